This design comes from an exercise in tuning for small area and a short achievable clock period on the open sky130 flow, not from production work. RTL that was checked went through simulation tests only; none was proved equivalent to the original. The runs stand in the order in which they began. Some may have run side by side, so a run need not build on the results above it, and the first need not be the original design. Not every run is shown, and edits may drop behaviour that the tests do not exercise. For runs 2 to 9, 12 to 15, 21 and 26, only the layout was checked, not whether the RTL still works. Power and IR drop assume default switching activity.

File: flow/design.v
`timescale 1ns / 1ps
module Full_adder(
	output sum,
	output carryout,
	input x,
	input y,
	input carryin
	);
	assign sum = carryin^(x^y);						 
	assign carryout = ((x^y)&carryin) | (x&y);	 
endmodule
`timescale 1ns / 1ps
module add_sub_8bit(
	output [7:0] S_D,
	output C_B ,
	output Overflow,
	input [7:0] A,
	input [7:0] B,
	input Operator
	);
	wire [7:0] Bq;		 
	wire [6:0] Cout;
	assign Bq[0] = B[0] ^ Operator;
	assign Bq[1] = B[1] ^ Operator;
	assign Bq[2] = B[2] ^ Operator;
	assign Bq[3] = B[3] ^ Operator;
	assign Bq[4] = B[4] ^ Operator;
	assign Bq[5] = B[5] ^ Operator;
	assign Bq[6] = B[6] ^ Operator;
	assign Bq[7] = B[7] ^ Operator;
	Full_adder fb1(S_D[0], Cout[0], A[0], Bq[0], Operator);
	Full_adder fb2(S_D[1], Cout[1], A[1], Bq[1], Cout[0]);
	Full_adder fb3(S_D[2], Cout[2], A[2], Bq[2], Cout[1]);
	Full_adder fb4(S_D[3], Cout[3], A[3], Bq[3], Cout[2]);
	Full_adder fb5(S_D[4], Cout[4], A[4], Bq[4], Cout[3]);
	Full_adder fb6(S_D[5], Cout[5], A[5], Bq[5], Cout[4]);
	Full_adder fb7(S_D[6], Cout[6], A[6], Bq[6], Cout[5]);
	Full_adder fb8(S_D[7], C_B, A[7], Bq[7], Cout[6]);
	assign Overflow = C_B ^ Cout[6];
endmodule
`timescale 1ns / 1ps
module ALU(
	output [7:0] ans_tmp,
	output [7:0] data_out_buff,
	output [3:0] flag_ex,
	input [7:0] data_in,
	input [4:0] op_dec,
	input [7:0] A,
	input [7:0] B,
	input [7:0] ans_ex,
	input [7:0] data_out,
	input [3:0] flag_prev	 
	);
	wire [7:0] sum;
	wire tmp1, tmp2;
	add_sub_8bit adder1(sum, tmp1 , tmp2, A, B, op_dec[0]);
	assign ans_tmp = (op_dec == 5'b00000 || op_dec == 5'b01000) ? (sum) : 	 
						  (op_dec == 5'b00001 || op_dec == 5'b01001) ? (A - B) :  
						  (op_dec == 5'b00010 || op_dec == 5'b01010) ? (B) :		 
						  (op_dec == 5'b00100 || op_dec == 5'b01100) ? (A & B) :	 
						  (op_dec == 5'b00101 || op_dec == 5'b01101) ? (A | B) :	 
						  (op_dec == 5'b00110 || op_dec == 5'b01110) ? (A ^ B) :  
						  (op_dec == 5'b00111 || op_dec == 5'b01111) ? (~B) :		 
						  (op_dec == 5'b10100 || op_dec == 5'b10101) ? (A) :		 
						  (op_dec == 5'b10110) ? (data_in) :							 
						  (op_dec == 5'b11001) ? (A << B) :								 
						  (op_dec == 5'b11010) ? (A >> B) :								 
						  (op_dec == 5'b11011) ?((A[7]) ?								 
															((B == 0) ? A :
														   (B == 1) ? {1'b1, A[7:1]} :
														   (B == 2) ? {2'b11, A[7:2]} :
														   (B == 3) ? {3'b111, A[7:3]} :
														   (B == 4) ? {4'b1111, A[7:4]} :
														   (B == 5) ? {5'b11111, A[7:5]} :
														   (B == 6) ? {6'b111111, A[7:6]} :
														   (B == 7) ? {7'b1111111, A[7]} :
														    8'b11111111)
													  : (A >> B) ):
						(op_dec == 5'b10000 || op_dec == 5'b10001 || op_dec == 5'b10111 || op_dec == 5'b11000 || op_dec == 5'b11100 || op_dec == 5'b11101 || op_dec == 5'b11110 || op_dec == 5'b11111) ? ans_ex :  8'b0000_0000;
	assign data_out_buff  = (op_dec == 5'b10111 ) ? A : data_out;	 
	assign flag_ex[0] = (op_dec == 5'b00000 || op_dec == 5'b01000 || op_dec == 5'b00001 || op_dec == 5'b01001) ? tmp1 : (op_dec[4:2] == 3'b111) ? flag_prev[0] : 1'b0 ;
	assign flag_ex[1] = (op_dec == 5'b10000 || op_dec == 5'b10001 || op_dec == 5'b10100 || op_dec == 5'b10101 || op_dec == 5'b10111 || op_dec == 5'b11000) ? 1'b0 : (op_dec[4:2] == 3'b111) ? flag_prev[1] : &(~ans_tmp);												
	assign flag_ex[2] = (op_dec == 5'b00000 || op_dec == 5'b01000 || op_dec == 5'b00001 || op_dec == 5'b01001) ? tmp2 : (op_dec[4:2] == 3'b111) ? flag_prev[2] : 1'b0 ;	
	assign flag_ex[3] = (op_dec == 5'b10000 || op_dec == 5'b10001 || op_dec == 5'b10100 || op_dec == 5'b10101 || op_dec == 5'b10111 || op_dec == 5'b11000) ? 1'b0 : (op_dec[4:2] == 3'b111) ? flag_prev[3] : (^ans_tmp);												 
endmodule
`timescale 1ns / 1ps
module register(
    output reg [7:0] ans_ex,
    output reg [7:0] data_out,
    output reg [7:0] DM_data,
    input [7:0] ans_tmp,
    input [7:0] data_out_buff,
    input [7:0] B,
    input clk,
    input reset
    );
	 wire [7:0] temp1, temp2, temp3;
	 assign temp1 = (reset) ? ans_tmp : 8'b0000_0000;			 
	 assign temp2 = (reset) ? data_out_buff : 8'b0000_0000;	 
	 assign temp3 = (reset) ? B : 8'b0000_0000;					 
	 always @ (posedge clk)												 
	 begin
		ans_ex <= temp1;
		data_out <= temp2;
		DM_data <= temp3; 
	 end
endmodule
`timescale 1ns / 1ps
module execution_block(
    output [7:0] ans_ex,
    output [7:0] DM_data,
    output [7:0] data_out,
    output [3:0] flag_ex,
    input [7:0] A,
    input [7:0] B,
	 input [7:0] data_in,
    input [4:0] op_dec,
    input clk,
    input reset
    );
		wire [7:0] ans_tmp, data_out_buff;
		reg [3:0] flag_prev;
		always @(posedge clk)		 
			flag_prev <= reset ? flag_ex : 4'b0000;
		ALU ALU1(ans_tmp, data_out_buff, flag_ex, data_in, op_dec, A, B, ans_ex, data_out, flag_prev);		 
		register register1(ans_ex, data_out, DM_data, ans_tmp, data_out_buff, B, clk, reset);	 
endmodule
`timescale 1ns / 1ps
module Data_Memory_Block(
	 output [7:0] ans_dm,
    input [7:0] DM_out,
    input [7:0] ans_ex,
    input [7:0] DM_data,
    input mem_rw_ex,
    input mem_en_ex,
    input mem_mux_sel_dm,
    input reset,
    input clk
    );
	wire [7:0] Ex_out_tmp;
	reg [7:0] Ex_out;
	assign ans_dm = (mem_mux_sel_dm) ? DM_out : Ex_out;	 
	assign Ex_out_tmp = reset ?  ans_ex : 8'b0000_0000;
	always @(posedge clk)
	begin
		Ex_out <= Ex_out_tmp;
	end
endmodule
`timescale 1ns / 1ps
module Dependency_Check_Block(imm, RW_dm, op_dec, mux_sel_A, mux_sel_B, imm_sel, mem_en_ex, mem_rw_ex, mem_mux_sel_dm, ins, clk, reset);
	input [23:0] ins;
	input clk, reset;
	output reg [7:0] imm;
	output reg [4:0] RW_dm, op_dec;
	output [1:0] mux_sel_A, mux_sel_B;
	output imm_sel, mem_en_ex, mem_rw_ex, mem_mux_sel_dm;
	wire [5:0] op_dec_rst;
	wire JMP, Cond_J;
	wire [18:0] nJCL, flag, ins_tmp;
	wire mask;
	wire [4:0] RA, RB, RW;
	wire imm_flag, LD_flag, ST_flag, mem_rw;
	reg [4:0] RA_dec, RB_dec, RW_dec, RW_ex, RW_wb;
	reg LD1, LD_dec, mem_rw_dec, mem_mux_sel_ex, ST_dec, imm_sel, mem_rw_ex, mem_en_ex, mem_mux_sel_dm;
	wire LD1_rst, imm_flag_rst, LD_dec_rst, ST_dec_rst, mem_rw_dec_rst, mem_rw_ex_rst, mem_mux_sel_ex_rst, mem_en_ex_rst, mem_mux_sel_dm_rst;
	wire [4:0] RA_rst, RB_rst, RW_rst, RW_dec_rst, RW_ex_rst, RW_dm_rst;
	wire [7:0] imm_rst;
	assign JMP = ins[23] & ins[22] & ~ins[21] & ~ins[20] & ~ins[19];	 
	assign Cond_J = ins[23] & ins[22] & ins[21];  
	assign mask = ~(JMP | Cond_J | LD1);  
	assign nJCL = {mask, mask, mask, mask, mask, mask, mask, mask, mask, mask, mask, mask, mask, mask, mask, mask, mask, mask, mask};
	assign flag = ins[18:0] & nJCL;  
	assign ins_tmp = ins[18:0] & nJCL;
	assign RW = ins_tmp[18:14];	 
	assign RA = ins_tmp[13:9];  
	assign RB = ins_tmp[8:4];  
	assign mux_sel_A = (RA_dec == RW_ex) ? 2'b01 : (RA_dec == RW_dm) ? 2'b10 : (RA_dec == RW_wb) ? 2'b11 : 2'b00;
	assign mux_sel_B = (RB_dec == RW_ex) ? 2'b01 : (RB_dec == RW_dm) ? 2'b10 : (RB_dec == RW_wb) ? 2'b11 : 2'b00;
	assign imm_flag = ~ins[23] & ins[22];
	assign mem_rw = ins[19];
	assign LD_flag = ins[23] & ~ins[22] & ins[21] & ~ins[20] & ~ins[19];	 
	assign ST_flag = ins[23] & ~ins[22] & ins[21] & ~ins[20] & ins[19];  
	assign LD1_rst = (reset == 1'b0) ? 1'b0 : ins[23] & ~ins[22] & ins[21] & ~ins[20] & ~ins[19] & ~LD1;
	assign RA_rst = (reset == 1'b0) ? 5'b0_0000 : RA;
	assign RB_rst = (reset == 1'b0) ? 5'b0_0000 : RB;
	assign RW_rst = (reset == 1'b0) ? 5'b0_0000 : RW;
	assign RW_dec_rst = (reset == 1'b0) ? 5'b0_0000 : RW_dec;
	assign RW_ex_rst = (reset == 1'b0) ? 5'b0_0000 : RW_ex;
	assign RW_dm_rst = (reset == 1'b0) ? 5'b0_0000 : RW_dm;
	assign imm_flag_rst = (reset == 1'b0) ? 1'b0 : imm_flag;
	assign imm_rst = (reset == 1'b0) ? 8'b0000_0000 : ins[8:1];
	assign LD_dec_rst = (reset == 1'b0) ? 1'b0 : LD_flag & ~LD_dec;
	assign ST_dec_rst = (reset == 1'b0) ? 1'b0 : ST_flag;
	assign op_dec_rst = (reset == 1'b0) ? 5'b0_0000 : ins[23:19];
	assign mem_rw_dec_rst = (reset == 1'b0) ? 1'b0 : ins[19];
	assign mem_rw_ex_rst = (reset == 1'b0) ? 1'b0 : mem_rw_dec;
	assign mem_mux_sel_ex_rst = (reset == 1'b0) ? 1'b0 : ~mem_rw_dec & (LD_dec | ST_dec);
	assign mem_en_ex_rst = (reset == 1'b0) ? 1'b0 : LD_dec | ST_dec;
	assign mem_mux_sel_dm_rst = (reset == 1'b0) ? 1'b0 : mem_mux_sel_ex;
	always @ (posedge clk)  
	begin
		op_dec <= op_dec_rst;
		LD1 <= LD1_rst;
		RA_dec <= RA_rst;
		RB_dec <= RB_rst;
		RW_dec <= RW_rst;
		RW_ex <= RW_dec_rst;
		RW_dm <= RW_ex_rst;
		RW_wb <= RW_dm_rst;
		imm_sel <= imm_flag_rst;
		imm <= imm_rst;
		LD_dec <= LD_dec_rst;
		ST_dec <= ST_dec_rst;
		mem_rw_dec <= mem_rw_dec_rst;
		mem_rw_ex <= mem_rw_ex_rst;
		mem_mux_sel_ex <= mem_mux_sel_ex_rst;
		mem_en_ex <= mem_en_ex_rst;
		mem_mux_sel_dm <= mem_mux_sel_dm_rst;
	end
endmodule
`timescale 1ns / 1ps
module Jump_Control_Block(
    output [7:0] jmp_loc,
    output pc_mux_sel,
    input [23:0] ins,
    input [7:0] Current_Address,
    input [3:0] flag_ex,
    input interrupt,
    input clk,
    input reset
    );
	wire JC, JNC, JZ, JNZ, JMP, RET;
	wire [7:0] Current_Address_temp1, Current_Address_temp2;
	reg [7:0] Current_Address_temp3;
	reg interrupt_temp1, interrupt_temp2;
	wire interrupt_rst, interrupt_temp1_rst;
	wire [3:0] flag_ex_temp1, flag_ex_temp3;
	reg [3:0] flag_ex_temp2;
	wire [7:0] jmp_loc_temp;
	assign JC = ~ins[19] & ~ins[20] & ins[21] & ins[22] & ins[23];
	assign JZ = ~ins[19] & ins[20] & ins[21] & ins[22] & ins[23];
	assign JNC = ins[19] & ~ins[20] & ins[21] & ins[22] & ins[23];
	assign JNZ = ins[19] & ins[20] & ins[21] & ins[22] & ins[23];
	assign JMP = ~ins[19] &  ~ins[20] & ~ins[21] & ins[22] & ins[23];
	assign RET = ~ins[19] & ~ins[20] & ~ins[21] & ~ins[22] & ins[23];
	assign Current_Address_temp1 = Current_Address + 1'b1;	 
	assign Current_Address_temp2 = (reset == 1'b1) ? ((interrupt == 1'b0) ? Current_Address_temp3 : Current_Address_temp1) : 8'b0000_0000;	 
	assign jmp_loc_temp = (interrupt_temp1 == 1'b0) ? ins[7:0] : 8'hf0;	 
	assign jmp_loc = (RET == 1'b1) ? Current_Address_temp3 : jmp_loc_temp;	 
	assign flag_ex_temp1 = (reset == 1'b1) ? ((interrupt_temp2 == 1'b1) ? flag_ex : flag_ex_temp2) : 4'b0000;  
	assign interrupt_rst = (reset == 1'b1) ? interrupt : 1'b0;
	assign interrupt_temp1_rst = (reset == 1'b1) ? interrupt_temp1 : 1'b0;
	assign flag_ex_temp3 = (RET == 1'b1) ? flag_ex_temp2 : flag_ex;  
	assign pc_mux_sel = (JC & flag_ex_temp3[0]) | (~flag_ex_temp3[0] & JNC) | (JZ & flag_ex_temp3[1]) | (JNZ & ~flag_ex_temp3[1]) | JMP | RET | interrupt_temp1;
	always @ (posedge clk)
	begin
		Current_Address_temp3 <= Current_Address_temp2;	 
		interrupt_temp1 <= interrupt_rst;  
		interrupt_temp2 <= interrupt_temp1_rst;  
		flag_ex_temp2 <= flag_ex_temp1;  
	end
endmodule
`timescale 1ns / 1ps
module PCIM(
    output [23:0] ins,
    input [23:0] PM_out,
    output [7:0] Current_Address,
	 input [7:0] jmp_loc,
    input pc_mux_sel,
    input Stall,
    input Stall_pm,
    input reset,
    input clk
    );
	wire [7:0] CAJ, CAR, Hold_Address_temp, Next_Address_temp;
	wire [23:0] ins_pm;
	wire [23:0] ins_prv_temp;
	reg [7:0] Hold_Address, Next_Address;
	reg [23:0] ins_prv;
	assign CAJ = (Stall) ? Hold_Address : Next_Address;
	assign CAR = (pc_mux_sel) ? jmp_loc : CAJ;
	assign Current_Address = (reset) ? CAR : 8'b0000_0000;
	assign ins_pm = (Stall_pm) ? ins_prv : PM_out;
	assign ins = (reset) ? ins_pm : 24'b0000_0000_0000_0000_0000_0000;
	assign ins_prv_temp = (reset) ? ins : 24'b0000_0000_0000_0000_0000_0000;
	assign Hold_Address_temp = (reset) ? Current_Address : 8'b0000_0000;
	assign Next_Address_temp = (reset) ? Current_Address + 8'b0000_0001 : 8'b0000_0000;
	always @ (posedge clk)
	begin
		ins_prv <= ins_prv_temp;
		Hold_Address <= Hold_Address_temp;
		Next_Address <= Next_Address_temp;
	end
endmodule
`timescale 1ns / 1ps
module Register_Bank_Block(
	output [7:0] A,
    output [7:0] B,
    input [23:0] ins,
    input [7:0] ans_ex,
    input [7:0] ans_dm,
    input [7:0] ans_wb,
    input [7:0] imm,
    input [4:0] RW_dm,
    input [1:0] mux_sel_A,
    input [1:0] mux_sel_B,
    input imm_sel,
    input clk
    );
	wire [7:0] BI; 
	reg [7:0] reg_bank[0:31];		 
	reg [7:0] AR, BR;
	assign A = mux_sel_A[0] & mux_sel_A[1] ? ans_wb : mux_sel_A[0] & ~mux_sel_A[1] ? ans_ex : ~mux_sel_A[0] & mux_sel_A[1] ? ans_dm : AR;
	assign BI = mux_sel_B[0] & mux_sel_B[1] ? ans_wb : mux_sel_B[0] & ~mux_sel_B[1] ? ans_ex : ~mux_sel_B[0] & mux_sel_B[1] ? ans_dm : BR;
	assign B = imm_sel ? imm : BI;
	always@(posedge clk)
	begin
		AR <= reg_bank[ins[13:9]];
		BR <= reg_bank[ins[8:4]];
		reg_bank[RW_dm] <= ans_dm;
	end
endmodule
`timescale 1ns / 1ps
module Stall_Control_Block(
    output reg Stall_pm,
    output Stall,
    input [23:0] ins,
    input clk,
    input reset
    );
	wire jump_temp1, jump_temp3, ld_temp1;
	wire jump, ld, hlt, Stall_temp;
	wire [4:0] ins_temp;	 
	reg jump_temp2, jump_temp4, ld_temp2;
	assign ins_temp = ins[23:19];
	assign jump = ins_temp[4] & ins_temp[3] & ins_temp[2] & ~jump_temp4;
	assign ld = ins_temp[4] & ~ins_temp[3] & ins_temp[2] & ~ins_temp[1] & ~ins_temp[0] & ~ld_temp2;
	assign hlt = ins_temp[4] & ~ins_temp[3] & ~ins_temp[2] & ~ins_temp[1] & ins_temp[0];
	assign Stall = jump | ld | hlt;  
	assign jump_temp1 = reset ?  jump : 1'b0;	 
	assign ld_temp1 = reset ?  ld : 1'b0;	 
	assign jump_temp3 = reset ?  jump_temp2 : 1'b0;	 
	assign Stall_temp = reset ? Stall : 1'b0;	 
	always @(posedge clk)
	begin
		jump_temp2 <= jump_temp1;	 
		jump_temp4 <= jump_temp3;	 
		ld_temp2 <= ld_temp1;	 
		Stall_pm <= Stall_temp;	 
	end
endmodule
`timescale 1ns / 1ps
module Write_Back_Block(
    output reg [7:0] ans_wb,
    input [7:0] ans_dm,
    input clk,
    input reset
    );
	 wire[7:0] ans_wb_temp;
	 assign ans_wb_temp = (reset == 1'b0) ? 8'b0000_0000 : ans_dm;  
	always@(posedge clk)
	begin
		ans_wb <= ans_wb_temp;	 
	end
endmodule
`timescale 1ns / 1ps
module Microprocessor(
    input clk,
    input reset,                  
    input interrupt,
    input [7:0] data_in,          
    output [7:0] data_out,        
    output [7:0] pm_addr,         
    input [23:0] pm_data,         
    output dm_en,                 
    output dm_we,                 
    output [7:0] dm_addr,         
    output [7:0] dm_wdata,        
    input [7:0] dm_rdata          
    );
wire [7:0] DM_data, imm, jmp_loc;
wire mem_rw_ex, mem_en_ex, mem_mux_sel_dm, pc_mux_sel, Stall, Stall_pm;
wire [4:0] RW_dm, op_dec;
wire [3:0] flag_ex;
wire [23:0] ins;
wire [7:0] A, B, Current_Address, ans_ex, ans_dm, ans_wb;
wire [1:0] mux_sel_A, mux_sel_B;
wire imm_sel;
assign pm_addr = Current_Address;
assign dm_en = mem_en_ex;
assign dm_we = mem_rw_ex;
assign dm_addr = ans_ex;
assign dm_wdata = DM_data;
Data_Memory_Block Data_Memory_Block1(ans_dm, dm_rdata, ans_ex, DM_data, mem_rw_ex, mem_en_ex, mem_mux_sel_dm, reset, clk);
Dependency_Check_Block Dependency_Check_Block1(imm, RW_dm, op_dec, mux_sel_A, mux_sel_B, imm_sel, mem_en_ex, mem_rw_ex, mem_mux_sel_dm, ins, clk, reset);
execution_block Execution_block1(ans_ex, DM_data, data_out, flag_ex, A, B, data_in, op_dec, clk, reset);
Jump_Control_Block Jump_Control_Block1(jmp_loc, pc_mux_sel, ins, Current_Address, flag_ex, interrupt, clk, reset);
PCIM PCIM1(ins, pm_data, Current_Address, jmp_loc, pc_mux_sel, Stall, Stall_pm, reset, clk);
Register_Bank_Block Register_Bank_Block1(A, B, ins, ans_ex, ans_dm, ans_wb, imm, RW_dm, mux_sel_A, mux_sel_B, imm_sel, clk);
Stall_Control_Block Stall_Control_Block1(Stall_pm, Stall, ins, clk, reset);
Write_Back_Block Write_Back_Block1(ans_wb, ans_dm, clk, reset);
endmodule
File: flow/run.sh
#!/bin/bash
# synth_recipe.tcl (not shown) runs the flow's synth.tcl, then flattens the netlist and writes it again
# the make line also repeats each setting of config.mk as NAME=value (left out here)
make -C /OpenROAD-flow-scripts/flow DESIGN_CONFIG=/design/flow/config.mk WORK_HOME=/design/flow/orfs CLKGATE_MAP_FILE= SYNTH_SCRIPT=/design/flow/synth_recipe.tcl finish
File: flow/config.mk
export PLATFORM = sky130hd
export DESIGN_NAME = Microprocessor
export DESIGN_NICKNAME = Microprocessor
export VERILOG_FILES = /design/flow/design.v
export SDC_FILE = /design/flow/constraint.sdc
export NUM_CORES = 4
export LEC_CHECK = 0
export CAP_MARGIN = 20
export CORE_MARGIN = 2
export CORE_UTILIZATION = 40
export SLEW_MARGIN = 20
File: flow/constraint.sdc
create_clock -name core_clock -period 12.5 [get_ports {clk}]
set_input_delay 2.5000 -clock core_clock [delete_from_list [all_inputs] [get_ports {clk}]]
set_output_delay 2.5000 -clock core_clock [all_outputs]
set_load 0.01 [all_outputs]
==> key figures, run 1 <==
Die
  – Die X: 236.5 µm
  – Initial core utilization: 0.4035
  – FP Rows: 85
  – Core region area: 53,600 µm²
  – Die Y: 236.5 µm
  – Die Footprint: 55,950 µm²
  – Number of top-level pins: 77

Global route
  – Vias in the first global route: 16,440
  – Antenna violations before repair: 0
  – Largest net degree at the start of global routing: 66
  – First-pass GRT wire length: 107.0 mm
  – GRT Overall Usage: 0.2538
  – Gr ovfl total: 0

Finish
  – Layout cells sized above 1: 0.1575
  – Fin nets: 2,145
  – Final Util: 0.4660
  – Filler cells: 5,028
  – ANT cells: 0
  – Layout area overhead: 15.48%
  – Final std cells w/o fill: 2,804

Clocking
  – H-tree Lvls: 2
  – Clk slew on worst S/H paths: 0.06 ns
  – Clock Latency Late Sink: 0.61 ns
  – Total CTS buffers: 48
  – CTS max path bufs: 3
  – TritonCTS clock tree: built
  – Clock sinks: 407
  – CTS Root Cell: clkbuf_16

Synth
  – Cell accounting for the most synthesized area: edfxtp_1
  – Yosys warnings: 9
  – Post-synth top flop: edfxtp_1
  – Gate Count Post-Synth: 2,004
  – Post-Syn Area: 21,630 µm²
  – Yosys top cell area share: 0.3554
  – Syn avg cell area: 10.79 µm²
  – Synthesized flop and latch total: 407
  – EDFF count, synth: 256
  – Ys async rst share: 0
  – Unique masters post-synth: 98
  – Sequential share of the synthesized area: 0.4952
  – Top cells by area, synth: edfxtp_1 (36%), dfxtp_1 (14%), mux4_2 (8.3%)

Setup path
  – Setup Crit Path Kind: in -> out
  – Worst R2R Path Depth: 32
  – Max incr delay on CP: 0.46 ns
  – Worst Path Max Fanout: 4
  – Crit path depth: 27
  – Setup crit end kind: output pin
  – Top Family by Delay on Critical Path: adder cells
  – Most frequent CP cell: fa_2
  – CP max-delay cell: or4_4
  – Buf/Inv on CP: 5
  – CP startpoint kind: primary input
  – Critical Path AT: 9.84 ns
  – Worst endpoint required time: 10.00 ns

Routing
  – Post-route DRC violation count: 0
  – Drt first-iter violations: 1,643
  – Post-DRT Antenna Nets: 0
  – WL/cell: 25.53 µm
  – Vias per std cell: 6.035
  – Routed WL: 71.58 mm
  – Drt pass-1 iters: 5
  – Vias: 16,920

STA
  – Final min period: 12.34 ns
  – Slew HR: 0.2464
  – Worst-margin pin slew: 1.122 ns
  – Max Clock Skew: 0.03759 ns
  – # setup viols final: 0
  – Final Hold Viols: 0
  – RSZ-0062 raised after global routing: false
  – Fin. max-slew vios: 0
  – Final period utilization: 0.9872
  – Worst hold slack: 0.4080 ns
  – Final setup slack of the worst path: 0.1605 ns
  – TNS Setup: 0 ns
  – F_max: 81.04 MHz

Min path
  – Min-Delay Path Class: reg -> reg
  – Min-Delay Path Depth: 1

Pwr
  – Worst VDD drop: 0.1157 mV
  – PwrDens: 165.8 nW/µm²
  – Static Leak: 0.009124 µW

Placed design
  – I/O Buffers: 76
  – GP Congestion: 0.9423
  – Setup WS pre-CTS: -0.5794 ns
  – Dpl hpwl: 48.95 mm
  – Placed cells: 2,709

Flow run
  – Max Cap Viol: 0

Outcome
  – Status: timing/DRC/antenna clean
==> synth_stat cells, types with 46 or more instances <==
library cell / count
edfxtp_1: 256
nand2_1: 252
nor2_1: 180
dfxtp_1: 151
mux2i_1: 99
clkbuf_1: 98
a21oi_1: 88
mux4_2: 80
nand3_1: 78
o21ai_0: 57
and2_1: 47
and3_1: 46
==> cell families (layout without fill, tap and decap cells) <==
logic type               Yosys count  in the layout  synth area share
AO/OA/AOI/OAI                    393            394            0.1299
XOR/XNOR                          52             52           0.02175
adder cells (fa/ha/maj)           32             32           0.02129
buffers and inverters            202            305           0.03714
flip-flops                       407            407            0.4952
multiplexers                     201            201            0.1407
AND/OR/NAND/NOR                  717            717            0.1540
==> registers in the layout, indices dropped and copies added, names as in the netlist, 2 cells and up <==
name,count
Data_Memory_Block1.Ex_out,8
Dependency_Check_Block1.RA_dec,5
Dependency_Check_Block1.RB_dec,5
Dependency_Check_Block1.RW_dec,5
Dependency_Check_Block1.RW_dm,5
Dependency_Check_Block1.RW_ex,5
Dependency_Check_Block1.RW_wb,5
Dependency_Check_Block1.imm,7
Dependency_Check_Block1.op_dec,5
Execution_block1.flag_prev,2
Execution_block1.register1.DM_data,8
Execution_block1.register1.ans_ex,8
Execution_block1.register1.data_out,8
Jump_Control_Block1.Current_Address_temp3,8
PCIM1.Hold_Address,8
PCIM1.Next_Address,8
PCIM1.ins_prv,12
Register_Bank_Block1.AR,8
Register_Bank_Block1.BR,8
Register_Bank_Block1.reg_bank,256
Write_Back_Block1.ans_wb,8
==> stage by stage <==
step	instance area [µm²]	total power [µW]
after global placement	23280	2699
after floorplan	21630	2278
after global routing	24980	4303
after CTS	24950	4134
final	24980	4143
after detailed placement	23280	2700
==> path summary, 6_finish.rpt <==
check	from	end	slack (ns)
worst max-delay path	dm_rdata[1]	pm_addr[5]	0.16
worst min-delay path	Stall_Control_Block1.jump_temp4	Stall_Control_Block1.jump_temp2	0.41
worst max register to register	Dependency_Check_Block1.RW_dm[0]	Jump_Control_Block1.Current_Address_temp3[6]	3.40
worst min register to register	Stall_Control_Block1.jump_temp4	Stall_Control_Block1.jump_temp2	0.41
==> layout make-up <==
type                       instances  area, µm²  area share
sequential                       407      10710      0.4288
multi-input combinational       1396      10220      0.4093
timing repair buffer             159       1358     0.05435
clock buffer                      60       1266     0.05069
tap                              696      870.8     0.03486
clock inverter                    28      327.8     0.01312
inverter                          58      220.2    0.008816
==> cells in the final DEF (no fill, tap or decap), types with 7 or more instances in the layout <==
| cell | instances |
|---|---|
| clkbuf_1 | 10 |
| a21o_1 | 12 |
| nand2_1 | 248 |
| ha_1 | 24 |
| inv_1 | 42 |
| nand4_1 | 11 |
| mux4_2 | 80 |
| a221oi_1 | 7 |
| a221o_1 | 11 |
| xor2_1 | 9 |
| nand3_1 | 78 |
| clkbuf_16 | 48 |
| and2_1 | 47 |
| a211oi_1 | 38 |
| xnor2_1 | 41 |
| mux2_2 | 21 |
| a21oi_1 | 88 |
| buf_4 | 82 |
| o211ai_1 | 10 |
| o221ai_1 | 8 |
| nor4_1 | 9 |
| nor2_1 | 177 |
| inv_2 | 12 |
| clkinv_1 | 12 |
| and3_1 | 46 |
| dfxtp_1 | 150 |
| clkdlybuf4s50_1 | 67 |
| mux2i_1 | 97 |
| a311oi_1 | 25 |
| o22ai_1 | 12 |
| a32oi_1 | 7 |
| o21ai_0 | 56 |
| nand2b_1 | 8 |
| edfxtp_1 | 256 |
| o31ai_1 | 8 |
| clkinv_2 | 8 |
| a31oi_1 | 29 |
| nor3_1 | 35 |
| or3_1 | 9 |
==> what timing repair did <==
action                     in CTS  in global routing
setup buffers                   4                  1
resized for setup              21                 13
gates cloned                    1                  0
pin swaps                       4                  6
hold buffers                    0                  0
setup endpoints to repair       8                  7
==> routing by layer <==
| metal | up-vias | global-route usage | wire (µm) |
|---|---|---|---|
| li1 | 7647 | - | - |
| met1 | 8418 | 0.3417 | 30590 |
| met2 | 706 | 0.4162 | 33590 |
| met3 | 151 | 0.03544 | 4613 |
| met4 | 0 | 0.09858 | 2782 |
| met5 | - | 0 | 0 |
==> power by group <==
group	leakage, µW	switching, µW	internal, µW
Clock	0.000774	588	845
Combinational	0.00473	719	425
Sequential	0.00362	51.2	1510
==> inputs of run 2 (changes only) <==
==> flow/design.v (replaced) <==
`timescale 1ns / 1ps
module Microprocessor(
    input clk,
    input reset,                  
    input interrupt,
    input [7:0] data_in,          
    output [7:0] data_out,        
    output [7:0] pm_addr,         
    input [23:0] pm_data,         
    output dm_en,                 
    output dm_we,                 
    output [7:0] dm_addr,         
    output [7:0] dm_wdata,        
    input [7:0] dm_rdata          
    );
reg  [23:0] ins_prv;         
reg  [7:0]  pc_q;            
reg         rst_q;           
reg  [7:0]  ret_q;           
reg         int_q;           
reg         stall_q;         
reg         jt2, jt4;        
reg         ld1;             
reg  [4:0]  op_dec;
reg  [4:0]  RA_dec, RW_dec;
reg  [7:0]  imm;             
reg  [7:0]  AR;              
reg  [4:0]  RW_ex, RW_dm, RW_wb;
reg  [7:0]  ans_ex, ex_out, ans_wb;
reg  [7:0]  dout_q, dm_data_q;
reg  [1:0]  flag_q;          
reg         mem_rw_ex, mem_en_ex, msel_ex, msel_dm;
reg  [7:0]  rf [0:31];
wire [23:0] ins_raw = stall_q ? ins_prv : pm_data;
wire [23:0] ins = reset ? ins_raw : 24'd0;
wire [4:0]  op = ins[23:19];
wire is_cj  = op[4] & op[3] & op[2];
wire is_jmp = (op == 5'b11000);
wire is_ret = (op == 5'b10000);
wire is_ld  = (op == 5'b10100);
wire is_hlt = (op == 5'b10001);
wire stall = (is_cj & ~jt4) | (is_ld & ~ld1) | is_hlt;
wire [7:0] next_addr = rst_q ? pc_q + 8'd1 : 8'd0;
wire [7:0] ret_addr  = int_q ? next_addr : ret_q;
wire [7:0] seq_addr  = stall ? pc_q : next_addr;
wire [7:0] jmp_loc   = is_ret ? ret_addr : (int_q ? 8'hf0 : ins[7:0]);
wire       uncond    = is_jmp | is_ret | int_q;
wire [7:0] ans_dm = msel_dm ? dm_rdata : ex_out;
wire [4:0] RB_dec = imm[7:3];
wire imm_sel = ~op_dec[4] & op_dec[3];
wire [7:0] A = (RA_dec == RW_ex) ? ans_ex :
               (RA_dec == RW_dm) ? ans_dm :
               (RA_dec == RW_wb) ? ans_wb : AR;
wire [7:0] B = imm_sel ? imm :
               (RB_dec == RW_ex) ? ans_ex :
               (RB_dec == RW_dm) ? ans_dm : rf[RB_dec];
wire sub = op_dec[0];
wire [7:0] Bx = B ^ {8{sub}};
wire [8:0] sum = {1'b0, A} + {1'b0, Bx} + {8'd0, sub};
wire big = |B[7:3];
wire fill = op_dec[1] & op_dec[0] & A[7];
wire [15:0] rsh = {{8{fill}}, A} >> B[2:0];
wire [7:0] shr = big ? {8{fill}} : rsh[7:0];
wire [7:0] shl = big ? 8'd0 : (A << B[2:0]);
reg [7:0] res_nadd;      
always @* begin
    casez (op_dec)
        5'b0?010: res_nadd = B;
        5'b0?100: res_nadd = A & B;
        5'b0?101: res_nadd = A | B;
        5'b0?110: res_nadd = A ^ B;
        5'b0?111: res_nadd = ~B;
        5'b1010?: res_nadd = A;
        5'b10110: res_nadd = data_in;
        5'b11001: res_nadd = shl;
        5'b11010, 5'b11011: res_nadd = shr;
        5'b10000, 5'b10001, 5'b10111, 5'b11000, 5'b111??: res_nadd = ans_ex;
        default:  res_nadd = 8'd0;
    endcase
end
wire is_addsub = ~op_dec[4] & ~op_dec[2] & ~op_dec[1];
wire [7:0] ans_tmp = is_addsub ? sum[7:0] : res_nadd;
wire [7:0] kin = {A[6:0] | Bx[6:0], sub};
wire [7:0] zt  = A ^ Bx ^ kin;
wire zero_res = ~|(is_addsub ? zt : res_nadd);
wire op_j   = op_dec[4] & op_dec[3] & op_dec[2];
wire z_off  = (op_dec == 5'b10000) | (op_dec == 5'b10001) | (op_dec == 5'b10100) |
              (op_dec == 5'b10101) | (op_dec == 5'b10111) | (op_dec == 5'b11000);
wire flag_z = op_j ? flag_q[1] : (~z_off & zero_res);
wire flag_c = op_j ? flag_q[0] : (is_addsub & sum[8]);
wire fsel  = ins[20] ? flag_z : flag_c;     
wire tk1   = uncond | (is_cj & ~ins[19]);   
wire tk0   = uncond | (is_cj &  ins[19]);   
wire [7:0] addr1 = tk1 ? jmp_loc : seq_addr;
wire [7:0] addr0 = tk0 ? jmp_loc : seq_addr;
wire [7:0] cur_addr = reset ? (fsel ? addr1 : addr0) : 8'd0;
wire mask = is_jmp | is_cj | ld1;
always @(posedge clk) begin
    ins_prv <= ins_raw;
    pc_q    <= cur_addr;
    rst_q   <= reset;
    ret_q   <= reset ? ret_addr : 8'd0;
    int_q   <= reset & interrupt;
    stall_q <= reset & stall;
    jt2     <= reset & is_cj & ~jt4;
    jt4     <= reset & jt2;
    ld1     <= reset & is_ld & ~ld1;
    op_dec  <= op;
    RA_dec  <= mask ? 5'd0 : ins[13:9];
    RW_dec  <= mask ? 5'd0 : ins[18:14];
    imm     <= ins[8:1];
    AR      <= rf[ins_raw[13:9]];
    RW_ex   <= reset ? RW_dec : 5'd0;
    RW_dm   <= reset ? RW_ex : 5'd0;
    RW_wb   <= reset ? RW_dm : 5'd0;
    ans_ex  <= reset ? ans_tmp : 8'd0;
    ex_out  <= reset ? ans_ex : 8'd0;
    ans_wb  <= reset ? ans_dm : 8'd0;
    dout_q  <= reset ? ((op_dec == 5'b10111) ? A : dout_q) : 8'd0;
    dm_data_q <= B;
    flag_q  <= reset ? {flag_z, flag_c} : 2'd0;
    mem_rw_ex <= reset & op_dec[0];
    mem_en_ex <= reset & (ld1 | (op_dec == 5'b10101));
    msel_ex   <= reset & ld1;
    msel_dm   <= reset & msel_ex;
    rf[RW_dm] <= ans_dm;
end
assign pm_addr  = cur_addr;
assign data_out = dout_q;
assign dm_en    = mem_en_ex;
assign dm_we    = mem_rw_ex;
assign dm_addr  = ans_ex;
assign dm_wdata = dm_data_q;
endmodule
==> key figures, run 2 <==
Die
  – Die Footprint: 51,820 µm² (-7.4%)
  – Core region area: 49,150 µm² (-8.3%)
  – Initial core utilization: 0.4070 (+0.003450)
  – Die Y: 227.6 µm (-3.8%)
  – FP Rows: 81 (-4.7%)
  – Number of top-level pins: 77 (unchanged)
  – Die X: 227.6 µm (-3.8%)

Routing
  – Post-route DRC violation count: 0 (unchanged)
  – WL/cell: 25.60 µm (+0.30%)
  – Drt first-iter violations: 1,909 (+16%)
  – Vias per std cell: 6.009 (-0.43%)
  – Routed WL: 65.19 mm (-8.9%)
  – Post-DRT Antenna Nets: 0 (unchanged)
  – Vias: 15,300 (-9.6%)
  – Drt pass-1 iters: 5 (unchanged)

Synth
  – Post-synth top flop: edfxtp_1
  – Post-Synth Adder-Cell Area: 0.01238 (-0.008903)
  – Synthesized flop and latch total: 394 (-3.2%)
  – Synth Area in XOR/XNOR: 0.02452 (+0.002768)
  – EDFF count, synth: 256 (unchanged)
  – Commonest cells in the netlist: nand2_1 (315), edfxtp_1 (256), dfxtp_1 (138)
  – Gate Count Post-Synth: 1,819 (-9.2%)
  – Post-Synth Simple-Gate Area: 0.1631 (+0.009013)
  – Top-count cell post-synth: nand2_1
  – Mux cell area share after synthesis: 0.1215 (-0.01928)
  – Yosys warnings: 1 (-8)
  – Unique masters post-synth: 83 (-15%)
  – Synth Area in Compound Gates: 0.1197 (-0.01015)
  – Largest family of logic cells by synthesized area: simple AND/OR/NAND/NOR gates
  – Syn avg cell area: 11.00 µm² (+1.9%)
  – Ys async rst share: 0 (unchanged)
  – Cell accounting for the most synthesized area: edfxtp_1
  – Yosys top cell area share: 0.3843 (+0.02888)
  – Sequential share of the synthesized area: 0.5224 (+0.02722)
  – Top cells by area, synth: edfxtp_1 (38%), dfxtp_1 (14%), mux4_2 (6.1%)
  – Post-Syn Area: 20,000 µm² (-7.5%)

Finish
  – Fin nets: 1,908 (-11%)
  – Layout cells sized above 1: 0.1217 (-0.03582)
  – Max reg flops: 256 (unchanged)
  – Commonest cells after routing, fill and taps aside: nand2_1 (315), edfxtp_1 (256), dfxtp_1 (134), nor2_1 (85), nand3_1 (77)
  – ANT cells: 0 (unchanged)
  – Reg with most FFs: rf
  – Commonest non-fill, non-tap cell in the layout: nand2_1
  – Layout area overhead: 14.12%
  – Biggest regs: rf: 256 flops, ins_prv: 24 flops

STA
  – RSZ-0062 raised after global routing: false
  – Max Clock Skew: 0.02464 ns (-0.01296 ns)
  – Final Hold Viols: 0 (unchanged)
  – # setup viols final: 0 (unchanged)
  – Worst-margin pin slew: 1.253 ns (+0.1310 ns)
  – Final period utilization: 0.9205 (-0.06664)
  – TNS Setup: 0 ns (unchanged)
  – Worst hold slack: 0.3998 ns (-0.008213 ns)
  – Slew HR: 0.1542 (-0.09216)
  – Fin. max-slew vios: 0 (unchanged)
  – F_max: 86.91 MHz (+7.2%)
  – Final min period: 11.51 ns (-0.8330 ns)

Global route
  – First-pass GRT wire length: 95.97 mm (-10%)
  – Vias in the first global route: 14,660 (-11%)
  – Antenna violations before repair: 1 (+1)
  – Largest net degree at the start of global routing: 92 (+39%)
  – Gr ovfl total: 0 (unchanged)
  – GRT Overall Usage: 0.2516 (-0.002260)

Min path
  – Hold_sp: jt4
  – Min-Delay Path Depth: 1 (unchanged)
  – Min-Delay Path Class: reg -> reg
  – WHS Endpoint: jt2

Setup path
  – Setup Crit Path Kind: in -> out
  – Worst endpoint required time: 10.00 ns (about the same)
  – Worst R2R Path Depth: 19 (-41%)
  – CP startpoint kind: primary input
  – R2R Path End: pc_q[6]
  – R2R Path Start: imm[5]
  – Worst Path Max Fanout: 35 (+31)
  – Setup crit end kind: output pin
  – FF-to-FF setup slack: 5.24 ns (+1.84 ns)
  – Critical Path AT: 9.01 ns (-0.83 ns)

Pwr
  – PwrDens: 174.9 nW/µm² (+5.5%)
  – Worst VDD drop: 0.09676 mV (-16%)
  – Static Leak: 0.008219 µW (-9.9%)

Clocking
  – Post-CTS Hold Buffers: 0 (unchanged)
  – H-tree Lvls: 2 (unchanged)
  – TritonCTS clock tree: built
  – Clock Latency Late Sink: 0.59 ns (-0.02 ns)
  – CTS Root Cell: clkbuf_16
  – Setup bufs post-CTS: 0 (-4)
  – Cts repair resizes: 0 (-100%)
  – Clk slew on worst S/H paths: 0.06 ns (about the same)
  – Clock sinks: 394 (-3.2%)
  – Total CTS buffers: 45 (-6.3%)
  – CTS max path bufs: 3 (unchanged)

Placed design
  – GP Congestion: 0.9674 (+2.7%)
  – Dpl hpwl: 42.38 mm (-13%)
  – I/O Buffers: 76 (unchanged)

Outcome
  – Status: timing/DRC/antenna clean

Flow run
  – Max Cap Viol: 0 (unchanged)
-- run 2: cell count changes after synthesis, moves of 26 or more --
| cell | delta |
|---|---|
| nor2_1 | -95 |
| nand2_1 | +63 |
| a21oi_1 | -47 |
| a22oi_1 | +33 |
| a311oi_1 | +32 |
| a211oi_1 | -31 |
| mux4_2 | -26 |
-- run 2: report_power, final --
group / leakage, µW / switching [µW] / total [µW] / internal [µW]
combinational: 0.00397 / 646 / 1050 / 403
clock: 0.000739 / 560 / 1370 / 808
sequential: 0.00351 / 76.9 / 1580 / 1500
total: 0.00822 / 1280 / 3990 / 2710
-- run 2: stage by stage --
stage | setup WS, ns | area [µm²] | utilization | power [µW] | cells
after global routing | 0.6471 | 22830 | 0.4644 | 4147 | 2546
after detailed placement | 1.063 | 21280 | 0.4330 | 2629 | 2460
after global placement | 1.128 | 21270 | 0.4328 | 2622 | 2458
after floorplan | 3.021 | 20000 | - | 2250 | 1819
after CTS | 1.026 | 22800 | 0.4638 | 3987 | 2543
final | 0.9935 | 22830 | 0.4644 | 3993 | 2546
-- run 2: kinds of logic (layout without fill, tap and decap cells) --
kind of cell,Yosys count,after routing
xor gates and xnor gates,56,56
buffers and inverters,164,227
AOI/OAI and AO/OA,320,320
DFF,394,394
muxes,168,168
adders and majority gates,20,20
and+or+nand+nor,697,697
-- run 2: worst max-delay path: stages --
cell and delay (ns):
clkdlybuf4s50_1 0.39, mux2_2 0.52, o2111ai_1 0.22, a21oi_1 0.11
a21oi_2 0.77, inv_2 0.38, ha_1 0.31, a22oi_1 0.15
o21ai_0 0.13, o21bai_1 0.17, a221oi_1 0.23, o211ai_1 0.14
a311oi_1 0.21, o21ai_1 0.14, or4_1 0.57, or4_4 0.59
mux2i_4 0.21, a21oi_4 0.37, mux2i_1 0.29, clkdlybuf4s50_1 0.57
-- run 2: how the worst max path moves through the flow --
stage	start	endpoint	slack, ns	cells past startpoint
finish	dm_rdata[0]	pm_addr[0]	0.99	20
global route	dm_rdata[0]	pm_addr[7]	0.65	20
global placement	dm_rdata[0]	pm_addr[7]	1.13	20
CTS	dm_rdata[0]	pm_addr[3]	1.03	20
floorplan	dm_rdata[0]	pm_addr[0]	3.02	20
detailed placement	dm_rdata[0]	pm_addr[3]	1.06	20
-- run 2: cell type report --
| class | count | area [µm²] |
|---|---|---|
| multi-input combinational | 1261 | 8871 |
| sequential | 394 | 10460 |
| fill | 4480 | 26330 |
| inverter | 35 | 133.9 |
| tap | 664 | 830.8 |
| clock inverter | 29 | 324.1 |
| timing repair buffer | 109 | 1021 |
| clock buffer | 54 | 1190 |
-- run 2: metal layers --
metal | track usage | vias up | part of all wire
met1 | 0.3384 | 7603 | 0.41
li1 | - | 6827 | -
met3 | 0.03702 | 140 | 0.071
met5 | 0 | - | 0.00017
met2 | 0.4006 | 727 | 0.47
met4 | 0.1212 | 2 | 0.045
==> inputs of run 3 (changes only) <==
--- a/flow/config.mk
+++ b/flow/config.mk
@@ -7,5 +7,6 @@
 export LEC_CHECK = 0
 export CAP_MARGIN = 20
 export CORE_MARGIN = 2
-export CORE_UTILIZATION = 40
+export CORE_UTILIZATION = 60
+export SETUP_SLACK_MARGIN = 5.0
 export SLEW_MARGIN = 20
==> key figures, run 3 <==
Global route
  – GRT Overall Usage: 0.3575 (+0.1059)
  – First-pass GRT wire length: 93.78 mm (-2.3%)
  – Gr ovfl total: 0 (unchanged)
  – Antenna violations before repair: 2 (+1)
  – Largest net degree at the start of global routing: 92 (unchanged)
  – Vias in the first global route: 15,210 (+3.7%)

Finish
  – Reg with most FFs: rf
  – Layout cells sized above 1: 0.1786 (+0.05693)
  – Max reg flops: 256 (unchanged)
  – Multi-input logic area: 9368 µm² (+5.6%)
  – Seq. cell area: 10,460 µm² (about the same)
  – Commonest cells after routing, fill and taps aside: nand2_1 (315), edfxtp_1 (256), dfxtp_1 (133), nand3_1 (77), nor2_1 (75)
  – Biggest regs: rf: 256 flops, ins_prv: 24 flops
  – Commonest non-fill, non-tap cell in the layout: nand2_1
  – Final Util: 0.7094 (+0.2450)
  – Layout area overhead: 15.97%
  – Filler cells: 2,376 (-47%)
  – Fin nets: 1,956 (+2.5%)

Synth
  – Synth Area in Compound Gates: 0.1197 (unchanged)
  – Gate Count Post-Synth: 1,819 (unchanged)
  – Synth Area in XOR/XNOR: 0.02452 (unchanged)
  – EDFF count, synth: 256 (unchanged)
  – Yosys warnings: 1 (unchanged)
  – Post-Synth Adder-Cell Area: 0.01238 (unchanged)
  – Largest family of logic cells by synthesized area: simple AND/OR/NAND/NOR gates
  – Unique masters post-synth: 83 (unchanged)
  – Post-synth top flop: edfxtp_1
  – Synthesized flop and latch total: 394 (unchanged)
  – Syn avg cell area: 11.00 µm² (unchanged)
  – Ys async rst share: 0 (unchanged)
  – Top cells by area, synth: edfxtp_1 (38%), dfxtp_1 (14%), mux4_2 (6.1%)
  – Yosys top cell area share: 0.3843 (unchanged)
  – Post-Synth Simple-Gate Area: 0.1631 (unchanged)
  – Post-Syn Area: 20,000 µm² (unchanged)
  – Commonest cells in the netlist: nand2_1 (315), edfxtp_1 (256), dfxtp_1 (138)
  – Sequential share of the synthesized area: 0.5224 (unchanged)
  – Top-count cell post-synth: nand2_1
  – Cell accounting for the most synthesized area: edfxtp_1
  – Mux cell area share after synthesis: 0.1215 (unchanged)

Routing
  – Routed WL: 63.13 mm (-3.2%)
  – Drt pass-1 iters: 8 (+3)
  – Post-DRT Antenna Nets: 0 (unchanged)
  – Post-route DRC violation count: 0 (unchanged)
  – WL/cell: 26.65 µm (+4.1%)
  – Vias: 15,910 (+4.0%)
  – Drt first-iter violations: 2,378 (+25%)
  – Vias per std cell: 6.717 (+12%)

Clocking
  – Post-CTS Hold Buffers: 0 (unchanged)
  – Clk slew on worst S/H paths: 0.06 ns (about the same)
  – CTS max path bufs: 3 (unchanged)
  – Clock sinks: 394 (unchanged)
  – CTS Root Cell: clkbuf_16
  – TritonCTS clock tree: built
  – Total CTS buffers: 42 (-6.7%)
  – Clock Latency Late Sink: 0.58 ns (about the same)
  – H-tree Lvls: 2 (unchanged)

STA
  – Worst-margin pin slew: 1.169 ns (-0.08366 ns)
  – Slew HR: 0.2177 (+0.06350)
  – Max Clock Skew: 0.03172 ns (+0.007082 ns)
  – TNS Setup: 0 ns (unchanged)
  – Final Hold Viols: 0 (unchanged)
  – # setup viols final: 0 (unchanged)
  – Final period utilization: 0.7579 (-0.1626)
  – Final min period: 9.474 ns (-2.032 ns)
  – F_max: 105.6 MHz (+21%)
  – Worst hold slack: 0.4030 ns (+0.003187 ns)
  – RSZ-0062 raised after global routing: true
  – Fin. max-slew vios: 0 (unchanged)

Die
  – Initial core utilization: 0.6117 (+0.2047)
  – Die X: 186.6 µm (-18%)
  – FP Rows: 66 (-19%)
  – Die Y: 186.6 µm (-18%)
  – Core region area: 32,700 µm² (-33%)
  – Die Footprint: 34,820 µm² (-33%)
  – Number of top-level pins: 77 (unchanged)

Placed design
  – GP Congestion: 0.9873 (+2.1%)
  – Dpl hpwl: 39.31 mm (-7.2%)
  – I/O Buffers: 76 (unchanged)

Pwr
  – PwrDens: 171.3 nW/µm² (-2.1%)
  – Worst VDD drop: 0.1738 mV (+80%)
  – Static Leak: 0.008496 µW (+3.4%)

Setup path
  – Worst endpoint required time: 10.00 ns (about the same)
  – Setup crit end kind: output pin
  – CP max-delay cell: or4_4
  – Setup Crit Path Kind: in -> out
  – Max incr delay on CP: 0.59 ns (-0.18 ns)
  – Critical Path AT: 6.97 ns (-2.04 ns)
  – Worst Path Max Fanout: 8 (-77%)
  – Most frequent CP cell: buf_4
  – CP startpoint kind: primary input

Flow run
  – Max Cap Viol: 0 (unchanged)

Min path
  – Min-Delay Path Class: reg -> reg

Outcome
  – Status: timing/DRC/antenna clean
## run 3: cell counts after synthesis
Identical to the previous run, type by type.
## run 3: worst paths after layout
kind	slack (ns)	depth (start not counted)	endpoint	start
max reg2reg	6.13	22	pc_q[4]	imm[3]
min reg2reg	0.40	1	jt2	jt4
max	3.03	25	pm_addr[2]	dm_rdata[0]
min	0.40	1	jt2	jt4
## run 3: where the power goes
group          switching [µW]  internal [µW]
registers                83.9           1500
clock network             525            677
logic                     691            500
## run 3: cells by family after synthesis
group                      Yosys count
buffers and inverters              164
muxes                              168
AOI/OAI and AO/OA                  320
and+or+nand+nor                    697
xor gates and xnor gates            56
adders and majority gates           20
DFF                                394
## run 3: cell type report
type,count,share of cell area
inverter,35,0.006095
sequential,394,0.4511
tap,442,0.02384
timing repair buffer,156,0.05830
antenna,1,0.0001079
clock buffer,49,0.04735
multi-input combinational,1265,0.4038
clock inverter,27,0.009439
## run 3: routing by layer
layer  track usage  vias to the layer above  wire length (µm)  part of all wire
li1              -                     6932                 -                 -
met1        0.5053                     7717             24690              0.39
met2        0.5362                     1080             28220              0.45
met3       0.07974                      182              7626              0.12
met4        0.1523                        2              2591             0.041
met5             0                        -                 4          0.000063
## run 3: worst max-delay path, delay by kind of cell
kind / cells / cell delay, ns
buffers and inverters: 12 / 1.32
muxes: 6 / 1.46
and+or+nand+nor: 4 / 1.26
AOI/OAI and AO/OA: 3 / 0.42
## run 3: timing repair
item,in CTS,in global routing
buffers inserted,36,7
setup endpoints to repair,8,8
pin swaps,22,14
gates cloned,6,0
gates resized for setup,93,28
## run 3: per-stage QoR
step | power (µW) | cell area (µm²) | instances | worst slack [ns]
after floorplan | 2258 | 20070 | 1819 | 3.338
after global placement | 2596 | 21110 | 2243 | 1.781
after detailed placement | 2601 | 21110 | 2243 | 1.665
after CTS | 3910 | 23000 | 2361 | 3.036
after global routing | 4107 | 23200 | 2368 | 2.920
final | 3975 | 23200 | 2369 | 3.026
==> inputs of run 4 (changes only) <==
==> flow/design.v (replaced) <==
`timescale 1ns / 1ps
module Microprocessor(
    input clk,
    input reset,                  
    input interrupt,
    input [7:0] data_in,          
    output [7:0] data_out,        
    output [7:0] pm_addr,         
    input [23:0] pm_data,         
    output dm_en,                 
    output dm_we,                 
    output [7:0] dm_addr,         
    output [7:0] dm_wdata,        
    input [7:0] dm_rdata          
    );
reg  [23:0] ins_prv;         
reg  [7:0]  pc_q;            
reg         rst_q;           
reg  [7:0]  ret_q;           
reg         int_q;           
reg         stall_q;         
reg         jt2, jt4;        
reg         ld1;             
reg  [4:0]  op_dec;
reg  [4:0]  RA_dec, RW_dec;
reg  [7:0]  imm;             
reg  [7:0]  AR;              
reg  [4:0]  RW_ex, RW_dm, RW_wb;
reg  [7:0]  ans_ex, ex_out, ans_wb;
reg  [7:0]  dout_q, dm_data_q;
reg  [1:0]  flag_q;          
reg         mem_rw_ex, mem_en_ex, msel_ex, msel_dm;
reg  [7:0]  rf [0:31];
wire [23:0] ins_raw = stall_q ? ins_prv : pm_data;
wire [23:0] ins = reset ? ins_raw : 24'd0;
wire [4:0]  op = ins[23:19];
wire is_cj  = op[4] & op[3] & op[2];
wire is_jmp = (op == 5'b11000);
wire is_ret = (op == 5'b10000);
wire is_ld  = (op == 5'b10100);
wire is_hlt = (op == 5'b10001);
wire stall;
wire [7:0] ret_addr;
wire [7:0] ans_dm = msel_dm ? dm_rdata : ex_out;
wire [4:0] RB_dec = imm[7:3];
wire imm_sel = ~op_dec[4] & op_dec[3];
wire a_ex = (RA_dec == RW_ex);
wire a_dm = ~a_ex & (RA_dec == RW_dm);
wire [7:0] A_e = a_ex ? ans_ex : a_dm ? ex_out : (RA_dec == RW_wb) ? ans_wb : AR;
wire a_rd = a_dm & msel_dm;
wire b_ex = (RB_dec == RW_ex);
wire b_dm = ~b_ex & (RB_dec == RW_dm);
wire [7:0] B_e = imm_sel ? imm : b_ex ? ans_ex : b_dm ? ex_out : rf[RB_dec];
wire b_rd = ~imm_sel & b_dm & msel_dm;
wire [7:0] A, B, ans_tmp;
wire flag_z, flag_c;
wire [7:0] cur_addr;
Late_Block late(
    .rdata(dm_rdata), .A_e(A_e), .B_e(B_e), .a_rd(a_rd), .b_rd(b_rd),
    .op_dec(op_dec), .flag_q(flag_q), .data_in(data_in), .ans_ex(ans_ex),
    .ins(ins), .reset(reset), .stall_q(stall_q), .jt4(jt4), .ld1(ld1), .int_q(int_q),
    .pc_q(pc_q), .rst_q(rst_q), .ret_q(ret_q),
    .A(A), .B(B), .ans_tmp(ans_tmp), .flag_z(flag_z), .flag_c(flag_c),
    .stall(stall), .ret_addr(ret_addr), .cur_addr(cur_addr));
wire mask = is_jmp | is_cj | ld1;
always @(posedge clk) begin
    ins_prv <= ins_raw;
    pc_q    <= cur_addr;
    rst_q   <= reset;
    ret_q   <= reset ? ret_addr : 8'd0;
    int_q   <= reset & interrupt;
    stall_q <= reset & stall;
    jt2     <= reset & is_cj & ~jt4;
    jt4     <= reset & jt2;
    ld1     <= reset & is_ld & ~ld1;
    op_dec  <= op;
    RA_dec  <= mask ? 5'd0 : ins[13:9];
    RW_dec  <= mask ? 5'd0 : ins[18:14];
    imm     <= ins[8:1];
    AR      <= rf[ins_raw[13:9]];
    RW_ex   <= reset ? RW_dec : 5'd0;
    RW_dm   <= reset ? RW_ex : 5'd0;
    RW_wb   <= reset ? RW_dm : 5'd0;
    ans_ex  <= reset ? ans_tmp : 8'd0;
    ex_out  <= reset ? ans_ex : 8'd0;
    ans_wb  <= reset ? ans_dm : 8'd0;
    dout_q  <= reset ? ((op_dec == 5'b10111) ? A : dout_q) : 8'd0;
    dm_data_q <= B;
    flag_q  <= reset ? {flag_z, flag_c} : 2'd0;
    mem_rw_ex <= reset & op_dec[0];
    mem_en_ex <= reset & (ld1 | (op_dec == 5'b10101));
    msel_ex   <= reset & ld1;
    msel_dm   <= reset & msel_ex;
    rf[RW_dm] <= ans_dm;
end
assign pm_addr  = cur_addr;
assign data_out = dout_q;
assign dm_en    = mem_en_ex;
assign dm_we    = mem_rw_ex;
assign dm_addr  = ans_ex;
assign dm_wdata = dm_data_q;
endmodule
module Late_Block(
    input  [7:0] rdata,
    input  [7:0] A_e, B_e,
    input        a_rd, b_rd,
    input  [4:0] op_dec,
    input  [1:0] flag_q,
    input  [7:0] data_in,
    input  [7:0] ans_ex,
    input  [23:0] ins,
    input        reset, stall_q, jt4, ld1, int_q,
    input  [7:0] pc_q,
    input        rst_q,
    input  [7:0] ret_q,
    output [7:0] A, B,
    output [7:0] ans_tmp,
    output       flag_z, flag_c,
    output       stall,
    output [7:0] ret_addr,
    output [7:0] cur_addr
    );
assign A = a_rd ? rdata : A_e;
assign B = b_rd ? rdata : B_e;
wire sub = op_dec[0];
wire [7:0] Bx = B ^ {8{sub}};
wire [8:0] sum = {1'b0, A} + {1'b0, Bx} + {8'd0, sub};
wire big = |B[7:3];
wire fill = op_dec[1] & op_dec[0] & A[7];
wire [15:0] rsh = {{8{fill}}, A} >> B[2:0];
wire [7:0] shr = big ? {8{fill}} : rsh[7:0];
wire [7:0] shl = big ? 8'd0 : (A << B[2:0]);
reg [7:0] res_nadd;      
always @* begin
    casez (op_dec)
        5'b0?010: res_nadd = B;
        5'b0?100: res_nadd = A & B;
        5'b0?101: res_nadd = A | B;
        5'b0?110: res_nadd = A ^ B;
        5'b0?111: res_nadd = ~B;
        5'b1010?: res_nadd = A;
        5'b10110: res_nadd = data_in;
        5'b11001: res_nadd = shl;
        5'b11010, 5'b11011: res_nadd = shr;
        5'b10000, 5'b10001, 5'b10111, 5'b11000, 5'b111??: res_nadd = ans_ex;
        default:  res_nadd = 8'd0;
    endcase
end
wire is_addsub = ~op_dec[4] & ~op_dec[2] & ~op_dec[1];
assign ans_tmp = is_addsub ? sum[7:0] : res_nadd;
wire [7:0] kin = {A[6:0] | Bx[6:0], sub};
wire [7:0] zt  = A ^ Bx ^ kin;
wire zero_res = ~|(is_addsub ? zt : res_nadd);
wire op_j   = op_dec[4] & op_dec[3] & op_dec[2];
wire z_off  = (op_dec == 5'b10000) | (op_dec == 5'b10001) | (op_dec == 5'b10100) |
              (op_dec == 5'b10101) | (op_dec == 5'b10111) | (op_dec == 5'b11000);
assign flag_z = op_j ? flag_q[1] : (~z_off & zero_res);
assign flag_c = op_j ? flag_q[0] : (is_addsub & sum[8]);
wire [4:0] op = ins[23:19];
wire is_cj  = op[4] & op[3] & op[2];
wire is_jmp = (op == 5'b11000);
wire is_ret = (op == 5'b10000);
wire is_ld  = (op == 5'b10100);
wire is_hlt = (op == 5'b10001);
assign stall = (is_cj & ~jt4) | (is_ld & ~ld1) | is_hlt;
wire [7:0] next_addr = rst_q ? pc_q + 8'd1 : 8'd0;
assign ret_addr = int_q ? next_addr : ret_q;
wire [7:0] seq_addr  = stall ? pc_q : next_addr;
wire [7:0] jmp_loc   = is_ret ? ret_addr : (int_q ? 8'hf0 : ins[7:0]);
wire       uncond    = is_jmp | is_ret | int_q;
wire fsel  = ins[20] ? flag_z : flag_c;     
wire tk1   = uncond | (is_cj & ~ins[19]);   
wire tk0   = uncond | (is_cj &  ins[19]);   
wire [7:0] addr1 = tk1 ? jmp_loc : seq_addr;
wire [7:0] addr0 = tk0 ? jmp_loc : seq_addr;
assign cur_addr = reset ? (fsel ? addr1 : addr0) : 8'd0;
endmodule
--- a/flow/config.mk
+++ b/flow/config.mk
@@ -10,3 +10,4 @@
 export CORE_UTILIZATION = 60
 export SETUP_SLACK_MARGIN = 5.0
 export SLEW_MARGIN = 20
+export SYNTH_HIERARCHICAL = 1
==> key figures, run 4 <==
Clocking
  – CTS Root Cell: clkbuf_16
  – CTS max path bufs: 3 (unchanged)
  – Post-CTS Hold Buffers: 0 (unchanged)
  – Total CTS buffers: 42 (unchanged)
  – Clock sinks: 394 (unchanged)
  – Clk slew on worst S/H paths: 0.06 ns (about the same)
  – Clock Latency Late Sink: 0.56 ns (-0.02 ns)
  – TritonCTS clock tree: built
  – H-tree Lvls: 2 (unchanged)

Global route
  – GR Util met3: 0.07472 (-0.005024)
  – Met2 usage in global routing: 0.5321 (-0.004091)
  – First-pass GRT wire length: 95.08 mm (+1.4%)
  – Antenna violations before repair: 1 (-1)
  – GR peak layer: met2
  – Largest net degree at the start of global routing: 88 (-4.3%)
  – Grt met1 use: 0.5018 (-0.003487)
  – GRT Overall Usage: 0.3484 (-0.009119)
  – Vias in the first global route: 15,620 (+2.7%)
  – Gr ovfl total: 0 (unchanged)

Routing
  – Vias per std cell: 6.829 (+1.7%)
  – Post-DRT Antenna Nets: 0 (unchanged)
  – Vias: 16,420 (+3.2%)
  – Post-route DRC violation count: 0 (unchanged)
  – Drt pass-1 iters: 6 (-2)
  – WL/cell: 26.70 µm (+0.20%)
  – Drt first-iter violations: 2,248 (-5.5%)
  – Routed WL: 64.20 mm (+1.7%)

Setup path
  – R2R Path Start: imm[3]
  – CP startpoint kind: primary input
  – Setup Crit Path Kind: in -> out
  – Most frequent CP cell: buf_6
  – Worst Path Max Fanout: 8 (unchanged)
  – Crit-path cells: clkdlybuf4s15_2 > nor4b_1 > a22o_2 > nand2_1 > nor4_1 > a211oi_1 > and4b_2 > buf_6 > and4_4 > or4_4 > nand3_2 > buf_6
  – FF-to-FF setup slack: 7.52 ns (+1.39 ns)
  – Max incr delay on CP: 0.54 ns (-0.05 ns)
  – Worst R2R Path Depth: 21 (-4.5%)
  – Crit path depth: 12 (-52%)
  – Setup crit end kind: output pin
  – Crit. Startpoint: dm_rdata[5]
  – CP max-delay cell: nor4_1
  – Top Family by Delay on Critical Path: simple AND/OR/NAND/NOR gates
  – Worst endpoint required time: 10.00 ns (about the same)
  – Buf/Inv on CP: 3 (-9)
  – R2R Path End: pc_q[0]
  – Critical Path AT: 5.61 ns (-1.36 ns)
  – Critical Path End: pm_addr[0]

Die
  – Initial core utilization: 0.6098 (-0.001936)
  – Die X: 191.4 µm (+2.6%)
  – Number of top-level pins: 77 (unchanged)
  – Core region area: 34,540 µm² (+5.6%)
  – FP Rows: 68 (+3.0%)
  – Die Y: 191.4 µm (+2.6%)
  – Die Footprint: 36,620 µm² (+5.2%)

Finish
  – Biggest regs: rf: 256 flops, ins_prv: 24 flops
  – Commonest non-fill, non-tap cell in the layout: edfxtp_1
  – Final std cells w/o fill: 2,404 (+1.5%)
  – Max reg flops: 256 (unchanged)
  – ANT cells: 0 (-1)
  – Layout area overhead: 17.68%
  – Layout cells sized above 1: 0.2201 (+0.04150)
  – Final Util: 0.7176 (+0.008213)
  – Commonest cells after routing, fill and taps aside: edfxtp_1 (256), mux2i_1 (146), dfxtp_1 (130), nand2_1 (121), buf_4 (101)
  – Filler cells: 2,449 (+3.1%)
  – Multi-input logic area: 10,390 µm² (+11%)
  – Fin nets: 1,988 (+1.6%)
  – Seq. cell area: 10,470 µm² (about the same)
  – Reg with most FFs: rf

Pwr
  – Static Leak: 0.008945 µW (+5.3%)
  – PwrDens: 157.3 nW/µm² (-8.2%)
  – Tot Pwr: 3901 µW (-1.9%)
  – Worst VDD drop: 0.1638 mV (-5.7%)

STA
  – Final period utilization: 0.6484 (-0.1095)
  – Worst-margin pin slew: 1.113 ns (-0.05653 ns)
  – TNS Setup: 0 ns (unchanged)
  – Worst hold slack: 0.4271 ns (+0.02415 ns)
  – RSZ-0062 raised after global routing: true
  – Max Clock Skew: 0.02380 ns (-0.007917 ns)
  – Slew HR: 0.2556 (+0.03783)
  – Final Hold Viols: 0 (unchanged)
  – Final min period: 8.105 ns (-1.369 ns)
  – # setup viols final: 0 (unchanged)
  – F_max: 123.4 MHz (+17%)
  – Fin. max-slew vios: 0 (unchanged)

Synth
  – Yosys warnings: 8 (+7)
  – Syn avg cell area: 11.72 µm² (+6.6%)
  – Gate Count Post-Synth: 1,797 (-1.2%)
  – Post-Syn Area: 21,060 µm² (+5.3%)

Placed design
  – Dpl hpwl: 40.83 mm (+3.9%)
  – I/O Buffers: 76 (unchanged)
  – Placed cells: 2,228 (-0.67%)
  – GP Congestion: 0.9847 (-0.26%)

Min path
  – Min-Delay Path Class: reg -> reg

Flow run
  – Max Cap Viol: 0 (unchanged)

Outcome
  – Status: timing/DRC/antenna clean
[run 4: per-layer routing]
metal	routed length, µm	share of wire
met5	10	0.00016
met4	2006	0.031
met3	7576	0.12
met2	28780	0.45
met1	25830	0.40
[run 4: final cells by class]
class | count | area share
Sequential cell | 394 | 0.4223
Multi-Input combinational cell | 1230 | 0.4192
Timing Repair Buffer | 198 | 0.07379
Clock buffer | 52 | 0.04512
Tap cell | 455 | 0.02297
Inverter | 53 | 0.009237
Clock inverter | 22 | 0.007420
[run 4: worst min path at each step]
stage,to,slack [ns],cells past startpoint,from
after global routing,jt2,0.44,1,jt4
after CTS,jt2,0.43,1,jt4
final,jt2,0.43,1,jt4
after floorplan,jt2,0.40,1,jt4
after global placement,jt2,0.42,1,jt4
after detailed placement,jt2,0.42,1,jt4
[run 4: through the flow]
| stage | setup slack, ns | area [µm²] |
|---|---|---|
| 2_1_floorplan | 4.929 | 21120 |
| 3_3_place_gp | 3.018 | 22000 |
| 3_5_place_dp | 2.970 | 22000 |
| 4_1_cts | 4.373 | 24310 |
| 5_1_grt | 4.302 | 24790 |
| 6_report | 4.395 | 24790 |
[run 4: what timing repair did]
item,CTS,global route
hold endpoints to repair,0,0
resized for setup,147,62
setup buffers,73,28
gates cloned,0,1
endpoints found under the setup margin,8,8
pin swaps,32,22
[run 4: power breakdown]
part	switching, µW	total (µW)	internal, µW
logic	661	1160	502
clock network	516	1190	679
registers	59.9	1540	1480
total	1240	3900	2660
==> inputs of run 5 (changes only) <==
--- a/flow/config.mk
+++ b/flow/config.mk
@@ -7,7 +7,8 @@
 export LEC_CHECK = 0
 export CAP_MARGIN = 20
 export CORE_MARGIN = 2
-export CORE_UTILIZATION = 60
+export CORE_UTILIZATION = 70
+export CTS_BUF_LIST = sky130_fd_sc_hd__clkbuf_4
 export SETUP_SLACK_MARGIN = 5.0
 export SLEW_MARGIN = 20
 export SYNTH_HIERARCHICAL = 1
==> key figures, run 5 <==
STA
  – Max Clock Skew: 0.06575 ns (+0.04195 ns)
  – Worst-margin pin slew: 1.037 ns (-0.07552 ns)
  – Slew HR: 0.3061 (+0.05053)
  – Worst hold slack: 0.4288 ns (+0.001694 ns)
  – Fin. max-slew vios: 0 (unchanged)
  – TNS Setup: 0 ns (unchanged)
  – Final min period: 8.339 ns (+0.2340 ns)
  – # setup viols final: 0 (unchanged)
  – Final Hold Viols: 0 (unchanged)
  – Final period utilization: 0.6671 (+0.01872)
  – F_max: 119.9 MHz (-2.8%)
  – RSZ-0062 raised after global routing: true

Pwr
  – Sw Share: 0.3407 (+0.02368)
  – Net Sw Power: 1319 µW (+6.7%)
  – Static Leak: 0.009086 µW (+1.6%)
  – Worst VDD drop: 0.1287 mV (-21%)
  – Clock power share: 0.282 (-0.024)
  – PwrDens: 155.5 nW/µm² (-1.2%)
  – Reg power frac: 0.400 (+0.004)
  – Comb pwr share: 0.319 (+0.021)
  – Internal: 2552 µW (-4.2%)

Die
  – Number of top-level pins: 77 (unchanged)
  – Die X: 177.5 µm (-7.3%)
  – Core region area: 29,640 µm² (-14%)
  – Die Footprint: 31,500 µm² (-14%)
  – Initial core utilization: 0.7107 (+0.1009)
  – Die Y: 177.5 µm (-7.3%)
  – FP Rows: 63 (-7.4%)

Synth
  – Yosys warnings: 8 (unchanged)
  – Syn avg cell area: 11.72 µm² (unchanged)
  – Post-Syn Area: 21,060 µm² (unchanged)
  – Gate Count Post-Synth: 1,797 (unchanged)

Clocking
  – Total CTS buffers: 95 (+130%)
  – CTS Root Cell: clkbuf_4
  – Clk slew on worst S/H paths: 0.07 ns (about the same)
  – Post-CTS Hold Buffers: 0 (unchanged)
  – TritonCTS clock tree: built
  – Clock sinks: 394 (unchanged)
  – CTS max path bufs: 3 (unchanged)
  – H-tree Lvls: 3 (+1)
  – Clock Latency Late Sink: 0.79 ns (+0.23 ns)

Global route
  – Gr ovfl total: 0 (unchanged)
  – First-pass GRT wire length: 100.7 mm (+5.9%)
  – Largest net degree at the start of global routing: 88 (unchanged)
  – Vias in the first global route: 17,530 (+12%)
  – Antenna violations before repair: 1 (unchanged)
  – GRT Overall Usage: 0.4295 (+0.08117)

Finish
  – Layout cells sized above 1: 0.2666 (+0.04646)
  – Biggest regs: rf: 256 flops, ins_prv: 24 flops
  – Layout area overhead: 18.21%
  – Final std cells w/o fill: 2,428 (+1.0%)
  – Commonest non-fill, non-tap cell in the layout: edfxtp_1
  – Max reg flops: 256 (unchanged)
  – Filler cells: 1,526 (-38%)
  – Reg with most FFs: rf
  – Commonest cells after routing, fill and taps aside: edfxtp_1 (256), mux2i_1 (137), clkbuf_4 (136), dfxtp_1 (129), nand2_1 (121)
  – Fin nets: 2,041 (+2.7%)

Flow run
  – Max Cap Viol: 0 (unchanged)

Placed design
  – GP Congestion: 0.9455 (-4.0%)
  – Dpl hpwl: 40.43 mm (-0.97%)
  – Placed cells: 2,161 (-3.0%)
  – I/O Buffers: 76 (unchanged)

Setup path
  – CP startpoint kind: register
  – Worst endpoint required time: 10.00 ns (about the same)
  – Setup crit end kind: output pin
  – Worst R2R Path Depth: 20 (-4.8%)
  – Setup Crit Path Kind: reg -> out
  – Worst Path Max Fanout: 24 (+16)
  – Critical Path AT: 5.84 ns (+0.23 ns)

Routing
  – Drt pass-1 iters: 8 (+2)
  – Post-route DRC violation count: 0 (unchanged)
  – Vias per std cell: 7.359 (+7.8%)
  – Vias: 17,870 (+8.8%)
  – Routed WL: 69.40 mm (+8.1%)
  – WL/cell: 28.58 µm (+7.0%)
  – Drt first-iter violations: 3,704 (+65%)
  – Post-DRT Antenna Nets: 0 (unchanged)

Outcome
  – Status: timing/DRC/antenna clean

Min path
  – Min-Delay Path Depth: 1 (unchanged)
  – Min-Delay Path Class: reg -> reg
## run 5: final cells by class
class | instances | area (µm²) | area share
clock inverters | 26 | 178.9 | 0.007186
well taps | 390 | 488.0 | 0.01960
diodes | 1 | 2.502 | 0.0001005
clock buffers | 136 | 1021 | 0.04101
repair buffers | 198 | 1898 | 0.07623
multi-input cells | 1230 | 10610 | 0.4261
flip-flops and latches | 394 | 10470 | 0.4206
inverters | 53 | 230.2 | 0.009246
## run 5: through the flow
step	power, µW	setup WS (ns)	instance area, µm²	utilization
2_1_floorplan	2182	4.929	21120	-
3_3_place_gp	2461	3.124	21900	0.7390
3_5_place_dp	2472	3.010	21900	0.7390
4_1_cts	3712	4.396	24410	0.8238
5_1_grt	3973	4.055	24900	0.8401
6_report	3871	4.161	24900	0.8401
## run 5: path summary, 6_finish.rpt
check	startpoint	to	slack (ns)
worst min-delay path	RW_dec[3]	RW_ex[3]	0.43
worst max register to register	imm[3]	pc_q[2]	7.45
worst min register to register	RW_dec[3]	RW_ex[3]	0.43
worst max-delay path	imm[3]	pm_addr[0]	4.16
## run 5: critical path, stage by stage (launching register included)
cell      delay (ns)
dfxtp_4         0.41
buf_8           0.17
buf_12          0.24
mux2i_1         0.37
a221oi_2        0.15
o21a_1          0.23
a221oi_2        0.48
a221oi_2        0.21
mux2i_4         0.22
xor2_1          0.23
ha_1            0.38
xor2_1          0.21
a41oi_1         0.23
nor4_1          0.08
and4b_2         0.32
buf_6           0.14
and4_4          0.21
or4_1           0.54
nand3_2         0.11
buf_6           0.10
## run 5: power groups by stage
stage               clock, µW  combinational (µW)  sequential (µW)
finish                   1090                1230             1550
floorplan                   0                 638             1540
global placement            0                 886             1580
CTS                      1070                1100             1540
detailed placement          0                 895             1580
global route             1140                1280             1550
## run 5: what timing repair did
action	in CTS	in global routing
gates resized for setup	174	63
pin swaps	27	26
buffers inserted	83	19
gates cloned	1	1
endpoints found under the setup margin	8	8
## run 5: per-layer routing
layer  GRT usage  wire length [µm]  vias to the layer above
met5           0                 0                        -
met4      0.2247              4397                        0
met3      0.1452             10700                      466
met2      0.6581             31220                     1705
met1      0.5439             23080                     8442
li1            -                 -                     7254
==> inputs of run 6 (changes only) <==
--- a/flow/config.mk
+++ b/flow/config.mk
@@ -8,7 +8,7 @@
 export CAP_MARGIN = 20
 export CORE_MARGIN = 2
 export CORE_UTILIZATION = 70
-export CTS_BUF_LIST = sky130_fd_sc_hd__clkbuf_4
-export SETUP_SLACK_MARGIN = 5.0
+export CTS_BUF_LIST = sky130_fd_sc_hd__clkbuf_8
+export SETUP_SLACK_MARGIN = 3.5
 export SLEW_MARGIN = 20
 export SYNTH_HIERARCHICAL = 1
==> key figures, run 6 <==
Pwr
  – Sw Share: 0.3264 (-0.01432)
  – Net Sw Power: 1182 µW (-10%)
  – Static Leak: 0.008668 µW (-4.6%)
  – Clock power share: 0.293 (+0.011)
  – Internal: 2440 µW (-4.4%)
  – Comb pwr share: 0.279 (-0.040)
  – PwrDens: 152.8 nW/µm² (-1.8%)
  – Worst VDD drop: 0.1426 mV (+11%)
  – Reg power frac: 0.427 (+0.027)

Finish
  – Filler cells: 1,813 (+19%)
  – Commonest non-fill, non-tap cell in the layout: edfxtp_1
  – Reg with most FFs: rf
  – Fin nets: 1,948 (-4.6%)
  – Biggest regs: rf: 256 flops, ins_prv: 24 flops
  – Final Util: 0.8000 (-0.04010)
  – Layout area overhead: 12.56%
  – Layout cells sized above 1: 0.1643 (-0.1022)
  – ANT cells: 0 (-1)
  – Commonest cells after routing, fill and taps aside: edfxtp_1 (256), mux2i_1 (146), dfxtp_1 (133), nand2_1 (122), nor2_1 (97)
  – Max reg flops: 256 (unchanged)
  – Final std cells w/o fill: 2,319 (-4.5%)

STA
  – Final Hold Viols: 0 (unchanged)
  – F_max: 110.9 MHz (-7.5%)
  – Fin. max-slew vios: 0 (unchanged)
  – TNS Setup: 0 ns (unchanged)
  – Worst-margin pin slew: 1.150 ns (+0.1134 ns)
  – RSZ-0062 raised after global routing: true
  – Final min period: 9.013 ns (+0.6740 ns)
  – Max Clock Skew: 0.03310 ns (-0.03265 ns)
  – Final period utilization: 0.7211 (+0.05392)
  – # setup viols final: 0 (unchanged)
  – Slew HR: 0.2179 (-0.08823)

Die
  – Die X: 177.5 µm (unchanged)
  – Die Y: 177.5 µm (unchanged)
  – Die Footprint: 31,500 µm² (unchanged)
  – Number of top-level pins: 77 (unchanged)
  – FP Rows: 63 (unchanged)
  – Initial core utilization: 0.7107 (unchanged)
  – Core region area: 29,640 µm² (unchanged)

Setup path
  – Max incr delay on CP: 0.60 ns (+0.06 ns)
  – Most frequent CP cell: clkdlybuf4s50_1
  – Crit-path cells: clkdlybuf4s50_1 > mux2i_4 > inv_2 > o2111ai_1 > a41oi_1 > or4_4 > nor3_1 > and4_4 > o311ai_0 > o211ai_1 > clkdlybuf4s50_1
  – CP max-delay cell: clkdlybuf4s50_1
  – Worst Path Max Fanout: 8 (-67%)
  – Worst endpoint required time: 10.00 ns (about the same)
  – Critical Path AT: 6.51 ns (+0.67 ns)
  – Setup Crit Path Kind: in -> out
  – CP startpoint kind: primary input
  – Worst R2R Path Depth: 19 (-5.0%)
  – Setup crit end kind: output pin

Global route
  – Vias in the first global route: 16,000 (-8.7%)
  – Largest net degree at the start of global routing: 88 (unchanged)
  – GRT Overall Usage: 0.3929 (-0.03664)
  – Antenna violations before repair: 0 (-1)
  – Gr ovfl total: 0 (unchanged)
  – First-pass GRT wire length: 92.83 mm (-7.8%)
  – GR Util met3: 0.1131 (-0.03213)
  – Grt met1 use: 0.5344 (-0.009448)
  – GR peak layer: met2
  – Met2 usage in global routing: 0.5959 (-0.06218)

Min path
  – Min-Delay Path Class: reg -> reg
  – Min-Delay Path Depth: 1 (unchanged)

Clocking
  – H-tree Lvls: 2 (-1)
  – Total CTS buffers: 59 (-38%)
  – Clk slew on worst S/H paths: 0.06 ns (about the same)
  – CTS Root Cell: clkbuf_8
  – TritonCTS clock tree: built
  – Clock Latency Late Sink: 0.63 ns (-0.16 ns)
  – CTS max path bufs: 3 (unchanged)
  – Clock sinks: 394 (unchanged)

Routing
  – Drt pass-1 iters: 7 (-1)
  – WL/cell: 27.11 µm (-5.1%)
  – Post-route DRC violation count: 0 (unchanged)
  – Post-DRT Antenna Nets: 0 (unchanged)
  – Drt first-iter violations: 2,731 (-26%)
  – Vias: 16,790 (-6.0%)
  – Routed WL: 62.88 mm (-9.4%)
  – Vias per std cell: 7.239 (-1.6%)

Synth
  – Syn avg cell area: 11.72 µm² (unchanged)
  – Post-Syn Area: 21,060 µm² (unchanged)
  – Gate Count Post-Synth: 1,797 (unchanged)
  – Yosys warnings: 8 (unchanged)

Outcome
  – Status: timing/DRC/antenna clean

Flow run
  – Max Cap Viol: 0 (unchanged)

Placed design
  – GP Congestion: 0.9485 (+0.32%)
  – Placed cells: 2,159 (-0.093%)
  – I/O Buffers: 76 (unchanged)
  – Dpl hpwl: 39.71 mm (-1.8%)
## run 6: cell type report
cell class / instances / area, µm² / share of cell area
clock buffers: 63 / 867.1 / 0.03657
flip-flops and latches: 394 / 10460 / 0.4412
multi-input cells: 1230 / 10000 / 0.4217
well taps: 390 / 488.0 / 0.02058
clock inverters: 48 / 309.0 / 0.01303
inverters: 53 / 220.2 / 0.009288
repair buffers: 141 / 1365 / 0.05757
## run 6: per-layer routing
layer  part of all wire  up-vias
met1               0.37     8030
met3               0.14      280
met2               0.45     1451
li1                   -     7027
met4              0.045        0
met5                  0        -
## run 6: worst paths after layout
path                            slack, ns         from    endpoint
worst min register to register       0.43          jt4         jt2
worst max register to register       7.19       imm[3]     pc_q[0]
worst max-delay path                 3.49  dm_rdata[4]  pm_addr[3]
worst min-delay path                 0.43          jt4         jt2
## run 6: critical path, delay by kind of cell
family,cells,cell delay (ns)
muxes,1,0.44
AOI/OAI and AO/OA,4,0.81
buffers and inverters,3,1.35
and+or+nand+nor,3,1.41
## run 6: what timing repair did
item | 4_1_cts | 5_1_grt
setup endpoints to repair | 8 | 8
hold endpoints to repair | 0 | 0
resized for setup | 31 | 33
hold buffers | 0 | 0
buffers inserted | 14 | 35
pin swaps | 0 | 11
## run 6: per-stage QoR
stage	hold WS (ns)	cell area [µm²]	total power, µW	setup slack (ns)
floorplan	0.3980	21060	2172	4.595
global placement	0.4150	21850	2441	2.764
detailed placement	0.4196	21850	2458	2.700
CTS	0.4351	23280	3534	3.444
global route	0.4470	23710	3722	3.426
finish	0.4314	23710	3622	3.487
## run 6: power by group through the flow
| stage | Clock, µW | Sequential [µW] | Combinational, µW |
|---|---|---|---|
| 3_5_place_dp | 0 | 1580 | 883 |
| 3_3_place_gp | 0 | 1570 | 868 |
| 6_report | 1060 | 1550 | 1010 |
| 2_1_floorplan | 0 | 1540 | 627 |
| 5_1_grt | 1110 | 1550 | 1070 |
| 4_1_cts | 1060 | 1550 | 933 |
==> inputs of run 7 (changes only) <==
--- a/flow/design.v
+++ b/flow/design.v
@@ -41,6 +41,19 @@
 wire is_hlt = (op == 5'b10001);
 wire stall;
 wire [7:0] ret_addr;
+wire [31:0] sel_a, sel_b;
+wire [7:0] rd_a, rd_b;
+Read_Decode dec_a(.idx(ins_raw[13:9]), .sel(sel_a));
+Read_Decode dec_b(.idx(imm[7:3]), .sel(sel_b));
+genvar gi, gr;
+generate for (gi = 0; gi < 8; gi = gi + 1) begin : rdbit
+    wire [31:0] col;
+    for (gr = 0; gr < 32; gr = gr + 1) begin : row
+        assign col[gr] = rf[gr][gi];
+    end
+    Read_Select rsa(.d(col), .sel(sel_a), .y(rd_a[gi]));
+    Read_Select rsb(.d(col), .sel(sel_b), .y(rd_b[gi]));
+end endgenerate
 wire [7:0] ans_dm = msel_dm ? dm_rdata : ex_out;
 wire [4:0] RB_dec = imm[7:3];
 wire imm_sel = ~op_dec[4] & op_dec[3];
@@ -50,7 +63,7 @@
 wire a_rd = a_dm & msel_dm;
 wire b_ex = (RB_dec == RW_ex);
 wire b_dm = ~b_ex & (RB_dec == RW_dm);
-wire [7:0] B_e = imm_sel ? imm : b_ex ? ans_ex : b_dm ? ex_out : rf[RB_dec];
+wire [7:0] B_e = imm_sel ? imm : b_ex ? ans_ex : b_dm ? ex_out : rd_b;
 wire b_rd = ~imm_sel & b_dm & msel_dm;
 wire [7:0] A, B, ans_tmp;
 wire flag_z, flag_c;
@@ -77,7 +90,7 @@
     RA_dec  <= mask ? 5'd0 : ins[13:9];
     RW_dec  <= mask ? 5'd0 : ins[18:14];
     imm     <= ins[8:1];
-    AR      <= rf[ins_raw[13:9]];
+    AR      <= rd_a;
     RW_ex   <= reset ? RW_dec : 5'd0;
     RW_dm   <= reset ? RW_ex : 5'd0;
     RW_wb   <= reset ? RW_dm : 5'd0;
@@ -175,3 +188,9 @@
 wire [7:0] addr0 = tk0 ? jmp_loc : seq_addr;
 assign cur_addr = reset ? (fsel ? addr1 : addr0) : 8'd0;
 endmodule
+module Read_Decode(input [4:0] idx, output [31:0] sel);
+assign sel = 32'd1 << idx;
+endmodule
+module Read_Select(input [31:0] d, input [31:0] sel, output y);
+assign y = |(d & sel);
+endmodule
--- a/flow/config.mk
+++ b/flow/config.mk
@@ -8,7 +8,7 @@
 export CAP_MARGIN = 20
 export CORE_MARGIN = 2
 export CORE_UTILIZATION = 70
-export CTS_BUF_LIST = sky130_fd_sc_hd__clkbuf_8
-export SETUP_SLACK_MARGIN = 3.5
+export CTS_BUF_LIST = sky130_fd_sc_hd__clkbuf_4
+export SETUP_SLACK_MARGIN = 5.0
 export SLEW_MARGIN = 20
 export SYNTH_HIERARCHICAL = 1
==> key figures, run 7 <==
Clocking
  – CTS max path bufs: 3 (unchanged)
  – Clk slew on worst S/H paths: 0.10 ns (+0.04 ns)
  – H-tree Lvls: 3 (+1)
  – CTS Root Cell: clkbuf_4
  – Clock sinks: 394 (unchanged)
  – Clock Latency Late Sink: 0.83 ns (+0.20 ns)
  – Total CTS buffers: 96 (+63%)
  – TritonCTS clock tree: built

Setup path
  – Crit. Startpoint: imm[6]
  – Worst endpoint required time: 10.00 ns (about the same)
  – Worst Path Max Fanout: 8 (unchanged)
  – Top Family by Delay on Critical Path: simple AND/OR/NAND/NOR gates
  – R2R Path Start: imm[6]
  – FF-to-FF setup slack: 6.14 ns (-1.05 ns)
  – Buf/Inv on CP: 4 (+1)
  – Setup crit end kind: output pin
  – Crit-path cells: buf_6 > or3b_4 > buf_6 > nor2_4 > a22oi_2 > nand4_1 > or4_4 > mux2i_2 > a211oi_2 > nor4_2 > a22o_2 > a21oi_1 > o21a_1 > a2111oi_2 > or4b_4 > o31ai_4 > mux2i_2 > a211oi_4 > buf_12 > mux2i_4 > buf_2
  – Critical Path AT: 6.92 ns (+0.41 ns)
  – CP startpoint kind: register
  – Crit path depth: 21 (+10)
  – Setup Crit Path Kind: reg -> out
  – R2R Path End: pc_q[6]
  – Worst R2R Path Depth: 23 (+4)
  – Critical Path End: pm_addr[5]
  – Max incr delay on CP: 0.76 ns (+0.16 ns)
  – CP max-delay cell: or4_4

Pwr
  – Sw Share: 0.3332 (+0.006771)
  – Comb pwr share: 0.268 (-0.011)
  – PwrDens: 163.0 nW/µm² (+6.7%)
  – Worst VDD drop: 0.1406 mV (-1.4%)
  – Static Leak: 0.007901 µW (-8.8%)
  – Tot Pwr: 3645 µW (+0.63%)
  – Reg power frac: 0.424 (-0.003)
  – Clock power share: 0.307 (+0.014)
  – Net Sw Power: 1214 µW (+2.7%)
  – Internal: 2430 µW (-0.38%)

Routing
  – Post-DRT Antenna Nets: 0 (unchanged)
  – Vias: 16,930 (+0.82%)
  – Drt first-iter violations: 3,040 (+11%)
  – Vias per std cell: 7.532 (+4.0%)
  – WL/cell: 29.89 µm (+10%)
  – Drt pass-1 iters: 9 (+2)
  – Routed WL: 67.17 mm (+6.8%)
  – Post-route DRC violation count: 0 (unchanged)

Finish
  – Layout cells sized above 1: 0.2244 (+0.06005)
  – Biggest regs: rf: 256 flops, ins_prv: 24 flops
  – Max reg flops: 256 (unchanged)
  – Reg with most FFs: rf
  – Fin nets: 1,901 (-2.4%)
  – Commonest non-fill, non-tap cell in the layout: edfxtp_1
  – Final Cell Area: 22,370 µm² (-5.7%)
  – Commonest cells after routing, fill and taps aside: edfxtp_1 (256), a22oi_1 (230), clkbuf_4 (141), dfxtp_1 (129), nor2_1 (127)
  – Final std cells w/o fill: 2,247 (-3.1%)
  – Layout area overhead: 17.85%

Placed design
  – I/O Buffers: 76 (unchanged)
  – GP Congestion: 1.063 (+12%)
  – Cell Area, Placed: 20,010 µm² (-8.4%)
  – Dpl hpwl: 41.09 mm (+3.5%)
  – Placed cells: 2,013 (-6.8%)

Die
  – FP Rows: 60 (-4.8%)
  – Die X: 168.7 µm (-5.0%)
  – Number of top-level pins: 77 (unchanged)
  – Die Y: 168.7 µm (-5.0%)
  – Initial core utilization: 0.7081 (-0.002621)
  – Die Footprint: 28,440 µm² (-9.7%)
  – Core region area: 26,800 µm² (-9.6%)

STA
  – # setup viols final: 0 (unchanged)
  – F_max: 106.2 MHz (-4.3%)
  – Final Hold Viols: 0 (unchanged)
  – Slew HR: 0.3326 (+0.1147)
  – RSZ-0062 raised after global routing: true
  – TNS Setup: 0 ns (unchanged)
  – Final period utilization: 0.7532 (+0.03216)
  – Final min period: 9.415 ns (+0.4021 ns)
  – Worst-margin pin slew: 0.9998 ns (-0.1507 ns)
  – Max Clock Skew: 0.1180 ns (+0.08494 ns)
  – Fin. max-slew vios: 0 (unchanged)

Global route
  – Antenna violations before repair: 6 (+6)
  – Grt met1 use: 0.5288 (-0.005665)
  – Met2 usage in global routing: 0.7245 (+0.1285)
  – First-pass GRT wire length: 96.05 mm (+3.5%)
  – Largest net degree at the start of global routing: 98 (+11%)
  – Vias in the first global route: 16,400 (+2.6%)
  – Gr ovfl total: 0 (unchanged)
  – GRT Overall Usage: 0.4502 (+0.05732)
  – GR peak layer: met2
  – GR Util met3: 0.1202 (+0.007067)

Synth
  – Post-Syn Area: 18,980 µm² (-9.9%)
  – Gate Count Post-Synth: 1,651 (-8.1%)
  – Yosys warnings: 8 (unchanged)
  – Syn avg cell area: 11.49 µm² (-1.9%)

Outcome
  – Status: timing/DRC/antenna clean

Min path
  – Min-Delay Path Class: reg -> reg

Flow run
  – Max Cap Viol: 0 (unchanged)
[run 7: cell count changes in the layout (fill, tap and decap cells not counted), sizes merged, moves of 28 or more]
| cell | change |
|---|---|
| a211oi | -28 |
| mux4 | -71 |
| a21oi | -40 |
| clkbuf | +78 |
| nand2 | -66 |
| nand4 | +55 |
| nor2 | +57 |
| mux2i | -92 |
| a22oi | +233 |
[run 7: metrics by stage]
stage	hold slack (ns)	setup WS (ns)	utilization
3_5_place_dp	0.4210	2.346	0.7467
6_report	0.3856	3.085	0.8345
3_3_place_gp	0.4175	2.486	0.7467
4_1_cts	0.3741	3.725	0.8220
2_1_floorplan	0.4024	4.374	-
5_1_grt	0.4084	3.159	0.8344
[run 7: power by group through the flow]
stage / registers [µW] / clock network [µW] / logic [µW]
2_1_floorplan: 1540 / 0 / 514
3_3_place_gp: 1560 / 0 / 747
3_5_place_dp: 1560 / 0 / 760
4_1_cts: 1540 / 1100 / 869
5_1_grt: 1550 / 1180 / 1010
6_report: 1550 / 1120 / 977
[run 7: layout make-up]
cell class                      count  area (µm²)
Sequential cell                   394       10470
Multi-Input combinational cell   1147        8688
Fill cell                        1376        4436
Timing Repair Buffer              146        1328
Clock buffer                      141        1059
Tap cell                          341       426.7
Clock inverter                     28       193.9
Inverter                           47       188.9
Antenna cell                        3       7.507
[run 7: layer usage]
metal | vias to the layer above | routed length, µm
li1 | 6832 | -
met1 | 7843 | 21640
met2 | 1705 | 30660
met3 | 541 | 8695
met4 | 4 | 6157
met5 | - | 24
[run 7: how the worst min path moves through the flow]
| stage | start | slack, ns | endpoint | cells after the start |
|---|---|---|---|---|
| 2_1_floorplan | jt4 | 0.40 | jt2 | 1 |
| 3_3_place_gp | jt4 | 0.42 | jt2 | 1 |
| 3_5_place_dp | jt4 | 0.42 | jt2 | 1 |
| 4_1_cts | RW_dec[0] | 0.37 | RW_ex[0] | 1 |
| 5_1_grt | RW_dec[0] | 0.41 | RW_ex[0] | 1 |
| 6_report | RW_dec[0] | 0.39 | RW_ex[0] | 1 |
[run 7: what timing repair did]
action | in CTS | in global routing
endpoints found under the hold margin | 0 | 0
setup endpoints to repair | 8 | 8
resized for setup | 149 | 43
pin swaps | 16 | 18
setup buffers | 43 | 17
hold buffers | 0 | 0
cloned | 1 | 0
==> inputs of run 8 (changes only) <==
--- a/flow/design.v
+++ b/flow/design.v
@@ -65,15 +65,33 @@
 wire b_dm = ~b_ex & (RB_dec == RW_dm);
 wire [7:0] B_e = imm_sel ? imm : b_ex ? ans_ex : b_dm ? ex_out : rd_b;
 wire b_rd = ~imm_sel & b_dm & msel_dm;
-wire [7:0] A, B, ans_tmp;
+wire [7:0] A = a_rd ? dm_rdata : A_e;
+wire [7:0] B = b_rd ? dm_rdata : B_e;
+wire [7:0] ans_tmp;
 wire flag_z, flag_c;
 wire [7:0] cur_addr;
-Late_Block late(
-    .rdata(dm_rdata), .A_e(A_e), .B_e(B_e), .a_rd(a_rd), .b_rd(b_rd),
-    .op_dec(op_dec), .flag_q(flag_q), .data_in(data_in), .ans_ex(ans_ex),
-    .ins(ins), .reset(reset), .stall_q(stall_q), .jt4(jt4), .ld1(ld1), .int_q(int_q),
+wire is_addsub = ~op_dec[4] & ~op_dec[2] & ~op_dec[1];
+wire f_mov = ~op_dec[4] & (op_dec[2:0] == 3'b010);
+wire f_and = ~op_dec[4] & (op_dec[2:0] == 3'b100);
+wire f_or  = ~op_dec[4] & (op_dec[2:0] == 3'b101);
+wire f_xor = ~op_dec[4] & (op_dec[2:0] == 3'b110);
+wire f_not = ~op_dec[4] & (op_dec[2:0] == 3'b111);
+wire f_in  = (op_dec == 5'b10110);
+wire f_ls  = (op_dec == 5'b11001);
+wire f_rs  = (op_dec == 5'b11010) | (op_dec == 5'b11011);
+wire f_rsa = (op_dec == 5'b11011);
+wire op_j  = op_dec[4] & op_dec[3] & op_dec[2];
+wire z_off = (op_dec == 5'b10000) | (op_dec == 5'b10001) | (op_dec == 5'b10100) |
+             (op_dec == 5'b10101) | (op_dec == 5'b10111) | (op_dec == 5'b11000);
+ALU_Result alu(.A(A), .B(B), .op_dec(op_dec), .data_in(data_in), .ans_ex(ans_ex), .ans_tmp(ans_tmp));
+Flag_Unit flags(
+    .rdata(dm_rdata), .A_e(A_e), .B_e(B_e), .a_rd(a_rd), .b_rd(b_rd), .data_in(data_in),
+    .sub(op_dec[0]), .f_add(is_addsub), .f_mov(f_mov), .f_and(f_and), .f_or(f_or), .f_xor(f_xor),
+    .f_not(f_not), .f_in(f_in), .f_ls(f_ls), .f_rs(f_rs), .f_rsa(f_rsa),
+    .op_j(op_j), .z_off(z_off), .flag_q(flag_q), .flag_z(flag_z), .flag_c(flag_c));
+Next_Address nxt(
+    .ins(ins), .flag_z(flag_z), .flag_c(flag_c), .reset(reset), .jt4(jt4), .ld1(ld1), .int_q(int_q),
     .pc_q(pc_q), .rst_q(rst_q), .ret_q(ret_q),
-    .A(A), .B(B), .ans_tmp(ans_tmp), .flag_z(flag_z), .flag_c(flag_c),
     .stall(stall), .ret_addr(ret_addr), .cur_addr(cur_addr));
 wire mask = is_jmp | is_cj | ld1;
 always @(posedge clk) begin
@@ -113,62 +131,100 @@
 assign dm_addr  = ans_ex;
 assign dm_wdata = dm_data_q;
 endmodule
-module Late_Block(
-    input  [7:0] rdata,
-    input  [7:0] A_e, B_e,
-    input        a_rd, b_rd,
+module ALU_Result(
+    input  [7:0] A, B,
     input  [4:0] op_dec,
-    input  [1:0] flag_q,
     input  [7:0] data_in,
     input  [7:0] ans_ex,
-    input  [23:0] ins,
-    input        reset, stall_q, jt4, ld1, int_q,
-    input  [7:0] pc_q,
-    input        rst_q,
-    input  [7:0] ret_q,
-    output [7:0] A, B,
-    output [7:0] ans_tmp,
-    output       flag_z, flag_c,
-    output       stall,
-    output [7:0] ret_addr,
-    output [7:0] cur_addr
-    );
-assign A = a_rd ? rdata : A_e;
-assign B = b_rd ? rdata : B_e;
+    output [7:0] ans_tmp
+    );
 wire sub = op_dec[0];
-wire [7:0] Bx = B ^ {8{sub}};
-wire [8:0] sum = {1'b0, A} + {1'b0, Bx} + {8'd0, sub};
+wire [7:0] sum = A + (B ^ {8{sub}}) + {7'd0, sub};
 wire big = |B[7:3];
 wire fill = op_dec[1] & op_dec[0] & A[7];
 wire [15:0] rsh = {{8{fill}}, A} >> B[2:0];
 wire [7:0] shr = big ? {8{fill}} : rsh[7:0];
 wire [7:0] shl = big ? 8'd0 : (A << B[2:0]);
-reg [7:0] res_nadd;      
+reg [7:0] res;
 always @* begin
     casez (op_dec)
-        5'b0?010: res_nadd = B;
-        5'b0?100: res_nadd = A & B;
-        5'b0?101: res_nadd = A | B;
-        5'b0?110: res_nadd = A ^ B;
-        5'b0?111: res_nadd = ~B;
-        5'b1010?: res_nadd = A;
-        5'b10110: res_nadd = data_in;
-        5'b11001: res_nadd = shl;
-        5'b11010, 5'b11011: res_nadd = shr;
-        5'b10000, 5'b10001, 5'b10111, 5'b11000, 5'b111??: res_nadd = ans_ex;
-        default:  res_nadd = 8'd0;
+        5'b0?000, 5'b0?001: res = sum;
+        5'b0?010: res = B;
+        5'b0?100: res = A & B;
+        5'b0?101: res = A | B;
+        5'b0?110: res = A ^ B;
+        5'b0?111: res = ~B;
+        5'b1010?: res = A;
+        5'b10110: res = data_in;
+        5'b11001: res = shl;
+        5'b11010, 5'b11011: res = shr;
+        5'b10000, 5'b10001, 5'b10111, 5'b11000, 5'b111??: res = ans_ex;
+        default:  res = 8'd0;
     endcase
 end
-wire is_addsub = ~op_dec[4] & ~op_dec[2] & ~op_dec[1];
-assign ans_tmp = is_addsub ? sum[7:0] : res_nadd;
-wire [7:0] kin = {A[6:0] | Bx[6:0], sub};
-wire [7:0] zt  = A ^ Bx ^ kin;
-wire zero_res = ~|(is_addsub ? zt : res_nadd);
-wire op_j   = op_dec[4] & op_dec[3] & op_dec[2];
-wire z_off  = (op_dec == 5'b10000) | (op_dec == 5'b10001) | (op_dec == 5'b10100) |
-              (op_dec == 5'b10101) | (op_dec == 5'b10111) | (op_dec == 5'b11000);
-assign flag_z = op_j ? flag_q[1] : (~z_off & zero_res);
-assign flag_c = op_j ? flag_q[0] : (is_addsub & sum[8]);
+assign ans_tmp = res;
+endmodule
+module Flag_Unit(
+    input  [7:0] rdata,
+    input  [7:0] A_e, B_e,
+    input        a_rd, b_rd,
+    input  [7:0] data_in,
+    input        sub, f_add, f_mov, f_and, f_or, f_xor, f_not, f_in, f_ls, f_rs, f_rsa,
+    input        op_j, z_off,
+    input  [1:0] flag_q,
+    output       flag_z, flag_c
+    );
+wire [7:0] a = a_rd ? rdata : A_e;
+wire [7:0] b = b_rd ? rdata : B_e;
+wire [7:0] bx = b ^ {8{sub}};
+wire [7:0] kin = {a[6:0] | bx[6:0], sub};
+wire [7:0] zt  = a ^ bx ^ kin;
+wire [2:0] s = b[2:0];
+wire nb = ~|b[7:3];
+wire [7:0] ls_keep, rs_keep;    
+genvar i;
+generate for (i = 0; i < 8; i = i + 1) begin : sh
+    assign ls_keep[i] = nb & (s <= 7 - i);
+    assign rs_keep[i] = (nb & (s <= i)) | ((i == 7) ? f_rsa : 1'b0);
+end endgenerate
+wire [7:0] t = ({8{f_add}} & zt) |
+               ({8{f_mov}} & b) |
+               ({8{f_and}} & a & b) |
+               ({8{f_or}}  & (a | b)) |
+               ({8{f_xor}} & (a ^ b)) |
+               ({8{f_not}} & ~b) |
+               ({8{f_in}}  & data_in) |
+               ({8{f_ls}}  & a & ls_keep) |
+               ({8{f_rs}}  & a & rs_keep);
+wire zero = ~|t;
+wire [7:0] g = a & bx;
+wire [7:0] p = a | bx;
+wire g0 = g[0] | (p[0] & sub);
+wire g10 = g[1] | (p[1] & g0);
+wire g32 = g[3] | (p[3] & g[2]);
+wire p32 = p[3] & p[2];
+wire g54 = g[5] | (p[5] & g[4]);
+wire p54 = p[5] & p[4];
+wire g76 = g[7] | (p[7] & g[6]);
+wire p76 = p[7] & p[6];
+wire g30 = g32 | (p32 & g10);
+wire g74 = g76 | (p76 & g54);
+wire p74 = p76 & p54;
+wire cout = g74 | (p74 & g30);
+assign flag_z = op_j ? flag_q[1] : (~z_off & zero);
+assign flag_c = op_j ? flag_q[0] : (f_add & cout);
+endmodule
+module Next_Address(
+    input  [23:0] ins,
+    input        flag_z, flag_c,
+    input        reset, jt4, ld1, int_q,
+    input  [7:0] pc_q,
+    input        rst_q,
+    input  [7:0] ret_q,
+    output       stall,
+    output [7:0] ret_addr,
+    output [7:0] cur_addr
+    );
 wire [4:0] op = ins[23:19];
 wire is_cj  = op[4] & op[3] & op[2];
 wire is_jmp = (op == 5'b11000);
@@ -184,9 +240,9 @@
 wire fsel  = ins[20] ? flag_z : flag_c;     
 wire tk1   = uncond | (is_cj & ~ins[19]);   
 wire tk0   = uncond | (is_cj &  ins[19]);   
-wire [7:0] addr1 = tk1 ? jmp_loc : seq_addr;
-wire [7:0] addr0 = tk0 ? jmp_loc : seq_addr;
-assign cur_addr = reset ? (fsel ? addr1 : addr0) : 8'd0;
+wire [7:0] addr1 = reset ? (tk1 ? jmp_loc : seq_addr) : 8'd0;
+wire [7:0] addr0 = reset ? (tk0 ? jmp_loc : seq_addr) : 8'd0;
+assign cur_addr = fsel ? addr1 : addr0;
 endmodule
 module Read_Decode(input [4:0] idx, output [31:0] sel);
 assign sel = 32'd1 << idx;
==> key figures, run 8 <==
Outcome
  – Status: timing/DRC/antenna clean

Finish
  – Biggest regs: rf: 256 flops, ins_prv: 24 flops
  – Fin nets: 2,051 (+7.9%)
  – Layout area overhead: 17.22%
  – Final Cell Area: 23,440 µm² (+4.8%)
  – Layout cells sized above 1: 0.2229 (-0.001503)
  – Commonest non-fill, non-tap cell in the layout: edfxtp_1
  – Commonest cells after routing, fill and taps aside: edfxtp_1 (256), a22oi_1 (222), clkbuf_4 (144), nor2_1 (141), dfxtp_1 (129)
  – Max reg flops: 256 (unchanged)
  – Reg with most FFs: rf

Clocking
  – CTS max path bufs: 3 (unchanged)
  – TritonCTS clock tree: built
  – H-tree Lvls: 3 (unchanged)
  – Clock Latency Late Sink: 0.80 ns (-0.03 ns)
  – Total CTS buffers: 96 (unchanged)
  – Clk slew on worst S/H paths: 0.08 ns (-0.02 ns)
  – CTS Root Cell: clkbuf_4
  – Clock sinks: 394 (unchanged)
  – Post-CTS Hold Buffers: 0 (unchanged)

STA
  – TNS Setup: 0 ns (unchanged)
  – Fin. max-slew vios: 0 (unchanged)
  – Worst-margin pin slew: 1.120 ns (+0.1207 ns)
  – Final min period: 9.225 ns (-0.1905 ns)
  – Final Hold Viols: 0 (unchanged)
  – # setup viols final: 0 (unchanged)
  – F_max: 108.4 MHz (+2.1%)
  – RSZ-0062 raised after global routing: true
  – Final setup slack of the worst path: 3.275 ns (+0.1905 ns)
  – Slew HR: 0.2522 (-0.08038)
  – Worst hold slack: 0.4465 ns (+0.06092 ns)
  – Max Clock Skew: 0.06747 ns (-0.05058 ns)
  – Final period utilization: 0.7380 (-0.01524)

Pwr
  – Worst VDD drop: 0.1798 mV (+28%)
  – Net Sw Power: 1261 µW (+3.8%)
  – Static Leak: 0.008243 µW (+4.3%)
  – Sw Share: 0.3407 (+0.007541)
  – Clock power share: 0.295 (-0.012)
  – Reg power frac: 0.413 (-0.011)
  – PwrDens: 157.9 nW/µm² (-3.1%)
  – Internal: 2439 µW (+0.37%)
  – Comb pwr share: 0.293 (+0.025)

Routing
  – Vias: 18,040 (+6.6%)
  – Post-DRT Antenna Nets: 0 (unchanged)
  – Post-route DRC violation count: 0 (unchanged)
  – Routed WL: 69.58 mm (+3.6%)
  – Vias per std cell: 7.492 (-0.53%)
  – WL/cell: 28.90 µm (-3.3%)
  – Drt first-iter violations: 3,053 (+0.43%)
  – Drt pass-1 iters: 7 (-2)

Die
  – FP Rows: 61 (+1.7%)
  – Core region area: 27,930 µm² (+4.2%)
  – Die Footprint: 29,930 µm² (+5.2%)
  – Number of top-level pins: 77 (unchanged)
  – Die X: 173 µm (+2.6%)
  – Initial core utilization: 0.7157 (+0.007636)
  – Die Y: 173 µm (+2.6%)

Global route
  – First-pass GRT wire length: 104.6 mm (+8.9%)
  – Gr ovfl total: 0 (unchanged)
  – Largest net degree at the start of global routing: 63 (-36%)
  – Antenna violations before repair: 2 (-4)
  – GRT Overall Usage: 0.4565 (+0.006260)
  – Vias in the first global route: 17,490 (+6.6%)

Setup path
  – CP startpoint kind: register
  – Critical Path AT: 6.72 ns (-0.20 ns)
  – R2R Path Start: imm[3]
  – Crit. Startpoint: imm[3]
  – Setup Crit Path Kind: reg -> out
  – Top Family by Delay on Critical Path: simple AND/OR/NAND/NOR gates
  – Worst Path Max Fanout: 8 (unchanged)
  – Buf/Inv on CP: 3 (-1)
  – Worst endpoint required time: 10.00 ns (about the same)
  – Max incr delay on CP: 0.70 ns (-0.06 ns)
  – Setup crit end kind: output pin
  – CP max-delay cell: or4_4

Synth
  – Gate Count Post-Synth: 1,796 (+8.8%)
  – Syn avg cell area: 11.13 µm² (-3.2%)
  – Yosys warnings: 8 (unchanged)
  – Post-Syn Area: 19,990 µm² (+5.4%)

Placed design
  – Dpl hpwl: 44.25 mm (+7.7%)
  – Setup WS pre-CTS: 3.017 ns (+0.6708 ns)
  – GP Congestion: 0.9812 (-7.7%)
  – Cell Area, Placed: 21,150 µm² (+5.7%)
  – I/O Buffers: 76 (unchanged)

Flow run
  – Max Cap Viol: 0 (unchanged)

Min path
  – Hold_sp: msel_ex
  – Min-Delay Path Class: reg -> reg
==> run 8: worst paths after layout <==
kind / end / slack, ns / depth (start not counted)
max: pm_addr[0] / 3.28 / 25
min reg2reg: msel_dm / 0.45 / 1
max reg2reg: pc_q[0] / 6.60 / 25
min: msel_dm / 0.45 / 1
==> run 8: worst register-to-register path, cell delays in order, from the launching register on <==
cell and delay (ns):
dfxtp_4 0.38, or3b_4 0.31, nor2_4 0.09, a22oi_1 0.23, nand4_1 0.45, or4_4 0.70, mux2_4 0.31, a21oi_4 0.15
o21ai_2 0.08, nand2b_1 0.15, nand2_2 0.09, inv_4 0.09, xnor2_2 0.07, ha_1 0.33, xor2_1 0.17, nand4_1 0.12
o21ai_2 0.17, nand3_2 0.11, o41ai_4 0.47, nand2_1 0.16, nor3b_2 0.25, o311ai_4 0.13, buf_6 0.19, a221oi_1 0.36
a211oi_2 0.10, buf_4 0.15
==> run 8: timing repair <==
item                                    in CTS  in global routing
pin swaps                                   29                 27
endpoints found under the hold margin        0                  0
resized for setup                          180                 27
endpoints found under the setup margin       8                  8
buffers inserted                            34                 10
==> run 8: stage by stage <==
step                total power [µW]  cells    util
floorplan                       2160   1796       -
global placement                2446   2195  0.7570
detailed placement              2477   2195  0.7570
CTS                             3594   2396  0.8315
global route                    3819   2407  0.8389
finish                          3700   2408  0.8390
==> run 8: layout make-up <==
class | instances | area (µm²)
Antenna cell | 2 | 5.005
Clock buffer | 144 | 1081
Clock inverter | 23 | 131.4
Fill cell | 1449 | 4498
Inverter | 80 | 304.0
Multi-Input combinational cell | 1255 | 9753
Sequential cell | 394 | 10470
Tap cell | 378 | 473.0
Timing Repair Buffer | 132 | 1215
==> run 8: routing by layer <==
metal  track usage  share of wire
met1        0.5401           0.33
met2        0.7320           0.46
met3        0.1229           0.13
met4        0.3111          0.090
met5             0        0.00019
==> run 8: power by group through the flow <==
stage               sequential [µW]  combinational (µW)  clock (µW)
floorplan                      1540                 623           0
global placement               1550                 898           0
detailed placement             1550                 927           0
CTS                            1520                 998        1070
global route                   1530                1140        1150
finish                         1530                1080        1090
==> inputs of run 9 (changes only) <==
--- a/flow/design.v
+++ b/flow/design.v
@@ -24,7 +24,7 @@
 reg  [4:0]  op_dec;
 reg  [4:0]  RA_dec, RW_dec;
 reg  [7:0]  imm;             
-reg  [7:0]  AR;              
+reg  [7:0]  AR, BR;          
 reg  [4:0]  RW_ex, RW_dm, RW_wb;
 reg  [7:0]  ans_ex, ex_out, ans_wb;
 reg  [7:0]  dout_q, dm_data_q;
@@ -44,7 +44,7 @@
 wire [31:0] sel_a, sel_b;
 wire [7:0] rd_a, rd_b;
 Read_Decode dec_a(.idx(ins_raw[13:9]), .sel(sel_a));
-Read_Decode dec_b(.idx(imm[7:3]), .sel(sel_b));
+Read_Decode dec_b(.idx(ins_raw[8:4]), .sel(sel_b));
 genvar gi, gr;
 generate for (gi = 0; gi < 8; gi = gi + 1) begin : rdbit
     wire [31:0] col;
@@ -63,7 +63,7 @@
 wire a_rd = a_dm & msel_dm;
 wire b_ex = (RB_dec == RW_ex);
 wire b_dm = ~b_ex & (RB_dec == RW_dm);
-wire [7:0] B_e = imm_sel ? imm : b_ex ? ans_ex : b_dm ? ex_out : rd_b;
+wire [7:0] B_e = imm_sel ? imm : b_ex ? ans_ex : b_dm ? ex_out : (RB_dec == RW_wb) ? ans_wb : BR;
 wire b_rd = ~imm_sel & b_dm & msel_dm;
 wire [7:0] A = a_rd ? dm_rdata : A_e;
 wire [7:0] B = b_rd ? dm_rdata : B_e;
@@ -109,6 +109,7 @@
     RW_dec  <= mask ? 5'd0 : ins[18:14];
     imm     <= ins[8:1];
     AR      <= rd_a;
+    BR      <= rd_b;
     RW_ex   <= reset ? RW_dec : 5'd0;
     RW_dm   <= reset ? RW_ex : 5'd0;
     RW_wb   <= reset ? RW_dm : 5'd0;
==> key figures, run 9 <==
Die
  – Die Y: 176.1 µm (+1.8%)
  – Core region area: 28,940 µm² (+3.6%)
  – FP Rows: 62 (+1.6%)
  – Number of top-level pins: 77 (unchanged)
  – Die X: 176.1 µm (+1.8%)
  – Initial core utilization: 0.7163 (about the same)
  – Die Footprint: 31,000 µm² (+3.6%)

Setup path
  – Critical Path AT: 5.63 ns (-1.09 ns)
  – Setup crit end kind: output pin
  – CP startpoint kind: register
  – Setup Crit Path Kind: reg -> out
  – Worst Path Max Fanout: 7 (-1)
  – Worst endpoint required time: 10.00 ns (about the same)

Synth
  – Post-Syn Area: 20,730 µm² (+3.7%)
  – Syn avg cell area: 11.06 µm² (-0.64%)
  – Gate Count Post-Synth: 1,874 (+4.3%)
  – Yosys warnings: 8 (unchanged)

Finish
  – Commonest non-fill, non-tap cell in the layout: edfxtp_1
  – Reg with most FFs: rf
  – Biggest regs: rf: 256 flops, ins_prv: 24 flops
  – Layout cells sized above 1: 0.2132 (-0.009672)
  – Fin nets: 2,136 (+4.1%)
  – Commonest cells after routing, fill and taps aside: edfxtp_1 (256), a22oi_1 (246), clkbuf_4 (155), nor2_1 (152), dfxtp_1 (131)
  – Max reg flops: 256 (unchanged)
  – Filler cells: 1,536 (+6.0%)
  – Final Cell Area: 24,270 µm² (+3.6%)
  – Layout area overhead: 17.09%

Clocking
  – TritonCTS clock tree: built
  – Clock sinks: 402 (+2.0%)
  – Total CTS buffers: 99 (+3.1%)
  – Clk slew on worst S/H paths: 0.08 ns (about the same)
  – CTS max path bufs: 3 (unchanged)
  – Post-CTS Hold Buffers: 0 (unchanged)
  – H-tree Lvls: 3 (unchanged)
  – Clock Latency Late Sink: 0.82 ns (+0.02 ns)
  – CTS Root Cell: clkbuf_4

STA
  – TNS Setup: 0 ns (unchanged)
  – # setup viols final: 0 (unchanged)
  – Fin. max-slew vios: 0 (unchanged)
  – Final Hold Viols: 0 (unchanged)
  – Final period utilization: 0.6506 (-0.08740)
  – F_max: 123.0 MHz (+13%)
  – Final min period: 8.132 ns (-1.092 ns)
  – Max Clock Skew: 0.08479 ns (+0.01732 ns)
  – Slew HR: 0.2367 (-0.01553)
  – Worst hold slack: 0.4368 ns (-0.009679 ns)
  – RSZ-0062 raised after global routing: true
  – Worst-margin pin slew: 1.113 ns (-0.007312 ns)

Global route
  – Gr ovfl total: 0 (unchanged)
  – Largest net degree at the start of global routing: 79 (+25%)
  – GRT Overall Usage: 0.4644 (+0.007894)
  – First-pass GRT wire length: 107.8 mm (+3.1%)
  – Antenna violations before repair: 8 (+6)
  – Vias in the first global route: 18,050 (+3.2%)

Routing
  – Routed WL: 73.57 mm (+5.7%)
  – Drt pass-1 iters: 13 (+6)
  – Vias per std cell: 7.552 (+0.80%)
  – Vias: 18,950 (+5.0%)
  – Post-DRT Antenna Nets: 0 (unchanged)
  – Post-route DRC violation count: 0 (unchanged)
  – WL/cell: 29.32 µm (+1.5%)
  – Drt first-iter violations: 3,341 (+9.4%)

Placed design
  – Dpl hpwl: 47.24 mm (+6.8%)
  – GP Congestion: 1.070 (+9.1%)
  – I/O Buffers: 76 (unchanged)
  – Cell Area, Placed: 21,810 µm² (+3.1%)

Pwr
  – PwrDens: 163.6 nW/µm² (+3.6%)
  – Static Leak: 0.008540 µW (+3.6%)
  – Worst VDD drop: 0.1784 mV (-0.75%)

Outcome
  – Status: timing/DRC/antenna clean

Min path
  – Min-Delay Path Class: reg -> reg

Flow run
  – Max Cap Viol: 0 (unchanged)
run 9: cell count changes in the layout (fill, tap and decap cells not counted), sizes merged, moves of 9 or more:
cell	before	now
a21boi	3	27
a21oi	33	43
mux2i	50	41
buf	63	90
nor2	172	157
clkbuf	144	155
o21a	12	3
nor3	26	41
nand2	86	72
run 9: final timing paths:
check | start | end | slack, ns | cells after the start
worst max-delay path | RW_wb[1] | pm_addr[5] | 4.37 | 23
worst min-delay path | jt4 | jt2 | 0.44 | 1
worst max register to register | RW_wb[1] | pc_q[0] | 7.67 | 23
worst min register to register | jt4 | jt2 | 0.44 | 1
run 9: timing repair:
action,in CTS,in global routing
gates cloned,2,2
endpoints found under the setup margin,8,8
resized for setup,171,60
setup buffers,26,31
pin swaps,40,23
run 9: power breakdown:
| group | internal (µW) | switching [µW] |
|---|---|---|
| registers | 1510 | 63.1 |
| clock network | 626 | 568 |
| logic | 478 | 725 |
run 9: worst max-delay path, cell delays in order, from the launching register on:
cell and delay, ns:
dfxtp_1 0.43, xor2_2 0.35, nor3_4 0.12, buf_4 0.17, a21boi_1 0.23, o21ai_0 0.20
a21oi_2 0.26, nand2b_1 0.15, nand2_4 0.10, inv_4 0.04, buf_4 0.15, ha_1 0.32
nor4_4 0.18, nand2_1 0.10, a21oi_2 0.14, nand4_1 0.12, o41ai_2 0.41, nand2_1 0.13
nor3b_2 0.26, o311ai_4 0.12, buf_6 0.18, a21o_4 0.24, o32ai_4 0.26, buf_2 0.17
run 9: layout make-up:
cell class | instances | area (µm²) | area share
diodes | 5 | 12.51 | 0.0005155
clock buffers | 155 | 1164 | 0.04795
clock inverters | 22 | 188.9 | 0.007785
inverters | 73 | 300.3 | 0.01237
multi-input cells | 1318 | 10120 | 0.4169
flip-flops and latches | 402 | 10650 | 0.4387
well taps | 384 | 480.5 | 0.01980
repair buffers | 149 | 1354 | 0.05578
repair inverters | 1 | 5.005 | 0.0002062
run 9: per-stage QoR:
step                worst slack [ns]  instances  total power (µW)    util
finish                         4.368       2509              3971  0.8388
global route                   4.103       2507              4083  0.8386
CTS                            4.510       2470              3806  0.8197
detailed placement             3.264       2265              2580  0.7536
global placement               3.305       2263              2557  0.7526
floorplan                      5.000       1874              2250       -
run 9: routing by layer:
metal,GRT usage,vias to the layer above,share of wire
met2,0.7525,1841,0.46
met5,0,-,0.00058
met3,0.1270,554,0.13
met4,0.2941,6,0.085
li1,-,7746,-
met1,0.5502,8802,0.32
==> inputs of run 10 (changes only) <==
--- a/flow/design.v
+++ b/flow/design.v
@@ -22,10 +22,10 @@
 reg         jt2, jt4;        
 reg         ld1;             
 reg  [4:0]  op_dec;
-reg  [4:0]  RA_dec, RW_dec;
+reg  [4:0]  RW_dec;
 reg  [7:0]  imm;             
 reg  [7:0]  AR, BR;          
-reg  [4:0]  RW_ex, RW_dm, RW_wb;
+reg  [4:0]  RW_ex, RW_dm;
 reg  [7:0]  ans_ex, ex_out, ans_wb;
 reg  [7:0]  dout_q, dm_data_q;
 reg  [1:0]  flag_q;          
@@ -40,6 +40,7 @@
 wire is_ld  = (op == 5'b10100);
 wire is_hlt = (op == 5'b10001);
 wire stall;
+wire mask = is_jmp | is_cj | ld1;
 wire [7:0] ret_addr;
 wire [31:0] sel_a, sel_b;
 wire [7:0] rd_a, rd_b;
@@ -55,16 +56,35 @@
     Read_Select rsb(.d(col), .sel(sel_b), .y(rd_b[gi]));
 end endgenerate
 wire [7:0] ans_dm = msel_dm ? dm_rdata : ex_out;
-wire [4:0] RB_dec = imm[7:3];
-wire imm_sel = ~op_dec[4] & op_dec[3];
-wire a_ex = (RA_dec == RW_ex);
-wire a_dm = ~a_ex & (RA_dec == RW_dm);
-wire [7:0] A_e = a_ex ? ans_ex : a_dm ? ex_out : (RA_dec == RW_wb) ? ans_wb : AR;
-wire a_rd = a_dm & msel_dm;
-wire b_ex = (RB_dec == RW_ex);
-wire b_dm = ~b_ex & (RB_dec == RW_dm);
-wire [7:0] B_e = imm_sel ? imm : b_ex ? ans_ex : b_dm ? ex_out : (RB_dec == RW_wb) ? ans_wb : BR;
-wire b_rd = ~imm_sel & b_dm & msel_dm;
+wire [4:0] RA_n    = mask ? 5'd0 : ins[13:9];
+wire [4:0] RB_n    = ins[8:4];
+wire [4:0] RWex_n  = reset ? RW_dec : 5'd0;
+wire [4:0] RWdm_n  = reset ? RW_ex : 5'd0;
+wire [4:0] RWwb_n  = reset ? RW_dm : 5'd0;
+wire       mseldm_n = reset & msel_ex;
+wire       immsel_n = ~op[4] & op[3];
+wire ea_ex = (RA_n == RWex_n), ea_dm = (RA_n == RWdm_n), ea_wb = (RA_n == RWwb_n);
+wire eb_ex = (RB_n == RWex_n), eb_dm = (RB_n == RWdm_n), eb_wb = (RB_n == RWwb_n);
+reg sa_ex, sa_x, sa_rd, sa_wb, sa_r;
+reg sb_imm, sb_ex, sb_x, sb_rd, sb_wb, sb_r;
+always @(posedge clk) begin
+    sa_ex <= ea_ex;
+    sa_x  <= ~ea_ex & ea_dm & ~mseldm_n;
+    sa_rd <= ~ea_ex & ea_dm & mseldm_n;
+    sa_wb <= ~ea_ex & ~ea_dm & ea_wb;
+    sa_r  <= ~ea_ex & ~ea_dm & ~ea_wb;
+    sb_imm <= immsel_n;
+    sb_ex <= ~immsel_n & eb_ex;
+    sb_x  <= ~immsel_n & ~eb_ex & eb_dm & ~mseldm_n;
+    sb_rd <= ~immsel_n & ~eb_ex & eb_dm & mseldm_n;
+    sb_wb <= ~immsel_n & ~eb_ex & ~eb_dm & eb_wb;
+    sb_r  <= ~immsel_n & ~eb_ex & ~eb_dm & ~eb_wb;
+end
+wire [7:0] A_e = ({8{sa_ex}} & ans_ex) | ({8{sa_x}} & ex_out) | ({8{sa_wb}} & ans_wb) | ({8{sa_r}} & AR);
+wire a_rd = sa_rd;
+wire [7:0] B_e = ({8{sb_imm}} & imm) | ({8{sb_ex}} & ans_ex) | ({8{sb_x}} & ex_out) |
+                 ({8{sb_wb}} & ans_wb) | ({8{sb_r}} & BR);
+wire b_rd = sb_rd;
 wire [7:0] A = a_rd ? dm_rdata : A_e;
 wire [7:0] B = b_rd ? dm_rdata : B_e;
 wire [7:0] ans_tmp;
@@ -93,7 +113,6 @@
     .ins(ins), .flag_z(flag_z), .flag_c(flag_c), .reset(reset), .jt4(jt4), .ld1(ld1), .int_q(int_q),
     .pc_q(pc_q), .rst_q(rst_q), .ret_q(ret_q),
     .stall(stall), .ret_addr(ret_addr), .cur_addr(cur_addr));
-wire mask = is_jmp | is_cj | ld1;
 always @(posedge clk) begin
     ins_prv <= ins_raw;
     pc_q    <= cur_addr;
@@ -105,14 +124,12 @@
     jt4     <= reset & jt2;
     ld1     <= reset & is_ld & ~ld1;
     op_dec  <= op;
-    RA_dec  <= mask ? 5'd0 : ins[13:9];
     RW_dec  <= mask ? 5'd0 : ins[18:14];
     imm     <= ins[8:1];
     AR      <= rd_a;
     BR      <= rd_b;
     RW_ex   <= reset ? RW_dec : 5'd0;
     RW_dm   <= reset ? RW_ex : 5'd0;
-    RW_wb   <= reset ? RW_dm : 5'd0;
     ans_ex  <= reset ? ans_tmp : 8'd0;
     ex_out  <= reset ? ans_ex : 8'd0;
     ans_wb  <= reset ? ans_dm : 8'd0;
==> flow/flow/run.sh (new file) <==
#!/bin/bash
# The standard layout, with two changes to how it is made:
#  - ports are buffered with buf_4 cells instead of the default delay-buffer cell,
#  - the resizer may swap a cell for one of a different footprint.
set -euo pipefail
bash standard.sh MATCH_CELL_FOOTPRINT=0 "BUFFER_PORTS_ARGS=-buffer_cell sky130_fd_sc_hd__buf_4" finish > flow_make.log 2>&1
==> flow/standard.sh (new file) <==
#!/bin/bash
# synth_recipe.tcl (not shown) runs the flow's synth.tcl, then flattens the netlist and writes it again
# the make line also repeats each setting of config.mk as NAME=value (left out here)
make -C /OpenROAD-flow-scripts/flow DESIGN_CONFIG=/design/flow/config.mk WORK_HOME=/design/flow/orfs CLKGATE_MAP_FILE= SYNTH_SCRIPT=/design/flow/synth_recipe.tcl "${@:-finish}"
--- a/flow/config.mk
+++ b/flow/config.mk
@@ -8,7 +8,6 @@
 export CAP_MARGIN = 20
 export CORE_MARGIN = 2
 export CORE_UTILIZATION = 70
-export CTS_BUF_LIST = sky130_fd_sc_hd__clkbuf_4
 export SETUP_SLACK_MARGIN = 5.0
 export SLEW_MARGIN = 20
 export SYNTH_HIERARCHICAL = 1
removed: flow/run.sh
==> key figures, run 10 <==
Global route
  – Antenna violations before repair: 1 (-7)
  – GRT Overall Usage: 0.4223 (-0.04205)
  – First-pass GRT wire length: 98.01 mm (-9.1%)
  – Gr ovfl total: 0 (unchanged)
  – Vias in the first global route: 16,320 (-9.6%)
  – Largest net degree at the start of global routing: 93 (+18%)

STA
  – # setup viols final: 0 (unchanged)
  – F_max: 124.1 MHz (+0.93%)
  – Slew HR: 0.2666 (+0.02990)
  – Max Clock Skew: 0.03295 ns (-0.05184 ns)
  – Fin. max-slew vios: 0 (unchanged)
  – Final min period: 8.058 ns (-0.07482 ns)
  – Worst-margin pin slew: 1.096 ns (-0.01706 ns)
  – Final Hold Viols: 0 (unchanged)
  – TNS Setup: 0 ns (unchanged)
  – Final period utilization: 0.6446 (-0.005986)
  – RSZ-0062 raised after global routing: true

Setup path
  – Buf/Inv on CP: 3 (-2)
  – R2R Path Start: sb_rd
  – CP startpoint kind: primary input
  – Critical Path AT: 5.56 ns (-0.07 ns)
  – Most frequent CP cell: buf_6
  – Worst Path Max Fanout: 7 (unchanged)
  – Setup crit end kind: output pin
  – Max incr delay on CP: 0.37 ns (-0.06 ns)
  – Crit. Startpoint: dm_rdata[3]
  – CP max-delay cell: o41ai_2
  – Crit-path cells: buf_6 > mux2i_4 > xnor2_2 > ha_1 > xor2_1 > nand4_1 > o21ai_2 > nand3_1 > o41ai_2 > nand2_1 > nor3b_2 > o311ai_4 > buf_12 > a21o_4 > o32ai_4 > buf_6
  – Top Family by Delay on Critical Path: compound AO/OA/AOI/OAI gates
  – Worst endpoint required time: 10.00 ns (about the same)
  – Setup Crit Path Kind: in -> out

Clocking
  – H-tree Lvls: 2 (-1)
  – Total CTS buffers: 41 (-59%)
  – Clock Latency Late Sink: 0.56 ns (-0.26 ns)
  – Clock sinks: 403 (+0.25%)
  – Clk slew on worst S/H paths: 0.06 ns (-0.02 ns)
  – TritonCTS clock tree: built
  – CTS max path bufs: 3 (unchanged)
  – CTS Root Cell: clkbuf_16
  – Post-CTS Hold Buffers: 0 (unchanged)

Routing
  – WL/cell: 28.34 µm (-3.3%)
  – Vias: 17,110 (-9.7%)
  – Post-DRT Antenna Nets: 0 (unchanged)
  – Drt pass-1 iters: 10 (-3)
  – Post-route DRC violation count: 0 (unchanged)
  – Drt first-iter violations: 3,569 (+6.8%)
  – Routed WL: 64.45 mm (-12%)
  – Vias per std cell: 7.525 (-0.37%)

Die
  – Initial core utilization: 0.7078 (-0.008582)
  – Die Y: 174.1 µm (-1.1%)
  – Core region area: 28,630 µm² (-1.1%)
  – Die X: 174.1 µm (-1.1%)
  – Number of top-level pins: 77 (unchanged)
  – FP Rows: 62 (unchanged)
  – Die Footprint: 30,320 µm² (-2.2%)

Pwr
  – Static Leak: 0.008251 µW (-3.4%)
  – PwrDens: 155.0 nW/µm² (-5.3%)
  – Worst VDD drop: 0.1891 mV (+6.0%)

Outcome
  – Status: timing/DRC/antenna clean

Placed design
  – I/O Buffers: 76 (unchanged)
  – Placed cells: 2,180 (-3.8%)
  – GP Congestion: 1.092 (+2.0%)
  – Dpl hpwl: 42.76 mm (-9.5%)
  – Cell Area, Placed: 21,180 µm² (-2.9%)

Finish
  – Layout cells sized above 1: 0.1667 (-0.04654)
  – Final Util: 0.8074 (-0.03138)
  – Commonest cells after routing, fill and taps aside: a22oi_1 (270), edfxtp_1 (256), nor2_1 (157), dfxtp_1 (145), buf_4 (88)
  – Reg with most FFs: rf
  – Final std cells w/o fill: 2,274 (-9.4%)
  – Max reg flops: 256 (unchanged)
  – Commonest non-fill, non-tap cell in the layout: a22oi_1
  – Biggest regs: rf: 256 flops, ins_prv: 24 flops
  – Filler cells: 1,685 (+9.7%)
  – Layout area overhead: 14.07%
  – Fin nets: 1,949 (-8.8%)
  – ANT cells: 0 (-5)
  – Final Cell Area: 23,110 µm² (-4.8%)

Flow run
  – Max Cap Viol: 0 (unchanged)

Synth
  – Syn avg cell area: 11.38 µm² (+2.8%)
  – Yosys warnings: 8 (unchanged)
  – Gate Count Post-Synth: 1,781 (-5.0%)
  – Post-Syn Area: 20,260 µm² (-2.3%)

Min path
  – Min-Delay Path Class: reg -> reg
  – Hold_sp: jt4
==> run 10: worst register-to-register path, stage by stage, from the launching register on <==
cell and delay, ns:
dfxtp_2 1.01, mux2i_4 0.47, xnor2_2 0.10, ha_1 0.33, xor2_1 0.15, nand4_1 0.12
o21ai_2 0.18, nand3_1 0.11, o41ai_2 0.37, nand2_1 0.13, nor3b_2 0.26, o311ai_4 0.13
buf_12 0.18, a21o_4 0.23, o32ai_4 0.24, buf_4 0.15
==> run 10: worst paths after layout <==
path,endpoint,slack (ns),cells past startpoint
worst min register to register,jt2,0.45,1
worst min-delay path,jt2,0.45,1
worst max-delay path,pm_addr[5],4.44,16
worst max register to register,pc_q[6],8.30,15
==> run 10: layout make-up <==
| cell class | instances | area [µm²] | area share |
|---|---|---|---|
| tap | 384 | 480.5 | 0.02079 |
| sequential | 403 | 10630 | 0.4601 |
| multi-input combinational | 1239 | 9440 | 0.4085 |
| timing repair buffer | 102 | 839.6 | 0.03633 |
| inverter | 71 | 280.3 | 0.01213 |
| clock inverter | 27 | 354.1 | 0.01532 |
| clock buffer | 48 | 1084 | 0.04688 |
==> run 10: routing by layer <==
| layer | up-vias | global-route usage | routed length (µm) |
|---|---|---|---|
| met4 | 2 | 0.2335 | 4784 |
| met2 | 1504 | 0.6648 | 29360 |
| li1 | 7189 | - | - |
| met3 | 356 | 0.09252 | 7860 |
| met1 | 8060 | 0.5484 | 22430 |
| met5 | - | 0 | 14 |
==> run 10: through the flow <==
stage	setup slack (ns)	power, µW	hold WS (ns)
after global routing	4.288	3685	0.4544
after global placement	4.143	2190	0.4155
after detailed placement	4.158	2206	0.4268
after CTS	4.433	3520	0.4533
final	4.442	3581	0.4524
after floorplan	4.988	1990	0.3905
==> run 10: repair_timing <==
action,CTS,global route
gates resized for setup,34,29
setup buffers,17,2
cloned,0,0
setup endpoints to repair,8,8
pin swaps,24,23
==> run 10: power breakdown <==
part           switching (µW)  internal, µW  total, µW  leakage (µW)
clock                     536           774       1310      0.000699
combinational             442           289        731       0.00396
sequential               52.5          1490       1540       0.00359
==> inputs of run 11 (changes only) <==
==> flow/run.sh (new file) <==
#!/bin/bash
# synth_recipe.tcl (not shown) runs the flow's synth.tcl, then flattens the netlist and writes it again
# the make line also repeats each setting of config.mk as NAME=value (left out here)
make -C /OpenROAD-flow-scripts/flow DESIGN_CONFIG=/design/flow/config.mk WORK_HOME=/design/flow/orfs CLKGATE_MAP_FILE= SYNTH_SCRIPT=/design/flow/synth_recipe.tcl finish
removed: flow/flow/run.sh
removed: flow/standard.sh
==> key figures, run 11 <==
STA
  – Final Hold Viols: 0 (unchanged)
  – TNS Setup: 0 ns (unchanged)
  – Worst hold slack: 0.4319 ns (-0.02047 ns)
  – Fin. max-slew vios: 0 (unchanged)
  – Slew HR: 0.3034 (+0.03680)
  – Worst-margin pin slew: 1.045 ns (-0.05115 ns)
  – Max Clock Skew: 0.03127 ns (-0.001679 ns)
  – # setup viols final: 0 (unchanged)
  – Final period utilization: 0.6496 (+0.005030)
  – F_max: 123.1 MHz (-0.77%)
  – RSZ-0062 raised after global routing: true
  – Final min period: 8.120 ns (+0.06287 ns)
  – Final setup slack of the worst path: 4.380 ns (-0.06287 ns)

Setup path
  – Crit. Startpoint: dm_rdata[0]
  – Max incr delay on CP: 0.42 ns (+0.05 ns)
  – CP max-delay cell: o41ai_2
  – CP startpoint kind: primary input
  – Critical Path AT: 5.62 ns (+0.06 ns)
  – R2R Path Start: stall_q
  – Most frequent CP cell: nand2_1
  – Worst Path Max Fanout: 3 (-4)
  – Worst endpoint required time: 10.00 ns (about the same)
  – Setup crit end kind: output pin
  – Setup Crit Path Kind: in -> out
  – Crit-path cells: buf_12 > mux2_4 > inv_4 > ha_4 > nor4_4 > nand2_1 > a21oi_1 > nand4_1 > o41ai_2 > nand2_1 > nor3b_2 > o311ai_4 > buf_6 > a21o_4 > o32ai_4 > buf_2

Routing
  – WL/cell: 27.65 µm (-2.5%)
  – Drt first-iter violations: 3,226 (-9.6%)
  – Routed WL: 63.11 mm (-2.1%)
  – Post-DRT Antenna Nets: 0 (unchanged)
  – Post-route DRC violation count: 0 (unchanged)
  – Vias per std cell: 7.476 (-0.65%)
  – Vias: 17,070 (-0.26%)
  – Drt pass-1 iters: 10 (unchanged)

Clocking
  – H-tree Lvls: 2 (unchanged)
  – Total CTS buffers: 41 (unchanged)
  – CTS Root Cell: clkbuf_16
  – Clock Latency Late Sink: 0.56 ns (about the same)
  – TritonCTS clock tree: built
  – CTS max path bufs: 3 (unchanged)
  – Clk slew on worst S/H paths: 0.06 ns (about the same)
  – Clock sinks: 403 (unchanged)

Finish
  – Layout area overhead: 14.00% (about the same)
  – Max reg flops: 256 (unchanged)
  – Commonest cells after routing, fill and taps aside: a22oi_1 (270), edfxtp_1 (256), nor2_1 (157), dfxtp_1 (145), nand2_1 (74)
  – Filler cells: 1,660 (-1.5%)
  – Multi-input logic area: 9423 µm² (-0.19%)
  – Reg with most FFs: rf
  – Fin nets: 1,955 (+0.31%)
  – Seq. cell area: 10,630 µm² (unchanged)
  – Commonest non-fill, non-tap cell in the layout: a22oi_1
  – Layout cells sized above 1: 0.1339 (-0.03277)
  – Biggest regs: rf: 256 flops, ins_prv: 24 flops

Global route
  – Largest net degree at the start of global routing: 93 (unchanged)
  – Antenna violations before repair: 4 (+3)
  – First-pass GRT wire length: 96.46 mm (-1.6%)
  – Gr ovfl total: 0 (unchanged)
  – Vias in the first global route: 16,360 (+0.25%)
  – GRT Overall Usage: 0.4135 (-0.008836)

Placed design
  – GP Congestion: 1.024 (-6.2%)
  – Setup WS pre-CTS: 3.180 ns (-0.9773 ns)
  – I/O Buffers: 76 (unchanged)
  – Dpl hpwl: 42.64 mm (-0.27%)

Synth
  – Yosys warnings: 8 (unchanged)
  – Gate Count Post-Synth: 1,781 (unchanged)
  – Post-Syn Area: 20,260 µm² (unchanged)
  – Syn avg cell area: 11.38 µm² (unchanged)

Min path
  – Min-Delay Path Class: reg -> reg
  – Hold_sp: jt4

Die
  – Initial core utilization: 0.7078 (unchanged)
  – Die Y: 174.1 µm (unchanged)
  – Die Footprint: 30,320 µm² (unchanged)
  – Number of top-level pins: 77 (unchanged)
  – Core region area: 28,630 µm² (unchanged)
  – FP Rows: 62 (unchanged)
  – Die X: 174.1 µm (unchanged)

Pwr
  – Static Leak: 0.008135 µW (-1.4%)
  – Worst VDD drop: 0.2020 mV (+6.8%)
  – PwrDens: 149.2 nW/µm² (-3.7%)

Outcome
  – Status: timing/DRC/antenna clean

Flow run
  – Max Cap Viol: 0 (unchanged)
[run 11: per-layer routing]
| metal | routed length [µm] | vias up | GRT usage | share of wire |
|---|---|---|---|---|
| met4 | 4290 | 4 | 0.2244 | 0.068 |
| li1 | - | 7188 | - | - |
| met5 | 21 | - | 0 | 0.00033 |
| met3 | 7787 | 351 | 0.08946 | 0.12 |
| met1 | 22510 | 7966 | 0.5394 | 0.36 |
| met2 | 28500 | 1558 | 0.6509 | 0.45 |
[run 11: layout make-up]
cell class	count	share of cell area
Sequential cell	403	0.4604
Multi-Input combinational cell	1239	0.4080
Clock buffer	61	0.05076
Timing Repair Buffer	108	0.04323
Tap cell	384	0.02080
Inverter	71	0.01214
Clock inverter	15	0.004496
Antenna cell	2	0.0002167
[run 11: repair_timing]
item,4_1_cts,5_1_grt
setup buffers,22,3
endpoints found under the setup margin,8,8
pin swaps,26,11
gates resized for setup,123,14
hold buffers,0,0
[run 11: worst paths after layout]
kind / slack [ns] / endpoint / cells past startpoint
max: 4.38 / pm_addr[5] / 16
min: 0.43 / jt2 / 1
min reg2reg: 0.43 / jt2 / 1
max reg2reg: 8.23 / BR[0] / 8
[run 11: where the power goes]
part / total, µW / internal [µW] / switching (µW)
Sequential: 1540 / 1490 / 51.9
Clock: 1170 / 656 / 518
Combinational: 732 / 295 / 438
Total: 3450 / 2440 / 1010
[run 11: metrics by stage]
stage | power (µW) | std cells | utilization | cell area [µm²]
final | 3446 | 2283 | 0.8068 | 23100
after global routing | 3545 | 2281 | 0.8067 | 23090
after CTS | 3399 | 2278 | 0.8023 | 22970
after detailed placement | 2210 | 2180 | 0.7464 | 21370
after global placement | 2194 | 2180 | 0.7464 | 21370
after floorplan | 1990 | 1781 | - | 20410
[run 11: critical path, delay by kind of cell]
kind | cells | cell delay [ns]
multiplexers | 1 | 0.28
AND/OR/NAND/NOR | 5 | 0.93
AO/OA/AOI/OAI | 5 | 1.17
adder cells (fa/ha/maj) | 1 | 0.20
buffers and inverters | 4 | 0.53
==> inputs of run 12 (changes only) <==
--- a/flow/design.v
+++ b/flow/design.v
@@ -104,15 +104,32 @@
 wire z_off = (op_dec == 5'b10000) | (op_dec == 5'b10001) | (op_dec == 5'b10100) |
              (op_dec == 5'b10101) | (op_dec == 5'b10111) | (op_dec == 5'b11000);
 ALU_Result alu(.A(A), .B(B), .op_dec(op_dec), .data_in(data_in), .ans_ex(ans_ex), .ans_tmp(ans_tmp));
-Flag_Unit flags(
-    .rdata(dm_rdata), .A_e(A_e), .B_e(B_e), .a_rd(a_rd), .b_rd(b_rd), .data_in(data_in),
+wire [7:0] t00, t01, t10, t11, g0, g1, p0, p1;
+wire ls_d, rs_d, rsa_d;
+Flag_Tables ftab(
+    .A_e(A_e), .B_e(B_e), .a_rd(a_rd), .b_rd(b_rd), .data_in(data_in),
     .sub(op_dec[0]), .f_add(is_addsub), .f_mov(f_mov), .f_and(f_and), .f_or(f_or), .f_xor(f_xor),
     .f_not(f_not), .f_in(f_in), .f_ls(f_ls), .f_rs(f_rs), .f_rsa(f_rsa),
-    .op_j(op_j), .z_off(z_off), .flag_q(flag_q), .flag_z(flag_z), .flag_c(flag_c));
+    .t00(t00), .t01(t01), .t10(t10), .t11(t11), .g0(g0), .g1(g1), .p0(p0), .p1(p1),
+    .ls_d(ls_d), .rs_d(rs_d), .rsa_d(rsa_d));
+wire zero, cout;
+Flag_Late flate(
+    .d(dm_rdata), .A_e(A_e), .a_rd(a_rd),
+    .t00(t00), .t01(t01), .t10(t10), .t11(t11), .g0(g0), .g1(g1), .p0(p0), .p1(p1),
+    .ls_d(ls_d), .rs_d(rs_d), .rsa_d(rsa_d), .zero(zero), .cout(cout));
+assign flag_z = op_j ? flag_q[1] : (~z_off & zero);
+assign flag_c = op_j ? flag_q[0] : (is_addsub & cout);
+wire [7:0] addr1, addr0;
+wire k_f, en_z, en_c;
 Next_Address nxt(
-    .ins(ins), .flag_z(flag_z), .flag_c(flag_c), .reset(reset), .jt4(jt4), .ld1(ld1), .int_q(int_q),
+    .ins(ins), .reset(reset), .jt4(jt4), .ld1(ld1), .int_q(int_q),
     .pc_q(pc_q), .rst_q(rst_q), .ret_q(ret_q),
-    .stall(stall), .ret_addr(ret_addr), .cur_addr(cur_addr));
+    .op_j(op_j), .z_off(z_off), .f_add(is_addsub), .flag_q(flag_q),
+    .stall(stall), .ret_addr(ret_addr), .addr1(addr1), .addr0(addr0),
+    .k_f(k_f), .en_z(en_z), .en_c(en_c));
+Address_Select asel(
+    .zero(zero), .cout(cout), .k_f(k_f), .en_z(en_z), .en_c(en_c),
+    .addr1(addr1), .addr0(addr0), .cur_addr(cur_addr));
 always @(posedge clk) begin
     ins_prv <= ins_raw;
     pc_q    <= cur_addr;
@@ -182,43 +199,94 @@
 end
 assign ans_tmp = res;
 endmodule
-module Flag_Unit(
-    input  [7:0] rdata,
+module Flag_Tables(
     input  [7:0] A_e, B_e,
     input        a_rd, b_rd,
     input  [7:0] data_in,
     input        sub, f_add, f_mov, f_and, f_or, f_xor, f_not, f_in, f_ls, f_rs, f_rsa,
-    input        op_j, z_off,
-    input  [1:0] flag_q,
-    output       flag_z, flag_c
+    output [7:0] t00, t01, t10, t11,    
+    output [7:0] g0, g1, p0, p1,        
+    output       ls_d, rs_d, rsa_d      
+    );
+wire [2:0] s = B_e[2:0];
+wire nb = ~|B_e[7:3];
+function tbit;
+    input x, y;             
+    input ae, aem1, be, bem1, first, din, lsk, rsk;
+    reg a, am1, b, bm1, bx, bxm1, k, zt;
+    begin
+        a   = a_rd ? x : ae;
+        am1 = a_rd ? y : aem1;
+        b   = b_rd ? x : be;
+        bm1 = b_rd ? y : bem1;
+        bx   = b ^ sub;
+        bxm1 = bm1 ^ sub;
+        k  = first ? sub : (am1 | bxm1);
+        zt = a ^ bx ^ k;
+        tbit = (f_add & zt) | (f_mov & b) | (f_and & a & b) | (f_or & (a | b)) |
+               (f_xor & (a ^ b)) | (f_not & ~b) | (f_in & din) |
+               (~b_rd & f_ls & a & lsk) | (~b_rd & f_rs & a & rsk);
+    end
+endfunction
+function gbit;
+    input x, ae, be, first;
+    reg a, bx, g, pp;
+    begin
+        a  = a_rd ? x : ae;
+        bx = (b_rd ? x : be) ^ sub;
+        g  = a & bx;
+        pp = a | bx;
+        gbit = first ? (g | (pp & sub)) : g;
+    end
+endfunction
+function pbit;
+    input x, ae, be;
+    begin
+        pbit = (a_rd ? x : ae) | ((b_rd ? x : be) ^ sub);
+    end
+endfunction
+genvar i;
+generate for (i = 0; i < 8; i = i + 1) begin : tb
+    wire aem1 = (i == 0) ? 1'b0 : A_e[(i == 0) ? 0 : i - 1];
+    wire bem1 = (i == 0) ? 1'b0 : B_e[(i == 0) ? 0 : i - 1];
+    wire lsk = nb & (s <= 7 - i);
+    wire rsk = (nb & (s <= i)) | ((i == 7) ? f_rsa : 1'b0);
+    wire first = (i == 0);
+    assign t00[i] = tbit(1'b0, 1'b0, A_e[i], aem1, B_e[i], bem1, first, data_in[i], lsk, rsk);
+    assign t01[i] = tbit(1'b0, 1'b1, A_e[i], aem1, B_e[i], bem1, first, data_in[i], lsk, rsk);
+    assign t10[i] = tbit(1'b1, 1'b0, A_e[i], aem1, B_e[i], bem1, first, data_in[i], lsk, rsk);
+    assign t11[i] = tbit(1'b1, 1'b1, A_e[i], aem1, B_e[i], bem1, first, data_in[i], lsk, rsk);
+    assign g0[i] = gbit(1'b0, A_e[i], B_e[i], first);
+    assign g1[i] = gbit(1'b1, A_e[i], B_e[i], first);
+    assign p0[i] = pbit(1'b0, A_e[i], B_e[i]);
+    assign p1[i] = pbit(1'b1, A_e[i], B_e[i]);
+end endgenerate
+assign ls_d  = b_rd & f_ls;
+assign rs_d  = b_rd & f_rs;
+assign rsa_d = b_rd & f_rsa;
+endmodule
+module Flag_Late(
+    input  [7:0] d,
+    input  [7:0] A_e,
+    input        a_rd,
+    input  [7:0] t00, t01, t10, t11, g0, g1, p0, p1,
+    input        ls_d, rs_d, rsa_d,
+    output       zero, cout
     );
-wire [7:0] a = a_rd ? rdata : A_e;
-wire [7:0] b = b_rd ? rdata : B_e;
-wire [7:0] bx = b ^ {8{sub}};
-wire [7:0] kin = {a[6:0] | bx[6:0], sub};
-wire [7:0] zt  = a ^ bx ^ kin;
-wire [2:0] s = b[2:0];
-wire nb = ~|b[7:3];
-wire [7:0] ls_keep, rs_keep;    
+wire [7:0] dm1 = {d[6:0], 1'b0};
+wire [7:0] t = (d & dm1 & t11) | (d & ~dm1 & t10) | (~d & dm1 & t01) | (~d & ~dm1 & t00);
+wire [2:0] s = d[2:0];
+wire nb = ~|d[7:3];
+wire [7:0] a = a_rd ? d : A_e;
+wire [7:0] tsh;
 genvar i;
 generate for (i = 0; i < 8; i = i + 1) begin : sh
-    assign ls_keep[i] = nb & (s <= 7 - i);
-    assign rs_keep[i] = (nb & (s <= i)) | ((i == 7) ? f_rsa : 1'b0);
+    assign tsh[i] = a[i] & ((ls_d & nb & (s <= 7 - i)) | (rs_d & nb & (s <= i)) | ((i == 7) ? rsa_d : 1'b0));
 end endgenerate
-wire [7:0] t = ({8{f_add}} & zt) |
-               ({8{f_mov}} & b) |
-               ({8{f_and}} & a & b) |
-               ({8{f_or}}  & (a | b)) |
-               ({8{f_xor}} & (a ^ b)) |
-               ({8{f_not}} & ~b) |
-               ({8{f_in}}  & data_in) |
-               ({8{f_ls}}  & a & ls_keep) |
-               ({8{f_rs}}  & a & rs_keep);
-wire zero = ~|t;
-wire [7:0] g = a & bx;
-wire [7:0] p = a | bx;
-wire g0 = g[0] | (p[0] & sub);
-wire g10 = g[1] | (p[1] & g0);
+assign zero = ~|(t | tsh);
+wire [7:0] g = (d & g1) | (~d & g0);
+wire [7:0] p = (d & p1) | (~d & p0);
+wire g10 = g[1] | (p[1] & g[0]);
 wire g32 = g[3] | (p[3] & g[2]);
 wire p32 = p[3] & p[2];
 wire g54 = g[5] | (p[5] & g[4]);
@@ -228,20 +296,20 @@
 wire g30 = g32 | (p32 & g10);
 wire g74 = g76 | (p76 & g54);
 wire p74 = p76 & p54;
-wire cout = g74 | (p74 & g30);
-assign flag_z = op_j ? flag_q[1] : (~z_off & zero);
-assign flag_c = op_j ? flag_q[0] : (f_add & cout);
+assign cout = g74 | (p74 & g30);
 endmodule
 module Next_Address(
     input  [23:0] ins,
-    input        flag_z, flag_c,
     input        reset, jt4, ld1, int_q,
     input  [7:0] pc_q,
     input        rst_q,
     input  [7:0] ret_q,
+    input        op_j, z_off, f_add,
+    input  [1:0] flag_q,
     output       stall,
     output [7:0] ret_addr,
-    output [7:0] cur_addr
+    output [7:0] addr1, addr0,
+    output       k_f, en_z, en_c
     );
 wire [4:0] op = ins[23:19];
 wire is_cj  = op[4] & op[3] & op[2];
@@ -255,11 +323,20 @@
 wire [7:0] seq_addr  = stall ? pc_q : next_addr;
 wire [7:0] jmp_loc   = is_ret ? ret_addr : (int_q ? 8'hf0 : ins[7:0]);
 wire       uncond    = is_jmp | is_ret | int_q;
-wire fsel  = ins[20] ? flag_z : flag_c;     
 wire tk1   = uncond | (is_cj & ~ins[19]);   
 wire tk0   = uncond | (is_cj &  ins[19]);   
-wire [7:0] addr1 = reset ? (tk1 ? jmp_loc : seq_addr) : 8'd0;
-wire [7:0] addr0 = reset ? (tk0 ? jmp_loc : seq_addr) : 8'd0;
+assign addr1 = reset ? (tk1 ? jmp_loc : seq_addr) : 8'd0;
+assign addr0 = reset ? (tk0 ? jmp_loc : seq_addr) : 8'd0;
+assign k_f  = op_j & (ins[20] ? flag_q[1] : flag_q[0]);
+assign en_z = ~op_j & ins[20] & ~z_off;
+assign en_c = ~op_j & ~ins[20] & f_add;
+endmodule
+module Address_Select(
+    input        zero, cout, k_f, en_z, en_c,
+    input  [7:0] addr1, addr0,
+    output [7:0] cur_addr
+    );
+wire fsel = k_f | (en_z & zero) | (en_c & cout);
 assign cur_addr = fsel ? addr1 : addr0;
 endmodule
 module Read_Decode(input [4:0] idx, output [31:0] sel);
==> key figures, run 12 <==
Outcome
  – Status: timing/DRC/antenna clean

Finish
  – Final Util: 0.7762 (-0.03067)
  – Reg with most FFs: rf
  – Max reg flops: 256 (unchanged)
  – Layout cells sized above 1: 0.1129 (-0.02098)
  – Final std cells w/o fill: 2,563 (+12%)
  – Commonest non-fill, non-tap cell in the layout: a22oi_1
  – Commonest cells after routing, fill and taps aside: a22oi_1 (273), edfxtp_1 (256), nor2_1 (164), dfxtp_1 (146), nand2_1 (94)
  – Biggest regs: rf: 256 flops, ins_prv: 24 flops
  – Layout area overhead: 8.485%
  – Fin nets: 2,229 (+14%)
  – ANT cells: 0 (-2)

Min path
  – Min-Delay Path Class: reg -> reg

Pwr
  – Worst VDD drop: 0.1225 mV (-39%)
  – PwrDens: 151.9 nW/µm² (+1.8%)
  – Tot Pwr: 3739 µW (+8.5%)
  – Static Leak: 0.008974 µW (+10%)

Setup path
  – Crit-path cells: buf_8 > a222oi_1 > o211ai_1 > a311oi_1 > o21ai_1 > a221o_1 > or4_4 > nor4_4 > o211ai_1 > a211oi_2 > a221oi_4 > buf_6 > mux2_4 > buf_6
  – Setup Crit Path Kind: in -> out
  – Worst endpoint required time: 10.00 ns (about the same)
  – CP max-delay cell: or4_4
  – Critical Path AT: 5.86 ns (+0.24 ns)
  – Worst Path Max Fanout: 6 (+3)
  – CP startpoint kind: primary input
  – Setup crit end kind: output pin
  – Max incr delay on CP: 0.53 ns (+0.11 ns)

STA
  – Final Hold Viols: 0 (unchanged)
  – Fin. max-slew vios: 0 (unchanged)
  – Final min period: 8.356 ns (+0.2355 ns)
  – Worst-margin pin slew: 1.131 ns (+0.08649 ns)
  – # setup viols final: 0 (unchanged)
  – Slew HR: 0.2447 (-0.05869)
  – Final period utilization: 0.6685 (+0.01884)
  – F_max: 119.7 MHz (-2.8%)
  – RSZ-0062 raised after global routing: true
  – Worst hold slack: 0.4269 ns (-0.004952 ns)
  – Max Clock Skew: 0.02296 ns (-0.008303 ns)
  – TNS Setup: 0 ns (unchanged)

Routing
  – Vias: 19,380 (+14%)
  – Post-route DRC violation count: 0 (unchanged)
  – Drt first-iter violations: 3,100 (-3.9%)
  – WL/cell: 28.22 µm (+2.1%)
  – Vias per std cell: 7.561 (+1.1%)
  – Drt pass-1 iters: 6 (-4)
  – Post-DRT Antenna Nets: 0 (unchanged)
  – Routed WL: 72.32 mm (+15%)

Clocking
  – Clk slew on worst S/H paths: 0.06 ns (about the same)
  – Clock Latency Late Sink: 0.55 ns (about the same)
  – CTS max path bufs: 3 (unchanged)
  – H-tree Lvls: 2 (unchanged)
  – CTS Root Cell: clkbuf_16
  – Total CTS buffers: 40 (-2.4%)
  – Clock sinks: 403 (unchanged)
  – TritonCTS clock tree: built

Placed design
  – GP Congestion: 1.047 (+2.2%)
  – I/O Buffers: 76 (unchanged)
  – Dpl hpwl: 49.76 mm (+17%)
  – Placed cells: 2,479 (+14%)

Die
  – Core region area: 31,720 µm² (+11%)
  – Initial core utilization: 0.7155 (+0.007709)
  – Die Y: 184.1 µm (+5.7%)
  – Die X: 184.1 µm (+5.7%)
  – Die Footprint: 33,870 µm² (+12%)
  – Number of top-level pins: 77 (unchanged)
  – FP Rows: 65 (+4.8%)

Synth
  – Syn avg cell area: 10.62 µm² (-6.6%)
  – Post-Syn Area: 22,690 µm² (+12%)
  – Gate Count Post-Synth: 2,136 (+20%)
  – Yosys warnings: 9 (+1)

Global route
  – Vias in the first global route: 18,460 (+13%)
  – GRT Overall Usage: 0.4301 (+0.01662)
  – First-pass GRT wire length: 109.7 mm (+14%)
  – Gr ovfl total: 0 (unchanged)
  – Largest net degree at the start of global routing: 100 (+7.5%)
  – Antenna violations before repair: 3 (-1)

Flow run
  – Max Cap Viol: 0 (unchanged)
==> run 12: routing by layer <==
metal	track usage	share of wire	up-vias
met1	0.5474	0.36	9177
met3	0.07706	0.11	363
li1	-	-	8196
met2	0.6945	0.46	1641
met4	0.2496	0.072	2
met5	0	0.00015	-
==> run 12: worst paths after layout <==
| kind | cells past startpoint | slack, ns | start | to |
|---|---|---|---|---|
| setup / recovery | 14 | 4.14 | data_in[6] | pm_addr[0] |
| hold / removal | 1 | 0.43 | jt4 | jt2 |
| setup reg to reg | 16 | 7.56 | sb_imm | pc_q[0] |
| hold reg to reg | 1 | 0.43 | jt4 | jt2 |
==> run 12: per-stage QoR <==
| step | setup slack [ns] | instance area (µm²) |
|---|---|---|
| after global placement | 3.494 | 23170 |
| final | 4.144 | 24620 |
| after global routing | 4.043 | 24620 |
| after detailed placement | 3.482 | 23170 |
| after CTS | 4.024 | 24550 |
| after floorplan | 4.802 | 22700 |
==> run 12: area by class of cell <==
cell class / count / area [µm²]
Inverter: 88 / 330.3
Clock buffer: 51 / 1125
Multi-Input combinational cell: 1495 / 10890
Tap cell: 402 / 503.0
Sequential cell: 403 / 10630
Timing Repair Buffer: 101 / 960.9
Clock inverter: 23 / 177.7
Fill cell: 1986 / 7099
==> run 12: critical path, delay by kind of cell <==
kind            cells  cell delay (ns)
compound gates      8             1.87
simple gates        2             0.76
buf+inv             3             0.40
mux                 1             0.32
==> run 12: what timing repair did <==
| item | CTS | global route |
|---|---|---|
| endpoints found under the setup margin | 8 | 8 |
| resized for setup | 58 | 23 |
| hold endpoints to repair | 0 | 0 |
| pin swaps | 22 | 14 |
| setup buffers | 6 | 4 |
| hold buffers | 0 | 0 |
==> run 12: report_power, final <==
group / internal [µW] / total, µW / switching [µW]
Combinational: 391 / 1000 / 608
Sequential: 1500 / 1550 / 56.1
Clock: 665 / 1190 / 522
Total: 2550 / 3740 / 1190
==> inputs of run 13 (changes only) <==
--- a/flow/design.v
+++ b/flow/design.v
@@ -104,19 +104,12 @@
 wire z_off = (op_dec == 5'b10000) | (op_dec == 5'b10001) | (op_dec == 5'b10100) |
              (op_dec == 5'b10101) | (op_dec == 5'b10111) | (op_dec == 5'b11000);
 ALU_Result alu(.A(A), .B(B), .op_dec(op_dec), .data_in(data_in), .ans_ex(ans_ex), .ans_tmp(ans_tmp));
-wire [7:0] t00, t01, t10, t11, g0, g1, p0, p1;
-wire ls_d, rs_d, rsa_d;
-Flag_Tables ftab(
-    .A_e(A_e), .B_e(B_e), .a_rd(a_rd), .b_rd(b_rd), .data_in(data_in),
+wire zero, cout;
+Flag_Unit flags(
+    .rdata(dm_rdata), .A_e(A_e), .B_e(B_e), .a_rd(a_rd), .b_rd(b_rd), .data_in(data_in),
     .sub(op_dec[0]), .f_add(is_addsub), .f_mov(f_mov), .f_and(f_and), .f_or(f_or), .f_xor(f_xor),
     .f_not(f_not), .f_in(f_in), .f_ls(f_ls), .f_rs(f_rs), .f_rsa(f_rsa),
-    .t00(t00), .t01(t01), .t10(t10), .t11(t11), .g0(g0), .g1(g1), .p0(p0), .p1(p1),
-    .ls_d(ls_d), .rs_d(rs_d), .rsa_d(rsa_d));
-wire zero, cout;
-Flag_Late flate(
-    .d(dm_rdata), .A_e(A_e), .a_rd(a_rd),
-    .t00(t00), .t01(t01), .t10(t10), .t11(t11), .g0(g0), .g1(g1), .p0(p0), .p1(p1),
-    .ls_d(ls_d), .rs_d(rs_d), .rsa_d(rsa_d), .zero(zero), .cout(cout));
+    .zero(zero), .cout(cout));
 assign flag_z = op_j ? flag_q[1] : (~z_off & zero);
 assign flag_c = op_j ? flag_q[0] : (is_addsub & cout);
 wire [7:0] addr1, addr0;
@@ -199,94 +192,41 @@
 end
 assign ans_tmp = res;
 endmodule
-module Flag_Tables(
+module Flag_Unit(
+    input  [7:0] rdata,
     input  [7:0] A_e, B_e,
     input        a_rd, b_rd,
     input  [7:0] data_in,
     input        sub, f_add, f_mov, f_and, f_or, f_xor, f_not, f_in, f_ls, f_rs, f_rsa,
-    output [7:0] t00, t01, t10, t11,    
-    output [7:0] g0, g1, p0, p1,        
-    output       ls_d, rs_d, rsa_d      
-    );
-wire [2:0] s = B_e[2:0];
-wire nb = ~|B_e[7:3];
-function tbit;
-    input x, y;             
-    input ae, aem1, be, bem1, first, din, lsk, rsk;
-    reg a, am1, b, bm1, bx, bxm1, k, zt;
-    begin
-        a   = a_rd ? x : ae;
-        am1 = a_rd ? y : aem1;
-        b   = b_rd ? x : be;
-        bm1 = b_rd ? y : bem1;
-        bx   = b ^ sub;
-        bxm1 = bm1 ^ sub;
-        k  = first ? sub : (am1 | bxm1);
-        zt = a ^ bx ^ k;
-        tbit = (f_add & zt) | (f_mov & b) | (f_and & a & b) | (f_or & (a | b)) |
-               (f_xor & (a ^ b)) | (f_not & ~b) | (f_in & din) |
-               (~b_rd & f_ls & a & lsk) | (~b_rd & f_rs & a & rsk);
-    end
-endfunction
-function gbit;
-    input x, ae, be, first;
-    reg a, bx, g, pp;
-    begin
-        a  = a_rd ? x : ae;
-        bx = (b_rd ? x : be) ^ sub;
-        g  = a & bx;
-        pp = a | bx;
-        gbit = first ? (g | (pp & sub)) : g;
-    end
-endfunction
-function pbit;
-    input x, ae, be;
-    begin
-        pbit = (a_rd ? x : ae) | ((b_rd ? x : be) ^ sub);
-    end
-endfunction
-genvar i;
-generate for (i = 0; i < 8; i = i + 1) begin : tb
-    wire aem1 = (i == 0) ? 1'b0 : A_e[(i == 0) ? 0 : i - 1];
-    wire bem1 = (i == 0) ? 1'b0 : B_e[(i == 0) ? 0 : i - 1];
-    wire lsk = nb & (s <= 7 - i);
-    wire rsk = (nb & (s <= i)) | ((i == 7) ? f_rsa : 1'b0);
-    wire first = (i == 0);
-    assign t00[i] = tbit(1'b0, 1'b0, A_e[i], aem1, B_e[i], bem1, first, data_in[i], lsk, rsk);
-    assign t01[i] = tbit(1'b0, 1'b1, A_e[i], aem1, B_e[i], bem1, first, data_in[i], lsk, rsk);
-    assign t10[i] = tbit(1'b1, 1'b0, A_e[i], aem1, B_e[i], bem1, first, data_in[i], lsk, rsk);
-    assign t11[i] = tbit(1'b1, 1'b1, A_e[i], aem1, B_e[i], bem1, first, data_in[i], lsk, rsk);
-    assign g0[i] = gbit(1'b0, A_e[i], B_e[i], first);
-    assign g1[i] = gbit(1'b1, A_e[i], B_e[i], first);
-    assign p0[i] = pbit(1'b0, A_e[i], B_e[i]);
-    assign p1[i] = pbit(1'b1, A_e[i], B_e[i]);
-end endgenerate
-assign ls_d  = b_rd & f_ls;
-assign rs_d  = b_rd & f_rs;
-assign rsa_d = b_rd & f_rsa;
-endmodule
-module Flag_Late(
-    input  [7:0] d,
-    input  [7:0] A_e,
-    input        a_rd,
-    input  [7:0] t00, t01, t10, t11, g0, g1, p0, p1,
-    input        ls_d, rs_d, rsa_d,
     output       zero, cout
     );
-wire [7:0] dm1 = {d[6:0], 1'b0};
-wire [7:0] t = (d & dm1 & t11) | (d & ~dm1 & t10) | (~d & dm1 & t01) | (~d & ~dm1 & t00);
-wire [2:0] s = d[2:0];
-wire nb = ~|d[7:3];
-wire [7:0] a = a_rd ? d : A_e;
-wire [7:0] tsh;
+wire [7:0] a = a_rd ? rdata : A_e;
+wire [7:0] b = b_rd ? rdata : B_e;
+wire [7:0] bx = b ^ {8{sub}};
+wire [7:0] kin = {a[6:0] | bx[6:0], sub};
+wire [7:0] zt  = a ^ bx ^ kin;
+wire [2:0] s = b[2:0];
+wire nb = ~|b[7:3];
+wire [7:0] ls_keep, rs_keep;    
 genvar i;
 generate for (i = 0; i < 8; i = i + 1) begin : sh
-    assign tsh[i] = a[i] & ((ls_d & nb & (s <= 7 - i)) | (rs_d & nb & (s <= i)) | ((i == 7) ? rsa_d : 1'b0));
+    assign ls_keep[i] = nb & (s <= 7 - i);
+    assign rs_keep[i] = (nb & (s <= i)) | ((i == 7) ? f_rsa : 1'b0);
 end endgenerate
-assign zero = ~|(t | tsh);
-wire [7:0] g = (d & g1) | (~d & g0);
-wire [7:0] p = (d & p1) | (~d & p0);
-wire g10 = g[1] | (p[1] & g[0]);
+wire [7:0] t = ({8{f_add}} & zt) |
+               ({8{f_mov}} & b) |
+               ({8{f_and}} & a & b) |
+               ({8{f_or}}  & (a | b)) |
+               ({8{f_xor}} & (a ^ b)) |
+               ({8{f_not}} & ~b) |
+               ({8{f_in}}  & data_in) |
+               ({8{f_ls}}  & a & ls_keep) |
+               ({8{f_rs}}  & a & rs_keep);
+assign zero = ~|t;
+wire [7:0] g = a & bx;
+wire [7:0] p = a | bx;
+wire g0 = g[0] | (p[0] & sub);
+wire g10 = g[1] | (p[1] & g0);
 wire g32 = g[3] | (p[3] & g[2]);
 wire p32 = p[3] & p[2];
 wire g54 = g[5] | (p[5] & g[4]);
==> key figures, run 13 <==
Outcome
  – Status: timing/DRC/antenna clean

STA
  – F_max: 128.1 MHz (+7.1%)
  – RSZ-0062 raised after global routing: true
  – Final min period: 7.804 ns (-0.5515 ns)
  – Worst hold slack: 0.4173 ns (-0.009639 ns)
  – Final Hold Viols: 0 (unchanged)
  – TNS Setup: 0 ns (unchanged)
  – # setup viols final: 0 (unchanged)
  – Final period utilization: 0.6244 (-0.04412)
  – Worst-margin pin slew: 1.130 ns (-0.001924 ns)
  – Max Clock Skew: 0.01630 ns (-0.006666 ns)
  – Slew HR: 0.2367 (-0.007952)
  – Fin. max-slew vios: 0 (unchanged)

Pwr
  – Net Sw Power: 1009 µW (-15%)
  – Comb pwr share: 0.208 (-0.059)
  – PwrDens: 150.6 nW/µm² (-0.86%)
  – Internal: 2495 µW (-2.2%)
  – Sw Share: 0.2879 (-0.02952)
  – Static Leak: 0.008310 µW (-7.4%)
  – Reg power frac: 0.438 (+0.023)
  – Worst VDD drop: 0.1408 mV (+15%)
  – Clock power share: 0.355 (+0.037)

Finish
  – Seq. cell area: 10,630 µm² (about the same)
  – Layout cells sized above 1: 0.1364 (+0.02352)
  – Max reg flops: 256 (unchanged)
  – Final Util: 0.8108 (+0.03464)
  – Filler cells: 1,642 (-17%)
  – Layout area overhead: 14.12%
  – ANT cells: 0 (unchanged)
  – Commonest cells after routing, fill and taps aside: a22oi_1 (276), edfxtp_1 (256), nor2_1 (161), dfxtp_1 (145), nand2_1 (86)
  – Reg with most FFs: rf
  – Biggest regs: rf: 256 flops, ins_prv: 24 flops
  – Multi-input logic area: 9477 µm² (-13%)
  – Fin nets: 1,993 (-11%)
  – Commonest non-fill, non-tap cell in the layout: a22oi_1

Setup path
  – Worst endpoint required time: 10.00 ns (about the same)
  – Setup crit end kind: output pin
  – Worst R2R Path Depth: 8 (-8)
  – FF-to-FF setup slack: 8.22 ns (+0.66 ns)
  – Worst Path Max Fanout: 8 (+2)
  – R2R Path End: BR[5]
  – R2R Path Start: stall_q
  – Crit. Startpoint: dm_rdata[5]
  – Setup Crit Path Kind: in -> out
  – Critical Path AT: 5.30 ns (-0.56 ns)
  – CP startpoint kind: primary input

Synth
  – Post-Syn Area: 20,390 µm² (-10%)
  – Yosys warnings: 8 (-1)
  – Syn avg cell area: 11.21 µm² (+5.5%)
  – Gate Count Post-Synth: 1,819 (-15%)

Routing
  – Post-DRT Antenna Nets: 0 (unchanged)
  – WL/cell: 27.82 µm (-1.4%)
  – Vias per std cell: 7.531 (-0.39%)
  – Routed WL: 64.52 mm (-11%)
  – Post-route DRC violation count: 0 (unchanged)
  – Drt pass-1 iters: 9 (+3)
  – Drt first-iter violations: 3,055 (-1.5%)
  – Vias: 17,470 (-9.9%)

Global route
  – Gr ovfl total: 0 (unchanged)
  – First-pass GRT wire length: 97.74 mm (-11%)
  – GRT Overall Usage: 0.4159 (-0.01422)
  – Vias in the first global route: 16,520 (-10%)
  – Largest net degree at the start of global routing: 79 (-21%)
  – Antenna violations before repair: 0 (-3)

Clocking
  – H-tree Lvls: 2 (unchanged)
  – Clk slew on worst S/H paths: 0.06 ns (about the same)
  – Post-CTS Hold Buffers: 0 (unchanged)
  – CTS max path bufs: 3 (unchanged)
  – Clock Latency Late Sink: 0.54 ns (about the same)
  – CTS Root Cell: clkbuf_16
  – TritonCTS clock tree: built
  – Clock sinks: 403 (unchanged)
  – Total CTS buffers: 41 (+2.5%)

Min path
  – Min-Delay Path Depth: 1 (unchanged)
  – WHS Endpoint: jt2
  – Min-Delay Path Class: reg -> reg
  – Hold_sp: jt4

Die
  – Initial core utilization: 0.7105 (-0.005001)
  – Die Y: 174.7 µm (-5.1%)
  – FP Rows: 62 (-4.6%)
  – Die Footprint: 30,510 µm² (-9.9%)
  – Die X: 174.7 µm (-5.1%)
  – Core region area: 28,700 µm² (-9.5%)
  – Number of top-level pins: 77 (unchanged)

Placed design
  – Dpl hpwl: 43.48 mm (-13%)
  – I/O Buffers: 76 (unchanged)
  – GP Congestion: 1.035 (-1.1%)

Flow run
  – Max Cap Viol: 0 (unchanged)
## run 13: layout make-up
| cell class | count | area share |
|---|---|---|
| Sequential cell | 403 | 0.4569 |
| Timing Repair Buffer | 112 | 0.04694 |
| Multi-Input combinational cell | 1285 | 0.4072 |
| Clock inverter | 23 | 0.01000 |
| Inverter | 59 | 0.01005 |
| Tap cell | 384 | 0.02065 |
| Clock buffer | 53 | 0.04828 |
## run 13: power groups by stage
| stage | Combinational, µW | Clock [µW] | Sequential [µW] |
|---|---|---|---|
| after floorplan | 416 | 0 | 1540 |
| after global placement | 595 | 0 | 1560 |
| after detailed placement | 611 | 0 | 1560 |
| after CTS | 670 | 1240 | 1530 |
| after global routing | 761 | 1290 | 1540 |
| final | 727 | 1240 | 1530 |
## run 13: critical path, cell delays in order
cell and delay (ns):
buf_12 0.11, mux2_4 0.28, inv_4 0.07, ha_4 0.20, nor4_4 0.31, nand2_1 0.11
a32o_2 0.24, a21oi_2 0.11, nand4_1 0.18, a2111oi_4 0.34, a221oi_4 0.13, buf_12 0.17
buf_6 0.11, mux2_4 0.30, buf_6 0.13
## run 13: worst max-delay path by stage
stage,end,depth (start not counted)
2_1_floorplan,pm_addr[0],10
3_3_place_gp,pm_addr[1],12
3_5_place_dp,pm_addr[6],12
4_1_cts,pm_addr[6],15
5_1_grt,pm_addr[5],15
6_report,pm_addr[6],15
## run 13: per-layer routing
layer,up-vias,GRT usage,share of wire
li1,7287,-,-
met1,8214,0.5364,0.35
met2,1597,0.6507,0.45
met3,367,0.08964,0.13
met4,0,0.2479,0.075
met5,-,0,0
## run 13: repair_timing
item | CTS | global route
resized for setup | 125 | 35
pin swaps | 8 | 17
buffers inserted | 24 | 3
setup endpoints to repair | 8 | 8
## run 13: per-stage QoR
stage	total power (µW)	setup WS, ns	area [µm²]	cells
3_3_place_gp	2150	3.712	21350	2216
5_1_grt	3583	4.611	23270	2319
2_1_floorplan	1953	5.240	20390	1819
4_1_cts	3439	4.710	23090	2316
3_5_place_dp	2168	3.648	21350	2216
6_report	3504	4.696	23270	2319
==> inputs of run 14 (changes only) <==
--- a/flow/design.v
+++ b/flow/design.v
@@ -144,7 +144,7 @@
     ex_out  <= reset ? ans_ex : 8'd0;
     ans_wb  <= reset ? ans_dm : 8'd0;
     dout_q  <= reset ? ((op_dec == 5'b10111) ? A : dout_q) : 8'd0;
-    dm_data_q <= B;
+    dm_data_q <= reset ? B : 8'd0;
     flag_q  <= reset ? {flag_z, flag_c} : 2'd0;
     mem_rw_ex <= reset & op_dec[0];
     mem_en_ex <= reset & (ld1 | (op_dec == 5'b10101));
@@ -202,27 +202,53 @@
     );
 wire [7:0] a = a_rd ? rdata : A_e;
 wire [7:0] b = b_rd ? rdata : B_e;
-wire [7:0] bx = b ^ {8{sub}};
-wire [7:0] kin = {a[6:0] | bx[6:0], sub};
-wire [7:0] zt  = a ^ bx ^ kin;
-wire [2:0] s = b[2:0];
-wire nb = ~|b[7:3];
-wire [7:0] ls_keep, rs_keep;    
+wire [7:0] am1 = {a[6:0], 1'b0};
+wire [7:0] bm1 = {b[6:0], 1'b0};
+wire [7:0] t;
+genvar i;
+generate for (i = 0; i < 8; i = i + 1) begin : zb
+    Zero_Term zt(.a(a[i]), .b(b[i]), .am1(am1[i]), .bm1(bm1[i]), .first(i == 0),
+                 .din(data_in[i]), .sub(sub), .f_add(f_add), .f_mov(f_mov), .f_and(f_and),
+                 .f_or(f_or), .f_xor(f_xor), .f_not(f_not), .f_in(f_in), .t(t[i]));
+end endgenerate
+wire zsh;
+Shift_Zero sz(.a(a), .b(b), .f_rsa(f_rsa), .f_ls(f_ls), .zero(zsh));
+assign zero = (f_ls | f_rs) ? zsh : ~|t;
+Carry_Out co(.a(a), .b(b), .sub(sub), .cout(cout));
+endmodule
+module Zero_Term(
+    input a, b, am1, bm1, first, din,
+    input sub, f_add, f_mov, f_and, f_or, f_xor, f_not, f_in,
+    output t
+    );
+wire bx = b ^ sub;
+wire k = first ? sub : (am1 | (bm1 ^ sub));
+assign t = (f_add & (a ^ bx ^ k)) | (f_mov & b) | (f_and & a & b) | (f_or & (a | b)) |
+           (f_xor & (a ^ b)) | (f_not & ~b) | (f_in & din);
+endmodule
+module Shift_Zero(
+    input  [7:0] a, b,
+    input        f_rsa, f_ls,
+    output       zero
+    );
+wire big = |b[7:3];
+wire [7:0] lo, hi;    
 genvar i;
-generate for (i = 0; i < 8; i = i + 1) begin : sh
-    assign ls_keep[i] = nb & (s <= 7 - i);
-    assign rs_keep[i] = (nb & (s <= i)) | ((i == 7) ? f_rsa : 1'b0);
+generate for (i = 0; i < 8; i = i + 1) begin : pr
+    assign lo[i] = |a[i:0];
+    assign hi[i] = |a[7:i];
 end endgenerate
-wire [7:0] t = ({8{f_add}} & zt) |
-               ({8{f_mov}} & b) |
-               ({8{f_and}} & a & b) |
-               ({8{f_or}}  & (a | b)) |
-               ({8{f_xor}} & (a ^ b)) |
-               ({8{f_not}} & ~b) |
-               ({8{f_in}}  & data_in) |
-               ({8{f_ls}}  & a & ls_keep) |
-               ({8{f_rs}}  & a & rs_keep);
-assign zero = ~|t;
+wire [7:0] lo_r = {lo[0], lo[1], lo[2], lo[3], lo[4], lo[5], lo[6], lo[7]};
+wire any_ls = lo_r[b[2:0]];    
+wire any_rs = hi[b[2:0]];      
+assign zero = f_ls ? (big | ~any_ls) : (~(f_rsa & a[7]) & (big | ~any_rs));
+endmodule
+module Carry_Out(
+    input  [7:0] a, b,
+    input        sub,
+    output       cout
+    );
+wire [7:0] bx = b ^ {8{sub}};
 wire [7:0] g = a & bx;
 wire [7:0] p = a | bx;
 wire g0 = g[0] | (p[0] & sub);
==> key figures, run 14 <==
Synth
  – Syn avg cell area: 11.12 µm² (-0.81%)
  – Post-Syn Area: 20,860 µm² (+2.3%)
  – Yosys warnings: 8 (unchanged)
  – Gate Count Post-Synth: 1,876 (+3.1%)

Setup path
  – Crit. Startpoint: dm_rdata[6]
  – Buf/Inv on CP: 4 (-1)
  – Setup Crit Path Kind: in -> out
  – Max incr delay on CP: 0.57 ns (+0.23 ns)
  – R2R Path Start: stall_q
  – Setup crit end kind: output pin
  – FF-to-FF setup slack: 8.29 ns (+0.07 ns)
  – Worst endpoint required time: 10.00 ns (about the same)
  – CP startpoint kind: primary input
  – Top Family by Delay on Critical Path: compound AO/OA/AOI/OAI gates
  – R2R Path End: BR[2]
  – Most frequent CP cell: buf_6
  – Crit-path cells: buf_6 > mux2_4 > inv_2 > ha_4 > a22oi_2 > o2111a_1 > o211ai_1 > or4_4 > o41ai_4 > a221oi_4 > buf_6 > mux2_4 > buf_6
  – Worst Path Max Fanout: 5 (-3)
  – Worst R2R Path Depth: 8 (unchanged)
  – CP max-delay cell: or4_4
  – Critical Path AT: 5.38 ns (+0.08 ns)

Min path
  – Min-Delay Path Class: reg -> reg
  – Min-Delay Path Depth: 1 (unchanged)
  – WHS Endpoint: jt2
  – Hold_sp: jt4

Placed design
  – I/O Buffers: 76 (unchanged)
  – GP Congestion: 1.067 (+3.2%)
  – Cell Area, Placed: 21,930 µm² (+2.7%)
  – Dpl hpwl: 45.37 mm (+4.4%)

STA
  – Fin. max-slew vios: 0 (unchanged)
  – # setup viols final: 0 (unchanged)
  – Worst hold slack: 0.4269 ns (+0.009578 ns)
  – Worst-margin pin slew: 1.158 ns (+0.02832 ns)
  – F_max: 126.8 MHz (-1.0%)
  – Slew HR: 0.2253 (-0.01147)
  – Final period utilization: 0.6308 (+0.006399)
  – Max Clock Skew: 0.04880 ns (+0.03250 ns)
  – TNS Setup: 0 ns (unchanged)
  – RSZ-0062 raised after global routing: true
  – Final min period: 7.884 ns (+0.07999 ns)
  – Final Hold Viols: 0 (unchanged)

Pwr
  – Sw Share: 0.3025 (+0.01461)
  – Static Leak: 0.008408 µW (+1.2%)
  – Internal: 2507 µW (+0.48%)
  – Comb pwr share: 0.229 (+0.021)
  – Worst VDD drop: 0.1903 mV (+35%)
  – Net Sw Power: 1087 µW (+7.8%)
  – Reg power frac: 0.430 (-0.008)
  – Clock power share: 0.341 (-0.014)
  – PwrDens: 151.0 nW/µm² (+0.31%)

Finish
  – Fin nets: 2,061 (+3.4%)
  – Filler cells: 1,715 (+4.4%)
  – Max reg flops: 256 (unchanged)
  – Layout cells sized above 1: 0.1537 (+0.01726)
  – Reg with most FFs: rf
  – Commonest non-fill, non-tap cell in the layout: a22oi_1
  – Final Util: 0.8073 (-0.003537)
  – Layout area overhead: 14.09% (about the same)
  – Commonest cells after routing, fill and taps aside: a22oi_1 (273), edfxtp_1 (256), dfxtp_1 (146), nor2_1 (146), nand2_1 (75)
  – Final Cell Area: 23,800 µm² (+2.3%)
  – Biggest regs: rf: 256 flops, ins_prv: 24 flops

Routing
  – Drt first-iter violations: 3,168 (+3.7%)
  – WL/cell: 28.49 µm (+2.4%)
  – Routed WL: 68.61 mm (+6.3%)
  – Post-DRT Antenna Nets: 0 (unchanged)
  – Vias: 18,080 (+3.5%)
  – Post-route DRC violation count: 0 (unchanged)
  – Vias per std cell: 7.509 (-0.30%)
  – Drt pass-1 iters: 8 (-1)

Die
  – Die Footprint: 31,200 µm² (+2.2%)
  – Number of top-level pins: 77 (unchanged)
  – Initial core utilization: 0.7076 (-0.002882)
  – FP Rows: 63 (+1.6%)
  – Core region area: 29,480 µm² (+2.7%)
  – Die X: 176.6 µm (+1.1%)
  – Die Y: 176.6 µm (+1.1%)

Global route
  – Gr ovfl total: 0 (unchanged)
  – Largest net degree at the start of global routing: 92 (+16%)
  – Antenna violations before repair: 4 (+4)
  – Vias in the first global route: 16,930 (+2.4%)
  – First-pass GRT wire length: 102.3 mm (+4.7%)
  – GRT Overall Usage: 0.4377 (+0.02183)

Clocking
  – Clock sinks: 403 (unchanged)
  – Clk slew on worst S/H paths: 0.06 ns (about the same)
  – Total CTS buffers: 40 (-2.4%)
  – H-tree Lvls: 2 (unchanged)
  – CTS Root Cell: clkbuf_16
  – CTS max path bufs: 3 (unchanged)
  – TritonCTS clock tree: built
  – Clock Latency Late Sink: 0.58 ns (+0.04 ns)

Flow run
  – Max Cap Viol: 0 (unchanged)

Outcome
  – Status: timing/DRC/antenna clean
-- run 14: worst max-delay path by stage --
stage,end,slack [ns],depth (start not counted)
floorplan,pm_addr[0],5.01,10
global placement,pm_addr[7],3.69,12
detailed placement,pm_addr[7],3.62,12
CTS,pm_addr[6],4.67,13
global route,pm_addr[7],4.55,13
finish,pm_addr[7],4.62,13
-- run 14: area by class of cell --
| cell class | count | area (µm²) | share of cell area |
|---|---|---|---|
| sequential | 403 | 10630 | 0.4467 |
| multi-input combinational | 1337 | 9922 | 0.4169 |
| timing repair buffer | 119 | 1101 | 0.04626 |
| clock buffer | 50 | 1079 | 0.04532 |
| tap | 390 | 488.0 | 0.02050 |
| inverter | 84 | 332.8 | 0.01398 |
| clock inverter | 24 | 242.7 | 0.01020 |
| antenna | 1 | 2.502 | 0.0001051 |
-- run 14: worst register-to-register path, stage by stage, from the launching register on --
cell and delay, ns:
dfxtp_1 0.62, buf_4 0.40, mux2i_1 0.74, inv_1 0.32
or3_1 0.60, nor2_1 0.66, a22oi_1 0.23, nand4_1 0.32
or4_1 0.24
-- run 14: power by group through the flow --
stage               clock network [µW]  registers (µW)  logic, µW
finish                            1220            1550        824
global route                      1270            1550        869
global placement                     0            1570        691
CTS                               1210            1540        773
floorplan                            0            1540        497
detailed placement                   0            1570        707
-- run 14: stage by stage --
stage | std cells | setup WS, ns | power [µW]
5_1_grt | 2407 | 4.550 | 3683
3_3_place_gp | 2299 | 3.688 | 2257
2_1_floorplan | 1893 | 5.006 | 2039
3_5_place_dp | 2299 | 3.616 | 2277
6_report | 2408 | 4.616 | 3594
4_1_cts | 2404 | 4.667 | 3529
-- run 14: routing by layer --
| metal | part of all wire | wire length, µm | global-route usage | vias up |
|---|---|---|---|---|
| met5 | 0.00019 | 13 | 0 | - |
| met2 | 0.45 | 30920 | 0.6930 | 1608 |
| met3 | 0.13 | 8823 | 0.1048 | 401 |
| met1 | 0.34 | 23260 | 0.5483 | 8505 |
| li1 | - | - | - | 7565 |
| met4 | 0.082 | 5596 | 0.2638 | 2 |
-- run 14: repair_timing --
action                                 CTS  global route
setup endpoints to repair                8             8
endpoints found under the hold margin    0             0
hold buffers                             0             0
buffers inserted                        31             3
pin swaps                               12             7
gates resized for setup                131            24
==> inputs of run 15 (changes only) <==
--- a/flow/design.v
+++ b/flow/design.v
@@ -103,13 +103,24 @@
 wire op_j  = op_dec[4] & op_dec[3] & op_dec[2];
 wire z_off = (op_dec == 5'b10000) | (op_dec == 5'b10001) | (op_dec == 5'b10100) |
              (op_dec == 5'b10101) | (op_dec == 5'b10111) | (op_dec == 5'b11000);
-ALU_Result alu(.A(A), .B(B), .op_dec(op_dec), .data_in(data_in), .ans_ex(ans_ex), .ans_tmp(ans_tmp));
+reg [3:0] lut;       
+always @* begin
+    casez (op_dec)
+        5'b0?010: lut = 4'b1010;    
+        5'b0?100: lut = 4'b1000;    
+        5'b0?101: lut = 4'b1110;    
+        5'b0?110: lut = 4'b0110;    
+        5'b0?111: lut = 4'b0101;    
+        5'b1010?: lut = 4'b1100;    
+        default:  lut = 4'b0000;
+    endcase
+end
+ALU_Result alu(.A(A), .B(B), .op_dec(op_dec), .data_in(data_in), .ans_ex(ans_ex), .lut(lut), .ans_tmp(ans_tmp));
 wire zero, cout;
 Flag_Unit flags(
     .rdata(dm_rdata), .A_e(A_e), .B_e(B_e), .a_rd(a_rd), .b_rd(b_rd), .data_in(data_in),
-    .sub(op_dec[0]), .f_add(is_addsub), .f_mov(f_mov), .f_and(f_and), .f_or(f_or), .f_xor(f_xor),
-    .f_not(f_not), .f_in(f_in), .f_ls(f_ls), .f_rs(f_rs), .f_rsa(f_rsa),
-    .zero(zero), .cout(cout));
+    .sub(op_dec[0]), .f_add(is_addsub), .f_in(f_in), .f_ls(f_ls), .f_rs(f_rs), .f_rsa(f_rsa),
+    .lut(lut), .zero(zero), .cout(cout));
 assign flag_z = op_j ? flag_q[1] : (~z_off & zero);
 assign flag_c = op_j ? flag_q[0] : (is_addsub & cout);
 wire [7:0] addr1, addr0;
@@ -164,40 +175,50 @@
     input  [4:0] op_dec,
     input  [7:0] data_in,
     input  [7:0] ans_ex,
+    input  [3:0] lut,
     output [7:0] ans_tmp
     );
 wire sub = op_dec[0];
-wire [7:0] sum = A + (B ^ {8{sub}}) + {7'd0, sub};
+wire [7:0] bxs = B ^ {8{sub}};
+wire [8:0] cy;
+wire [7:0] sum;
+assign cy[0] = sub;
+genvar k;
+generate for (k = 0; k < 8; k = k + 1) begin : rc
+    assign sum[k] = A[k] ^ bxs[k] ^ cy[k];
+    assign cy[k+1] = (A[k] & bxs[k]) | (cy[k] & (A[k] ^ bxs[k]));
+end endgenerate
 wire big = |B[7:3];
-wire fill = op_dec[1] & op_dec[0] & A[7];
-wire [15:0] rsh = {{8{fill}}, A} >> B[2:0];
-wire [7:0] shr = big ? {8{fill}} : rsh[7:0];
-wire [7:0] shl = big ? 8'd0 : (A << B[2:0]);
-reg [7:0] res;
-always @* begin
-    casez (op_dec)
-        5'b0?000, 5'b0?001: res = sum;
-        5'b0?010: res = B;
-        5'b0?100: res = A & B;
-        5'b0?101: res = A | B;
-        5'b0?110: res = A ^ B;
-        5'b0?111: res = ~B;
-        5'b1010?: res = A;
-        5'b10110: res = data_in;
-        5'b11001: res = shl;
-        5'b11010, 5'b11011: res = shr;
-        5'b10000, 5'b10001, 5'b10111, 5'b11000, 5'b111??: res = ans_ex;
-        default:  res = 8'd0;
-    endcase
-end
-assign ans_tmp = res;
+wire lsh = ~op_dec[1];                        
+wire fill = op_dec[1] & op_dec[0] & A[7];     
+wire [7:0] A_rev = {A[0], A[1], A[2], A[3], A[4], A[5], A[6], A[7]};
+wire [7:0] sh_in = lsh ? A_rev : A;
+wire [15:0] rsh = {{8{fill}}, sh_in} >> B[2:0];
+wire [7:0] sh_o = big ? {8{fill}} : rsh[7:0];
+wire [7:0] sh_rev = {sh_o[0], sh_o[1], sh_o[2], sh_o[3], sh_o[4], sh_o[5], sh_o[6], sh_o[7]};
+wire [7:0] shl = sh_rev;
+wire [7:0] shr = sh_o;
+wire e_add  = ~op_dec[4] & ~op_dec[2] & ~op_dec[1];
+wire e_in   = (op_dec == 5'b10110);
+wire e_sh   = (op_dec == 5'b11001) | (op_dec == 5'b11010) | (op_dec == 5'b11011);
+wire e_hold = (op_dec == 5'b10000) | (op_dec == 5'b10001) | (op_dec == 5'b10111) |
+              (op_dec == 5'b11000) | (op_dec[4:2] == 3'b111);
+wire [7:0] lu;
+genvar m;
+generate for (m = 0; m < 8; m = m + 1) begin : lub
+    assign lu[m] = lut[{A[m], B[m]}];
+end endgenerate
+wire [7:0] sh_res = lsh ? shl : shr;
+assign ans_tmp = ({8{e_add}} & sum) | lu | ({8{e_in}} & data_in) | ({8{e_sh}} & sh_res) |
+                 ({8{e_hold}} & ans_ex);
 endmodule
 module Flag_Unit(
     input  [7:0] rdata,
     input  [7:0] A_e, B_e,
     input        a_rd, b_rd,
     input  [7:0] data_in,
-    input        sub, f_add, f_mov, f_and, f_or, f_xor, f_not, f_in, f_ls, f_rs, f_rsa,
+    input        sub, f_add, f_in, f_ls, f_rs, f_rsa,
+    input  [3:0] lut,
     output       zero, cout
     );
 wire [7:0] a = a_rd ? rdata : A_e;
@@ -208,8 +229,7 @@
 genvar i;
 generate for (i = 0; i < 8; i = i + 1) begin : zb
     Zero_Term zt(.a(a[i]), .b(b[i]), .am1(am1[i]), .bm1(bm1[i]), .first(i == 0),
-                 .din(data_in[i]), .sub(sub), .f_add(f_add), .f_mov(f_mov), .f_and(f_and),
-                 .f_or(f_or), .f_xor(f_xor), .f_not(f_not), .f_in(f_in), .t(t[i]));
+                 .din(data_in[i]), .sub(sub), .f_add(f_add), .lut(lut), .f_in(f_in), .t(t[i]));
 end endgenerate
 wire zsh;
 Shift_Zero sz(.a(a), .b(b), .f_rsa(f_rsa), .f_ls(f_ls), .zero(zsh));
@@ -218,13 +238,13 @@
 endmodule
 module Zero_Term(
     input a, b, am1, bm1, first, din,
-    input sub, f_add, f_mov, f_and, f_or, f_xor, f_not, f_in,
+    input sub, f_add, f_in,
+    input [3:0] lut,
     output t
     );
 wire bx = b ^ sub;
 wire k = first ? sub : (am1 | (bm1 ^ sub));
-assign t = (f_add & (a ^ bx ^ k)) | (f_mov & b) | (f_and & a & b) | (f_or & (a | b)) |
-           (f_xor & (a ^ b)) | (f_not & ~b) | (f_in & din);
+assign t = (f_add & (a ^ bx ^ k)) | lut[{a, b}] | (f_in & din);
 endmodule
 module Shift_Zero(
     input  [7:0] a, b,
==> key figures, run 15 <==
Placed design
  – Placed cells: 2,153 (-6.4%)
  – I/O Buffers: 76 (unchanged)
  – GP Congestion: 1.114 (+4.3%)
  – Setup WS pre-CTS: 3.563 ns (-0.05241 ns)
  – Dpl hpwl: 41.39 mm (-8.8%)
  – Cell Area, Placed: 21,000 µm² (-4.3%)

Setup path
  – Worst endpoint required time: 10.00 ns (about the same)
  – Buf/Inv on CP: 5 (+1)
  – Critical Path AT: 5.65 ns (+0.27 ns)
  – R2R Path End: ans_ex[7]
  – R2R Path Start: sb_rd
  – Worst Path Max Fanout: 7 (+2)
  – Setup crit end kind: output pin
  – Crit-path cells: buf_2 > mux2_4 > or3_4 > o21ai_2 > mux2i_1 > a221o_1 > or4_4 > o41ai_4 > buf_4 > a221oi_4 > buf_12 > buf_12 > mux2_4 > buf_6
  – CP startpoint kind: primary input
  – CP max-delay cell: or4_4
  – Setup Crit Path Kind: in -> out
  – Max incr delay on CP: 0.54 ns (-0.03 ns)
  – Worst R2R Path Depth: 17 (+9)
  – FF-to-FF setup slack: 7.60 ns (-0.69 ns)
  – Top Family by Delay on Critical Path: simple AND/OR/NAND/NOR gates

Clocking
  – CTS Root Cell: clkbuf_16
  – Clk slew on worst S/H paths: 0.06 ns (about the same)
  – Total CTS buffers: 41 (+2.5%)
  – Post-CTS Hold Buffers: 0 (unchanged)
  – Clock Latency Late Sink: 0.54 ns (-0.04 ns)
  – TritonCTS clock tree: built
  – Clock sinks: 403 (unchanged)
  – H-tree Lvls: 2 (unchanged)
  – CTS max path bufs: 3 (unchanged)

Finish
  – Layout area overhead: 14.39%
  – Layout cells sized above 1: 0.1582 (+0.004507)
  – Commonest non-fill, non-tap cell in the layout: a22oi_1
  – Biggest regs: rf: 256 flops, ins_prv: 24 flops
  – Commonest cells after routing, fill and taps aside: a22oi_1 (265), edfxtp_1 (256), nor2_1 (170), dfxtp_1 (147), nand2_1 (78)
  – Fin nets: 1,910 (-7.3%)
  – Max reg flops: 256 (unchanged)
  – Final Cell Area: 22,790 µm² (-4.3%)
  – Reg with most FFs: rf
  – Final std cells w/o fill: 2,272 (-5.6%)

STA
  – Max Clock Skew: 0.01907 ns (-0.02973 ns)
  – # setup viols final: 0 (unchanged)
  – RSZ-0062 raised after global routing: true
  – F_max: 122.8 MHz (-3.2%)
  – Final Hold Viols: 0 (unchanged)
  – TNS Setup: 0 ns (unchanged)
  – Final setup slack of the worst path: 4.354 ns (-0.2611 ns)
  – Worst hold slack: 0.4162 ns (-0.01070 ns)
  – Slew HR: 0.2864 (+0.06111)
  – Final min period: 8.146 ns (+0.2611 ns)
  – Fin. max-slew vios: 0 (unchanged)
  – Final period utilization: 0.6516 (+0.02089)
  – Worst-margin pin slew: 1.069 ns (-0.08885 ns)

Global route
  – Antenna violations before repair: 5 (+1)
  – Vias in the first global route: 15,850 (-6.4%)
  – Gr ovfl total: 0 (unchanged)
  – Largest net degree at the start of global routing: 87 (-5.4%)
  – GRT Overall Usage: 0.4072 (-0.03053)
  – First-pass GRT wire length: 93.54 mm (-8.6%)

Pwr
  – PwrDens: 151.3 nW/µm² (+0.17%)
  – Static Leak: 0.007965 µW (-5.3%)
  – Worst VDD drop: 0.1183 mV (-38%)

Outcome
  – Status: timing/DRC/antenna clean

Routing
  – Vias: 16,720 (-7.5%)
  – Vias per std cell: 7.359 (-2.0%)
  – Post-DRT Antenna Nets: 0 (unchanged)
  – Routed WL: 61.66 mm (-10%)
  – WL/cell: 27.14 µm (-4.8%)
  – Drt first-iter violations: 3,265 (+3.1%)
  – Drt pass-1 iters: 7 (-1)
  – Post-route DRC violation count: 0 (unchanged)

Die
  – Core region area: 27,930 µm² (-5.2%)
  – Number of top-level pins: 77 (unchanged)
  – Initial core utilization: 0.7131 (+0.005490)
  – FP Rows: 61 (-3.2%)
  – Die Y: 172.7 µm (-2.2%)
  – Die Footprint: 29,820 µm² (-4.4%)
  – Die X: 172.7 µm (-2.2%)

Min path
  – Min-Delay Path Class: reg -> reg
  – WHS Endpoint: jt2
  – Hold_sp: jt4
  – Min-Delay Path Depth: 1 (unchanged)

Synth
  – Syn avg cell area: 11.41 µm² (+2.7%)
  – Gate Count Post-Synth: 1,745 (-7.0%)
  – Yosys warnings: 7 (-1)
  – Post-Syn Area: 19,920 µm² (-4.5%)

Flow run
  – Max Cap Viol: 0 (unchanged)
-- run 15: cell type report --
class	instances	area (µm²)
well taps	378	473.0
clock buffers	56	1175
multi-input cells	1240	8990
inverters	46	173.9
clock inverters	17	165.2
flip-flops and latches	403	10630
diodes	4	10.01
repair buffers	128	1169
fillers	1635	5149
-- run 15: how the worst max path moves through the flow --
stage                           start  slack, ns  cells after the start          to
after global placement          reset       3.66                     10  pm_addr[4]
final                     dm_rdata[2]       4.35                     14  pm_addr[4]
after floorplan           dm_rdata[1]       4.99                      9  pm_addr[0]
after global routing      dm_rdata[2]       4.28                     14  pm_addr[2]
after CTS                 dm_rdata[6]       4.44                     14  pm_addr[2]
after detailed placement        reset       3.56                     10  pm_addr[4]
-- run 15: per-layer routing --
metal | routed length, µm | share of wire | GRT usage
met3 | 7561 | 0.12 | 0.09169
met1 | 21010 | 0.34 | 0.5064
met2 | 28670 | 0.46 | 0.6623
met5 | 13 | 0.00021 | 0
met4 | 4404 | 0.071 | 0.2309
-- run 15: what timing repair did --
item,CTS,global route
endpoints found under the setup margin,8,8
pin swaps,9,5
gates resized for setup,99,6
setup buffers,34,8
-- run 15: power breakdown --
part,switching [µW],total (µW),leakage (µW),internal (µW)
sequential,48.4,1530,0.00360,1480
combinational,408,706,0.00370,298
clock,506,1210,0.000658,703
-- run 15: through the flow --
step / utilization / power [µW]
after floorplan: - / 1979
after global placement: 0.7517 / 2161
after detailed placement: 0.7517 / 2177
after CTS: 0.8127 / 3412
after global routing: 0.8155 / 3552
final: 0.8157 / 3447
==> inputs of run 16 (changes only) <==
--- a/flow/design.v
+++ b/flow/design.v
@@ -223,45 +223,41 @@
     );
 wire [7:0] a = a_rd ? rdata : A_e;
 wire [7:0] b = b_rd ? rdata : B_e;
-wire [7:0] am1 = {a[6:0], 1'b0};
-wire [7:0] bm1 = {b[6:0], 1'b0};
-wire [7:0] t;
+wire [7:0] bx = b ^ {8{sub}};
+wire [7:0] kin = {a[6:0] | bx[6:0], sub};
+wire [7:0] zt  = a ^ bx ^ kin;
+wire [2:0] s = b[2:0];
+wire nb = ~|b[7:3];
+wire [7:0] ls_keep, rs_keep, lu;    
 genvar i;
-generate for (i = 0; i < 8; i = i + 1) begin : zb
-    Zero_Term zt(.a(a[i]), .b(b[i]), .am1(am1[i]), .bm1(bm1[i]), .first(i == 0),
-                 .din(data_in[i]), .sub(sub), .f_add(f_add), .lut(lut), .f_in(f_in), .t(t[i]));
+generate for (i = 0; i < 8; i = i + 1) begin : sh
+    assign ls_keep[i] = nb & (s <= 7 - i);
+    assign rs_keep[i] = (nb & (s <= i)) | ((i == 7) ? f_rsa : 1'b0);
+    assign lu[i] = lut[{a[i], b[i]}];
 end endgenerate
-wire zsh;
-Shift_Zero sz(.a(a), .b(b), .f_rsa(f_rsa), .f_ls(f_ls), .zero(zsh));
-assign zero = (f_ls | f_rs) ? zsh : ~|t;
+wire [7:0] t = ({8{f_add}} & zt) | lu |
+               ({8{f_in}}  & data_in) |
+               ({8{f_ls}}  & a & ls_keep) |
+               ({8{f_rs}}  & a & rs_keep);
+Nor8 nz(.x(t), .y(zero));
 Carry_Out co(.a(a), .b(b), .sub(sub), .cout(cout));
 endmodule
-module Zero_Term(
-    input a, b, am1, bm1, first, din,
-    input sub, f_add, f_in,
-    input [3:0] lut,
-    output t
-    );
-wire bx = b ^ sub;
-wire k = first ? sub : (am1 | (bm1 ^ sub));
-assign t = (f_add & (a ^ bx ^ k)) | lut[{a, b}] | (f_in & din);
+module Nor8(input [7:0] x, output y);
+wire [3:0] u;
+wire [1:0] v;
+Gate_Nor2  g0(.a(x[0]), .b(x[1]), .y(u[0]));
+Gate_Nor2  g1(.a(x[2]), .b(x[3]), .y(u[1]));
+Gate_Nor2  g2(.a(x[4]), .b(x[5]), .y(u[2]));
+Gate_Nor2  g3(.a(x[6]), .b(x[7]), .y(u[3]));
+Gate_Nand2 g4(.a(u[0]), .b(u[1]), .y(v[0]));
+Gate_Nand2 g5(.a(u[2]), .b(u[3]), .y(v[1]));
+Gate_Nor2  g6(.a(v[0]), .b(v[1]), .y(y));
 endmodule
-module Shift_Zero(
-    input  [7:0] a, b,
-    input        f_rsa, f_ls,
-    output       zero
-    );
-wire big = |b[7:3];
-wire [7:0] lo, hi;    
-genvar i;
-generate for (i = 0; i < 8; i = i + 1) begin : pr
-    assign lo[i] = |a[i:0];
-    assign hi[i] = |a[7:i];
-end endgenerate
-wire [7:0] lo_r = {lo[0], lo[1], lo[2], lo[3], lo[4], lo[5], lo[6], lo[7]};
-wire any_ls = lo_r[b[2:0]];    
-wire any_rs = hi[b[2:0]];      
-assign zero = f_ls ? (big | ~any_ls) : (~(f_rsa & a[7]) & (big | ~any_rs));
+module Gate_Nor2(input a, b, output y);
+assign y = ~(a | b);
+endmodule
+module Gate_Nand2(input a, b, output y);
+assign y = ~(a & b);
 endmodule
 module Carry_Out(
     input  [7:0] a, b,
==> key figures, run 16 <==
Outcome
  – Status: timing/DRC/antenna clean

Setup path
  – Setup Crit Path Kind: in -> out
  – R2R Path End: ans_ex[7]
  – Worst endpoint required time: 10.00 ns (about the same)
  – R2R Path Start: sb_imm
  – FF-to-FF setup slack: 7.52 ns (-0.08 ns)
  – Critical Path AT: 4.99 ns (-0.66 ns)
  – Worst R2R Path Depth: 19 (+2)
  – Setup crit end kind: output pin
  – CP startpoint kind: primary input
  – Worst Path Max Fanout: 12 (+5)

Routing
  – Vias per std cell: 7.447 (+1.2%)
  – Post-DRT Antenna Nets: 0 (unchanged)
  – Routed WL: 62.50 mm (+1.4%)
  – Post-route DRC violation count: 0 (unchanged)
  – Drt pass-1 iters: 7 (unchanged)
  – WL/cell: 27.52 µm (+1.4%)
  – Vias: 16,910 (+1.1%)
  – Drt first-iter violations: 2,923 (-10%)

Clocking
  – Total CTS buffers: 40 (-2.4%)
  – CTS max path bufs: 3 (unchanged)
  – Post-CTS Hold Buffers: 0 (unchanged)
  – TritonCTS clock tree: built
  – H-tree Lvls: 2 (unchanged)
  – CTS Root Cell: clkbuf_16
  – Clk slew on worst S/H paths: 0.06 ns (about the same)
  – Clock Latency Late Sink: 0.55 ns (about the same)
  – Clock sinks: 403 (unchanged)

STA
  – TNS Setup: 0 ns (unchanged)
  – Final Hold Viols: 0 (unchanged)
  – Worst-margin pin slew: 1.110 ns (+0.04086 ns)
  – Max Clock Skew: 0.02986 ns (+0.01080 ns)
  – RSZ-0062 raised after global routing: true
  – Slew HR: 0.2574 (-0.02900)
  – # setup viols final: 0 (unchanged)
  – Final period utilization: 0.5992 (-0.05243)
  – F_max: 133.5 MHz (+8.7%)
  – Fin. max-slew vios: 0 (unchanged)
  – Final min period: 7.490 ns (-0.6554 ns)

Global route
  – Largest net degree at the start of global routing: 87 (unchanged)
  – Vias in the first global route: 16,050 (+1.3%)
  – First-pass GRT wire length: 94.85 mm (+1.4%)
  – Grt met1 use: 0.5187 (+0.01234)
  – GR Util met3: 0.09952 (+0.007830)
  – Gr ovfl total: 0 (unchanged)
  – Antenna violations before repair: 1 (-4)
  – GR peak layer: met2
  – GRT Overall Usage: 0.4076 (about the same)
  – Met2 usage in global routing: 0.6277 (-0.03466)

Pwr
  – Tot Pwr: 3413 µW (-0.98%)
  – Worst VDD drop: 0.1272 mV (+7.5%)
  – Static Leak: 0.008014 µW (+0.63%)
  – PwrDens: 148.8 nW/µm² (-1.7%)

Synth
  – Syn avg cell area: 11.39 µm² (-0.19%)
  – Gate Count Post-Synth: 1,776 (+1.8%)
  – Post-Syn Area: 20,230 µm² (+1.6%)
  – Yosys warnings: 7 (unchanged)

Die
  – Number of top-level pins: 77 (unchanged)
  – FP Rows: 62 (+1.6%)
  – Die Footprint: 30,280 µm² (+1.5%)
  – Core region area: 28,550 µm² (+2.2%)
  – Die Y: 174.0 µm (+0.77%)
  – Die X: 174.0 µm (+0.77%)
  – Initial core utilization: 0.7088 (-0.004269)

Placed design
  – I/O Buffers: 76 (unchanged)
  – Dpl hpwl: 42.96 mm (+3.8%)
  – GP Congestion: 1.018 (-8.6%)

Finish
  – Biggest regs: rf: 256 flops, ins_prv: 24 flops
  – Commonest cells after routing, fill and taps aside: a22oi_1 (268), edfxtp_1 (256), nor2_1 (153), dfxtp_1 (146), nand2_1 (74)
  – Max reg flops: 256 (unchanged)
  – Layout cells sized above 1: 0.1480 (-0.01019)
  – Reg with most FFs: rf
  – Commonest non-fill, non-tap cell in the layout: a22oi_1
  – Layout area overhead: 13.39%
  – Fin nets: 1,905 (-0.26%)

Min path
  – Hold_sp: jt4
  – WHS Endpoint: jt2
  – Min-Delay Path Class: reg -> reg
  – Min-Delay Path Depth: 1 (unchanged)

Flow run
  – Max Cap Viol: 0 (unchanged)
[run 16: where the power goes]
group          switching [µW]  internal, µW
combinational             420           279
sequential               51.9          1480
clock                     511           668
[run 16: layout make-up]
type                    instances  area (µm²)
diodes                          2       5.005
inverters                      61       239.0
clock buffers                  63        1210
repair buffers                111        1062
flip-flops and latches        403       10630
multi-input cells            1237        9248
well taps                     384       480.5
fillers                      1744        5603
clock inverters                10       68.82
[run 16: how the worst max path moves through the flow]
stage                start         end
5_1_grt        dm_rdata[6]  pm_addr[3]
3_3_place_gp   dm_rdata[2]  pm_addr[4]
4_1_cts        dm_rdata[4]  pm_addr[4]
3_5_place_dp         reset  pm_addr[4]
2_1_floorplan        reset  pm_addr[4]
6_report       pm_data[23]  pm_addr[6]
[run 16: critical path: stages]
cell,delay (ns)
clkdlybuf4s50_1,0.53
mux2_2,0.21
and2_4,0.24
nand2b_1,0.17
nor2_8,0.17
buf_4,0.12
mux2_1,0.34
o22ai_2,0.18
o22ai_1,0.11
mux2_4,0.29
buf_6,0.12
[run 16: metrics by stage]
| step | hold slack, ns | area [µm²] | setup slack (ns) | cells | util |
|---|---|---|---|---|---|
| final | 0.4394 | 22940 | 5.010 | 2271 | 0.8037 |
| after global routing | 0.4530 | 22940 | 4.944 | 2269 | 0.8036 |
| after CTS | 0.4386 | 22810 | 4.959 | 2266 | 0.7992 |
| after detailed placement | 0.4270 | 21190 | 3.374 | 2173 | 0.7422 |
| after global placement | 0.4117 | 21190 | 3.370 | 2173 | 0.7422 |
| after floorplan | 0.3905 | 20230 | 5.041 | 1776 | - |
[run 16: layer usage]
layer	part of all wire	vias up	wire (µm)
li1	-	7163	-
met1	0.35	7998	21980
met2	0.45	1449	27870
met3	0.12	302	7768
met4	0.078	0	4882
met5	0	-	0
[run 16: repair_timing]
item,4_1_cts,5_1_grt
gates resized for setup,129,28
buffers inserted,20,3
pin swaps,14,13
setup endpoints to repair,8,8
==> inputs of run 17 (changes only) <==
--- a/flow/design.v
+++ b/flow/design.v
@@ -239,26 +239,9 @@
                ({8{f_in}}  & data_in) |
                ({8{f_ls}}  & a & ls_keep) |
                ({8{f_rs}}  & a & rs_keep);
-Nor8 nz(.x(t), .y(zero));
+assign zero = ~|t;
 Carry_Out co(.a(a), .b(b), .sub(sub), .cout(cout));
 endmodule
-module Nor8(input [7:0] x, output y);
-wire [3:0] u;
-wire [1:0] v;
-Gate_Nor2  g0(.a(x[0]), .b(x[1]), .y(u[0]));
-Gate_Nor2  g1(.a(x[2]), .b(x[3]), .y(u[1]));
-Gate_Nor2  g2(.a(x[4]), .b(x[5]), .y(u[2]));
-Gate_Nor2  g3(.a(x[6]), .b(x[7]), .y(u[3]));
-Gate_Nand2 g4(.a(u[0]), .b(u[1]), .y(v[0]));
-Gate_Nand2 g5(.a(u[2]), .b(u[3]), .y(v[1]));
-Gate_Nor2  g6(.a(v[0]), .b(v[1]), .y(y));
-endmodule
-module Gate_Nor2(input a, b, output y);
-assign y = ~(a | b);
-endmodule
-module Gate_Nand2(input a, b, output y);
-assign y = ~(a & b);
-endmodule
 module Carry_Out(
     input  [7:0] a, b,
     input        sub,
==> key figures, run 17 <==
Finish
  – Reg with most FFs: rf
  – Layout cells sized above 1: 0.1466 (-0.001436)
  – Final std cells w/o fill: 2,267 (-0.18%)
  – Max reg flops: 256 (unchanged)
  – Biggest regs: rf: 256 flops, ins_prv: 24 flops
  – Fin nets: 1,902 (-0.16%)
  – Commonest non-fill, non-tap cell in the layout: a22oi_1
  – Commonest cells after routing, fill and taps aside: a22oi_1 (267), edfxtp_1 (256), nor2_1 (149), dfxtp_1 (146), nand2_1 (75)
  – Layout area overhead: 13.74%
  – ANT cells: 0 (-2)
  – Filler cells: 1,689 (-3.2%)

Setup path
  – Setup Crit Path Kind: in -> out
  – Worst R2R Path Depth: 19 (unchanged)
  – Critical Path AT: 5.12 ns (+0.13 ns)
  – Setup crit end kind: output pin
  – Worst Path Max Fanout: 8 (-4)
  – Worst endpoint required time: 10.00 ns (about the same)
  – CP startpoint kind: primary input

Routing
  – Drt pass-1 iters: 8 (+1)
  – Vias per std cell: 7.526 (+1.1%)
  – WL/cell: 27.77 µm (+0.91%)
  – Routed WL: 62.96 mm (+0.73%)
  – Drt first-iter violations: 2,951 (+0.96%)
  – Post-route DRC violation count: 0 (unchanged)
  – Post-DRT Antenna Nets: 0 (unchanged)
  – Vias: 17,060 (+0.88%)

Die
  – Core region area: 28,470 µm² (-0.27%)
  – Die Y: 173.5 µm (-0.32%)
  – Initial core utilization: 0.7062 (-0.002639)
  – Die Footprint: 30,090 µm² (-0.63%)
  – FP Rows: 62 (unchanged)
  – Number of top-level pins: 77 (unchanged)
  – Die X: 173.5 µm (-0.32%)

Pwr
  – PwrDens: 153.6 nW/µm² (+3.3%)
  – Static Leak: 0.007889 µW (-1.6%)
  – Worst VDD drop: 0.1333 mV (+4.8%)

STA
  – # setup viols final: 0 (unchanged)
  – RSZ-0062 raised after global routing: true
  – TNS Setup: 0 ns (unchanged)
  – Slew HR: 0.3391 (+0.08175)
  – Final min period: 7.621 ns (+0.1313 ns)
  – Max Clock Skew: 0.02912 ns (-0.0007485 ns)
  – F_max: 131.2 MHz (-1.7%)
  – Final Hold Viols: 0 (unchanged)
  – Worst hold slack: 0.4272 ns (-0.01223 ns)
  – Worst-margin pin slew: 0.9877 ns (-0.1222 ns)
  – Final period utilization: 0.6097 (+0.01050)
  – Fin. max-slew vios: 0 (unchanged)

Global route
  – Met2 usage in global routing: 0.6738 (+0.04618)
  – Grt met1 use: 0.5197 (+0.001035)
  – GR Util met3: 0.08509 (-0.01443)
  – Vias in the first global route: 16,260 (+1.3%)
  – GRT Overall Usage: 0.4145 (+0.006964)
  – GR peak layer: met2
  – First-pass GRT wire length: 96.08 mm (+1.3%)
  – Largest net degree at the start of global routing: 87 (unchanged)
  – Gr ovfl total: 0 (unchanged)
  – Antenna violations before repair: 2 (+1)

Clocking
  – H-tree Lvls: 2 (unchanged)
  – Clock sinks: 403 (unchanged)
  – CTS max path bufs: 3 (unchanged)
  – Clock Latency Late Sink: 0.56 ns (about the same)
  – Post-CTS Hold Buffers: 0 (unchanged)
  – Total CTS buffers: 41 (+2.5%)
  – Clk slew on worst S/H paths: 0.07 ns (about the same)
  – TritonCTS clock tree: built
  – CTS Root Cell: clkbuf_16

Placed design
  – Dpl hpwl: 42.92 mm (about the same)
  – I/O Buffers: 76 (unchanged)
  – Placed cells: 2,167 (-0.28%)
  – GP Congestion: 1.024 (+0.58%)

Synth
  – Yosys warnings: 7 (unchanged)
  – Syn avg cell area: 11.34 µm² (-0.47%)
  – Post-Syn Area: 20,100 µm² (-0.64%)
  – Gate Count Post-Synth: 1,773 (-0.17%)

Flow run
  – Max Cap Viol: 0 (unchanged)

Outcome
  – Status: timing/DRC/antenna clean

Min path
  – Min-Delay Path Depth: 1 (unchanged)
  – Min-Delay Path Class: reg -> reg
[run 17: final timing paths]
kind	to	slack (ns)	start
worst max register to register	ans_ex[7]	7.59	sb_imm
worst max-delay path	pm_addr[3]	4.88	dm_rdata[2]
worst min-delay path	jt2	0.43	jt4
worst min register to register	jt2	0.43	jt4
[run 17: critical path, cell delays in order]
cell and delay (ns):
buf_4 0.14, mux2i_4 0.10, buf_4 0.18, clkinvlp_4 0.14, o22ai_1 0.10, a31oi_1 0.23
nand4_1 0.19, a222oi_1 0.50, o2111a_2 0.33, a221oi_4 0.08, buf_12 0.18, mux2_4 0.31
buf_6 0.12
[run 17: layer usage]
layer,routed length (µm),vias to the layer above
li1,-,7156
met1,21690,8051
met2,29120,1513
met3,7489,339
met4,4649,2
met5,11,-
[run 17: cell type report]
cell class              count  area [µm²]  area share
clock buffers              50        1102     0.04821
clock inverters            25       301.5     0.01319
inverters                  57       230.2     0.01007
multi-input cells        1239        9094      0.3977
flip-flops and latches    403       10630      0.4649
well taps                 384       480.5     0.02101
repair buffers            107        1013     0.04432
repair inverters            2       12.51   0.0005472
[run 17: where the power goes]
group / switching (µW) / total [µW] / internal, µW
clock network: 527 / 1280 / 757
logic: 417 / 695 / 277
registers: 51.5 / 1530 / 1480
[run 17: through the flow]
| stage | util | power [µW] | cell area, µm² | setup slack, ns |
|---|---|---|---|---|
| floorplan | - | 1976 | 20100 | 5.041 |
| global placement | 0.7391 | 2164 | 21040 | 3.478 |
| detailed placement | 0.7391 | 2178 | 21040 | 3.388 |
| CTS | 0.8026 | 3478 | 22850 | 4.983 |
| global route | 0.8032 | 3602 | 22870 | 4.807 |
| finish | 0.8032 | 3512 | 22870 | 4.879 |
[run 17: timing repair]
action,4_1_cts,5_1_grt
setup endpoints to repair,8,8
resized for setup,151,1
buffers inserted,21,2
pin swaps,21,1
gates cloned,2,0
==> inputs of run 18 (changes only) <==
--- a/flow/config.mk
+++ b/flow/config.mk
@@ -8,6 +8,9 @@
 export CAP_MARGIN = 20
 export CORE_MARGIN = 2
 export CORE_UTILIZATION = 70
+export CTS_BUF_LIST = sky130_fd_sc_hd__clkbuf_16
+export CTS_CLUSTER_DIAMETER = 100
+export CTS_CLUSTER_SIZE = 30
 export SETUP_SLACK_MARGIN = 5.0
 export SLEW_MARGIN = 20
 export SYNTH_HIERARCHICAL = 1
==> key figures, run 18 <==
Outcome
  – Status: timing/DRC/antenna clean

Clocking
  – Total CTS buffers: 18 (-56%)
  – Clock Latency Late Sink: 0.58 ns (+0.02 ns)
  – Post-CTS Hold Buffers: 0 (unchanged)
  – H-tree Lvls: 1 (-1)
  – Clock sinks: 403 (unchanged)
  – Clk slew on worst S/H paths: 0.12 ns (+0.05 ns)
  – CTS max path bufs: 3 (unchanged)
  – CTS Root Cell: clkbuf_16
  – TritonCTS clock tree: built

Finish
  – Filler cells: 1,819 (+7.7%)
  – Max reg flops: 256 (unchanged)
  – Reg with most FFs: rf
  – Layout cells sized above 1: 0.1316 (-0.01498)
  – Multi-input logic area: 9109 µm² (+0.17%)
  – Seq. cell area: 10,630 µm² (unchanged)
  – Fin nets: 1,879 (-1.2%)
  – Layout area overhead: 9.721%
  – Final std cells w/o fill: 2,225 (-1.9%)
  – Biggest regs: rf: 256 flops, ins_prv: 24 flops
  – Commonest cells after routing, fill and taps aside: a22oi_1 (267), edfxtp_1 (256), nor2_1 (149), dfxtp_1 (146), nand2_1 (75)
  – Final Util: 0.7748 (-0.02835)
  – Commonest non-fill, non-tap cell in the layout: a22oi_1

Min path
  – Min-Delay Path Class: reg -> reg
  – Min-Delay Path Depth: 1 (unchanged)
  – WHS Endpoint: jt4
  – Hold_sp: jt2

Setup path
  – Most frequent CP cell: buf_4
  – Crit-path cells: buf_4 > mux2i_4 > buf_4 > clkinvlp_4 > o22ai_1 > a31oi_1 > nand4_1 > a222oi_1 > o2111a_2 > a221oi_4 > buf_12 > mux2_4 > buf_6
  – Setup crit end kind: output pin
  – Critical Path AT: 5.16 ns (+0.04 ns)
  – Buf/Inv on CP: 5 (unchanged)
  – FF-to-FF setup slack: 7.59 ns (about the same)
  – R2R Path Start: sb_wb
  – Setup Crit Path Kind: in -> out
  – CP startpoint kind: primary input
  – Top Family by Delay on Critical Path: compound AO/OA/AOI/OAI gates
  – R2R Path End: ans_ex[7]
  – Worst endpoint required time: 10.00 ns (about the same)
  – Max incr delay on CP: 0.49 ns (about the same)
  – Worst R2R Path Depth: 19 (unchanged)
  – CP max-delay cell: a222oi_1
  – Worst Path Max Fanout: 8 (unchanged)

Global route
  – Gr ovfl total: 0 (unchanged)
  – First-pass GRT wire length: 92.71 mm (-3.5%)
  – GRT Overall Usage: 0.4008 (-0.01377)
  – Antenna violations before repair: 2 (unchanged)
  – Vias in the first global route: 15,640 (-3.8%)
  – Largest net degree at the start of global routing: 87 (unchanged)

STA
  – TNS Setup: 0 ns (unchanged)
  – RSZ-0062 raised after global routing: true
  – # setup viols final: 0 (unchanged)
  – Worst-margin pin slew: 0.9717 ns (-0.01598 ns)
  – Final min period: 7.658 ns (+0.03670 ns)
  – Final setup slack of the worst path: 4.842 ns (-0.03670 ns)
  – Final period utilization: 0.6126 (+0.002936)
  – F_max: 130.6 MHz (-0.48%)
  – Final Hold Viols: 0 (unchanged)
  – Fin. max-slew vios: 0 (unchanged)
  – Slew HR: 0.3498 (+0.01069)
  – Max Clock Skew: 0.06517 ns (+0.03606 ns)

Die
  – FP Rows: 62 (unchanged)
  – Die X: 173.5 µm (unchanged)
  – Die Y: 173.5 µm (unchanged)
  – Initial core utilization: 0.7062 (unchanged)
  – Number of top-level pins: 77 (unchanged)
  – Core region area: 28,470 µm² (unchanged)
  – Die Footprint: 30,090 µm² (unchanged)

Pwr
  – Worst VDD drop: 0.1431 mV (+7.3%)
  – PwrDens: 133.5 nW/µm² (-13%)
  – Static Leak: 0.007523 µW (-4.6%)

Flow run
  – Max Cap Viol: 0 (unchanged)

Routing
  – Post-route DRC violation count: 0 (unchanged)
  – WL/cell: 27.54 µm (-0.82%)
  – Post-DRT Antenna Nets: 0 (unchanged)
  – Vias: 16,730 (-2.0%)
  – Drt first-iter violations: 3,148 (+6.7%)
  – Drt pass-1 iters: 10 (+2)
  – Routed WL: 61.29 mm (-2.7%)
  – Vias per std cell: 7.518 (-0.10%)

Synth
  – Yosys warnings: 7 (unchanged)
  – Post-Syn Area: 20,100 µm² (unchanged)
  – Syn avg cell area: 11.34 µm² (unchanged)
  – Gate Count Post-Synth: 1,773 (unchanged)

Placed design
  – Dpl hpwl: 42.92 mm (unchanged)
  – I/O Buffers: 76 (unchanged)
  – Placed cells: 2,167 (unchanged)
  – Setup WS pre-CTS: 3.388 ns (unchanged)
  – GP Congestion: 1.024 (unchanged)
[run 18: worst max-delay path by stage]
stage / start / end / cells past startpoint
after floorplan: reset / pm_addr[4] / 10
after global placement: reset / pm_addr[4] / 10
after detailed placement: reset / pm_addr[4] / 10
after CTS: dm_rdata[0] / pm_addr[3] / 15
after global routing: dm_rdata[0] / pm_addr[5] / 15
final: dm_rdata[2] / pm_addr[4] / 13
[run 18: timing repair]
| item | 4_1_cts | 5_1_grt |
|---|---|---|
| setup endpoints to repair | 8 | 8 |
| setup buffers | 22 | 2 |
| cloned | 1 | 0 |
| pin swaps | 19 | 3 |
| resized for setup | 150 | 6 |
[run 18: where the power goes]
group	internal, µW	switching (µW)
combinational	278	417
clock	291	426
sequential	1480	50.6
total	2050	894
[run 18: metal layers]
metal | share of wire | global-route usage | vias to the layer above
met5 | 0.00023 | 0 | -
met4 | 0.065 | 0.2087 | 2
met3 | 0.12 | 0.07982 | 306
met2 | 0.47 | 0.6547 | 1420
met1 | 0.35 | 0.5110 | 7904
li1 | - | - | 7096
[run 18: final cells by class]
class                      instances  area share
clock buffer                      19     0.02155
sequential                       403      0.4820
clock inverter                    12    0.004254
antenna                            2   0.0002269
multi-input combinational       1239      0.4129
inverter                          57     0.01061
tap                              384     0.02178
timing repair buffer             108     0.04634
timing repair inverter             1   0.0003403
[run 18: stage by stage]
stage	power, µW	area [µm²]	hold WS, ns
floorplan	1976	20100	0.3905
global placement	2164	21040	0.4112
detailed placement	2178	21040	0.4174
CTS	2907	22020	0.4414
global route	3027	22050	0.4585
finish	2944	22060	0.4482
[run 18: worst register-to-register path, stage by stage, from the launching register on]
cell      delay (ns)
dfxtp_1         0.40
a222oi_1        0.36
nand2_1         0.27
mux2_2          0.54
mux2i_1         0.26
fa_1            0.24
fa_1            0.18
inv_1           0.05
fa_1            0.38
fa_1            0.36
inv_1           0.07
fa_1            0.16
inv_1           0.05
fa_1            0.38
xor2_1          0.26
xnor2_1         0.11
a221o_1         0.31
a21oi_1         0.12
o21ai_0         0.09
and2_1          0.15
==> inputs of run 19 (changes only) <==
--- a/flow/design.v
+++ b/flow/design.v
@@ -239,9 +239,26 @@
                ({8{f_in}}  & data_in) |
                ({8{f_ls}}  & a & ls_keep) |
                ({8{f_rs}}  & a & rs_keep);
-assign zero = ~|t;
+Nor8 nz(.x(t), .y(zero));
 Carry_Out co(.a(a), .b(b), .sub(sub), .cout(cout));
 endmodule
+module Nor8(input [7:0] x, output y);
+wire [3:0] u;
+wire [1:0] v;
+Gate_Nor2  g0(.a(x[0]), .b(x[1]), .y(u[0]));
+Gate_Nor2  g1(.a(x[2]), .b(x[3]), .y(u[1]));
+Gate_Nor2  g2(.a(x[4]), .b(x[5]), .y(u[2]));
+Gate_Nor2  g3(.a(x[6]), .b(x[7]), .y(u[3]));
+Gate_Nand2 g4(.a(u[0]), .b(u[1]), .y(v[0]));
+Gate_Nand2 g5(.a(u[2]), .b(u[3]), .y(v[1]));
+Gate_Nor2  g6(.a(v[0]), .b(v[1]), .y(y));
+endmodule
+module Gate_Nor2(input a, b, output y);
+assign y = ~(a | b);
+endmodule
+module Gate_Nand2(input a, b, output y);
+assign y = ~(a & b);
+endmodule
 module Carry_Out(
     input  [7:0] a, b,
     input        sub,
==> flow/flow/run.sh (new file) <==
#!/bin/bash
# The standard layout (standard.sh, standard synthesis), with these changes to
# how it is made:
#  - ports are buffered with buf_4 cells instead of the default delay-buffer cell,
#  - the resizer may swap a cell for one of another footprint,
set -euo pipefail
bash standard.sh SETUP_SLACK_MARGIN=6.0 MATCH_CELL_FOOTPRINT=0 \
  "BUFFER_PORTS_ARGS=-buffer_cell sky130_fd_sc_hd__buf_4" finish > flow_make.log 2>&1
==> flow/standard.sh (new file) <==
#!/bin/bash
# synth_recipe.tcl (not shown) runs the flow's synth.tcl, then flattens the netlist and writes it again
# the make line also repeats each setting of config.mk as NAME=value (left out here)
make -C /OpenROAD-flow-scripts/flow DESIGN_CONFIG=/design/flow/config.mk WORK_HOME=/design/flow/orfs CLKGATE_MAP_FILE= SYNTH_SCRIPT=/design/flow/synth_recipe.tcl "${@:-finish}"
--- a/flow/config.mk
+++ b/flow/config.mk
@@ -8,9 +8,6 @@
 export CAP_MARGIN = 20
 export CORE_MARGIN = 2
 export CORE_UTILIZATION = 70
-export CTS_BUF_LIST = sky130_fd_sc_hd__clkbuf_16
-export CTS_CLUSTER_DIAMETER = 100
-export CTS_CLUSTER_SIZE = 30
 export SETUP_SLACK_MARGIN = 5.0
 export SLEW_MARGIN = 20
 export SYNTH_HIERARCHICAL = 1
removed: flow/run.sh
==> key figures, run 19 <==
Outcome
  – Status: timing/DRC/antenna clean

Finish
  – Reg with most FFs: rf
  – Layout area overhead: 12.51%
  – Filler cells: 1,724 (-5.2%)
  – Commonest cells after routing, fill and taps aside: a22oi_1 (268), edfxtp_1 (256), nor2_1 (153), dfxtp_1 (146), buf_4 (91)
  – Final Util: 0.7975 (+0.02266)
  – Commonest non-fill, non-tap cell in the layout: a22oi_1
  – Biggest regs: rf: 256 flops, ins_prv: 24 flops
  – Max reg flops: 256 (unchanged)
  – Layout cells sized above 1: 0.1760 (+0.04438)
  – Fin nets: 1,899 (+1.1%)
  – Final std cells w/o fill: 2,268 (+1.9%)

Setup path
  – Max incr delay on CP: 0.32 ns (-0.17 ns)
  – CP startpoint kind: primary input
  – Crit. Startpoint: dm_rdata[7]
  – R2R Path Start: sb_imm
  – Setup Crit Path Kind: in -> out
  – Most frequent CP cell: xor2_1
  – Crit-path cells: buf_4 > mux2i_2 > xor2_1 > o22ai_1 > xor2_1 > o221ai_1 > nor2_1 > nand2_1 > nor2_4 > a221oi_4 > buf_12 > mux2_4 > buf_6
  – Critical Path AT: 4.94 ns (-0.22 ns)
  – CP max-delay cell: mux2_4
  – Buf/Inv on CP: 3 (-2)
  – Top Family by Delay on Critical Path: compound AO/OA/AOI/OAI gates
  – Setup crit end kind: output pin
  – Worst endpoint required time: 10.00 ns (about the same)
  – Worst Path Max Fanout: 9 (+1)

STA
  – Max Clock Skew: 0.03164 ns (-0.03354 ns)
  – F_max: 134.4 MHz (+2.9%)
  – Final Hold Viols: 0 (unchanged)
  – TNS Setup: 0 ns (unchanged)
  – RSZ-0062 raised after global routing: true
  – Fin. max-slew vios: 0 (unchanged)
  – Final period utilization: 0.5953 (-0.01733)
  – Final setup slack of the worst path: 5.059 ns (+0.2167 ns)
  – Slew HR: 0.2901 (-0.05970)
  – Worst-margin pin slew: 1.056 ns (+0.08412 ns)
  – # setup viols final: 0 (unchanged)
  – Final min period: 7.441 ns (-0.2167 ns)

Die
  – Die X: 174.0 µm (+0.32%)
  – Number of top-level pins: 77 (unchanged)
  – Core region area: 28,550 µm² (+0.27%)
  – Initial core utilization: 0.7088 (+0.002639)
  – Die Y: 174.0 µm (+0.32%)
  – Die Footprint: 30,280 µm² (+0.64%)
  – FP Rows: 62 (unchanged)

Clocking
  – Clk slew on worst S/H paths: 0.06 ns (-0.06 ns)
  – CTS max path bufs: 3 (unchanged)
  – H-tree Lvls: 2 (+1)
  – Clock sinks: 403 (unchanged)
  – Total CTS buffers: 42 (+24)
  – Clock Latency Late Sink: 0.56 ns (-0.02 ns)
  – CTS Root Cell: clkbuf_16
  – TritonCTS clock tree: built

Routing
  – Post-route DRC violation count: 0 (unchanged)
  – Drt first-iter violations: 3,281 (+4.2%)
  – Vias: 17,180 (+2.7%)
  – WL/cell: 28.77 µm (+4.4%)
  – Drt pass-1 iters: 6 (-4)
  – Post-DRT Antenna Nets: 0 (unchanged)
  – Routed WL: 65.24 mm (+6.5%)
  – Vias per std cell: 7.575 (+0.75%)

Placed design
  – I/O Buffers: 76 (unchanged)
  – Dpl hpwl: 43.71 mm (+1.9%)
  – Placed cells: 2,173 (+0.28%)
  – Setup WS pre-CTS: 4.810 ns (+1.421 ns)
  – GP Congestion: 1.069 (+4.3%)

Global route
  – First-pass GRT wire length: 97.99 mm (+5.7%)
  – Gr ovfl total: 0 (unchanged)
  – Largest net degree at the start of global routing: 51 (-41%)
  – Vias in the first global route: 16,240 (+3.9%)
  – Antenna violations before repair: 5 (+3)
  – GRT Overall Usage: 0.4227 (+0.02194)

Synth
  – Gate Count Post-Synth: 1,776 (+0.17%)
  – Post-Syn Area: 20,230 µm² (+0.65%)
  – Yosys warnings: 7 (unchanged)
  – Syn avg cell area: 11.39 µm² (+0.48%)

Pwr
  – Worst VDD drop: 0.1686 mV (+18%)
  – Static Leak: 0.008068 µW (+7.2%)
  – PwrDens: 153.7 nW/µm² (+15%)

Min path
  – Hold_sp: jt4
  – Min-Delay Path Class: reg -> reg

Flow run
  – Max Cap Viol: 0 (unchanged)
==> run 19: report_power, final <==
group	internal [µW]	switching [µW]
Combinational	269	423
Sequential	1480	54.6
Clock	733	536
Total	2480	1010
==> run 19: final timing paths <==
kind	endpoint	slack (ns)	depth (start not counted)
setup / recovery	pm_addr[1]	5.06	13
hold / removal	jt2	0.45	1
setup reg to reg	ans_ex[7]	7.43	19
hold reg to reg	jt2	0.45	1
==> run 19: what timing repair did <==
item                                    4_1_cts  5_1_grt
pin swaps                                    13       14
setup buffers                                11        4
gates resized for setup                      37        7
endpoints found under the setup margin        8        8
hold buffers                                  0        0
==> run 19: metrics by stage <==
| stage | hold slack [ns] | power, µW | instance area [µm²] |
|---|---|---|---|
| finish | 0.4492 | 3499 | 22770 |
| global route | 0.4624 | 3591 | 22760 |
| CTS | 0.4470 | 3455 | 22690 |
| detailed placement | 0.4405 | 2181 | 21040 |
| global placement | 0.4187 | 2166 | 21040 |
| floorplan | 0.3904 | 1980 | 20280 |
==> run 19: per-layer routing <==
metal  global-route usage  vias up  share of wire
met5                    0        -        0.00015
met2               0.6791     1547           0.46
li1                     -     7150              -
met4               0.2482        2          0.073
met3              0.08552      371           0.12
met1               0.5357     8110           0.34
==> run 19: final cells by class <==
type                       instances  area (µm²)  share of cell area
sequential                       403       10630              0.4670
inverter                          61       235.2             0.01033
timing repair buffer             103       835.8             0.03671
multi-input combinational       1237        9169              0.4027
antenna                            3       7.507           0.0003298
clock inverter                    21       230.2             0.01011
clock buffer                      56        1176             0.05166
tap                              384       480.5             0.02110
==> inputs of run 20 (changes only) <==
==> flow/run.sh (new file) <==
#!/bin/bash
# synth_recipe.tcl (not shown) runs the flow's synth.tcl, then flattens the netlist and writes it again
# the make line also repeats each setting of config.mk as NAME=value (left out here)
make -C /OpenROAD-flow-scripts/flow DESIGN_CONFIG=/design/flow/config.mk WORK_HOME=/design/flow/orfs CLKGATE_MAP_FILE= SYNTH_SCRIPT=/design/flow/synth_recipe.tcl finish
--- a/flow/config.mk
+++ b/flow/config.mk
@@ -8,6 +8,9 @@
 export CAP_MARGIN = 20
 export CORE_MARGIN = 2
 export CORE_UTILIZATION = 70
+export CTS_BUF_LIST = sky130_fd_sc_hd__clkbuf_16
+export CTS_CLUSTER_DIAMETER = 60
+export CTS_CLUSTER_SIZE = 24
 export SETUP_SLACK_MARGIN = 5.0
 export SLEW_MARGIN = 20
 export SYNTH_HIERARCHICAL = 1
removed: flow/flow/run.sh
removed: flow/standard.sh
==> key figures, run 20 <==
Synth
  – Yosys warnings: 7 (unchanged)
  – Post-Syn Area: 20,230 µm² (unchanged)
  – Gate Count Post-Synth: 1,776 (unchanged)
  – Syn avg cell area: 11.39 µm² (unchanged)

Setup path
  – Worst R2R Path Depth: 19 (unchanged)
  – CP startpoint kind: primary input
  – Max incr delay on CP: 0.55 ns (+0.23 ns)
  – Crit-path cells: buf_6 > nor4b_4 > a22oi_2 > or4_1 > nand2_1 > nor2_2 > nand2_2 > nor2_4 > a221oi_4 > buf_12 > mux2_4 > buf_6
  – Setup crit end kind: output pin
  – CP max-delay cell: or4_1
  – Worst endpoint required time: 10.00 ns (about the same)
  – Setup Crit Path Kind: in -> out
  – Most frequent CP cell: buf_6
  – Worst Path Max Fanout: 8 (-1)
  – Critical Path AT: 4.97 ns (+0.03 ns)

Min path
  – Min-Delay Path Class: reg -> reg
  – Min-Delay Path Depth: 1 (unchanged)

Global route
  – GRT Overall Usage: 0.4036 (-0.01911)
  – First-pass GRT wire length: 94.03 mm (-4.0%)
  – GR Util met3: 0.09646 (+0.01094)
  – Met2 usage in global routing: 0.6328 (-0.04631)
  – GR peak layer: met2
  – Gr ovfl total: 0 (unchanged)
  – Grt met1 use: 0.5136 (-0.02218)
  – Antenna violations before repair: 3 (-2)
  – Vias in the first global route: 15,900 (-2.1%)
  – Largest net degree at the start of global routing: 87 (+71%)

Outcome
  – Status: timing/DRC/antenna clean

Placed design
  – GP Congestion: 1.018 (-4.7%)
  – I/O Buffers: 76 (unchanged)
  – Dpl hpwl: 42.96 mm (-1.7%)

STA
  – Max Clock Skew: 0.02852 ns (-0.003121 ns)
  – Worst-margin pin slew: 1.145 ns (+0.08895 ns)
  – F_max: 133.9 MHz (-0.34%)
  – Final period utilization: 0.5973 (+0.002012)
  – Final min period: 7.467 ns (+0.02515 ns)
  – TNS Setup: 0 ns (unchanged)
  – RSZ-0062 raised after global routing: true
  – # setup viols final: 0 (unchanged)
  – Fin. max-slew vios: 0 (unchanged)
  – Final Hold Viols: 0 (unchanged)
  – Slew HR: 0.2340 (-0.05611)

Die
  – Number of top-level pins: 77 (unchanged)
  – Die X: 174.0 µm (unchanged)
  – FP Rows: 62 (unchanged)
  – Die Footprint: 30,280 µm² (unchanged)
  – Core region area: 28,550 µm² (unchanged)
  – Die Y: 174.0 µm (unchanged)
  – Initial core utilization: 0.7088 (unchanged)

Finish
  – Max reg flops: 256 (unchanged)
  – Commonest non-fill, non-tap cell in the layout: a22oi_1
  – Biggest regs: rf: 256 flops, ins_prv: 24 flops
  – Fin nets: 1,892 (-0.37%)
  – Reg with most FFs: rf
  – Layout area overhead: 12.44% (about the same)
  – Commonest cells after routing, fill and taps aside: a22oi_1 (268), edfxtp_1 (256), nor2_1 (153), dfxtp_1 (146), nand2_1 (74)
  – Final Util: 0.7969 (about the same)
  – Seq. cell area: 10,630 µm² (unchanged)
  – Layout cells sized above 1: 0.1460 (-0.02997)
  – Filler cells: 1,761 (+2.1%)
  – Multi-input logic area: 9245 µm² (+0.83%)

Clocking
  – Clock sinks: 403 (unchanged)
  – H-tree Lvls: 1 (-1)
  – Total CTS buffers: 29 (-31%)
  – Clock Latency Late Sink: 0.60 ns (+0.04 ns)
  – CTS max path bufs: 3 (unchanged)
  – Clk slew on worst S/H paths: 0.09 ns (+0.03 ns)
  – TritonCTS clock tree: built
  – CTS Root Cell: clkbuf_16

Routing
  – WL/cell: 27.53 µm (-4.3%)
  – Post-route DRC violation count: 0 (unchanged)
  – Vias per std cell: 7.477 (-1.3%)
  – Drt pass-1 iters: 9 (+3)
  – Post-DRT Antenna Nets: 0 (unchanged)
  – Vias: 16,840 (-2.0%)
  – Routed WL: 62.00 mm (-5.0%)
  – Drt first-iter violations: 3,085 (-6.0%)

Flow run
  – Max Cap Viol: 0 (unchanged)

Pwr
  – Static Leak: 0.007926 µW (-1.8%)
  – Worst VDD drop: 0.1282 mV (-24%)
  – PwrDens: 144.3 nW/µm² (-6.1%)
run 20: stage by stage:
stage / hold WS, ns / power, µW / worst slack (ns) / instances / area, µm²
global placement: 0.4117 / 2172 / 3.370 / 2173 / 21190
floorplan: 0.3905 / 1977 / 5.041 / 1776 / 20230
CTS: 0.4314 / 3234 / 4.925 / 2245 / 22550
global route: 0.4737 / 3377 / 4.927 / 2248 / 22740
finish: 0.4386 / 3282 / 5.033 / 2252 / 22750
detailed placement: 0.4270 / 2186 / 3.374 / 2173 / 21190
run 20: metal layers:
| metal | wire length [µm] | up-vias |
|---|---|---|
| met5 | 0 | - |
| li1 | - | 7137 |
| met1 | 21590 | 7941 |
| met2 | 28030 | 1440 |
| met4 | 4931 | 0 |
| met3 | 7452 | 321 |
run 20: area by class of cell:
class | count | area share
Tap cell | 384 | 0.02112
Multi-Input combinational cell | 1237 | 0.4064
Timing Repair Buffer | 109 | 0.04713
Clock buffer | 29 | 0.03190
Clock inverter | 24 | 0.01512
Inverter | 61 | 0.01050
Antenna cell | 5 | 0.0005500
Sequential cell | 403 | 0.4673
run 20: final timing paths:
| check | start | endpoint | slack [ns] |
|---|---|---|---|
| max | dm_rdata[6] | pm_addr[3] | 5.03 |
| max reg2reg | sb_imm | ans_ex[7] | 7.42 |
| min | jt4 | jt2 | 0.44 |
| min reg2reg | jt4 | jt2 | 0.44 |
run 20: where the power goes:
group          total, µW  switching (µW)  internal (µW)
clock network       1050             541            508
registers           1530            53.2           1480
logic                699             421            278
run 20: what timing repair did:
action                     4_1_cts  5_1_grt
cloned                           0        0
setup endpoints to repair        8        8
hold buffers                     0        0
setup buffers                   19        2
pin swaps                       12       15
resized for setup              111       51
run 20: critical path: cells and delay by family:
kind,cells,cell delay [ns]
AND/OR/NAND/NOR,6,1.18
AO/OA/AOI/OAI,2,0.52
buffers and inverters,3,0.42
multiplexers,1,0.32
==> inputs of run 21 (changes only) <==
--- a/flow/design.v
+++ b/flow/design.v
@@ -223,9 +223,15 @@
     );
 wire [7:0] a = a_rd ? rdata : A_e;
 wire [7:0] b = b_rd ? rdata : B_e;
-wire [7:0] bx = b ^ {8{sub}};
-wire [7:0] kin = {a[6:0] | bx[6:0], sub};
-wire [7:0] zt  = a ^ bx ^ kin;
+wire [7:0] O = a_rd ? B_e : A_e;
+wire [7:0] T = sub ? O : (~O + 8'd1);
+wire eq;
+Nor8 neq(.x(rdata ^ T), .y(eq));
+wire z_both = sub | ~|rdata[6:0];
+wire [7:0] bxe = B_e ^ {8{sub}};
+wire [7:0] kin = {A_e[6:0] | bxe[6:0], sub};     
+wire z_e = ~|(A_e ^ bxe ^ kin);
+wire z_add = (a_rd & b_rd) ? z_both : (a_rd | b_rd) ? eq : z_e;
 wire [2:0] s = b[2:0];
 wire nb = ~|b[7:3];
 wire [7:0] ls_keep, rs_keep, lu;    
@@ -235,11 +241,13 @@
     assign rs_keep[i] = (nb & (s <= i)) | ((i == 7) ? f_rsa : 1'b0);
     assign lu[i] = lut[{a[i], b[i]}];
 end endgenerate
-wire [7:0] t = ({8{f_add}} & zt) | lu |
+wire [7:0] t = lu |
                ({8{f_in}}  & data_in) |
                ({8{f_ls}}  & a & ls_keep) |
                ({8{f_rs}}  & a & rs_keep);
-Nor8 nz(.x(t), .y(zero));
+wire z_oth;
+Nor8 nz(.x(t), .y(z_oth));
+assign zero = f_add ? z_add : z_oth;
 Carry_Out co(.a(a), .b(b), .sub(sub), .cout(cout));
 endmodule
 module Nor8(input [7:0] x, output y);
--- a/flow/config.mk
+++ b/flow/config.mk
@@ -9,8 +9,8 @@
 export CORE_MARGIN = 2
 export CORE_UTILIZATION = 70
 export CTS_BUF_LIST = sky130_fd_sc_hd__clkbuf_16
-export CTS_CLUSTER_DIAMETER = 60
-export CTS_CLUSTER_SIZE = 24
+export CTS_CLUSTER_DIAMETER = 80
+export CTS_CLUSTER_SIZE = 20
 export SETUP_SLACK_MARGIN = 5.0
 export SLEW_MARGIN = 20
 export SYNTH_HIERARCHICAL = 1
==> key figures, run 21 <==
Finish
  – Commonest cells after routing, fill and taps aside: a22oi_1 (268), edfxtp_1 (256), nor2_1 (153), dfxtp_1 (146), nand2_1 (89)
  – ANT cells: 0 (-5)
  – Max reg flops: 256 (unchanged)
  – Layout area overhead: 10.52%
  – Biggest regs: rf: 256 flops, ins_prv: 24 flops
  – Reg with most FFs: rf
  – Final Cell Area: 22,540 µm² (-0.93%)
  – Filler cells: 1,808 (+2.7%)
  – Commonest non-fill, non-tap cell in the layout: a22oi_1
  – Fin nets: 1,928 (+1.9%)
  – Layout cells sized above 1: 0.1336 (-0.01242)

Routing
  – Routed WL: 62.57 mm (+0.91%)
  – WL/cell: 27.65 µm (+0.42%)
  – Post-route DRC violation count: 0 (unchanged)
  – Vias: 16,710 (-0.75%)
  – Drt pass-1 iters: 7 (-2)
  – Post-DRT Antenna Nets: 0 (unchanged)
  – Drt first-iter violations: 2,646 (-14%)
  – Vias per std cell: 7.385 (-1.2%)

Setup path
  – Setup Crit Path Kind: in -> out
  – Worst endpoint required time: 10.00 ns (about the same)
  – Critical Path AT: 5.01 ns (+0.04 ns)
  – Worst Path Max Fanout: 8 (unchanged)
  – Setup crit end kind: output pin
  – R2R Path End: ans_ex[7]
  – FF-to-FF setup slack: 7.04 ns (-0.38 ns)
  – R2R Path Start: sb_wb
  – CP startpoint kind: primary input
  – Worst R2R Path Depth: 18 (-1)

Clocking
  – CTS max path bufs: 3 (unchanged)
  – Clk slew on worst S/H paths: 0.09 ns (about the same)
  – CTS Root Cell: clkbuf_16
  – Total CTS buffers: 24 (-17%)
  – TritonCTS clock tree: built
  – H-tree Lvls: 1 (unchanged)
  – Clock Latency Late Sink: 0.56 ns (-0.04 ns)
  – Post-CTS Hold Buffers: 0 (unchanged)
  – Clock sinks: 403 (unchanged)

Global route
  – Gr ovfl total: 0 (unchanged)
  – First-pass GRT wire length: 92.92 mm (-1.2%)
  – Antenna violations before repair: 0 (-3)
  – Largest net degree at the start of global routing: 87 (unchanged)
  – Vias in the first global route: 15,950 (+0.30%)
  – Grt met1 use: 0.5025 (-0.01104)
  – Met2 usage in global routing: 0.6403 (+0.007514)
  – GR Util met3: 0.08116 (-0.01530)
  – GRT Overall Usage: 0.4009 (-0.002690)
  – GR peak layer: met2

STA
  – Max Clock Skew: 0.02599 ns (-0.002528 ns)
  – Worst hold slack: 0.4301 ns (-0.008465 ns)
  – TNS Setup: 0 ns (unchanged)
  – Final Hold Viols: 0 (unchanged)
  – Worst-margin pin slew: 0.9810 ns (-0.1637 ns)
  – Final period utilization: 0.6008 (+0.003443)
  – Slew HR: 0.3409 (+0.1069)
  – Final setup slack of the worst path: 4.990 ns (-0.04304 ns)
  – RSZ-0062 raised after global routing: true
  – # setup viols final: 0 (unchanged)
  – Final min period: 7.510 ns (+0.04304 ns)
  – Fin. max-slew vios: 0 (unchanged)
  – F_max: 133.2 MHz (-0.57%)

Pwr
  – Tot Pwr: 3065 µW (-6.6%)
  – Net Sw Power: 920.8 µW (-9.3%)
  – Reg power frac: 0.499 (+0.032)
  – PwrDens: 136.0 nW/µm² (-5.8%)
  – Internal: 2144 µW (-5.4%)
  – Clock power share: 0.257 (-0.062)
  – Worst VDD drop: 0.1725 mV (+35%)
  – Comb pwr share: 0.243 (+0.030)
  – Static Leak: 0.007854 µW (-0.91%)
  – Sw Share: 0.3005 (-0.008952)

Synth
  – Post-Syn Area: 20,390 µm² (+0.79%)
  – Syn avg cell area: 11.29 µm² (-0.94%)
  – Gate Count Post-Synth: 1,807 (+1.7%)
  – Yosys warnings: 7 (unchanged)

Placed design
  – I/O Buffers: 76 (unchanged)
  – Cell Area, Placed: 21,360 µm² (+0.79%)
  – Dpl hpwl: 43.03 mm (+0.18%)
  – GP Congestion: 1.099 (+8.0%)
  – Setup WS pre-CTS: 3.567 ns (+0.1929 ns)

Min path
  – Min-Delay Path Class: reg -> reg
  – Min-Delay Path Depth: 1 (unchanged)
  – WHS Endpoint: jt2
  – Hold_sp: jt4

Flow run
  – Max Cap Viol: 0 (unchanged)

Die
  – Die Footprint: 30,520 µm² (+0.77%)
  – Initial core utilization: 0.7105 (+0.001748)
  – Core region area: 28,700 µm² (+0.54%)
  – Number of top-level pins: 77 (unchanged)
  – Die Y: 174.7 µm (+0.39%)
  – FP Rows: 62 (unchanged)
  – Die X: 174.7 µm (+0.39%)

Outcome
  – Status: timing/DRC/antenna clean
run 21: how the worst max path moves through the flow:
stage,depth (start not counted),endpoint,start
floorplan,10,pm_addr[4],reset
global placement,10,pm_addr[4],reset
detailed placement,10,pm_addr[4],reset
CTS,13,pm_addr[4],dm_rdata[6]
global route,16,pm_addr[3],dm_rdata[3]
finish,16,pm_addr[3],dm_rdata[3]
run 21: power groups by stage:
stage / sequential (µW) / clock (µW) / combinational (µW)
2_1_floorplan: 1540 / 0 / 477
3_3_place_gp: 1550 / 0 / 651
3_5_place_dp: 1560 / 0 / 667
4_1_cts: 1530 / 782 / 695
5_1_grt: 1530 / 827 / 789
6_report: 1530 / 788 / 746
run 21: critical path: stages:
cell      delay (ns)
buf_12          0.12
nor3_4          0.23
a22o_1          0.22
buf_4           0.13
buf_6           0.09
a31oi_1         0.07
a32oi_1         0.22
nor2_1          0.08
nand2_1         0.07
nor2_1          0.04
inv_1           0.10
o22ai_4         0.12
a221oi_4        0.37
buf_12          0.18
mux2_4          0.32
buf_6           0.12
run 21: area by class of cell:
| type | instances | area, µm² | area share |
|---|---|---|---|
| clock buffer | 25 | 625.6 | 0.02776 |
| clock inverter | 10 | 55.05 | 0.002443 |
| inverter | 58 | 225.2 | 0.009992 |
| multi-input combinational | 1275 | 9478 | 0.4205 |
| sequential | 403 | 10630 | 0.4717 |
| tap | 384 | 480.5 | 0.02132 |
| timing repair buffer | 108 | 1044 | 0.04630 |
run 21: per-stage QoR:
step	util	cells
finish	0.7853	2263
global route	0.7853	2263
CTS	0.7775	2256
detailed placement	0.7441	2207
global placement	0.7441	2207
floorplan	-	1807
run 21: what timing repair did:
item / 4_1_cts / 5_1_grt
setup buffers: 14 / 7
setup endpoints to repair: 8 / 8
pin swaps: 14 / 12
gates resized for setup: 116 / 49
run 21: metal layers:
metal,wire [µm],share of wire
met1,21930,0.35
met2,28990,0.46
met3,6952,0.11
met4,4696,0.075
met5,0,0
==> inputs of run 22 (changes only) <==
--- a/flow/design.v
+++ b/flow/design.v
@@ -223,15 +223,9 @@
     );
 wire [7:0] a = a_rd ? rdata : A_e;
 wire [7:0] b = b_rd ? rdata : B_e;
-wire [7:0] O = a_rd ? B_e : A_e;
-wire [7:0] T = sub ? O : (~O + 8'd1);
-wire eq;
-Nor8 neq(.x(rdata ^ T), .y(eq));
-wire z_both = sub | ~|rdata[6:0];
-wire [7:0] bxe = B_e ^ {8{sub}};
-wire [7:0] kin = {A_e[6:0] | bxe[6:0], sub};     
-wire z_e = ~|(A_e ^ bxe ^ kin);
-wire z_add = (a_rd & b_rd) ? z_both : (a_rd | b_rd) ? eq : z_e;
+wire [7:0] bx = b ^ {8{sub}};
+wire [7:0] kin = {a[6:0] | bx[6:0], sub};
+wire [7:0] zt  = a ^ bx ^ kin;
 wire [2:0] s = b[2:0];
 wire nb = ~|b[7:3];
 wire [7:0] ls_keep, rs_keep, lu;    
@@ -241,13 +235,11 @@
     assign rs_keep[i] = (nb & (s <= i)) | ((i == 7) ? f_rsa : 1'b0);
     assign lu[i] = lut[{a[i], b[i]}];
 end endgenerate
-wire [7:0] t = lu |
+wire [7:0] t = ({8{f_add}} & zt) | lu |
                ({8{f_in}}  & data_in) |
                ({8{f_ls}}  & a & ls_keep) |
                ({8{f_rs}}  & a & rs_keep);
-wire z_oth;
-Nor8 nz(.x(t), .y(z_oth));
-assign zero = f_add ? z_add : z_oth;
+Nor8 nz(.x(t), .y(zero));
 Carry_Out co(.a(a), .b(b), .sub(sub), .cout(cout));
 endmodule
 module Nor8(input [7:0] x, output y);
==> key figures, run 22 <==
Setup path
  – Worst R2R Path Depth: 19 (+1)
  – CP max-delay cell: clkdlybuf4s50_1
  – Worst Path Max Fanout: 7 (-1)
  – CP startpoint kind: primary input
  – Worst endpoint required time: 10.00 ns (about the same)
  – Critical Path AT: 4.97 ns (-0.04 ns)
  – Max incr delay on CP: 0.52 ns (+0.15 ns)
  – Most frequent CP cell: mux2_4
  – Setup Crit Path Kind: in -> out
  – Setup crit end kind: output pin
  – Crit-path cells: clkdlybuf4s50_1 > mux2i_4 > nor2_4 > nand2b_2 > nor2_8 > buf_4 > buf_12 > mux2_4 > o21ai_2 > a31oi_1 > mux2_4 > buf_6

Finish
  – Final Cell Area: 22,580 µm² (+0.19%)
  – Layout area overhead: 11.60%
  – Commonest cells after routing, fill and taps aside: a22oi_1 (268), edfxtp_1 (256), nor2_1 (153), dfxtp_1 (146), nand2_1 (74)
  – Commonest non-fill, non-tap cell in the layout: a22oi_1
  – Fin nets: 1,900 (-1.5%)
  – Multi-input logic area: 9299 µm² (-1.9%)
  – Biggest regs: rf: 256 flops, ins_prv: 24 flops
  – Reg with most FFs: rf
  – Layout cells sized above 1: 0.1442 (+0.01058)
  – Filler cells: 1,765 (-2.4%)
  – Max reg flops: 256 (unchanged)
  – Seq. cell area: 10,630 µm² (unchanged)

Routing
  – Vias per std cell: 7.478 (+1.3%)
  – Drt first-iter violations: 3,009 (+14%)
  – WL/cell: 27.68 µm (+0.11%)
  – Vias: 16,840 (+0.76%)
  – Routed WL: 62.34 mm (-0.37%)
  – Post-route DRC violation count: 0 (unchanged)
  – Drt pass-1 iters: 8 (+1)
  – Post-DRT Antenna Nets: 0 (unchanged)

STA
  – Slew HR: 0.2549 (-0.08608)
  – Fin. max-slew vios: 0 (unchanged)
  – Final min period: 7.468 ns (-0.04162 ns)
  – RSZ-0062 raised after global routing: true
  – Worst-margin pin slew: 1.114 ns (+0.1325 ns)
  – Final Hold Viols: 0 (unchanged)
  – Max Clock Skew: 0.04094 ns (+0.01495 ns)
  – Final period utilization: 0.5974 (-0.003330)
  – TNS Setup: 0 ns (unchanged)
  – # setup viols final: 0 (unchanged)
  – F_max: 133.9 MHz (+0.56%)
  – Worst hold slack: 0.4433 ns (+0.01322 ns)

Synth
  – Gate Count Post-Synth: 1,776 (-1.7%)
  – Post-Syn Area: 20,230 µm² (-0.79%)
  – Yosys warnings: 7 (unchanged)
  – Syn avg cell area: 11.39 µm² (+0.95%)

Pwr
  – Worst VDD drop: 0.1145 mV (-34%)
  – Sw Share: 0.3030 (+0.002579)
  – Clock power share: 0.269 (+0.012)
  – Static Leak: 0.007882 µW (+0.36%)
  – Comb pwr share: 0.232 (-0.011)
  – PwrDens: 136.0 nW/µm² (about the same)
  – Net Sw Power: 930.8 µW (+1.1%)
  – Tot Pwr: 3071 µW (+0.22%)
  – Internal: 2141 µW (-0.15%)
  – Reg power frac: 0.499 (about the same)

Global route
  – Gr ovfl total: 0 (unchanged)
  – GRT Overall Usage: 0.4023 (+0.001381)
  – Vias in the first global route: 15,810 (-0.87%)
  – Largest net degree at the start of global routing: 87 (unchanged)
  – Antenna violations before repair: 3 (+3)
  – First-pass GRT wire length: 93.90 mm (+1.1%)

Min path
  – Min-Delay Path Class: reg -> reg
  – Min-Delay Path Depth: 1 (unchanged)

Clocking
  – Total CTS buffers: 25 (+4.2%)
  – Clock Latency Late Sink: 0.59 ns (+0.03 ns)
  – CTS Root Cell: clkbuf_16
  – Clock sinks: 403 (unchanged)
  – TritonCTS clock tree: built
  – Clk slew on worst S/H paths: 0.09 ns (about the same)
  – CTS max path bufs: 3 (unchanged)
  – H-tree Lvls: 1 (unchanged)

Outcome
  – Status: timing/DRC/antenna clean

Placed design
  – Dpl hpwl: 42.96 mm (-0.18%)
  – GP Congestion: 1.018 (-7.4%)
  – I/O Buffers: 76 (unchanged)
  – Cell Area, Placed: 21,190 µm² (-0.78%)

Die
  – Core region area: 28,550 µm² (-0.54%)
  – Initial core utilization: 0.7088 (-0.001748)
  – Die Y: 174.0 µm (-0.38%)
  – Number of top-level pins: 77 (unchanged)
  – Die Footprint: 30,280 µm² (-0.77%)
  – Die X: 174.0 µm (-0.38%)
  – FP Rows: 62 (unchanged)

Flow run
  – Max Cap Viol: 0 (unchanged)
[run 22: per-layer routing]
layer,track usage,up-vias,wire [µm]
li1,-,7136,-
met1,0.5105,7916,21890
met2,0.6321,1444,27910
met3,0.09536,344,7442
met4,0.2423,0,5096
met5,0,-,0
[run 22: power groups by stage]
stage | clock [µW] | sequential, µW | combinational [µW]
2_1_floorplan | 0 | 1540 | 441
3_3_place_gp | 0 | 1560 | 616
3_5_place_dp | 0 | 1560 | 626
4_1_cts | 822 | 1530 | 663
5_1_grt | 867 | 1540 | 751
6_report | 827 | 1530 | 711
[run 22: critical path, delay by kind of cell]
kind	cells	cell delay [ns]
AO/OA/AOI/OAI	2	0.21
buffers and inverters	4	0.88
AND/OR/NAND/NOR	3	0.48
multiplexers	3	0.88
[run 22: cell type report]
type	count	area share
diodes	2	0.0002216
well taps	384	0.02128
clock inverters	19	0.005485
repair buffers	121	0.05214
multi-input cells	1237	0.4118
inverters	61	0.01058
flip-flops and latches	403	0.4708
clock buffers	25	0.02770
[run 22: timing repair]
item                       in CTS  in global routing
resized for setup             128                 45
gates cloned                    0                  0
setup endpoints to repair       8                  8
buffers inserted               19                 14
hold buffers                    0                  0
pin swaps                      14                 16
[run 22: worst paths after layout]
kind | to | slack [ns] | from
setup / recovery | pm_addr[2] | 5.03 | pm_data[22]
hold / removal | jt4 | 0.44 | jt2
setup reg to reg | ans_ex[7] | 7.46 | sb_imm
hold reg to reg | jt4 | 0.44 | jt2
[run 22: through the flow]
stage          worst slack (ns)  utilization  std cells
6_report                  5.032       0.7910       2252
5_1_grt                   4.986       0.7908       2250
4_1_cts                   4.967       0.7814       2236
3_5_place_dp              3.374       0.7422       2173
3_3_place_gp              3.370       0.7422       2173
2_1_floorplan             5.041            -       1776
==> inputs of run 23 (changes only) <==
--- a/flow/config.mk
+++ b/flow/config.mk
@@ -10,7 +10,7 @@
 export CORE_UTILIZATION = 70
 export CTS_BUF_LIST = sky130_fd_sc_hd__clkbuf_16
 export CTS_CLUSTER_DIAMETER = 80
-export CTS_CLUSTER_SIZE = 20
+export CTS_CLUSTER_SIZE = 28
 export SETUP_SLACK_MARGIN = 5.0
 export SLEW_MARGIN = 20
 export SYNTH_HIERARCHICAL = 1
==> key figures, run 23 <==
Clocking
  – CTS Root Cell: clkbuf_16
  – Post-CTS Hold Buffers: 0 (unchanged)
  – Clock Latency Late Sink: 0.58 ns (about the same)
  – Clock sinks: 403 (unchanged)
  – TritonCTS clock tree: built
  – Clk slew on worst S/H paths: 0.11 ns (+0.02 ns)
  – H-tree Lvls: 1 (unchanged)
  – Total CTS buffers: 20 (-20%)
  – CTS max path bufs: 3 (unchanged)

STA
  – Worst hold slack: 0.4529 ns (+0.009570 ns)
  – Final period utilization: 0.5963 (-0.001187)
  – Worst-margin pin slew: 1.109 ns (-0.005009 ns)
  – RSZ-0062 raised after global routing: false
  – Final setup slack of the worst path: 5.047 ns (+0.01484 ns)
  – Final Hold Viols: 0 (unchanged)
  – F_max: 134.2 MHz (+0.20%)
  – # setup viols final: 0 (unchanged)
  – Fin. max-slew vios: 0 (unchanged)
  – Max Clock Skew: 0.05165 ns (+0.01071 ns)
  – TNS Setup: 0 ns (unchanged)
  – Final min period: 7.453 ns (-0.01484 ns)
  – Slew HR: 0.2553 (+0.0003960)

Outcome
  – Status: timing/DRC/antenna clean

Finish
  – Commonest cells after routing, fill and taps aside: a22oi_1 (268), edfxtp_1 (256), nor2_1 (153), dfxtp_1 (146), nand2_1 (74)
  – Layout cells sized above 1: 0.1404 (-0.003770)
  – Layout area overhead: 10.75%
  – Max reg flops: 256 (unchanged)
  – Final Cell Area: 22,410 µm² (-0.76%)
  – Commonest non-fill, non-tap cell in the layout: a22oi_1
  – Fin nets: 1,890 (-0.53%)
  – Biggest regs: rf: 256 flops, ins_prv: 24 flops
  – Reg with most FFs: rf

Setup path
  – Setup Crit Path Kind: in -> out
  – CP startpoint kind: primary input
  – Most frequent CP cell: mux2_4
  – Max incr delay on CP: 0.40 ns (-0.12 ns)
  – Crit-path cells: dlygate4sd2_1 > mux2_4 > nand2_4 > inv_4 > or3_4 > nor2_8 > buf_6 > mux2_4 > o22ai_4 > o22ai_2 > mux2_4 > buf_6
  – Setup crit end kind: output pin
  – Worst endpoint required time: 10.00 ns (about the same)
  – CP max-delay cell: or3_4
  – Worst Path Max Fanout: 9 (+2)
  – Critical Path AT: 4.95 ns (-0.02 ns)

Placed design
  – GP Congestion: 1.018 (unchanged)
  – Setup WS pre-CTS: 3.374 ns (unchanged)
  – I/O Buffers: 76 (unchanged)
  – Dpl hpwl: 42.96 mm (unchanged)
  – Cell Area, Placed: 21,190 µm² (unchanged)

Global route
  – Gr ovfl total: 0 (unchanged)
  – Largest net degree at the start of global routing: 87 (unchanged)
  – GR peak layer: met2
  – Vias in the first global route: 15,820 (+0.070%)
  – Grt met1 use: 0.5124 (+0.001868)
  – GRT Overall Usage: 0.4011 (-0.001145)
  – GR Util met3: 0.09318 (-0.002187)
  – First-pass GRT wire length: 93.51 mm (-0.41%)
  – Antenna violations before repair: 5 (+2)
  – Met2 usage in global routing: 0.6301 (-0.001992)

Routing
  – Vias per std cell: 7.436 (-0.56%)
  – Routed WL: 61.59 mm (-1.2%)
  – Post-route DRC violation count: 0 (unchanged)
  – Drt pass-1 iters: 8 (unchanged)
  – Post-DRT Antenna Nets: 0 (unchanged)
  – Vias: 16,630 (-1.2%)
  – Drt first-iter violations: 2,804 (-6.8%)
  – WL/cell: 27.53 µm (-0.53%)

Die
  – Initial core utilization: 0.7088 (unchanged)
  – Number of top-level pins: 77 (unchanged)
  – Die X: 174.0 µm (unchanged)
  – Die Y: 174.0 µm (unchanged)
  – Core region area: 28,550 µm² (unchanged)
  – Die Footprint: 30,280 µm² (unchanged)
  – FP Rows: 62 (unchanged)

Min path
  – Min-Delay Path Class: reg -> reg

Flow run
  – Max Cap Viol: 0 (unchanged)

Pwr
  – Tot Pwr: 3000 µW (-2.3%)
  – Worst VDD drop: 0.1723 mV (+50%)
  – PwrDens: 133.9 nW/µm² (-1.6%)
  – Static Leak: 0.007771 µW (-1.4%)

Synth
  – Yosys warnings: 7 (unchanged)
  – Syn avg cell area: 11.39 µm² (unchanged)
  – Gate Count Post-Synth: 1,776 (unchanged)
  – Post-Syn Area: 20,230 µm² (unchanged)
-- run 23: path summary, 6_finish.rpt --
path                from         end  slack (ns)  cells past startpoint
max reg2reg       imm[0]   ans_ex[7]        7.47                     19
min                  jt2         jt4        0.45                      1
min reg2reg          jt2         jt4        0.45                      1
max          pm_data[21]  pm_addr[6]        5.05                     12
-- run 23: power breakdown --
group | internal [µW] | total [µW] | leakage (µW) | switching, µW
combinational | 284 | 707 | 0.00384 | 423
sequential | 1480 | 1530 | 0.00360 | 52.1
clock | 310 | 760 | 0.000332 | 450
-- run 23: cell type report --
| class | count | area [µm²] |
|---|---|---|
| clock inverters | 15 | 136.4 |
| fillers | 1825 | 6137 |
| flip-flops and latches | 403 | 10630 |
| inverters | 61 | 239.0 |
| diodes | 1 | 2.502 |
| repair buffers | 116 | 1131 |
| well taps | 384 | 480.5 |
| multi-input cells | 1237 | 9289 |
| clock buffers | 20 | 500.5 |
-- run 23: metrics by stage --
step,instances,util
2_1_floorplan,1776,-
3_3_place_gp,2173,0.7422
3_5_place_dp,2173,0.7422
4_1_cts,2227,0.7770
5_1_grt,2236,0.7849
6_report,2237,0.7850
-- run 23: metal layers --
metal  wire length (µm)  vias up  part of all wire
met2              27430     1319              0.45
met5                 38        -           0.00062
met1              21670     7892              0.35
li1                   -     7111                 -
met4               4874        6             0.079
met3               7580      306              0.12
-- run 23: timing repair --
item,in CTS,in global routing
gates resized for setup,128,41
setup buffers,19,9
endpoints found under the setup margin,8,8
pin swaps,15,15
-- run 23: critical path, delay by kind of cell --
family	cells	cell delay [ns]
compound gates	2	0.34
buf+inv	4	0.56
mux	3	0.89
simple gates	3	0.66
==> inputs of run 24 (changes only) <==
==> flow/flow/run.sh (new file) <==
#!/bin/bash
# The standard layout (standard.sh with its standard synthesis), with two
# changes to how it is made:
#  - ports are buffered with buf_2 cells instead of the default delay-buffer cell,
#  - the resizer may swap a cell for one of another footprint.
# The make output goes to flow_make.log; ORFS keeps each step's log under orfs/logs.
set -euo pipefail
bash standard.sh MATCH_CELL_FOOTPRINT=0 \
  "BUFFER_PORTS_ARGS=-buffer_cell sky130_fd_sc_hd__buf_2" finish > flow_make.log 2>&1
==> flow/standard.sh (new file) <==
#!/bin/bash
# synth_recipe.tcl (not shown) runs the flow's synth.tcl, then flattens the netlist and writes it again
# the make line also repeats each setting of config.mk as NAME=value (left out here)
make -C /OpenROAD-flow-scripts/flow DESIGN_CONFIG=/design/flow/config.mk WORK_HOME=/design/flow/orfs CLKGATE_MAP_FILE= SYNTH_SCRIPT=/design/flow/synth_recipe.tcl "${@:-finish}"
--- a/flow/config.mk
+++ b/flow/config.mk
@@ -10,7 +10,7 @@
 export CORE_UTILIZATION = 70
 export CTS_BUF_LIST = sky130_fd_sc_hd__clkbuf_16
 export CTS_CLUSTER_DIAMETER = 80
-export CTS_CLUSTER_SIZE = 28
+export CTS_CLUSTER_SIZE = 20
 export SETUP_SLACK_MARGIN = 5.0
 export SLEW_MARGIN = 20
 export SYNTH_HIERARCHICAL = 1
removed: flow/run.sh
==> key figures, run 24 <==
Synth
  – Yosys warnings: 7 (unchanged)
  – Gate Count Post-Synth: 1,776 (unchanged)
  – Syn avg cell area: 11.39 µm² (unchanged)
  – Post-Syn Area: 20,230 µm² (unchanged)

Clocking
  – H-tree Lvls: 1 (unchanged)
  – Clk slew on worst S/H paths: 0.08 ns (-0.03 ns)
  – CTS Root Cell: clkbuf_16
  – Total CTS buffers: 25 (+25%)
  – Post-CTS Hold Buffers: 0 (unchanged)
  – Clock Latency Late Sink: 0.58 ns (about the same)
  – TritonCTS clock tree: built
  – CTS max path bufs: 3 (unchanged)
  – Clock sinks: 403 (unchanged)

Setup path
  – Buf/Inv on CP: 5 (+1)
  – Max incr delay on CP: 0.32 ns (-0.08 ns)
  – Critical Path AT: 5.00 ns (+0.05 ns)
  – Worst Path Max Fanout: 8 (-1)
  – Top Family by Delay on Critical Path: compound AO/OA/AOI/OAI gates
  – CP max-delay cell: mux2_4
  – Setup Crit Path Kind: in -> out
  – Worst endpoint required time: 10.00 ns (about the same)
  – Setup crit end kind: output pin
  – Crit-path cells: clkbuf_4 > mux2i_1 > buf_4 > clkinvlp_4 > a21o_1 > a211oi_1 > a31oi_1 > a31oi_2 > o22ai_2 > a221oi_4 > buf_12 > mux2_4 > buf_6
  – CP startpoint kind: primary input

Die
  – Die Y: 174.0 µm (unchanged)
  – Die X: 174.0 µm (unchanged)
  – Die Footprint: 30,280 µm² (unchanged)
  – Core region area: 28,550 µm² (unchanged)
  – Number of top-level pins: 77 (unchanged)
  – Initial core utilization: 0.7088 (unchanged)
  – FP Rows: 62 (unchanged)

Finish
  – Layout area overhead: 8.379%
  – Max reg flops: 256 (unchanged)
  – Commonest non-fill, non-tap cell in the layout: a22oi_1
  – Biggest regs: rf: 256 flops, ins_prv: 24 flops
  – Layout cells sized above 1: 0.1561 (+0.01571)
  – Reg with most FFs: rf
  – Fin nets: 1,878 (-0.63%)
  – Seq. cell area: 10,630 µm² (unchanged)
  – Multi-input logic area: 9185 µm² (-1.1%)
  – Commonest cells after routing, fill and taps aside: a22oi_1 (268), edfxtp_1 (256), nor2_1 (153), dfxtp_1 (146), nand2_1 (75)
  – Filler cells: 1,898 (+4.0%)

STA
  – Final period utilization: 0.6003 (+0.004062)
  – Final min period: 7.504 ns (+0.05078 ns)
  – F_max: 133.3 MHz (-0.68%)
  – Worst-margin pin slew: 1.042 ns (-0.06643 ns)
  – Final Hold Viols: 0 (unchanged)
  – TNS Setup: 0 ns (unchanged)
  – Max Clock Skew: 0.03772 ns (-0.01393 ns)
  – Fin. max-slew vios: 0 (unchanged)
  – RSZ-0062 raised after global routing: true
  – Slew HR: 0.2999 (+0.04463)
  – # setup viols final: 0 (unchanged)

Routing
  – Post-DRT Antenna Nets: 0 (unchanged)
  – Drt first-iter violations: 3,015 (+7.5%)
  – Vias: 16,630 (-0.0060%)
  – WL/cell: 27.27 µm (-0.96%)
  – Routed WL: 60.81 mm (-1.3%)
  – Drt pass-1 iters: 7 (-1)
  – Post-route DRC violation count: 0 (unchanged)
  – Vias per std cell: 7.459 (+0.31%)

Pwr
  – Tot Pwr: 3018 µW (+0.57%)
  – Static Leak: 0.007733 µW (-0.49%)
  – PwrDens: 137.6 nW/µm² (+2.8%)
  – Worst VDD drop: 0.1390 mV (-19%)

Global route
  – Vias in the first global route: 15,860 (+0.27%)
  – Gr ovfl total: 0 (unchanged)
  – First-pass GRT wire length: 92.34 mm (-1.2%)
  – Antenna violations before repair: 1 (-4)
  – GRT Overall Usage: 0.3958 (-0.005293)
  – Largest net degree at the start of global routing: 88 (+1.1%)

Placed design
  – GP Congestion: 1.028 (+0.92%)
  – Dpl hpwl: 42.54 mm (-0.97%)
  – I/O Buffers: 76 (unchanged)

Min path
  – Min-Delay Path Class: reg -> reg

Outcome
  – Status: timing/DRC/antenna clean

Flow run
  – Max Cap Viol: 0 (unchanged)
[run 24: cell count changes in the layout (fill, tap and decap cells not counted), sizes merged]
cell           before  now
clkdlybuf4s15       1    0
clkdlybuf4s50      56    0
buf                56   97
dlygate4sd2         2    0
clkinvlp            1    3
clkinv              4    2
inv                71   77
clkbuf             20   26
dlymetal6s2s        1    0
[run 24: what timing repair did]
action / 4_1_cts / 5_1_grt
gates resized for setup: 16 / 45
buffers inserted: 6 / 6
pin swaps: 2 / 17
gates cloned: 1 / 0
endpoints found under the setup margin: 8 / 8
[run 24: final timing paths]
kind	to	startpoint	depth (start not counted)	slack, ns
worst max-delay path	pm_addr[4]	dm_rdata[2]	13	5.00
worst min-delay path	jt2	jt4	1	0.44
worst max register to register	ans_ex[7]	sb_imm	19	7.39
worst min register to register	jt2	jt4	1	0.44
[run 24: layer usage]
layer / global-route usage / vias to the layer above / share of wire
met3: 0.07196 / 291 / 0.12
met1: 0.5110 / 7927 / 0.35
li1: - / 7061 / -
met2: 0.6421 / 1354 / 0.46
met5: 0 / - / 0
met4: 0.2111 / 0 / 0.068
[run 24: per-stage QoR]
step	instances	area, µm²	hold slack (ns)	utilization	worst slack [ns]
after floorplan	1776	20230	0.3905	-	5.041
after global placement	2171	20800	0.4170	0.7286	3.811
after detailed placement	2171	20800	0.4286	0.7286	3.705
after CTS	2223	21670	0.4413	0.7591	5.005
after global routing	2229	21930	0.4601	0.7681	4.958
final	2230	21930	0.4389	0.7682	4.996
[run 24: report_power, final]
group | internal [µW] | switching (µW) | total [µW]
Sequential | 1480 | 54.4 | 1540
Clock | 373 | 444 | 817
Combinational | 257 | 409 | 666
[run 24: layout make-up]
class                      instances  share of cell area
antenna                            1           0.0001141
clock inverter                    20            0.005306
timing repair buffer              98             0.02950
sequential                       403              0.4848
inverter                          61             0.01078
clock buffer                      25             0.02853
timing repair inverter             1           0.0002282
multi-input combinational       1237              0.4188
tap                              384             0.02191
==> inputs of run 25 (changes only) <==
==> flow/flow/run.sh (replaced) <==
#!/bin/bash
# The standard layout (standard.sh with its standard synthesis), with two
# changes to how it is made:
#  - ports are buffered with buf_2 cells instead of the default delay-buffer cell,
#  - the resizer may swap a cell for one of another footprint,
#  - the resizer aims at a setup margin of 5.5 ns.
# The make output goes to flow_make.log; ORFS keeps each step's log under orfs/logs.
set -euo pipefail
bash standard.sh SETUP_SLACK_MARGIN=5.5 MATCH_CELL_FOOTPRINT=0 \
  "BUFFER_PORTS_ARGS=-buffer_cell sky130_fd_sc_hd__buf_2" finish > flow_make.log 2>&1
==> key figures, run 25 <==
Synth
  – Gate Count Post-Synth: 1,776 (unchanged)
  – Post-Syn Area: 20,230 µm² (unchanged)
  – Syn avg cell area: 11.39 µm² (unchanged)
  – Yosys warnings: 7 (unchanged)

Routing
  – Vias per std cell: 7.495 (+0.49%)
  – Post-DRT Antenna Nets: 0 (unchanged)
  – Drt pass-1 iters: 7 (unchanged)
  – Post-route DRC violation count: 0 (unchanged)
  – Routed WL: 61.98 mm (+1.9%)
  – Drt first-iter violations: 2,760 (-8.5%)
  – WL/cell: 27.74 µm (+1.7%)
  – Vias: 16,740 (+0.67%)

Placed design
  – GP Congestion: 1.050 (+2.1%)
  – I/O Buffers: 76 (unchanged)
  – Cell Area, Placed: 20,860 µm² (+0.31%)
  – Dpl hpwl: 43.05 mm (+1.2%)
  – Setup WS pre-CTS: 4.546 ns (+0.8413 ns)

Die
  – Die Y: 174.0 µm (unchanged)
  – Die Footprint: 30,280 µm² (unchanged)
  – Number of top-level pins: 77 (unchanged)
  – Core region area: 28,550 µm² (unchanged)
  – Die X: 174.0 µm (unchanged)
  – Initial core utilization: 0.7088 (unchanged)
  – FP Rows: 62 (unchanged)

STA
  – Final min period: 7.501 ns (-0.002560 ns)
  – Final setup slack of the worst path: 4.999 ns (+0.002560 ns)
  – Max Clock Skew: 0.04572 ns (+0.008000 ns)
  – Final Hold Viols: 0 (unchanged)
  – F_max: 133.3 MHz (about the same)
  – Fin. max-slew vios: 0 (unchanged)
  – Worst-margin pin slew: 1.140 ns (+0.09760 ns)
  – TNS Setup: 0 ns (unchanged)
  – # setup viols final: 0 (unchanged)
  – RSZ-0062 raised after global routing: true
  – Worst hold slack: 0.4477 ns (+0.008761 ns)
  – Final period utilization: 0.6001 (about the same)
  – Slew HR: 0.2374 (-0.06253)

Clocking
  – CTS Root Cell: clkbuf_16
  – CTS max path bufs: 3 (unchanged)
  – TritonCTS clock tree: built
  – Clock sinks: 403 (unchanged)
  – Total CTS buffers: 25 (unchanged)
  – H-tree Lvls: 1 (unchanged)
  – Clock Latency Late Sink: 0.58 ns (about the same)
  – Clk slew on worst S/H paths: 0.08 ns (about the same)

Setup path
  – CP startpoint kind: primary input
  – Worst Path Max Fanout: 86 (+78)
  – Worst R2R Path Depth: 19 (unchanged)
  – FF-to-FF setup slack: 7.56 ns (+0.17 ns)
  – R2R Path End: ans_ex[7]
  – Critical Path AT: 5.00 ns (about the same)
  – Setup Crit Path Kind: in -> out
  – Worst endpoint required time: 10.00 ns (about the same)
  – Setup crit end kind: output pin
  – R2R Path Start: sb_imm

Finish
  – Layout area overhead: 8.682%
  – Filler cells: 1,867 (-1.6%)
  – Commonest cells after routing, fill and taps aside: a22oi_1 (268), edfxtp_1 (256), nor2_1 (154), dfxtp_1 (146), nand2_1 (74)
  – Seq. cell area: 10,630 µm² (unchanged)
  – Commonest non-fill, non-tap cell in the layout: a22oi_1
  – Layout cells sized above 1: 0.1627 (+0.006605)
  – ANT cells: 0 (-1)
  – Multi-input logic area: 9198 µm² (+0.14%)
  – Reg with most FFs: rf
  – Max reg flops: 256 (unchanged)
  – Biggest regs: rf: 256 flops, ins_prv: 24 flops
  – Fin nets: 1,884 (+0.32%)
  – Final Cell Area: 21,990 µm² (+0.28%)

Global route
  – Gr ovfl total: 0 (unchanged)
  – Vias in the first global route: 15,870 (+0.032%)
  – Largest net degree at the start of global routing: 87 (-1.1%)
  – GRT Overall Usage: 0.4060 (+0.01018)
  – First-pass GRT wire length: 94.37 mm (+2.2%)
  – Antenna violations before repair: 2 (+1)

Pwr
  – Static Leak: 0.007795 µW (+0.79%)
  – Tot Pwr: 3055 µW (+1.3%)
  – Worst VDD drop: 0.1268 mV (-8.8%)
  – PwrDens: 138.9 nW/µm² (+0.97%)

Min path
  – WHS Endpoint: jt2
  – Hold_sp: jt4
  – Min-Delay Path Class: reg -> reg
  – Min-Delay Path Depth: 1 (unchanged)

Outcome
  – Status: timing/DRC/antenna clean

Flow run
  – Max Cap Viol: 0 (unchanged)
[run 25: final cells by class]
type,instances,share of cell area
multi-input combinational,1237,0.4182
sequential,403,0.4834
timing repair buffer,105,0.03107
clock inverter,19,0.006429
clock buffer,25,0.02845
tap,384,0.02185
inverter,61,0.01053
[run 25: what timing repair did]
action / CTS / global route
hold endpoints to repair: 0 / 0
hold buffers: 0 / 0
buffers inserted: 9 / 6
resized for setup: 41 / 14
gates cloned: 0 / 0
endpoints found under the setup margin: 8 / 8
pin swaps: 13 / 9
[run 25: where the power goes]
part / internal (µW) / total (µW) / switching (µW)
clock: 393 / 844 / 451
combinational: 260 / 680 / 420
sequential: 1480 / 1530 / 50.8
total: 2130 / 3060 / 921
[run 25: metal layers]
metal  wire length, µm  track usage  up-vias  share of wire
met5                16            0        -        0.00026
met2             29050       0.6633     1382           0.47
met3              7026      0.07196      298           0.11
met4              4315       0.2164        2          0.070
met1             21570       0.5209     7963           0.35
li1                  -            -     7099              -
[run 25: critical path, stage by stage]
cell and delay, ns:
buf_2 0.12, buf_12 0.18, inv_4 0.31, nor2_4 0.12, nand2b_1 0.26, nor2_8 0.23
mux2_2 0.37, o21ai_0 0.29, a21oi_1 0.10, mux2_4 0.31, buf_6 0.12
[run 25: worst max path at each step]
stage           startpoint    endpoint
2_1_floorplan  dm_rdata[0]  pm_addr[0]
3_3_place_gp         reset  pm_addr[4]
3_5_place_dp         reset  pm_addr[4]
4_1_cts        dm_rdata[0]  pm_addr[5]
5_1_grt              reset  pm_addr[0]
6_report             reset  pm_addr[0]
[run 25: through the flow]
| step | std cells | utilization |
|---|---|---|
| after detailed placement | 2175 | 0.7308 |
| after global routing | 2234 | 0.7703 |
| after CTS | 2228 | 0.7663 |
| after global placement | 2175 | 0.7308 |
| final | 2234 | 0.7703 |
| after floorplan | 1776 | - |
==> inputs of run 26 (changes only) <==
--- a/flow/design.v
+++ b/flow/design.v
@@ -223,9 +223,15 @@
     );
 wire [7:0] a = a_rd ? rdata : A_e;
 wire [7:0] b = b_rd ? rdata : B_e;
-wire [7:0] bx = b ^ {8{sub}};
-wire [7:0] kin = {a[6:0] | bx[6:0], sub};
-wire [7:0] zt  = a ^ bx ^ kin;
+wire [7:0] O = a_rd ? B_e : A_e;
+wire [7:0] T = sub ? O : (~O + 8'd1);
+wire eq;
+Nor8 neq(.x(rdata ^ T), .y(eq));
+wire z_both = sub | ~|rdata[6:0];
+wire [7:0] bxe = B_e ^ {8{sub}};
+wire [7:0] kin = {A_e[6:0] | bxe[6:0], sub};     
+wire z_e = ~|(A_e ^ bxe ^ kin);
+wire z_add = (a_rd & b_rd) ? z_both : (a_rd | b_rd) ? eq : z_e;
 wire [2:0] s = b[2:0];
 wire nb = ~|b[7:3];
 wire [7:0] ls_keep, rs_keep, lu;    
@@ -235,11 +241,13 @@
     assign rs_keep[i] = (nb & (s <= i)) | ((i == 7) ? f_rsa : 1'b0);
     assign lu[i] = lut[{a[i], b[i]}];
 end endgenerate
-wire [7:0] t = ({8{f_add}} & zt) | lu |
+wire [7:0] t = lu |
                ({8{f_in}}  & data_in) |
                ({8{f_ls}}  & a & ls_keep) |
                ({8{f_rs}}  & a & rs_keep);
-Nor8 nz(.x(t), .y(zero));
+wire z_oth;
+Nor8 nz(.x(t), .y(z_oth));
+assign zero = f_add ? z_add : z_oth;
 Carry_Out co(.a(a), .b(b), .sub(sub), .cout(cout));
 endmodule
 module Nor8(input [7:0] x, output y);
==> flow/flow/run.sh (replaced) <==
#!/bin/bash
# The standard layout (standard.sh with its standard synthesis), with two
# changes to how it is made:
#  - ports are buffered with buf_2 cells instead of the default delay-buffer cell,
#  - the resizer may swap a cell for one of another footprint.
# The make output goes to flow_make.log; ORFS keeps each step's log under orfs/logs.
set -euo pipefail
bash standard.sh MATCH_CELL_FOOTPRINT=0 \
  "BUFFER_PORTS_ARGS=-buffer_cell sky130_fd_sc_hd__buf_2" finish > flow_make.log 2>&1
==> key figures, run 26 <==
Global route
  – Antenna violations before repair: 2 (unchanged)
  – Gr ovfl total: 0 (unchanged)
  – GRT Overall Usage: 0.3897 (-0.01631)
  – Vias in the first global route: 15,740 (-0.83%)
  – Largest net degree at the start of global routing: 88 (+1.1%)
  – First-pass GRT wire length: 91.34 mm (-3.2%)

Min path
  – Min-Delay Path Class: reg -> reg

STA
  – Final setup slack of the worst path: 5.026 ns (+0.02726 ns)
  – F_max: 133.8 MHz (+0.36%)
  – Max Clock Skew: 0.02276 ns (-0.02296 ns)
  – RSZ-0062 raised after global routing: true
  – Final min period: 7.474 ns (-0.02726 ns)
  – TNS Setup: 0 ns (unchanged)
  – Worst-margin pin slew: 1.022 ns (-0.1182 ns)
  – Slew HR: 0.3165 (+0.07912)
  – Fin. max-slew vios: 0 (unchanged)
  – Final Hold Viols: 0 (unchanged)
  – Final period utilization: 0.5979 (-0.002181)
  – # setup viols final: 0 (unchanged)

Setup path
  – CP startpoint kind: primary input
  – Max incr delay on CP: 0.34 ns (-0.03 ns)
  – Most frequent CP cell: nor2_1
  – CP max-delay cell: a221oi_4
  – Buf/Inv on CP: 4 (unchanged)
  – Worst Path Max Fanout: 8 (-91%)
  – Setup crit end kind: output pin
  – Crit-path cells: clkbuf_4 > nor2b_2 > a22o_1 > and3_4 > a221oi_2 > a31oi_1 > nor2_1 > nand2_1 > nor2_1 > inv_1 > o22ai_4 > a221oi_4 > buf_12 > mux2_4 > buf_2
  – Top Family by Delay on Critical Path: compound AO/OA/AOI/OAI gates
  – Worst endpoint required time: 10.00 ns (about the same)
  – Setup Crit Path Kind: in -> out
  – Critical Path AT: 4.97 ns (-0.03 ns)

Clocking
  – CTS Root Cell: clkbuf_16
  – H-tree Lvls: 1 (unchanged)
  – Total CTS buffers: 24 (-4.0%)
  – TritonCTS clock tree: built
  – CTS max path bufs: 3 (unchanged)
  – Clk slew on worst S/H paths: 0.09 ns (about the same)
  – Clock Latency Late Sink: 0.56 ns (-0.02 ns)
  – Post-CTS Hold Buffers: 0 (unchanged)
  – Clock sinks: 403 (unchanged)

Pwr
  – Tot Pwr: 3018 µW (-1.2%)
  – Comb pwr share: 0.232 (+0.009)
  – Internal: 2116 µW (-0.81%)
  – PwrDens: 137.0 nW/µm² (-1.4%)
  – Static Leak: 0.007829 µW (+0.44%)
  – Worst VDD drop: 0.1293 mV (+2.0%)
  – Clock power share: 0.261 (-0.015)
  – Sw Share: 0.2988 (-0.002781)
  – Net Sw Power: 901.9 µW (-2.1%)
  – Reg power frac: 0.507 (+0.006)

Placed design
  – Setup WS pre-CTS: 3.851 ns (-0.6948 ns)
  – Placed cells: 2,207 (+1.5%)
  – Dpl hpwl: 42.37 mm (-1.6%)
  – GP Congestion: 1.085 (+3.3%)
  – I/O Buffers: 76 (unchanged)

Die
  – Die X: 174.7 µm (+0.39%)
  – Number of top-level pins: 77 (unchanged)
  – Die Footprint: 30,520 µm² (+0.77%)
  – Die Y: 174.7 µm (+0.39%)
  – FP Rows: 62 (unchanged)
  – Initial core utilization: 0.7105 (+0.001748)
  – Core region area: 28,700 µm² (+0.54%)

Routing
  – Post-route DRC violation count: 0 (unchanged)
  – Post-DRT Antenna Nets: 0 (unchanged)
  – Drt pass-1 iters: 9 (+2)
  – Routed WL: 60.44 mm (-2.5%)
  – Met2 WL: 27.59 mm (-5.0%)
  – Max layer used: met4
  – WL/cell: 26.74 µm (-3.6%)
  – Vias: 16,630 (-0.66%)
  – Vias per std cell: 7.360 (-1.8%)
  – Drt first-iter violations: 2,929 (+6.1%)
  – Met1 Wirelength: 21.31 mm (-1.2%)
  – Wire length on met3: 6.886 mm (-2.0%)

Synth
  – Syn avg cell area: 11.29 µm² (-0.94%)
  – Yosys warnings: 7 (unchanged)
  – Post-Syn Area: 20,390 µm² (+0.79%)
  – Gate Count Post-Synth: 1,807 (+1.7%)

Finish
  – Fin nets: 1,919 (+1.9%)
  – Layout cells sized above 1: 0.1541 (-0.008569)
  – Final std cells w/o fill: 2,260 (+1.2%)
  – Biggest regs: rf: 256 flops, ins_prv: 24 flops
  – Reg with most FFs: rf
  – Layout area overhead: 8.055%
  – Commonest cells after routing, fill and taps aside: a22oi_1 (269), edfxtp_1 (256), nor2_1 (153), dfxtp_1 (146), nand2_1 (89)
  – Final Util: 0.7678 (-0.002551)
  – Max reg flops: 256 (unchanged)
  – Commonest non-fill, non-tap cell in the layout: a22oi_1

Flow run
  – Max Cap Viol: 0 (unchanged)

Outcome
  – Status: timing/DRC/antenna clean
## run 26: worst register-to-register path, cell delays in order, from the launching register on
cell and delay [ns]:
dfxtp_1 0.39, a222oi_1 0.38, nand2_1 0.33, mux2_2 0.51, mux2_2 0.33, fa_1 0.40
fa_1 0.41, fa_1 0.40, fa_1 0.38, inv_1 0.09, fa_1 0.17, inv_1 0.05
fa_1 0.38, xnor2_1 0.15, xnor2_1 0.16, a221o_1 0.31, a211oi_1 0.17, o21ai_1 0.08
and2_1 0.15
## run 26: power by group through the flow
stage	logic [µW]	registers, µW	clock network [µW]
after global routing	747	1540	833
after global placement	628	1550	0
final	700	1530	788
after CTS	658	1530	787
after floorplan	477	1540	0
after detailed placement	641	1560	0
## run 26: path summary, 6_finish.rpt
path / slack, ns / to / depth (start not counted) / startpoint
worst min-delay path: 0.42 / jt2 / 1 / jt4
worst min register to register: 0.42 / jt2 / 1 / jt4
worst max-delay path: 5.03 / pm_addr[4] / 15 / dm_rdata[7]
worst max register to register: 7.19 / ans_ex[7] / 18 / sb_imm
## run 26: cell type report
type / instances / area (µm²)
antenna: 1 / 2.502
sequential: 403 / 10630
fill: 1861 / 6665
inverter: 58 / 224.0
timing repair inverter: 1 / 5.005
clock buffer: 25 / 625.6
timing repair buffer: 98 / 598.1
clock inverter: 15 / 70.07
tap: 384 / 480.5
multi-input combinational: 1275 / 9400
## run 26: layer usage
| layer | up-vias | track usage |
|---|---|---|
| met3 | 291 | 0.06876 |
| met1 | 7895 | 0.5047 |
| met2 | 1285 | 0.6163 |
| li1 | 7163 | - |
| met5 | - | 0 |
| met4 | 0 | 0.2389 |
## run 26: per-stage QoR
stage / area (µm²) / hold WS, ns
5_1_grt: 22030 / 0.4341
4_1_cts: 21810 / 0.4188
3_3_place_gp: 20980 / 0.4055
2_1_floorplan: 20390 / 0.3905
3_5_place_dp: 20980 / 0.4058
6_report: 22040 / 0.4172
## run 26: what timing repair did
item / CTS / global route
gates resized for setup: 19 / 41
cloned: 1 / 0
pin swaps: 5 / 5
setup endpoints to repair: 8 / 8
buffers inserted: 4 / 7
==> inputs of run 27 (changes only) <==
--- a/flow/design.v
+++ b/flow/design.v
@@ -223,15 +223,9 @@
     );
 wire [7:0] a = a_rd ? rdata : A_e;
 wire [7:0] b = b_rd ? rdata : B_e;
-wire [7:0] O = a_rd ? B_e : A_e;
-wire [7:0] T = sub ? O : (~O + 8'd1);
-wire eq;
-Nor8 neq(.x(rdata ^ T), .y(eq));
-wire z_both = sub | ~|rdata[6:0];
-wire [7:0] bxe = B_e ^ {8{sub}};
-wire [7:0] kin = {A_e[6:0] | bxe[6:0], sub};     
-wire z_e = ~|(A_e ^ bxe ^ kin);
-wire z_add = (a_rd & b_rd) ? z_both : (a_rd | b_rd) ? eq : z_e;
+wire [7:0] bx = b ^ {8{sub}};
+wire [7:0] kin = {a[6:0] | bx[6:0], sub};
+wire [7:0] zt  = a ^ bx ^ kin;
 wire [2:0] s = b[2:0];
 wire nb = ~|b[7:3];
 wire [7:0] ls_keep, rs_keep, lu;    
@@ -241,13 +235,11 @@
     assign rs_keep[i] = (nb & (s <= i)) | ((i == 7) ? f_rsa : 1'b0);
     assign lu[i] = lut[{a[i], b[i]}];
 end endgenerate
-wire [7:0] t = lu |
+wire [7:0] t = ({8{f_add}} & zt) | lu |
                ({8{f_in}}  & data_in) |
                ({8{f_ls}}  & a & ls_keep) |
                ({8{f_rs}}  & a & rs_keep);
-wire z_oth;
-Nor8 nz(.x(t), .y(z_oth));
-assign zero = f_add ? z_add : z_oth;
+Nor8 nz(.x(t), .y(zero));
 Carry_Out co(.a(a), .b(b), .sub(sub), .cout(cout));
 endmodule
 module Nor8(input [7:0] x, output y);
==> flow/flow/run.sh (replaced) <==
#!/bin/bash
# The standard layout (standard.sh with its standard synthesis), with these
# changes to how it is made:
#  - ports are buffered with buf_1 cells instead of the default delay-buffer cell,
#  - the resizer may swap a cell for one of another footprint,
#  - clock tree synthesis inserts no dummy loads (clusters of at most 26 sinks).
# The make output goes to flow_make.log; ORFS keeps each step's log under orfs/logs.
set -euo pipefail
bash standard.sh MATCH_CELL_FOOTPRINT=0 \
  "BUFFER_PORTS_ARGS=-buffer_cell sky130_fd_sc_hd__buf_1" \
  "CTS_ARGS=-sink_clustering_enable -repair_clock_nets -sink_clustering_size 26 -sink_clustering_max_diameter 80 -buf_list sky130_fd_sc_hd__clkbuf_16 -dont_use_dummy_load" \
  finish > flow_make.log 2>&1
--- a/flow/config.mk
+++ b/flow/config.mk
@@ -10,7 +10,7 @@
 export CORE_UTILIZATION = 70
 export CTS_BUF_LIST = sky130_fd_sc_hd__clkbuf_16
 export CTS_CLUSTER_DIAMETER = 80
-export CTS_CLUSTER_SIZE = 20
+export CTS_CLUSTER_SIZE = 26
 export SETUP_SLACK_MARGIN = 5.0
 export SLEW_MARGIN = 20
 export SYNTH_HIERARCHICAL = 1
==> key figures, run 27 <==
Outcome
  – Status: timing/DRC/antenna clean

Pwr
  – PwrDens: 133.5 nW/µm² (-2.5%)
  – Static Leak: 0.007385 µW (-5.7%)
  – Net Sw Power: 858.4 µW (-4.8%)
  – Comb pwr share: 0.228 (-0.004)
  – Clock power share: 0.242 (-0.019)
  – Internal: 2032 µW (-4.0%)
  – Worst VDD drop: 0.1185 mV (-8.4%)
  – Reg power frac: 0.530 (+0.023)
  – Sw Share: 0.2969 (-0.001879)

Finish
  – Final std cells w/o fill: 2,211 (-2.2%)
  – Max reg flops: 256 (unchanged)
  – Reg with most FFs: rf
  – Commonest non-fill, non-tap cell in the layout: a22oi_1
  – Biggest regs: rf: 256 flops, ins_prv: 24 flops
  – Layout cells sized above 1: 0.1234 (-0.03071)
  – Commonest cells after routing, fill and taps aside: a22oi_1 (268), edfxtp_1 (256), nor2_1 (153), dfxtp_1 (146), nand2_1 (75)
  – Layout area overhead: 6.975%
  – Fin nets: 1,876 (-2.2%)

Routing
  – Post-DRT Antenna Nets: 0 (unchanged)
  – Routed WL: 59.60 mm (-1.4%)
  – Drt pass-1 iters: 9 (unchanged)
  – WL/cell: 26.95 µm (+0.80%)
  – Vias per std cell: 7.407 (+0.64%)
  – Vias: 16,380 (-1.5%)
  – Drt first-iter violations: 2,619 (-11%)
  – Post-route DRC violation count: 0 (unchanged)

Die
  – FP Rows: 62 (unchanged)
  – Core region area: 28,550 µm² (-0.54%)
  – Die Footprint: 30,280 µm² (-0.77%)
  – Number of top-level pins: 77 (unchanged)
  – Initial core utilization: 0.7088 (-0.001748)
  – Die X: 174.0 µm (-0.38%)
  – Die Y: 174.0 µm (-0.38%)

Setup path
  – FF-to-FF setup slack: 7.53 ns (+0.34 ns)
  – CP startpoint kind: primary input
  – Worst endpoint required time: 10.00 ns (about the same)
  – CP max-delay cell: a221oi_1
  – Worst Path Max Fanout: 8 (unchanged)
  – Crit-path cells: buf_12 > mux2i_4 > xnor2_2 > ha_2 > xnor2_2 > xnor2_1 > xnor2_1 > a221oi_1 > nand2_1 > nor2_2 > nand2_2 > nor2_4 > a221oi_4 > buf_12 > mux2_4 > buf_6
  – Setup crit end kind: output pin
  – Setup Crit Path Kind: in -> out
  – Critical Path AT: 4.99 ns (+0.02 ns)
  – Max incr delay on CP: 0.31 ns (-0.03 ns)

Min path
  – Min-Delay Path Class: reg -> reg

Clocking
  – Total CTS buffers: 21 (-13%)
  – TritonCTS clock tree: built
  – Clock sinks: 403 (unchanged)
  – Post-CTS Hold Buffers: 0 (unchanged)
  – H-tree Lvls: 1 (unchanged)
  – Clk slew on worst S/H paths: 0.09 ns (about the same)
  – CTS max path bufs: 3 (unchanged)
  – Clock Latency Late Sink: 0.56 ns (about the same)
  – CTS Root Cell: clkbuf_16

STA
  – F_max: 133.5 MHz (-0.20%)
  – Max Clock Skew: 0.07662 ns (+0.05386 ns)
  – Final Hold Viols: 0 (unchanged)
  – # setup viols final: 0 (unchanged)
  – Final period utilization: 0.5991 (+0.001170)
  – TNS Setup: 0 ns (unchanged)
  – Fin. max-slew vios: 0 (unchanged)
  – RSZ-0062 raised after global routing: true
  – Slew HR: 0.2054 (-0.1110)
  – Final setup slack of the worst path: 5.011 ns (-0.01462 ns)
  – Worst hold slack: 0.4304 ns (+0.01326 ns)
  – Final min period: 7.489 ns (+0.01462 ns)
  – Worst-margin pin slew: 1.187 ns (+0.1660 ns)

Synth
  – Gate Count Post-Synth: 1,776 (-1.7%)
  – Yosys warnings: 7 (unchanged)
  – Post-Syn Area: 20,230 µm² (-0.79%)
  – Syn avg cell area: 11.39 µm² (+0.95%)

Global route
  – GRT Overall Usage: 0.3843 (-0.005413)
  – First-pass GRT wire length: 89.65 mm (-1.9%)
  – Gr ovfl total: 0 (unchanged)
  – Antenna violations before repair: 2 (unchanged)
  – Vias in the first global route: 15,340 (-2.5%)
  – Largest net degree at the start of global routing: 88 (unchanged)

Placed design
  – GP Congestion: 1.073 (-1.1%)
  – Dpl hpwl: 42.01 mm (-0.86%)
  – Setup WS pre-CTS: 3.758 ns (-0.09323 ns)
  – I/O Buffers: 76 (unchanged)
  – Placed cells: 2,171 (-1.6%)

Flow run
  – Max Cap Viol: 0 (unchanged)
-- run 27: layout make-up --
cell class                 count  area (µm²)
tap                          384       480.5
timing repair inverter         1       5.005
clock buffer                  21       525.5
antenna                        4       10.01
sequential                   403       10630
timing repair buffer         100       569.3
multi-input combinational   1237        9191
fill                        1962        6902
inverter                      61       232.7
-- run 27: what timing repair did --
action	CTS	global route
pin swaps	3	15
endpoints found under the setup margin	8	8
cloned	1	0
setup buffers	5	9
gates resized for setup	26	60
-- run 27: worst max-delay path: cells and delay by family --
| kind | cells | cell delay, ns |
|---|---|---|
| simple gates | 4 | 0.45 |
| compound gates | 2 | 0.40 |
| fa+ha+maj | 1 | 0.20 |
| mux | 2 | 0.49 |
| buf+inv | 3 | 0.41 |
| xor+xnor | 4 | 0.53 |
-- run 27: power groups by stage --
stage               Clock (µW)  Sequential [µW]  Combinational (µW)
floorplan                    0             1540                 441
detailed placement           0             1560                 595
global route               735             1540                 699
CTS                        695             1530                 612
finish                     698             1530                 659
global placement             0             1560                 587
-- run 27: stage by stage --
stage / utilization / area [µm²] / total power, µW
detailed placement: 0.7253 / 20700 / 2157
finish: 0.7582 / 21650 / 2891
global placement: 0.7253 / 20700 / 2146
floorplan: - / 20230 / 1977
global route: 0.7579 / 21640 / 2972
CTS: 0.7489 / 21380 / 2839
-- run 27: path summary, 6_finish.rpt --
| check | end | depth (start not counted) | from |
|---|---|---|---|
| min reg2reg | jt2 | 1 | jt4 |
| min | jt2 | 1 | jt4 |
| max | pm_addr[4] | 16 | dm_rdata[0] |
| max reg2reg | ans_ex[7] | 19 | sb_imm |
-- run 27: metal layers --
metal / global-route usage / wire length (µm)
met1: 0.4974 / 21440
met2: 0.6154 / 27240
met3: 0.07196 / 6597
met4: 0.2146 / 4319
met5: 0.003205 / 0
==> inputs of run 28 (changes only) <==
==> flow/flow/run.sh (replaced) <==
#!/bin/bash
# The standard layout (standard.sh with its standard synthesis), with these
# changes to how it is made:
#  - ports are buffered with buf_1 cells instead of the default delay-buffer cell,
#  - the resizer may swap a cell for one of another footprint,
#  - clock tree synthesis inserts no dummy loads (clusters of at most 20 sinks).
# The make output goes to flow_make.log; ORFS keeps each step's log under orfs/logs.
set -euo pipefail
bash standard.sh MATCH_CELL_FOOTPRINT=0 \
  "BUFFER_PORTS_ARGS=-buffer_cell sky130_fd_sc_hd__buf_1" \
  "CTS_ARGS=-sink_clustering_enable -repair_clock_nets -sink_clustering_size 20 -sink_clustering_max_diameter 80 -buf_list sky130_fd_sc_hd__clkbuf_16 -dont_use_dummy_load" \
  finish > flow_make.log 2>&1
--- a/flow/config.mk
+++ b/flow/config.mk
@@ -10,7 +10,7 @@
 export CORE_UTILIZATION = 70
 export CTS_BUF_LIST = sky130_fd_sc_hd__clkbuf_16
 export CTS_CLUSTER_DIAMETER = 80
-export CTS_CLUSTER_SIZE = 26
+export CTS_CLUSTER_SIZE = 20
 export SETUP_SLACK_MARGIN = 5.0
 export SLEW_MARGIN = 20
 export SYNTH_HIERARCHICAL = 1
==> key figures, run 28 <==
Setup path
  – Worst endpoint required time: 10.00 ns (about the same)
  – Worst Path Max Fanout: 8 (unchanged)
  – R2R Path Start: sb_imm
  – Max incr delay on CP: 0.31 ns (about the same)
  – CP startpoint kind: primary input
  – CP max-delay cell: a221oi_1
  – Setup crit end kind: output pin
  – Crit. Startpoint: dm_rdata[0]
  – Crit-path cells: buf_12 > mux2i_4 > xnor2_2 > ha_2 > xnor2_2 > xnor2_1 > xnor2_1 > a221oi_1 > nand2_1 > nor2_2 > nand2_2 > nor2_4 > a221oi_4 > buf_12 > mux2_4 > buf_6
  – Setup Crit Path Kind: in -> out
  – Critical Path AT: 4.99 ns (about the same)

Finish
  – Max reg flops: 256 (unchanged)
  – Layout cells sized above 1: 0.1243 (+0.0008925)
  – Reg with most FFs: rf
  – Commonest cells after routing, fill and taps aside: a22oi_1 (268), edfxtp_1 (256), nor2_1 (153), dfxtp_1 (146), nand2_1 (75)
  – Biggest regs: rf: 256 flops, ins_prv: 24 flops
  – Multi-input logic area: 9188 µm² (about the same)
  – Commonest non-fill, non-tap cell in the layout: a22oi_1
  – Layout area overhead: 7.328%
  – Final std cells w/o fill: 2,211 (unchanged)
  – Seq. cell area: 10,630 µm² (unchanged)
  – Fin nets: 1,879 (+0.16%)
  – Final Util: 0.7607 (+0.002498)
  – Filler cells: 1,949 (-0.66%)
  – Final Cell Area: 21,720 µm² (+0.33%)

Pwr
  – Tot Pwr: 2957 µW (+2.3%)
  – Static Leak: 0.007420 µW (+0.47%)
  – PwrDens: 136.2 nW/µm² (+2.0%)
  – Worst VDD drop: 0.1168 mV (-1.4%)

Die
  – Initial core utilization: 0.7088 (unchanged)
  – Number of top-level pins: 77 (unchanged)
  – Die Y: 174.0 µm (unchanged)
  – Die X: 174.0 µm (unchanged)
  – FP Rows: 62 (unchanged)
  – Core region area: 28,550 µm² (unchanged)
  – Die Footprint: 30,280 µm² (unchanged)

Clocking
  – CTS max path bufs: 3 (unchanged)
  – Total CTS buffers: 25 (+19%)
  – Clock Latency Late Sink: 0.58 ns (+0.02 ns)
  – H-tree Lvls: 1 (unchanged)
  – CTS Root Cell: clkbuf_16
  – TritonCTS clock tree: built
  – Clock sinks: 403 (unchanged)
  – Clk slew on worst S/H paths: 0.08 ns (about the same)

STA
  – # setup viols final: 0 (unchanged)
  – Worst-margin pin slew: 1.140 ns (-0.04766 ns)
  – Slew HR: 0.2373 (+0.03189)
  – Max Clock Skew: 0.07543 ns (-0.001192 ns)
  – Final Hold Viols: 0 (unchanged)
  – Fin. max-slew vios: 0 (unchanged)
  – TNS Setup: 0 ns (unchanged)
  – RSZ-0062 raised after global routing: true
  – Final min period: 7.489 ns (-0.00004000 ns)
  – F_max: 133.5 MHz (about the same)
  – Final period utilization: 0.5991 (about the same)

Routing
  – Post-DRT Antenna Nets: 0 (unchanged)
  – WL/cell: 27.15 µm (+0.73%)
  – Vias per std cell: 7.436 (+0.38%)
  – Routed WL: 60.03 mm (+0.73%)
  – Drt first-iter violations: 2,892 (+10%)
  – Drt pass-1 iters: 8 (-1)
  – Vias: 16,440 (+0.38%)
  – Post-route DRC violation count: 0 (unchanged)

Global route
  – First-pass GRT wire length: 90.47 mm (+0.92%)
  – Gr ovfl total: 0 (unchanged)
  – GRT Overall Usage: 0.3879 (+0.003620)
  – Vias in the first global route: 15,390 (+0.35%)
  – Antenna violations before repair: 1 (-1)
  – Largest net degree at the start of global routing: 88 (unchanged)

Synth
  – Yosys warnings: 7 (unchanged)
  – Post-Syn Area: 20,230 µm² (unchanged)
  – Syn avg cell area: 11.39 µm² (unchanged)
  – Gate Count Post-Synth: 1,776 (unchanged)

Placed design
  – Placed cells: 2,171 (unchanged)
  – Cell Area, Placed: 20,700 µm² (unchanged)
  – Dpl hpwl: 42.01 mm (unchanged)
  – GP Congestion: 1.073 (unchanged)
  – I/O Buffers: 76 (unchanged)

Flow run
  – Max Cap Viol: 0 (unchanged)

Outcome
  – Status: timing/DRC/antenna clean

Min path
  – Hold_sp: jt2
  – Min-Delay Path Class: reg -> reg
[run 28: path summary, 6_finish.rpt]
check | to | slack, ns | depth (start not counted)
max | pm_addr[4] | 5.01 | 16
max reg2reg | ans_ex[7] | 7.57 | 19
min | jt4 | 0.44 | 1
min reg2reg | jt4 | 0.44 | 1
[run 28: what timing repair did]
action,in CTS,in global routing
resized for setup,26,54
hold buffers,0,0
gates cloned,1,0
endpoints found under the setup margin,8,8
pin swaps,3,15
buffers inserted,5,8
[run 28: area by class of cell]
cell class,instances,share of cell area
antenna,1,0.0001152
clock buffer,25,0.02881
inverter,61,0.01072
multi-input combinational,1237,0.4231
sequential,403,0.4895
tap,384,0.02212
timing repair buffer,99,0.02541
timing repair inverter,1,0.0002305
[run 28: stage by stage]
stage | hold slack (ns) | setup slack (ns)
finish | 0.4410 | 5.011
global route | 0.4455 | 4.919
CTS | 0.4399 | 5.006
detailed placement | 0.4230 | 3.758
global placement | 0.4079 | 3.806
floorplan | 0.3905 | 5.041
[run 28: power breakdown]
group	internal, µW	switching [µW]
clock network	353	411
logic	249	408
registers	1480	53.0
total	2080	873
[run 28: worst max-delay path: cells and delay by family]
family	cells	cell delay [ns]
xor+xnor	4	0.53
mux	2	0.49
simple gates	4	0.45
buf+inv	3	0.40
compound gates	2	0.40
fa+ha+maj	1	0.20
[run 28: metal layers]
| layer | GRT usage | vias up | routed length, µm |
|---|---|---|---|
| met5 | 0.003205 | - | 0 |
| met4 | 0.2066 | 0 | 4293 |
| met3 | 0.07305 | 324 | 7075 |
| met2 | 0.6227 | 1315 | 27370 |
| met1 | 0.5047 | 7746 | 21290 |
| li1 | - | 7055 | - |
==> inputs of run 29 (changes only) <==
--- a/flow/config.mk
+++ b/flow/config.mk
@@ -7,7 +7,7 @@
 export LEC_CHECK = 0
 export CAP_MARGIN = 20
 export CORE_MARGIN = 2
-export CORE_UTILIZATION = 70
+export CORE_UTILIZATION = 75
 export CTS_BUF_LIST = sky130_fd_sc_hd__clkbuf_16
 export CTS_CLUSTER_DIAMETER = 80
 export CTS_CLUSTER_SIZE = 20
==> key figures, run 29 <==
Die
  – Initial core utilization: 0.7571 (+0.04832)
  – Die Footprint: 28,310 µm² (-6.5%)
  – Number of top-level pins: 77 (unchanged)
  – FP Rows: 60 (-3.2%)
  – Die Y: 168.3 µm (-3.3%)
  – Core region area: 26,730 µm² (-6.4%)
  – Die X: 168.3 µm (-3.3%)

Synth
  – Post-Syn Area: 20,230 µm² (unchanged)
  – Syn avg cell area: 11.39 µm² (unchanged)
  – Gate Count Post-Synth: 1,776 (unchanged)
  – Yosys warnings: 7 (unchanged)

Placed design
  – I/O Buffers: 76 (unchanged)
  – GP Congestion: 1.073 (about the same)
  – Dpl hpwl: 42.28 mm (+0.65%)
  – Placed cells: 2,128 (-2.0%)

Finish
  – Commonest non-fill, non-tap cell in the layout: a22oi_1
  – Layout area overhead: 7.229% (about the same)
  – Reg with most FFs: rf
  – Final std cells w/o fill: 2,173 (-1.7%)
  – Fin nets: 1,885 (+0.32%)
  – Final Util: 0.8118 (+0.05111)
  – Filler cells: 1,558 (-20%)
  – Layout cells sized above 1: 0.1245 (+0.0001387)
  – Commonest cells after routing, fill and taps aside: a22oi_1 (268), edfxtp_1 (256), nor2_1 (155), dfxtp_1 (146), nand2_1 (76)
  – Multi-input logic area: 9209 µm² (+0.23%)
  – Max reg flops: 256 (unchanged)
  – ANT cells: 0 (-1)
  – Seq. cell area: 10,630 µm² (unchanged)
  – Biggest regs: rf: 256 flops, ins_prv: 24 flops

STA
  – Max Clock Skew: 0.07354 ns (-0.001888 ns)
  – TNS Setup: 0 ns (unchanged)
  – Fin. max-slew vios: 0 (unchanged)
  – F_max: 133.5 MHz (about the same)
  – Worst hold slack: 0.4412 ns (+0.0001490 ns)
  – # setup viols final: 0 (unchanged)
  – Final Hold Viols: 0 (unchanged)
  – Final period utilization: 0.5992 (about the same)
  – Final min period: 7.490 ns (+0.001000 ns)
  – Worst-margin pin slew: 1.052 ns (-0.08741 ns)
  – Slew HR: 0.2958 (+0.05849)
  – RSZ-0062 raised after global routing: false

Global route
  – GRT Overall Usage: 0.4211 (+0.03319)
  – Gr ovfl total: 0 (unchanged)
  – Largest net degree at the start of global routing: 88 (unchanged)
  – Vias in the first global route: 15,750 (+2.4%)
  – Antenna violations before repair: 2 (+1)
  – First-pass GRT wire length: 91.52 mm (+1.2%)

Clocking
  – H-tree Lvls: 1 (unchanged)
  – CTS Root Cell: clkbuf_16
  – Clk slew on worst S/H paths: 0.08 ns (about the same)
  – Clock sinks: 403 (unchanged)
  – Total CTS buffers: 24 (-4.0%)
  – CTS max path bufs: 3 (unchanged)
  – Clock Latency Late Sink: 0.57 ns (about the same)
  – TritonCTS clock tree: built

Setup path
  – CP max-delay cell: mux2_4
  – FF-to-FF setup slack: 7.43 ns (-0.14 ns)
  – R2R Path Start: sb_imm
  – Crit-path cells: buf_12 > mux2i_4 > xnor2_2 > ha_4 > xnor2_2 > xnor2_1 > xnor2_1 > a221oi_1 > nand2_1 > nor2_1 > nand2_1 > nor2_4 > a221oi_4 > buf_12 > mux2_4 > buf_6
  – Top Family by Delay on Critical Path: XOR/XNOR gates
  – Setup Crit Path Kind: in -> out
  – Critical Path AT: 4.99 ns (about the same)
  – Buf/Inv on CP: 3 (unchanged)
  – Max incr delay on CP: 0.31 ns (about the same)
  – Setup crit end kind: output pin
  – CP startpoint kind: primary input
  – Worst endpoint required time: 10.00 ns (about the same)
  – R2R Path End: ans_ex[7]
  – Worst R2R Path Depth: 19 (unchanged)
  – Worst Path Max Fanout: 8 (unchanged)

Routing
  – Post-DRT Antenna Nets: 0 (unchanged)
  – Post-route DRC violation count: 0 (unchanged)
  – WL/cell: 27.92 µm (+2.8%)
  – Routed WL: 60.67 mm (+1.1%)
  – Vias: 16,750 (+1.9%)
  – Drt first-iter violations: 3,253 (+12%)
  – Drt pass-1 iters: 9 (+1)
  – Vias per std cell: 7.710 (+3.7%)

Min path
  – WHS Endpoint: jt4
  – Hold_sp: jt2
  – Min-Delay Path Class: reg -> reg
  – Min-Delay Path Depth: 1 (unchanged)

Flow run
  – Max Cap Viol: 0 (unchanged)

Pwr
  – PwrDens: 136.0 nW/µm² (-0.12%)
  – Worst VDD drop: 0.1432 mV (+23%)
  – Static Leak: 0.007438 µW (+0.24%)
  – Tot Pwr: 2951 µW (-0.21%)

Outcome
  – Status: timing/DRC/antenna clean
[run 29: report_power, final]
group	internal (µW)	total [µW]	switching, µW
registers	1480	1530	52.4
clock network	341	746	405
logic	256	671	415
total	2080	2950	873
[run 29: layout make-up]
type	count	area share
inverters	61	0.01073
flip-flops and latches	403	0.4900
repair buffers	106	0.02728
clock buffers	24	0.02768
well taps	341	0.01966
repair inverters	1	0.0002307
multi-input cells	1237	0.4244
[run 29: metal layers]
metal	up-vias	track usage	routed length, µm
met3	321	0.09450	7712
met2	1520	0.6695	27620
met4	2	0.2466	4534
met5	-	0	11
li1	7059	-	-
met1	7852	0.5357	20800
[run 29: metrics by stage]
stage	area (µm²)	setup slack [ns]
after floorplan	20230	5.041
after global routing	21700	4.967
after detailed placement	20650	3.699
after global placement	20650	3.831
final	21700	5.010
after CTS	21430	5.007
[run 29: how the worst max path moves through the flow]
stage          depth (start not counted)  slack [ns]   startpoint         end
2_1_floorplan                         10        5.04        reset  pm_addr[4]
3_3_place_gp                          10        3.83        reset  pm_addr[4]
3_5_place_dp                          10        3.70        reset  pm_addr[4]
4_1_cts                               13        5.01  dm_rdata[7]  pm_addr[5]
5_1_grt                               16        4.97  dm_rdata[0]  pm_addr[5]
6_report                              16        5.01  dm_rdata[0]  pm_addr[1]
[run 29: repair_timing]
item | CTS | global route
gates resized for setup | 24 | 53
pin swaps | 6 | 14
gates cloned | 1 | 0
hold buffers | 0 | 0
setup endpoints to repair | 8 | 8
setup buffers | 9 | 11

==> port drivers added, routing unchanged <==
Ports are ideal in the flow. The routed layouts listed here were re-timed in OpenROAD. Step 1 assumes that a clkbuf_16 drives the clock port and a buf_2 every other input. Step 2, shift: input delay + t, output delay - t, t = (earliest + latest rising clock arrival at the registers) / 2. This alone moves slack from input paths to output paths. Slacks: no drivers / after step 1 / after step 2; pairs: no drivers / after step 1.
run	t (ns)	setup slack, ns	worst setup path after step 2	worst register clock-pin slew, ns	worst data-port slew with drivers (ns)
run 1	0.649	0.160 / 0.115 / 0.115	input to output	0.06 / 0.06	0.06
run 2	0.637	0.993 / 0.949 / 0.949	input to output	0.07 / 0.07	0.06
run 3	0.612	3.026 / 2.985 / 2.985	input to output	0.06 / 0.06	0.05
run 4	0.604	4.395 / 4.366 / 4.366	input to output	0.06 / 0.06	0.06
run 5	0.815	4.161 / 4.109 / 4.256	input to output	0.08 / 0.08	0.04
run 6	0.661	3.487 / 3.458 / 3.458	input to output	0.07 / 0.07	0.06
run 7	0.822	3.085 / 3.036 / 3.454	input to output	0.10 / 0.10	0.07
run 8	0.818	3.275 / 3.225 / 3.462	input to output	0.09 / 0.09	0.05
run 9	0.829	4.368 / 4.312 / 4.345	input to output	0.11 / 0.11	0.06
run 10	0.595	4.442 / 4.407 / 4.407	input to output	0.07 / 0.07	0.06
run 11	0.600	4.380 / 4.331 / 4.331	input to output	0.07 / 0.07	0.07
run 12	0.592	4.144 / 4.095 / 4.095	input to output	0.07 / 0.07	0.06
run 13	0.583	4.696 / 4.647 / 4.647	input to output	0.07 / 0.07	0.06
run 14	0.613	4.616 / 4.549 / 4.549	input to output	0.07 / 0.07	0.10
run 15	0.589	4.354 / 4.309 / 4.309	input to output	0.06 / 0.06	0.08
run 16	0.587	5.010 / 4.983 / 4.983	input to output	0.07 / 0.07	0.07
run 17	0.602	4.879 / 4.839 / 4.839	input to output	0.07 / 0.07	0.06
run 18	0.597	4.842 / 4.801 / 4.801	input to output	0.12 / 0.12	0.06
run 19	0.597	5.059 / 5.029 / 5.029	input to output	0.07 / 0.07	0.06
run 20	0.637	5.033 / 4.998 / 4.998	input to output	0.09 / 0.09	0.06
run 21	0.605	4.990 / 4.944 / 4.944	input to output	0.09 / 0.09	0.06
run 22	0.625	5.032 / 5.011 / 5.011	input to output	0.09 / 0.09	0.07
run 23	0.606	5.047 / 5.023 / 5.023	input to output	0.11 / 0.11	0.05
run 24	0.611	4.996 / 4.969 / 4.969	input to output	0.09 / 0.09	0.07
run 25	0.619	4.999 / 4.978 / 4.978	input to output	0.09 / 0.09	0.07
run 26	0.599	5.026 / 4.988 / 4.988	input to output	0.09 / 0.09	0.05
run 27	0.578	5.011 / 4.960 / 4.960	input to output	0.10 / 0.10	0.07
run 28	0.596	5.011 / 4.961 / 4.961	input to output	0.09 / 0.09	0.06
run 29	0.588	5.010 / 4.961 / 4.961	input to output	0.09 / 0.09	0.06
After both steps setup and hold are still met in every run listed. For run 14, which loses most, drivers alone change the setup slack by -0.067 ns; drivers and shift together by -0.067 ns.
